This design comes from an exercise in tuning for small area on the open sky130 flow, not from production work.
At most, simulation tests tie the RTL to the original design; equivalence was not proved.
Runs are listed by start time; runs that overlapped did not see each other's results, and the first one shown may already differ from the original design.
The series may have gaps, and a smaller design here may also do less where the tests do not look.
Only the layout flow was run in runs 19, 23 and 34; the RTL was not checked for function there.
Power figures rest on the tool's default switching activity, not on a simulated workload.

===== design/flow/config.mk =====
export PLATFORM = sky130hd
export DESIGN_NAME = arp_packet_generator
export DESIGN_NICKNAME = arp_packet_generator
export VERILOG_FILES = /design/flow/design.v
export SDC_FILE = /design/flow/constraint.sdc
export NUM_CORES = 4
export LEC_CHECK = 0
export CAP_MARGIN = 20
export CORE_MARGIN = 2
export CORE_UTILIZATION = 40
export SLEW_MARGIN = 20

===== design/flow/constraint.sdc =====
create_clock -name core_clock -period 5.0 [get_ports {clk}]
set_input_delay 1.0000 -clock core_clock [delete_from_list [all_inputs] [get_ports {clk}]]
set_output_delay 1.0000 -clock core_clock [all_outputs]
set_load 0.01 [all_outputs]

===== design/flow/design.v =====
package arp_packet_generator_package;
	typedef logic [47:0] mac_address;
	typedef logic [31:0] ip_address;
	typedef logic [15:0] arp_operator;
	typedef logic [543:0] arp_packet;
	localparam [55:0] PREAMBLE = 56'h55555555555555;
	localparam [7:0] SFD = 8'hd5;
	localparam [15:0] ARP_ETHERTYPE = 16'h0806;
	localparam [15:0] HTYPE = 16'd1;
	localparam [15:0] PTYPE = 16'h0800;
	localparam [7:0] HLEN = 8'd6;
	localparam [7:0] PLEN = 8'd4;
	localparam [143:0] PADDING = 144'd0;
endpackage 
package crc_32_byte_package;
	localparam [31:0] CRC_POLY = 32'h04c11db7;
	localparam [31:0] CRC_INITIAL_VALUE = 32'hffffffff;
endpackage
import crc_32_byte_package::*;
module crc_32_byte
(
	input wire clk,
	input wire rst_n,
	input wire [7:0] data_in,
	input wire crc_en,
	input wire clr,
	output logic [31:0] crc_out,
	output logic crc_ready
);
	function automatic logic [7:0] revers_byts(logic [7:0] data_to_revers);
		logic [7:0] reversed;
		for(int i = 0; i < 8; i++) begin
			reversed[i] = data_to_revers[7-i];
		end
		revers_byts = reversed;
	endfunction
	function automatic logic [31:0] not_reverse_4_byts(logic [31:0] data_to_revers_and_not);
		logic [31:0] reversed;
		begin
			for (int i = 0; i < 32; i = i + 1) begin
				reversed[i] = ~data_to_revers_and_not[31-i];
			end
			not_reverse_4_byts = reversed;
		end
	endfunction
	logic [31:0] crc_reg;
	logic [31:0] crc_next;
	logic [31:0] crc_out_reg;
	logic [31:0] crc_out_next;
	logic crc_ready_reg;
	logic crc_ready_next;
	assign crc_out = crc_out_reg;
	assign crc_ready = crc_ready_reg;
	always_comb begin
		crc_next = crc_reg;
		crc_out_next = crc_out_reg;
		crc_ready_next = crc_ready_reg;
		if(clr == 1'b1) begin
			crc_next = CRC_INITIAL_VALUE;
			crc_out_next = 32'd0;
			crc_ready_next = 1'b0;
		end else begin
			if(crc_en == 1'b1) begin
				crc_next = crc_next ^ {revers_byts(data_in), 24'd0};
				for(integer i = 0; i < 8; i++) begin
					if(crc_next[31] == 1'b1) begin
						crc_next = {crc_next[30:0], 1'b0} ^ CRC_POLY;
					end else begin
						crc_next = {crc_next[30:0], 1'b0};
					end
				end
				crc_out_next = not_reverse_4_byts(crc_next);
				crc_ready_next = 1'b1;
			end
		end
	end
	always_ff@(posedge clk or negedge rst_n) begin
		if(rst_n == 1'b0) begin
			crc_reg <= CRC_INITIAL_VALUE;
			crc_out_reg <= 32'd0;
			crc_ready_reg <= 1'b0;
		end else begin
			crc_reg <= crc_next;
			crc_out_reg <= crc_out_next;
			crc_ready_reg <= crc_ready_next;
		end
	end
endmodule 
import arp_packet_generator_package::*;
import crc_32_byte_package::*;
module arp_packet_generator
(
	input wire clk,
	input wire rst_n,
	input wire [47:0] src_mac_add,
	input wire [47:0] des_mac_add,
	input wire [31:0] src_ip_add,
	input wire [31:0] des_ip_add,
	input wire [15:0] operator,
	input wire req,
	output logic gmii_tx_en,
	output logic [7:0] gmii_txd
);
	logic [543:0] packet;
	enum {STATE_IDLE, STATE_PRE_SFD, STATE_DATA, STATE_FCS} state_mashine;
	logic [5:0] cnt;
	logic crc_en;
	logic crc_clr;
	logic crc_ready;
	logic [31:0] crc_out;
	crc_32_byte u0
	(
		.clk(clk),
		.rst_n(rst_n),
		.data_in(packet[543-:8]),
		.crc_en(crc_en),
		.clr(crc_clr),
		.crc_out(crc_out),
		.crc_ready(crc_ready)
	);
	always_ff@(posedge clk or negedge rst_n) begin
		if(rst_n == 1'b0) begin
			packet <= '0;
			gmii_tx_en <= 1'b0;
			gmii_txd <= 8'd0;
			cnt <= 6'd0;
			crc_en <= 1'b0;
			crc_clr <= 1'b0;
			state_mashine <= STATE_IDLE;
		end else begin
			case(state_mashine)
				STATE_IDLE: begin
					crc_clr <= 1'b1;
					gmii_tx_en <= 1'b0;
					gmii_txd <= 8'd0;
					if(req == 1'b1) begin
						packet <= {PREAMBLE, SFD, des_mac_add,
									  src_mac_add, ARP_ETHERTYPE,
									  HTYPE, PTYPE, HLEN, PLEN,
									  operator, src_mac_add,
									  src_ip_add, des_mac_add,
									  des_ip_add, PADDING
									 };
						state_mashine <= STATE_PRE_SFD;
					end
				end
				STATE_PRE_SFD: begin
					crc_clr <= 1'b0;
					gmii_tx_en <= 1'b1;
					gmii_txd <= packet[543-:8];
					packet <= {packet[535:0], 8'd0};
					if(packet[543-:8] == SFD) begin
						crc_en <= 1'b1;
					end
					if(gmii_txd == 8'hd5) begin
						state_mashine <= STATE_DATA;
						cnt <= cnt + 6'd1;
					end
				end
				STATE_DATA: begin
					if(cnt == 6'd60) begin
						gmii_txd <= crc_out[7:0];
						cnt <= 6'd1;
						state_mashine <= STATE_FCS;
					end else begin
						gmii_txd <= packet[543-:8];
						packet <= {packet[535:0], 8'd0};
						cnt <= cnt + 6'd1;
						if(cnt == 6'd59) begin
							crc_en <= 1'b0;
						end
					end
				end
				STATE_FCS: begin
					if(cnt == 6'd3) begin
						gmii_txd <= crc_out[31:24];
						cnt <= 6'd0;
						state_mashine <= STATE_IDLE; 
					end else begin
						cnt <= cnt + 6'd1;
						case(cnt)
							6'd2: begin
								gmii_txd <= crc_out[23:16];
							end
							6'd1: begin
								gmii_txd <= crc_out[15:8];
							end
						endcase
					end
				end
			endcase
		end
	end
endmodule 

===== design/flow/run.sh =====
#!/bin/bash
# synth_recipe.tcl (not shown) runs the flow's synth.tcl, then flattens the netlist and writes it again
# the make line also repeats each setting of config.mk as NAME=value (left out here)
make -C /OpenROAD-flow-scripts/flow DESIGN_CONFIG=/design/flow/config.mk WORK_HOME=/design/flow/orfs CLKGATE_MAP_FILE= SYNTH_SCRIPT=/design/flow/synth_recipe.tcl finish

==> results of run 1 <==
-- layout make-up --
| class | instances | area share [%] |
|---|---|---|
| Tap cell | 696 | 3.36 |
| Clock inverter | 12 | 0.764 |
| Clock buffer | 84 | 6.23 |
| Antenna cell | 2 | 0.0193 |
| Timing Repair Buffer | 206 | 8.38 |
| Inverter | 54 | 0.783 |
| Sequential cell | 483 | 46.9 |
| Multi-Input combinational cell | 1555 | 33.6 |
-- critical path: stages (launching register included) --
cell      delay (ns)
dfrtp_1         0.40
inv_1           0.15
ha_1            0.41
nand4_1         0.31
o311ai_4        0.25
buf_12          0.55
o21ai_0         0.25
-- power groups by stage --
stage | Clock, uW | Combinational [uW] | Sequential, uW
after floorplan | 0 | 12.0 | 3980
after detailed placement | 0 | 259 | 3980
after global routing | 4270 | 274 | 3910
after CTS | 4120 | 259 | 3910
final | 4000 | 250 | 3910
after global placement | 0 | 258 | 3980
-- routing by layer --
metal  track usage [%]  part of all wire (%)  vias to the layer above
met4              6.44                   2.8                       12
met1              26.9                    46                     7734
li1                  -                     -                     7816
met5                 0                  0.13                        -
met3              4.17                   5.5                       90
met2              29.8                    45                      325
-- how the worst max path moves through the flow --
stage / to / slack (ns) / cells after the start
2_1_floorplan: packet[347] / 2.85 / 7
3_3_place_gp: packet[495] / 1.84 / 6
3_5_place_dp: packet[487] / 1.80 / 6
4_1_cts: packet[269] / 2.25 / 6
5_1_grt: packet[260] / 1.99 / 6
6_report: packet[269] / 2.25 / 6
-- kinds of logic after synthesis --
family | count (synthesis) | synth area share (%)
xor+xnor | 66 | 4.11
flops | 483 | 55.9
mux | 80 | 3.70
fa+ha+maj | 8 | 0.461
simple gates | 761 | 15.7
compound gates | 640 | 16.0
buf+inv | 221 | 4.21
-- Yosys cell counts (9+ instances only) --
library cell and number:
inv_1 54, nor2_1 58, clkbuf_1 109, nor2b_1 98, o21a_1 17, nor3b_1 14
a31oi_1 28, nand3_1 99, o21ai_0 304, a211oi_1 16, buf_2 46, nand2_1 453
dfstp_2 32, dfrtp_1 451, xnor2_2 9, xnor2_1 37, a22o_1 12, mux2i_1 79
a21oi_1 238
-- metrics by stage --
step	util, %	worst slack, ns	cell area, sq um	hold slack, ns
3_3_place_gp	44.8	1.84	24100	0.450
5_1_grt	48.2	1.99	25900	0.492
6_report	48.2	2.25	25900	0.402
4_1_cts	48.2	2.25	25900	0.470
2_1_floorplan	-	2.85	21700	0.438
3_5_place_dp	44.8	1.80	24100	0.456
==> summary.log, run 1 <==
INFO  outcome        status=timing/DRC/antenna clean
INFO  synth          yosys_warnings=2
INFO  power          total_power=8160uW
INFO  synth          synth.top_cell.area_share=52.0%
INFO  final_layout   layout.cells.most_common=nand2_1
INFO  global_route   grt_max_degree=240
INFO  clock_network  cts_resized=0
INFO  timing         unrepaired_setup_endpoints_after_global_routing=no
INFO  floorplan      die_width=237um
INFO  clock_network  cts_buffers=53
INFO  final_layout   final_layout_size_suffix_gt1_share=6.89%
INFO  worst_setup_path crit_type=reg2reg
INFO  final_layout   post_layout_nonfiller_instances=3092
INFO  worst_setup_path reg2reg_slack=2.25ns
INFO  placement      placedCellCount=2994
INFO  synth          post_synth_inst_count=2259
INFO  worst_setup_path worstSetupStartpoint=state_mashine[0]
INFO  worst_setup_path critPathMaxFanout=239
INFO  clock_network  cts_tree=done
INFO  synth          synth.avg_cell_area=9.61squm
INFO  floorplan      starting_density_of_the_core=40.4%
INFO  power          p_sw_share=21.3%
INFO  placement      final_weighted_congestion_of_routability_driven_global_placement=0.829
INFO  global_route   global_route.usage.total=19.2%
INFO  power          net_switching_power_figure=1740uW
INFO  placement      place.port_buffers=187
INFO  floorplan      placementRows=85
INFO  drt            finalWirelength=53400um
INFO  final_layout   signed_area_change_from_the_synthesized_netlist_to_the_final_layout=19.3%
INFO  synth          synth-edff-count=0
INFO  clock_network  clockRootBuffer=clkbuf_16
INFO  final_layout   largest_reg_flops=400
INFO  timing         fin_worst_skew=0.0279ns
INFO  timing         slew_viol_final=0
INFO  drt            route.detailed.vias_per_inst=5.17
INFO  clock_network  tritoncts_num_sinks=483
INFO  final_layout   final.fill_count=4944
INFO  worst_setup_path length_in_cells_of_the_worst_reg_to_reg_path=6
INFO  timing         final.setup.tns=0ns
INFO  worst_setup_path startpoint_type_of_the_worst_setup_path=register
INFO  drt            remaining_drc_errors=0
INFO  power          internal_power=6420uW
INFO  synth          synthesis.area=21700squm
INFO  synth          ys_async_sr_fraction=100%
INFO  timing         worst_slew_margin_rel=29.0%
INFO  global_route   global_route_wire_length_before_repair=86300um
INFO  power          power_frac_seq=47.9%
INFO  final_layout   sequential_cell_area=12100squm
INFO  worst_setup_path critPathCaptureType=register
INFO  timing         finalSetupViolations=0
INFO  drt            antenna_left=0
INFO  floorplan      die_h=237um
INFO  drt            first_pass_iters=5
INFO  timing         fmaxAchievable=364MHz
INFO  global_route   number_of_global_route_vias_before_repair=15900
INFO  timing         finalCriticalPeriod=2.75ns
INFO  power          combinationalPowerShare=3.1%
INFO  clock_network  cts-root-to-sink-buffers=3
INFO  power          power.share.clock=49.0%
INFO  min_path       holdCritPathClass=in2async
INFO  drt            drt-initial-drc-count=1172
INFO  clock_network  worst_skew_pair.late_latency=0.61ns
INFO  clock_network  clk_pin_slew=0.06ns
INFO  synth          synth_largest_area_cell=dfrtp_1
INFO  timing         hold_viol_final=0
INFO  clock_network  h_tree_level_count=2
INFO  final_layout   multi_input_comb_area=8700squm
INFO  worst_setup_path crit-reg2reg-capture=packet[269]
INFO  synth          synth.ff_latch_count=483
INFO  clock_network  cts.hold.buffers_added=0
INFO  synth          synth_seq_area_share=55.9%
INFO  global_route   grt-ovfl-total=0
INFO  floorplan      num_io_pins=188
INFO  final_layout   num-nets-final=2540
INFO  power          power.leakage=0.0120uW
INFO  final_layout   mostFrequentLayoutCells=nand2_1, dfrtp_1, o21ai_0, a21oi_1, clkdlybuf4s50_1
INFO  timing         worstMarginPinSlew=1.06ns
INFO  synth          synthDistinctLibCells=54
INFO  worst_setup_path timing.rr.start=state_mashine[0]
INFO  synth          yosys-top-cells-area=dfrtp_1, nand2_1, o21ai_0, a21oi_1, dfstp_2
INFO  floorplan      core-area=53700squm
INFO  floorplan      die_ar=56100squm
INFO  power          power.density_cell_area=315nW/um^2
INFO  power          ir_drop=0.254mV
INFO  clock_network  cts_setup_buffers=0
INFO  drt            detail_route.wl_per_cell=17.3um
INFO  synth          ys_dominant_reg_cell=dfrtp_1
INFO  worst_setup_path worstPathRequired=5.43ns
INFO  worst_setup_path endpoint_arrival_time_on_the_critical_path=3.18ns
INFO  run            timing.max_cap.violations=0
INFO  drt            vias=16000
INFO  global_route   grt_antenna_before_repair=10
INFO  placement      dp_hpwl=35600um
INFO  synth          postSynthNetCount=2446
INFO  timing         finalCritPeriodShare=55.0%
==> run 2: changes to the inputs <==
==> design/flow/design.v (replaced) <==
package arp_packet_generator_package;
	localparam [7:0] PRE_BYTE = 8'h55;
	localparam [7:0] SFD = 8'hd5;
	localparam [15:0] ARP_ETHERTYPE = 16'h0806;
	localparam [15:0] HTYPE = 16'd1;
	localparam [15:0] PTYPE = 16'h0800;
	localparam [7:0] HLEN = 8'd6;
	localparam [7:0] PLEN = 8'd4;
endpackage
package crc_32_byte_package;
	localparam [31:0] CRC_POLY_REFL = 32'hedb88320;
	localparam [31:0] CRC_PRELOAD = 32'hbbb07fe5;  
endpackage
import crc_32_byte_package::*;
module crc_32_byte
(
	input wire [31:0] crc_in,
	input wire [7:0] idx,
	output logic [31:0] crc_next
);
	always_comb begin
		logic [31:0] c;
		c = {24'd0, idx};
		for (int i = 0; i < 8; i++)
			c = c[0] ? ((c >> 1) ^ CRC_POLY_REFL) : (c >> 1);
		crc_next = {8'd0, crc_in[31:8]} ^ c;
	end
endmodule
import arp_packet_generator_package::*;
import crc_32_byte_package::*;
module arp_packet_generator
(
	input wire clk,
	input wire rst_n,
	input wire [47:0] src_mac_add,
	input wire [47:0] des_mac_add,
	input wire [31:0] src_ip_add,
	input wire [31:0] des_ip_add,
	input wire [15:0] operator,
	input wire req,
	output logic gmii_tx_en,
	output logic [7:0] gmii_txd
);
	logic [6:0] st;
	logic [7:0] ring_a [16];
	logic [7:0] ring_b [6];
	logic [31:0] crc;
	logic [31:0] crc_next;
	logic accept;
	logic sel_a, sel_b1, sel_b2, sel_fcs;
	logic [7:0] field_byte;
	logic [7:0] const_byte;
	logic [7:0] preload;
	logic crc_feed;
	logic [7:0] idx;
	assign accept = req && (st == 7'd0 || st == 7'd73);
	always_ff @(posedge clk or negedge rst_n) begin
		if (!rst_n)
			st <= 7'd0;
		else if (st == 7'd0 || st == 7'd73)
			st <= {6'd0, req};
		else
			st <= st + 7'd1;
	end
	always_ff @(posedge clk) begin
		if (accept) begin
			ring_a[9]  <= des_mac_add[47:40];
			ring_a[10] <= des_mac_add[39:32];
			ring_a[11] <= des_mac_add[31:24];
			ring_a[12] <= des_mac_add[23:16];
			ring_a[13] <= des_mac_add[15:8];
			ring_a[14] <= des_mac_add[7:0];
			ring_a[15] <= src_mac_add[47:40];
			ring_a[0]  <= src_mac_add[39:32];
			ring_a[1]  <= src_mac_add[31:24];
			ring_a[2]  <= src_mac_add[23:16];
			ring_a[3]  <= src_mac_add[15:8];
			ring_a[4]  <= src_mac_add[7:0];
			ring_a[5]  <= src_ip_add[31:24];
			ring_a[6]  <= src_ip_add[23:16];
			ring_a[7]  <= src_ip_add[15:8];
			ring_a[8]  <= src_ip_add[7:0];
			ring_b[5] <= operator[15:8];
			ring_b[0] <= operator[7:0];
			ring_b[1] <= des_ip_add[31:24];
			ring_b[2] <= des_ip_add[23:16];
			ring_b[3] <= des_ip_add[15:8];
			ring_b[4] <= des_ip_add[7:0];
		end else begin
			for (int i = 0; i < 16; i++)
				ring_a[i] <= ring_a[(i + 1) % 16];
			for (int i = 0; i < 6; i++)
				ring_b[i] <= ring_b[(i + 1) % 6];
		end
	end
	always_comb begin
		sel_a = (st >= 7'd10 && st <= 7'd21) || (st >= 7'd32 && st <= 7'd47);
		sel_b1 = (st == 7'd30 || st == 7'd31);
		sel_b2 = (st >= 7'd48 && st <= 7'd51);
		sel_fcs = (st >= 7'd70 && st <= 7'd73);
		crc_feed = (st >= 7'd10 && st <= 7'd69);
		case (st)
			7'd2, 7'd3, 7'd4, 7'd5, 7'd6, 7'd7, 7'd8: const_byte = PRE_BYTE;
			7'd9:  const_byte = SFD;
			7'd22: const_byte = ARP_ETHERTYPE[15:8];
			7'd23: const_byte = ARP_ETHERTYPE[7:0];
			7'd24: const_byte = HTYPE[15:8];
			7'd25: const_byte = HTYPE[7:0];
			7'd26: const_byte = PTYPE[15:8];
			7'd27: const_byte = PTYPE[7:0];
			7'd28: const_byte = HLEN;
			7'd29: const_byte = PLEN;
			default: const_byte = 8'd0;
		endcase
		case (st)
			7'd6: preload = CRC_PRELOAD[7:0];
			7'd7: preload = CRC_PRELOAD[15:8];
			7'd8: preload = CRC_PRELOAD[23:16];
			7'd9: preload = CRC_PRELOAD[31:24];
			default: preload = 8'd0;
		endcase
	end
	assign field_byte = ({8{sel_a}} & ring_a[0]) | ({8{sel_b1}} & ring_b[0]) |
	                    ({8{sel_b2}} & ring_b[2]);
	assign idx = ({8{crc_feed}} & (crc[7:0] ^ field_byte)) | preload;
	crc_32_byte u0
	(
		.crc_in(crc),
		.idx(idx),
		.crc_next(crc_next)
	);
	always_ff @(posedge clk)
		crc <= crc_next;
	assign gmii_tx_en = (st >= 7'd2 && st <= 7'd73);
	assign gmii_txd = field_byte | const_byte | ({8{sel_fcs}} & crc[7:0]);
endmodule
==> run 2 against run 1 <==
Compared with the run above: register-to-register slack lost 0.98 ns; global-route usage shrank 1.6 points; utilization grew 6.8 points; area after synthesis shrank 62%; largest cell class unchanged; maximum frequency shrank 40%; worst hold slack gained 0.027 ns; non-clock buffer count shrank 16; critical path type is now reg2out; cell area shrank 57%; first-iteration DRC count shrank 84%.
==> summary.log, run 2 <==
INFO  clock_network  cts_tree=done
INFO  global_route   grt_max_degree=135
INFO  synth          ys_dominant_reg_cell=dfxtp_1
INFO  final_layout   regMostFlops=ring_a
INFO  worst_setup_path critical-path-slowest-cell=or4b_2
INFO  synth          yosys_warnings=4
INFO  run            timing.max_cap.violations=0
INFO  clock_network  h_tree_level_count=1
INFO  min_path       holdCritPathClass=reg2reg
INFO  drt            detail_route.wl_per_cell=17.8um
INFO  synth          ys_async_sr_fraction=3.26%
INFO  synth          synthDistinctLibCells=72
INFO  synth          synth-edff-count=0
INFO  worst_setup_path critPathMaxStageDelay=0.62ns
INFO  worst_setup_path critPathMaxFanout=12
INFO  synth          synth.ff_latch_count=215
INFO  floorplan      die_h=148um
INFO  final_layout   num_antenna_cells=0
INFO  worst_setup_path reg2reg_slack=1.27ns
INFO  floorplan      num_io_pins=188
INFO  timing         final.setup.tns=0ns
INFO  timing         hold_viol_final=0
INFO  worst_setup_path crit_type=reg2out
INFO  clock_network  cts.hold.buffers_added=0
INFO  global_route   global_route_wire_length_before_repair=30400um
INFO  timing         slew_viol_final=0
INFO  final_layout   mostFrequentLayoutCells=dfxtp_1, clkdlybuf4s50_1, mux2_2, xnor2_1, clkbuf_16
INFO  final_layout   num-nets-final=1004
INFO  worst_setup_path startpoint_type_of_the_worst_setup_path=register
INFO  synth          post_synth_inst_count=633
INFO  clock_network  clockRootBuffer=clkbuf_16
INFO  timing         unrepaired_setup_endpoints_after_global_routing=no
INFO  clock_network  worst_skew_pair.late_latency=0.51ns
INFO  final_layout   layout.cells.most_common=dfxtp_1
INFO  worst_setup_path worstPathRequired=4.00ns
INFO  synth          synthesis.area=8340squm
INFO  worst_setup_path critical_path.endpoint=gmii_txd[3]
INFO  timing         fin_worst_hold_slack=0.429ns
INFO  drt            antenna_left=0
INFO  worst_setup_path length_in_cells_of_the_worst_reg_to_reg_path=9
INFO  global_route   global_route.usage.total=17.6%
INFO  drt            vias=5261
INFO  synth          synth.top_cell.area_share=49.9%
INFO  final_layout   signed_area_change_from_the_synthesized_netlist_to_the_final_layout=34.2%
INFO  worst_setup_path timing.rr.start=st[1]
INFO  worst_setup_path worstSetupStartpoint=st[1]
INFO  synth          yosys.cell_count.top_type=dfxtp_1
INFO  synth          post_synth_top_cells=dfxtp_1, mux2_2, xnor2_1, inv_1, clkbuf_1
INFO  global_route   grt-ovfl-total=0
INFO  worst_setup_path critPathCaptureType=output port
INFO  outcome        status=timing/DRC/antenna clean
INFO  final_layout   largest_reg_flops=128
INFO  floorplan      starting_density_of_the_core=41.0%
INFO  clock_network  cts_setup_buffers=0
INFO  synth          synth.avg_cell_area=13.2squm
INFO  timing         finalSetupViolations=0
INFO  timing         worst_slew_margin_rel=50.5%
INFO  clock_network  cts-root-to-sink-buffers=3
INFO  clock_network  tritoncts_num_sinks=215
INFO  synth          postSynthNetCount=818
INFO  timing         worstMarginPinSlew=0.743ns
INFO  drt            route.detailed.vias_per_inst=4.75
INFO  placement      dp_hpwl=14600um
INFO  timing         finalCritPeriodShare=91.2%
INFO  floorplan      core-area=20400squm
INFO  worst_setup_path crit-reg2reg-capture=crc[20]
INFO  clock_network  clk_pin_slew=0.06ns
INFO  drt            first_pass_iters=4
INFO  synth          yosys-top-cells-area=dfxtp_1, mux2_2, xnor2_1, dfrtp_1, xor2_1
INFO  clock_network  cts_resized=0
INFO  final_layout   final_layout_size_suffix_gt1_share=30.5%
INFO  timing         fin_worst_skew=0.00806ns
INFO  global_route   number_of_global_route_vias_before_repair=5562
INFO  synth          synth_largest_area_cell=dfxtp_1
INFO  final_layout   final.fill_count=1753
INFO  floorplan      die_ar=22000squm
INFO  floorplan      placementRows=52
INFO  drt            finalWirelength=19700um
INFO  global_route   grt_antenna_before_repair=0
INFO  worst_setup_path endpoint_arrival_time_on_the_critical_path=3.56ns
INFO  timing         finalCriticalPeriod=4.56ns
INFO  floorplan      die_width=148um
INFO  timing         fmaxAchievable=219MHz
INFO  placement      final_weighted_congestion_of_routability_driven_global_placement=0.810
INFO  drt            remaining_drc_errors=0
INFO  synth          synth_seq_area_share=52.0%
INFO  clock_network  cts_buffers=24
INFO  worst_setup_path worstPathCellList=inv_1 > ha_1 > o21bai_1 > a22o_1 > and3_1 > nand2_1 > o21ai_0 > or4b_2 > clkdlybuf4s50_1
INFO  placement      place.port_buffers=187
INFO  drt            drt-initial-drc-count=184
-- run 2: cell count changes after synthesis, sizes merged, moves of 45 or more --
cell / delta
dfrtp: -444
nor2b: -96
mux2: +175
a21oi: -228
o21ai: -293
buf: -46
nand3: -95
nor2: -45
clkbuf: -91
nand2: -439
mux2i: -79
dfxtp: +208
-- run 2: metrics by stage --
step / area, sq um / instances / util, % / setup WS, ns
finish: 11200 / 1107 / 55.0 / 0.438
global route: 11200 / 1107 / 55.0 / 0.251
global placement: 10400 / 1063 / 51.2 / 1.05
floorplan: 8340 / 633 / - / 1.74
detailed placement: 10400 / 1063 / 51.2 / 1.00
CTS: 11200 / 1107 / 55.0 / 0.439
-- run 2: critical path: cells and delay by family (launching register included) --
| family | cells | cell delay, ns |
|---|---|---|
| simple gates | 3 | 1.03 |
| flops | 1 | 0.58 |
| compound gates | 3 | 0.53 |
| fa+ha+maj | 1 | 0.26 |
| buf+inv | 2 | 0.66 |
-- run 2: routing by layer --
layer | up-vias | track usage [%] | part of all wire (%) | wire, um
li1 | 2594 | - | - | -
met1 | 2486 | 23.5 | 44 | 8740
met2 | 141 | 28.5 | 47 | 9240
met3 | 40 | 3.83 | 5.5 | 1070
met4 | 0 | 5.86 | 3.1 | 614
met5 | - | 0 | 0 | 0
-- run 2: how the worst min path moves through the flow --
stage | startpoint | endpoint | slack, ns | depth (start not counted)
after detailed placement | crc[30] | crc[22] | 0.42 | 1
after global placement | crc[19] | crc[11] | 0.41 | 1
final | crc[29] | crc[21] | 0.43 | 1
after global routing | crc[19] | crc[11] | 0.45 | 1
after floorplan | crc[19] | crc[11] | 0.41 | 1
after CTS | crc[19] | crc[11] | 0.43 | 1
-- run 2: logic make-up (layout without fill, tap and decap cells) --
kind of cell	after synthesis	after routing	share of synthesized area (%)
flip-flops	215	215	52.0
multiplexers	176	176	23.8
AO/OA/AOI/OAI	66	66	7.66
XOR/XNOR	65	65	8.59
AND/OR/NAND/NOR	58	58	4.23
buffers and inverters	47	251	2.86
adder cells (fa/ha/maj)	6	6	0.900
-- run 2: layout make-up --
type	count	area [sq um]	area share, %
inverter	17	63.8	0.570
sequential	215	4340	38.7
timing repair buffer	190	1910	17.0
clock buffer	35	682	6.09
tap	270	338	3.02
clock inverter	9	96.3	0.860
multi-input combinational	371	3770	33.7
Power of run 2 is not shown: the default activity estimate is doubtful for this run.
==> run 3: changes to the inputs <==
--- a/design/flow/design.v
+++ b/design/flow/design.v
@@ -11,3 +11,2 @@
 	localparam [31:0] CRC_POLY_REFL = 32'hedb88320;
-	localparam [31:0] CRC_PRELOAD = 32'hbbb07fe5;  
 endpackage
@@ -18,2 +17,3 @@
 	input wire [7:0] idx,
+	input wire fill,
 	output logic [31:0] crc_next
@@ -25,3 +25,3 @@
 			c = c[0] ? ((c >> 1) ^ CRC_POLY_REFL) : (c >> 1);
-		crc_next = {8'd0, crc_in[31:8]} ^ c;
+		crc_next = {{8{fill}}, crc_in[31:8]} ^ c;
 	end
@@ -52,3 +52,2 @@
 	logic [7:0] const_byte;
-	logic [7:0] preload;
 	logic crc_feed;
@@ -66,29 +65,29 @@
 		if (accept) begin
-			ring_a[9]  <= des_mac_add[47:40];
-			ring_a[10] <= des_mac_add[39:32];
-			ring_a[11] <= des_mac_add[31:24];
-			ring_a[12] <= des_mac_add[23:16];
-			ring_a[13] <= des_mac_add[15:8];
-			ring_a[14] <= des_mac_add[7:0];
-			ring_a[15] <= src_mac_add[47:40];
-			ring_a[0]  <= src_mac_add[39:32];
-			ring_a[1]  <= src_mac_add[31:24];
-			ring_a[2]  <= src_mac_add[23:16];
-			ring_a[3]  <= src_mac_add[15:8];
-			ring_a[4]  <= src_mac_add[7:0];
-			ring_a[5]  <= src_ip_add[31:24];
-			ring_a[6]  <= src_ip_add[23:16];
-			ring_a[7]  <= src_ip_add[15:8];
-			ring_a[8]  <= src_ip_add[7:0];
-			ring_b[5] <= operator[15:8];
-			ring_b[0] <= operator[7:0];
-			ring_b[1] <= des_ip_add[31:24];
-			ring_b[2] <= des_ip_add[23:16];
-			ring_b[3] <= des_ip_add[15:8];
-			ring_b[4] <= des_ip_add[7:0];
+			ring_a[9]  <= ~des_mac_add[47:40];
+			ring_a[10] <= ~des_mac_add[39:32];
+			ring_a[11] <= ~des_mac_add[31:24];
+			ring_a[12] <= ~des_mac_add[23:16];
+			ring_a[13] <= ~des_mac_add[15:8];
+			ring_a[14] <= ~des_mac_add[7:0];
+			ring_a[15] <= ~src_mac_add[47:40];
+			ring_a[0]  <= ~src_mac_add[39:32];
+			ring_a[1]  <= ~src_mac_add[31:24];
+			ring_a[2]  <= ~src_mac_add[23:16];
+			ring_a[3]  <= ~src_mac_add[15:8];
+			ring_a[4]  <= ~src_mac_add[7:0];
+			ring_a[5]  <= ~src_ip_add[31:24];
+			ring_a[6]  <= ~src_ip_add[23:16];
+			ring_a[7]  <= ~src_ip_add[15:8];
+			ring_a[8]  <= ~src_ip_add[7:0];
+			ring_b[5] <= ~operator[15:8];
+			ring_b[0] <= ~operator[7:0];
+			ring_b[1] <= ~des_ip_add[31:24];
+			ring_b[2] <= ~des_ip_add[23:16];
+			ring_b[3] <= ~des_ip_add[15:8];
+			ring_b[4] <= ~des_ip_add[7:0];
 		end else begin
 			for (int i = 0; i < 16; i++)
-				ring_a[i] <= ring_a[(i + 1) % 16];
+				ring_a[i] <= ~ring_a[(i + 1) % 16];
 			for (int i = 0; i < 6; i++)
-				ring_b[i] <= ring_b[(i + 1) % 6];
+				ring_b[i] <= ~ring_b[(i + 1) % 6];
 		end
@@ -114,13 +113,8 @@
 		endcase
-		case (st)
-			7'd6: preload = CRC_PRELOAD[7:0];
-			7'd7: preload = CRC_PRELOAD[15:8];
-			7'd8: preload = CRC_PRELOAD[23:16];
-			7'd9: preload = CRC_PRELOAD[31:24];
-			default: preload = 8'd0;
-		endcase
 	end
-	assign field_byte = ({8{sel_a}} & ring_a[0]) | ({8{sel_b1}} & ring_b[0]) |
-	                    ({8{sel_b2}} & ring_b[2]);
-	assign idx = ({8{crc_feed}} & (crc[7:0] ^ field_byte)) | preload;
+	logic [7:0] tap_raw;
+	assign tap_raw = ({8{sel_a}} & ring_a[0]) | ({8{sel_b1}} & ring_b[0]) |
+	                 ({8{sel_b2}} & ring_b[2]);
+	assign field_byte = tap_raw ^ {8{st[0] & (sel_a | sel_b1 | sel_b2)}};
+	assign idx = {8{crc_feed}} & (crc[7:0] ^ gmii_txd);
 	crc_32_byte u0
@@ -129,2 +123,3 @@
 		.idx(idx),
+		.fill(!crc_feed),
 		.crc_next(crc_next)
@@ -134,3 +129,3 @@
 	assign gmii_tx_en = (st >= 7'd2 && st <= 7'd73);
-	assign gmii_txd = field_byte | const_byte | ({8{sel_fcs}} & crc[7:0]);
+	assign gmii_txd = field_byte | const_byte | ({8{sel_fcs}} & ~crc[7:0]);
 endmodule
==> run 3 against run 2 <==
Compared with the run above: still clean on timing, DRC and antenna; maximum frequency is 1.2% higher; clock skew is 0.00057 ns higher; flip-flop and latch count stayed put; clock-buffer cell count is 1 lower; non-clock buffer count is 5 higher; area after synthesis is 4.4% lower; cell count is 0.36% higher; global-route usage hardly changed; routed wire length is 5.3% lower; critical path type unchanged; highest routed layer unchanged.
==> summary.log, run 3 <==
INFO  min_path       holdCritPathClass=reg2reg
INFO  worst_setup_path endpoint_arrival_time_on_the_critical_path=3.51ns
INFO  global_route   grt_max_degree=61
INFO  global_route   global_route.usage.total=17.6%
INFO  worst_setup_path worstSetupPathDepth=9
INFO  timing         finalCritPeriodShare=90.2%
INFO  synth          synth-edff-count=0
INFO  synth          synth.avg_cell_area=12.4squm
INFO  final_layout   mostFrequentLayoutCells=dfxtp_1, clkdlybuf4s50_1, mux2i_1, xnor2_1, xor2_1
INFO  drt            remaining_drc_errors=0
INFO  clock_network  worst_skew_pair.late_latency=0.51ns
INFO  clock_network  tritoncts_num_sinks=215
INFO  synth          synthDistinctLibCells=65
INFO  floorplan      die_h=145um
INFO  clock_network  h_tree_level_count=1
INFO  clock_network  cts_setup_buffers=0
INFO  final_layout   num_antenna_cells=0
INFO  worst_setup_path cp_common_cell=inv_1
INFO  timing         fin_worst_skew=0.00863ns
INFO  timing         slew_viol_final=0
INFO  drt            vias=5171
INFO  drt            first_pass_iters=4
INFO  worst_setup_path worstPathRequired=4.00ns
INFO  drt            finalWirelength=18600um
INFO  worst_setup_path critPathMaxStageDelay=0.53ns
INFO  global_route   grt_antenna_before_repair=0
INFO  clock_network  cts-root-to-sink-buffers=3
INFO  clock_network  clockRootBuffer=clkbuf_16
INFO  synth          postSynthNetCount=829
INFO  drt            drt-initial-drc-count=244
INFO  min_path       hold-path-cell-count=1
INFO  synth          post_synth_top_cells=dfxtp_1, mux2i_1, xnor2_1, xor2_1, nand2_1
INFO  synth          yosys_warnings=4
INFO  worst_setup_path crit_type=reg2out
INFO  synth          synth.top_cell.area_share=52.2%
INFO  worst_setup_path worstPathCellList=inv_1 > ha_1 > o21ba_2 > a21oi_1 > o21ai_1 > o221ai_1 > a211oi_1 > inv_1 > clkdlybuf4s50_1
INFO  final_layout   layout.cells.most_common=dfxtp_1
INFO  timing         unrepaired_setup_endpoints_after_global_routing=no
INFO  placement      placed_area=10100squm
INFO  timing         hold_viol_final=0
INFO  worst_setup_path critical-path-slowest-cell=dfrtp_1
INFO  clock_network  cts_resized=0
INFO  floorplan      die_width=145um
INFO  timing         final.setup.tns=0ns
INFO  timing         worst_slew_margin_rel=35.1%
INFO  drt            detail_route.wl_per_cell=16.8um
INFO  floorplan      starting_density_of_the_core=40.8%
INFO  floorplan      die_ar=21100squm
INFO  synth          synth.ff_latch_count=215
INFO  global_route   number_of_global_route_vias_before_repair=5546
INFO  synth          ys_dominant_reg_cell=dfxtp_1
INFO  timing         fmaxAchievable=222MHz
INFO  placement      dp_hpwl=14200um
INFO  clock_network  cts_tree=done
INFO  synth          synthesis.area=7970squm
INFO  floorplan      placementRows=51
INFO  clock_network  cts.hold.buffers_added=0
INFO  floorplan      core-area=19500squm
INFO  worst_setup_path critPathMaxFanout=10
INFO  synth          synth_seq_area_share=54.4%
INFO  final_layout   regMostFlops=ring_a
INFO  floorplan      num_io_pins=188
INFO  placement      placedCellCount=1073
INFO  run            timing.max_cap.violations=0
INFO  synth          synth_largest_area_cell=dfxtp_1
INFO  placement      place.port_buffers=187
INFO  final_layout   final_layout_size_suffix_gt1_share=8.16%
INFO  clock_network  cts_buffers=23
INFO  worst_setup_path critical_path.n_buffers_inverters=3
INFO  worst_setup_path critPathCaptureType=output port
INFO  final_layout   num-nets-final=1018
INFO  timing         finalSetupViolations=0
INFO  synth          ys_async_sr_fraction=3.26%
INFO  worst_setup_path startpoint_type_of_the_worst_setup_path=register
INFO  drt            antenna_left=0
INFO  worst_setup_path length_in_cells_of_the_worst_reg_to_reg_path=12
INFO  synth          yosys-top-cells-area=dfxtp_1, mux2i_1, xnor2_1, xor2_1, dfrtp_1
INFO  worst_setup_path timing.critical_path.max_delay_family=compound AO/OA/AOI/OAI gates
INFO  timing         finalCriticalPeriod=4.51ns
INFO  global_route   global_route_wire_length_before_repair=29600um
INFO  final_layout   largest_reg_flops=128
INFO  placement      final_weighted_congestion_of_routability_driven_global_placement=0.860
INFO  outcome        status=timing/DRC/antenna clean
INFO  global_route   grt-ovfl-total=0
INFO  synth          yosys.cell_count.top_type=dfxtp_1
INFO  final_layout   final_design_area_no_fill=10900squm
INFO  final_layout   signed_area_change_from_the_synthesized_netlist_to_the_final_layout=36.2%
INFO  drt            route.detailed.vias_per_inst=4.65
INFO  clock_network  clk_pin_slew=0.06ns
INFO  final_layout   post_layout_nonfiller_instances=1111
INFO  synth          post_synth_inst_count=644
INFO  timing         worstMarginPinSlew=0.966ns
==> run 3: cell families after synthesis <==
| kind of cell | synth area share (%) |
|---|---|
| AOI/OAI and AO/OA | 6.97 |
| xor gates and xnor gates | 9.07 |
| muxes | 22.4 |
| buffers and inverters | 2.29 |
| adders and majority gates | 0.941 |
| and+or+nand+nor | 3.92 |
| DFF | 54.4 |
==> run 3: worst register-to-register path: stages, from the launching register on <==
cell     delay (ns)
dfrtp_1        0.53
inv_1          0.13
ha_1           0.23
o21ba_2        0.29
a21oi_1        0.09
o21ai_1        0.50
o22ai_1        0.14
o21ai_0        0.36
mux2i_1        0.43
xnor2_1        0.21
xor2_1         0.47
nor2_1         0.10
xor2_1         0.17
==> run 3: per-stage QoR <==
step	utilization (%)	setup slack (ns)	hold slack, ns
after floorplan	-	1.75	0.391
after global placement	51.8	1.13	0.394
after detailed placement	51.8	1.06	0.399
after CTS	55.6	0.500	0.405
after global routing	55.6	0.248	0.418
final	55.6	0.492	0.405
==> run 3: final timing paths <==
kind                       slack (ns)           end         start
min in group asynchronous        0.75         st[1]         rst_n
hold reg to reg                  0.40  ring_a[4][0]  ring_a[5][0]
hold / removal                   0.40  ring_a[4][0]  ring_a[5][0]
setup / recovery                 0.49   gmii_txd[2]         st[1]
max in group asynchronous        4.00         st[4]         rst_n
setup reg to reg                 1.24        crc[7]         st[1]
==> run 3: layer usage <==
layer / up-vias / wire, um / global-route usage [%]
li1: 2628 / - / -
met1: 2357 / 8180 / 21.9
met2: 153 / 8600 / 29.4
met3: 33 / 1330 / 5.41
met4: 0 / 507 / 5.10
met5: - / 0 / 0
==> run 3: cell type report <==
type / instances / area (sq um)
inverter: 9 / 33.8
fill: 1717 / 8660
timing repair buffer: 195 / 1940
clock inverter: 4 / 37.5
sequential: 215 / 4340
clock buffer: 34 / 718
multi-input combinational: 389 / 3460
tap: 265 / 332
Power of run 3 is not shown: the default activity estimate is doubtful for this run.
==> run 4: changes to the inputs <==
==> design/flow/flow/run.sh (new file) <==
#!/bin/bash
# Layout with the standard ORFS flow, with two changes:
#  - the input and output ports get the smallest buffer (buf_1);
#  - clock tree synthesis inserts no dummy loads.
cp standard.sh standard.sh.txt
export BUFFER_PORTS_ARGS="-buffer_cell sky130_fd_sc_hd__buf_1"
export CTS_ARGS="-sink_clustering_enable -repair_clock_nets -dont_use_dummy_load"
bash standard.sh > standard.log 2>&1
==> design/flow/standard.sh (new file) <==
#!/bin/bash
# synth_recipe.tcl (not shown) runs the flow's synth.tcl, then flattens the netlist and writes it again
# the make line also repeats each setting of config.mk as NAME=value (left out here)
make -C /OpenROAD-flow-scripts/flow DESIGN_CONFIG=/design/flow/config.mk WORK_HOME=/design/flow/orfs CLKGATE_MAP_FILE= SYNTH_SCRIPT=/design/flow/synth_recipe.tcl "${@:-finish}"
removed: design/flow/run.sh
==> run 4 against run 3 <==
Compared with the run above: still clean; global-route usage shrank 1.0 points; routed wire length shrank 5.2%; clock-buffer cell count shrank 11; worst setup slack gained 0.0044 ns; clock skew grew 0.014 ns; die area is the same; synthesized cell count is the same; maximum frequency is essentially flat; via count shrank 1.1%; register-to-register slack lost 0.25 ns; critical path type unchanged.
==> summary.log, run 4 <==
INFO  clock_network  tritoncts_num_sinks=215
INFO  floorplan      starting_density_of_the_core=40.8%
INFO  floorplan      num_io_pins=188
INFO  drt            remaining_drc_errors=0
INFO  global_route   global_route_wire_length_before_repair=28000um
INFO  clock_network  h_tree_level_count=1
INFO  global_route   global_route.usage.total=16.6%
INFO  floorplan      die_h=145um
INFO  floorplan      core-area=19500squm
INFO  clock_network  cts_resized=0
INFO  final_layout   final_layout_size_suffix_gt1_share=6.63%
INFO  outcome        status=timing/DRC/antenna clean
INFO  worst_setup_path critPathMaxStageDelay=0.66ns
INFO  synth          synthesis.area=7970squm
INFO  clock_network  cts.hold.buffers_added=0
INFO  synth          postSynthNetCount=829
INFO  worst_setup_path critPathMaxFanout=17
INFO  worst_setup_path crit_type=reg2out
INFO  clock_network  worst_skew_pair.late_latency=0.50ns
INFO  drt            first_pass_iters=4
INFO  final_layout   num-nets-final=1017
INFO  worst_setup_path critPathCaptureType=output port
INFO  placement      final_weighted_congestion_of_routability_driven_global_placement=0.849
INFO  timing         finalSetupViolations=0
INFO  placement      dp_hpwl=13200um
INFO  synth          ys_async_sr_fraction=3.26%
INFO  synth          synth_largest_area_cell=dfxtp_1
INFO  synth          synth.ff_latch_count=215
INFO  drt            vias=5113
INFO  worst_setup_path critical-path-slowest-cell=dfrtp_1
INFO  timing         fin_worst_hold_slack=0.393ns
INFO  global_route   grt-ovfl-total=0
INFO  worst_setup_path timing.critical_path.max_delay_family=compound AO/OA/AOI/OAI gates
INFO  final_layout   layout.cells.most_common=dfxtp_1
INFO  floorplan      placementRows=51
INFO  final_layout   num_antenna_cells=0
INFO  min_path       holdCritPathClass=in2async
INFO  timing         final.setup.tns=0ns
INFO  placement      dp_slack=1.05ns
INFO  final_layout   signed_area_change_from_the_synthesized_netlist_to_the_final_layout=19.2%
INFO  floorplan      die_ar=21100squm
INFO  clock_network  clk_pin_slew=0.06ns
INFO  worst_setup_path crit-reg2reg-capture=crc[28]
INFO  clock_network  cts_tree=done
INFO  final_layout   regMostFlops=ring_a
INFO  timing         unrepaired_setup_endpoints_after_global_routing=no
INFO  final_layout   final.fill_count=1869
INFO  final_layout   utilization=48.7%
INFO  timing         worst_slew_margin_rel=38.0%
INFO  timing         finalCriticalPeriod=4.50ns
INFO  clock_network  cts-root-to-sink-buffers=3
INFO  timing         slew_viol_final=0
INFO  clock_network  clockRootBuffer=clkbuf_16
INFO  drt            drt-initial-drc-count=171
INFO  worst_setup_path worstPathCellList=clkinv_1 > ha_1 > o211ai_1 > nor2_4 > a22o_1 > a211o_1 > a211oi_1 > inv_1 > buf_1
INFO  synth          yosys.cell_count.top_type=dfxtp_1
INFO  synth          post_synth_top_cells=dfxtp_1, mux2i_1, xnor2_1, xor2_1, nand2_1
INFO  final_layout   largest_reg_flops=128
INFO  clock_network  cts_buffers=23
INFO  synth          synth.avg_cell_area=12.4squm
INFO  worst_setup_path worstSetupStartpoint=st[0]
INFO  synth          synth_seq_area_share=54.4%
INFO  timing         worstMarginPinSlew=0.923ns
INFO  global_route   grt_max_degree=66
INFO  synth          yosys_warnings=4
INFO  global_route   grt_antenna_before_repair=0
INFO  synth          synth.top_cell.area_share=52.2%
INFO  worst_setup_path endpoint_arrival_time_on_the_critical_path=3.50ns
INFO  synth          yosys-top-cells-area=dfxtp_1, mux2i_1, xnor2_1, xor2_1, dfrtp_1
INFO  drt            detail_route.wl_per_cell=16.1um
INFO  worst_setup_path length_in_cells_of_the_worst_reg_to_reg_path=11
INFO  worst_setup_path critical_path.n_buffers_inverters=3
INFO  drt            finalWirelength=17700um
INFO  drt            route.detailed.vias_per_inst=4.67
INFO  worst_setup_path timing.rr.start=st[0]
INFO  clock_network  cts_setup_buffers=0
INFO  worst_setup_path startpoint_type_of_the_worst_setup_path=register
INFO  timing         finalCritPeriodShare=90.1%
INFO  timing         fmaxAchievable=222MHz
INFO  synth          synth-edff-count=0
INFO  timing         fin_worst_skew=0.0230ns
INFO  timing         hold_viol_final=0
INFO  worst_setup_path reg2reg_slack=0.99ns
INFO  synth          synthDistinctLibCells=65
INFO  synth          ys_dominant_reg_cell=dfxtp_1
INFO  floorplan      die_width=145um
INFO  global_route   number_of_global_route_vias_before_repair=5279
INFO  run            timing.max_cap.violations=0
INFO  final_layout   mostFrequentLayoutCells=dfxtp_1, buf_1, mux2i_1, xnor2_1, xor2_1
INFO  drt            antenna_left=0
INFO  placement      place.port_buffers=187
INFO  timing         postLayoutSetupSlackWorst=0.496ns
INFO  worst_setup_path worstPathRequired=4.00ns
INFO  synth          post_synth_inst_count=644
-- run 4: final cells by class --
type                       instances  area [sq um]  share of cell area, %
clock buffer                      23           576                   6.05
inverter                           9          33.8                  0.355
multi-input combinational        389          3460                   36.4
sequential                       215          4340                   45.6
tap                              265           332                   3.49
timing repair buffer             194           767                   8.07
-- run 4: how the worst max path moves through the flow --
stage                     depth (start not counted)           to  slack, ns
after floorplan                                  13      crc[19]       1.75
after global placement                            9  gmii_txd[2]       1.11
after detailed placement                          9  gmii_txd[2]       1.05
after CTS                                         9  gmii_txd[2]       0.51
after global routing                              9  gmii_txd[2]       0.23
final                                             9  gmii_txd[2]       0.50
-- run 4: logic make-up after synthesis --
| kind of cell | count (synthesis) | synth area share [%] |
|---|---|---|
| xor+xnor | 75 | 9.07 |
| simple gates | 62 | 3.92 |
| flops | 215 | 54.4 |
| fa+ha+maj | 6 | 0.941 |
| compound gates | 68 | 6.97 |
| buf+inv | 40 | 2.29 |
| mux | 178 | 22.4 |
-- run 4: per-layer routing --
| metal | share of wire (%) | global-route usage, % |
|---|---|---|
| met2 | 46 | 27.1 |
| met1 | 46 | 21.8 |
| met3 | 7.0 | 4.69 |
| met4 | 1.6 | 3.92 |
| met5 | 0 | 0 |
-- run 4: per-stage QoR --
stage | instance area [sq um] | cells
2_1_floorplan | 7970 | 644
3_3_place_gp | 8930 | 1072
3_5_place_dp | 8930 | 1072
4_1_cts | 9510 | 1095
5_1_grt | 9510 | 1095
6_report | 9510 | 1095
Power of run 4 is not shown: the default activity estimate is doubtful for this run.
==> run 5: changes to the inputs <==
--- a/design/flow/flow/run.sh
+++ b/design/flow/flow/run.sh
@@ -6,3 +6,3 @@
 export BUFFER_PORTS_ARGS="-buffer_cell sky130_fd_sc_hd__buf_1"
-export CTS_ARGS="-sink_clustering_enable -repair_clock_nets -dont_use_dummy_load"
+export CTS_ARGS="-sink_clustering_enable -repair_clock_nets -dont_use_dummy_load -buf_list {sky130_fd_sc_hd__clkbuf_4}"
 bash standard.sh > standard.log 2>&1
==> run 5 against run 4 <==
Compared with the run above: cell count up 3.1%; worst hold slack worse by 0.14 ns; die area unchanged; via count up 2.8%; non-clock buffer count unchanged; maximum frequency down 3.1%; global-route usage up 0.39 points; highest routed layer unchanged.
==> summary.log, run 5 <==
INFO  outcome        status=timing/DRC/antenna clean
INFO  timing         fmaxAchievable=215MHz
INFO  synth          synth-edff-count=0
INFO  clock_network  h_tree_level_count=2
INFO  final_layout   final_layout_size_suffix_gt1_share=10.3%
INFO  timing         fin_worst_skew=0.0828ns
INFO  drt            detail_route.wl_per_cell=15.7um
INFO  drt            first_pass_iters=4
INFO  synth          postSynthNetCount=829
INFO  final_layout   num-nets-final=1051
INFO  floorplan      num_io_pins=188
INFO  synth          ys_async_sr_fraction=3.26%
INFO  worst_setup_path critPathCaptureType=output port
INFO  global_route   number_of_global_route_vias_before_repair=5474
INFO  clock_network  worst_skew_pair.late_latency=0.66ns
INFO  timing         worstMarginPinSlew=0.924ns
INFO  global_route   grt_max_degree=66
INFO  placement      place.port_buffers=187
INFO  clock_network  cts_buffers=57
INFO  placement      final_weighted_congestion_of_routability_driven_global_placement=0.849
INFO  synth          yosys-top-cells-area=dfxtp_1, mux2i_1, xnor2_1, xor2_1, dfrtp_1
INFO  drt            remaining_drc_errors=0
INFO  synth          synth.ff_latch_count=215
INFO  synth          yosys.cell_count.top_type=dfxtp_1
INFO  worst_setup_path endpoint_arrival_time_on_the_critical_path=3.65ns
INFO  timing         finalCritPeriodShare=93.0%
INFO  global_route   grt_antenna_before_repair=0
INFO  final_layout   signed_area_change_from_the_synthesized_netlist_to_the_final_layout=17.4%
INFO  floorplan      die_width=145um
INFO  final_layout   layout.cells.most_common=dfxtp_1
INFO  floorplan      die_ar=21100squm
INFO  synth          post_synth_top_cells=dfxtp_1, mux2i_1, xnor2_1, xor2_1, nand2_1
INFO  timing         slew_viol_final=0
INFO  clock_network  cts_tree=done
INFO  synth          yosys_warnings=4
INFO  synth          post_synth_inst_count=644
INFO  clock_network  cts.hold.buffers_added=0
INFO  timing         finalCriticalPeriod=4.65ns
INFO  final_layout   largest_reg_flops=128
INFO  drt            drt-initial-drc-count=154
INFO  worst_setup_path critical-path-slowest-cell=dfrtp_1
INFO  final_layout   mostFrequentLayoutCells=dfxtp_1, buf_1, mux2i_1, clkbuf_4, xnor2_1
INFO  final_layout   regMostFlops=ring_a
INFO  synth          synthDistinctLibCells=65
INFO  synth          synth_seq_area_share=54.4%
INFO  final_layout   num_antenna_cells=0
INFO  worst_setup_path crit_type=reg2out
INFO  min_path       holdCritPathClass=in2async
INFO  drt            antenna_left=0
INFO  drt            finalWirelength=17800um
INFO  timing         worst_slew_margin_rel=37.9%
INFO  timing         unrepaired_setup_endpoints_after_global_routing=no
INFO  clock_network  clk_pin_slew=0.05ns
INFO  clock_network  tritoncts_num_sinks=215
INFO  worst_setup_path critPathMaxFanout=17
INFO  global_route   grt-ovfl-total=0
INFO  worst_setup_path timing.critical_path.max_delay_family=compound AO/OA/AOI/OAI gates
INFO  synth          ys_dominant_reg_cell=dfxtp_1
INFO  worst_setup_path worstPathRequired=4.00ns
INFO  clock_network  cts-root-to-sink-buffers=3
INFO  floorplan      placementRows=51
INFO  synth          synth.top_cell.area_share=52.2%
INFO  floorplan      starting_density_of_the_core=40.8%
INFO  placement      dp_hpwl=13200um
INFO  timing         finalSetupViolations=0
INFO  drt            vias=5254
INFO  run            timing.max_cap.violations=0
INFO  timing         final.setup.tns=0ns
INFO  clock_network  clockRootBuffer=clkbuf_4
INFO  synth          synth_largest_area_cell=dfxtp_1
INFO  worst_setup_path critPathMaxStageDelay=0.66ns
INFO  worst_setup_path startpoint_type_of_the_worst_setup_path=register
INFO  worst_setup_path critical_path.n_buffers_inverters=3
INFO  clock_network  cts_setup_buffers=0
INFO  synth          synth.avg_cell_area=12.4squm
INFO  floorplan      die_h=145um
INFO  timing         hold_viol_final=0
INFO  drt            route.detailed.vias_per_inst=4.65
INFO  synth          synthesis.area=7970squm
INFO  clock_network  cts_resized=0
INFO  worst_setup_path worstPathCellList=clkinv_1 > ha_1 > o211ai_1 > nor2_4 > a22o_1 > a211o_1 > a211oi_1 > inv_1 > buf_1
INFO  final_layout   final.fill_count=1900
INFO  floorplan      core-area=19500squm
INFO  global_route   global_route_wire_length_before_repair=28300um
INFO  global_route   global_route.usage.total=17.0%
## run 5: path summary, 6_finish.rpt
path                                endpoint  slack (ns)          from  cells after the start
worst max register to register       crc[25]        0.95         st[0]                     11
worst max-delay path             gmii_txd[2]        0.35         st[0]                      9
worst min-delay path                   st[1]        0.25         rst_n                      1
min in group core_clock         ring_b[4][0]        0.38  ring_b[5][0]                      1
worst min register to register  ring_b[4][0]        0.38  ring_b[5][0]                      1
max in group asynchronous              st[6]        4.42         rst_n                      1
## run 5: cell families (layout without fill, tap and decap cells)
kind of cell	after synthesis	count (layout)	share of synthesized area [%]
AO/OA/AOI/OAI	68	68	6.97
XOR/XNOR	75	75	9.07
adder cells (fa/ha/maj)	6	6	0.941
buffers and inverters	40	260	2.29
flip-flops	215	215	54.4
multiplexers	178	178	22.4
AND/OR/NAND/NOR	62	62	3.92
## run 5: final cells by class
| class | count | area (sq um) | share of cell area [%] |
|---|---|---|---|
| inverters | 9 | 33.8 | 0.361 |
| clock buffers | 57 | 428 | 4.57 |
| flip-flops and latches | 215 | 4340 | 46.4 |
| well taps | 265 | 332 | 3.54 |
| multi-input cells | 389 | 3460 | 37.0 |
| repair buffers | 194 | 767 | 8.20 |
## run 5: worst reg2reg max path, stage by stage, from the launching register on
cell	delay [ns]
dfrtp_1	0.66
clkinv_1	0.42
ha_1	0.33
o211ai_1	0.28
nor2_4	0.12
a22o_1	0.25
a221oi_2	0.40
mux2i_2	0.56
xnor2_1	0.22
xor2_1	0.39
nand2_1	0.12
xnor2_1	0.13
## run 5: metrics by stage
step	cells	cell area, sq um	hold slack, ns	utilization, %	setup slack [ns]
finish	1129	9360	0.249	47.9	0.351
global route	1129	9360	0.218	47.9	0.0268
CTS	1129	9360	0.189	47.9	0.301
detailed placement	1072	8930	0.398	45.7	1.05
global placement	1072	8930	0.394	45.7	1.11
floorplan	644	7970	0.391	-	1.75
## run 5: metal layers
| metal | routed length, um | part of all wire [%] | vias to the layer above | GRT usage, % |
|---|---|---|---|---|
| li1 | - | - | 2689 | - |
| met1 | 7980 | 45 | 2391 | 21.4 |
| met2 | 8240 | 46 | 157 | 27.2 |
| met3 | 1300 | 7.3 | 17 | 6.19 |
| met4 | 235 | 1.3 | 0 | 5.25 |
| met5 | 0 | 0 | - | 0 |
Power of run 5 is not shown: the default activity estimate is doubtful for this run.
==> run 6: changes to the inputs <==
--- a/design/flow/flow/run.sh
+++ b/design/flow/flow/run.sh
@@ -6,3 +6,3 @@
 export BUFFER_PORTS_ARGS="-buffer_cell sky130_fd_sc_hd__buf_1"
-export CTS_ARGS="-sink_clustering_enable -repair_clock_nets -dont_use_dummy_load -buf_list {sky130_fd_sc_hd__clkbuf_4}"
+export CTS_ARGS="-sink_clustering_enable -repair_clock_nets -dont_use_dummy_load -buf_list {sky130_fd_sc_hd__clkbuf_8}"
 bash standard.sh > standard.log 2>&1
==> run 6 against run 5 <==
Compared with the run above: still clean on timing, DRC and antenna; cell area is 1.0% higher; non-clock buffer count is the same; worst hold slack better by 0.12 ns; clock-buffer cell count decreased by 19; routed wire length rose by 0.45%; die area unchanged; critical path type unchanged.
==> summary.log, run 6 <==
INFO  clock_network  cts.hold.buffers_added=0
INFO  run            timing.max_cap.violations=0
INFO  final_layout   mostFrequentLayoutCells=dfxtp_1, buf_1, mux2i_1, xnor2_1, clkbuf_8
INFO  final_layout   largest_reg_flops=128
INFO  timing         finalCriticalPeriod=4.55ns
INFO  placement      dp_slack=1.05ns
INFO  clock_network  cts_tree=done
INFO  global_route   number_of_global_route_vias_before_repair=5340
INFO  final_layout   num-nets-final=1032
INFO  clock_network  tritoncts_num_sinks=215
INFO  timing         worstMarginPinSlew=0.928ns
INFO  final_layout   final.fill_count=1887
INFO  synth          yosys.cell_count.top_type=dfxtp_1
INFO  clock_network  clockRootBuffer=clkbuf_8
INFO  final_layout   num_antenna_cells=0
INFO  drt            antenna_left=0
INFO  synth          synth.ff_latch_count=215
INFO  global_route   grt_antenna_before_repair=0
INFO  synth          post_synth_top_cells=dfxtp_1, mux2i_1, xnor2_1, xor2_1, nand2_1
INFO  floorplan      core-area=19500squm
INFO  final_layout   final_layout_size_suffix_gt1_share=8.28%
INFO  timing         finalSetupViolations=0
INFO  placement      placed_area=8930squm
INFO  synth          synthDistinctLibCells=65
INFO  drt            route.detailed.vias_per_inst=4.66
INFO  synth          synthesis.area=7970squm
INFO  global_route   global_route.usage.total=16.9%
INFO  synth          postSynthNetCount=829
INFO  synth          synth.avg_cell_area=12.4squm
INFO  final_layout   sequential_cell_area=4340squm
INFO  drt            first_pass_iters=4
INFO  final_layout   utilization=48.4%
INFO  clock_network  cts_resized=0
INFO  worst_setup_path reg2reg_slack=0.97ns
INFO  drt            drt-initial-drc-count=192
INFO  worst_setup_path worstPathRequired=4.00ns
INFO  synth          yosys_warnings=4
INFO  timing         postLayoutSetupSlackWorst=0.448ns
INFO  synth          synth-edff-count=0
INFO  drt            finalWirelength=17800um
INFO  placement      final_weighted_congestion_of_routability_driven_global_placement=0.849
INFO  synth          post_synth_inst_count=644
INFO  synth          yosys-top-cells-area=dfxtp_1, mux2i_1, xnor2_1, xor2_1, dfrtp_1
INFO  timing         final.setup.tns=0ns
INFO  final_layout   layout.cells.most_common=dfxtp_1
INFO  timing         worst_slew_margin_rel=37.7%
INFO  synth          ys_async_sr_fraction=3.26%
INFO  worst_setup_path length_in_cells_of_the_worst_reg_to_reg_path=11
INFO  worst_setup_path startpoint_type_of_the_worst_setup_path=register
INFO  synth          ys_dominant_reg_cell=dfxtp_1
INFO  timing         finalCritPeriodShare=91.0%
INFO  global_route   grt_max_degree=66
INFO  placement      place.port_buffers=187
INFO  clock_network  cts-root-to-sink-buffers=3
INFO  drt            remaining_drc_errors=0
INFO  floorplan      placementRows=51
INFO  timing         slew_viol_final=0
INFO  global_route   global_route_wire_length_before_repair=28200um
INFO  clock_network  cts_setup_buffers=0
INFO  timing         unrepaired_setup_endpoints_after_global_routing=no
INFO  min_path       holdCritPathClass=in2async
INFO  final_layout   multi_input_comb_area=3460squm
INFO  clock_network  h_tree_level_count=2
INFO  synth          synth.top_cell.area_share=52.2%
INFO  floorplan      num_io_pins=188
INFO  synth          synth_largest_area_cell=dfxtp_1
INFO  placement      dp_hpwl=13200um
INFO  floorplan      die_ar=21100squm
INFO  final_layout   signed_area_change_from_the_synthesized_netlist_to_the_final_layout=18.6%
INFO  drt            detail_route.wl_per_cell=16.1um
INFO  timing         fin_worst_skew=0.0522ns
INFO  worst_setup_path critPathCaptureType=output port
INFO  drt            vias=5176
INFO  floorplan      starting_density_of_the_core=40.8%
INFO  clock_network  cts_buffers=38
INFO  final_layout   final_design_area_no_fill=9450squm
INFO  synth          synth_seq_area_share=54.4%
INFO  floorplan      die_width=145um
INFO  timing         hold_viol_final=0
INFO  outcome        status=timing/DRC/antenna clean
INFO  worst_setup_path endpoint_arrival_time_on_the_critical_path=3.55ns
INFO  worst_setup_path crit-reg2reg-capture=crc[25]
INFO  clock_network  worst_skew_pair.late_latency=0.52ns
INFO  floorplan      die_h=145um
INFO  final_layout   regMostFlops=ring_a
INFO  global_route   grt-ovfl-total=0
INFO  worst_setup_path timing.rr.start=st[0]
INFO  worst_setup_path crit_type=reg2out
INFO  timing         fmaxAchievable=220MHz
INFO  worst_setup_path critPathMaxFanout=17
INFO  clock_network  clk_pin_slew=0.05ns
## run 6: routing by layer
layer / vias up / track usage [%] / routed length [um]
met5: - / 0 / 0
met4: 0 / 5.34 / 385
met3: 30 / 5.72 / 1310
met2: 157 / 27.4 / 8110
met1: 2354 / 21.3 / 8040
li1: 2635 / - / -
## run 6: worst max path at each step
stage | from | end | slack [ns] | cells past startpoint
final | st[0] | gmii_txd[2] | 0.45 | 9
after global routing | st[0] | gmii_txd[2] | 0.20 | 9
after CTS | st[0] | gmii_txd[2] | 0.42 | 9
after detailed placement | st[0] | gmii_txd[2] | 1.05 | 9
after global placement | st[0] | gmii_txd[2] | 1.11 | 9
after floorplan | st[0] | crc[19] | 1.75 | 13
## run 6: cell families after synthesis
kind of cell | after synthesis | synth area share, %
buf+inv | 40 | 2.29
xor+xnor | 75 | 9.07
mux | 178 | 22.4
simple gates | 62 | 3.92
fa+ha+maj | 6 | 0.941
compound gates | 68 | 6.97
flops | 215 | 54.4
## run 6: final cells by class
cell class,count,share of cell area [%]
Timing Repair Buffer,194,8.11
Sequential cell,215,45.9
Multi-Input combinational cell,389,36.6
Inverter,9,0.357
Tap cell,265,3.51
Clock buffer,38,5.53
## run 6: worst max-delay path, cell delays in order, from the launching register on
cell	delay, ns
dfrtp_1	0.66
clkinv_1	0.42
ha_1	0.33
o211ai_1	0.28
nor2_4	0.12
a22o_1	0.23
a211o_1	0.27
a211oi_1	0.47
inv_1	0.11
buf_1	0.14
## run 6: through the flow
step / hold slack (ns) / std cells
finish: 0.365 / 1110
global route: 0.384 / 1110
CTS: 0.342 / 1110
detailed placement: 0.398 / 1072
global placement: 0.394 / 1072
floorplan: 0.391 / 644
Power of run 6 is not shown: the default activity estimate is doubtful for this run.
==> run 7: changes to the inputs <==
--- a/design/flow/flow/run.sh
+++ b/design/flow/flow/run.sh
@@ -6,3 +6,3 @@
 export BUFFER_PORTS_ARGS="-buffer_cell sky130_fd_sc_hd__buf_1"
-export CTS_ARGS="-sink_clustering_enable -repair_clock_nets -dont_use_dummy_load -buf_list {sky130_fd_sc_hd__clkbuf_8}"
+export CTS_ARGS="-sink_clustering_enable -repair_clock_nets -dont_use_dummy_load -buf_list {sky130_fd_sc_hd__clkbuf_2 sky130_fd_sc_hd__clkbuf_4 sky130_fd_sc_hd__clkbuf_8} -sink_clustering_size 30"
 bash standard.sh > standard.log 2>&1
==> run 7 against run 6 <==
Compared with the run above: global-route usage stayed put; register-to-register slack about the same; cell area did not move; via count unchanged.
==> summary.log, run 7 <==
INFO  drt            antenna_left=0
INFO  placement      place.port_buffers=187
INFO  drt            detail_route.wl_per_cell=16.1um
INFO  floorplan      placementRows=51
INFO  worst_setup_path reg2reg_slack=0.97ns
INFO  timing         fmaxAchievable=220MHz
INFO  timing         finalCritPeriodShare=91.0%
INFO  drt            route.detailed.vias_per_inst=4.66
INFO  worst_setup_path worstPathRequired=4.00ns
INFO  clock_network  worst_skew_pair.late_latency=0.52ns
INFO  floorplan      starting_density_of_the_core=40.8%
INFO  clock_network  cts.hold.buffers_added=0
INFO  worst_setup_path worstSetupPathDepth=9
INFO  worst_setup_path worstSetupStartpoint=st[0]
INFO  synth          synth.avg_cell_area=12.4squm
INFO  worst_setup_path length_in_cells_of_the_worst_reg_to_reg_path=11
INFO  final_layout   largest_reg_flops=128
INFO  drt            vias=5176
INFO  worst_setup_path worstPathCellList=clkinv_1 > ha_1 > o211ai_1 > nor2_4 > a22o_1 > a211o_1 > a211oi_1 > inv_1 > buf_1
INFO  floorplan      num_io_pins=188
INFO  timing         hold_viol_final=0
INFO  clock_network  cts-root-to-sink-buffers=3
INFO  worst_setup_path critPathMaxFanout=17
INFO  global_route   grt_antenna_before_repair=0
INFO  synth          synth_largest_area_cell=dfxtp_1
INFO  worst_setup_path critical_path.n_buffers_inverters=3
INFO  floorplan      die_ar=21100squm
INFO  worst_setup_path startpoint_type_of_the_worst_setup_path=register
INFO  synth          yosys_warnings=4
INFO  synth          synthesis.area=7970squm
INFO  worst_setup_path crit-reg2reg-capture=crc[25]
INFO  final_layout   signed_area_change_from_the_synthesized_netlist_to_the_final_layout=18.6%
INFO  final_layout   final_layout_size_suffix_gt1_share=8.28%
INFO  drt            finalWirelength=17800um
INFO  synth          postSynthNetCount=829
INFO  clock_network  cts_tree=done
INFO  final_layout   layout.cells.most_common=dfxtp_1
INFO  final_layout   mostFrequentLayoutCells=dfxtp_1, buf_1, mux2i_1, xnor2_1, clkbuf_8
INFO  worst_setup_path timing.critical_path.max_delay_family=compound AO/OA/AOI/OAI gates
INFO  synth          post_synth_inst_count=644
INFO  synth          synth_seq_area_share=54.4%
INFO  worst_setup_path critical_path.endpoint=gmii_txd[2]
INFO  min_path       holdCritPathClass=in2async
INFO  synth          synth.ff_latch_count=215
INFO  timing         final.setup.tns=0ns
INFO  drt            drt-initial-drc-count=192
INFO  floorplan      die_width=145um
INFO  worst_setup_path critical-path-slowest-cell=dfrtp_1
INFO  worst_setup_path endpoint_arrival_time_on_the_critical_path=3.55ns
INFO  clock_network  h_tree_level_count=2
INFO  synth          synth.top_cell.area_share=52.2%
INFO  drt            first_pass_iters=4
INFO  timing         worst_slew_margin_rel=37.7%
INFO  placement      final_weighted_congestion_of_routability_driven_global_placement=0.849
INFO  placement      dp_hpwl=13200um
INFO  timing         finalSetupViolations=0
INFO  timing         finalCriticalPeriod=4.55ns
INFO  outcome        status=timing/DRC/antenna clean
INFO  timing         slew_viol_final=0
INFO  floorplan      die_h=145um
INFO  worst_setup_path timing.rr.start=st[0]
INFO  global_route   grt-ovfl-total=0
INFO  clock_network  clk_pin_slew=0.05ns
INFO  synth          ys_async_sr_fraction=3.26%
INFO  final_layout   num-nets-final=1032
INFO  clock_network  cts_setup_buffers=0
INFO  timing         worstMarginPinSlew=0.928ns
INFO  synth          synth-edff-count=0
INFO  worst_setup_path critPathCaptureType=output port
INFO  clock_network  tritoncts_num_sinks=215
INFO  clock_network  cts_buffers=38
INFO  timing         fin_worst_skew=0.0522ns
INFO  global_route   global_route.usage.total=16.9%
INFO  worst_setup_path crit_type=reg2out
INFO  run            timing.max_cap.violations=0
INFO  synth          yosys-top-cells-area=dfxtp_1, mux2i_1, xnor2_1, xor2_1, dfrtp_1
INFO  clock_network  clockRootBuffer=clkbuf_8
INFO  synth          synthDistinctLibCells=65
INFO  worst_setup_path critPathMaxStageDelay=0.66ns
INFO  synth          ys_dominant_reg_cell=dfxtp_1
INFO  global_route   grt_max_degree=66
INFO  synth          post_synth_top_cells=dfxtp_1, mux2i_1, xnor2_1, xor2_1, nand2_1
INFO  global_route   global_route_wire_length_before_repair=28200um
INFO  final_layout   final.fill_count=1887
INFO  final_layout   num_antenna_cells=0
INFO  global_route   number_of_global_route_vias_before_repair=5340
INFO  final_layout   regMostFlops=ring_a
INFO  timing         unrepaired_setup_endpoints_after_global_routing=no
INFO  drt            remaining_drc_errors=0
INFO  synth          yosys.cell_count.top_type=dfxtp_1
INFO  floorplan      core-area=19500squm
INFO  clock_network  cts_resized=0
-- run 7: cell counts after synthesis --
Identical to the previous run, type by type.
-- run 7: layout make-up --
class	instances	area (sq um)	area share, %
repair buffers	194	767	8.11
multi-input cells	389	3460	36.6
clock buffers	38	523	5.53
inverters	9	33.8	0.357
flip-flops and latches	215	4340	45.9
well taps	265	332	3.51
-- run 7: cell families (layout without fill, tap and decap cells) --
group | Yosys count | after routing | synth area share (%)
AOI/OAI and AO/OA | 68 | 68 | 6.97
xor gates and xnor gates | 75 | 75 | 9.07
adders and majority gates | 6 | 6 | 0.941
buffers and inverters | 40 | 241 | 2.29
DFF | 215 | 215 | 54.4
muxes | 178 | 178 | 22.4
and+or+nand+nor | 62 | 62 | 3.92
-- run 7: through the flow --
stage | setup slack, ns | util (%) | instance area [sq um] | hold WS [ns] | instances
CTS | 0.419 | 48.4 | 9450 | 0.342 | 1110
detailed placement | 1.05 | 45.7 | 8930 | 0.398 | 1072
global placement | 1.11 | 45.7 | 8930 | 0.394 | 1072
floorplan | 1.75 | - | 7970 | 0.391 | 644
finish | 0.448 | 48.4 | 9450 | 0.365 | 1110
global route | 0.197 | 48.4 | 9450 | 0.384 | 1110
-- run 7: per-layer routing --
metal	up-vias	wire length, um	GRT usage, %
met5	-	0	0
met1	2354	8040	21.3
met4	0	385	5.34
li1	2635	-	-
met2	157	8110	27.4
met3	30	1310	5.72
-- run 7: worst min-delay path by stage --
| stage | from | end | slack [ns] | depth (start not counted) |
|---|---|---|---|---|
| finish | rst_n | st[1] | 0.37 | 1 |
| global route | rst_n | st[1] | 0.38 | 1 |
| CTS | rst_n | st[0] | 0.34 | 1 |
| detailed placement | ring_b[3][5] | ring_b[2][5] | 0.40 | 1 |
| global placement | ring_b[1][3] | ring_b[0][3] | 0.39 | 1 |
| floorplan | ring_a[1][0] | ring_a[0][0] | 0.39 | 1 |
-- run 7: worst reg2reg max path: stages, from the launching register on --
cell	delay [ns]
dfrtp_1	0.66
clkinv_1	0.42
ha_1	0.33
o211ai_1	0.28
nor2_4	0.12
a22o_1	0.25
a221oi_2	0.39
mux2i_2	0.54
xnor2_1	0.22
xor2_1	0.42
nand2_1	0.12
xnor2_1	0.14
Power of run 7 is not shown: the default activity estimate is doubtful for this run.
==> run 8: changes to the inputs <==
==> design/flow/flow/run.sh (replaced) <==
#!/bin/bash
# Layout with the standard ORFS flow, with two changes:
#  - the input and output ports get the smallest buffer (buf_1);
#  - clock tree synthesis inserts no dummy loads.
cp standard.sh standard.sh.txt
export BUFFER_PORTS_ARGS="-buffer_cell sky130_fd_sc_hd__buf_1"
export CTS_ARGS="-sink_clustering_enable -repair_clock_nets -dont_use_dummy_load -buf_list {sky130_fd_sc_hd__clkbuf_4} -sink_buffer_max_cap_derate 0.5"
bash standard.sh > standard.log 2>&1
==> run 8 against run 7 <==
Compared with the run above: clock-buffer cell count rose by 19; worst hold slack got worse by 0.12 ns; utilization is 0.49 points lower; global-route usage increased by 0.055 points; non-clock buffer count did not move; area after synthesis stayed put; maximum frequency fell by 2.1%; critical path depth unchanged; first-iteration DRC count is 20% lower; clock skew grew 0.031 ns; register-to-register slack lost 0.02 ns; synthesized cell count stayed put.
==> summary.log, run 8 <==
INFO  outcome        status=timing/DRC/antenna clean
INFO  timing         hold_viol_final=0
INFO  drt            vias=5254
INFO  worst_setup_path critical-path-slowest-cell=dfrtp_1
INFO  clock_network  clk_pin_slew=0.05ns
INFO  synth          synth-edff-count=0
INFO  timing         worstMarginPinSlew=0.924ns
INFO  global_route   global_route_wire_length_before_repair=28300um
INFO  worst_setup_path worstSetupStartpoint=st[0]
INFO  clock_network  cts_setup_buffers=0
INFO  min_path       holdCritPathClass=in2async
INFO  worst_setup_path crit_type=reg2out
INFO  floorplan      starting_density_of_the_core=40.8%
INFO  timing         worst_slew_margin_rel=37.9%
INFO  clock_network  cts_buffers=57
INFO  clock_network  cts-root-to-sink-buffers=3
INFO  global_route   grt_antenna_before_repair=0
INFO  synth          yosys-top-cells-area=dfxtp_1, mux2i_1, xnor2_1, xor2_1, dfrtp_1
INFO  placement      final_weighted_congestion_of_routability_driven_global_placement=0.849
INFO  final_layout   layout.cells.most_common=dfxtp_1
INFO  floorplan      num_io_pins=188
INFO  floorplan      die_h=145um
INFO  synth          synth.avg_cell_area=12.4squm
INFO  floorplan      core-area=19500squm
INFO  drt            first_pass_iters=4
INFO  drt            antenna_left=0
INFO  timing         finalCritPeriodShare=93.0%
INFO  synth          synth.ff_latch_count=215
INFO  drt            route.detailed.vias_per_inst=4.65
INFO  global_route   grt_max_degree=66
INFO  synth          post_synth_inst_count=644
INFO  floorplan      die_ar=21100squm
INFO  placement      dp_hpwl=13200um
INFO  synth          synth_largest_area_cell=dfxtp_1
INFO  timing         unrepaired_setup_endpoints_after_global_routing=no
INFO  synth          yosys.cell_count.top_type=dfxtp_1
INFO  synth          synthDistinctLibCells=65
INFO  floorplan      die_width=145um
INFO  worst_setup_path worstPathCellList=clkinv_1 > ha_1 > o211ai_1 > nor2_4 > a22o_1 > a211o_1 > a211oi_1 > inv_1 > buf_1
INFO  synth          synthesis.area=7970squm
INFO  drt            finalWirelength=17800um
INFO  worst_setup_path critical_path.n_buffers_inverters=3
INFO  synth          yosys.area_share.xor_xnor=9.07%
INFO  worst_setup_path critPathCaptureType=output port
INFO  synth          postSynthNetCount=829
INFO  synth          yosys_warnings=4
INFO  final_layout   final_layout_size_suffix_gt1_share=10.3%
INFO  timing         final.setup.tns=0ns
INFO  synth          muxShareOfSynthArea=22.4%
INFO  clock_network  cts_tree=done
INFO  worst_setup_path timing.critical_path.max_delay_family=compound AO/OA/AOI/OAI gates
INFO  timing         fmaxAchievable=215MHz
INFO  worst_setup_path timing.rr.start=st[0]
INFO  clock_network  cts_resized=0
INFO  worst_setup_path endpoint_arrival_time_on_the_critical_path=3.65ns
INFO  drt            detail_route.wl_per_cell=15.7um
INFO  worst_setup_path critPathMaxFanout=17
INFO  worst_setup_path crit-reg2reg-capture=crc[25]
INFO  synth          synthSimpleGateAreaFrac=3.92%
INFO  timing         finalCriticalPeriod=4.65ns
INFO  worst_setup_path critPathMaxStageDelay=0.66ns
INFO  clock_network  worst_skew_pair.late_latency=0.66ns
INFO  global_route   global_route.usage.total=17.0%
INFO  clock_network  cts.hold.buffers_added=0
INFO  worst_setup_path worstPathRequired=4.00ns
INFO  final_layout   final.fill_count=1900
INFO  worst_setup_path length_in_cells_of_the_worst_reg_to_reg_path=11
INFO  clock_network  tritoncts_num_sinks=215
INFO  placement      place.port_buffers=187
INFO  drt            drt-initial-drc-count=154
INFO  synth          synth_top_family_by_area=multiplexers
INFO  global_route   number_of_global_route_vias_before_repair=5474
INFO  synth          synth_seq_area_share=54.4%
INFO  drt            remaining_drc_errors=0
INFO  synth          ys_dominant_reg_cell=dfxtp_1
INFO  final_layout   regMostFlops=ring_a
INFO  synth          synth.top_cell.area_share=52.2%
INFO  synth          ys_async_sr_fraction=3.26%
INFO  timing         fin_worst_skew=0.0828ns
INFO  floorplan      placementRows=51
INFO  timing         finalSetupViolations=0
INFO  final_layout   final_design_area_no_fill=9360squm
INFO  final_layout   largest_reg_flops=128
INFO  global_route   grt-ovfl-total=0
INFO  synth          synth_compound_gate_area_share=6.97%
INFO  synth          synth-adder-area-share=0.941%
INFO  final_layout   num_antenna_cells=0
INFO  clock_network  clockRootBuffer=clkbuf_4
INFO  final_layout   signed_area_change_from_the_synthesized_netlist_to_the_final_layout=17.4%
INFO  clock_network  h_tree_level_count=2
INFO  timing         slew_viol_final=0
INFO  run            timing.max_cap.violations=0
INFO  final_layout   num-nets-final=1051
INFO  worst_setup_path reg2reg_slack=0.95ns
INFO  placement      placed_area=8930squm
INFO  synth          post_synth_top_cells=dfxtp_1, mux2i_1, xnor2_1, xor2_1, nand2_1
INFO  worst_setup_path startpoint_type_of_the_worst_setup_path=register
INFO  final_layout   mostFrequentLayoutCells=dfxtp_1, buf_1, mux2i_1, clkbuf_4, xnor2_1
==> run 8: cell counts after synthesis <==
Identical to the previous run, type by type.
==> run 8: area by class of cell <==
class                      count  area, sq um  share of cell area, %
tap                          265          332                   3.54
clock buffer                  57          428                   4.57
inverter                       9         33.8                  0.361
sequential                   215         4340                   46.4
multi-input combinational    389         3460                   37.0
timing repair buffer         194          767                   8.20
==> run 8: through the flow <==
step	std cells	setup WS [ns]	utilization, %	hold WS (ns)
2_1_floorplan	644	1.75	-	0.391
3_3_place_gp	1072	1.11	45.7	0.394
3_5_place_dp	1072	1.05	45.7	0.398
4_1_cts	1129	0.301	47.9	0.189
5_1_grt	1129	0.0268	47.9	0.218
6_report	1129	0.351	47.9	0.249
==> run 8: how the worst max path moves through the flow <==
stage	slack [ns]	depth (start not counted)	end
6_report	0.35	9	gmii_txd[2]
5_1_grt	0.03	9	gmii_txd[2]
4_1_cts	0.30	9	gmii_txd[2]
3_5_place_dp	1.05	9	gmii_txd[2]
3_3_place_gp	1.11	9	gmii_txd[2]
2_1_floorplan	1.75	13	crc[19]
==> run 8: layer usage <==
| layer | up-vias | global-route usage (%) | share of wire (%) |
|---|---|---|---|
| li1 | 2689 | - | - |
| met1 | 2391 | 21.4 | 45 |
| met2 | 157 | 27.2 | 46 |
| met3 | 17 | 6.19 | 7.3 |
| met4 | 0 | 5.25 | 1.3 |
| met5 | - | 0 | 0 |
==> run 8: cell families (layout without fill, tap and decap cells) <==
group | Yosys count | in the layout
DFF | 215 | 215
xor gates and xnor gates | 75 | 75
muxes | 178 | 178
and+or+nand+nor | 62 | 62
AOI/OAI and AO/OA | 68 | 68
adders and majority gates | 6 | 6
buffers and inverters | 40 | 260
==> run 8: worst register-to-register path, stage by stage, from the launching register on <==
cell and delay, ns:
dfrtp_1 0.66, clkinv_1 0.42, ha_1 0.33, o211ai_1 0.28, nor2_4 0.12, a22o_1 0.25
a221oi_2 0.40, mux2i_2 0.56, xnor2_1 0.22, xor2_1 0.39, nand2_1 0.12, xnor2_1 0.13
Power of run 8 is not shown: the default activity estimate is doubtful for this run.
==> run 9: changes to the inputs <==
==> design/flow/flow/run.sh (replaced) <==
#!/bin/bash
# Layout with the standard ORFS flow, with two changes:
#  - the input and output ports get the smallest buffer (buf_1);
#  - clock tree synthesis inserts no dummy loads.
cp standard.sh standard.sh.txt
export BUFFER_PORTS_ARGS="-buffer_cell sky130_fd_sc_hd__buf_1"
export CTS_ARGS="-sink_clustering_enable -repair_clock_nets -dont_use_dummy_load -buf_list {sky130_fd_sc_hd__clkbuf_16} -sink_clustering_size 25 -sink_clustering_max_diameter 300"
bash standard.sh > standard.log 2>&1
==> run 9 against run 8 <==
Compared with the run above: cell area decreased by 1.4%; via count down 4.5%; still clean; largest cell class unchanged; synthesized cell count stayed put; global-route usage decreased by 0.64 points; utilization fell by 0.65 points; area after synthesis unchanged; cell count shrank 4.0%.
==> summary.log, run 9 <==
INFO  worst_setup_path worstPathRequired=4.00ns
INFO  floorplan      core-area=19500squm
INFO  floorplan      die_width=145um
INFO  drt            route.detailed.vias_per_inst=4.63
INFO  synth          postSynthNetCount=829
INFO  clock_network  worst_skew_pair.late_latency=0.46ns
INFO  timing         finalSetupViolations=0
INFO  min_path       holdCritPathClass=reg2reg
INFO  global_route   grt_antenna_before_repair=0
INFO  placement      final_weighted_congestion_of_routability_driven_global_placement=0.849
INFO  final_layout   mostFrequentLayoutCells=dfxtp_1, buf_1, mux2i_1, xnor2_1, xor2_1
INFO  worst_setup_path worstPathCellList=clkinv_1 > ha_1 > o211ai_1 > nor2_4 > a22o_1 > a211o_1 > a211oi_1 > inv_1 > buf_1
INFO  worst_setup_path endpoint_arrival_time_on_the_critical_path=3.48ns
INFO  synth          synthDistinctLibCells=65
INFO  global_route   number_of_global_route_vias_before_repair=5104
INFO  synth          yosys.cell_count.top_type=dfxtp_1
INFO  worst_setup_path critical-path-slowest-cell=dfrtp_1
INFO  floorplan      die_ar=21100squm
INFO  drt            first_pass_iters=4
INFO  timing         final.setup.tns=0ns
INFO  drt            drt-initial-drc-count=198
INFO  synth          synth_seq_area_share=54.4%
INFO  clock_network  tritoncts_num_sinks=215
INFO  placement      dp_hpwl=13200um
INFO  final_layout   num-nets-final=1006
INFO  placement      dp_slack=1.05ns
INFO  timing         unrepaired_setup_endpoints_after_global_routing=no
INFO  synth          synth-edff-count=0
INFO  floorplan      starting_density_of_the_core=40.8%
INFO  final_layout   num_antenna_cells=0
INFO  clock_network  cts_buffers=12
INFO  clock_network  cts_tree=done
INFO  floorplan      die_h=145um
INFO  final_layout   layout.cells.most_common=dfxtp_1
INFO  drt            detail_route.wl_per_cell=16.0um
INFO  worst_setup_path critPathMaxStageDelay=0.67ns
INFO  synth          ys_dominant_reg_cell=dfxtp_1
INFO  synth          synth_largest_area_cell=dfxtp_1
INFO  global_route   grt_max_degree=66
INFO  final_layout   final_design_area_no_fill=9230squm
INFO  worst_setup_path timing.critical_path.max_delay_family=compound AO/OA/AOI/OAI gates
INFO  drt            antenna_left=0
INFO  synth          synth.top_cell.area_share=52.2%
INFO  synth          post_synth_inst_count=644
INFO  clock_network  cts_resized=0
INFO  timing         postLayoutSetupSlackWorst=0.516ns
INFO  synth          ys_async_sr_fraction=3.26%
INFO  synth          synthesis.area=7970squm
INFO  timing         fin_worst_skew=0.0266ns
INFO  global_route   global_route_wire_length_before_repair=27400um
INFO  synth          synth.avg_cell_area=12.4squm
INFO  timing         hold_viol_final=0
INFO  floorplan      placementRows=51
INFO  worst_setup_path critPathCaptureType=output port
INFO  clock_network  clockRootBuffer=clkbuf_16
INFO  clock_network  cts_setup_buffers=0
INFO  timing         finalCritPeriodShare=89.7%
INFO  clock_network  clk_pin_slew=0.09ns
INFO  run            timing.max_cap.violations=0
INFO  global_route   global_route.usage.total=16.3%
INFO  final_layout   final_layout_size_suffix_gt1_share=5.37%
INFO  clock_network  h_tree_level_count=1
INFO  final_layout   signed_area_change_from_the_synthesized_netlist_to_the_final_layout=15.8%
INFO  clock_network  cts-root-to-sink-buffers=3
INFO  timing         slew_viol_final=0
INFO  synth          synth.ff_latch_count=215
INFO  synth          post_synth_top_cells=dfxtp_1, mux2i_1, xnor2_1, xor2_1, nand2_1
INFO  global_route   grt-ovfl-total=0
INFO  placement      place.port_buffers=187
INFO  final_layout   regMostFlops=ring_a
INFO  worst_setup_path crit_type=reg2out
INFO  drt            vias=5019
INFO  synth          yosys-top-cells-area=dfxtp_1, mux2i_1, xnor2_1, xor2_1, dfrtp_1
INFO  placement      placed_area=8930squm
INFO  worst_setup_path critPathMaxFanout=17
INFO  drt            finalWirelength=17300um
INFO  timing         worstMarginPinSlew=0.944ns
INFO  final_layout   largest_reg_flops=128
INFO  final_layout   final.fill_count=1891
INFO  floorplan      num_io_pins=188
INFO  timing         fmaxAchievable=223MHz
INFO  timing         worst_slew_margin_rel=36.6%
INFO  timing         finalCriticalPeriod=4.48ns
INFO  clock_network  cts.hold.buffers_added=0
INFO  worst_setup_path startpoint_type_of_the_worst_setup_path=register
INFO  outcome        status=timing/DRC/antenna clean
INFO  worst_setup_path critical_path.n_buffers_inverters=3
INFO  synth          yosys_warnings=4
INFO  drt            remaining_drc_errors=0
-- run 9: cell counts after synthesis --
Identical to the previous run, type by type.
-- run 9: metrics by stage --
stage          hold slack [ns]  util (%)  cells
6_report                 0.373      47.3   1084
5_1_grt                  0.380      47.3   1084
3_3_place_gp             0.394      45.7   1072
2_1_floorplan            0.391         -    644
3_5_place_dp             0.398      45.7   1072
4_1_cts                  0.379      47.3   1084
-- run 9: worst paths after layout --
kind,startpoint,end,slack (ns),cells past startpoint
max,st[0],gmii_txd[2],0.52,9
min,ring_a[10][5],ring_a[9][5],0.37,1
max reg2reg,st[0],crc[28],0.97,11
min reg2reg,ring_a[10][5],ring_a[9][5],0.37,1
max in group asynchronous,rst_n,st[0],4.31,1
min in group asynchronous,rst_n,st[6],0.41,1
-- run 9: cell families after synthesis --
group | after synthesis | share of synthesized area [%]
AO/OA/AOI/OAI | 68 | 6.97
XOR/XNOR | 75 | 9.07
adder cells (fa/ha/maj) | 6 | 0.941
buffers and inverters | 40 | 2.29
flip-flops | 215 | 54.4
multiplexers | 178 | 22.4
AND/OR/NAND/NOR | 62 | 3.92
-- run 9: routing by layer --
metal	global-route usage, %	share of wire (%)
met1	21.5	46
met3	4.25	6.4
met4	3.63	1.6
met2	27.1	46
met5	0	0
-- run 9: final cells by class --
type | instances | area [sq um] | share of cell area (%)
Sequential cell | 215 | 4340 | 47.0
Multi-Input combinational cell | 389 | 3460 | 37.5
Timing Repair Buffer | 194 | 767 | 8.31
Tap cell | 265 | 332 | 3.59
Clock buffer | 12 | 300 | 3.25
Inverter | 9 | 33.8 | 0.366
Power of run 9 is not shown: the default activity estimate is doubtful for this run.
==> run 10: changes to the inputs <==
==> design/flow/flow/run.sh (replaced) <==
#!/bin/bash
# Layout with the standard ORFS flow, with two changes:
#  - the input and output ports get the smallest buffer (buf_1);
#  - clock tree synthesis inserts no dummy loads.
cp standard.sh standard.sh.txt
export BUFFER_PORTS_ARGS="-buffer_cell sky130_fd_sc_hd__buf_1"
export CTS_ARGS="-sink_clustering_enable -repair_clock_nets -dont_use_dummy_load -buf_list {sky130_fd_sc_hd__clkbuf_8} -sink_clustering_size 16 -sink_clustering_max_diameter 300"
bash standard.sh > standard.log 2>&1
==> run 10 against run 9 <==
Compared with the run above: still clean on timing, DRC and antenna; die area unchanged; cell area down 0.72%; worst hold slack worse by 0.012 ns; maximum frequency down 0.55%; utilization down 0.34 points; non-clock buffer count unchanged; register-to-register slack about the same; global-route usage up 0.11 points; sequential share of layout area up 0.34 points; via count up 0.94%; critical endpoint unchanged; highest routed layer unchanged.
==> summary.log, run 10 <==
INFO  clock_network  clk_pin_slew=0.10ns
INFO  placement      place.port_buffers=187
INFO  timing         finalCriticalPeriod=4.51ns
INFO  final_layout   largest_reg_flops=128
INFO  timing         final.setup.tns=0ns
INFO  worst_setup_path length_in_cells_of_the_worst_reg_to_reg_path=11
INFO  clock_network  cts_tree=done
INFO  worst_setup_path worstSetupStartpoint=st[0]
INFO  drt            drt-initial-drc-count=207
INFO  drt            first_pass_iters=4
INFO  timing         worst_slew_margin_rel=37.1%
INFO  clock_network  cts_resized=0
INFO  synth          synthDistinctLibCells=65
INFO  synth          postSynthNetCount=829
INFO  drt            finalWirelength=17400um
INFO  worst_setup_path worstPathCellList=clkinv_1 > ha_1 > o211ai_1 > nor2_4 > a22o_1 > a211o_1 > a211oi_1 > inv_1 > buf_1
INFO  global_route   gr-usage-met1=21.6%
INFO  synth          ys_dominant_reg_cell=dfxtp_1
INFO  floorplan      die_h=145um
INFO  placement      final_weighted_congestion_of_routability_driven_global_placement=0.849
INFO  min_path       hold-path-cell-count=1
INFO  min_path       holdCritPathClass=reg2reg
INFO  timing         hold_viol_final=0
INFO  worst_setup_path endpoint_arrival_time_on_the_critical_path=3.51ns
INFO  synth          post_synth_top_cells=dfxtp_1, mux2i_1, xnor2_1, xor2_1, nand2_1
INFO  global_route   met2_usage=27.1%
INFO  clock_network  cts.hold.buffers_added=0
INFO  floorplan      die_width=145um
INFO  final_layout   layout.cells.most_common=dfxtp_1
INFO  clock_network  cts-root-to-sink-buffers=3
INFO  timing         fin_worst_skew=0.0355ns
INFO  run            timing.max_cap.violations=0
INFO  outcome        status=timing/DRC/antenna clean
INFO  worst_setup_path timing.rr.start=st[0]
INFO  worst_setup_path critPathMaxStageDelay=0.67ns
INFO  worst_setup_path critPathCaptureType=output port
INFO  global_route   grt_max_degree=66
INFO  global_route   global_route.usage.met3=4.09%
INFO  synth          synth_largest_area_cell=dfxtp_1
INFO  global_route   global_route_wire_length_before_repair=27600um
INFO  timing         fmaxAchievable=222MHz
INFO  synth          synth.avg_cell_area=12.4squm
INFO  worst_setup_path critical-path-slowest-cell=dfrtp_1
INFO  synth          synth.ff_latch_count=215
INFO  min_path       worst_hold_startpoint=ring_a[12][4]
INFO  global_route   global_route.usage.total=16.4%
INFO  global_route   grt-ovfl-total=0
INFO  timing         worstMarginPinSlew=0.936ns
INFO  worst_setup_path worstPathRequired=4.00ns
INFO  drt            detail_route.wl_per_cell=16.0um
INFO  synth          yosys-top-cells-area=dfxtp_1, mux2i_1, xnor2_1, xor2_1, dfrtp_1
INFO  drt            vias=5066
INFO  final_layout   signed_area_change_from_the_synthesized_netlist_to_the_final_layout=14.9%
INFO  worst_setup_path crit_type=reg2out
INFO  floorplan      die_ar=21100squm
INFO  clock_network  tritoncts_num_sinks=215
INFO  timing         finalSetupViolations=0
INFO  synth          yosys_warnings=4
INFO  synth          synthesis.area=7970squm
INFO  synth          synth-edff-count=0
INFO  timing         unrepaired_setup_endpoints_after_global_routing=no
INFO  floorplan      placementRows=51
INFO  final_layout   num-nets-final=1011
INFO  clock_network  clockRootBuffer=clkbuf_8
INFO  worst_setup_path startpoint_type_of_the_worst_setup_path=register
INFO  final_layout   mostFrequentLayoutCells=dfxtp_1, buf_1, mux2i_1, xnor2_1, xor2_1
INFO  worst_setup_path timing.critical_path.max_delay_family=compound AO/OA/AOI/OAI gates
INFO  worst_setup_path critical_path.n_buffers_inverters=3
INFO  timing         finalCritPeriodShare=90.2%
INFO  worst_setup_path worstSetupPathDepth=9
INFO  synth          synth_seq_area_share=54.4%
INFO  clock_network  cts_setup_buffers=0
INFO  clock_network  worst_skew_pair.late_latency=0.51ns
INFO  synth          synth.top_cell.area_share=52.2%
INFO  global_route   number_of_global_route_vias_before_repair=5166
INFO  timing         slew_viol_final=0
INFO  worst_setup_path critPathMaxFanout=17
INFO  placement      dp_hpwl=13200um
INFO  floorplan      num_io_pins=188
INFO  synth          ys_async_sr_fraction=3.26%
INFO  final_layout   regMostFlops=ring_a
INFO  clock_network  cts_buffers=17
INFO  synth          post_synth_inst_count=644
INFO  floorplan      starting_density_of_the_core=40.8%
INFO  final_layout   final_layout_size_suffix_gt1_share=5.95%
INFO  drt            route.detailed.vias_per_inst=4.65
INFO  synth          yosys.cell_count.top_type=dfxtp_1
INFO  drt            remaining_drc_errors=0
INFO  drt            antenna_left=0
INFO  final_layout   num_antenna_cells=0
INFO  global_route   busiest_layer=met2
INFO  floorplan      core-area=19500squm
INFO  global_route   grt_antenna_before_repair=0
INFO  clock_network  h_tree_level_count=1
[run 10: cell counts after synthesis]
Identical to the previous run, type by type.
[run 10: cell type report]
cell class | count | area (sq um)
Clock buffer | 17 | 234
Fill cell | 1907 | 10400
Inverter | 9 | 33.8
Multi-Input combinational cell | 389 | 3460
Sequential cell | 215 | 4340
Tap cell | 265 | 332
Timing Repair Buffer | 194 | 767
[run 10: logic make-up (layout without fill, tap and decap cells)]
kind of cell	Yosys count	in the layout	synth area share [%]
flops	215	215	54.4
mux	178	178	22.4
xor+xnor	75	75	9.07
compound gates	68	68	6.97
simple gates	62	62	3.92
buf+inv	40	220	2.29
fa+ha+maj	6	6	0.941
[run 10: stage by stage]
step	util (%)	cell area (sq um)	instances	setup slack (ns)	hold slack [ns]
finish	46.9	9170	1089	0.491	0.361
global route	46.9	9170	1089	0.184	0.356
CTS	46.9	9170	1089	0.452	0.345
detailed placement	45.7	8930	1072	1.05	0.398
global placement	45.7	8930	1072	1.11	0.394
floorplan	-	7970	644	1.75	0.391
[run 10: per-layer routing]
layer | up-vias | wire length (um) | part of all wire, %
li1 | 2590 | - | -
met1 | 2331 | 8010 | 46
met2 | 121 | 7990 | 46
met3 | 24 | 1110 | 6.4
met4 | 0 | 304 | 1.7
met5 | - | 0 | 0
[run 10: worst register-to-register path: stages (launching register included)]
cell and delay [ns]:
dfrtp_1 0.67, clkinv_1 0.42, ha_1 0.33, o211ai_1 0.28
nor2_4 0.11, a22o_1 0.25, a221oi_2 0.40, mux2i_2 0.56
xnor2_1 0.22, xor2_1 0.42, xor2_1 0.18, nand2_1 0.07
[run 10: worst paths after layout]
path                                 endpoint  slack, ns
worst min-delay path            ring_a[11][4]       0.36
max in group asynchronous               st[4]       4.35
worst max register to register        crc[28]       0.96
worst max-delay path              gmii_txd[2]       0.49
min in group asynchronous               st[2]       0.37
worst min register to register  ring_a[11][4]       0.36
Power of run 10 is not shown: the default activity estimate is doubtful for this run.
==> run 11: changes to the inputs <==
==> design/flow/flow/run.sh (replaced) <==
#!/bin/bash
# Layout with the standard ORFS flow, with two changes:
#  - the input and output ports get the smallest buffer (buf_1);
#  - clock tree synthesis inserts no dummy loads.
cp standard.sh standard.sh.txt
export BUFFER_PORTS_ARGS="-buffer_cell sky130_fd_sc_hd__buf_1"
export CTS_ARGS="-sink_clustering_enable -repair_clock_nets -dont_use_dummy_load -buf_list {sky130_fd_sc_hd__clkbuf_16} -sink_clustering_size 30 -sink_clustering_max_diameter 300"
bash standard.sh > standard.log 2>&1
==> run 11 against run 10 <==
Compared with the run above: still clean on timing, DRC and antenna; flip-flop and latch count unchanged; worst hold slack got worse by 0.030 ns; cell area increased by 0.45%; die area unchanged; clock skew increased by 0.032 ns; routed wire length decreased by 0.45%; area after synthesis unchanged; via count decreased by 0.43%; non-clock buffer count unchanged; critical path depth unchanged; critical path type unchanged.
==> summary.log, run 11 <==
INFO  worst_setup_path reg2reg_slack=0.98ns
INFO  drt            route.layer.met1.wl=8050um
INFO  synth          postSynthNetCount=829
INFO  drt            vias=5044
INFO  floorplan      die_ar=21100squm
INFO  worst_setup_path worstSetupPathDepth=9
INFO  synth          post_synth_inst_count=644
INFO  synth          synth.top_cell.area_share=52.2%
INFO  run            timing.max_cap.violations=0
INFO  synth          synthesis.area=7970squm
INFO  clock_network  cts_resized=0
INFO  drt            highest_routing_layer_actually_used=met4
INFO  synth          synthDistinctLibCells=65
INFO  drt            remaining_drc_errors=0
INFO  global_route   grt_antenna_before_repair=0
INFO  worst_setup_path startpoint_type_of_the_worst_setup_path=register
INFO  timing         unrepaired_setup_endpoints_after_global_routing=no
INFO  clock_network  worst_skew_pair.late_latency=0.47ns
INFO  final_layout   final.fill_count=1896
INFO  synth          yosys-top-cells-area=dfxtp_1, mux2i_1, xnor2_1, xor2_1, dfrtp_1
INFO  worst_setup_path endpoint_arrival_time_on_the_critical_path=3.49ns
INFO  floorplan      placementRows=51
INFO  clock_network  tritoncts_num_sinks=215
INFO  final_layout   signed_area_change_from_the_synthesized_netlist_to_the_final_layout=15.5%
INFO  final_layout   sequential_cell_area=4340squm
INFO  final_layout   num-nets-final=1005
INFO  outcome        status=timing/DRC/antenna clean
INFO  drt            detail_route.wl_per_cell=16.0um
INFO  worst_setup_path crit-reg2reg-capture=crc[28]
INFO  worst_setup_path worstPathCellList=clkinv_1 > ha_1 > o211ai_1 > nor2_4 > a22o_1 > a211o_1 > a211oi_1 > inv_1 > buf_1
INFO  synth          synth.ff_latch_count=215
INFO  timing         worst_slew_margin_rel=38.1%
INFO  timing         finalCriticalPeriod=4.49ns
INFO  synth          synth.avg_cell_area=12.4squm
INFO  floorplan      die_width=145um
INFO  clock_network  cts.hold.buffers_added=0
INFO  final_layout   multi_input_comb_area=3460squm
INFO  clock_network  cts_setup_buffers=0
INFO  floorplan      die_h=145um
INFO  final_layout   regMostFlops=ring_a
INFO  timing         finalSetupViolations=0
INFO  worst_setup_path critical-path-slowest-cell=dfrtp_1
INFO  floorplan      starting_density_of_the_core=40.8%
INFO  worst_setup_path worstPathRequired=4.00ns
INFO  global_route   grt_max_degree=66
INFO  final_layout   mostFrequentLayoutCells=dfxtp_1, buf_1, mux2i_1, xnor2_1, xor2_1
INFO  clock_network  cts_buffers=11
INFO  synth          ys_dominant_reg_cell=dfxtp_1
INFO  global_route   global_route_wire_length_before_repair=27400um
INFO  drt            detailroute.wirelength.met2=8000um
INFO  placement      placed_area=8930squm
INFO  worst_setup_path crit_type=reg2out
INFO  final_layout   final_layout_size_suffix_gt1_share=5.26%
INFO  global_route   global_route.usage.total=16.3%
INFO  drt            first_pass_iters=4
INFO  final_layout   layout.cells.most_common=dfxtp_1
INFO  synth          synth_largest_area_cell=dfxtp_1
INFO  worst_setup_path critPathCaptureType=output port
INFO  clock_network  clk_pin_slew=0.11ns
INFO  final_layout   final_design_area_no_fill=9210squm
INFO  worst_setup_path critPathMaxFanout=17
INFO  placement      dp_hpwl=13200um
INFO  worst_setup_path critPathMaxStageDelay=0.68ns
INFO  timing         fin_worst_skew=0.0670ns
INFO  drt            finalWirelength=17300um
INFO  drt            drt-initial-drc-count=221
INFO  drt            route.detailed.vias_per_inst=4.66
INFO  floorplan      num_io_pins=188
INFO  clock_network  clockRootBuffer=clkbuf_16
INFO  global_route   number_of_global_route_vias_before_repair=5110
INFO  timing         final.setup.tns=0ns
INFO  worst_setup_path timing.critical_path.max_delay_family=compound AO/OA/AOI/OAI gates
INFO  synth          synth-edff-count=0
INFO  timing         slew_viol_final=0
INFO  timing         hold_viol_final=0
INFO  worst_setup_path timing.rr.start=st[0]
INFO  placement      final_weighted_congestion_of_routability_driven_global_placement=0.849
INFO  floorplan      core-area=19500squm
INFO  drt            met3_length=984um
INFO  placement      place.port_buffers=187
INFO  synth          yosys_warnings=4
INFO  timing         finalCritPeriodShare=89.8%
INFO  synth          synth_seq_area_share=54.4%
INFO  final_layout   num_antenna_cells=0
INFO  clock_network  cts_tree=done
INFO  global_route   grt-ovfl-total=0
INFO  synth          ys_async_sr_fraction=3.26%
INFO  worst_setup_path worstSetupStartpoint=st[0]
INFO  clock_network  cts-root-to-sink-buffers=3
INFO  worst_setup_path length_in_cells_of_the_worst_reg_to_reg_path=11
INFO  drt            antenna_left=0
INFO  worst_setup_path critical_path.n_buffers_inverters=3
INFO  worst_setup_path critical_path.endpoint=gmii_txd[2]
INFO  timing         fmaxAchievable=223MHz
INFO  timing         worstMarginPinSlew=0.921ns
INFO  min_path       holdCritPathClass=reg2reg
INFO  synth          post_synth_top_cells=dfxtp_1, mux2i_1, xnor2_1, xor2_1, nand2_1
INFO  final_layout   largest_reg_flops=128
INFO  clock_network  h_tree_level_count=1
INFO  synth          yosys.cell_count.top_type=dfxtp_1
-- run 11: logic make-up after synthesis --
logic type / synth area share [%]
buffers and inverters: 2.29
adders and majority gates: 0.941
xor gates and xnor gates: 9.07
and+or+nand+nor: 3.92
DFF: 54.4
AOI/OAI and AO/OA: 6.97
muxes: 22.4
-- run 11: layout make-up --
class                   instances  share of cell area, %
multi-input cells             389                   37.6
inverters                       9                  0.367
well taps                     265                   3.60
flip-flops and latches        215                   47.1
clock buffers                  11                   2.99
repair buffers                194                   8.33
-- run 11: layer usage --
layer  track usage (%)  vias to the layer above
met2              27.1                      121
met3              4.12                       18
li1                  -                     2574
met1              21.6                     2331
met5                 0                        -
met4              3.33                        0
-- run 11: how the worst min path moves through the flow --
stage / cells after the start / start / end
3_5_place_dp: 1 / ring_b[3][5] / ring_b[2][5]
3_3_place_gp: 1 / ring_b[1][3] / ring_b[0][3]
2_1_floorplan: 1 / ring_a[1][0] / ring_a[0][0]
5_1_grt: 1 / ring_a[14][6] / ring_a[13][6]
4_1_cts: 1 / ring_a[11][0] / ring_a[10][0]
6_report: 1 / ring_a[11][0] / ring_a[10][0]
-- run 11: metrics by stage --
| step | setup slack (ns) | hold WS, ns | instances | utilization, % |
|---|---|---|---|---|
| floorplan | 1.75 | 0.391 | 644 | - |
| CTS | 0.513 | 0.330 | 1083 | 47.1 |
| global placement | 1.11 | 0.394 | 1072 | 45.7 |
| global route | 0.229 | 0.345 | 1083 | 47.1 |
| detailed placement | 1.05 | 0.398 | 1072 | 45.7 |
| finish | 0.509 | 0.332 | 1083 | 47.1 |
Power of run 11 is not shown: the default activity estimate is doubtful for this run.
==> run 12: changes to the inputs <==
==> design/flow/flow/run.sh (replaced) <==
#!/bin/bash
# Layout with the standard ORFS flow (standard.sh), with these changes:
#  - synthesis maps the logic with ABC's area mapper (flow/synth_area.tcl);
#  - the input and output ports get the smallest buffer (buf_1);
#  - clock tree synthesis inserts no dummy loads and uses clkbuf_4.
set -e
export FLOW_WORK=$PWD
sed "s#SYNTH_SCRIPT=[^ ]*#SYNTH_SCRIPT=$PWD/flow/synth_area.tcl#" standard.sh > standard_area.sh
grep -q "SYNTH_SCRIPT=$PWD/flow/synth_area.tcl" standard_area.sh
export BUFFER_PORTS_ARGS="-buffer_cell sky130_fd_sc_hd__buf_1"
export CTS_ARGS="-sink_clustering_enable -repair_clock_nets -dont_use_dummy_load -buf_list {sky130_fd_sc_hd__clkbuf_4}"
bash standard_area.sh > standard.log 2>&1
==> design/flow/flow/area.abc (new file) <==
strash
dch -f
amap
==> design/flow/flow/synth_area.tcl (new file) <==
# The standard synthesis (synth_recipe.tcl, which this sources unchanged),
# except that the technology mapping of the combinational logic uses ABC's
# area-oriented mapper (area.abc) instead of ORFS's delay-oriented script.
set area_abc_script [file join [file dirname [file normalize [info script]]] area.abc]
proc abc {args} {
  set i [lsearch -exact $args -script]
  if { $i >= 0 } {
    lset args [expr { $i + 1 }] $::area_abc_script
  }
  yosys abc {*}$args
}
source $::env(FLOW_WORK)/synth_recipe.tcl
==> run 12 against run 11 <==
Compared with the run above: worst setup slack got worse by 0.049 ns; cell count up 2.9%; sequential share of layout area grew 4.6 points; register-to-register slack worse by 0.47 ns; non-clock buffer count rose by 10; routed wire length grew 4.9%; still clean.
==> summary.log, run 12 <==
INFO  outcome        status=timing/DRC/antenna clean
INFO  timing         unrepaired_setup_endpoints_after_global_routing=yes
INFO  timing         postLayoutSetupSlackWorst=0.460ns
INFO  placement      place.port_buffers=187
INFO  worst_setup_path reg2reg_slack=0.51ns
INFO  worst_setup_path timing.rr.start=st[2]
INFO  clock_network  cts_buffers=52
INFO  worst_setup_path worstPathRequired=4.00ns
INFO  worst_setup_path endpoint_arrival_time_on_the_critical_path=3.54ns
INFO  synth          synth.top_cell.area_share=61.6%
INFO  synth          post_synth_inst_count=636
INFO  global_route   global_route.usage.total=19.8%
INFO  global_route   grt_max_degree=177
INFO  worst_setup_path crit-reg2reg-capture=crc[20]
INFO  clock_network  worst_skew_pair.late_latency=0.62ns
INFO  synth          yosys-top-cells-area=dfxtp_1, o22ai_1, nor2_1, dfrtp_1, a21oi_1
INFO  worst_setup_path critPathCaptureType=output port
INFO  min_path       holdCritPathClass=in2async
INFO  drt            remaining_drc_errors=0
INFO  timing         worstMarginPinSlew=1.07ns
INFO  timing         slew_viol_final=0
INFO  timing         fmaxAchievable=220MHz
INFO  drt            first_pass_iters=6
INFO  synth          ys_async_sr_fraction=3.26%
INFO  timing         finalCriticalPeriod=4.54ns
INFO  synth          postSynthNetCount=821
INFO  clock_network  cts_tree=done
INFO  run            timing.max_cap.violations=0
INFO  global_route   number_of_global_route_vias_before_repair=5906
INFO  floorplan      placementRows=47
INFO  clock_network  h_tree_level_count=2
INFO  synth          synth.avg_cell_area=10.6squm
INFO  clock_network  cts-root-to-sink-buffers=3
INFO  drt            route.layer.met1.wl=7710um
INFO  synth          ys_dominant_reg_cell=dfxtp_1
INFO  placement      dp_slack=0.333ns
INFO  drt            highest_routing_layer_actually_used=met4
INFO  floorplan      die_h=134um
INFO  worst_setup_path length_in_cells_of_the_worst_reg_to_reg_path=19
INFO  clock_network  tritoncts_num_sinks=215
INFO  timing         fin_worst_skew=0.0609ns
INFO  timing         finalSetupViolations=0
INFO  synth          yosys_warnings=4
INFO  drt            route.detailed.vias_per_inst=5.35
INFO  final_layout   largest_reg_flops=128
INFO  worst_setup_path startpoint_type_of_the_worst_setup_path=register
INFO  final_layout   signed_area_change_from_the_synthesized_netlist_to_the_final_layout=24.1%
INFO  clock_network  clk_pin_slew=0.06ns
INFO  synth          synth-edff-count=0
INFO  placement      dp_hpwl=12600um
INFO  final_layout   regMostFlops=ring_a
INFO  final_layout   num-nets-final=1079
INFO  synth          synth_seq_area_share=64.2%
INFO  drt            drt-initial-drc-count=299
INFO  global_route   grt-ovfl-total=0
INFO  synth          synthesis.area=6760squm
INFO  worst_setup_path crit_type=reg2out
INFO  worst_setup_path critPathMaxFanout=9
INFO  clock_network  cts.hold.buffers_added=0
INFO  timing         hold_viol_final=0
INFO  clock_network  clockRootBuffer=clkbuf_4
INFO  floorplan      die_ar=18000squm
INFO  final_layout   final_layout_size_suffix_gt1_share=9.87%
INFO  synth          synth.ff_latch_count=215
INFO  drt            met3_length=1500um
INFO  drt            vias=5962
INFO  drt            detail_route.wl_per_cell=16.3um
INFO  global_route   global_route_wire_length_before_repair=28500um
INFO  floorplan      die_width=134um
INFO  synth          synth_largest_area_cell=dfxtp_1
INFO  synth          yosys.cell_count.top_type=dfxtp_1
INFO  synth          synthDistinctLibCells=27
INFO  drt            antenna_left=0
INFO  placement      final_weighted_congestion_of_routability_driven_global_placement=0.927
INFO  floorplan      starting_density_of_the_core=40.9%
INFO  timing         finalCritPeriodShare=90.8%
INFO  final_layout   mostFrequentLayoutCells=dfxtp_1, o22ai_1, buf_1, nor2_1, clkbuf_4
INFO  final_layout   utilization=50.8%
INFO  timing         worst_slew_margin_rel=28.6%
INFO  global_route   grt_antenna_before_repair=1
INFO  synth          post_synth_top_cells=dfxtp_1, o22ai_1, nor2_1, clkinv_1, a21oi_1
INFO  drt            detailroute.wirelength.met2=8520um
INFO  final_layout   layout.cells.most_common=dfxtp_1
INFO  drt            finalWirelength=18200um
INFO  floorplan      num_io_pins=188
INFO  floorplan      core-area=16500squm
## run 12: kinds of logic (layout without fill, tap and decap cells)
logic type / count (synthesis) / count (layout) / share of synthesized area (%)
xor gates and xnor gates: 8 / 8 / 1.04
other: 0 / 2 / 0
adders and majority gates: 6 / 6 / 1.11
buffers and inverters: 33 / 289 / 1.83
AOI/OAI and AO/OA: 288 / 288 / 26.6
DFF: 215 / 215 / 64.2
and+or+nand+nor: 86 / 86 / 5.24
## run 12: final cells by class
class / count / area (sq um)
diodes: 2 / 5.00
clock buffers: 52 / 390
fillers: 1605 / 8140
inverters: 33 / 126
multi-input cells: 388 / 2410
flip-flops and latches: 215 / 4340
well taps: 220 / 275
repair buffers: 204 / 842
## run 12: worst max path at each step
stage	to	slack (ns)	depth (start not counted)	startpoint
after floorplan	crc[19]	0.07	17	st[6]
after global placement	crc[19]	0.48	19	st[3]
after detailed placement	crc[19]	0.33	17	st[3]
after CTS	crc[22]	0.31	18	st[3]
after global routing	crc[20]	-0.09	20	st[2]
final	gmii_txd[3]	0.46	12	st[2]
## run 12: critical path, stage by stage (launching register included)
cell and delay (ns):
dfrtp_1 0.44, clkinv_1 0.19, nor2_1 0.16, nand2_1 0.09, nor2_1 0.17, clkinv_1 0.11, a31oi_1 0.27, o32ai_4 0.20
a222oi_1 0.49, nor2_1 0.08, a221oi_1 0.26, o21ai_0 0.25, buf_1 0.23
## run 12: what timing repair did
item                       CTS  global route
setup endpoints to repair    0            11
buffers inserted             0             1
gates resized for setup      0            16
## run 12: stage by stage
step                setup TNS, ns  hold WS, ns  instance area, sq um  cells
floorplan                       0        0.407                  6770    636
global placement                0        0.412                  7900   1059
detailed placement              0        0.415                  7900   1059
CTS                             0        0.292                  8290   1111
global route               -0.268        0.320                  8390   1114
finish                          0        0.315                  8390   1114
## run 12: routing by layer
layer  track usage (%)  vias up
met1              23.9     2685
li1                  -     2995
met5                 0        -
met3              5.78       38
met4              8.63        0
met2              32.9      244
Power of run 12 is not shown: the default activity estimate is doubtful for this run.
==> run 13: changes to the inputs <==
--- a/design/flow/flow/run.sh
+++ b/design/flow/flow/run.sh
@@ -4,3 +4,3 @@
 #  - the input and output ports get the smallest buffer (buf_1);
-#  - clock tree synthesis inserts no dummy loads and uses clkbuf_4.
+#  - clock tree synthesis inserts no dummy loads and uses clkbuf_8 buffers with clusters of at most 16 sinks.
 set -e
@@ -10,3 +10,3 @@
 export BUFFER_PORTS_ARGS="-buffer_cell sky130_fd_sc_hd__buf_1"
-export CTS_ARGS="-sink_clustering_enable -repair_clock_nets -dont_use_dummy_load -buf_list {sky130_fd_sc_hd__clkbuf_4}"
+export CTS_ARGS="-sink_clustering_enable -repair_clock_nets -dont_use_dummy_load -buf_list {sky130_fd_sc_hd__clkbuf_8} -sink_clustering_size 16 -sink_clustering_max_diameter 300"
 bash standard_area.sh > standard.log 2>&1
==> run 13 against run 12 <==
Compared with the run above: clock-buffer cell count decreased by 35; global-route usage decreased by 0.66 points; utilization decreased by 0.98 points; flip-flop and latch count unchanged; register-to-register slack about the same; die area unchanged.
==> summary.log, run 13 <==
INFO  timing         fin_worst_skew=0.0438ns
INFO  synth          yosys-top-cells-area=dfxtp_1, o22ai_1, nor2_1, dfrtp_1, a21oi_1
INFO  worst_setup_path crit_type=reg2reg
INFO  worst_setup_path critPathMaxFanout=9
INFO  synth          yosys_warnings=4
INFO  final_layout   final_layout_size_suffix_gt1_share=6.18%
INFO  drt            detail_route.wl_per_cell=16.5um
INFO  timing         unrepaired_setup_endpoints_after_global_routing=yes
INFO  final_layout   final.fill_count=1594
INFO  final_layout   largest_reg_flops=128
INFO  synth          synth_largest_area_cell=dfxtp_1
INFO  floorplan      die_ar=18000squm
INFO  final_layout   num_antenna_cells=0
INFO  synth          synth-edff-count=0
INFO  worst_setup_path critPathMaxStageDelay=0.49ns
INFO  placement      final_weighted_congestion_of_routability_driven_global_placement=0.927
INFO  outcome        status=timing/DRC/antenna clean
INFO  placement      place.port_buffers=187
INFO  min_path       holdCritPathClass=in2async
INFO  clock_network  cts_buffers=17
INFO  clock_network  clockRootBuffer=clkbuf_8
INFO  synth          yosys.cell_count.top_type=dfxtp_1
INFO  clock_network  cts.hold.buffers_added=0
INFO  worst_setup_path startpoint_type_of_the_worst_setup_path=register
INFO  worst_setup_path critPathCaptureType=register
INFO  synth          synth.avg_cell_area=10.6squm
INFO  drt            finalWirelength=17800um
INFO  drt            met3_length=1310um
INFO  final_layout   layout.cells.most_common=dfxtp_1
INFO  synth          synthesis.area=6760squm
INFO  synth          post_synth_top_cells=dfxtp_1, o22ai_1, nor2_1, clkinv_1, a21oi_1
INFO  timing         finalSetupViolations=0
INFO  global_route   grt-ovfl-total=0
INFO  synth          synth_seq_area_share=64.2%
INFO  global_route   global_route.usage.total=19.1%
INFO  timing         worstMarginPinSlew=1.06ns
INFO  global_route   grt_max_degree=177
INFO  final_layout   mostFrequentLayoutCells=dfxtp_1, o22ai_1, buf_1, nor2_1, a21oi_1
INFO  worst_setup_path critical-path-slowest-cell=a222oi_1
INFO  final_layout   num-nets-final=1044
INFO  floorplan      die_width=134um
INFO  synth          ys_dominant_reg_cell=dfxtp_1
INFO  final_layout   signed_area_change_from_the_synthesized_netlist_to_the_final_layout=21.7%
INFO  worst_setup_path endpoint_arrival_time_on_the_critical_path=4.88ns
INFO  drt            route.layer.met1.wl=7820um
INFO  worst_setup_path length_in_cells_of_the_worst_reg_to_reg_path=19
INFO  global_route   grt_antenna_before_repair=0
INFO  clock_network  h_tree_level_count=1
INFO  drt            vias=5733
INFO  drt            drt-initial-drc-count=331
INFO  floorplan      starting_density_of_the_core=40.9%
INFO  run            timing.max_cap.violations=0
INFO  worst_setup_path worstPathCellList=clkinv_1 > nor2_1 > nand2_1 > nor2_1 > clkinv_1 > a31oi_1 > o32ai_4 > a222oi_1 > nor2_1 > a221oi_1 > o21ai_0 > a211oi_2 > clkinv_1 > o22ai_1 > clkinv_1 > o22ai_2 > clkinv_1 > o22ai_2 > o21ai_0
INFO  drt            detailroute.wirelength.met2=8190um
INFO  drt            highest_routing_layer_actually_used=met4
INFO  drt            route.detailed.vias_per_inst=5.32
INFO  floorplan      core-area=16500squm
INFO  synth          post_synth_inst_count=636
INFO  drt            first_pass_iters=7
INFO  drt            remaining_drc_errors=0
INFO  timing         slew_viol_final=0
INFO  clock_network  clk_pin_slew=0.10ns
INFO  final_layout   regMostFlops=ring_a
INFO  final_layout   utilization=49.8%
INFO  global_route   number_of_global_route_vias_before_repair=5622
INFO  synth          postSynthNetCount=821
INFO  floorplan      die_h=134um
INFO  timing         fin_worst_hold_slack=0.396ns
INFO  clock_network  worst_skew_pair.late_latency=0.50ns
INFO  timing         worst_slew_margin_rel=29.2%
INFO  worst_setup_path cp_common_cell=clkinv_1
INFO  timing         fmaxAchievable=222MHz
INFO  floorplan      num_io_pins=188
INFO  drt            antenna_left=0
INFO  global_route   global_route_wire_length_before_repair=27800um
INFO  timing         hold_viol_final=0
INFO  synth          synthDistinctLibCells=27
INFO  timing         finalCritPeriodShare=90.0%
INFO  clock_network  tritoncts_num_sinks=215
INFO  clock_network  cts-root-to-sink-buffers=3
INFO  timing         finalCriticalPeriod=4.50ns
INFO  worst_setup_path worstPathRequired=5.38ns
INFO  synth          synth.ff_latch_count=215
INFO  synth          ys_async_sr_fraction=3.26%
INFO  final_layout   post_layout_nonfiller_instances=1077
INFO  placement      dp_hpwl=12600um
INFO  floorplan      placementRows=47
INFO  clock_network  cts_tree=done
INFO  synth          synth.top_cell.area_share=61.6%
INFO  placement      placedCellCount=1059
run 13: cell counts after synthesis:
No cell type changed its count.
run 13: worst paths after layout:
check / endpoint / slack [ns] / start
max in group asynchronous: st[4] / 4.29 / rst_n
min: st[2] / 0.40 / rst_n
max reg2reg: crc[20] / 0.50 / st[2]
min reg2reg: ring_a[1][2] / 0.40 / ring_a[2][2]
min in group core_clock: ring_a[1][2] / 0.40 / ring_a[2][2]
max: crc[20] / 0.50 / st[2]
run 13: metrics by stage:
step / TNS [ns] / setup slack [ns] / area, sq um
floorplan: 0 / 0.0734 / 6770
global placement: 0 / 0.481 / 7900
detailed placement: 0 / 0.333 / 7900
CTS: 0 / 0.298 / 8130
global route: -0.329 / -0.112 / 8230
finish: 0 / 0.501 / 8230
run 13: cells by family (layout without fill, tap and decap cells):
family	Yosys count	count (layout)	synth area share [%]
AO/OA/AOI/OAI	288	288	26.6
flip-flops	215	215	64.2
AND/OR/NAND/NOR	86	86	5.24
buffers and inverters	33	254	1.83
XOR/XNOR	8	8	1.04
adder cells (fa/ha/maj)	6	6	1.11
run 13: worst max-delay path: cells and delay by family, from the launching register on:
family | cells | cell delay [ns]
AO/OA/AOI/OAI | 10 | 2.63
flip-flops | 1 | 0.46
buffers and inverters | 5 | 0.78
AND/OR/NAND/NOR | 4 | 0.50
run 13: layer usage:
metal,vias to the layer above,GRT usage [%]
met1,2573,24.3
met5,-,0
met2,215,32.4
met4,0,5.91
li1,2909,-
met3,36,4.50
run 13: timing repair:
item	4_1_cts	5_1_grt
endpoints found under the setup margin	0	12
buffers inserted	0	1
resized for setup	0	16
run 13: final cells by class:
type	instances	area (sq um)	area share [%]
inverters	33	126	1.54
clock buffers	17	234	2.84
well taps	220	275	3.35
repair buffers	204	842	10.2
flip-flops and latches	215	4340	52.8
multi-input cells	388	2410	29.3
Power of run 13 is not shown: the default activity estimate is doubtful for this run.
==> run 14: changes to the inputs <==
--- a/design/flow/flow/run.sh
+++ b/design/flow/flow/run.sh
@@ -10,3 +10,3 @@
 export BUFFER_PORTS_ARGS="-buffer_cell sky130_fd_sc_hd__buf_1"
-export CTS_ARGS="-sink_clustering_enable -repair_clock_nets -dont_use_dummy_load -buf_list {sky130_fd_sc_hd__clkbuf_8} -sink_clustering_size 16 -sink_clustering_max_diameter 300"
+export CTS_ARGS="-sink_clustering_enable -repair_clock_nets -dont_use_dummy_load -buf_list {sky130_fd_sc_hd__clkbuf_4} -sink_clustering_size 10 -sink_clustering_max_diameter 300"
 bash standard_area.sh > standard.log 2>&1
==> run 14 against run 13 <==
Compared with the run above: critical path type is now reg2out; routed wire length is 0.60% higher; critical path depth is 7 lower; area after synthesis stayed put; still clean on timing, DRC and antenna; register-to-register slack better by 0.06 ns; global-route usage is 0.058 points higher; via count is 1.9% higher; clock-buffer cell count is 8 higher; clock skew is 0.00053 ns higher; largest cell class unchanged; synthesized cell count stayed put.
==> summary.log, run 14 <==
INFO  synth          synth-edff-count=0
INFO  global_route   global_route.usage.total=19.2%
INFO  final_layout   layout.cells.most_common=dfxtp_1
INFO  synth          yosys_warnings=4
INFO  worst_setup_path critPathMaxStageDelay=0.49ns
INFO  floorplan      core-area=16500squm
INFO  worst_setup_path timing.critical_path.max_delay_family=compound AO/OA/AOI/OAI gates
INFO  clock_network  worst_skew_pair.late_latency=0.62ns
INFO  clock_network  cts-root-to-sink-buffers=3
INFO  final_layout   final.fill_count=1617
INFO  clock_network  clk_pin_slew=0.11ns
INFO  drt            route.detailed.vias_per_inst=5.38
INFO  floorplan      die_h=134um
INFO  floorplan      starting_density_of_the_core=40.9%
INFO  timing         slew_viol_final=0
INFO  timing         worst_slew_margin_rel=29.0%
INFO  drt            finalWirelength=17900um
INFO  synth          synthesis.area=6760squm
INFO  floorplan      die_width=134um
INFO  global_route   grt_antenna_before_repair=1
INFO  drt            drt-initial-drc-count=369
INFO  timing         finalCritPeriodShare=89.4%
INFO  drt            vias=5843
INFO  worst_setup_path worstPathCellList=clkinv_1 > nor2_1 > nand2_1 > nor2_1 > clkinv_1 > a31oi_1 > o32ai_4 > a222oi_1 > nor2_1 > a221oi_1 > o21ai_1 > buf_1
INFO  drt            antenna_left=0
INFO  final_layout   post_layout_nonfiller_instances=1087
INFO  final_layout   final_design_area_no_fill=8180squm
INFO  clock_network  cts_buffers=25
INFO  timing         worstMarginPinSlew=1.07ns
INFO  worst_setup_path timing.rr.start=st[2]
INFO  global_route   grt_max_degree=177
INFO  final_layout   mostFrequentLayoutCells=dfxtp_1, o22ai_1, buf_1, nor2_1, a21oi_1
INFO  global_route   number_of_global_route_vias_before_repair=5677
INFO  synth          synth.avg_cell_area=10.6squm
INFO  floorplan      die_ar=18000squm
INFO  timing         hold_viol_final=0
INFO  synth          post_synth_top_cells=dfxtp_1, o22ai_1, nor2_1, clkinv_1, a21oi_1
INFO  worst_setup_path worstSetupStartpoint=st[2]
INFO  synth          yosys.cell_count.top_type=dfxtp_1
INFO  final_layout   regMostFlops=ring_a
INFO  worst_setup_path critical-path-slowest-cell=a222oi_1
INFO  clock_network  cts_tree=done
INFO  timing         final.setup.tns=0ns
INFO  placement      placedCellCount=1059
INFO  worst_setup_path critPathMaxFanout=9
INFO  synth          synth.ff_latch_count=215
INFO  timing         finalSetupViolations=0
INFO  worst_setup_path endpoint_arrival_time_on_the_critical_path=3.47ns
INFO  placement      dp_hpwl=12600um
INFO  worst_setup_path critPathCaptureType=output port
INFO  floorplan      placementRows=47
INFO  clock_network  clockRootBuffer=clkbuf_4
INFO  synth          postSynthNetCount=821
INFO  floorplan      num_io_pins=188
INFO  final_layout   sequential_cell_area=4340squm
INFO  min_path       holdCritPathClass=in2async
INFO  synth          synth.top_cell.area_share=61.6%
INFO  timing         fin_worst_hold_slack=0.277ns
INFO  final_layout   final_layout_size_suffix_gt1_share=7.05%
INFO  timing         fmaxAchievable=224MHz
INFO  worst_setup_path worstPathRequired=4.00ns
INFO  clock_network  h_tree_level_count=1
INFO  drt            remaining_drc_errors=0
INFO  worst_setup_path startpoint_type_of_the_worst_setup_path=register
INFO  placement      place.port_buffers=187
INFO  global_route   global_route_wire_length_before_repair=27900um
INFO  synth          yosys-top-cells-area=dfxtp_1, o22ai_1, nor2_1, dfrtp_1, a21oi_1
INFO  synth          ys_dominant_reg_cell=dfxtp_1
INFO  synth          post_synth_inst_count=636
INFO  outcome        status=timing/DRC/antenna clean
INFO  placement      final_weighted_congestion_of_routability_driven_global_placement=0.927
INFO  worst_setup_path critical_path.n_buffers_inverters=3
INFO  final_layout   multi_input_comb_area=2410squm
INFO  drt            detail_route.wl_per_cell=16.5um
INFO  timing         finalCriticalPeriod=4.47ns
INFO  synth          synth_largest_area_cell=dfxtp_1
INFO  timing         fin_worst_skew=0.0443ns
INFO  worst_setup_path cp_common_cell=nor2_1
INFO  synth          ys_async_sr_fraction=3.26%
INFO  clock_network  tritoncts_num_sinks=215
INFO  global_route   grt-ovfl-total=0
INFO  drt            first_pass_iters=5
INFO  final_layout   num-nets-final=1052
INFO  placement      placed_area=7900squm
INFO  worst_setup_path crit_type=reg2out
INFO  run            timing.max_cap.violations=0
INFO  synth          synthDistinctLibCells=27
INFO  final_layout   largest_reg_flops=128
INFO  final_layout   signed_area_change_from_the_synthesized_netlist_to_the_final_layout=21.1%
INFO  synth          synth_seq_area_share=64.2%
run 14: cell types whose count changed in the layout (fill, tap and decap cells not counted), sizes merged:
cell    previous run  this run
clkbuf            17        25
diode              0         2
run 14: area by class of cell:
class | instances | share of cell area (%)
diodes | 2 | 0.0612
clock buffers | 25 | 2.29
inverters | 33 | 1.54
multi-input cells | 388 | 29.4
flip-flops and latches | 215 | 53.0
well taps | 220 | 3.36
repair buffers | 204 | 10.3
run 14: metrics by stage:
step                      setup WS, ns  utilization [%]
after floorplan                 0.0734                -
after global placement           0.481             47.8
final                            0.528             49.5
after detailed placement         0.333             47.8
after global routing           -0.0465             49.5
after CTS                        0.292             48.9
run 14: logic make-up (layout without fill, tap and decap cells):
logic type | count (synthesis) | count (layout) | share of synthesized area, %
compound gates | 288 | 288 | 26.6
flops | 215 | 215 | 64.2
simple gates | 86 | 86 | 5.24
buf+inv | 33 | 262 | 1.83
xor+xnor | 8 | 8 | 1.04
fa+ha+maj | 6 | 6 | 1.11
other cells | 0 | 2 | 0
run 14: path summary, 6_finish.rpt:
| check | end | slack [ns] | cells after the start |
|---|---|---|---|
| worst max-delay path | gmii_txd[3] | 0.53 | 12 |
| worst min-delay path | st[0] | 0.28 | 1 |
| worst max register to register | crc[20] | 0.56 | 22 |
| worst min register to register | ring_a[9][0] | 0.39 | 1 |
| max in group asynchronous | st[5] | 4.39 | 1 |
| min in group core_clock | ring_a[9][0] | 0.39 | 1 |
run 14: layer usage:
layer	GRT usage [%]	part of all wire, %	vias to the layer above
li1	-	-	2933
met1	24.5	43	2637
met2	31.9	46	234
met3	4.69	7.9	39
met4	6.32	3.1	0
met5	0	0	-
run 14: repair_timing:
action / in CTS / in global routing
gates resized for setup: 0 / 18
endpoints found under the hold margin: 0 / 0
hold buffers: 0 / 0
buffers inserted: 0 / 1
setup endpoints to repair: 0 / 13
run 14: worst register-to-register path, stage by stage, from the launching register on:
cell,delay [ns]
dfrtp_1,0.46
clkinv_1,0.18
nor2_1,0.16
nand2_1,0.09
nor2_1,0.17
clkinv_1,0.11
a31oi_1,0.27
o32ai_4,0.19
o31ai_2,0.28
buf_4,0.21
nor2_1,0.05
a21oi_1,0.13
nor2_1,0.08
o21ai_0,0.16
nor2_1,0.09
a211oi_2,0.26
clkinv_1,0.24
o22ai_1,0.37
clkinv_1,0.17
o22ai_2,0.23
clkinv_1,0.13
o22ai_2,0.21
o21ai_0,0.11
Power of run 14 is not shown: the default activity estimate is doubtful for this run.
==> run 15: changes to the inputs <==
--- a/design/flow/flow/run.sh
+++ b/design/flow/flow/run.sh
@@ -10,3 +10,3 @@
 export BUFFER_PORTS_ARGS="-buffer_cell sky130_fd_sc_hd__buf_1"
-export CTS_ARGS="-sink_clustering_enable -repair_clock_nets -dont_use_dummy_load -buf_list {sky130_fd_sc_hd__clkbuf_4} -sink_clustering_size 10 -sink_clustering_max_diameter 300"
+export CTS_ARGS="-sink_clustering_enable -repair_clock_nets -dont_use_dummy_load -buf_list {sky130_fd_sc_hd__clkbuf_2} -sink_clustering_size 6 -sink_clustering_max_diameter 300"
 bash standard_area.sh > standard.log 2>&1
==> run 15 against run 14 <==
Compared with the run above: first-iteration DRC count fell by 16%; die area stayed put; still clean on timing, DRC and antenna; critical path type unchanged; routed wire length is 1.6% higher; clock skew rose by 0.047 ns; flip-flop and latch count stayed put; critical path depth fell by 1; sequential share of layout area decreased by 0.11 points; highest routed layer unchanged; cell area increased by 0.23%; worst setup slack got worse by 0.091 ns.
==> summary.log, run 15 <==
INFO  drt            route.detailed.vias_per_inst=5.37
INFO  placement      place.port_buffers=187
INFO  synth          ys_dominant_reg_cell=dfxtp_1
INFO  outcome        status=timing/DRC/antenna clean
INFO  final_layout   largest_reg_flops=128
INFO  worst_setup_path endpoint_arrival_time_on_the_critical_path=3.56ns
INFO  worst_setup_path worstPathRequired=4.00ns
INFO  timing         worst_slew_margin_rel=28.7%
INFO  synth          yosys.cell_count.top_type=dfxtp_1
INFO  clock_network  clockRootBuffer=clkbuf_2
INFO  clock_network  cts_buffers=41
INFO  clock_network  clk_pin_slew=0.12ns
INFO  synth          synth-edff-count=0
INFO  global_route   grt_antenna_before_repair=1
INFO  min_path       holdCritPathClass=in2async
INFO  drt            remaining_drc_errors=0
INFO  final_layout   multi_input_comb_area=2410squm
INFO  synth          synth_largest_area_cell=dfxtp_1
INFO  final_layout   signed_area_change_from_the_synthesized_netlist_to_the_final_layout=21.4%
INFO  timing         fin_worst_hold_slack=0.207ns
INFO  final_layout   mostFrequentLayoutCells=dfxtp_1, o22ai_1, buf_1, nor2_1, clkbuf_2
INFO  clock_network  tritoncts_num_sinks=215
INFO  timing         fmaxAchievable=219MHz
INFO  synth          synthDistinctLibCells=27
INFO  placement      dp_hpwl=12600um
INFO  global_route   grt_max_degree=177
INFO  placement      placed_area=7900squm
INFO  floorplan      core-area=16500squm
INFO  floorplan      num_io_pins=188
INFO  clock_network  worst_skew_pair.late_latency=0.73ns
INFO  timing         slew_viol_final=0
INFO  floorplan      die_h=134um
INFO  clock_network  cts.hold.buffers_added=0
INFO  final_layout   final_design_area_no_fill=8200squm
INFO  clock_network  h_tree_level_count=2
INFO  timing         hold_viol_final=0
INFO  synth          synth.avg_cell_area=10.6squm
INFO  drt            detail_route.wl_per_cell=16.5um
INFO  drt            drt-initial-drc-count=311
INFO  synth          yosys_warnings=4
INFO  synth          synth_seq_area_share=64.2%
INFO  timing         worstMarginPinSlew=1.07ns
INFO  timing         finalSetupViolations=0
INFO  final_layout   final_layout_size_suffix_gt1_share=8.85%
INFO  drt            vias=5924
INFO  timing         fin_worst_skew=0.0918ns
INFO  drt            antenna_left=0
INFO  global_route   global_route.usage.total=19.8%
INFO  global_route   grt-ovfl-total=0
INFO  clock_network  cts-root-to-sink-buffers=3
INFO  worst_setup_path length_in_cells_of_the_worst_reg_to_reg_path=22
INFO  run            timing.max_cap.violations=0
INFO  worst_setup_path crit_type=reg2out
INFO  final_layout   sequential_cell_area=4340squm
INFO  clock_network  cts_tree=done
INFO  floorplan      die_ar=18000squm
INFO  timing         postLayoutSetupSlackWorst=0.437ns
INFO  synth          postSynthNetCount=821
INFO  final_layout   num-nets-final=1068
INFO  synth          synthesis.area=6760squm
INFO  worst_setup_path critPathMaxFanout=9
INFO  floorplan      starting_density_of_the_core=40.9%
INFO  final_layout   utilization=49.6%
INFO  timing         finalCriticalPeriod=4.56ns
INFO  drt            first_pass_iters=5
INFO  placement      final_weighted_congestion_of_routability_driven_global_placement=0.927
INFO  worst_setup_path startpoint_type_of_the_worst_setup_path=register
INFO  floorplan      placementRows=47
INFO  placement      dp_slack=0.333ns
INFO  synth          post_synth_inst_count=636
INFO  drt            finalWirelength=18200um
INFO  global_route   number_of_global_route_vias_before_repair=5831
INFO  synth          synth.ff_latch_count=215
INFO  worst_setup_path critPathCaptureType=output port
INFO  final_layout   regMostFlops=ring_a
INFO  final_layout   final.fill_count=1622
INFO  timing         finalCritPeriodShare=91.3%
INFO  synth          synth.top_cell.area_share=61.6%
INFO  floorplan      die_width=134um
INFO  synth          ys_async_sr_fraction=3.26%
INFO  synth          yosys-top-cells-area=dfxtp_1, o22ai_1, nor2_1, dfrtp_1, a21oi_1
INFO  final_layout   layout.cells.most_common=dfxtp_1
INFO  synth          post_synth_top_cells=dfxtp_1, o22ai_1, nor2_1, clkinv_1, a21oi_1
INFO  global_route   global_route_wire_length_before_repair=28400um
## run 15: final cells by class
type / instances / share of cell area [%]
tap: 220 / 3.36
inverter: 33 / 1.54
clock buffer: 41 / 2.50
antenna: 2 / 0.0610
multi-input combinational: 388 / 29.4
sequential: 215 / 52.9
timing repair buffer: 204 / 10.3
## run 15: logic make-up after synthesis
kind of cell | after synthesis | share of synthesized area, %
AO/OA/AOI/OAI | 288 | 26.6
AND/OR/NAND/NOR | 86 | 5.24
buffers and inverters | 33 | 1.83
XOR/XNOR | 8 | 1.04
flip-flops | 215 | 64.2
adder cells (fa/ha/maj) | 6 | 1.11
## run 15: stage by stage
| step | setup TNS (ns) | cells |
|---|---|---|
| after detailed placement | 0 | 1059 |
| final | 0 | 1103 |
| after global routing | -0.00989 | 1103 |
| after floorplan | 0 | 636 |
| after global placement | 0 | 1059 |
| after CTS | 0 | 1100 |
## run 15: path summary, 6_finish.rpt
path                       slack, ns          from      endpoint
setup reg to reg                0.51         st[1]       crc[17]
setup / recovery                0.44         st[3]   gmii_txd[3]
hold reg to reg                 0.37  ring_b[5][7]  ring_b[4][7]
max in group asynchronous       4.44         rst_n         st[5]
hold / removal                  0.21         rst_n         st[3]
min in group core_clock         0.37  ring_b[5][7]  ring_b[4][7]
## run 15: layer usage
| metal | share of wire [%] | vias up | global-route usage, % |
|---|---|---|---|
| met5 | 0 | - | 0 |
| met4 | 3.3 | 0 | 8.63 |
| met3 | 8.4 | 51 | 5.93 |
| met2 | 45 | 257 | 32.2 |
| met1 | 43 | 2642 | 24.3 |
| li1 | - | 2974 | - |
## run 15: worst max-delay path, cell delays in order (launching register included)
cell and delay, ns:
dfrtp_1 0.50, clkinv_1 0.22, nor2_1 0.29, nand2_1 0.16, nor3_1 0.22, a31oi_2 0.09
o32ai_4 0.25, a222oi_1 0.23, buf_4 0.18, a221oi_1 0.33, o21ai_1 0.19, buf_1 0.21
## run 15: repair_timing
action / in CTS / in global routing
resized for setup: 0 / 18
endpoints found under the setup margin: 0 / 13
buffers inserted: 0 / 1
Power of run 15 is not shown: the default activity estimate is doubtful for this run.
==> run 16: changes to the inputs <==
--- a/design/flow/flow/run.sh
+++ b/design/flow/flow/run.sh
@@ -10,3 +10,3 @@
 export BUFFER_PORTS_ARGS="-buffer_cell sky130_fd_sc_hd__buf_1"
-export CTS_ARGS="-sink_clustering_enable -repair_clock_nets -dont_use_dummy_load -buf_list {sky130_fd_sc_hd__clkbuf_2} -sink_clustering_size 6 -sink_clustering_max_diameter 300"
+export CTS_ARGS="-sink_clustering_enable -repair_clock_nets -dont_use_dummy_load -buf_list {sky130_fd_sc_hd__clkbuf_4} -sink_clustering_size 10 -sink_clustering_max_diameter 300"
 bash standard_area.sh > standard.log 2>&1
--- a/design/flow/config.mk
+++ b/design/flow/config.mk
@@ -7,5 +7,5 @@
 export LEC_CHECK = 0
-export CAP_MARGIN = 20
+export CAP_MARGIN = 0
 export CORE_MARGIN = 2
 export CORE_UTILIZATION = 40
-export SLEW_MARGIN = 20
+export SLEW_MARGIN = 0
==> run 16 against run 15 <==
Compared with the run above: sequential share of layout area up 0.11 points; worst hold slack better by 0.070 ns; first-iteration DRC count up 19%; worst setup slack better by 0.091 ns; synthesized cell count unchanged; highest routed layer unchanged; register-to-register slack better by 0.05 ns; cell count down 1.5%; routed wire length down 1.6%; global-route usage down 0.58 points; cell area down 0.23%; largest cell class unchanged.
==> summary.log, run 16 <==
INFO  outcome        status=timing/DRC/antenna clean
INFO  drt            route.detailed.vias_per_inst=5.38
INFO  drt            first_pass_iters=5
INFO  clock_network  worst_skew_pair.late_latency=0.62ns
INFO  final_layout   largest_reg_flops=128
INFO  floorplan      core-area=16500squm
INFO  timing         fin_worst_hold_slack=0.277ns
INFO  worst_setup_path cp_common_cell=nor2_1
INFO  clock_network  cts_tree=done
INFO  synth          synth-edff-count=0
INFO  timing         worst_slew_margin_rel=29.0%
INFO  floorplan      starting_density_of_the_core=40.9%
INFO  worst_setup_path worstPathCellList=clkinv_1 > nor2_1 > nand2_1 > nor2_1 > clkinv_1 > a31oi_1 > o32ai_4 > a222oi_1 > nor2_1 > a221oi_1 > o21ai_1 > buf_1
INFO  drt            antenna_left=0
INFO  final_layout   layout.cells.most_common=dfxtp_1
INFO  run            timing.max_cap.violations=0
INFO  floorplan      placementRows=47
INFO  worst_setup_path endpoint_arrival_time_on_the_critical_path=3.47ns
INFO  timing         slew_viol_final=0
INFO  placement      final_weighted_congestion_of_routability_driven_global_placement=0.927
INFO  worst_setup_path critical_path.n_buffers_inverters=3
INFO  synth          synthesis.area=6760squm
INFO  final_layout   regMostFlops=ring_a
INFO  synth          ys_async_sr_fraction=3.26%
INFO  clock_network  cts.hold.buffers_added=0
INFO  worst_setup_path timing.critical_path.max_delay_family=compound AO/OA/AOI/OAI gates
INFO  worst_setup_path critPathMaxFanout=9
INFO  drt            vias=5843
INFO  worst_setup_path critPathCaptureType=output port
INFO  drt            detail_route.wl_per_cell=16.5um
INFO  worst_setup_path startpoint_type_of_the_worst_setup_path=register
INFO  global_route   grt-ovfl-total=0
INFO  floorplan      die_h=134um
INFO  timing         finalSetupViolations=0
INFO  timing         finalCritPeriodShare=89.4%
INFO  worst_setup_path reg2reg_slack=0.56ns
INFO  worst_setup_path crit_type=reg2out
INFO  final_layout   mostFrequentLayoutCells=dfxtp_1, o22ai_1, buf_1, nor2_1, a21oi_1
INFO  final_layout   signed_area_change_from_the_synthesized_netlist_to_the_final_layout=21.1%
INFO  synth          post_synth_top_cells=dfxtp_1, o22ai_1, nor2_1, clkinv_1, a21oi_1
INFO  clock_network  clockRootBuffer=clkbuf_4
INFO  synth          yosys-top-cells-area=dfxtp_1, o22ai_1, nor2_1, dfrtp_1, a21oi_1
INFO  global_route   grt_antenna_before_repair=1
INFO  clock_network  tritoncts_num_sinks=215
INFO  final_layout   final_layout_size_suffix_gt1_share=7.05%
INFO  synth          ys_dominant_reg_cell=dfxtp_1
INFO  drt            remaining_drc_errors=0
INFO  final_layout   utilization=49.5%
INFO  synth          synth_seq_area_share=64.2%
INFO  synth          synth.top_cell.area_share=61.6%
INFO  global_route   global_route.usage.total=19.2%
INFO  timing         worstMarginPinSlew=1.07ns
INFO  worst_setup_path critPathMaxStageDelay=0.49ns
INFO  final_layout   num-nets-final=1052
INFO  floorplan      die_width=134um
INFO  min_path       holdCritPathClass=in2async
INFO  timing         hold_viol_final=0
INFO  global_route   global_route_wire_length_before_repair=27900um
INFO  worst_setup_path worstPathRequired=4.00ns
INFO  clock_network  cts_buffers=25
INFO  global_route   number_of_global_route_vias_before_repair=5677
INFO  synth          yosys.cell_count.top_type=dfxtp_1
INFO  synth          yosys_warnings=4
INFO  synth          synthDistinctLibCells=27
INFO  clock_network  cts-root-to-sink-buffers=3
INFO  synth          synth.avg_cell_area=10.6squm
INFO  drt            finalWirelength=17900um
INFO  placement      place.port_buffers=187
INFO  timing         fmaxAchievable=224MHz
INFO  synth          post_synth_inst_count=636
INFO  floorplan      die_ar=18000squm
INFO  worst_setup_path critical-path-slowest-cell=a222oi_1
INFO  clock_network  h_tree_level_count=1
INFO  global_route   grt_max_degree=177
INFO  drt            drt-initial-drc-count=369
INFO  floorplan      num_io_pins=188
INFO  timing         finalCriticalPeriod=4.47ns
INFO  synth          postSynthNetCount=821
INFO  timing         fin_worst_skew=0.0443ns
INFO  clock_network  clk_pin_slew=0.11ns
INFO  synth          synth_largest_area_cell=dfxtp_1
INFO  placement      dp_hpwl=12600um
INFO  synth          synth.ff_latch_count=215
[run 16: metrics by stage]
stage | area (sq um) | setup TNS, ns | setup slack (ns) | instances
2_1_floorplan | 6770 | 0 | 0.0734 | 636
3_3_place_gp | 7900 | 0 | 0.481 | 1059
3_5_place_dp | 7900 | 0 | 0.333 | 1059
4_1_cts | 8090 | 0 | 0.292 | 1084
5_1_grt | 8180 | -0.0630 | -0.0465 | 1087
6_report | 8180 | 0 | 0.528 | 1087
[run 16: layer usage]
layer / GRT usage [%] / up-vias / share of wire, % / wire length (um)
met5: 0 / - / 0 / 0
met4: 6.32 / 0 / 3.1 / 548
met3: 4.69 / 39 / 7.9 / 1410
met2: 31.9 / 234 / 46 / 8290
met1: 24.5 / 2637 / 43 / 7660
li1: - / 2933 / - / -
[run 16: worst paths after layout]
path | start | to | depth (start not counted)
setup / recovery | st[2] | gmii_txd[3] | 12
hold / removal | rst_n | st[0] | 1
hold reg to reg | ring_a[10][0] | ring_a[9][0] | 1
max in group asynchronous | rst_n | st[5] | 1
min in group core_clock | ring_a[10][0] | ring_a[9][0] | 1
setup reg to reg | st[2] | crc[20] | 22
[run 16: cell families (layout without fill, tap and decap cells)]
family                   count (synthesis)  in the layout  synth area share (%)
adder cells (fa/ha/maj)                  6              6                  1.11
other                                    0              2                     0
buffers and inverters                   33            262                  1.83
XOR/XNOR                                 8              8                  1.04
AND/OR/NAND/NOR                         86             86                  5.24
AO/OA/AOI/OAI                          288            288                  26.6
flip-flops                             215            215                  64.2
[run 16: worst register-to-register path, delay by kind of cell, from the launching register on]
kind	cells	cell delay, ns
AND/OR/NAND/NOR	6	0.64
flip-flops	1	0.46
buffers and inverters	6	1.04
AO/OA/AOI/OAI	10	2.21
[run 16: final cells by class]
class | instances | area (sq um)
clock buffer | 25 | 188
multi-input combinational | 388 | 2410
fill | 1617 | 8340
sequential | 215 | 4340
antenna | 2 | 5.00
timing repair buffer | 204 | 842
tap | 220 | 275
inverter | 33 | 126
[run 16: repair_timing]
item,4_1_cts,5_1_grt
setup buffers,0,1
resized for setup,0,18
setup endpoints to repair,0,13
Power of run 16 is not shown: the default activity estimate is doubtful for this run.
==> run 17: changes to the inputs <==
--- a/design/flow/config.mk
+++ b/design/flow/config.mk
@@ -7,5 +7,6 @@
 export LEC_CHECK = 0
-export CAP_MARGIN = 0
+export CAP_MARGIN = 20
 export CORE_MARGIN = 2
 export CORE_UTILIZATION = 40
-export SLEW_MARGIN = 0
+export GPL_TIMING_DRIVEN = 0
+export SLEW_MARGIN = 20
==> run 17 against run 16 <==
Compared with the run above: worst setup slack got worse by 0.24 ns; critical path type is now reg2reg; cell count increased by 0.37%; clock-buffer cell count unchanged; register-to-register slack got worse by 0.27 ns; global-route usage about the same; still clean on timing, DRC and antenna; flip-flop and latch count unchanged; first-iteration DRC count decreased by 28%; utilization increased by 1.2 points; die area unchanged.
==> summary.log, run 17 <==
INFO  timing         fmaxAchievable=212MHz
INFO  timing         postLayoutSetupSlackWorst=0.287ns
INFO  synth          synthesis.area=6760squm
INFO  clock_network  h_tree_level_count=1
INFO  worst_setup_path startpoint_type_of_the_worst_setup_path=register
INFO  final_layout   num-nets-final=1057
INFO  min_path       holdCritPathClass=in2async
INFO  run            timing.max_cap.violations=0
INFO  drt            detail_route.wl_per_cell=16.4um
INFO  worst_setup_path endpoint_arrival_time_on_the_critical_path=5.20ns
INFO  timing         hold_viol_final=0
INFO  global_route   grt-ovfl-total=0
INFO  floorplan      die_ar=18000squm
INFO  synth          synthDistinctLibCells=27
INFO  synth          ys_async_sr_fraction=3.26%
INFO  final_layout   regMostFlops=ring_a
INFO  synth          synth_largest_area_cell=dfxtp_1
INFO  floorplan      placementRows=47
INFO  synth          synth.top_cell.area_share=61.6%
INFO  drt            antenna_left=0
INFO  global_route   grt_antenna_before_repair=1
INFO  worst_setup_path critPathMaxFanout=7
INFO  placement      dp_slack=-1.34ns
INFO  timing         worst_slew_margin_rel=24.6%
INFO  synth          yosys_warnings=4
INFO  final_layout   final_layout_size_suffix_gt1_share=10.3%
INFO  timing         final.setup.tns=0ns
INFO  clock_network  cts_tree=done
INFO  placement      dp_hpwl=12100um
INFO  floorplan      num_io_pins=188
INFO  final_layout   largest_reg_flops=128
INFO  synth          post_synth_top_cells=dfxtp_1, o22ai_1, nor2_1, clkinv_1, a21oi_1
INFO  clock_network  cts.hold.buffers_added=0
INFO  outcome        status=timing/DRC/antenna clean
INFO  drt            drt-initial-drc-count=264
INFO  floorplan      die_h=134um
INFO  drt            route.detailed.vias_per_inst=5.39
INFO  timing         fin_worst_skew=0.0867ns
INFO  timing         finalSetupViolations=0
INFO  placement      place.port_buffers=187
INFO  synth          postSynthNetCount=821
INFO  worst_setup_path crit_type=reg2reg
INFO  clock_network  cts_buffers=25
INFO  floorplan      starting_density_of_the_core=40.9%
INFO  clock_network  clk_pin_slew=0.12ns
INFO  floorplan      die_width=134um
INFO  clock_network  worst_skew_pair.late_latency=0.64ns
INFO  worst_setup_path critPathCaptureType=register
INFO  global_route   grt_max_degree=177
INFO  synth          ys_dominant_reg_cell=dfxtp_1
INFO  final_layout   signed_area_change_from_the_synthesized_netlist_to_the_final_layout=24.2%
INFO  timing         worstMarginPinSlew=1.12ns
INFO  synth          synth-edff-count=0
INFO  synth          yosys.cell_count.top_type=dfxtp_1
INFO  clock_network  tritoncts_num_sinks=215
INFO  placement      final_weighted_congestion_of_routability_driven_global_placement=0.827
INFO  drt            first_pass_iters=5
INFO  timing         finalCritPeriodShare=94.3%
INFO  synth          synth.avg_cell_area=10.6squm
INFO  final_layout   mostFrequentLayoutCells=dfxtp_1, o22ai_1, buf_1, nor2_1, a21oi_1
INFO  drt            vias=5878
INFO  timing         finalCriticalPeriod=4.71ns
INFO  synth          synth.ff_latch_count=215
INFO  worst_setup_path worstPathRequired=5.49ns
INFO  global_route   number_of_global_route_vias_before_repair=5809
INFO  floorplan      core-area=16500squm
INFO  global_route   global_route.usage.total=19.2%
INFO  worst_setup_path length_in_cells_of_the_worst_reg_to_reg_path=22
INFO  clock_network  cts-root-to-sink-buffers=3
INFO  synth          synth_seq_area_share=64.2%
INFO  final_layout   layout.cells.most_common=dfxtp_1
INFO  synth          post_synth_inst_count=636
INFO  synth          yosys-top-cells-area=dfxtp_1, o22ai_1, nor2_1, dfrtp_1, a21oi_1
INFO  timing         slew_viol_final=0
INFO  drt            remaining_drc_errors=0
INFO  timing         fin_worst_hold_slack=0.243ns
INFO  clock_network  clockRootBuffer=clkbuf_4
INFO  global_route   global_route_wire_length_before_repair=28300um
INFO  drt            finalWirelength=17900um
-- run 17: through the flow --
| stage | util, % | cell area, sq um | cells |
|---|---|---|---|
| finish | 50.8 | 8390 | 1091 |
| global placement | 46.9 | 7740 | 1043 |
| global route | 50.8 | 8390 | 1091 |
| floorplan | - | 6770 | 636 |
| CTS | 49.3 | 8150 | 1074 |
| detailed placement | 47.4 | 7830 | 1047 |
-- run 17: layout make-up --
type	instances	area, sq um
Timing Repair Buffer	209	887
Antenna cell	1	2.50
Tap cell	220	275
Clock buffer	25	188
Fill cell	1619	8130
Sequential cell	215	4340
Inverter	33	146
Multi-Input combinational cell	388	2550
-- run 17: path summary, 6_finish.rpt --
| path | startpoint | end | slack, ns |
|---|---|---|---|
| max reg2reg | st[6] | crc[23] | 0.29 |
| min | rst_n | st[6] | 0.24 |
| max | st[6] | crc[23] | 0.29 |
| min in group core_clock | ring_a[2][0] | ring_a[1][0] | 0.40 |
| max in group asynchronous | rst_n | st[2] | 4.42 |
| min reg2reg | ring_a[2][0] | ring_a[1][0] | 0.40 |
-- run 17: cells by family (layout without fill, tap and decap cells) --
logic type               count (synthesis)  in the layout  share of synthesized area, %
flip-flops                             215            215                          64.2
XOR/XNOR                                 8              8                          1.04
AO/OA/AOI/OAI                          288            288                          26.6
AND/OR/NAND/NOR                         86             86                          5.24
buffers and inverters                   33            267                          1.83
other                                    0              1                             0
adder cells (fa/ha/maj)                  6              6                          1.11
-- run 17: repair_timing --
action,CTS,global route
setup buffers,2,16
resized for setup,26,27
setup endpoints to repair,35,22
pin swaps,5,13
-- run 17: critical path, cell delays in order, from the launching register on --
cell      delay, ns
dfrtp_1        0.48
nor2_2         0.32
clkinv_1       0.19
nor2_1         0.18
o21ai_0        0.15
clkinv_1       0.08
o32ai_2        0.11
buf_4          0.22
a222oi_1       0.34
buf_4          0.18
nor2_1         0.04
a21oi_1        0.16
nor2_1         0.09
o21ai_0        0.20
nor2_1         0.14
a211oi_4       0.29
clkinv_2       0.18
o22ai_2        0.27
clkinv_1       0.15
o22ai_2        0.24
clkinv_1       0.16
o22ai_2        0.26
o21ai_0        0.11
-- run 17: layer usage --
metal	vias up	wire length, um	GRT usage [%]	share of wire, %
li1	2931	-	-	-
met5	-	0	0	0
met3	41	1180	4.16	6.6
met4	0	527	6.50	2.9
met1	2687	7970	24.5	44
met2	219	8270	32.3	46
Power of run 17 is not shown: the default activity estimate is doubtful for this run.
==> run 18: changes to the inputs <==
--- a/design/flow/config.mk
+++ b/design/flow/config.mk
@@ -9,4 +9,3 @@
 export CORE_MARGIN = 2
-export CORE_UTILIZATION = 40
-export GPL_TIMING_DRIVEN = 0
+export CORE_UTILIZATION = 65
 export SLEW_MARGIN = 20
==> run 18 against run 17 <==
Compared with the run above: still clean; worst hold slack improved by 0.074 ns; via count grew 3.4%; sequential share of layout area increased by 1.9 points; critical endpoint unchanged.
==> summary.log, run 18 <==
INFO  floorplan      starting_density_of_the_core=66.1%
INFO  worst_setup_path critPathMaxFanout=9
INFO  worst_setup_path critical_path.n_buffers_inverters=5
INFO  drt            finalWirelength=17400um
INFO  synth          ys_async_sr_fraction=3.26%
INFO  drt            met3_length=1310um
INFO  timing         finalCritPeriodShare=94.1%
INFO  clock_network  cts_buffers=25
INFO  timing         fmaxAchievable=213MHz
INFO  drt            route.layer.met1.wl=7120um
INFO  final_layout   layout.cells.most_common=dfxtp_1
INFO  floorplan      num_io_pins=188
INFO  worst_setup_path worstSetupStartpoint=st[1]
INFO  synth          yosys-top-cells-area=dfxtp_1, o22ai_1, nor2_1, dfrtp_1, a21oi_1
INFO  worst_setup_path timing.rr.start=st[1]
INFO  timing         worst_slew_margin_rel=37.1%
INFO  clock_network  clockRootBuffer=clkbuf_4
INFO  worst_setup_path worstPathCellList=clkinv_1 > nor2_1 > nand2_1 > nor2_1 > clkinv_1 > a31oi_1 > o32ai_4 > a222oi_1 > buf_4 > nor2_1 > a21oi_1 > a21oi_1 > o21ai_0 > nor2_1 > a211oi_2 > nor2_1 > a21oi_1 > clkinv_1 > o22ai_1 > clkinv_1 > o22ai_2 > nand2_1 > o21ai_0
INFO  timing         finalSetupViolations=0
INFO  synth          synthDistinctLibCells=27
INFO  drt            vias=6078
INFO  placement      dp_hpwl=12200um
INFO  worst_setup_path crit_type=reg2reg
INFO  drt            drt-initial-drc-count=559
INFO  final_layout   num-nets-final=1054
INFO  drt            first_pass_iters=5
INFO  clock_network  tritoncts_num_sinks=215
INFO  floorplan      die_h=106um
INFO  worst_setup_path startpoint_type_of_the_worst_setup_path=register
INFO  clock_network  cts.hold.buffers_added=0
INFO  synth          synth_largest_area_cell=dfxtp_1
INFO  run            timing.max_cap.violations=0
INFO  global_route   number_of_global_route_vias_before_repair=5867
INFO  clock_network  h_tree_level_count=1
INFO  final_layout   regMostFlops=ring_a
INFO  synth          synth.ff_latch_count=215
INFO  global_route   global_route.usage.total=29.8%
INFO  min_path       holdCritPathClass=in2async
INFO  floorplan      die_width=106um
INFO  drt            detailroute.wirelength.met2=8330um
INFO  drt            highest_routing_layer_actually_used=met4
INFO  timing         hold_viol_final=0
INFO  worst_setup_path worstPathRequired=5.50ns
INFO  worst_setup_path critPathMaxStageDelay=0.42ns
INFO  final_layout   mostFrequentLayoutCells=dfxtp_1, o22ai_1, buf_1, nor2_1, a21oi_1
INFO  synth          synth_seq_area_share=64.2%
INFO  final_layout   num_antenna_cells=0
INFO  drt            antenna_left=0
INFO  global_route   grt_max_degree=132
INFO  synth          yosys_warnings=4
INFO  synth          synthesis.area=6760squm
INFO  timing         fin_worst_hold_slack=0.317ns
INFO  synth          synth-edff-count=0
INFO  synth          synth.top_cell.area_share=61.6%
INFO  timing         fin_worst_skew=0.0304ns
INFO  clock_network  cts_tree=done
INFO  placement      dp_slack=0.185ns
INFO  final_layout   final_layout_size_suffix_gt1_share=7.15%
INFO  placement      place.port_buffers=187
INFO  placement      final_weighted_congestion_of_routability_driven_global_placement=0.914
INFO  worst_setup_path critical-path-slowest-cell=a211oi_2
INFO  global_route   grt_antenna_before_repair=0
INFO  clock_network  clk_pin_slew=0.10ns
INFO  global_route   global_route_wire_length_before_repair=27100um
INFO  clock_network  worst_skew_pair.late_latency=0.60ns
INFO  timing         postLayoutSetupSlackWorst=0.296ns
INFO  synth          post_synth_top_cells=dfxtp_1, o22ai_1, nor2_1, clkinv_1, a21oi_1
INFO  timing         slew_viol_final=0
INFO  final_layout   largest_reg_flops=128
INFO  clock_network  cts-root-to-sink-buffers=3
INFO  synth          postSynthNetCount=821
INFO  timing         finalCriticalPeriod=4.70ns
INFO  synth          ys_dominant_reg_cell=dfxtp_1
INFO  drt            route.detailed.vias_per_inst=6.06
INFO  worst_setup_path critPathCaptureType=register
INFO  synth          yosys.cell_count.top_type=dfxtp_1
INFO  drt            detail_route.wl_per_cell=17.3um
INFO  drt            remaining_drc_errors=0
INFO  floorplan      placementRows=37
INFO  outcome        status=timing/DRC/antenna clean
INFO  global_route   grt-ovfl-total=0
INFO  synth          post_synth_inst_count=636
INFO  worst_setup_path timing.critical_path.max_delay_family=compound AO/OA/AOI/OAI gates
INFO  floorplan      core-area=10200squm
INFO  final_layout   signed_area_change_from_the_synthesized_netlist_to_the_final_layout=19.6%
INFO  floorplan      die_ar=11200squm
INFO  worst_setup_path cp_common_cell=nor2_1
INFO  worst_setup_path endpoint_arrival_time_on_the_critical_path=5.21ns
INFO  timing         worstMarginPinSlew=0.934ns
INFO  synth          synth.avg_cell_area=10.6squm
run 18: cell count changes in the layout (fill, tap and decap cells not counted), sizes merged:
| cell | change |
|---|---|
| clkinv | +5 |
| buf | -3 |
| inv | -3 |
| clkinvlp | -2 |
| diode | -1 |
run 18: final cells by class:
| type | instances | area [sq um] |
|---|---|---|
| timing repair buffer | 206 | 861 |
| sequential | 215 | 4340 |
| multi-input combinational | 388 | 2400 |
| fill | 720 | 2150 |
| tap | 136 | 170 |
| inverter | 33 | 126 |
| clock buffer | 25 | 188 |
run 18: worst reg2reg max path, cell delays in order, from the launching register on:
cell      delay, ns
dfrtp_1        0.41
clkinv_1       0.21
nor2_1         0.18
nand2_1        0.09
nor2_1         0.16
clkinv_1       0.11
a31oi_1        0.31
o32ai_4        0.22
a222oi_1       0.36
buf_4          0.18
nor2_1         0.04
a21oi_1        0.11
a21oi_1        0.07
o21ai_0        0.23
nor2_1         0.13
a211oi_2       0.43
nor2_1         0.08
a21oi_1        0.20
clkinv_1       0.24
o22ai_1        0.33
clkinv_1       0.18
o22ai_2        0.21
nand2_1        0.09
o21ai_0        0.08
run 18: worst paths after layout:
check,slack [ns],endpoint,cells past startpoint
setup / recovery,0.30,crc[23],23
hold / removal,0.32,st[4],1
setup reg to reg,0.30,crc[23],23
hold reg to reg,0.40,ring_a[8][5],1
max in group asynchronous,4.35,st[2],1
min in group core_clock,0.40,ring_a[8][5],1
run 18: cell families (layout without fill, tap and decap cells):
family	Yosys count	count (layout)	synth area share, %
buf+inv	33	264	1.83
xor+xnor	8	8	1.04
compound gates	288	288	26.6
fa+ha+maj	6	6	1.11
simple gates	86	86	5.24
flops	215	215	64.2
run 18: routing by layer:
metal	vias to the layer above	global-route usage, %
li1	2932	-
met1	2799	36.6
met2	288	50.9
met3	59	6.19
met4	0	12.8
met5	-	0
run 18: per-stage QoR:
step                      TNS [ns]  cell area, sq um  utilization, %  cells
after floorplan                  0              6770               -    636
after global placement           0              7800            76.3    976
after detailed placement         0              7800            76.3    976
after CTS                        0              7990            78.1   1001
after global routing        -0.160              8080            79.0   1003
final                            0              8080            79.0   1003
run 18: what timing repair did:
item                       in CTS  in global routing
buffers inserted                0                  2
setup endpoints to repair       0                 14
gates resized for setup         0                 15
Power of run 18 is not shown: the default activity estimate is doubtful for this run.
==> run 19: changes to the inputs <==
--- a/design/flow/design.v
+++ b/design/flow/design.v
@@ -51,3 +51,4 @@
 	logic [7:0] field_byte;
-	logic [7:0] const_byte;
+	logic [7:0] pre_byte;
+	logic [7:0] hdr_byte;
 	logic crc_feed;
@@ -101,13 +102,16 @@
 		case (st)
-			7'd2, 7'd3, 7'd4, 7'd5, 7'd6, 7'd7, 7'd8: const_byte = PRE_BYTE;
-			7'd9:  const_byte = SFD;
-			7'd22: const_byte = ARP_ETHERTYPE[15:8];
-			7'd23: const_byte = ARP_ETHERTYPE[7:0];
-			7'd24: const_byte = HTYPE[15:8];
-			7'd25: const_byte = HTYPE[7:0];
-			7'd26: const_byte = PTYPE[15:8];
-			7'd27: const_byte = PTYPE[7:0];
-			7'd28: const_byte = HLEN;
-			7'd29: const_byte = PLEN;
-			default: const_byte = 8'd0;
+			7'd2, 7'd3, 7'd4, 7'd5, 7'd6, 7'd7, 7'd8: pre_byte = PRE_BYTE;
+			7'd9:  pre_byte = SFD;
+			default: pre_byte = 8'd0;
+		endcase
+		case (st)
+			7'd22: hdr_byte = ARP_ETHERTYPE[15:8];
+			7'd23: hdr_byte = ARP_ETHERTYPE[7:0];
+			7'd24: hdr_byte = HTYPE[15:8];
+			7'd25: hdr_byte = HTYPE[7:0];
+			7'd26: hdr_byte = PTYPE[15:8];
+			7'd27: hdr_byte = PTYPE[7:0];
+			7'd28: hdr_byte = HLEN;
+			7'd29: hdr_byte = PLEN;
+			default: hdr_byte = 8'd0;
 		endcase
@@ -118,3 +122,3 @@
 	assign field_byte = tap_raw ^ {8{st[0] & (sel_a | sel_b1 | sel_b2)}};
-	assign idx = {8{crc_feed}} & (crc[7:0] ^ gmii_txd);
+	assign idx = ({8{crc_feed}} & crc[7:0]) ^ (field_byte | hdr_byte);
 	crc_32_byte u0
@@ -129,3 +133,3 @@
 	assign gmii_tx_en = (st >= 7'd2 && st <= 7'd73);
-	assign gmii_txd = field_byte | const_byte | ({8{sel_fcs}} & ~crc[7:0]);
+	assign gmii_txd = field_byte | pre_byte | hdr_byte | ({8{sel_fcs}} & ~crc[7:0]);
 endmodule
--- a/design/flow/config.mk
+++ b/design/flow/config.mk
@@ -9,3 +9,3 @@
 export CORE_MARGIN = 2
-export CORE_UTILIZATION = 65
+export CORE_UTILIZATION = 40
 export SLEW_MARGIN = 20
==> run 19 against run 18 <==
Compared with the run above: still clean; cell count up 10%; area after synthesis up 1.2%; routed wire length up 2.9%; critical endpoint is now gmii_txd[1]; utilization down 30 points; die area up 62%; register-to-register slack better by 0.22 ns; cell area up 1.3%; synthesized cell count up 2.7%.
==> summary.log, run 19 <==
INFO  outcome        status=timing/DRC/antenna clean
INFO  drt            highest_routing_layer_actually_used=met4
INFO  synth          synth.top_cell.area_share=60.9%
INFO  floorplan      core-area=16600squm
INFO  timing         hold_viol_final=0
INFO  clock_network  cts.hold.buffers_added=0
INFO  final_layout   largest_reg_flops=128
INFO  global_route   grt_antenna_before_repair=0
INFO  global_route   number_of_global_route_vias_before_repair=5527
INFO  timing         worst_slew_margin_rel=30.4%
INFO  placement      placedCellCount=1079
INFO  drt            detailroute.wirelength.met2=8050um
INFO  clock_network  worst_skew_pair.late_latency=0.62ns
INFO  drt            detail_route.wl_per_cell=16.2um
INFO  floorplan      num_io_pins=188
INFO  synth          synthDistinctLibCells=30
INFO  clock_network  cts_buffers=25
INFO  timing         finalCritPeriodShare=91.0%
INFO  clock_network  h_tree_level_count=1
INFO  final_layout   signed_area_change_from_the_synthesized_netlist_to_the_final_layout=19.7%
INFO  synth          yosys_warnings=4
INFO  synth          ys_async_sr_fraction=3.26%
INFO  worst_setup_path endpoint_arrival_time_on_the_critical_path=3.55ns
INFO  drt            vias=5784
INFO  synth          synth-adder-area-share=1.10%
INFO  final_layout   post_layout_nonfiller_instances=1104
INFO  clock_network  clockRootBuffer=clkbuf_4
INFO  synth          ys_dominant_reg_cell=dfxtp_1
INFO  drt            antenna_left=0
INFO  final_layout   sequential_cell_area=4340squm
INFO  final_layout   num-nets-final=1071
INFO  final_layout   mostFrequentLayoutCells=dfxtp_1, o22ai_1, buf_1, nor2_1, clkinv_1
INFO  drt            met3_length=1290um
INFO  worst_setup_path critPathCaptureType=output port
INFO  synth          synth_compound_gate_area_share=26.0%
INFO  timing         worstMarginPinSlew=1.04ns
INFO  synth          synth.avg_cell_area=10.5squm
INFO  timing         slew_viol_final=0
INFO  synth          synth_top_family_by_area=compound AO/OA/AOI/OAI gates
INFO  drt            route.layer.met1.wl=8110um
INFO  drt            drt-initial-drc-count=266
INFO  synth          muxShareOfSynthArea=0%
INFO  floorplan      starting_density_of_the_core=41.1%
INFO  floorplan      die_h=135um
INFO  worst_setup_path critPathMaxFanout=9
INFO  clock_network  clk_pin_slew=0.12ns
INFO  clock_network  tritoncts_num_sinks=215
INFO  worst_setup_path startpoint_type_of_the_worst_setup_path=register
INFO  synth          synthesis.area=6840squm
INFO  synth          synth_largest_area_cell=dfxtp_1
INFO  timing         fin_worst_hold_slack=0.264ns
INFO  run            timing.max_cap.violations=0
INFO  timing         fmaxAchievable=220MHz
INFO  placement      final_weighted_congestion_of_routability_driven_global_placement=0.897
INFO  min_path       holdCritPathClass=in2async
INFO  synth          post_synth_top_cells=dfxtp_1, o22ai_1, nor2_1, clkinv_1, nand2_1
INFO  global_route   grt_max_degree=107
INFO  global_route   global_route_wire_length_before_repair=27700um
INFO  final_layout   final_layout_size_suffix_gt1_share=5.77%
INFO  clock_network  cts_tree=done
INFO  placement      place.port_buffers=187
INFO  synth          synth_seq_area_share=63.4%
INFO  drt            first_pass_iters=5
INFO  synth          synth-edff-count=0
INFO  global_route   global_route.usage.total=18.9%
INFO  final_layout   final.fill_count=1621
INFO  placement      dp_hpwl=12600um
INFO  synth          postSynthNetCount=838
INFO  synth          synth.ff_latch_count=215
INFO  synth          post_synth_inst_count=653
INFO  final_layout   layout.cells.most_common=dfxtp_1
INFO  final_layout   regMostFlops=ring_a
INFO  timing         fin_worst_skew=0.0456ns
INFO  timing         finalSetupViolations=0
INFO  synth          yosys.area_share.xor_xnor=1.28%
INFO  synth          synthSimpleGateAreaFrac=6.35%
INFO  floorplan      die_width=135um
INFO  clock_network  cts-root-to-sink-buffers=3
INFO  final_layout   multi_input_comb_area=2410squm
INFO  timing         finalCriticalPeriod=4.55ns
INFO  floorplan      placementRows=47
INFO  drt            route.detailed.vias_per_inst=5.24
INFO  drt            finalWirelength=17900um
INFO  worst_setup_path crit_type=reg2out
INFO  final_layout   num_antenna_cells=0
INFO  worst_setup_path worstPathRequired=4.00ns
INFO  synth          yosys-top-cells-area=dfxtp_1, o22ai_1, nor2_1, dfrtp_1, o21ai_0
INFO  drt            remaining_drc_errors=0
INFO  synth          yosys.cell_count.top_type=dfxtp_1
INFO  global_route   grt-ovfl-total=0
INFO  floorplan      die_ar=18200squm
-- run 19: changes by cell type after synthesis, moves of 2 or more --
cell,before,now
nand2_1,18,29
a21oi_1,32,22
a211oi_1,11,3
nor2b_1,4,10
o21ai_0,22,28
a22oi_1,0,3
nor2_1,52,55
a221o_1,0,2
a31oi_1,2,4
nor3_1,5,3
xor2_1,7,9
-- run 19: area by class of cell --
type / count / share of cell area (%)
flip-flops and latches: 215 / 53.0
multi-input cells: 404 / 29.4
repair buffers: 206 / 10.3
well taps: 220 / 3.36
clock buffers: 25 / 2.29
inverters: 34 / 1.59
-- run 19: final timing paths --
path	start	endpoint	slack (ns)	cells after the start
worst max-delay path	st[6]	gmii_txd[1]	0.45	12
worst min-delay path	rst_n	st[3]	0.26	1
worst max register to register	st[6]	crc[20]	0.52	20
worst min register to register	ring_a[6][4]	ring_a[5][4]	0.39	1
max in group asynchronous	rst_n	st[4]	4.41	1
min in group core_clock	ring_a[6][4]	ring_a[5][4]	0.39	1
-- run 19: per-layer routing --
metal	track usage, %	up-vias
met5	0	-
met4	5.61	0
met3	4.80	34
met2	31.0	181
met1	24.7	2593
li1	-	2976
-- run 19: cell families (layout without fill, tap and decap cells) --
family,Yosys count,in the layout
AOI/OAI and AO/OA,284,284
xor gates and xnor gates,10,10
adders and majority gates,6,6
buffers and inverters,34,265
DFF,215,215
and+or+nand+nor,104,104
-- run 19: timing repair --
action,CTS,global route
setup endpoints to repair,0,8
buffers inserted,0,0
gates resized for setup,0,5
-- run 19: metrics by stage --
step / utilization, % / worst slack (ns) / setup TNS, ns / area, sq um
final: 49.2 / 0.448 / 0 / 8190
after global routing: 49.2 / -0.0251 / -0.0293 / 8190
after CTS: 49.1 / 0.334 / 0 / 8170
after detailed placement: 47.9 / 0.491 / 0 / 7980
after global placement: 47.9 / 0.565 / 0 / 7980
after floorplan: - / 0.542 / 0 / 6850
-- run 19: worst max-delay path, cell delays in order, from the launching register on --
cell and delay, ns:
dfrtp_1 0.48, nor2_1 0.26, clkinv_1 0.16, nor2_1 0.21, clkinv_1 0.15, nor2_1 0.12, o22ai_1 0.11, buf_4 0.19
a222oi_1 0.46, nor2_1 0.10, a211oi_2 0.29, o21ai_0 0.25, buf_1 0.20
Power of run 19 is not shown: the default activity estimate is doubtful for this run.
==> run 20: changes to the inputs <==
--- a/design/flow/design.v
+++ b/design/flow/design.v
@@ -51,4 +51,3 @@
 	logic [7:0] field_byte;
-	logic [7:0] pre_byte;
-	logic [7:0] hdr_byte;
+	logic [7:0] const_byte;
 	logic crc_feed;
@@ -102,16 +101,13 @@
 		case (st)
-			7'd2, 7'd3, 7'd4, 7'd5, 7'd6, 7'd7, 7'd8: pre_byte = PRE_BYTE;
-			7'd9:  pre_byte = SFD;
-			default: pre_byte = 8'd0;
-		endcase
-		case (st)
-			7'd22: hdr_byte = ARP_ETHERTYPE[15:8];
-			7'd23: hdr_byte = ARP_ETHERTYPE[7:0];
-			7'd24: hdr_byte = HTYPE[15:8];
-			7'd25: hdr_byte = HTYPE[7:0];
-			7'd26: hdr_byte = PTYPE[15:8];
-			7'd27: hdr_byte = PTYPE[7:0];
-			7'd28: hdr_byte = HLEN;
-			7'd29: hdr_byte = PLEN;
-			default: hdr_byte = 8'd0;
+			7'd2, 7'd3, 7'd4, 7'd5, 7'd6, 7'd7, 7'd8: const_byte = PRE_BYTE;
+			7'd9:  const_byte = SFD;
+			7'd22: const_byte = ARP_ETHERTYPE[15:8];
+			7'd23: const_byte = ARP_ETHERTYPE[7:0];
+			7'd24: const_byte = HTYPE[15:8];
+			7'd25: const_byte = HTYPE[7:0];
+			7'd26: const_byte = PTYPE[15:8];
+			7'd27: const_byte = PTYPE[7:0];
+			7'd28: const_byte = HLEN;
+			7'd29: const_byte = PLEN;
+			default: const_byte = 8'd0;
 		endcase
@@ -122,3 +118,3 @@
 	assign field_byte = tap_raw ^ {8{st[0] & (sel_a | sel_b1 | sel_b2)}};
-	assign idx = ({8{crc_feed}} & crc[7:0]) ^ (field_byte | hdr_byte);
+	assign idx = {8{crc_feed}} & (crc[7:0] ^ gmii_txd);
 	crc_32_byte u0
@@ -133,3 +129,3 @@
 	assign gmii_tx_en = (st >= 7'd2 && st <= 7'd73);
-	assign gmii_txd = field_byte | pre_byte | hdr_byte | ({8{sel_fcs}} & ~crc[7:0]);
+	assign gmii_txd = field_byte | const_byte | ({8{sel_fcs}} & ~crc[7:0]);
 endmodule
--- a/design/flow/flow/run.sh
+++ b/design/flow/flow/run.sh
@@ -4,3 +4,3 @@
 #  - the input and output ports get the smallest buffer (buf_1);
-#  - clock tree synthesis inserts no dummy loads and uses clkbuf_8 buffers with clusters of at most 16 sinks.
+#  - clock tree synthesis inserts no dummy loads and uses clkbuf_4 buffers with clusters of at most 10 sinks.
 set -e
==> run 20 against run 19 <==
Compared with the run above: critical path depth unchanged; cell area hardly changed; utilization grew 0.33 points; worst setup slack better by 0.080 ns; flip-flop and latch count stayed put; cell count decreased by 1.5%; synthesized cell count decreased by 2.6%; routed wire length is 0.13% higher; clock skew decreased by 0.0012 ns.
==> summary.log, run 20 <==
INFO  global_route   global_route_wire_length_before_repair=27900um
INFO  drt            route.detailed.vias_per_inst=5.38
INFO  global_route   grt_antenna_before_repair=1
INFO  clock_network  worst_skew_pair.late_latency=0.62ns
INFO  worst_setup_path crit_type=reg2out
INFO  worst_setup_path critPathCaptureType=output port
INFO  final_layout   mostFrequentLayoutCells=dfxtp_1, o22ai_1, buf_1, nor2_1, a21oi_1
INFO  drt            drt-initial-drc-count=369
INFO  synth          synth_largest_area_cell=dfxtp_1
INFO  global_route   grt_max_degree=177
INFO  worst_setup_path length_in_cells_of_the_worst_reg_to_reg_path=22
INFO  clock_network  cts_tree=done
INFO  synth          yosys.cell_count.top_type=dfxtp_1
INFO  synth          postSynthNetCount=821
INFO  final_layout   num-nets-final=1052
INFO  drt            remaining_drc_errors=0
INFO  synth          synth.avg_cell_area=10.6squm
INFO  clock_network  h_tree_level_count=1
INFO  min_path       holdCritPathClass=in2async
INFO  floorplan      core-area=16500squm
INFO  synth          synth_seq_area_share=64.2%
INFO  floorplan      die_ar=18000squm
INFO  timing         fmaxAchievable=224MHz
INFO  placement      final_weighted_congestion_of_routability_driven_global_placement=0.927
INFO  floorplan      num_io_pins=188
INFO  floorplan      starting_density_of_the_core=40.9%
INFO  drt            finalWirelength=17900um
INFO  worst_setup_path reg2reg_slack=0.56ns
INFO  global_route   global_route.usage.total=19.2%
INFO  timing         postLayoutSetupSlackWorst=0.528ns
INFO  global_route   busiest_layer=met2
INFO  final_layout   final_layout_size_suffix_gt1_share=7.05%
INFO  global_route   grt-ovfl-total=0
INFO  timing         slew_viol_final=0
INFO  synth          yosys_warnings=4
INFO  worst_setup_path worstSetupPathDepth=12
INFO  placement      placed_area=7900squm
INFO  worst_setup_path endpoint_arrival_time_on_the_critical_path=3.47ns
INFO  timing         finalCritPeriodShare=89.4%
INFO  timing         finalSetupViolations=0
INFO  worst_setup_path startpoint_type_of_the_worst_setup_path=register
INFO  synth          synth.ff_latch_count=215
INFO  worst_setup_path timing.critical_path.max_delay_family=compound AO/OA/AOI/OAI gates
INFO  final_layout   final_design_area_no_fill=8180squm
INFO  worst_setup_path critPathMaxStageDelay=0.49ns
INFO  synth          synth-edff-count=0
INFO  drt            antenna_left=0
INFO  timing         worst_slew_margin_rel=29.0%
INFO  clock_network  clk_pin_slew=0.11ns
INFO  global_route   global_route.usage.met3=4.69%
INFO  synth          synth.top_cell.area_share=61.6%
INFO  drt            vias=5843
INFO  drt            first_pass_iters=5
INFO  global_route   met2_usage=31.9%
INFO  worst_setup_path critical-path-slowest-cell=a222oi_1
INFO  clock_network  cts-root-to-sink-buffers=3
INFO  clock_network  tritoncts_num_sinks=215
INFO  worst_setup_path worstPathCellList=clkinv_1 > nor2_1 > nand2_1 > nor2_1 > clkinv_1 > a31oi_1 > o32ai_4 > a222oi_1 > nor2_1 > a221oi_1 > o21ai_1 > buf_1
INFO  synth          ys_async_sr_fraction=3.26%
INFO  floorplan      die_width=134um
INFO  worst_setup_path worstPathRequired=4.00ns
INFO  timing         hold_viol_final=0
INFO  floorplan      placementRows=47
INFO  synth          synthesis.area=6760squm
INFO  placement      place.port_buffers=187
INFO  floorplan      die_h=134um
INFO  synth          post_synth_top_cells=dfxtp_1, o22ai_1, nor2_1, clkinv_1, a21oi_1
INFO  placement      dp_slack=0.333ns
INFO  final_layout   regMostFlops=ring_a
INFO  timing         finalCriticalPeriod=4.47ns
INFO  run            timing.max_cap.violations=0
INFO  worst_setup_path cp_common_cell=nor2_1
INFO  synth          ys_dominant_reg_cell=dfxtp_1
INFO  synth          yosys-top-cells-area=dfxtp_1, o22ai_1, nor2_1, dfrtp_1, a21oi_1
INFO  worst_setup_path critPathMaxFanout=9
INFO  drt            detail_route.wl_per_cell=16.5um
INFO  final_layout   largest_reg_flops=128
INFO  timing         fin_worst_skew=0.0443ns
INFO  final_layout   layout.cells.most_common=dfxtp_1
INFO  global_route   gr-usage-met1=24.5%
INFO  clock_network  clockRootBuffer=clkbuf_4
INFO  clock_network  cts_buffers=25
INFO  placement      dp_hpwl=12600um
INFO  synth          synthDistinctLibCells=27
INFO  worst_setup_path critical_path.n_buffers_inverters=3
INFO  timing         worstMarginPinSlew=1.07ns
INFO  global_route   number_of_global_route_vias_before_repair=5677
INFO  outcome        status=timing/DRC/antenna clean
INFO  final_layout   signed_area_change_from_the_synthesized_netlist_to_the_final_layout=21.1%
INFO  synth          post_synth_inst_count=636
==> run 20: changes by cell type in the layout (fill, tap and decap cells not counted), moves of 3 or more <==
cell      change
a211oi_2      +3
o21ai_1       +3
nor2b_1       -6
a22oi_1       -3
a211oi_1      +5
a21oi_1      +10
nand2_1      -11
nor2_1        -3
o21ai_0       -9
o22ai_1       -7
buf_4         -3
o22ai_2       +6
==> run 20: path summary, 6_finish.rpt <==
| check | from | endpoint |
|---|---|---|
| max reg2reg | st[2] | crc[20] |
| min | rst_n | st[0] |
| min reg2reg | ring_a[10][0] | ring_a[9][0] |
| min in group core_clock | ring_a[10][0] | ring_a[9][0] |
| max | st[2] | gmii_txd[3] |
| max in group asynchronous | rst_n | st[5] |
==> run 20: cell type report <==
type | instances | area, sq um
Multi-Input combinational cell | 388 | 2410
Tap cell | 220 | 275
Timing Repair Buffer | 204 | 842
Inverter | 33 | 126
Sequential cell | 215 | 4340
Antenna cell | 2 | 5.00
Clock buffer | 25 | 188
Fill cell | 1617 | 8340
==> run 20: what timing repair did <==
| item | 4_1_cts | 5_1_grt |
|---|---|---|
| hold buffers | 0 | 0 |
| endpoints found under the setup margin | 0 | 13 |
| gates resized for setup | 0 | 18 |
| setup buffers | 0 | 1 |
==> run 20: kinds of logic (layout without fill, tap and decap cells) <==
logic type / after synthesis / count (layout) / synth area share, %
xor gates and xnor gates: 8 / 8 / 1.04
adders and majority gates: 6 / 6 / 1.11
AOI/OAI and AO/OA: 288 / 288 / 26.6
buffers and inverters: 33 / 262 / 1.83
and+or+nand+nor: 86 / 86 / 5.24
DFF: 215 / 215 / 64.2
other: 0 / 2 / 0
==> run 20: routing by layer <==
layer	vias up	part of all wire (%)
met5	-	0
met4	0	3.1
met3	39	7.9
met2	234	46
met1	2637	43
li1	2933	-
==> run 20: worst reg2reg max path, cell delays in order (launching register included) <==
cell,delay (ns)
dfrtp_1,0.46
clkinv_1,0.18
nor2_1,0.16
nand2_1,0.09
nor2_1,0.17
clkinv_1,0.11
a31oi_1,0.27
o32ai_4,0.19
o31ai_2,0.28
buf_4,0.21
nor2_1,0.05
a21oi_1,0.13
nor2_1,0.08
o21ai_0,0.16
nor2_1,0.09
a211oi_2,0.26
clkinv_1,0.24
o22ai_1,0.37
clkinv_1,0.17
o22ai_2,0.23
clkinv_1,0.13
o22ai_2,0.21
o21ai_0,0.11
==> run 20: stage by stage <==
step                      hold WS [ns]  cells  TNS (ns)  utilization, %
final                            0.277   1087         0            49.5
after global routing             0.269   1087   -0.0630            49.5
after CTS                        0.256   1084         0            48.9
after detailed placement         0.415   1059         0            47.8
after global placement           0.412   1059         0            47.8
after floorplan                  0.407    636         0               -
Power of run 20 is not shown: the default activity estimate is doubtful for this run.
==> run 21: changes to the inputs <==
--- a/design/flow/config.mk
+++ b/design/flow/config.mk
@@ -10,2 +10,3 @@
 export CORE_UTILIZATION = 40
+export SETUP_SLACK_MARGIN = -0.3
 export SLEW_MARGIN = 20
==> run 21 against run 20 <==
Compared with the run above: synthesized cell count stayed put; cell count hardly changed; sequential share of layout area is 0.36 points higher.
==> summary.log, run 21 <==
INFO  outcome        status=timing/DRC/antenna clean
INFO  clock_network  clk_pin_slew=0.11ns
INFO  synth          postSynthNetCount=821
INFO  floorplan      die_h=134um
INFO  placement      dp_slack=0.333ns
INFO  drt            first_pass_iters=7
INFO  worst_setup_path cp_common_cell=clkinv_1
INFO  synth          yosys.cell_count.top_type=dfxtp_1
INFO  synth          ys_async_sr_fraction=3.26%
INFO  clock_network  tritoncts_num_sinks=215
INFO  global_route   global_route.usage.total=19.2%
INFO  synth          synthDistinctLibCells=27
INFO  placement      final_weighted_congestion_of_routability_driven_global_placement=0.927
INFO  floorplan      placementRows=47
INFO  synth          synth.top_cell.area_share=61.6%
INFO  worst_setup_path critPathMaxFanout=9
INFO  final_layout   largest_reg_flops=128
INFO  worst_setup_path critical-path-slowest-cell=dfrtp_1
INFO  placement      place.port_buffers=187
INFO  drt            drt-initial-drc-count=324
INFO  synth          synthesis.area=6760squm
INFO  clock_network  cts_buffers=25
INFO  worst_setup_path worstPathCellList=clkinv_1 > nor2_1 > nand2_1 > nor2_1 > clkinv_1 > a31oi_1 > o32ai_4 > o31ai_1 > clkinv_1 > o21ai_0 > nor2_1 > a211oi_1 > clkinv_1 > o22ai_1 > clkinv_1 > a21oi_1 > clkinv_1 > o22ai_1 > xor2_1
INFO  placement      dp_hpwl=12600um
INFO  worst_setup_path startpoint_type_of_the_worst_setup_path=register
INFO  clock_network  cts.hold.buffers_added=0
INFO  floorplan      num_io_pins=188
INFO  global_route   grt-ovfl-total=0
INFO  synth          synth_largest_area_cell=dfxtp_1
INFO  synth          synth.ff_latch_count=215
INFO  final_layout   final_layout_size_suffix_gt1_share=5.79%
INFO  clock_network  cts_tree=done
INFO  synth          synth-edff-count=0
INFO  drt            remaining_drc_errors=0
INFO  worst_setup_path crit_type=reg2reg
INFO  timing         slew_viol_final=0
INFO  clock_network  cts-root-to-sink-buffers=3
INFO  timing         fmaxAchievable=215MHz
INFO  drt            vias=5831
INFO  drt            antenna_left=0
INFO  final_layout   post_layout_nonfiller_instances=1086
INFO  synth          synth.avg_cell_area=10.6squm
INFO  final_layout   mostFrequentLayoutCells=dfxtp_1, o22ai_1, buf_1, nor2_1, clkinv_1
INFO  worst_setup_path worstSetupStartpoint=st[2]
INFO  synth          post_synth_inst_count=636
INFO  global_route   grt_max_degree=177
INFO  run            timing.max_cap.violations=0
INFO  timing         worstMarginPinSlew=1.08ns
INFO  global_route   global_route_wire_length_before_repair=27900um
INFO  timing         finalSetupViolations=0
INFO  timing         fin_worst_skew=0.0444ns
INFO  drt            route.detailed.vias_per_inst=5.37
INFO  drt            detail_route.wl_per_cell=16.5um
INFO  clock_network  cts_setup_buffers=0
INFO  final_layout   signed_area_change_from_the_synthesized_netlist_to_the_final_layout=20.3%
INFO  worst_setup_path endpoint_arrival_time_on_the_critical_path=5.19ns
INFO  drt            finalWirelength=17900um
INFO  synth          yosys_warnings=4
INFO  timing         finalCritPeriodShare=93.0%
INFO  final_layout   layout.cells.most_common=dfxtp_1
INFO  clock_network  clockRootBuffer=clkbuf_4
INFO  timing         finalCriticalPeriod=4.65ns
INFO  worst_setup_path critPathMaxStageDelay=0.46ns
INFO  synth          ys_dominant_reg_cell=dfxtp_1
INFO  worst_setup_path worstPathRequired=5.54ns
INFO  worst_setup_path critPathCaptureType=register
INFO  worst_setup_path timing.rr.start=st[2]
INFO  min_path       holdCritPathClass=in2async
INFO  clock_network  h_tree_level_count=1
INFO  synth          synth_seq_area_share=64.2%
INFO  floorplan      core-area=16500squm
INFO  global_route   grt_antenna_before_repair=1
INFO  floorplan      die_width=134um
INFO  placement      placedCellCount=1059
INFO  timing         final.setup.tns=0ns
INFO  synth          yosys-top-cells-area=dfxtp_1, o22ai_1, nor2_1, dfrtp_1, a21oi_1
INFO  timing         worst_slew_margin_rel=27.8%
INFO  final_layout   num-nets-final=1051
INFO  timing         hold_viol_final=0
INFO  global_route   number_of_global_route_vias_before_repair=5677
INFO  worst_setup_path timing.critical_path.max_delay_family=compound AO/OA/AOI/OAI gates
INFO  final_layout   regMostFlops=ring_a
INFO  synth          post_synth_top_cells=dfxtp_1, o22ai_1, nor2_1, clkinv_1, a21oi_1
INFO  floorplan      starting_density_of_the_core=40.9%
INFO  floorplan      die_ar=18000squm
INFO  worst_setup_path critical_path.n_buffers_inverters=6
INFO  clock_network  worst_skew_pair.late_latency=0.62ns
INFO  timing         postLayoutSetupSlackWorst=0.348ns
## run 21: cell counts after synthesis
Identical to the previous run, type by type.
## run 21: layout make-up
type                            instances  area, sq um
Inverter                               33          126
Clock buffer                           25          188
Multi-Input combinational cell        388         2360
Antenna cell                            2         5.00
Tap cell                              220          275
Fill cell                            1620         8400
Sequential cell                       215         4340
Timing Repair Buffer                  203          835
## run 21: stage by stage
stage          hold slack [ns]  cell area (sq um)  utilization (%)
3_5_place_dp             0.415               7900             47.8
4_1_cts                  0.256               8090             48.9
5_1_grt                  0.269               8130             49.2
2_1_floorplan            0.407               6770                -
6_report                 0.276               8130             49.2
3_3_place_gp             0.412               7900             47.8
## run 21: cells by family after synthesis
group | Yosys count | share of synthesized area, %
AOI/OAI and AO/OA | 288 | 26.6
xor gates and xnor gates | 8 | 1.04
adders and majority gates | 6 | 1.11
buffers and inverters | 33 | 1.83
DFF | 215 | 64.2
and+or+nand+nor | 86 | 5.24
## run 21: repair_timing
item | CTS | global route
resized for setup | 0 | 6
setup endpoints to repair | 0 | 3
hold endpoints to repair | 0 | 0
## run 21: worst paths after layout
path	end	slack, ns	depth (start not counted)
max	crc[18]	0.35	19
min	st[0]	0.28	1
max reg2reg	crc[18]	0.35	19
min reg2reg	ring_a[9][0]	0.39	1
max in group asynchronous	st[5]	4.39	1
min in group core_clock	ring_a[9][0]	0.39	1
## run 21: metal layers
metal	track usage, %	routed length, um
met5	0	0
met4	6.32	549
met3	4.69	1420
met2	31.9	8200
met1	24.5	7750
Power of run 21 is not shown: the default activity estimate is doubtful for this run.
==> run 22: changes to the inputs <==
--- a/design/flow/flow/run.sh
+++ b/design/flow/flow/run.sh
@@ -9,2 +9,3 @@
 grep -q "SYNTH_SCRIPT=$PWD/flow/synth_area.tcl" standard_area.sh
+export RECOVER_POWER=100
 export BUFFER_PORTS_ARGS="-buffer_cell sky130_fd_sc_hd__buf_1"
--- a/design/flow/config.mk
+++ b/design/flow/config.mk
@@ -10,3 +10,2 @@
 export CORE_UTILIZATION = 40
-export SETUP_SLACK_MARGIN = -0.3
 export SLEW_MARGIN = 20
==> run 22 against run 21 <==
Compared with the run above: the layout now fails its checks (max-capacitance violations, max-slew violations); routed wire length hardly changed; utilization is 0.11 points higher; via count up 0.19%; critical path depth fell by 10; maximum frequency is 2.5% higher; clock-buffer cell count is the same; global-route usage unchanged; worst setup slack improved by 0.11 ns; area after synthesis unchanged; sequential share of layout area down 0.12 points; cell area increased by 0.23%; register-to-register slack better by 0.11 ns.
==> summary.log, run 22 <==
INFO  timing         worst_slew_margin_rel=-49.7%
INFO  min_path       holdCritPathClass=in2async
INFO  timing         slew_viol_final=70
INFO  drt            antenna_left=0
INFO  final_layout   signed_area_change_from_the_synthesized_netlist_to_the_final_layout=20.6%
INFO  worst_setup_path critPathCaptureType=register
INFO  drt            first_pass_iters=5
INFO  floorplan      die_ar=18000squm
INFO  timing         hold_viol_final=0
INFO  worst_setup_path crit-reg2reg-capture=ring_a[0][6]
INFO  synth          post_synth_inst_count=636
INFO  global_route   grt-ovfl-total=0
INFO  timing         fin_worst_hold_slack=0.279ns
INFO  placement      final_weighted_congestion_of_routability_driven_global_placement=0.927
INFO  synth          ys_async_sr_fraction=3.26%
INFO  final_layout   final.fill_count=1624
INFO  global_route   number_of_global_route_vias_before_repair=5677
INFO  synth          synthDistinctLibCells=27
INFO  clock_network  clk_pin_slew=0.11ns
INFO  worst_setup_path reg2reg_slack=0.46ns
INFO  synth          ys_dominant_reg_cell=dfxtp_1
INFO  final_layout   final_layout_size_suffix_gt1_share=6.59%
INFO  timing         fmaxAchievable=220MHz
INFO  floorplan      num_io_pins=188
INFO  synth          postSynthNetCount=821
INFO  clock_network  worst_skew_pair.late_latency=0.61ns
INFO  floorplan      die_h=134um
INFO  synth          synth.top_cell.area_share=61.6%
INFO  worst_setup_path worstSetupStartpoint=st[1]
INFO  outcome        status=finished with violations
INFO  drt            drt-initial-drc-count=333
INFO  global_route   global_route.usage.total=19.2%
INFO  final_layout   num-nets-final=1052
INFO  synth          synth_largest_area_cell=dfxtp_1
INFO  synth          synth_seq_area_share=64.2%
INFO  placement      dp_hpwl=12600um
INFO  clock_network  cts.hold.buffers_added=0
INFO  timing         worstMarginPinSlew=2.24ns
INFO  timing         finalCriticalPeriod=4.54ns
INFO  run            timing.max_cap.violations=1
INFO  final_layout   final_design_area_no_fill=8150squm
INFO  floorplan      starting_density_of_the_core=40.9%
INFO  global_route   global_route_wire_length_before_repair=27900um
INFO  clock_network  h_tree_level_count=1
INFO  clock_network  cts_buffers=25
INFO  final_layout   multi_input_comb_area=2390squm
INFO  placement      place.port_buffers=187
INFO  clock_network  clockRootBuffer=clkbuf_4
INFO  worst_setup_path timing.rr.start=st[1]
INFO  drt            route.detailed.vias_per_inst=5.37
INFO  final_layout   layout.cells.most_common=dfxtp_1
INFO  final_layout   utilization=49.3%
INFO  outcome          check-failures=max-capacitance violations, max-slew violations
INFO  final_layout   largest_reg_flops=128
INFO  synth          synth-edff-count=0
INFO  synth          synth.avg_cell_area=10.6squm
INFO  worst_setup_path startpoint_type_of_the_worst_setup_path=register
INFO  drt            remaining_drc_errors=0
INFO  floorplan      placementRows=47
INFO  clock_network  cts-root-to-sink-buffers=3
INFO  global_route   grt_max_degree=177
INFO  timing         finalSetupViolations=0
INFO  timing         fin_worst_skew=0.0442ns
INFO  worst_setup_path crit_type=reg2reg
INFO  final_layout   sequential_cell_area=4340squm
INFO  floorplan      die_width=134um
INFO  timing         finalCritPeriodShare=90.8%
INFO  floorplan      core-area=16500squm
INFO  worst_setup_path critical_path.endpoint=ring_a[0][6]
INFO  worst_setup_path endpoint_arrival_time_on_the_critical_path=4.90ns
INFO  final_layout   regMostFlops=ring_a
INFO  clock_network  tritoncts_num_sinks=215
INFO  synth          synthesis.area=6760squm
INFO  drt            vias=5842
INFO  worst_setup_path critPathMaxFanout=176
INFO  timing         final.setup.tns=0ns
INFO  clock_network  cts_tree=done
INFO  worst_setup_path length_in_cells_of_the_worst_reg_to_reg_path=9
INFO  synth          synth.ff_latch_count=215
INFO  synth          post_synth_top_cells=dfxtp_1, o22ai_1, nor2_1, clkinv_1, a21oi_1
INFO  drt            finalWirelength=17900um
INFO  drt            detail_route.wl_per_cell=16.5um
INFO  synth          yosys-top-cells-area=dfxtp_1, o22ai_1, nor2_1, dfrtp_1, a21oi_1
INFO  worst_setup_path worstPathRequired=5.36ns
INFO  placement      placed_area=7900squm
INFO  synth          yosys_warnings=4
INFO  final_layout   mostFrequentLayoutCells=dfxtp_1, o22ai_1, buf_1, nor2_1, a21oi_1
INFO  synth          yosys.cell_count.top_type=dfxtp_1
INFO  global_route   grt_antenna_before_repair=1
-- run 22: cell types whose count changed in the layout (fill, tap and decap cells not counted), sizes merged --
cell / previous run / this run
inv: 1 / 3
clkinv: 32 / 30
buf: 203 / 200
clkbuf: 25 / 29
-- run 22: worst min-delay path by stage --
stage | from | to | slack (ns) | cells past startpoint
finish | rst_n | st[0] | 0.28 | 1
global placement | ring_a[13][3] | ring_a[12][3] | 0.41 | 1
global route | rst_n | st[0] | 0.27 | 1
floorplan | crc[30] | crc[22] | 0.41 | 1
CTS | rst_n | st[0] | 0.26 | 1
detailed placement | crc[8] | crc[0] | 0.42 | 1
-- run 22: kinds of logic (layout without fill, tap and decap cells) --
family / Yosys count / in the layout / synth area share (%)
AO/OA/AOI/OAI: 288 / 288 / 26.6
flip-flops: 215 / 215 / 64.2
AND/OR/NAND/NOR: 86 / 86 / 5.24
buffers and inverters: 33 / 262 / 1.83
XOR/XNOR: 8 / 8 / 1.04
adder cells (fa/ha/maj): 6 / 6 / 1.11
other: 0 / 2 / 0
-- run 22: cell type report --
type	count	share of cell area (%)
flip-flops and latches	215	53.3
multi-input cells	388	29.4
repair buffers	204	10.1
well taps	220	3.38
clock buffers	25	2.30
inverters	33	1.55
diodes	2	0.0614
-- run 22: through the flow --
stage                     setup slack, ns  cells
after floorplan                    0.0734    636
after global placement              0.481   1059
after detailed placement            0.333   1059
after CTS                           0.292   1084
after global routing              -0.0465   1087
final                               0.461   1087
-- run 22: metal layers --
| metal | wire length [um] | vias to the layer above | global-route usage [%] |
|---|---|---|---|
| li1 | - | 2936 | - |
| met5 | 0 | - | 0 |
| met4 | 545 | 0 | 6.32 |
| met3 | 1410 | 40 | 4.69 |
| met1 | 7720 | 2631 | 24.5 |
| met2 | 8240 | 235 | 31.9 |
-- run 22: critical path, cell delays in order (launching register included) --
cell and delay [ns]:
dfrtp_1 0.43, clkinv_1 0.14, ha_1 0.18, nand3_1 0.17, nor3_1 0.24, a31o_1 0.28, nand2_1 1.27, inv_4 0.31
buf_6 0.92, o22ai_1 0.19
-- run 22: repair_timing --
item,CTS,global route
setup buffers,0,1
endpoints found under the setup margin,0,13
resized for setup,0,18
Power of run 22 is not shown: the default activity estimate is doubtful for this run.
==> run 23: changes to the inputs <==
--- a/design/flow/design.v
+++ b/design/flow/design.v
@@ -48,3 +48,3 @@
 	logic [31:0] crc_next;
-	logic accept;
+	logic idle_or_last;
 	logic sel_a, sel_b1, sel_b2, sel_fcs;
@@ -54,3 +54,3 @@
 	logic [7:0] idx;
-	assign accept = req && (st == 7'd0 || st == 7'd73);
+	assign idle_or_last = (st == 7'd0 || st == 7'd73);
 	always_ff @(posedge clk or negedge rst_n) begin
@@ -58,3 +58,3 @@
 			st <= 7'd0;
-		else if (st == 7'd0 || st == 7'd73)
+		else if (idle_or_last)
 			st <= {6'd0, req};
@@ -64,3 +64,3 @@
 	always_ff @(posedge clk) begin
-		if (accept) begin
+		if (idle_or_last) begin
 			ring_a[9]  <= ~des_mac_add[47:40];
--- a/design/flow/flow/run.sh
+++ b/design/flow/flow/run.sh
@@ -9,3 +9,2 @@
 grep -q "SYNTH_SCRIPT=$PWD/flow/synth_area.tcl" standard_area.sh
-export RECOVER_POWER=100
 export BUFFER_PORTS_ARGS="-buffer_cell sky130_fd_sc_hd__buf_1"
--- a/design/flow/config.mk
+++ b/design/flow/config.mk
@@ -10,2 +10,3 @@
 export CORE_UTILIZATION = 40
+export SETUP_SLACK_MARGIN = -0.45
 export SLEW_MARGIN = 20
==> run 23 against run 22 <==
Compared with the run above: the run now finishes clean; global-route usage rose by 0.43 points; worst hold slack lost 0.013 ns; flip-flop and latch count unchanged; sequential share of layout area is 0.32 points lower; cell area rose by 0.63%; clock skew up 0.030 ns; first-iteration DRC count rose by 2.1%; utilization grew 0.31 points; die area about the same; area after synthesis barely moved; critical path type unchanged; critical endpoint is now crc[22]; highest routed layer unchanged.
==> summary.log, run 23 <==
INFO  final_layout   largest_reg_flops=128
INFO  floorplan      die_ar=17900squm
INFO  placement      final_weighted_congestion_of_routability_driven_global_placement=0.966
INFO  synth          ys_dominant_reg_cell=dfxtp_1
INFO  final_layout   final.fill_count=1564
INFO  synth          post_synth_inst_count=637
INFO  floorplan      die_h=134um
INFO  drt            vias=5799
INFO  synth          synthDistinctLibCells=25
INFO  placement      place.port_buffers=187
INFO  worst_setup_path critPathCaptureType=register
INFO  global_route   grt-ovfl-total=0
INFO  worst_setup_path critPathMaxFanout=9
INFO  floorplan      num_io_pins=188
INFO  drt            drt-initial-drc-count=340
INFO  min_path       holdCritPathClass=in2async
INFO  timing         slew_viol_final=0
INFO  final_layout   post_layout_nonfiller_instances=1092
INFO  drt            route.detailed.vias_per_inst=5.31
INFO  clock_network  cts_buffers=25
INFO  synth          synth.avg_cell_area=10.6squm
INFO  worst_setup_path endpoint_arrival_time_on_the_critical_path=5.31ns
INFO  worst_setup_path reg2reg_slack=0.21ns
INFO  floorplan      placementRows=47
INFO  drt            first_pass_iters=5
INFO  clock_network  cts_tree=done
INFO  global_route   global_route_wire_length_before_repair=28400um
INFO  timing         worst_slew_margin_rel=42.4%
INFO  global_route   number_of_global_route_vias_before_repair=5658
INFO  worst_setup_path startpoint_type_of_the_worst_setup_path=register
INFO  global_route   grt_max_degree=180
INFO  placement      placedCellCount=1065
INFO  synth          post_synth_top_cells=dfxtp_1, o22ai_1, nor2_1, a21oi_1, clkinv_1
INFO  worst_setup_path crit_type=reg2reg
INFO  final_layout   layout.cells.most_common=dfxtp_1
INFO  clock_network  worst_skew_pair.late_latency=0.62ns
INFO  timing         finalCritPeriodShare=95.7%
INFO  synth          ys_async_sr_fraction=3.26%
INFO  floorplan      core-area=16500squm
INFO  global_route   grt_antenna_before_repair=1
INFO  timing         fmaxAchievable=209MHz
INFO  outcome        status=timing/DRC/antenna clean
INFO  synth          synth-edff-count=0
INFO  drt            antenna_left=0
INFO  synth          yosys_warnings=4
INFO  timing         finalCriticalPeriod=4.79ns
INFO  synth          synth.top_cell.area_share=61.7%
INFO  final_layout   signed_area_change_from_the_synthesized_netlist_to_the_final_layout=21.4%
INFO  final_layout   regMostFlops=ring_a
INFO  timing         fin_worst_hold_slack=0.267ns
INFO  placement      dp_hpwl=12600um
INFO  clock_network  clockRootBuffer=clkbuf_4
INFO  final_layout   num-nets-final=1058
INFO  worst_setup_path worstPathRequired=5.52ns
INFO  timing         finalSetupViolations=0
INFO  clock_network  cts-root-to-sink-buffers=3
INFO  global_route   global_route.usage.total=19.6%
INFO  final_layout   mostFrequentLayoutCells=dfxtp_1, o22ai_1, buf_1, nor2_1, a21oi_1
INFO  synth          yosys-top-cells-area=dfxtp_1, o22ai_1, nor2_1, a21oi_1, dfrtp_1
INFO  clock_network  tritoncts_num_sinks=215
INFO  timing         hold_viol_final=0
INFO  synth          yosys.cell_count.top_type=dfxtp_1
INFO  clock_network  cts.hold.buffers_added=0
INFO  synth          synth_largest_area_cell=dfxtp_1
INFO  synth          postSynthNetCount=822
INFO  synth          synthesis.area=6750squm
INFO  clock_network  cts_resized=0
INFO  clock_network  cts_setup_buffers=0
INFO  drt            finalWirelength=18000um
INFO  drt            detail_route.wl_per_cell=16.5um
INFO  timing         fin_worst_skew=0.0747ns
INFO  clock_network  clk_pin_slew=0.11ns
INFO  run            timing.max_cap.violations=0
INFO  synth          synth_seq_area_share=64.3%
INFO  synth          synth.ff_latch_count=215
INFO  floorplan      starting_density_of_the_core=40.9%
INFO  clock_network  h_tree_level_count=1
INFO  timing         worstMarginPinSlew=0.865ns
INFO  final_layout   final_layout_size_suffix_gt1_share=6.54%
INFO  floorplan      die_width=134um
INFO  drt            remaining_drc_errors=0
-- run 23: cell count changes in the layout (fill, tap and decap cells not counted), sizes merged, moves of 2 or more --
cell,previous run,this run
clkbuf,29,25
a21oi,32,36
inv,3,1
buf,200,209
-- run 23: kinds of logic after synthesis --
family	count (synthesis)	synth area share (%)
AOI/OAI and AO/OA	290	26.6
and+or+nand+nor	86	5.17
DFF	215	64.3
adders and majority gates	6	1.11
xor gates and xnor gates	8	1.04
buffers and inverters	32	1.78
-- run 23: final cells by class --
cell class / instances / area [sq um] / share of cell area [%]
Inverter: 32 / 125 / 1.53
Antenna cell: 1 / 2.50 / 0.0305
Clock buffer: 25 / 188 / 2.29
Sequential cell: 215 / 4340 / 52.9
Tap cell: 220 / 275 / 3.36
Timing Repair Buffer: 209 / 912 / 11.1
Multi-Input combinational cell: 390 / 2360 / 28.7
-- run 23: path summary, 6_finish.rpt --
check	startpoint	to	cells past startpoint
min in group core_clock	ring_b[3][2]	ring_b[2][2]	1
setup / recovery	st[3]	crc[22]	17
hold / removal	rst_n	st[6]	1
setup reg to reg	st[3]	crc[22]	17
hold reg to reg	ring_b[3][2]	ring_b[2][2]	1
max in group asynchronous	rst_n	st[0]	1
-- run 23: worst max-delay path, cell delays in order (launching register included) --
cell,delay (ns)
dfrtp_1,0.54
clkinv_1,0.26
o21ai_0,0.31
clkinv_1,0.13
o32ai_2,0.61
a222oi_1,0.29
nor2_1,0.15
a21oi_1,0.05
or3_1,0.36
a211oi_1,0.40
clkinv_1,0.26
o22ai_1,0.29
clkinv_1,0.17
o22ai_1,0.38
nor2_1,0.07
a21oi_1,0.26
nor2_1,0.08
a21oi_1,0.12
-- run 23: stage by stage --
stage / util (%) / cell area [sq um] / setup WS (ns) / setup TNS, ns
3_5_place_dp: 48.3 / 7980 / 0.347 / 0
5_1_grt: 49.6 / 8200 / -0.412 / -1.98
2_1_floorplan: - / 6810 / -2.61 / -438.67
4_1_cts: 49.4 / 8170 / 0.231 / 0
6_report: 49.6 / 8200 / 0.213 / 0
3_3_place_gp: 48.3 / 7980 / 0.496 / 0
-- run 23: routing by layer --
layer / track usage, % / routed length [um] / part of all wire [%]
met2: 32.6 / 8370 / 46
met4: 7.45 / 623 / 3.5
met1: 24.9 / 8000 / 44
met5: 0 / 0 / 0
met3: 4.42 / 1040 / 5.8
Power of run 23 is not shown: the default activity estimate is doubtful for this run.
==> run 24: changes to the inputs <==
--- a/design/flow/design.v
+++ b/design/flow/design.v
@@ -48,3 +48,3 @@
 	logic [31:0] crc_next;
-	logic idle_or_last;
+	logic accept;
 	logic sel_a, sel_b1, sel_b2, sel_fcs;
@@ -54,3 +54,3 @@
 	logic [7:0] idx;
-	assign idle_or_last = (st == 7'd0 || st == 7'd73);
+	assign accept = req && (st == 7'd0 || st == 7'd73);
 	always_ff @(posedge clk or negedge rst_n) begin
@@ -58,3 +58,3 @@
 			st <= 7'd0;
-		else if (idle_or_last)
+		else if (st == 7'd0 || st == 7'd73)
 			st <= {6'd0, req};
@@ -64,3 +64,3 @@
 	always_ff @(posedge clk) begin
-		if (idle_or_last) begin
+		if (accept) begin
 			ring_a[9]  <= ~des_mac_add[47:40];
==> run 24 against run 23 <==
Compared with the run above: still clean on timing, DRC and antenna; flip-flop and latch count did not move; non-clock buffer count fell by 6; area after synthesis barely moved; register-to-register slack improved by 0.13 ns; first-iteration DRC count fell by 15%; sequential share of layout area rose by 0.54 points; global-route usage fell by 0.43 points; die area barely moved; maximum frequency rose by 2.8%; worst hold slack improved by 0.0081 ns; synthesized cell count fell by 0.16%; worst setup slack improved by 0.13 ns; critical endpoint is now crc[20].
==> summary.log, run 24 <==
INFO  synth          synth.avg_cell_area=10.6squm
INFO  synth          synthesis.area=6760squm
INFO  run            timing.max_cap.violations=0
INFO  final_layout   final_layout_size_suffix_gt1_share=5.44%
INFO  synth          synth_largest_area_cell=dfxtp_1
INFO  timing         final.setup.tns=0ns
INFO  synth          post_synth_inst_count=636
INFO  worst_setup_path critPathMaxFanout=9
INFO  synth          ys_dominant_reg_cell=dfxtp_1
INFO  timing         fmaxAchievable=215MHz
INFO  timing         hold_viol_final=0
INFO  timing         fin_worst_skew=0.0451ns
INFO  final_layout   regMostFlops=ring_a
INFO  drt            detail_route.wl_per_cell=16.5um
INFO  timing         postLayoutSetupSlackWorst=0.344ns
INFO  timing         finalSetupViolations=0
INFO  drt            remaining_drc_errors=0
INFO  worst_setup_path reg2reg_slack=0.34ns
INFO  synth          synth.ff_latch_count=215
INFO  clock_network  cts_tree=done
INFO  final_layout   largest_reg_flops=128
INFO  synth          synth_compound_gate_area_share=26.6%
INFO  drt            route.layer.met1.wl=7670um
INFO  clock_network  clk_pin_slew=0.12ns
INFO  worst_setup_path endpoint_arrival_time_on_the_critical_path=5.15ns
INFO  placement      placedCellCount=1059
INFO  clock_network  h_tree_level_count=1
INFO  final_layout   num-nets-final=1051
INFO  worst_setup_path critPathCaptureType=register
INFO  synth          synth_seq_area_share=64.2%
INFO  worst_setup_path worstPathRequired=5.49ns
INFO  floorplan      num_io_pins=188
INFO  timing         slew_viol_final=0
INFO  timing         finalCriticalPeriod=4.66ns
INFO  clock_network  clockRootBuffer=clkbuf_4
INFO  synth          muxShareOfSynthArea=0%
INFO  drt            met3_length=1440um
INFO  worst_setup_path startpoint_type_of_the_worst_setup_path=register
INFO  global_route   number_of_global_route_vias_before_repair=5677
INFO  final_layout   mostFrequentLayoutCells=dfxtp_1, o22ai_1, buf_1, nor2_1
INFO  worst_setup_path crit_type=reg2reg
INFO  synth          post_synth_top_cells=dfxtp_1, o22ai_1, nor2_1, clkinv_1, a21oi_1
INFO  timing         worstMarginPinSlew=1.06ns
INFO  placement      final_weighted_congestion_of_routability_driven_global_placement=0.927
INFO  drt            highest_routing_layer_actually_used=met4
INFO  floorplan      die_width=134um
INFO  drt            detailroute.wirelength.met2=8250um
INFO  synth          yosys_warnings=4
INFO  floorplan      placementRows=47
INFO  placement      dp_hpwl=12600um
INFO  final_layout   signed_area_change_from_the_synthesized_netlist_to_the_final_layout=20.1%
INFO  drt            vias=5850
INFO  timing         finalCritPeriodShare=93.1%
INFO  drt            first_pass_iters=7
INFO  clock_network  tritoncts_num_sinks=215
INFO  floorplan      core-area=16500squm
INFO  final_layout   layout.cells.most_common=dfxtp_1
INFO  synth          synth-edff-count=0
INFO  drt            drt-initial-drc-count=288
INFO  synth          yosys.area_share.xor_xnor=1.04%
INFO  placement      dp_slack=0.333ns
INFO  final_layout   post_layout_nonfiller_instances=1086
INFO  synth          postSynthNetCount=821
INFO  min_path       holdCritPathClass=in2async
INFO  global_route   global_route.usage.total=19.2%
INFO  synth          synth-adder-area-share=1.11%
INFO  outcome        status=timing/DRC/antenna clean
INFO  clock_network  cts.hold.buffers_added=0
INFO  synth          ys_async_sr_fraction=3.26%
INFO  drt            finalWirelength=17900um
INFO  floorplan      starting_density_of_the_core=40.9%
INFO  synth          synthDistinctLibCells=27
INFO  synth          yosys.cell_count.top_type=dfxtp_1
INFO  drt            antenna_left=0
INFO  clock_network  cts-root-to-sink-buffers=3
INFO  global_route   grt-ovfl-total=0
INFO  clock_network  cts_buffers=25
INFO  placement      place.port_buffers=187
INFO  drt            route.detailed.vias_per_inst=5.39
INFO  global_route   grt_max_degree=177
INFO  floorplan      die_ar=18000squm
INFO  synth          synthSimpleGateAreaFrac=5.24%
INFO  synth          synth.top_cell.area_share=61.6%
INFO  global_route   global_route_wire_length_before_repair=27900um
INFO  global_route   grt_antenna_before_repair=1
INFO  synth          synth_top_family_by_area=compound AO/OA/AOI/OAI gates
INFO  clock_network  worst_skew_pair.late_latency=0.62ns
INFO  floorplan      die_h=134um
INFO  synth          yosys-top-cells-area=dfxtp_1, o22ai_1, nor2_1, dfrtp_1, a21oi_1
INFO  timing         worst_slew_margin_rel=29.2%
==> run 24: cell types whose count changed after synthesis, sizes merged <==
cell and change:
a221oi +1, clkinv +1, a22oi -1, o22ai +1, a31o +1, a21oi -4, nor3b +1, nor3 +1
a211oi +1, a31oi -1, nor2 -1, nand2 -1
==> run 24: path summary, 6_finish.rpt <==
check | start | depth (start not counted) | endpoint
setup / recovery | st[2] | 19 | crc[20]
hold / removal | rst_n | 1 | st[0]
setup reg to reg | st[2] | 19 | crc[20]
hold reg to reg | ring_a[10][0] | 1 | ring_a[9][0]
max in group asynchronous | rst_n | 1 | st[5]
min in group core_clock | ring_a[10][0] | 1 | ring_a[9][0]
==> run 24: area by class of cell <==
cell class / count / area, sq um
Antenna cell: 2 / 5.00
Sequential cell: 215 / 4340
Tap cell: 220 / 275
Multi-Input combinational cell: 388 / 2350
Timing Repair Buffer: 203 / 835
Inverter: 33 / 126
Fill cell: 1623 / 8410
Clock buffer: 25 / 188
==> run 24: through the flow <==
stage | util, % | instance area (sq um) | hold WS (ns)
after global placement | 47.8 | 7900 | 0.412
after floorplan | - | 6770 | 0.407
after detailed placement | 47.8 | 7900 | 0.415
after CTS | 48.9 | 8090 | 0.256
after global routing | 49.1 | 8110 | 0.269
final | 49.1 | 8110 | 0.275
==> run 24: cell families after synthesis <==
group | count (synthesis)
compound gates | 288
flops | 215
simple gates | 86
buf+inv | 33
xor+xnor | 8
fa+ha+maj | 6
==> run 24: what timing repair did <==
| action | 4_1_cts | 5_1_grt |
|---|---|---|
| endpoints found under the hold margin | 0 | 0 |
| resized for setup | 0 | 3 |
| setup endpoints to repair | 0 | 2 |
| setup buffers | 0 | 0 |
==> run 24: routing by layer <==
metal / up-vias / GRT usage [%]
li1: 2940 / -
met1: 2627 / 24.5
met2: 244 / 31.9
met3: 39 / 4.69
met4: 0 / 6.32
met5: - / 0
==> run 24: worst max-delay path, stage by stage, from the launching register on <==
cell,delay [ns]
dfrtp_1,0.46
clkinv_1,0.18
nor2_1,0.16
nand2_1,0.09
nor2_1,0.17
clkinv_1,0.11
a31oi_1,0.27
o32ai_4,0.19
o31ai_1,0.32
clkinv_1,0.23
a221oi_1,0.33
o21ai_0,0.21
a211oi_1,0.38
clkinv_1,0.21
o22ai_1,0.28
clkinv_1,0.14
o22ai_1,0.27
clkinv_1,0.13
o22ai_1,0.28
o21ai_0,0.13
Power of run 24 is not shown: the default activity estimate is doubtful for this run.
==> run 25: changes to the inputs <==
--- a/design/flow/flow/run.sh
+++ b/design/flow/flow/run.sh
@@ -10,3 +10,3 @@
 export BUFFER_PORTS_ARGS="-buffer_cell sky130_fd_sc_hd__buf_1"
-export CTS_ARGS="-sink_clustering_enable -repair_clock_nets -dont_use_dummy_load -buf_list {sky130_fd_sc_hd__clkbuf_4} -sink_clustering_size 10 -sink_clustering_max_diameter 300"
+export CTS_ARGS="-sink_clustering_enable -repair_clock_nets -dont_use_dummy_load -buf_list {sky130_fd_sc_hd__clkbuf_4} -sink_clustering_size 10 -sink_clustering_max_diameter 300 -balance_levels"
 bash standard_area.sh > standard.log 2>&1
==> run 25 against run 24 <==
Compared with the run above: worst setup slack unchanged; flip-flop and latch count unchanged; routed wire length is the same; via count is the same; still clean on timing, DRC and antenna; non-clock buffer count is the same; synthesized cell count is the same; first-iteration DRC count stayed put; register-to-register slack barely moved.
==> summary.log, run 25 <==
INFO  outcome        status=timing/DRC/antenna clean
INFO  global_route   global_route_wire_length_before_repair=27900um
INFO  global_route   grt_max_degree=177
INFO  synth          synth_seq_area_share=64.2%
INFO  min_path       holdCritPathClass=in2async
INFO  synth          yosys-top-cells-area=dfxtp_1, o22ai_1, nor2_1, dfrtp_1, a21oi_1
INFO  final_layout   final_layout_size_suffix_gt1_share=5.44%
INFO  timing         hold_viol_final=0
INFO  timing         worst_slew_margin_rel=29.2%
INFO  drt            remaining_drc_errors=0
INFO  timing         fmaxAchievable=215MHz
INFO  global_route   global_route.usage.total=19.2%
INFO  global_route   grt_antenna_before_repair=1
INFO  worst_setup_path crit_type=reg2reg
INFO  timing         worstMarginPinSlew=1.06ns
INFO  synth          synthesis.area=6760squm
INFO  clock_network  cts_buffers=25
INFO  timing         slew_viol_final=0
INFO  drt            antenna_left=0
INFO  global_route   number_of_global_route_vias_before_repair=5677
INFO  floorplan      num_io_pins=188
INFO  floorplan      die_ar=18000squm
INFO  final_layout   regMostFlops=ring_a
INFO  synth          post_synth_top_cells=dfxtp_1, o22ai_1, nor2_1, clkinv_1, a21oi_1
INFO  synth          postSynthNetCount=821
INFO  final_layout   signed_area_change_from_the_synthesized_netlist_to_the_final_layout=20.1%
INFO  clock_network  clk_pin_slew=0.12ns
INFO  synth          synth.top_cell.area_share=61.6%
INFO  synth          synth.avg_cell_area=10.6squm
INFO  clock_network  cts_tree=done
INFO  placement      final_weighted_congestion_of_routability_driven_global_placement=0.927
INFO  clock_network  tritoncts_num_sinks=215
INFO  final_layout   mostFrequentLayoutCells=dfxtp_1, o22ai_1, buf_1, nor2_1
INFO  synth          yosys_warnings=4
INFO  clock_network  h_tree_level_count=1
INFO  floorplan      die_width=134um
INFO  worst_setup_path startpoint_type_of_the_worst_setup_path=register
INFO  drt            detail_route.wl_per_cell=16.5um
INFO  synth          ys_async_sr_fraction=3.26%
INFO  timing         finalCritPeriodShare=93.1%
INFO  final_layout   num-nets-final=1051
INFO  synth          synth_largest_area_cell=dfxtp_1
INFO  final_layout   layout.cells.most_common=dfxtp_1
INFO  drt            route.detailed.vias_per_inst=5.39
INFO  placement      dp_hpwl=12600um
INFO  worst_setup_path critPathCaptureType=register
INFO  clock_network  clockRootBuffer=clkbuf_4
INFO  timing         finalCriticalPeriod=4.66ns
INFO  floorplan      placementRows=47
INFO  drt            vias=5850
INFO  floorplan      die_h=134um
INFO  clock_network  cts_setup_buffers=0
INFO  synth          yosys.cell_count.top_type=dfxtp_1
INFO  synth          post_synth_inst_count=636
INFO  global_route   grt-ovfl-total=0
INFO  clock_network  cts-root-to-sink-buffers=3
INFO  worst_setup_path critPathMaxFanout=9
INFO  synth          ys_dominant_reg_cell=dfxtp_1
INFO  synth          synthDistinctLibCells=27
INFO  final_layout   largest_reg_flops=128
INFO  drt            finalWirelength=17900um
INFO  clock_network  worst_skew_pair.late_latency=0.62ns
INFO  timing         finalSetupViolations=0
INFO  placement      place.port_buffers=187
INFO  worst_setup_path endpoint_arrival_time_on_the_critical_path=5.15ns
INFO  synth          synth.ff_latch_count=215
INFO  synth          synth-edff-count=0
INFO  drt            first_pass_iters=7
INFO  floorplan      starting_density_of_the_core=40.9%
INFO  run            timing.max_cap.violations=0
INFO  worst_setup_path worstPathRequired=5.49ns
INFO  drt            drt-initial-drc-count=288
INFO  timing         fin_worst_hold_slack=0.275ns
INFO  floorplan      core-area=16500squm
INFO  timing         fin_worst_skew=0.0451ns
## run 25: logic make-up (layout without fill, tap and decap cells)
kind of cell               after synthesis  count (layout)  synth area share [%]
and+or+nand+nor                         86              86                  5.24
adders and majority gates                6               6                  1.11
buffers and inverters                   33             261                  1.83
other                                    0               2                     0
DFF                                    215             215                  64.2
AOI/OAI and AO/OA                      288             288                  26.6
xor gates and xnor gates                 8               8                  1.04
## run 25: what timing repair did
item / CTS / global route
setup endpoints to repair: 0 / 2
hold buffers: 0 / 0
gates resized for setup: 0 / 3
## run 25: layout make-up
type,instances,area (sq um)
clock buffer,25,188
antenna,2,5.00
fill,1623,8410
timing repair buffer,203,835
inverter,33,126
sequential,215,4340
tap,220,275
multi-input combinational,388,2350
## run 25: per-layer routing
metal,wire length [um],up-vias,track usage (%)
met4,550,0,6.32
li1,-,2940,-
met5,0,-,0
met2,8250,244,31.9
met3,1440,39,4.69
met1,7670,2627,24.5
## run 25: worst paths after layout
check / from / endpoint / slack, ns / cells past startpoint
min in group core_clock: ring_a[10][0] / ring_a[9][0] / 0.39 / 1
worst max-delay path: st[2] / crc[20] / 0.34 / 19
worst max register to register: st[2] / crc[20] / 0.34 / 19
max in group asynchronous: rst_n / st[5] / 4.40 / 1
worst min-delay path: rst_n / st[0] / 0.27 / 1
worst min register to register: ring_a[10][0] / ring_a[9][0] / 0.39 / 1
## run 25: through the flow
step | setup slack, ns | util [%] | instance area, sq um | TNS [ns] | cells
floorplan | 0.0734 | - | 6770 | 0 | 636
global placement | 0.481 | 47.8 | 7900 | 0 | 1059
detailed placement | 0.333 | 47.8 | 7900 | 0 | 1059
CTS | 0.292 | 48.9 | 8090 | 0 | 1084
global route | -0.380 | 49.1 | 8110 | -2.16 | 1086
finish | 0.344 | 49.1 | 8110 | 0 | 1086
## run 25: worst max-delay path: stages (launching register included)
cell and delay [ns]:
dfrtp_1 0.46, clkinv_1 0.18, nor2_1 0.16, nand2_1 0.09, nor2_1 0.17, clkinv_1 0.11, a31oi_1 0.27, o32ai_4 0.19
o31ai_1 0.32, clkinv_1 0.23, a221oi_1 0.33, o21ai_0 0.21, a211oi_1 0.38, clkinv_1 0.21, o22ai_1 0.28, clkinv_1 0.14
o22ai_1 0.27, clkinv_1 0.13, o22ai_1 0.28, o21ai_0 0.13
Power of run 25 is not shown: the default activity estimate is doubtful for this run.
==> run 26: changes to the inputs <==
--- a/design/flow/flow/run.sh
+++ b/design/flow/flow/run.sh
@@ -10,3 +10,3 @@
 export BUFFER_PORTS_ARGS="-buffer_cell sky130_fd_sc_hd__buf_1"
-export CTS_ARGS="-sink_clustering_enable -repair_clock_nets -dont_use_dummy_load -buf_list {sky130_fd_sc_hd__clkbuf_4} -sink_clustering_size 10 -sink_clustering_max_diameter 300 -balance_levels"
+export CTS_ARGS="-sink_clustering_enable -repair_clock_nets -dont_use_dummy_load -buf_list {sky130_fd_sc_hd__clkbuf_4} -sink_clustering_size 10 -sink_clustering_max_diameter 300"
 bash standard_area.sh > standard.log 2>&1
--- a/design/flow/config.mk
+++ b/design/flow/config.mk
@@ -10,2 +10,3 @@
 export CORE_UTILIZATION = 40
+export GPL_TIMING_DRIVEN = 0
 export SETUP_SLACK_MARGIN = -0.45
==> run 26 against run 25 <==
Compared with the run above: now fails the layout checks on negative setup slack; flip-flop and latch count stayed put; routed wire length is 1.2% lower; non-clock buffer count is 4 lower; worst hold slack worse by 0.041 ns; worst setup slack worse by 0.39 ns; cell area is 1.1% higher; register-to-register slack worse by 0.39 ns; via count hardly changed; critical endpoint is now crc[23]; cell count is 0.46% lower; clock-buffer cell count stayed put; sequential share of layout area is 0.60 points lower.
==> summary.log, run 26 <==
INFO  outcome        status=finished with violations
INFO  outcome          check-failures=negative setup slack
INFO  global_route   grt_max_degree=177
INFO  final_layout   multi_input_comb_area=2460squm
INFO  clock_network  cts_buffers=25
INFO  drt            remaining_drc_errors=0
INFO  worst_setup_path endpoint_arrival_time_on_the_critical_path=5.53ns
INFO  drt            detail_route.wl_per_cell=16.4um
INFO  drt            antenna_left=0
INFO  floorplan      die_width=134um
INFO  drt            finalWirelength=17700um
INFO  min_path       holdCritPathClass=in2async
INFO  clock_network  cts-root-to-sink-buffers=3
INFO  timing         postLayoutSetupSlackWorst=-0.0477ns
INFO  worst_setup_path reg2reg_slack=-0.05ns
INFO  synth          ys_async_sr_fraction=3.26%
INFO  timing         unrepaired_setup_endpoints_after_global_routing=yes
INFO  placement      final_weighted_congestion_of_routability_driven_global_placement=0.827
INFO  worst_setup_path critical_path.n_buffers_inverters=7
INFO  final_layout   num-nets-final=1047
INFO  synth          yosys.cell_count.top_type=dfxtp_1
INFO  final_layout   post_layout_nonfiller_instances=1081
INFO  final_layout   final_layout_size_suffix_gt1_share=7.33%
INFO  synth          synth_largest_area_cell=dfxtp_1
INFO  worst_setup_path startpoint_type_of_the_worst_setup_path=register
INFO  clock_network  clockRootBuffer=clkbuf_4
INFO  timing         finalSetupViolations=2
INFO  synth          postSynthNetCount=821
INFO  timing         slew_viol_final=0
INFO  final_layout   signed_area_change_from_the_synthesized_netlist_to_the_final_layout=21.4%
INFO  synth          yosys_warnings=4
INFO  drt            drt-initial-drc-count=308
INFO  timing         hold_viol_final=0
INFO  worst_setup_path worstPathRequired=5.48ns
INFO  synth          ys_dominant_reg_cell=dfxtp_1
INFO  worst_setup_path critical-path-slowest-cell=dfrtp_1
INFO  global_route   global_route_wire_length_before_repair=28300um
INFO  timing         finalCritPeriodShare=101%
INFO  placement      dp_hpwl=12100um
INFO  global_route   grt_antenna_before_repair=1
INFO  global_route   grt-ovfl-total=0
INFO  worst_setup_path timing.rr.start=st[2]
INFO  synth          post_synth_inst_count=636
INFO  synth          post_synth_top_cells=dfxtp_1, o22ai_1, nor2_1, clkinv_1, a21oi_1
INFO  synth          synth.ff_latch_count=215
INFO  floorplan      core-area=16500squm
INFO  synth          synth.top_cell.area_share=61.6%
INFO  timing         fin_worst_skew=0.0911ns
INFO  synth          synthDistinctLibCells=27
INFO  final_layout   layout.cells.most_common=dfxtp_1
INFO  worst_setup_path crit_type=reg2reg
INFO  floorplan      starting_density_of_the_core=40.9%
INFO  final_layout   mostFrequentLayoutCells=dfxtp_1, o22ai_1, buf_1, nor2_1, a21oi_1
INFO  clock_network  h_tree_level_count=1
INFO  floorplan      num_io_pins=188
INFO  final_layout   sequential_cell_area=4340squm
INFO  timing         worstMarginPinSlew=1.03ns
INFO  clock_network  clk_pin_slew=0.12ns
INFO  timing         fin_worst_hold_slack=0.234ns
INFO  worst_setup_path worstSetupStartpoint=st[2]
INFO  global_route   number_of_global_route_vias_before_repair=5762
INFO  timing         finalCriticalPeriod=5.05ns
INFO  timing         worst_slew_margin_rel=30.4%
INFO  worst_setup_path critPathMaxStageDelay=0.47ns
INFO  synth          synth_seq_area_share=64.2%
INFO  synth          yosys-top-cells-area=dfxtp_1, o22ai_1, nor2_1, dfrtp_1, a21oi_1
INFO  synth          synthesis.area=6760squm
INFO  floorplan      placementRows=47
INFO  placement      placedCellCount=1047
INFO  final_layout   largest_reg_flops=128
INFO  run            timing.max_cap.violations=0
INFO  drt            vias=5852
INFO  global_route   global_route.usage.total=19.2%
INFO  worst_setup_path worstPathCellList=clkinv_1 > nor2_1 > nand2_1 > nor2_1 > clkinv_1 > a31oi_1 > o32ai_2 > buf_4 > o31ai_4 > buf_4 > nor2_1 > a21oi_1 > nor2_1 > o21ai_0 > nor2_1 > a211oi_4 > clkinv_1 > o22ai_1 > clkinv_1 > o22ai_1 > clkinv_1 > o22ai_1 > o21ai_0
INFO  drt            first_pass_iters=5
INFO  final_layout   regMostFlops=ring_a
INFO  floorplan      die_h=134um
INFO  worst_setup_path timing.critical_path.max_delay_family=compound AO/OA/AOI/OAI gates
INFO  clock_network  cts_tree=done
INFO  clock_network  tritoncts_num_sinks=215
INFO  floorplan      die_ar=18000squm
INFO  synth          synth-edff-count=0
INFO  drt            route.detailed.vias_per_inst=5.41
INFO  worst_setup_path critPathCaptureType=register
INFO  worst_setup_path critPathMaxFanout=7
INFO  timing         fmaxAchievable=198MHz
INFO  synth          synth.avg_cell_area=10.6squm
INFO  placement      place.port_buffers=187
INFO  clock_network  worst_skew_pair.late_latency=0.65ns
INFO  final_layout   final.fill_count=1650
==> run 26: cell counts after synthesis <==
Identical to the previous run, type by type.
==> run 26: what timing repair did <==
item,4_1_cts,5_1_grt
gates cloned,0,0
resized for setup,10,20
hold buffers,0,0
setup buffers,0,8
pin swaps,0,9
setup endpoints to repair,25,17
==> run 26: area by class of cell <==
cell class / instances / share of cell area (%)
clock buffers: 25 / 2.29
flip-flops and latches: 215 / 52.9
diodes: 1 / 0.0305
well taps: 220 / 3.35
repair buffers: 199 / 9.86
multi-input cells: 388 / 29.9
inverters: 33 / 1.66
==> run 26: kinds of logic after synthesis <==
| kind of cell | after synthesis | synth area share [%] |
|---|---|---|
| compound gates | 288 | 26.6 |
| xor+xnor | 8 | 1.04 |
| fa+ha+maj | 6 | 1.11 |
| buf+inv | 33 | 1.83 |
| flops | 215 | 64.2 |
| simple gates | 86 | 5.24 |
==> run 26: path summary, 6_finish.rpt <==
kind,depth (start not counted),endpoint
worst max-delay path,23,crc[23]
worst min register to register,1,ring_a[1][0]
max in group asynchronous,1,st[2]
worst min-delay path,1,st[6]
min in group core_clock,1,ring_a[1][0]
worst max register to register,23,crc[23]
==> run 26: per-layer routing <==
metal,up-vias,routed length (um),global-route usage [%]
met5,-,0,0
met4,0,480,6.21
met3,37,1170,4.16
met2,209,8150,32.2
met1,2687,7900,24.6
li1,2919,-,-
==> run 26: metrics by stage <==
| stage | setup slack (ns) | area [sq um] | utilization [%] | setup TNS, ns |
|---|---|---|---|---|
| CTS | -0.377 | 8070 | 48.8 | -2.77 |
| global placement | -1.79 | 7740 | 46.9 | -161.45 |
| detailed placement | -1.34 | 7830 | 47.4 | -19.45 |
| floorplan | 0.0734 | 6770 | - | 0 |
| finish | -0.0477 | 8210 | 49.7 | -0.0914 |
| global route | -0.511 | 8210 | 49.7 | -4.22 |
Power of run 26 is not shown: the default activity estimate is doubtful for this run.
==> run 27: changes to the inputs <==
--- a/design/flow/flow/run.sh
+++ b/design/flow/flow/run.sh
@@ -10,3 +10,3 @@
 export BUFFER_PORTS_ARGS="-buffer_cell sky130_fd_sc_hd__buf_1"
-export CTS_ARGS="-sink_clustering_enable -repair_clock_nets -dont_use_dummy_load -buf_list {sky130_fd_sc_hd__clkbuf_4} -sink_clustering_size 10 -sink_clustering_max_diameter 300"
+export CTS_ARGS="-sink_clustering_enable -repair_clock_nets -dont_use_dummy_load -buf_list {sky130_fd_sc_hd__clkbuf_4} -sink_clustering_size 12 -sink_clustering_max_diameter 60"
 bash standard_area.sh > standard.log 2>&1
--- a/design/flow/config.mk
+++ b/design/flow/config.mk
@@ -10,3 +10,2 @@
 export CORE_UTILIZATION = 40
-export GPL_TIMING_DRIVEN = 0
 export SETUP_SLACK_MARGIN = -0.45
==> run 27 against run 26 <==
Compared with the run above: the run now finishes clean; sequential share of layout area increased by 0.88 points; worst hold slack improved by 0.047 ns; flip-flop and latch count unchanged; synthesized cell count stayed put; register-to-register slack better by 0.36 ns; die area unchanged; via count fell by 0.82%; critical path type unchanged; highest routed layer unchanged.
==> summary.log, run 27 <==
INFO  outcome        status=timing/DRC/antenna clean
INFO  final_layout   mostFrequentLayoutCells=dfxtp_1, o22ai_1, buf_1, nor2_1
INFO  floorplan      placementRows=47
INFO  drt            detail_route.wl_per_cell=16.5um
INFO  timing         final.setup.tns=0ns
INFO  worst_setup_path worstPathRequired=5.53ns
INFO  global_route   grt_antenna_before_repair=1
INFO  synth          ys_async_sr_fraction=3.26%
INFO  synth          synthSimpleGateAreaFrac=5.24%
INFO  floorplan      die_ar=18000squm
INFO  synth          synth-edff-count=0
INFO  worst_setup_path crit_type=reg2reg
INFO  global_route   grt-ovfl-total=0
INFO  worst_setup_path critPathCaptureType=register
INFO  final_layout   largest_reg_flops=128
INFO  floorplan      die_h=134um
INFO  synth          yosys_warnings=4
INFO  synth          synth_compound_gate_area_share=26.6%
INFO  timing         finalCritPeriodShare=93.7%
INFO  final_layout   regMostFlops=ring_a
INFO  min_path       holdCritPathClass=in2async
INFO  drt            highest_routing_layer_actually_used=met4
INFO  clock_network  cts_setup_buffers=0
INFO  clock_network  cts_buffers=22
INFO  final_layout   layout.cells.most_common=dfxtp_1
INFO  final_layout   final_design_area_no_fill=8070squm
INFO  final_layout   final.fill_count=1616
INFO  synth          post_synth_top_cells=dfxtp_1, o22ai_1, nor2_1, clkinv_1, a21oi_1
INFO  floorplan      num_io_pins=188
INFO  synth          synth.top_cell.area_share=61.6%
INFO  drt            antenna_left=0
INFO  worst_setup_path length_in_cells_of_the_worst_reg_to_reg_path=20
INFO  timing         hold_viol_final=0
INFO  placement      final_weighted_congestion_of_routability_driven_global_placement=0.927
INFO  final_layout   utilization=48.9%
INFO  clock_network  clk_pin_slew=0.12ns
INFO  drt            vias=5804
INFO  drt            finalWirelength=17900um
INFO  synth          muxShareOfSynthArea=0%
INFO  drt            met3_length=1390um
INFO  final_layout   post_layout_nonfiller_instances=1082
INFO  floorplan      core-area=16500squm
INFO  placement      dp_hpwl=12600um
INFO  timing         finalSetupViolations=0
INFO  timing         worst_slew_margin_rel=29.7%
INFO  global_route   number_of_global_route_vias_before_repair=5650
INFO  final_layout   num-nets-final=1048
INFO  synth          yosys.cell_count.top_type=dfxtp_1
INFO  drt            first_pass_iters=5
INFO  synth          synthesis.area=6760squm
INFO  global_route   grt_max_degree=177
INFO  synth          synth_top_family_by_area=compound AO/OA/AOI/OAI gates
INFO  timing         worstMarginPinSlew=1.05ns
INFO  floorplan      starting_density_of_the_core=40.9%
INFO  timing         fmaxAchievable=213MHz
INFO  final_layout   signed_area_change_from_the_synthesized_netlist_to_the_final_layout=19.5%
INFO  clock_network  cts-root-to-sink-buffers=3
INFO  final_layout   final_layout_size_suffix_gt1_share=4.99%
INFO  clock_network  cts.hold.buffers_added=0
INFO  drt            route.detailed.vias_per_inst=5.36
INFO  worst_setup_path reg2reg_slack=0.31ns
INFO  worst_setup_path timing.rr.start=st[3]
INFO  timing         fin_worst_skew=0.0591ns
INFO  synth          synth_largest_area_cell=dfxtp_1
INFO  synth          synth.ff_latch_count=215
INFO  worst_setup_path endpoint_arrival_time_on_the_critical_path=5.22ns
INFO  clock_network  cts_tree=done
INFO  timing         slew_viol_final=0
INFO  synth          synth_seq_area_share=64.2%
INFO  drt            route.layer.met1.wl=7840um
INFO  run            timing.max_cap.violations=0
INFO  drt            detailroute.wirelength.met2=8120um
INFO  clock_network  tritoncts_num_sinks=215
INFO  synth          ys_dominant_reg_cell=dfxtp_1
INFO  synth          synth.avg_cell_area=10.6squm
INFO  placement      place.port_buffers=187
INFO  synth          post_synth_inst_count=636
INFO  clock_network  clockRootBuffer=clkbuf_4
INFO  worst_setup_path crit-reg2reg-capture=crc[22]
INFO  global_route   global_route_wire_length_before_repair=28100um
INFO  drt            remaining_drc_errors=0
INFO  floorplan      die_width=134um
INFO  worst_setup_path startpoint_type_of_the_worst_setup_path=register
INFO  timing         finalCriticalPeriod=4.69ns
INFO  global_route   global_route.usage.total=19.3%
INFO  worst_setup_path critPathMaxFanout=10
INFO  synth          postSynthNetCount=821
INFO  clock_network  worst_skew_pair.late_latency=0.61ns
INFO  synth          yosys-top-cells-area=dfxtp_1, o22ai_1, nor2_1, dfrtp_1, a21oi_1
INFO  placement      placedCellCount=1059
INFO  clock_network  h_tree_level_count=1
INFO  synth          yosys.area_share.xor_xnor=1.04%
INFO  synth          synthDistinctLibCells=27
INFO  placement      placed_area=7900squm
INFO  drt            drt-initial-drc-count=341
INFO  synth          synth-adder-area-share=1.11%
## run 27: metal layers
layer | up-vias | global-route usage (%)
li1 | 2929 | -
met1 | 2601 | 24.3
met2 | 237 | 32.4
met3 | 37 | 4.88
met4 | 0 | 6.38
met5 | - | 0
## run 27: per-stage QoR
stage	setup WS, ns	hold slack [ns]
floorplan	0.0734	0.407
global placement	0.481	0.412
detailed placement	0.333	0.415
CTS	0.321	0.239
global route	-0.408	0.266
finish	0.313	0.281
## run 27: cell families (layout without fill, tap and decap cells)
logic type / after synthesis / in the layout
AO/OA/AOI/OAI: 288 / 288
XOR/XNOR: 8 / 8
adder cells (fa/ha/maj): 6 / 6
buffers and inverters: 33 / 258
flip-flops: 215 / 215
other: 0 / 1
AND/OR/NAND/NOR: 86 / 86
## run 27: area by class of cell
type	count	area [sq um]	area share [%]
Sequential cell	215	4340	53.8
Multi-Input combinational cell	388	2330	28.9
Timing Repair Buffer	203	835	10.3
Tap cell	220	275	3.41
Clock buffer	22	165	2.05
Inverter	33	126	1.57
Antenna cell	1	2.50	0.0310
## run 27: what timing repair did
action / 4_1_cts / 5_1_grt
hold endpoints to repair: 0 / 0
gates resized for setup: 0 / 1
setup endpoints to repair: 0 / 2
## run 27: worst max path at each step
stage,start,endpoint,slack [ns],cells past startpoint
after floorplan,st[6],crc[19],0.07,17
final,st[3],crc[22],0.31,20
after CTS,st[3],crc[22],0.32,18
after detailed placement,st[3],crc[19],0.33,17
after global routing,st[2],crc[22],-0.41,20
after global placement,st[3],crc[19],0.48,19
## run 27: worst max-delay path, cell delays in order, from the launching register on
cell	delay, ns
dfrtp_1	0.49
clkinv_1	0.22
nor2_1	0.29
nand2_1	0.16
nor3_1	0.16
a31oi_1	0.08
o32ai_2	0.34
o31ai_1	0.17
buf_4	0.20
nor2_1	0.10
a21oi_1	0.04
or3_1	0.36
a211oi_1	0.35
clkinv_1	0.25
o22ai_1	0.29
clkinv_1	0.19
o22ai_1	0.33
clkinv_1	0.17
a21oi_1	0.28
nor2_1	0.07
a21oi_1	0.11
Power of run 27 is not shown: the default activity estimate is doubtful for this run.
==> run 28: changes to the inputs <==
--- a/design/flow/flow/run.sh
+++ b/design/flow/flow/run.sh
@@ -10,3 +10,3 @@
 export BUFFER_PORTS_ARGS="-buffer_cell sky130_fd_sc_hd__buf_1"
-export CTS_ARGS="-sink_clustering_enable -repair_clock_nets -dont_use_dummy_load -buf_list {sky130_fd_sc_hd__clkbuf_4} -sink_clustering_size 12 -sink_clustering_max_diameter 60"
+export CTS_ARGS="-sink_clustering_enable -repair_clock_nets -dont_use_dummy_load -buf_list {sky130_fd_sc_hd__clkbuf_4} -sink_clustering_size 10 -sink_clustering_max_diameter 50"
 bash standard_area.sh > standard.log 2>&1
==> run 28 against run 27 <==
Compared with the run above: cell area increased by 0.40%; via count rose by 0.57%; area after synthesis is the same; worst setup slack got worse by 0.041 ns; non-clock buffer count unchanged; largest cell class unchanged.
==> summary.log, run 28 <==
INFO  final_layout   mostFrequentLayoutCells=dfxtp_1, o22ai_1, buf_1, nor2_1
INFO  timing         fin_worst_skew=0.0580ns
INFO  drt            route.detailed.vias_per_inst=5.37
INFO  worst_setup_path critPathMaxFanout=10
INFO  global_route   global_route_wire_length_before_repair=28000um
INFO  placement      placedCellCount=1059
INFO  worst_setup_path crit_type=reg2reg
INFO  placement      final_weighted_congestion_of_routability_driven_global_placement=0.927
INFO  worst_setup_path reg2reg_slack=0.27ns
INFO  clock_network  clk_pin_slew=0.11ns
INFO  drt            remaining_drc_errors=0
INFO  outcome        status=timing/DRC/antenna clean
INFO  synth          synth-edff-count=0
INFO  worst_setup_path timing.rr.start=st[3]
INFO  placement      place.port_buffers=187
INFO  worst_setup_path startpoint_type_of_the_worst_setup_path=register
INFO  final_layout   regMostFlops=ring_a
INFO  timing         worstMarginPinSlew=1.07ns
INFO  timing         slew_viol_final=0
INFO  final_layout   utilization=49.0%
INFO  placement      dp_hpwl=12600um
INFO  clock_network  cts-root-to-sink-buffers=3
INFO  synth          post_synth_inst_count=636
INFO  final_layout   final_design_area_no_fill=8110squm
INFO  clock_network  cts.hold.buffers_added=0
INFO  final_layout   post_layout_nonfiller_instances=1087
INFO  placement      placed_area=7900squm
INFO  final_layout   num-nets-final=1052
INFO  synth          synth.avg_cell_area=10.6squm
INFO  floorplan      die_ar=18000squm
INFO  synth          yosys.cell_count.top_type=dfxtp_1
INFO  synth          ys_async_sr_fraction=3.26%
INFO  final_layout   final_layout_size_suffix_gt1_share=5.43%
INFO  floorplan      die_h=134um
INFO  global_route   number_of_global_route_vias_before_repair=5670
INFO  floorplan      starting_density_of_the_core=40.9%
INFO  global_route   grt-ovfl-total=0
INFO  drt            finalWirelength=17900um
INFO  drt            drt-initial-drc-count=271
INFO  timing         fmaxAchievable=212MHz
INFO  worst_setup_path length_in_cells_of_the_worst_reg_to_reg_path=20
INFO  synth          ys_dominant_reg_cell=dfxtp_1
INFO  final_layout   largest_reg_flops=128
INFO  drt            first_pass_iters=5
INFO  synth          synth.top_cell.area_share=61.6%
INFO  clock_network  clockRootBuffer=clkbuf_4
INFO  timing         worst_slew_margin_rel=28.8%
INFO  timing         finalCriticalPeriod=4.73ns
INFO  clock_network  cts_buffers=26
INFO  worst_setup_path endpoint_arrival_time_on_the_critical_path=5.28ns
INFO  global_route   global_route.usage.total=19.2%
INFO  final_layout   layout.cells.most_common=dfxtp_1
INFO  clock_network  worst_skew_pair.late_latency=0.64ns
INFO  timing         hold_viol_final=0
INFO  timing         fin_worst_hold_slack=0.254ns
INFO  synth          synthesis.area=6760squm
INFO  clock_network  h_tree_level_count=1
INFO  floorplan      num_io_pins=188
INFO  global_route   grt_antenna_before_repair=1
INFO  clock_network  tritoncts_num_sinks=215
INFO  clock_network  cts_tree=done
INFO  synth          yosys_warnings=4
INFO  floorplan      placementRows=47
INFO  min_path       holdCritPathClass=in2async
INFO  worst_setup_path critPathCaptureType=register
INFO  synth          synth.ff_latch_count=215
INFO  floorplan      core-area=16500squm
INFO  synth          yosys-top-cells-area=dfxtp_1, o22ai_1, nor2_1, dfrtp_1, a21oi_1
INFO  global_route   grt_max_degree=177
INFO  worst_setup_path worstPathRequired=5.55ns
INFO  timing         finalSetupViolations=0
INFO  final_layout   signed_area_change_from_the_synthesized_netlist_to_the_final_layout=19.9%
INFO  synth          synth_seq_area_share=64.2%
INFO  drt            detail_route.wl_per_cell=16.5um
INFO  drt            vias=5837
INFO  run            timing.max_cap.violations=0
INFO  worst_setup_path crit-reg2reg-capture=crc[22]
INFO  synth          synthDistinctLibCells=27
INFO  synth          postSynthNetCount=821
INFO  floorplan      die_width=134um
INFO  drt            antenna_left=0
INFO  synth          post_synth_top_cells=dfxtp_1, o22ai_1, nor2_1, clkinv_1, a21oi_1
INFO  timing         finalCritPeriodShare=94.5%
INFO  synth          synth_largest_area_cell=dfxtp_1
## run 28: per-layer routing
metal / share of wire [%] / wire, um / global-route usage, %
met5: 0 / 0 / 0
met4: 3.3 / 590 / 6.80
met3: 8.7 / 1570 / 4.84
met2: 45 / 8070 / 32.0
met1: 43 / 7670 / 24.4
## run 28: logic make-up after synthesis
group / synth area share, %
buf+inv: 1.83
fa+ha+maj: 1.11
xor+xnor: 1.04
compound gates: 26.6
simple gates: 5.24
flops: 64.2
## run 28: timing repair
item | CTS | global route
endpoints found under the setup margin | 0 | 2
buffers inserted | 0 | 0
gates resized for setup | 0 | 1
hold endpoints to repair | 0 | 0
## run 28: critical path, stage by stage (launching register included)
cell      delay (ns)
dfrtp_1         0.48
clkinv_1        0.22
nor2_1          0.29
nand2_1         0.16
nor3_1          0.16
a31oi_1         0.08
o32ai_2         0.35
o31ai_1         0.17
buf_4           0.20
nor2_1          0.10
a21oi_1         0.04
or3_1           0.36
a211oi_1        0.35
clkinv_1        0.26
o22ai_1         0.29
clkinv_1        0.20
o22ai_1         0.34
clkinv_1        0.17
a21oi_1         0.28
nor2_1          0.07
a21oi_1         0.11
## run 28: final cells by class
class	count	area [sq um]
Antenna cell	2	5.00
Clock buffer	26	195
Fill cell	1615	8420
Inverter	33	126
Multi-Input combinational cell	388	2330
Sequential cell	215	4340
Tap cell	220	275
Timing Repair Buffer	203	835
## run 28: per-stage QoR
| stage | worst slack (ns) | setup TNS (ns) |
|---|---|---|
| after floorplan | 0.0734 | 0 |
| after global placement | 0.481 | 0 |
| after detailed placement | 0.333 | 0 |
| after CTS | 0.308 | 0 |
| after global routing | -0.423 | -1.93 |
| final | 0.273 | 0 |
## run 28: worst max path at each step
| stage | slack [ns] | start | endpoint | cells past startpoint |
|---|---|---|---|---|
| 3_3_place_gp | 0.48 | st[3] | crc[19] | 19 |
| 6_report | 0.27 | st[3] | crc[22] | 20 |
| 2_1_floorplan | 0.07 | st[6] | crc[19] | 17 |
| 3_5_place_dp | 0.33 | st[3] | crc[19] | 17 |
| 4_1_cts | 0.31 | st[3] | crc[22] | 18 |
| 5_1_grt | -0.42 | st[3] | crc[22] | 18 |
Power of run 28 is not shown: the default activity estimate is doubtful for this run.
==> run 29: changes to the inputs <==
--- a/design/flow/flow/run.sh
+++ b/design/flow/flow/run.sh
@@ -10,3 +10,3 @@
 export BUFFER_PORTS_ARGS="-buffer_cell sky130_fd_sc_hd__buf_1"
-export CTS_ARGS="-sink_clustering_enable -repair_clock_nets -dont_use_dummy_load -buf_list {sky130_fd_sc_hd__clkbuf_4} -sink_clustering_size 10 -sink_clustering_max_diameter 50"
+export CTS_ARGS="-sink_clustering_enable -repair_clock_nets -dont_use_dummy_load -buf_list {sky130_fd_sc_hd__clkbuf_4} -sink_clustering_size 11 -sink_clustering_max_diameter 60"
 bash standard_area.sh > standard.log 2>&1
==> run 29 against run 28 <==
Compared with the run above: area after synthesis is the same; clock-buffer cell count shrank 3; register-to-register slack gained 0.06 ns; maximum frequency grew 1.3%; non-clock buffer count is the same; via count shrank 0.79%.
==> summary.log, run 29 <==
INFO  final_layout   mostFrequentLayoutCells=dfxtp_1, o22ai_1, buf_1, nor2_1
INFO  global_route   grt-ovfl-total=0
INFO  floorplan      die_ar=18000squm
INFO  timing         fmaxAchievable=214MHz
INFO  synth          synth_seq_area_share=64.2%
INFO  synth          synth-adder-area-share=1.11%
INFO  synth          yosys.area_share.xor_xnor=1.04%
INFO  global_route   global_route_wire_length_before_repair=28000um
INFO  synth          yosys.cell_count.top_type=dfxtp_1
INFO  clock_network  cts_tree=done
INFO  placement      place.port_buffers=187
INFO  outcome        status=timing/DRC/antenna clean
INFO  synth          synthDistinctLibCells=27
INFO  worst_setup_path critPathMaxStageDelay=0.49ns
INFO  drt            antenna_left=0
INFO  synth          synthSimpleGateAreaFrac=5.24%
INFO  synth          postSynthNetCount=821
INFO  timing         finalSetupViolations=0
INFO  timing         hold_viol_final=0
INFO  synth          synth.avg_cell_area=10.6squm
INFO  worst_setup_path timing.critical_path.max_delay_family=compound AO/OA/AOI/OAI gates
INFO  synth          post_synth_top_cells=dfxtp_1, o22ai_1, nor2_1, clkinv_1, a21oi_1
INFO  synth          synth_compound_gate_area_share=26.6%
INFO  clock_network  cts-root-to-sink-buffers=3
INFO  floorplan      num_io_pins=188
INFO  placement      placedCellCount=1059
INFO  timing         finalCriticalPeriod=4.67ns
INFO  global_route   grt_antenna_before_repair=1
INFO  timing         finalCritPeriodShare=93.3%
INFO  placement      dp_hpwl=12600um
INFO  final_layout   final_layout_size_suffix_gt1_share=5.10%
INFO  timing         worstMarginPinSlew=1.05ns
INFO  final_layout   signed_area_change_from_the_synthesized_netlist_to_the_final_layout=19.6%
INFO  drt            route.detailed.vias_per_inst=5.35
INFO  clock_network  worst_skew_pair.late_latency=0.61ns
INFO  synth          ys_async_sr_fraction=3.26%
INFO  synth          synth_largest_area_cell=dfxtp_1
INFO  final_layout   layout.cells.most_common=dfxtp_1
INFO  worst_setup_path worstSetupStartpoint=st[3]
INFO  floorplan      placementRows=47
INFO  worst_setup_path critical_path.n_buffers_inverters=5
INFO  synth          synth.ff_latch_count=215
INFO  clock_network  tritoncts_num_sinks=215
INFO  worst_setup_path endpoint_arrival_time_on_the_critical_path=5.22ns
INFO  floorplan      die_h=134um
INFO  worst_setup_path critPathCaptureType=register
INFO  clock_network  cts_buffers=23
INFO  drt            vias=5791
INFO  floorplan      starting_density_of_the_core=40.9%
INFO  clock_network  clockRootBuffer=clkbuf_4
INFO  clock_network  cts_setup_buffers=0
INFO  drt            remaining_drc_errors=0
INFO  worst_setup_path worstPathCellList=clkinv_1 > nor2_1 > nand2_1 > nor3_1 > a31oi_1 > o32ai_2 > o31ai_1 > buf_4 > nor2_1 > a21oi_1 > or3_1 > a211oi_1 > clkinv_1 > o22ai_1 > clkinv_1 > o22ai_1 > clkinv_1 > a21oi_1 > nor2_1 > a21oi_1
INFO  synth          post_synth_inst_count=636
INFO  synth          yosys-top-cells-area=dfxtp_1, o22ai_1, nor2_1, dfrtp_1, a21oi_1
INFO  global_route   number_of_global_route_vias_before_repair=5676
INFO  clock_network  cts.hold.buffers_added=0
INFO  placement      final_weighted_congestion_of_routability_driven_global_placement=0.927
INFO  drt            first_pass_iters=5
INFO  worst_setup_path crit_type=reg2reg
INFO  timing         slew_viol_final=0
INFO  floorplan      core-area=16500squm
INFO  synth          synth_top_family_by_area=compound AO/OA/AOI/OAI gates
INFO  timing         worst_slew_margin_rel=29.9%
INFO  worst_setup_path startpoint_type_of_the_worst_setup_path=register
INFO  synth          yosys_warnings=4
INFO  synth          synth-edff-count=0
INFO  min_path       holdCritPathClass=in2async
INFO  clock_network  clk_pin_slew=0.11ns
INFO  final_layout   post_layout_nonfiller_instances=1083
INFO  worst_setup_path critical-path-slowest-cell=dfrtp_1
INFO  floorplan      die_width=134um
INFO  run            timing.max_cap.violations=0
INFO  timing         final.setup.tns=0ns
INFO  worst_setup_path timing.rr.start=st[3]
INFO  final_layout   regMostFlops=ring_a
INFO  synth          synth.top_cell.area_share=61.6%
INFO  synth          synthesis.area=6760squm
INFO  global_route   global_route.usage.total=19.2%
INFO  drt            drt-initial-drc-count=300
INFO  worst_setup_path cp_common_cell=clkinv_1
INFO  synth          ys_dominant_reg_cell=dfxtp_1
INFO  final_layout   largest_reg_flops=128
INFO  timing         fin_worst_skew=0.0384ns
INFO  worst_setup_path worstPathRequired=5.55ns
INFO  drt            finalWirelength=17800um
INFO  clock_network  h_tree_level_count=1
INFO  synth          muxShareOfSynthArea=0%
INFO  worst_setup_path critPathMaxFanout=10
INFO  global_route   grt_max_degree=177
INFO  drt            detail_route.wl_per_cell=16.4um
INFO  final_layout   num-nets-final=1049
run 29: cell counts after synthesis:
Identical to the previous run, type by type.
run 29: what timing repair did:
action	CTS	global route
hold endpoints to repair	0	0
resized for setup	0	1
setup endpoints to repair	0	2
run 29: path summary, 6_finish.rpt:
path / end / slack (ns) / cells past startpoint
max: crc[22] / 0.33 / 20
min: st[1] / 0.28 / 1
max reg2reg: crc[22] / 0.33 / 20
min reg2reg: ring_a[3][3] / 0.43 / 1
max in group asynchronous: st[3] / 4.39 / 1
min in group core_clock: ring_a[3][3] / 0.43 / 1
run 29: area by class of cell:
class	instances	area [sq um]
fill	1610	8440
sequential	215	4340
multi-input combinational	388	2330
timing repair buffer	203	835
tap	220	275
clock buffer	23	173
inverter	33	126
antenna	1	2.50
run 29: per-layer routing:
layer  vias up  track usage [%]  wire length [um]
met2       244             32.2              8190
met4         0             6.50               531
met5         -                0                 0
met3        37             4.65              1460
li1       2931                -                 -
met1      2579             24.4              7630
run 29: cell families after synthesis:
group                    after synthesis
adder cells (fa/ha/maj)                6
AO/OA/AOI/OAI                        288
buffers and inverters                 33
flip-flops                           215
XOR/XNOR                               8
AND/OR/NAND/NOR                       86
run 29: through the flow:
step / util, % / hold WS (ns) / worst slack, ns / cell area [sq um]
after floorplan: - / 0.407 / 0.0734 / 6770
after global placement: 47.8 / 0.412 / 0.481 / 7900
after detailed placement: 47.8 / 0.415 / 0.333 / 7900
after CTS: 48.8 / 0.265 / 0.338 / 8070
after global routing: 48.9 / 0.292 / -0.402 / 8080
final: 48.9 / 0.283 / 0.333 / 8080
Power of run 29 is not shown: the default activity estimate is doubtful for this run.
==> run 30: changes to the inputs <==
--- a/design/flow/flow/run.sh
+++ b/design/flow/flow/run.sh
@@ -4,3 +4,3 @@
 #  - the input and output ports get the smallest buffer (buf_1);
-#  - clock tree synthesis inserts no dummy loads and uses clkbuf_4 buffers with clusters of at most 10 sinks.
+#  - clock tree synthesis inserts no dummy loads and uses clkbuf_4 buffers with clusters of at most 11 sinks within 60 um.
 set -e
==> run 30 against run 29 <==
Compared with the run above: still clean on timing, DRC and antenna; worst setup slack unchanged; clock-buffer cell count unchanged; via count unchanged; utilization unchanged; synthesized cell count unchanged; sequential share of layout area unchanged; critical path type unchanged; critical endpoint unchanged.
==> summary.log, run 30 <==
INFO  worst_setup_path startpoint_type_of_the_worst_setup_path=register
INFO  global_route   global_route_wire_length_before_repair=28000um
INFO  global_route   grt-ovfl-total=0
INFO  clock_network  cts-root-to-sink-buffers=3
INFO  timing         finalCriticalPeriod=4.67ns
INFO  placement      final_weighted_congestion_of_routability_driven_global_placement=0.927
INFO  clock_network  tritoncts_num_sinks=215
INFO  global_route   grt_max_degree=177
INFO  synth          synth.avg_cell_area=10.6squm
INFO  synth          synth.top_cell.area_share=61.6%
INFO  placement      dp_hpwl=12600um
INFO  synth          yosys_warnings=4
INFO  synth          synth-edff-count=0
INFO  synth          postSynthNetCount=821
INFO  clock_network  clockRootBuffer=clkbuf_4
INFO  floorplan      die_ar=18000squm
INFO  synth          synthesis.area=6760squm
INFO  drt            route.layer.met1.wl=7630um
INFO  worst_setup_path length_in_cells_of_the_worst_reg_to_reg_path=20
INFO  worst_setup_path critPathCaptureType=register
INFO  worst_setup_path critPathMaxStageDelay=0.49ns
INFO  final_layout   largest_reg_flops=128
INFO  timing         slew_viol_final=0
INFO  synth          synth_compound_gate_area_share=26.6%
INFO  drt            first_pass_iters=5
INFO  min_path       holdCritPathClass=in2async
INFO  drt            highest_routing_layer_actually_used=met4
INFO  clock_network  cts_buffers=23
INFO  synth          yosys.cell_count.top_type=dfxtp_1
INFO  floorplan      starting_density_of_the_core=40.9%
INFO  run            timing.max_cap.violations=0
INFO  clock_network  cts_setup_buffers=0
INFO  timing         worst_slew_margin_rel=29.9%
INFO  drt            finalWirelength=17800um
INFO  synth          synthDistinctLibCells=27
INFO  drt            remaining_drc_errors=0
INFO  synth          yosys.area_share.xor_xnor=1.04%
INFO  floorplan      core-area=16500squm
INFO  clock_network  cts.hold.buffers_added=0
INFO  synth          muxShareOfSynthArea=0%
INFO  synth          synth_seq_area_share=64.2%
INFO  drt            route.detailed.vias_per_inst=5.35
INFO  drt            met3_length=1460um
INFO  worst_setup_path critical_path.n_buffers_inverters=5
INFO  worst_setup_path cp_common_cell=clkinv_1
INFO  synth          synth-adder-area-share=1.11%
INFO  worst_setup_path timing.rr.start=st[3]
INFO  worst_setup_path critPathMaxFanout=10
INFO  synth          post_synth_top_cells=dfxtp_1, o22ai_1, nor2_1, clkinv_1, a21oi_1
INFO  synth          synthSimpleGateAreaFrac=5.24%
INFO  worst_setup_path worstPathRequired=5.55ns
INFO  drt            drt-initial-drc-count=300
INFO  placement      place.port_buffers=187
INFO  floorplan      placementRows=47
INFO  timing         worstMarginPinSlew=1.05ns
INFO  clock_network  clk_pin_slew=0.11ns
INFO  timing         finalSetupViolations=0
INFO  outcome        status=timing/DRC/antenna clean
INFO  final_layout   num-nets-final=1049
INFO  drt            detail_route.wl_per_cell=16.4um
INFO  final_layout   mostFrequentLayoutCells=dfxtp_1, o22ai_1, buf_1, nor2_1
INFO  clock_network  cts_tree=done
INFO  synth          yosys-top-cells-area=dfxtp_1, o22ai_1, nor2_1, dfrtp_1, a21oi_1
INFO  worst_setup_path worstPathCellList=clkinv_1 > nor2_1 > nand2_1 > nor3_1 > a31oi_1 > o32ai_2 > o31ai_1 > buf_4 > nor2_1 > a21oi_1 > or3_1 > a211oi_1 > clkinv_1 > o22ai_1 > clkinv_1 > o22ai_1 > clkinv_1 > a21oi_1 > nor2_1 > a21oi_1
INFO  timing         finalCritPeriodShare=93.3%
INFO  global_route   global_route.usage.total=19.2%
INFO  synth          ys_async_sr_fraction=3.26%
INFO  floorplan      num_io_pins=188
INFO  synth          ys_dominant_reg_cell=dfxtp_1
INFO  timing         fmaxAchievable=214MHz
INFO  worst_setup_path crit_type=reg2reg
INFO  worst_setup_path timing.critical_path.max_delay_family=compound AO/OA/AOI/OAI gates
INFO  synth          synth_top_family_by_area=compound AO/OA/AOI/OAI gates
INFO  worst_setup_path critical-path-slowest-cell=dfrtp_1
INFO  worst_setup_path crit-reg2reg-capture=crc[22]
INFO  timing         fin_worst_hold_slack=0.283ns
INFO  worst_setup_path reg2reg_slack=0.33ns
INFO  synth          synth_largest_area_cell=dfxtp_1
INFO  global_route   number_of_global_route_vias_before_repair=5676
INFO  worst_setup_path endpoint_arrival_time_on_the_critical_path=5.22ns
INFO  synth          post_synth_inst_count=636
INFO  drt            vias=5791
INFO  drt            antenna_left=0
INFO  global_route   grt_antenna_before_repair=1
INFO  clock_network  h_tree_level_count=1
INFO  final_layout   signed_area_change_from_the_synthesized_netlist_to_the_final_layout=19.6%
INFO  timing         fin_worst_skew=0.0384ns
INFO  synth          synth.ff_latch_count=215
INFO  final_layout   regMostFlops=ring_a
INFO  clock_network  worst_skew_pair.late_latency=0.61ns
INFO  final_layout   layout.cells.most_common=dfxtp_1
INFO  floorplan      die_h=134um
INFO  timing         hold_viol_final=0
INFO  floorplan      die_width=134um
INFO  final_layout   final_layout_size_suffix_gt1_share=5.10%
INFO  drt            detailroute.wirelength.met2=8190um
## run 30: cell counts in the layout (fill, tap and decap cells not counted)
No cell type changed its count.
## run 30: worst max path at each step
| stage | from | endpoint | slack, ns | cells past startpoint |
|---|---|---|---|---|
| 3_5_place_dp | st[3] | crc[19] | 0.33 | 17 |
| 4_1_cts | st[3] | crc[22] | 0.34 | 18 |
| 3_3_place_gp | st[3] | crc[19] | 0.48 | 19 |
| 6_report | st[3] | crc[22] | 0.33 | 20 |
| 5_1_grt | st[3] | crc[22] | -0.40 | 18 |
| 2_1_floorplan | st[6] | crc[19] | 0.07 | 17 |
## run 30: routing by layer
layer  track usage, %  vias up
met5                0        -
met4             6.50        0
met3             4.65       37
met2             32.2      244
met1             24.4     2579
li1                 -     2931
## run 30: area by class of cell
class | count | area, sq um
Multi-Input combinational cell | 388 | 2330
Timing Repair Buffer | 203 | 835
Inverter | 33 | 126
Antenna cell | 1 | 2.50
Tap cell | 220 | 275
Clock buffer | 23 | 173
Fill cell | 1610 | 8440
Sequential cell | 215 | 4340
## run 30: metrics by stage
stage	utilization (%)	std cells	instance area, sq um	setup TNS (ns)	setup WS, ns
floorplan	-	636	6770	0	0.0734
global placement	47.8	1059	7900	0	0.481
detailed placement	47.8	1059	7900	0	0.333
CTS	48.8	1082	8070	0	0.338
global route	48.9	1083	8080	-1.75	-0.402
finish	48.9	1083	8080	0	0.333
## run 30: kinds of logic after synthesis
group                      after synthesis
adders and majority gates                6
buffers and inverters                   33
AOI/OAI and AO/OA                      288
DFF                                    215
and+or+nand+nor                         86
xor gates and xnor gates                 8
## run 30: what timing repair did
item	4_1_cts	5_1_grt
resized for setup	0	1
endpoints found under the setup margin	0	2
endpoints found under the hold margin	0	0
Power of run 30 is not shown: the default activity estimate is doubtful for this run.
==> run 31: changes to the inputs <==
--- a/design/flow/flow/run.sh
+++ b/design/flow/flow/run.sh
@@ -9,2 +9,3 @@
 grep -q "SYNTH_SCRIPT=$PWD/flow/synth_area.tcl" standard_area.sh
+export GPL_KEEP_OVERFLOW=0
 export BUFFER_PORTS_ARGS="-buffer_cell sky130_fd_sc_hd__buf_1"
==> run 31 against run 30 <==
Compared with the run above: the layout now fails its checks (negative setup slack); die area stayed put; clock-buffer cell count did not move; worst setup slack lost 0.39 ns; routed wire length grew 0.95%; synthesized cell count unchanged; non-clock buffer count fell by 11; cell count down 1.0%; register-to-register slack lost 0.39 ns; area after synthesis unchanged; global-route usage rose by 0.16 points; clock skew up 0.0089 ns; worst hold slack got worse by 0.018 ns; critical path type unchanged; critical endpoint unchanged.
==> summary.log, run 31 <==
INFO  outcome        status=finished with violations
INFO  outcome          check-failures=negative setup slack
INFO  floorplan      die_width=134um
INFO  clock_network  h_tree_level_count=1
INFO  final_layout   num-nets-final=1038
INFO  run            timing.max_cap.violations=0
INFO  worst_setup_path worstPathCellList=nor2_2 > clkinv_1 > nor2_1 > o21ai_0 > clkinv_1 > o32ai_4 > o31ai_4 > clkinv_1 > o221ai_2 > nor2_1 > a211oi_2 > clkinv_1 > o22ai_2 > clkinv_1 > o22ai_1 > clkinv_1 > a21oi_1 > nor2_1 > a21oi_1
INFO  synth          synth_largest_area_cell=dfxtp_1
INFO  timing         finalCritPeriodShare=101%
INFO  final_layout   largest_reg_flops=128
INFO  clock_network  tritoncts_num_sinks=215
INFO  floorplan      num_io_pins=188
INFO  worst_setup_path worstSetupStartpoint=st[6]
INFO  clock_network  clockRootBuffer=clkbuf_4
INFO  worst_setup_path critPathMaxStageDelay=0.46ns
INFO  global_route   global_route_wire_length_before_repair=28400um
INFO  timing         hold_viol_final=0
INFO  floorplan      placementRows=47
INFO  synth          yosys_warnings=4
INFO  worst_setup_path critPathCaptureType=register
INFO  global_route   global_route.usage.total=19.4%
INFO  global_route   global_route.usage.met3=4.84%
INFO  timing         postLayoutSetupSlackWorst=-0.0538ns
INFO  placement      final_weighted_congestion_of_routability_driven_global_placement=0.884
INFO  worst_setup_path critPathMaxFanout=9
INFO  worst_setup_path crit_type=reg2reg
INFO  timing         finalCriticalPeriod=5.05ns
INFO  drt            route.detailed.vias_per_inst=5.44
INFO  synth          synthDistinctLibCells=27
INFO  global_route   grt_max_degree=177
INFO  timing         worstMarginPinSlew=1.31ns
INFO  global_route   gr-usage-met1=24.7%
INFO  synth          synth.ff_latch_count=215
INFO  global_route   grt_antenna_before_repair=1
INFO  drt            detail_route.wl_per_cell=16.8um
INFO  timing         slew_viol_final=0
INFO  placement      dp_hpwl=12600um
INFO  final_layout   regMostFlops=ring_a
INFO  worst_setup_path endpoint_arrival_time_on_the_critical_path=5.60ns
INFO  drt            finalWirelength=18000um
INFO  synth          synth-edff-count=0
INFO  synth          ys_dominant_reg_cell=dfxtp_1
INFO  synth          synth.top_cell.area_share=61.6%
INFO  synth          post_synth_top_cells=dfxtp_1, o22ai_1, nor2_1, clkinv_1, a21oi_1
INFO  drt            remaining_drc_errors=0
INFO  synth          synth_seq_area_share=64.2%
INFO  clock_network  clk_pin_slew=0.12ns
INFO  synth          synth.avg_cell_area=10.6squm
INFO  clock_network  cts-root-to-sink-buffers=3
INFO  worst_setup_path critical_path.n_buffers_inverters=6
INFO  worst_setup_path timing.critical_path.max_delay_family=compound AO/OA/AOI/OAI gates
INFO  global_route   grt-ovfl-total=0
INFO  floorplan      core-area=16500squm
INFO  synth          ys_async_sr_fraction=3.26%
INFO  synth          synthesis.area=6760squm
INFO  synth          post_synth_inst_count=636
INFO  timing         worst_slew_margin_rel=12.2%
INFO  timing         finalSetupViolations=2
INFO  drt            first_pass_iters=6
INFO  placement      place.port_buffers=187
INFO  final_layout   signed_area_change_from_the_synthesized_netlist_to_the_final_layout=20.1%
INFO  global_route   busiest_layer=met2
INFO  timing         final.setup.tns=-0.0964ns
INFO  worst_setup_path critical-path-slowest-cell=dfrtp_1
INFO  worst_setup_path cp_common_cell=clkinv_1
INFO  worst_setup_path timing.rr.start=st[6]
INFO  timing         fin_worst_skew=0.0472ns
INFO  clock_network  worst_skew_pair.late_latency=0.63ns
INFO  global_route   met2_usage=32.2%
INFO  drt            antenna_left=0
INFO  drt            drt-initial-drc-count=343
INFO  final_layout   final_layout_size_suffix_gt1_share=5.64%
INFO  worst_setup_path worstPathRequired=5.55ns
INFO  synth          postSynthNetCount=821
INFO  floorplan      die_ar=18000squm
INFO  min_path       holdCritPathClass=in2async
INFO  clock_network  cts_tree=done
INFO  floorplan      starting_density_of_the_core=40.9%
INFO  timing         fin_worst_hold_slack=0.265ns
INFO  floorplan      die_h=134um
INFO  timing         fmaxAchievable=198MHz
INFO  clock_network  cts_buffers=23
INFO  worst_setup_path startpoint_type_of_the_worst_setup_path=register
INFO  final_layout   layout.cells.most_common=dfxtp_1
INFO  global_route   number_of_global_route_vias_before_repair=5683
INFO  synth          yosys.cell_count.top_type=dfxtp_1
INFO  final_layout   final.fill_count=1600
INFO  synth          yosys-top-cells-area=dfxtp_1, o22ai_1, nor2_1, dfrtp_1, a21oi_1
INFO  final_layout   mostFrequentLayoutCells=dfxtp_1, o22ai_1, buf_1, nor2_1
INFO  drt            vias=5829
==> run 31: cell types whose count changed in the layout (fill, tap and decap cells not counted), moves of 2 or more <==
cell | previous run | this run
a211oi_1 | 10 | 3
a211oi_2 | 1 | 6
nor2_2 | 0 | 2
nor2_1 | 52 | 50
buf_4 | 15 | 4
a211oi_4 | 0 | 2
==> run 31: per-layer routing <==
layer	part of all wire (%)	routed length [um]
met1	42	7510
met2	47	8510
met3	7.8	1390
met4	3.1	558
met5	0	0
==> run 31: final timing paths <==
path | end | slack (ns) | cells past startpoint
setup / recovery | crc[22] | -0.05 | 19
max in group asynchronous | st[6] | 4.42 | 1
setup reg to reg | crc[22] | -0.05 | 19
min in group core_clock | ring_a[1][6] | 0.42 | 1
hold reg to reg | ring_a[1][6] | 0.42 | 1
hold / removal | st[1] | 0.27 | 1
==> run 31: layout make-up <==
class | count | area, sq um | share of cell area [%]
antenna | 1 | 2.50 | 0.0308
clock buffer | 23 | 173 | 2.13
inverter | 33 | 136 | 1.68
timing repair buffer | 192 | 759 | 9.36
multi-input combinational | 388 | 2430 | 29.9
sequential | 215 | 4340 | 53.5
tap | 220 | 275 | 3.39
==> run 31: metrics by stage <==
step | utilization (%) | worst slack [ns] | area, sq um | instances
2_1_floorplan | - | 0.0734 | 6770 | 636
3_3_place_gp | 46.9 | -0.968 | 7740 | 1043
3_5_place_dp | 47.1 | -0.955 | 7790 | 1044
4_1_cts | 48.4 | -0.348 | 8000 | 1067
5_1_grt | 49.1 | -0.504 | 8110 | 1072
6_report | 49.1 | -0.0538 | 8110 | 1072
==> run 31: what timing repair did <==
action / CTS / global route
gates resized for setup: 6 / 17
setup buffers: 0 / 4
pin swaps: 0 / 3
hold buffers: 0 / 0
setup endpoints to repair: 18 / 17
==> run 31: cells by family (layout without fill, tap and decap cells) <==
kind of cell	count (synthesis)	in the layout	share of synthesized area, %
other	0	1	0
and+or+nand+nor	86	86	5.24
AOI/OAI and AO/OA	288	288	26.6
xor gates and xnor gates	8	8	1.04
adders and majority gates	6	6	1.11
DFF	215	215	64.2
buffers and inverters	33	248	1.83
Power of run 31 is not shown: the default activity estimate is doubtful for this run.
==> run 32: changes to the inputs <==
--- a/design/flow/flow/run.sh
+++ b/design/flow/flow/run.sh
@@ -9,3 +9,3 @@
 grep -q "SYNTH_SCRIPT=$PWD/flow/synth_area.tcl" standard_area.sh
-export GPL_KEEP_OVERFLOW=0
+export ADDER_MAP_FILE=
 export BUFFER_PORTS_ARGS="-buffer_cell sky130_fd_sc_hd__buf_1"
==> run 32 against run 31 <==
Compared with the run above: the run now finishes clean; clock skew fell by 0.011 ns; global-route usage fell by 0.52 points; sequential share of layout area rose by 0.84 points; routed wire length fell by 3.3%; worst hold slack improved by 0.016 ns; first-iteration DRC count rose by 9.3%.
==> summary.log, run 32 <==
INFO  synth          ys_async_sr_fraction=3.26%
INFO  final_layout   mostFrequentLayoutCells=o22ai_1, dfxtp_1, buf_1, nor2_1, clkinv_1
INFO  min_path       holdCritPathClass=in2async
INFO  floorplan      num_io_pins=188
INFO  clock_network  cts_setup_buffers=0
INFO  drt            drt-initial-drc-count=375
INFO  placement      placedCellCount=1049
INFO  worst_setup_path startpoint_type_of_the_worst_setup_path=register
INFO  synth          yosys_warnings=4
INFO  synth          ys_dominant_reg_cell=dfxtp_1
INFO  timing         hold_viol_final=0
INFO  timing         postLayoutSetupSlackWorst=0.265ns
INFO  placement      dp_hpwl=12400um
INFO  worst_setup_path crit_type=reg2reg
INFO  drt            route.detailed.vias_per_inst=5.34
INFO  global_route   grt-ovfl-total=0
INFO  drt            vias=5724
INFO  clock_network  clk_pin_slew=0.12ns
INFO  worst_setup_path endpoint_arrival_time_on_the_critical_path=5.23ns
INFO  placement      place.port_buffers=187
INFO  outcome        status=timing/DRC/antenna clean
INFO  final_layout   final.fill_count=1585
INFO  synth          yosys.cell_count.top_type=o22ai_1
INFO  global_route   number_of_global_route_vias_before_repair=5648
INFO  synth          postSynthNetCount=801
INFO  synth          synth_seq_area_share=65.2%
INFO  final_layout   num-nets-final=1033
INFO  timing         fmaxAchievable=211MHz
INFO  synth          synth.avg_cell_area=10.7squm
INFO  synth          synth_largest_area_cell=dfxtp_1
INFO  final_layout   largest_reg_flops=128
INFO  clock_network  cts_resized=0
INFO  timing         fin_worst_skew=0.0359ns
INFO  floorplan      core-area=16400squm
INFO  final_layout   post_layout_nonfiller_instances=1072
INFO  floorplan      placementRows=47
INFO  global_route   global_route_wire_length_before_repair=27400um
INFO  clock_network  h_tree_level_count=1
INFO  clock_network  cts.hold.buffers_added=0
INFO  synth          post_synth_inst_count=622
INFO  synth          synth.ff_latch_count=215
INFO  floorplan      die_h=133um
INFO  synth          synthesis.area=6660squm
INFO  synth          post_synth_top_cells=o22ai_1, dfxtp_1, nor2_1, clkinv_1, a21oi_1
INFO  clock_network  worst_skew_pair.late_latency=0.62ns
INFO  drt            antenna_left=0
INFO  run            timing.max_cap.violations=0
INFO  placement      dp_slack=0.360ns
INFO  global_route   grt_max_degree=100
INFO  timing         finalCritPeriodShare=94.7%
INFO  floorplan      die_ar=17700squm
INFO  floorplan      starting_density_of_the_core=40.6%
INFO  synth          synth-edff-count=0
INFO  final_layout   signed_area_change_from_the_synthesized_netlist_to_the_final_layout=20.0%
INFO  timing         slew_viol_final=0
INFO  synth          synthDistinctLibCells=25
INFO  final_layout   regMostFlops=ring_a
INFO  worst_setup_path worstPathRequired=5.49ns
INFO  timing         finalCriticalPeriod=4.73ns
INFO  final_layout   layout.cells.most_common=o22ai_1
INFO  timing         finalSetupViolations=0
INFO  synth          synth.top_cell.area_share=62.6%
INFO  clock_network  cts_tree=done
INFO  drt            detail_route.wl_per_cell=16.2um
INFO  global_route   grt_antenna_before_repair=0
INFO  drt            finalWirelength=17400um
INFO  global_route   global_route.usage.total=18.9%
INFO  placement      final_weighted_congestion_of_routability_driven_global_placement=0.843
INFO  final_layout   num_antenna_cells=0
INFO  drt            first_pass_iters=5
INFO  final_layout   final_layout_size_suffix_gt1_share=5.52%
INFO  worst_setup_path critPathMaxFanout=13
INFO  clock_network  tritoncts_num_sinks=215
INFO  timing         worst_slew_margin_rel=38.1%
INFO  synth          yosys-top-cells-area=dfxtp_1, o22ai_1, dfrtp_1, nor2_1, a21oi_1
INFO  floorplan      die_width=133um
INFO  clock_network  clockRootBuffer=clkbuf_4
INFO  drt            remaining_drc_errors=0
INFO  clock_network  cts-root-to-sink-buffers=3
INFO  clock_network  cts_buffers=23
INFO  worst_setup_path critPathCaptureType=register
INFO  timing         worstMarginPinSlew=0.928ns
[run 32: path summary, 6_finish.rpt]
kind                            cells after the start    startpoint  slack, ns            to
max in group asynchronous                           1         rst_n       4.43         st[2]
worst min register to register                      1  ring_a[7][4]       0.39  ring_a[6][4]
worst max register to register                     18         st[4]       0.27       crc[19]
worst min-delay path                                1         rst_n       0.28         st[6]
worst max-delay path                               18         st[4]       0.27       crc[19]
min in group core_clock                             1  ring_a[7][4]       0.39  ring_a[6][4]
[run 32: per-stage QoR]
| step | hold WS [ns] | instance area [sq um] | util [%] | TNS (ns) |
|---|---|---|---|---|
| after floorplan | 0.407 | 6660 | - | -0.0394 |
| after global placement | 0.411 | 7820 | 47.6 | 0 |
| after detailed placement | 0.417 | 7820 | 47.6 | 0 |
| after CTS | 0.257 | 7990 | 48.7 | 0 |
| after global routing | 0.291 | 7990 | 48.7 | -1.78 |
| final | 0.281 | 7990 | 48.7 | 0 |
[run 32: cells by family after synthesis]
group,synth area share (%)
flip-flops,65.2
AO/OA/AOI/OAI,26.6
XOR/XNOR,1.32
AND/OR/NAND/NOR,4.89
buffers and inverters,2.03
[run 32: critical path: stages (launching register included)]
cell and delay [ns]:
dfrtp_1 0.48, nor2_1 0.23, clkinv_1 0.12, nor2_1 0.23, o21ai_0 0.28, nand4_1 0.18
o31ai_2 0.18, o31ai_1 0.26, buf_4 0.22, a21oi_1 0.07, or3_1 0.36, a211oi_1 0.36
clkinv_1 0.23, o22ai_1 0.27, clkinv_1 0.19, o22ai_1 0.37, clkinv_1 0.15, o22ai_1 0.28
o21ai_0 0.14
[run 32: final cells by class]
class	count	area (sq um)	share of cell area, %
sequential	215	4340	54.3
timing repair buffer	207	865	10.8
multi-input combinational	371	2200	27.5
clock buffer	23	173	2.16
inverter	36	138	1.72
tap	220	275	3.45
[run 32: per-layer routing]
layer	global-route usage, %	part of all wire [%]
met1	24.0	43
met2	30.8	46
met3	4.37	7.0
met4	8.06	3.8
met5	0	0
Power of run 32 is not shown: the default activity estimate is doubtful for this run.
==> run 33: changes to the inputs <==
--- a/design/flow/flow/run.sh
+++ b/design/flow/flow/run.sh
@@ -2,3 +2,4 @@
 # Layout with the standard ORFS flow (standard.sh), with these changes:
-#  - synthesis maps the logic with ABC's area mapper (flow/synth_area.tcl);
+#  - synthesis maps the logic with ABC's area mapper (flow/synth_area.tcl)
+#    and leaves adders to ABC instead of mapping them to half-adder cells;
 #  - the input and output ports get the smallest buffer (buf_1);
==> run 33 against run 32 <==
Compared with the run above: first-iteration DRC count unchanged; worst setup slack unchanged; still clean on timing, DRC and antenna; routed wire length unchanged; synthesized cell count unchanged; largest cell class unchanged; cell area unchanged; maximum frequency unchanged; critical endpoint unchanged; area after synthesis unchanged.
==> summary.log, run 33 <==
INFO  outcome        status=timing/DRC/antenna clean
INFO  synth          yosys.cell_count.top_type=o22ai_1
INFO  timing         hold_viol_final=0
INFO  synth          synth.avg_cell_area=10.7squm
INFO  worst_setup_path startpoint_type_of_the_worst_setup_path=register
INFO  floorplan      num_io_pins=188
INFO  min_path       holdCritPathClass=in2async
INFO  placement      placedCellCount=1049
INFO  floorplan      starting_density_of_the_core=40.6%
INFO  final_layout   final.fill_count=1585
INFO  timing         worst_slew_margin_rel=38.1%
INFO  timing         fin_worst_skew=0.0359ns
INFO  timing         finalCriticalPeriod=4.73ns
INFO  final_layout   regMostFlops=ring_a
INFO  final_layout   mostFrequentLayoutCells=o22ai_1, dfxtp_1, buf_1, nor2_1, clkinv_1
INFO  clock_network  worst_skew_pair.late_latency=0.62ns
INFO  drt            first_pass_iters=5
INFO  timing         finalCritPeriodShare=94.7%
INFO  global_route   grt-ovfl-total=0
INFO  timing         finalSetupViolations=0
INFO  timing         slew_viol_final=0
INFO  final_layout   signed_area_change_from_the_synthesized_netlist_to_the_final_layout=20.0%
INFO  worst_setup_path worstPathRequired=5.49ns
INFO  worst_setup_path timing.rr.start=st[4]
INFO  synth          yosys_warnings=4
INFO  drt            drt-initial-drc-count=375
INFO  final_layout   final_layout_size_suffix_gt1_share=5.52%
INFO  global_route   global_route.usage.total=18.9%
INFO  drt            route.detailed.vias_per_inst=5.34
INFO  drt            antenna_left=0
INFO  placement      place.port_buffers=187
INFO  final_layout   post_layout_nonfiller_instances=1072
INFO  synth          synthesis.area=6660squm
INFO  final_layout   num-nets-final=1033
INFO  synth          yosys-top-cells-area=dfxtp_1, o22ai_1, dfrtp_1, nor2_1, a21oi_1
INFO  worst_setup_path endpoint_arrival_time_on_the_critical_path=5.23ns
INFO  global_route   grt_max_degree=100
INFO  floorplan      die_ar=17700squm
INFO  synth          synth_seq_area_share=65.2%
INFO  worst_setup_path reg2reg_slack=0.27ns
INFO  synth          synth_largest_area_cell=dfxtp_1
INFO  synth          ys_async_sr_fraction=3.26%
INFO  worst_setup_path critPathMaxFanout=13
INFO  synth          synthDistinctLibCells=25
INFO  run            timing.max_cap.violations=0
INFO  floorplan      die_h=133um
INFO  worst_setup_path critPathCaptureType=register
INFO  floorplan      core-area=16400squm
INFO  global_route   global_route_wire_length_before_repair=27400um
INFO  clock_network  h_tree_level_count=1
INFO  clock_network  cts_setup_buffers=0
INFO  synth          ys_dominant_reg_cell=dfxtp_1
INFO  drt            finalWirelength=17400um
INFO  floorplan      placementRows=47
INFO  placement      final_weighted_congestion_of_routability_driven_global_placement=0.843
INFO  final_layout   layout.cells.most_common=o22ai_1
INFO  clock_network  clockRootBuffer=clkbuf_4
INFO  clock_network  clk_pin_slew=0.12ns
INFO  synth          post_synth_top_cells=o22ai_1, dfxtp_1, nor2_1, clkinv_1, a21oi_1
INFO  global_route   number_of_global_route_vias_before_repair=5648
INFO  synth          post_synth_inst_count=622
INFO  clock_network  tritoncts_num_sinks=215
INFO  final_layout   multi_input_comb_area=2200squm
INFO  drt            remaining_drc_errors=0
INFO  final_layout   num_antenna_cells=0
INFO  synth          synth-edff-count=0
INFO  synth          synth.ff_latch_count=215
INFO  worst_setup_path length_in_cells_of_the_worst_reg_to_reg_path=18
INFO  clock_network  cts_tree=done
INFO  timing         worstMarginPinSlew=0.928ns
INFO  timing         final.setup.tns=0ns
INFO  worst_setup_path crit_type=reg2reg
INFO  clock_network  cts_buffers=23
INFO  final_layout   sequential_cell_area=4340squm
INFO  clock_network  cts-root-to-sink-buffers=3
INFO  drt            detail_route.wl_per_cell=16.2um
INFO  drt            vias=5724
INFO  synth          synth.top_cell.area_share=62.6%
INFO  synth          postSynthNetCount=801
INFO  placement      dp_hpwl=12400um
INFO  clock_network  cts_resized=0
INFO  timing         fmaxAchievable=211MHz
INFO  floorplan      die_width=133um
INFO  worst_setup_path crit-reg2reg-capture=crc[19]
INFO  final_layout   largest_reg_flops=128
INFO  global_route   grt_antenna_before_repair=0
INFO  clock_network  cts.hold.buffers_added=0
run 33: cell counts in the layout (fill, tap and decap cells not counted):
No cell type changed its count.
run 33: kinds of logic (layout without fill, tap and decap cells):
kind of cell,after synthesis,in the layout,share of synthesized area [%]
xor gates and xnor gates,10,10,1.32
AOI/OAI and AO/OA,282,282,26.6
and+or+nand+nor,79,79,4.89
DFF,215,215,65.2
buffers and inverters,36,266,2.03
run 33: per-layer routing:
metal | wire, um | global-route usage (%) | up-vias
met5 | 0 | 0 | -
met4 | 666 | 8.06 | 0
met3 | 1220 | 4.37 | 47
met2 | 7980 | 30.8 | 201
met1 | 7530 | 24.0 | 2586
li1 | - | - | 2890
run 33: how the worst max path moves through the flow:
stage	startpoint	end	slack [ns]	cells after the start
3_5_place_dp	st[4]	crc[19]	0.36	17
2_1_floorplan	st[4]	crc[19]	-0.03	17
3_3_place_gp	st[4]	crc[23]	0.57	20
4_1_cts	st[4]	crc[19]	0.31	17
6_report	st[4]	crc[19]	0.27	18
5_1_grt	st[4]	crc[19]	-0.39	17
run 33: worst max-delay path: stages (launching register included):
cell and delay (ns):
dfrtp_1 0.48, nor2_1 0.23, clkinv_1 0.12, nor2_1 0.23
o21ai_0 0.28, nand4_1 0.18, o31ai_2 0.18, o31ai_1 0.26
buf_4 0.22, a21oi_1 0.07, or3_1 0.36, a211oi_1 0.36
clkinv_1 0.23, o22ai_1 0.27, clkinv_1 0.19, o22ai_1 0.37
clkinv_1 0.15, o22ai_1 0.28, o21ai_0 0.14
run 33: per-stage QoR:
step,hold slack (ns),cell area [sq um],setup WS [ns],util [%]
after floorplan,0.407,6660,-0.0302,-
after global placement,0.411,7820,0.567,47.6
after detailed placement,0.417,7820,0.360,47.6
after CTS,0.257,7990,0.310,48.7
after global routing,0.291,7990,-0.393,48.7
final,0.281,7990,0.265,48.7
run 33: cell type report:
| class | count | share of cell area [%] |
|---|---|---|
| multi-input combinational | 371 | 27.5 |
| inverter | 36 | 1.72 |
| sequential | 215 | 54.3 |
| tap | 220 | 3.45 |
| clock buffer | 23 | 2.16 |
| timing repair buffer | 207 | 10.8 |
Power of run 33 is not shown: the default activity estimate is doubtful for this run.
==> run 34: changes to the inputs <==
--- a/design/flow/design.v
+++ b/design/flow/design.v
@@ -94,8 +94,17 @@
 	end
+	always_ff @(posedge clk or negedge rst_n) begin
+		if (!rst_n) begin
+			sel_a <= 1'b0;
+			sel_b1 <= 1'b0;
+			sel_b2 <= 1'b0;
+			crc_feed <= 1'b0;
+		end else begin
+			sel_a <= (st >= 7'd9 && st <= 7'd20) || (st >= 7'd31 && st <= 7'd46);
+			sel_b1 <= (st == 7'd29 || st == 7'd30);
+			sel_b2 <= (st >= 7'd47 && st <= 7'd50);
+			crc_feed <= (st >= 7'd9 && st <= 7'd68);
+		end
+	end
 	always_comb begin
-		sel_a = (st >= 7'd10 && st <= 7'd21) || (st >= 7'd32 && st <= 7'd47);
-		sel_b1 = (st == 7'd30 || st == 7'd31);
-		sel_b2 = (st >= 7'd48 && st <= 7'd51);
 		sel_fcs = (st >= 7'd70 && st <= 7'd73);
-		crc_feed = (st >= 7'd10 && st <= 7'd69);
 		case (st)
==> run 34 against run 33 <==
Compared with the run above: worst setup slack better by 0.33 ns; largest cell class unchanged; critical endpoint unchanged; routed wire length up 0.69%; clock skew up 0.024 ns; die area up 1.4%; still clean on timing, DRC and antenna; highest routed layer unchanged.
==> summary.log, run 34 <==
INFO  floorplan      starting_density_of_the_core=40.9%
INFO  worst_setup_path worstSetupStartpoint=st[3]
INFO  drt            remaining_drc_errors=0
INFO  final_layout   largest_reg_flops=128
INFO  worst_setup_path critical_path.endpoint=crc[19]
INFO  worst_setup_path endpoint_arrival_time_on_the_critical_path=4.93ns
INFO  synth          synthDistinctLibCells=23
INFO  timing         worstMarginPinSlew=0.986ns
INFO  final_layout   signed_area_change_from_the_synthesized_netlist_to_the_final_layout=18.0%
INFO  synth          synth_largest_area_cell=dfxtp_1
INFO  clock_network  cts_setup_buffers=0
INFO  worst_setup_path reg2reg_slack=0.60ns
INFO  synth          synth_seq_area_share=65.8%
INFO  drt            antenna_left=0
INFO  timing         fin_worst_hold_slack=0.346ns
INFO  final_layout   final_layout_size_suffix_gt1_share=3.66%
INFO  clock_network  clockRootBuffer=clkbuf_4
INFO  synth          synth.top_cell.area_share=61.7%
INFO  placement      final_weighted_congestion_of_routability_driven_global_placement=0.955
INFO  synth          ys_async_sr_fraction=5.02%
INFO  drt            met3_length=1380um
INFO  global_route   grt-ovfl-total=0
INFO  timing         slew_viol_final=0
INFO  timing         finalSetupViolations=0
INFO  worst_setup_path crit-reg2reg-capture=crc[19]
INFO  outcome        status=timing/DRC/antenna clean
INFO  synth          synthesis.area=6750squm
INFO  worst_setup_path critPathMaxFanout=10
INFO  clock_network  h_tree_level_count=1
INFO  final_layout   regMostFlops=ring_a
INFO  synth          synth.avg_cell_area=10.7squm
INFO  synth          post_synth_inst_count=631
INFO  final_layout   num-nets-final=1028
INFO  clock_network  cts.hold.buffers_added=0
INFO  clock_network  cts_buffers=24
INFO  synth          yosys-top-cells-area=dfxtp_1, o22ai_1, dfrtp_1, nor2_1, o21ai_0
INFO  clock_network  cts_tree=done
INFO  final_layout   mostFrequentLayoutCells=dfxtp_1, o22ai_1, buf_1, nor2_1, clkinv_1
INFO  drt            first_pass_iters=7
INFO  placement      placed_area=7790squm
INFO  synth          ys_dominant_reg_cell=dfxtp_1
INFO  final_layout   multi_input_comb_area=2200squm
INFO  synth          post_synth_top_cells=dfxtp_1, o22ai_1, nor2_1, clkinv_1
INFO  global_route   grt_max_degree=101
INFO  final_layout   num_antenna_cells=0
INFO  drt            route.layer.met1.wl=7570um
INFO  final_layout   final.fill_count=1615
INFO  timing         fmaxAchievable=227MHz
INFO  final_layout   sequential_cell_area=4440squm
INFO  synth          synth-edff-count=0
INFO  worst_setup_path timing.rr.start=st[3]
INFO  floorplan      die_ar=17900squm
INFO  worst_setup_path worstPathRequired=5.53ns
INFO  clock_network  cts_resized=0
INFO  floorplan      placementRows=47
INFO  timing         finalCritPeriodShare=88.1%
INFO  clock_network  worst_skew_pair.late_latency=0.62ns
INFO  drt            finalWirelength=17500um
INFO  floorplan      die_width=134um
INFO  final_layout   layout.cells.most_common=dfxtp_1
INFO  final_layout   post_layout_nonfiller_instances=1067
INFO  drt            vias=5721
INFO  run            timing.max_cap.violations=0
INFO  clock_network  tritoncts_num_sinks=219
INFO  floorplan      num_io_pins=188
INFO  min_path       holdCritPathClass=in2async
INFO  global_route   global_route.usage.total=18.7%
INFO  synth          synth.ff_latch_count=219
INFO  placement      placedCellCount=1043
INFO  final_layout   final_design_area_no_fill=7970squm
INFO  clock_network  clk_pin_slew=0.12ns
INFO  placement      place.port_buffers=187
INFO  worst_setup_path crit_type=reg2reg
INFO  timing         final.setup.tns=0ns
INFO  worst_setup_path length_in_cells_of_the_worst_reg_to_reg_path=15
INFO  floorplan      die_h=134um
INFO  timing         hold_viol_final=0
INFO  drt            highest_routing_layer_actually_used=met4
INFO  global_route   global_route_wire_length_before_repair=27400um
INFO  synth          yosys_warnings=4
INFO  synth          postSynthNetCount=810
INFO  drt            route.detailed.vias_per_inst=5.36
INFO  global_route   number_of_global_route_vias_before_repair=5538
INFO  clock_network  cts-root-to-sink-buffers=3
INFO  drt            detail_route.wl_per_cell=16.4um
INFO  timing         fin_worst_skew=0.0596ns
INFO  floorplan      core-area=16500squm
INFO  drt            detailroute.wirelength.met2=8160um
INFO  timing         finalCriticalPeriod=4.40ns
INFO  drt            drt-initial-drc-count=409
INFO  timing         unrepaired_setup_endpoints_after_global_routing=no
INFO  timing         worst_slew_margin_rel=34.3%
INFO  placement      dp_hpwl=12300um
INFO  worst_setup_path critPathCaptureType=register
INFO  global_route   grt_antenna_before_repair=0
INFO  worst_setup_path startpoint_type_of_the_worst_setup_path=register
INFO  synth          yosys.cell_count.top_type=dfxtp_1
-- run 34: cell types whose count changed in the layout (fill, tap and decap cells not counted), sizes merged, moves of 3 or more --
cell / previous run / this run
a211oi: 8 / 3
buf: 207 / 192
clkinv: 35 / 32
dfrtp: 7 / 11
nand2: 17 / 29
nand3: 4 / 0
o21ai: 17 / 29
o22ai: 210 / 204
-- run 34: cell families (layout without fill, tap and decap cells) --
group	count (synthesis)	in the layout	share of synthesized area, %
flip-flops	219	219	65.8
buffers and inverters	33	249	1.83
AO/OA/AOI/OAI	288	288	26.6
AND/OR/NAND/NOR	84	84	4.95
XOR/XNOR	7	7	0.908
-- run 34: worst max-delay path, cell delays in order (launching register included) --
cell,delay [ns]
dfrtp_1,0.46
clkinv_1,0.27
nor2_1,0.30
clkinv_1,0.14
o311ai_0,0.10
buf_4,0.21
o21ai_0,0.12
o21ai_0,0.59
clkinv_1,0.32
o22ai_1,0.42
clkinv_1,0.24
o22ai_1,0.44
clkinv_1,0.21
o22ai_1,0.29
nor2_1,0.08
a21oi_1,0.13
-- run 34: layer usage --
layer,vias up,global-route usage (%)
met5,-,0
met4,0,5.44
met3,38,4.23
met2,214,31.5
met1,2587,24.2
li1,2882,-
-- run 34: area by class of cell --
class | instances | share of cell area, %
clock buffer | 24 | 2.26
inverter | 33 | 1.59
multi-input combinational | 379 | 27.6
sequential | 219 | 55.7
tap | 220 | 3.45
timing repair buffer | 192 | 9.44
-- run 34: per-stage QoR --
step                utilization [%]  setup slack [ns]
floorplan                         -             0.837
global placement               47.1             0.834
detailed placement             47.1             0.756
CTS                            48.2             0.723
global route                   48.2             0.113
finish                         48.2             0.595
-- run 34: how the worst min path moves through the flow --
stage,start,endpoint,slack [ns],cells after the start
2_1_floorplan,crc[8],crc[0],0.41,1
3_3_place_gp,crc[15],crc[7],0.41,1
3_5_place_dp,crc[24],crc[16],0.41,1
4_1_cts,rst_n,crc_feed,0.31,1
5_1_grt,rst_n,crc_feed,0.34,1
6_report,rst_n,crc_feed,0.35,1
Power of run 34 is not shown: the default activity estimate is doubtful for this run.
==> run 35: changes to the inputs <==
--- a/design/flow/design.v
+++ b/design/flow/design.v
@@ -99,3 +99,2 @@
 			sel_b2 <= 1'b0;
-			crc_feed <= 1'b0;
 		end else begin
@@ -104,5 +103,6 @@
 			sel_b2 <= (st >= 7'd47 && st <= 7'd50);
-			crc_feed <= (st >= 7'd9 && st <= 7'd68);
 		end
 	end
+	always_ff @(posedge clk)
+		crc_feed <= (st >= 7'd9 && st <= 7'd68);
 	always_comb begin
--- a/design/flow/flow/run.sh
+++ b/design/flow/flow/run.sh
@@ -12,3 +12,3 @@
 export BUFFER_PORTS_ARGS="-buffer_cell sky130_fd_sc_hd__buf_1"
-export CTS_ARGS="-sink_clustering_enable -repair_clock_nets -dont_use_dummy_load -buf_list {sky130_fd_sc_hd__clkbuf_4} -sink_clustering_size 11 -sink_clustering_max_diameter 60"
+export CTS_ARGS="-sink_clustering_enable -repair_clock_nets -dont_use_dummy_load -buf_list {sky130_fd_sc_hd__clkbuf_4} -sink_clustering_size 10 -sink_clustering_max_diameter 60"
 bash standard_area.sh > standard.log 2>&1
==> run 35 against run 34 <==
Compared with the run above: first-iteration DRC count up 12%; global-route usage increased by 0.080 points; highest routed layer unchanged; area after synthesis about the same; via count rose by 1.2%.
==> summary.log, run 35 <==
INFO  outcome        status=timing/DRC/antenna clean
INFO  min_path       holdCritPathClass=in2async
INFO  synth          postSynthNetCount=810
INFO  final_layout   final_layout_size_suffix_gt1_share=4.11%
INFO  synth          synth.ff_latch_count=219
INFO  run            timing.max_cap.violations=0
INFO  worst_setup_path worstPathRequired=5.52ns
INFO  final_layout   num-nets-final=1032
INFO  floorplan      die_width=134um
INFO  floorplan      die_h=134um
INFO  synth          ys_dominant_reg_cell=dfxtp_1
INFO  floorplan      num_io_pins=188
INFO  worst_setup_path reg2reg_slack=0.58ns
INFO  floorplan      die_ar=17900squm
INFO  clock_network  cts_setup_buffers=0
INFO  global_route   grt_max_degree=80
INFO  clock_network  h_tree_level_count=1
INFO  clock_network  clockRootBuffer=clkbuf_4
INFO  timing         finalSetupViolations=0
INFO  worst_setup_path critPathMaxFanout=16
INFO  synth          synth_seq_area_share=65.7%
INFO  worst_setup_path crit_type=reg2reg
INFO  synth          synth.top_cell.area_share=62.0%
INFO  worst_setup_path startpoint_type_of_the_worst_setup_path=register
INFO  synth          synth-edff-count=0
INFO  timing         finalCriticalPeriod=4.42ns
INFO  placement      final_weighted_congestion_of_routability_driven_global_placement=0.977
INFO  drt            finalWirelength=17700um
INFO  synth          ys_async_sr_fraction=4.57%
INFO  timing         finalCritPeriodShare=88.3%
INFO  timing         slew_viol_final=0
INFO  final_layout   signed_area_change_from_the_synthesized_netlist_to_the_final_layout=18.5%
INFO  global_route   number_of_global_route_vias_before_repair=5596
INFO  clock_network  tritoncts_num_sinks=219
INFO  placement      dp_hpwl=12300um
INFO  timing         worstMarginPinSlew=0.738ns
INFO  global_route   grt-ovfl-total=0
INFO  timing         unrepaired_setup_endpoints_after_global_routing=no
INFO  synth          post_synth_inst_count=631
INFO  final_layout   mostFrequentLayoutCells=dfxtp_1, o22ai_1, buf_1, nor2_1, clkinv_1
INFO  synth          synthDistinctLibCells=23
INFO  drt            vias=5789
INFO  final_layout   regMostFlops=ring_a
INFO  global_route   global_route_wire_length_before_repair=27600um
INFO  final_layout   layout.cells.most_common=dfxtp_1
INFO  floorplan      placementRows=47
INFO  synth          post_synth_top_cells=dfxtp_1, o22ai_1, nor2_1, clkinv_1
INFO  synth          synth.avg_cell_area=10.7squm
INFO  clock_network  cts.hold.buffers_added=0
INFO  clock_network  cts_tree=done
INFO  global_route   global_route.usage.total=18.8%
INFO  timing         fin_worst_skew=0.0521ns
INFO  placement      place.port_buffers=187
INFO  drt            antenna_left=0
INFO  synth          yosys_warnings=4
INFO  clock_network  cts_buffers=25
INFO  timing         worst_slew_margin_rel=50.3%
INFO  drt            drt-initial-drc-count=458
INFO  global_route   grt_antenna_before_repair=0
INFO  worst_setup_path endpoint_arrival_time_on_the_critical_path=4.94ns
INFO  clock_network  cts-root-to-sink-buffers=3
INFO  clock_network  cts_resized=0
INFO  floorplan      core-area=16500squm
INFO  floorplan      starting_density_of_the_core=40.8%
INFO  drt            route.detailed.vias_per_inst=5.41
INFO  synth          synthesis.area=6750squm
INFO  synth          yosys.cell_count.top_type=dfxtp_1
INFO  final_layout   final.fill_count=1601
INFO  synth          yosys-top-cells-area=dfxtp_1, o22ai_1, dfrtp_1, nor2_1, o21ai_0
INFO  clock_network  worst_skew_pair.late_latency=0.64ns
INFO  drt            detail_route.wl_per_cell=16.5um
INFO  final_layout   largest_reg_flops=128
INFO  drt            first_pass_iters=6
INFO  timing         hold_viol_final=0
INFO  final_layout   num_antenna_cells=0
INFO  synth          synth_largest_area_cell=dfxtp_1
INFO  drt            remaining_drc_errors=0
INFO  worst_setup_path critPathCaptureType=register
INFO  timing         fmaxAchievable=226MHz
INFO  clock_network  clk_pin_slew=0.12ns
INFO  timing         final.setup.tns=0ns
[run 35: critical path: stages, from the launching register on]
cell and delay [ns]:
dfrtp_1 0.52, nor3_1 0.23, nor2_1 0.06, buf_4 0.18, nand2_1 0.06, o21ai_0 0.11
a31oi_1 0.21, o21ai_0 0.17, o21ai_0 0.59, clkinv_1 0.31, o22ai_1 0.33, clkinv_1 0.15
o22ai_1 0.24, clkinv_1 0.16, o22ai_1 0.31, clkinv_1 0.15, o22ai_1 0.33, nor2_1 0.08
a21oi_1 0.14
[run 35: cell type report]
class | instances | area (sq um) | area share [%]
sequential | 219 | 4430 | 55.5
multi-input combinational | 379 | 2200 | 27.5
timing repair buffer | 195 | 774 | 9.69
tap | 220 | 275 | 3.44
clock buffer | 25 | 188 | 2.35
inverter | 33 | 126 | 1.58
[run 35: per-layer routing]
metal | track usage [%] | wire [um]
met1 | 23.7 | 7560
met2 | 31.9 | 8310
met3 | 4.84 | 1350
met4 | 5.67 | 461
met5 | 0 | 0
[run 35: cell families (layout without fill, tap and decap cells)]
kind of cell	after synthesis	in the layout	share of synthesized area, %
AO/OA/AOI/OAI	288	288	26.6
XOR/XNOR	7	7	0.909
buffers and inverters	33	253	1.84
flip-flops	219	219	65.7
AND/OR/NAND/NOR	84	84	4.95
[run 35: path summary, 6_finish.rpt]
path | from | to | cells after the start
setup / recovery | sel_b1 | crc[23] | 18
hold / removal | rst_n | st[4] | 1
setup reg to reg | sel_b1 | crc[23] | 18
hold reg to reg | ring_b[3][4] | ring_b[2][4] | 1
max in group asynchronous | rst_n | st[0] | 1
min in group core_clock | ring_b[3][4] | ring_b[2][4] | 1
[run 35: through the flow]
| step | cells | cell area [sq um] | hold WS, ns | setup slack [ns] | utilization (%) |
|---|---|---|---|---|---|
| after global placement | 1046 | 7810 | 0.411 | 0.852 | 47.2 |
| after global routing | 1071 | 7990 | 0.347 | 0.127 | 48.4 |
| after CTS | 1071 | 7990 | 0.310 | 0.668 | 48.4 |
| after detailed placement | 1046 | 7810 | 0.416 | 0.723 | 47.2 |
| after floorplan | 631 | 6760 | 0.400 | 0.837 | - |
| final | 1071 | 7990 | 0.351 | 0.584 | 48.4 |
Power of run 35 is not shown: the default activity estimate is doubtful for this run.
==> run 36: changes to the inputs <==
--- a/design/flow/flow/run.sh
+++ b/design/flow/flow/run.sh
@@ -5,3 +5,3 @@
 #  - the input and output ports get the smallest buffer (buf_1);
-#  - clock tree synthesis inserts no dummy loads and uses clkbuf_4 buffers with clusters of at most 11 sinks within 60 um.
+#  - clock tree synthesis inserts no dummy loads and uses clkbuf_4 buffers with clusters of at most 10 sinks within 60 um.
 set -e
==> run 36 against run 35 <==
Compared with the run above: flip-flop and latch count did not move; non-clock buffer count unchanged; global-route usage did not move; clock skew unchanged; synthesized cell count did not move; maximum frequency unchanged; worst setup slack is the same; via count did not move; cell count unchanged; die area unchanged; critical path type unchanged; critical endpoint unchanged; largest cell class unchanged.
==> summary.log, run 36 <==
INFO  outcome        status=timing/DRC/antenna clean
INFO  final_layout   sequential_cell_area=4430squm
INFO  placement      dp_hpwl=12300um
INFO  drt            remaining_drc_errors=0
INFO  worst_setup_path crit_type=reg2reg
INFO  synth          ys_async_sr_fraction=4.57%
INFO  floorplan      core-area=16500squm
INFO  synth          yosys-top-cells-area=dfxtp_1, o22ai_1, dfrtp_1, nor2_1, o21ai_0
INFO  final_layout   final_layout_size_suffix_gt1_share=4.11%
INFO  timing         worstMarginPinSlew=0.738ns
INFO  synth          synthSimpleGateAreaFrac=4.95%
INFO  timing         fin_worst_skew=0.0521ns
INFO  placement      final_weighted_congestion_of_routability_driven_global_placement=0.977
INFO  final_layout   multi_input_comb_area=2200squm
INFO  synth          post_synth_inst_count=631
INFO  clock_network  cts.hold.buffers_added=0
INFO  final_layout   signed_area_change_from_the_synthesized_netlist_to_the_final_layout=18.5%
INFO  global_route   grt_max_degree=80
INFO  final_layout   num-nets-final=1032
INFO  timing         finalCritPeriodShare=88.3%
INFO  clock_network  worst_skew_pair.late_latency=0.64ns
INFO  global_route   global_route.usage.total=18.8%
INFO  drt            vias=5789
INFO  floorplan      placementRows=47
INFO  worst_setup_path critPathMaxStageDelay=0.59ns
INFO  drt            detail_route.wl_per_cell=16.5um
INFO  worst_setup_path critical-path-slowest-cell=o21ai_0
INFO  global_route   number_of_global_route_vias_before_repair=5596
INFO  worst_setup_path critical_path.n_buffers_inverters=5
INFO  clock_network  cts_resized=0
INFO  clock_network  tritoncts_num_sinks=219
INFO  worst_setup_path worstSetupPathDepth=18
INFO  timing         fin_worst_hold_slack=0.351ns
INFO  synth          muxShareOfSynthArea=0%
INFO  worst_setup_path startpoint_type_of_the_worst_setup_path=register
INFO  worst_setup_path worstPathRequired=5.52ns
INFO  run            timing.max_cap.violations=0
INFO  global_route   grt-ovfl-total=0
INFO  timing         final.setup.tns=0ns
INFO  timing         fmaxAchievable=226MHz
INFO  drt            antenna_left=0
INFO  synth          post_synth_top_cells=dfxtp_1, o22ai_1, nor2_1, clkinv_1
INFO  final_layout   layout.cells.most_common=dfxtp_1
INFO  final_layout   largest_reg_flops=128
INFO  final_layout   num_antenna_cells=0
INFO  synth          synth-edff-count=0
INFO  drt            drt-initial-drc-count=458
INFO  global_route   grt_antenna_before_repair=0
INFO  global_route   global_route_wire_length_before_repair=27600um
INFO  synth          synth_top_family_by_area=compound AO/OA/AOI/OAI gates
INFO  worst_setup_path worstPathCellList=nor3_1 > nor2_1 > buf_4 > nand2_1 > o21ai_0 > a31oi_1 > o21ai_0 > o21ai_0 > clkinv_1 > o22ai_1 > clkinv_1 > o22ai_1 > clkinv_1 > o22ai_1 > clkinv_1 > o22ai_1 > nor2_1 > a21oi_1
INFO  worst_setup_path timing.critical_path.max_delay_family=compound AO/OA/AOI/OAI gates
INFO  final_layout   regMostFlops=ring_a
INFO  timing         finalSetupViolations=0
INFO  clock_network  cts_buffers=25
INFO  worst_setup_path critPathCaptureType=register
INFO  min_path       holdCritPathClass=in2async
INFO  worst_setup_path endpoint_arrival_time_on_the_critical_path=4.94ns
INFO  timing         unrepaired_setup_endpoints_after_global_routing=no
INFO  clock_network  clk_pin_slew=0.12ns
INFO  synth          synth.ff_latch_count=219
INFO  synth          yosys.cell_count.top_type=dfxtp_1
INFO  synth          ys_dominant_reg_cell=dfxtp_1
INFO  synth          synth.avg_cell_area=10.7squm
INFO  floorplan      starting_density_of_the_core=40.8%
INFO  synth          synthesis.area=6750squm
INFO  drt            route.detailed.vias_per_inst=5.41
INFO  floorplan      die_ar=17900squm
INFO  clock_network  cts_tree=done
INFO  timing         worst_slew_margin_rel=50.3%
INFO  synth          synth_compound_gate_area_share=26.6%
INFO  synth          synthDistinctLibCells=23
INFO  clock_network  h_tree_level_count=1
INFO  floorplan      die_h=134um
INFO  timing         slew_viol_final=0
INFO  worst_setup_path critPathMaxFanout=16
INFO  clock_network  clockRootBuffer=clkbuf_4
INFO  placement      place.port_buffers=187
INFO  synth          synth_seq_area_share=65.7%
INFO  worst_setup_path length_in_cells_of_the_worst_reg_to_reg_path=18
INFO  drt            first_pass_iters=6
INFO  timing         finalCriticalPeriod=4.42ns
INFO  floorplan      die_width=134um
INFO  timing         hold_viol_final=0
INFO  synth          yosys.area_share.xor_xnor=0.909%
INFO  synth          synth-adder-area-share=0%
INFO  final_layout   mostFrequentLayoutCells=dfxtp_1, o22ai_1, buf_1, nor2_1, clkinv_1
INFO  synth          postSynthNetCount=810
INFO  final_layout   final.fill_count=1601
INFO  drt            finalWirelength=17700um
INFO  clock_network  cts_setup_buffers=0
INFO  synth          synth_largest_area_cell=dfxtp_1
INFO  clock_network  cts-root-to-sink-buffers=3
INFO  floorplan      num_io_pins=188
INFO  synth          synth.top_cell.area_share=62.0%
INFO  synth          yosys_warnings=4
run 36: area by class of cell:
| class | instances | area share (%) |
|---|---|---|
| clock buffer | 25 | 2.35 |
| inverter | 33 | 1.58 |
| multi-input combinational | 379 | 27.5 |
| sequential | 219 | 55.5 |
| tap | 220 | 3.44 |
| timing repair buffer | 195 | 9.69 |
run 36: kinds of logic (layout without fill, tap and decap cells):
group                     Yosys count  count (layout)
AOI/OAI and AO/OA                 288             288
DFF                               219             219
and+or+nand+nor                    84              84
buffers and inverters              33             253
xor gates and xnor gates            7               7
run 36: path summary, 6_finish.rpt:
path,from,to,slack (ns)
max in group asynchronous,rst_n,st[0],4.25
min reg2reg,ring_b[3][4],ring_b[2][4],0.41
min in group core_clock,ring_b[3][4],ring_b[2][4],0.41
max,sel_b1,crc[23],0.58
min,rst_n,st[4],0.35
max reg2reg,sel_b1,crc[23],0.58
run 36: per-layer routing:
layer	global-route usage, %	vias up	part of all wire (%)
met3	4.84	40	7.6
met1	23.7	2650	43
met4	5.67	0	2.6
met5	0	-	0
li1	-	2889	-
met2	31.9	210	47
run 36: worst register-to-register path, cell delays in order (launching register included):
cell	delay [ns]
dfrtp_1	0.52
nor3_1	0.23
nor2_1	0.06
buf_4	0.18
nand2_1	0.06
o21ai_0	0.11
a31oi_1	0.21
o21ai_0	0.17
o21ai_0	0.59
clkinv_1	0.31
o22ai_1	0.33
clkinv_1	0.15
o22ai_1	0.24
clkinv_1	0.16
o22ai_1	0.31
clkinv_1	0.15
o22ai_1	0.33
nor2_1	0.08
a21oi_1	0.14
run 36: per-stage QoR:
step                      area [sq um]  std cells  setup slack, ns  util [%]
after floorplan                   6760        631            0.837         -
after global placement            7810       1046            0.852      47.2
after detailed placement          7810       1046            0.723      47.2
after CTS                         7990       1071            0.668      48.4
after global routing              7990       1071            0.127      48.4
final                             7990       1071            0.584      48.4
Power of run 36 is not shown: the default activity estimate is doubtful for this run.

[re-timing with driven ports]
How much do the figures lean on ideal ports? The routed layouts below were timed once more, with nothing changed but the port constraints. Step 1 assumes that a clkbuf_16 drives the clock port and a buf_2 every other input. Step 2 also shifts input and output timing later by t, the mid clock arrival at the registers, as if the neighbouring blocks saw the same clock. Slacks: ideal / step 1 / step 2; pairs: ideal / step 1.
| run | t, ns | slack for setup (ns) | worst data-port slew with drivers (ns) | cell pins on the clock port's net |
|---|---|---|---|---|
| run 1 | 0.655 | 2.252 / 2.252 / 1.805 | 0.10 | 1 |
| run 2 | 0.549 | 0.438 / 0.396 / 0.945 | 0.07 | 1 |
| run 3 | 0.550 | 0.492 / 0.447 / 0.998 | 0.07 | 1 |
| run 4 | 0.528 | 0.496 / 0.456 / 0.983 | 0.06 | 1 |
| run 5 | 0.646 | 0.351 / 0.318 / 0.949 | 0.06 | 1 |
| run 6 | 0.535 | 0.448 / 0.411 / 0.946 | 0.07 | 1 |
| run 7 | 0.535 | 0.448 / 0.411 / 0.946 | 0.07 | 1 |
| run 8 | 0.646 | 0.351 / 0.318 / 0.949 | 0.06 | 1 |
| run 9 | 0.491 | 0.516 / 0.470 / 0.962 | 0.06 | 1 |
| run 10 | 0.527 | 0.491 / 0.456 / 0.965 | 0.06 | 1 |
| run 11 | 0.475 | 0.509 / 0.469 / 0.944 | 0.06 | 1 |
| run 12 | 0.629 | 0.460 / 0.419 / 0.505 | 0.06 | 1 |
| run 13 | 0.517 | 0.501 / 0.492 / 0.501 | 0.07 | 1 |
| run 14 | 0.630 | 0.528 / 0.491 / 0.555 | 0.06 | 1 |
| run 15 | 0.725 | 0.437 / 0.396 / 0.505 | 0.06 | 1 |
| run 16 | 0.630 | 0.528 / 0.491 / 0.555 | 0.06 | 1 |
| run 17 | 0.639 | 0.287 / 0.287 / 0.287 | 0.05 | 1 |
| run 18 | 0.614 | 0.296 / 0.296 / 0.296 | 0.06 | 1 |
| run 19 | 0.633 | 0.448 / 0.414 / 0.519 | 0.07 | 1 |
| run 20 | 0.630 | 0.528 / 0.491 / 0.555 | 0.06 | 1 |
| run 21 | 0.631 | 0.348 / 0.319 / 0.348 | 0.06 | 1 |
| run 22 | 0.626 | 0.461 / 0.461 / 0.461 | 0.06 | 1 |
| run 23 | 0.621 | 0.213 / 0.213 / 0.213 | 0.07 | 1 |
| run 24 | 0.631 | 0.344 / 0.344 / 0.344 | 0.06 | 1 |
| run 25 | 0.631 | 0.344 / 0.344 / 0.344 | 0.06 | 1 |
| run 26 | 0.645 | -0.048 / -0.048 / -0.048 | 0.05 | 1 |
| run 27 | 0.621 | 0.313 / 0.313 / 0.313 | 0.06 | 1 |
| run 28 | 0.649 | 0.273 / 0.273 / 0.273 | 0.06 | 1 |
| run 29 | 0.630 | 0.333 / 0.333 / 0.333 | 0.06 | 1 |
| run 30 | 0.630 | 0.333 / 0.333 / 0.333 | 0.06 | 1 |
| run 31 | 0.641 | -0.054 / -0.054 / -0.054 | 0.06 | 1 |
| run 32 | 0.639 | 0.265 / 0.265 / 0.265 | 0.06 | 1 |
| run 33 | 0.639 | 0.265 / 0.265 / 0.265 | 0.06 | 1 |
| run 34 | 0.621 | 0.595 / 0.595 / 0.595 | 0.06 | 1 |
| run 35 | 0.647 | 0.584 / 0.584 / 0.584 | 0.06 | 1 |
| run 36 | 0.647 | 0.584 / 0.584 / 0.584 | 0.06 | 1 |
For run 1, which loses most, drivers alone change the setup slack by 0.000 ns; drivers and shift together by -0.447 ns.
